Background: an optimization exercise with open tools, aiming at small area. Do not read the settings as production practice. Where RTL was checked, it was by simulation tests only, not by an equivalence proof against the original. The runs stand in the order in which they began. Some may have run side by side, so a run need not build on the results above it, and the first need not be the original design. The series may have gaps, and a smaller design here may also do less where the tests do not look. No functional check of the RTL was part of runs 2 and 11. Power and IR drop assume default switching activity.

## flow/design.v

```verilog
`timescale 1ns/100ps
module lfsr (out, clk, rst, seed);
  output reg [7:0] out;
  input clk, rst;
  input [7:0] seed;
  wire feedback;
  assign feedback = out[7] ^ ~out[6] ^ ~out[5] ^ ~out[4];
always @(posedge clk, posedge rst)
  begin
    if (rst)
      out <= seed;
    else
      out <= {out[6:0],feedback};
  end
endmodule
`timescale 1ns/100ps
module mux(
din_0      ,  
din_1      ,  
sel        ,  
mux_out       
);
input [7:0] din_0;
input [7:0] din_1; 
input sel ;
output [7:0] mux_out;
assign mux_out = (sel) ? din_1 : din_0;
endmodule  
`timescale 1ns/100ps
module crossover_selector(clk, rst, bias, prob, seed, select);
input clk;
input rst;
input [0:0] bias;
input [7:0] prob;
input [7:0] seed;
wire [7:0] random;
lfsr random_lfsr (.out(random), .clk(clk), .rst(rst), .seed(seed));
output reg select;
always @(posedge clk)
begin
    if(rst==1'b1)
        begin
            select <= 1'b0;
        end
    else 
    begin
        if (prob > random) 
        begin
            select <= 1 ^ bias;
        end
        else begin
            select <= 0 ^ bias;
        end
    end
end
endmodule
`timescale 1ns/100ps
module perturb_selector(clk, rst, perturb_prob, seed, select);
input clk;
input rst;
input [7:0] perturb_prob;
input [7:0] seed;
wire [7:0] random;
lfsr random_lfsr (.out(random), .clk(clk), .rst(rst), .seed(seed));
output reg select;
always @(posedge clk)
begin
    if(rst==1'b1)
        begin
            select <= 1'b0;
        end
    else 
    begin
        if (perturb_prob > random) 
        begin
            select <= 1;
        end
        else begin
            select <= 0;
        end
    end
end
endmodule
`timescale 1ns/100ps
module crossover_engine(clk, rst, bias, co_prob, parent_gene0, parent_gene1, crossover_gene);
input clk;
input rst;
input [31:0] parent_gene0;
input [31:0] parent_gene1;
input bias;
input [7:0] co_prob;
wire [7:0] seed_wire1 = 8'b00001110;
wire [7:0] seed_wire2 = 8'b00001111;
wire [7:0] seed_wire3 = 8'b11000001;
wire [7:0] seed_wire4 = 8'b11000011;
wire select_out1;
wire select_out2;
wire select_out3;
wire select_out4;
output [31:0] crossover_gene;
crossover_selector c1 (.clk(clk), .rst(rst), .bias(bias), .prob(co_prob), .seed(seed_wire1), .select(select_out1));
crossover_selector c2 (.clk(clk), .rst(rst), .bias(bias), .prob(co_prob), .seed(seed_wire2), .select(select_out2));
crossover_selector c3 (.clk(clk), .rst(rst), .bias(bias), .prob(co_prob), .seed(seed_wire3), .select(select_out3));
crossover_selector c4 (.clk(clk), .rst(rst), .bias(bias), .prob(co_prob), .seed(seed_wire4), .select(select_out4));
mux m1(.din_0(parent_gene0[7:0]), .din_1(parent_gene1[7:0]), .sel(select_out1), .mux_out(crossover_gene[7:0]));
mux m2(.din_0(parent_gene0[15:8]), .din_1(parent_gene1[15:8]), .sel(select_out2), .mux_out(crossover_gene[15:8]));
mux m3(.din_0(parent_gene0[23:16]), .din_1(parent_gene1[23:16]), .sel(select_out3), .mux_out(crossover_gene[23:16]));
mux m4(.din_0(parent_gene0[31:24]), .din_1(parent_gene1[31:24]), .sel(select_out4), .mux_out(crossover_gene[31:24]));
always @(posedge clk)
begin
    if(rst==1'b1)
        begin
        end
end
endmodule
`timescale 1ns/100ps
module perturb_engine(clk, rst, perturb_prob, crossover_gene, child_gene);
input clk;
input rst;
input [31:0] crossover_gene;
input [7:0] perturb_prob;
wire [7:0] seed_wire1 = 8'b00001110;
wire [7:0] seed_wire2 = 8'b00001111;
wire [7:0] seed_wire3 = 8'b11000001;
wire [7:0] seed_wire4 = 8'b11000011;
wire [7:0] mutatedseed_wire1 = 8'b11101100;
wire [7:0] mutatedseed_wire2 = 8'b00101110;
wire [7:0] mutatedseed_wire3 = 8'b11001001;
wire [7:0] mutatedseed_wire4 = 8'b01101001;
wire [7:0] random1_wire;
wire [7:0] random2_wire;
wire [7:0] random3_wire;
wire [7:0] random4_wire;
lfsr randomp1_lfsr (.out(random1_wire), .clk(clk), .rst(rst), .seed(mutatedseed_wire1));
lfsr randomp2_lfsr (.out(random2_wire), .clk(clk), .rst(rst), .seed(mutatedseed_wire2));
lfsr randomp3_lfsr (.out(random3_wire), .clk(clk), .rst(rst), .seed(mutatedseed_wire3));
lfsr randomp4_lfsr (.out(random4_wire), .clk(clk), .rst(rst), .seed(mutatedseed_wire4));
wire select_out1;
wire select_out2;
wire select_out3;
wire select_out4;
output [31:0] child_gene;
perturb_selector p1 (.clk(clk), .rst(rst), .perturb_prob(perturb_prob), .seed(seed_wire1), .select(select_out1));
perturb_selector p2 (.clk(clk), .rst(rst), .perturb_prob(perturb_prob), .seed(seed_wire2), .select(select_out2));
perturb_selector p3 (.clk(clk), .rst(rst), .perturb_prob(perturb_prob), .seed(seed_wire3), .select(select_out3));
perturb_selector p4 (.clk(clk), .rst(rst), .perturb_prob(perturb_prob), .seed(seed_wire4), .select(select_out4));
mux m1(.din_0(crossover_gene[7:0]), .din_1(random1_wire), .sel(select_out1), .mux_out(child_gene[7:0]));
mux m2(.din_0(crossover_gene[15:8]), .din_1(random2_wire), .sel(select_out2), .mux_out(child_gene[15:8]));
mux m3(.din_0(crossover_gene[23:16]), .din_1(random3_wire), .sel(select_out3), .mux_out(child_gene[23:16]));
mux m4(.din_0(crossover_gene[31:24]), .din_1(random4_wire), .sel(select_out4), .mux_out(child_gene[31:24]));
always @(posedge clk)
begin
    if(rst==1'b1)
        begin
        end
end
endmodule
`timescale 1ns/100ps
module PE(clk, rst, bias, co_prob, perturb_prob, parent_gene0, parent_gene1, child_gene);
input clk;
input rst;
input bias;
input [7:0] co_prob;
input [7:0] perturb_prob;
input [31:0] parent_gene0;
input [31:0] parent_gene1;
reg [31:0] temp_latch;
output reg [31:0] child_gene;
wire [31:0] crossover_gene;
crossover_engine c_engine (.clk(clk), .rst(rst), .bias(bias), .co_prob(co_prob), .parent_gene0(parent_gene0), .parent_gene1(parent_gene1), .crossover_gene(crossover_gene));
perturb_engine p_engine (.clk(clk), .rst(rst), .perturb_prob(perturb_prob), .crossover_gene(temp_latch), .child_gene(child_gene));
always @(posedge clk)
begin
    if(rst == 1'b0)
        begin
            temp_latch <= crossover_gene;
        end
end
endmodule
```

## flow/run.sh

```bash
#!/bin/bash
# synth_recipe.tcl (not shown) runs the flow's synth.tcl, then flattens the netlist and writes it again
# the make line also repeats each setting of config.mk as NAME=value (left out here)
make -C /OpenROAD-flow-scripts/flow DESIGN_CONFIG=/design/flow/config.mk WORK_HOME=/design/flow/orfs CLKGATE_MAP_FILE= SYNTH_SCRIPT=/design/flow/synth_recipe.tcl finish
```

## flow/config.mk

```make
export PLATFORM = sky130hd
export DESIGN_NAME = PE
export DESIGN_NICKNAME = PE
export VERILOG_FILES = /design/flow/design.v
export SDC_FILE = /design/flow/constraint.sdc
export NUM_CORES = 4
export LEC_CHECK = 0
export CAP_MARGIN = 20
export CORE_MARGIN = 2
export CORE_UTILIZATION = 40
export SLEW_MARGIN = 20
```

## flow/constraint.sdc

```tcl
create_clock -name core_clock -period 5.0 [get_ports {clk}]
set_input_delay 1.0000 -clock core_clock [delete_from_list [all_inputs] [get_ports {clk}]]
set_output_delay 1.0000 -clock core_clock [all_outputs]
set_load 0.01 [all_outputs]
```

==> results of run 1 <==
metrics by stage:
step	hold WS, ns	cells	setup slack, ns	total power [mW]	util (%)
finish	0.3620	821	2.132	2.605	52.71
global route	0.3667	821	2.072	2.711	52.71
CTS	0.3623	821	2.106	2.645	52.71
detailed placement	0.3559	789	2.175	1.494	49.26
global placement	0.3548	789	2.184	1.486	49.26
floorplan	0.3486	465	0.6459	1.343	-
synthesized netlist by cell type (5+ instances only):
master | number | area share (%)
dfrtp_1 | 51 | 20
buf_2 | 8 | 0.63
mux2_2 | 64 | 11
o21a_1 | 8 | 0.95
nand4_1 | 16 | 1.6
dfxtp_1 | 8 | 2.5
a21oi_1 | 24 | 1.9
a21o_1 | 8 | 0.95
ha_1 | 64 | 13
xnor2_1 | 36 | 5.0
dfstp_2 | 45 | 19
nand2_1 | 5 | 0.30
nor2b_1 | 8 | 0.79
edfxtp_1 | 32 | 15
inv_1 | 59 | 3.5
kinds of logic (layout without fill, tap and decap cells):
family | after synthesis | after routing | synth area share (%)
AOI/OAI and AO/OA | 60 | 60 | 6.633
xor gates and xnor gates | 36 | 36 | 4.974
adders and majority gates | 64 | 64 | 12.63
buffers and inverters | 67 | 207 | 4.126
DFF | 136 | 136 | 56.47
muxes | 68 | 68 | 12.00
and+or+nand+nor | 34 | 34 | 3.158
worst max-delay path: stages (launching register included):
cell             delay (ns)
dfxtp_1                0.57
mux2_2                 0.38
clkdlybuf4s50_1        0.51
layer usage:
layer	vias up	track usage, %
met5	-	0
met4	0	5.756
met3	17	4.387
met2	81	25.35
met1	1862	19.74
li1	1878	-
layout make-up:
type                    instances  area share [%]
clock buffers                  19           5.227
clock inverters                13           1.314
inverters                      59           2.704
multi-input cells             262           30.16
flip-flops and latches        136           43.22
well taps                     216           3.263
repair buffers                116           14.11
power groups by stage:
stage | logic [mW] | clock network, mW | registers (mW)
2_1_floorplan | 0.150 | 0 | 1.19
3_3_place_gp | 0.276 | 0 | 1.21
3_5_place_dp | 0.283 | 0 | 1.21
4_1_cts | 0.286 | 1.17 | 1.19
5_1_grt | 0.307 | 1.21 | 1.19
6_report | 0.280 | 1.13 | 1.19
path summary, 6_finish.rpt:
path,cells after the start,start,end,slack [ns]
min in group asynchronous,2,rst,p_engine.randomp4_lfsr.out[4],1.08
max in group asynchronous,3,rst,p_engine.randomp4_lfsr.out[6],3.10
min,0,p_engine.p1.random_lfsr.out[1],p_engine.p1.random_lfsr.out[2],0.36
max,2,p_engine.p4.select,child_gene[26],2.13
min reg2reg,0,p_engine.p1.random_lfsr.out[1],p_engine.p1.random_lfsr.out[2],0.36
max reg2reg,6,c_engine.c3.random_lfsr.out[7],c_engine.c3.select,3.32
==> metrics.md, run 1 <==
| Metric | Value |
|---|---|
| CP Capture Type | `output port` |
| Cts bufs inserted | `17` |
| Hold Crit Class | `reg2reg` |
| Yosys warns | `7` |
| #FFs+latches synth | `136` |
| Crit-path max FO | `8` |
| CTS clk-pin slew, worst paths | `~0.06 ns` |
| Final Max Slew Viols | `0` |
| Num ports | `115` |
| Finished Cell Area | `8282 um2` |
| Final Hold Vio Count | `0` |
| Initial core utilization | `40.34%` |
| Minimum clock period | `2.868 ns` |
| Final setup TNS | `0 ns` |
| Post-CTS resize count | `0` |
| Placed Area | `approximately 7700 um2` |
| Final Skew | `0.006448 ns` |
| Slew HR | `57.57%` |
| TritonCTS clock tree | `yes` |
| Commonest non-fill, non-tap cell in the layout | `clkdlybuf4s50_1` |
| Synth cell types | `23` |
| Max Root-Sink Buffers | `2` |
| Most frequent cells in the layout | `clkdlybuf4s50_1, mux2_2, ha_1, inv_1, dfrtp_1` |
| Post-Syn Instances | `465` |
| I/O Buffers | `114` |
| Drt drc | `0` |
| Detailed Route WL | `about 12000 um` |
| Flip-flop and latch area | `between 3000 and 4000 um2` |
| Met3 wire len | `548 um` |
| Global placement routability congestion | `0.7785` |
| Die height | `129.9 um` |
| WL/cell | `15.11 um` |
| Core area | `15710 um2` |
| # setup viols final | `0` |
| Lkg Pwr | `3.396 nW` |
| H-tree levels | `4` |
| Pint | `2.019 mW` |
| Top reg by flops | `temp_latch` |
| RSZ-0062 raised after global routing | `no` |
| Post-CTS Setup Bufs | `0` |
| Post-synth EDFFs | `32` |
| Area grow syn2layout | `30.66%` |
| CTS Hold Buffers Added | `0` |
| Ys flop type | `dfrtp_1` |
| Number of global-route vias before repair | `4083` |
| Initial antenna violation count | `0` |
| Net count of the mapped netlist | `612` |
| Clock sink count | `136` |
| Max-Cap Viols | `0` |
| Mean Syn Cell Area | `13.63 um2` |
| Part of the Yosys area used for sequential elements | `56.47%` |
| Pwr dens | `314.6 nW/um2` |
| Startpoint Class | `register` |
| Worst slew pin tran | `0.6365 ns` |
| Detail Route Antenna Nets | `0` |
| Hpwl dp | `9109 um` |
| Clock latency (worst-skew pair) | `roughly 0.41 ns` |
| # fillers | `around 1400` |
| Root buf cell | `clkbuf_16` |
| Logic pwr share | `10.8%` |
| DR WL met2 | `6045 um` |
| Part of the power in registers | `45.7%` |
| Largest net degree at the start of global routing | `56` |
| First-pass GRT wire length | `19760 um` |
| Max reg flops | `32` |
| Top Layer Used | `met4` |
| Final period util | `roughly 57%` |
| DRT iter0 DRCs | `145` |
| Share of synthesized registers carrying an async set or reset | `a little over two thirds` |
| Critical Path RT | `4.00 ns` |
| Ant diodes | `0` |
| Die Area | `16870 um2` |
| CP Data Arrival Time | `1.87 ns` |
| Multi-input gate area | `approximately 2500 um2` |
| Layout cell share with drive strength beyond 1 | `24.79%` |
| WL met1 | `5662 um` |
| Final net count | `between 700 and 800` |
| Maximum vdd drop | `0.2413 mV` |
| FMAX | `348.6 MHz` |
| Outcome | `complete, no violations` |
| Vias/cell | `4.675` |
| Net load switching power | `0.5858 mW` |
| DR pass1 iterations | `6` |
| Net Sw Frac | `about 22%` |
| Global-route congestion overflow total | `0` |
| GRT Overall Usage | `between 15 and 20%` |
| Vias | `~3800` |
| Clock Power Share | `43.5%` |
| Rows | `46` |
| Die width | `129.9 um` |
| Setup Crit Path Kind | `reg2out` |
| Post-Syn Area | `6339 um2` |
==> inputs of run 2 (changes only) <==
==> flow/design.v (replaced) <==
`timescale 1ns/100ps
module PE(clk, rst, bias, co_prob, perturb_prob, parent_gene0, parent_gene1, child_gene);
input clk;
input rst;
input bias;
input [7:0] co_prob;
input [7:0] perturb_prob;
input [31:0] parent_gene0;
input [31:0] parent_gene1;
output [31:0] child_gene;
reg [7:0] st;
wire [7:0] st_next;
assign st_next[0] = ~(st[2] ^ st[6] ^ st[7]);
assign st_next[1] = ~(st[0] ^ st[1] ^ st[2] ^ st[5] ^ st[6]);
assign st_next[2] = st[0] ^ st[1] ^ st[3] ^ st[5] ^ st[6];
assign st_next[3] = st[0] ^ st[2] ^ st[3] ^ st[4] ^ st[6] ^ st[7];
assign st_next[4] = st[0] ^ st[2] ^ st[5] ^ st[6] ^ st[7];
assign st_next[5] = ~(~(st[6]));
assign st_next[6] = ~(~(st[0] ^ st[1] ^ st[5] ^ st[6]));
assign st_next[7] = ~(st[2] ^ st[5] ^ st[6] ^ st[7]);
always @(posedge clk, posedge rst)
begin
    if (rst)
        st <= 8'h8E;
    else
        st <= st_next;
end
wire [7:0] s0;
assign s0[0] = st[0] ^ st[1] ^ st[2] ^ st[6];
assign s0[1] = ~(st[0] ^ st[1] ^ st[7]);
assign s0[2] = ~(st[1] ^ st[7]);
assign s0[3] = st[1] ^ st[4];
assign s0[4] = ~(st[2] ^ st[3] ^ st[5] ^ st[7]);
assign s0[5] = st[2] ^ st[5] ^ st[6] ^ st[7];
assign s0[6] = ~(st[7]);
assign s0[7] = ~(st[0] ^ st[1] ^ st[5] ^ st[6]);
wire [7:0] s1;
assign s1[0] = st[1] ^ st[4] ^ st[5];
assign s1[1] = ~(st[0] ^ st[2] ^ st[3] ^ st[5]);
assign s1[2] = ~(st[0] ^ st[1] ^ st[2] ^ st[4]);
assign s1[3] = st[1] ^ st[2] ^ st[3] ^ st[4] ^ st[5] ^ st[6];
assign s1[4] = st[0] ^ st[1] ^ st[3];
assign s1[5] = st[0] ^ st[2] ^ st[5] ^ st[7];
assign s1[6] = st[4] ^ st[5];
assign s1[7] = st[2] ^ st[3] ^ st[4] ^ st[6];
wire [7:0] s2;
assign s2[0] = st[0] ^ st[1] ^ st[3] ^ st[5] ^ st[6] ^ st[7];
assign s2[1] = st[0] ^ st[1] ^ st[2] ^ st[5] ^ st[6];
assign s2[2] = ~(st[1]);
assign s2[3] = st[0] ^ st[4] ^ st[5] ^ st[6];
assign s2[4] = ~(st[2] ^ st[3] ^ st[5] ^ st[6] ^ st[7]);
assign s2[5] = st[2] ^ st[6] ^ st[7];
assign s2[6] = ~(st[0]);
assign s2[7] = st[4] ^ st[7];
wire [7:0] s3;
assign s3[0] = ~(st[1] ^ st[7]);
assign s3[1] = st[1] ^ st[4];
assign s3[2] = ~(st[2] ^ st[3] ^ st[5] ^ st[7]);
assign s3[3] = st[2] ^ st[5] ^ st[6] ^ st[7];
assign s3[4] = ~(st[7]);
assign s3[5] = ~(st[0] ^ st[1] ^ st[5] ^ st[6]);
assign s3[6] = ~(st[6]);
assign s3[7] = ~(st[5]);
wire [7:0] m0n;
assign m0n[0] = st[0] ^ st[4] ^ st[5] ^ st[6];
assign m0n[1] = ~(st[2] ^ st[3] ^ st[5] ^ st[6] ^ st[7]);
assign m0n[2] = st[2] ^ st[6] ^ st[7];
assign m0n[3] = ~(st[0]);
assign m0n[4] = st[4] ^ st[7];
assign m0n[5] = st[1] ^ st[2] ^ st[3] ^ st[4] ^ st[5] ^ st[7];
assign m0n[6] = st[3] ^ st[6];
assign m0n[7] = st[2] ^ st[5] ^ st[6];
wire [7:0] m1n;
assign m1n[0] = st[0] ^ st[2] ^ st[5] ^ st[6] ^ st[7];
assign m1n[1] = st[4];
assign m1n[2] = st[0] ^ st[2] ^ st[3] ^ st[4] ^ st[6] ^ st[7];
assign m1n[3] = st[3];
assign m1n[4] = st[2] ^ st[6];
assign m1n[5] = ~(st[1] ^ st[5] ^ st[6]);
assign m1n[6] = st[4] ^ st[6] ^ st[7];
assign m1n[7] = st[1] ^ st[2] ^ st[3] ^ st[4] ^ st[7];
wire [7:0] m2n;
assign m2n[0] = st[0] ^ st[3] ^ st[6];
assign m2n[1] = ~(st[2] ^ st[4] ^ st[5] ^ st[6] ^ st[7]);
assign m2n[2] = st[0] ^ st[2] ^ st[3] ^ st[4] ^ st[6];
assign m2n[3] = st[0] ^ st[1] ^ st[3] ^ st[5] ^ st[6];
assign m2n[4] = st[2];
assign m2n[5] = ~(st[1] ^ st[6]);
assign m2n[6] = st[0] ^ st[4] ^ st[6];
assign m2n[7] = ~(st[0] ^ st[2] ^ st[3] ^ st[5] ^ st[6]);
wire [7:0] m3n;
assign m3n[0] = st[1] ^ st[4] ^ st[5] ^ st[6];
assign m3n[1] = ~(st[0] ^ st[2] ^ st[3]);
assign m3n[2] = ~(st[1] ^ st[2] ^ st[4] ^ st[7]);
assign m3n[3] = ~(st[0] ^ st[2] ^ st[3] ^ st[7]);
assign m3n[4] = ~(st[0] ^ st[2] ^ st[4] ^ st[5] ^ st[6] ^ st[7]);
assign m3n[5] = ~(st[0] ^ st[2] ^ st[3] ^ st[6] ^ st[7]);
assign m3n[6] = ~(st[0] ^ st[2] ^ st[4] ^ st[6] ^ st[7]);
assign m3n[7] = ~(st[2] ^ st[3] ^ st[6]);
wire [31:0] s_all = {s3, s2, s1, s0};
wire [31:0] m_all = {m3n, m2n, m1n, m0n};
reg [3:0] csel;
reg [31:0] child_n;
integer i;
always @(posedge clk)
begin
    for (i = 0; i < 4; i = i + 1) begin
        if (rst)
            csel[i] <= 1'b0;
        else
            csel[i] <= (co_prob > s_all[8*i +: 8]) ^ bias;
        child_n[8*i +: 8] <= ~((perturb_prob > s_all[8*i +: 8]) ? m_all[8*i +: 8] :
                               csel[i] ? parent_gene1[8*i +: 8] : parent_gene0[8*i +: 8]);
    end
end
assign child_gene = ~child_n;
endmodule
==> flow/flow/run.sh (new file) <==
#!/bin/bash
# Own layout flow for the PE.
#
# 1. the standard synthesis (standard.sh synth), unchanged.
# 2. Its netlist is replaced by flow/netlist.v, a hand-mapped netlist of the
#    same RTL (generated by gen/gen.py) that keeps exactly the standard
#    synthesis's registers: same instance names and cell types (checked
#    here by check_regs.py; the flow stops if they differ).
# 3. the standard layout (standard.sh finish) from that netlist, with:
#    - every input and output port buffered by a sky130 buf_1
#      (buffer_ports otherwise picks clkdlybuf4s50_1, which is larger);
#    - clock tree synthesis with small clock buffers and no dummy loads.
# Each tool's output goes to a log file of its own in this folder.
set -euo pipefail
export BUFFER_PORTS_ARGS="-buffer_cell sky130_fd_sc_hd__buf_1"
export CTS_ARGS="-sink_clustering_enable -repair_clock_nets -dont_use_dummy_load -buf_list {sky130_fd_sc_hd__clkbuf_4 sky130_fd_sc_hd__clkbuf_8}"
R=orfs/results/${FLOW_PLATFORM}/PE/base
bash standard.sh synth > make_synth.log 2>&1
cp $R/1_2_yosys.v standard_synth.v
python3 flow/check_regs.py standard_synth.v flow/netlist.v > check_regs.log 2>&1 || { cat check_regs.log; exit 1; }
cp flow/netlist.v $R/1_2_yosys.v
rm -f $R/1_synth.odb
bash standard.sh finish > make_finish.log 2>&1
==> flow/flow/check_regs.py (new file) <==
#!/usr/bin/env python3
"""check_regs.py STANDARD.v MINE.v: both netlists must hold the same flip-flops
(instance name and cell type)."""
import re, sys
def regs(path):
    txt = open(path).read()
    out = {}
    for m in re.finditer(r'(sky130_fd_sc_hd__(?:df|sdf|edf|dl)\w+)\s+(\\\S+|\w+)\s*\(', txt):
        out[m.group(2)] = m.group(1)
    return out
a, b = regs(sys.argv[1]), regs(sys.argv[2])
if a != b:
    for k in sorted(set(a) | set(b)):
        if a.get(k) != b.get(k):
            print('register mismatch:', k, a.get(k), b.get(k))
    sys.exit(1)
print('registers match:', len(a))
==> flow/flow/netlist.v (new file) <==
module PE(clk, rst, bias, co_prob, perturb_prob, parent_gene0, parent_gene1, child_gene);
  input clk;
  input rst;
  input bias;
  input [7:0] co_prob;
  input [7:0] perturb_prob;
  input [31:0] parent_gene0;
  input [31:0] parent_gene1;
  output [31:0] child_gene;
  wire \child_n[0] ;
  wire \child_n[10] ;
  wire \child_n[11] ;
  wire \child_n[12] ;
  wire \child_n[13] ;
  wire \child_n[14] ;
  wire \child_n[15] ;
  wire \child_n[16] ;
  wire \child_n[17] ;
  wire \child_n[18] ;
  wire \child_n[19] ;
  wire \child_n[1] ;
  wire \child_n[20] ;
  wire \child_n[21] ;
  wire \child_n[22] ;
  wire \child_n[23] ;
  wire \child_n[24] ;
  wire \child_n[25] ;
  wire \child_n[26] ;
  wire \child_n[27] ;
  wire \child_n[28] ;
  wire \child_n[29] ;
  wire \child_n[2] ;
  wire \child_n[30] ;
  wire \child_n[31] ;
  wire \child_n[3] ;
  wire \child_n[4] ;
  wire \child_n[5] ;
  wire \child_n[6] ;
  wire \child_n[7] ;
  wire \child_n[8] ;
  wire \child_n[9] ;
  wire \csel[0] ;
  wire \csel[1] ;
  wire \csel[2] ;
  wire \csel[3] ;
  wire \st[0] ;
  wire \st[0]_n ;
  wire \st[1] ;
  wire \st[2] ;
  wire \st[3] ;
  wire \st[4] ;
  wire \st[5] ;
  wire \st[6] ;
  wire \st[7] ;
  wire cd_0;
  wire cd_1;
  wire cd_2;
  wire cd_3;
  wire cn_d0;
  wire cn_d1;
  wire cn_d10;
  wire cn_d11;
  wire cn_d12;
  wire cn_d13;
  wire cn_d14;
  wire cn_d15;
  wire cn_d16;
  wire cn_d17;
  wire cn_d18;
  wire cn_d19;
  wire cn_d2;
  wire cn_d20;
  wire cn_d21;
  wire cn_d22;
  wire cn_d23;
  wire cn_d24;
  wire cn_d25;
  wire cn_d26;
  wire cn_d27;
  wire cn_d28;
  wire cn_d29;
  wire cn_d3;
  wire cn_d30;
  wire cn_d31;
  wire cn_d4;
  wire cn_d5;
  wire cn_d6;
  wire cn_d7;
  wire cn_d8;
  wire cn_d9;
  wire co0_n;
  wire cx_0;
  wire cx_1;
  wire cx_2;
  wire cx_3;
  wire gt_c_S0_1;
  wire gt_c_S0_2;
  wire gt_c_S0_3;
  wire gt_c_S0_4;
  wire gt_c_S0_5;
  wire gt_c_S0_6;
  wire gt_c_S0_7;
  wire gt_c_S0_8;
  wire gt_c_S1_1;
  wire gt_c_S1_2;
  wire gt_c_S1_3;
  wire gt_c_S1_4;
  wire gt_c_S1_5;
  wire gt_c_S1_6;
  wire gt_c_S1_7;
  wire gt_c_S1_8;
  wire gt_c_S2_1;
  wire gt_c_S2_2;
  wire gt_c_S2_3;
  wire gt_c_S2_4;
  wire gt_c_S2_5;
  wire gt_c_S2_6;
  wire gt_c_S2_7;
  wire gt_c_S2_8;
  wire gt_c_S3_1;
  wire gt_c_S3_2;
  wire gt_c_S3_3;
  wire gt_c_S3_4;
  wire gt_c_S3_5;
  wire gt_c_S3_6;
  wire gt_c_S3_7;
  wire gt_c_S3_8;
  wire gt_p_S0_1;
  wire gt_p_S0_2;
  wire gt_p_S0_3;
  wire gt_p_S0_4;
  wire gt_p_S0_5;
  wire gt_p_S0_6;
  wire gt_p_S0_7;
  wire gt_p_S0_8;
  wire gt_p_S1_1;
  wire gt_p_S1_2;
  wire gt_p_S1_3;
  wire gt_p_S1_4;
  wire gt_p_S1_5;
  wire gt_p_S1_6;
  wire gt_p_S1_7;
  wire gt_p_S1_8;
  wire gt_p_S2_1;
  wire gt_p_S2_2;
  wire gt_p_S2_3;
  wire gt_p_S2_4;
  wire gt_p_S2_5;
  wire gt_p_S2_6;
  wire gt_p_S2_7;
  wire gt_p_S2_8;
  wire gt_p_S3_1;
  wire gt_p_S3_2;
  wire gt_p_S3_3;
  wire gt_p_S3_4;
  wire gt_p_S3_5;
  wire gt_p_S3_6;
  wire gt_p_S3_7;
  wire gt_p_S3_8;
  wire pp0_n;
  wire sel0_0;
  wire sel0_1;
  wire sel0_2;
  wire sel0_3;
  wire sel1_0;
  wire sel1_1;
  wire sel1_2;
  wire sel1_3;
  wire x_01;
  wire x_02;
  wire x_03;
  wire x_04;
  wire x_07;
  wire x_08;
  wire x_0e;
  wire x_10;
  wire x_12;
  wire x_13;
  wire x_24;
  wire x_29;
  wire x_2f;
  wire x_35;
  wire x_35_n;
  wire x_38;
  wire x_41;
  wire x_42;
  wire x_47;
  wire x_47_n;
  wire x_48;
  wire x_52;
  wire x_59;
  wire x_5e;
  wire x_62;
  wire x_6a;
  wire x_6a_n;
  wire x_6f;
  wire x_77;
  wire x_7b;
  wire x_84;
  wire x_87;
  wire x_8e;
  wire x_90;
  wire x_9d;
  wire x_9d_n;
  wire x_a4;
  wire x_a7;
  wire x_ab;
  wire x_b2;
  wire x_b3;
  wire x_ba;
  wire x_bc;
  wire x_c4;
  wire x_ce;
  wire x_d2;
  wire x_de;
  wire x_e0;
  wire x_e3;
  wire x_e3_n;
  wire x_f6;
  sky130_fd_sc_hd__inv_1 g1 (.A(rst), .Y(rst_n));
  sky130_fd_sc_hd__dfrtp_1 \st[0]$_DFF_PP0_  (.CLK(clk), .D(x_9d), .RESET_B(rst_n), .Q(\st[0] ));
  sky130_fd_sc_hd__dfstp_2 \st[1]$_DFF_PP1_  (.CLK(clk), .D(x_a7), .SET_B(rst_n), .Q(\st[1] ));
  sky130_fd_sc_hd__dfstp_2 \st[2]$_DFF_PP1_  (.CLK(clk), .D(x_d2), .SET_B(rst_n), .Q(\st[2] ));
  sky130_fd_sc_hd__dfstp_2 \st[3]$_DFF_PP1_  (.CLK(clk), .D(x_38), .SET_B(rst_n), .Q(\st[3] ));
  sky130_fd_sc_hd__dfrtp_1 \st[4]$_DFF_PP0_  (.CLK(clk), .D(x_e0), .RESET_B(rst_n), .Q(\st[4] ));
  sky130_fd_sc_hd__dfrtp_1 \st[5]$_DFF_PP0_  (.CLK(clk), .D(\st[6] ), .RESET_B(rst_n), .Q(\st[5] ));
  sky130_fd_sc_hd__dfrtp_1 \st[6]$_DFF_PP0_  (.CLK(clk), .D(x_ce), .RESET_B(rst_n), .Q(\st[6] ));
  sky130_fd_sc_hd__dfstp_2 \st[7]$_DFF_PP1_  (.CLK(clk), .D(x_29), .SET_B(rst_n), .Q(\st[7] ));
  sky130_fd_sc_hd__xor2_1 g2 (.A(\st[6] ), .B(\st[2] ), .X(x_0e));
  sky130_fd_sc_hd__xnor2_1 g3 (.A(\st[4] ), .B(\st[1] ), .Y(x_a4));
  sky130_fd_sc_hd__xnor2_1 g4 (.A(\st[6] ), .B(\st[1] ), .Y(x_b3));
  sky130_fd_sc_hd__xnor2_1 g5 (.A(\st[4] ), .B(\st[5] ), .Y(x_c4));
  sky130_fd_sc_hd__xor2_1 g6 (.A(\st[7] ), .B(\st[1] ), .X(x_47));
  sky130_fd_sc_hd__xnor2_1 g7 (.A(\st[4] ), .B(\st[7] ), .Y(x_e3));
  sky130_fd_sc_hd__xor2_1 g8 (.A(\st[3] ), .B(\st[6] ), .X(x_7b));
  sky130_fd_sc_hd__xnor2_1 g9 (.A(\st[6] ), .B(x_e3), .Y(x_84));
  sky130_fd_sc_hd__xor2_1 g10 (.A(x_b3), .B(\st[5] ), .X(x_07));
  sky130_fd_sc_hd__xor2_1 g11 (.A(x_47), .B(\st[0] ), .X(x_8e));
  sky130_fd_sc_hd__xnor2_1 g12 (.A(x_a4), .B(\st[5] ), .Y(x_10));
  sky130_fd_sc_hd__xnor2_1 g13 (.A(x_0e), .B(\st[3] ), .Y(x_12));
  sky130_fd_sc_hd__xnor2_1 g14 (.A(x_0e), .B(\st[7] ), .Y(x_9d));
  sky130_fd_sc_hd__xor2_1 g15 (.A(x_7b), .B(\st[0] ), .X(x_b2));
  sky130_fd_sc_hd__xor2_1 g16 (.A(x_0e), .B(\st[5] ), .X(x_ba));
  sky130_fd_sc_hd__xor2_1 g17 (.A(x_b3), .B(x_c4), .X(x_77));
  sky130_fd_sc_hd__xor2_1 g18 (.A(x_b2), .B(x_b3), .X(x_01));
  sky130_fd_sc_hd__xor2_1 g19 (.A(x_10), .B(x_12), .X(x_02));
  sky130_fd_sc_hd__xor2_1 g20 (.A(x_b2), .B(x_ba), .X(x_08));
  sky130_fd_sc_hd__xnor2_1 g21 (.A(x_8e), .B(x_9d), .Y(x_13));
  sky130_fd_sc_hd__xnor2_1 g22 (.A(\st[7] ), .B(x_ba), .Y(x_29));
  sky130_fd_sc_hd__xor2_1 g23 (.A(x_9d), .B(x_b2), .X(x_2f));
  sky130_fd_sc_hd__xnor2_1 g24 (.A(x_0e), .B(x_b2), .Y(x_bc));
  sky130_fd_sc_hd__xnor2_1 g25 (.A(x_07), .B(\st[0] ), .Y(x_ce));
  sky130_fd_sc_hd__xnor2_1 g26 (.A(x_9d), .B(x_c4), .Y(x_59));
  sky130_fd_sc_hd__xor2_1 g27 (.A(x_12), .B(\st[4] ), .X(x_62));
  sky130_fd_sc_hd__xor2_1 g28 (.A(x_59), .B(\st[0] ), .X(x_90));
  sky130_fd_sc_hd__xnor2_1 g29 (.A(x_13), .B(\st[5] ), .Y(x_a7));
  sky130_fd_sc_hd__xnor2_1 g30 (.A(x_2f), .B(x_84), .Y(x_ab));
  sky130_fd_sc_hd__xnor2_1 g31 (.A(\st[3] ), .B(x_29), .Y(x_35));
  sky130_fd_sc_hd__xnor2_1 g32 (.A(x_84), .B(x_bc), .Y(x_38));
  sky130_fd_sc_hd__xor2_1 g33 (.A(x_2f), .B(\st[6] ), .X(x_48));
  sky130_fd_sc_hd__xnor2_1 g34 (.A(x_29), .B(x_7b), .Y(x_52));
  sky130_fd_sc_hd__xor2_1 g35 (.A(\st[3] ), .B(x_ce), .X(x_d2));
  sky130_fd_sc_hd__xnor2_1 g36 (.A(x_07), .B(x_59), .Y(x_5e));
  sky130_fd_sc_hd__xor2_1 g37 (.A(x_10), .B(x_ce), .X(x_de));
  sky130_fd_sc_hd__xnor2_1 g38 (.A(x_29), .B(\st[0] ), .Y(x_e0));
  sky130_fd_sc_hd__xor2_1 g39 (.A(x_08), .B(x_62), .X(x_6a));
  sky130_fd_sc_hd__xnor2_1 g40 (.A(x_08), .B(\st[6] ), .Y(x_6f));
  sky130_fd_sc_hd__xnor2_1 g41 (.A(x_35), .B(x_b2), .Y(x_87));
  sky130_fd_sc_hd__xnor2_1 g42 (.A(\st[3] ), .B(x_38), .Y(x_24));
  sky130_fd_sc_hd__xor2_1 g43 (.A(x_13), .B(x_52), .X(x_41));
  sky130_fd_sc_hd__xor2_1 g44 (.A(x_10), .B(x_52), .X(x_42));
  sky130_fd_sc_hd__xor2_1 g45 (.A(x_38), .B(x_ce), .X(x_f6));
  sky130_fd_sc_hd__xor2_1 g46 (.A(x_01), .B(x_02), .X(x_03));
  sky130_fd_sc_hd__xnor2_1 g47 (.A(x_03), .B(x_07), .Y(x_04));
  sky130_fd_sc_hd__inv_1 g48 (.A(x_35), .Y(x_35_n));
  sky130_fd_sc_hd__inv_1 g49 (.A(x_47), .Y(x_47_n));
  sky130_fd_sc_hd__inv_1 g50 (.A(x_6a), .Y(x_6a_n));
  sky130_fd_sc_hd__inv_1 g51 (.A(x_9d), .Y(x_9d_n));
  sky130_fd_sc_hd__inv_1 g52 (.A(\st[0] ), .Y(\st[0]_n ));
  sky130_fd_sc_hd__inv_1 g53 (.A(x_e3), .Y(x_e3_n));
  sky130_fd_sc_hd__inv_1 g54 (.A(co_prob[0]), .Y(co0_n));
  sky130_fd_sc_hd__inv_1 g55 (.A(perturb_prob[0]), .Y(pp0_n));
  sky130_fd_sc_hd__nor2_1 g56 (.A(co0_n), .B(x_13), .Y(gt_c_S0_1));
  sky130_fd_sc_hd__maj3_1 g57 (.A(co_prob[1]), .B(x_8e), .C(gt_c_S0_1), .X(gt_c_S0_2));
  sky130_fd_sc_hd__maj3_1 g58 (.A(co_prob[2]), .B(x_47), .C(gt_c_S0_2), .X(gt_c_S0_3));
  sky130_fd_sc_hd__maj3_1 g59 (.A(co_prob[3]), .B(x_a4), .C(gt_c_S0_3), .X(gt_c_S0_4));
  sky130_fd_sc_hd__maj3_1 g60 (.A(co_prob[4]), .B(x_52), .C(gt_c_S0_4), .X(gt_c_S0_5));
  sky130_fd_sc_hd__maj3_1 g61 (.A(co_prob[5]), .B(x_29), .C(gt_c_S0_5), .X(gt_c_S0_6));
  sky130_fd_sc_hd__maj3_1 g62 (.A(co_prob[6]), .B(\st[7] ), .C(gt_c_S0_6), .X(gt_c_S0_7));
  sky130_fd_sc_hd__maj3_1 g63 (.A(co_prob[7]), .B(x_ce), .C(gt_c_S0_7), .X(gt_c_S0_8));
  sky130_fd_sc_hd__nor2_1 g64 (.A(pp0_n), .B(x_13), .Y(gt_p_S0_1));
  sky130_fd_sc_hd__maj3_1 g65 (.A(perturb_prob[1]), .B(x_8e), .C(gt_p_S0_1), .X(gt_p_S0_2));
  sky130_fd_sc_hd__maj3_1 g66 (.A(perturb_prob[2]), .B(x_47), .C(gt_p_S0_2), .X(gt_p_S0_3));
  sky130_fd_sc_hd__maj3_1 g67 (.A(perturb_prob[3]), .B(x_a4), .C(gt_p_S0_3), .X(gt_p_S0_4));
  sky130_fd_sc_hd__maj3_1 g68 (.A(perturb_prob[4]), .B(x_52), .C(gt_p_S0_4), .X(gt_p_S0_5));
  sky130_fd_sc_hd__maj3_1 g69 (.A(perturb_prob[5]), .B(x_29), .C(gt_p_S0_5), .X(gt_p_S0_6));
  sky130_fd_sc_hd__maj3_1 g70 (.A(perturb_prob[6]), .B(\st[7] ), .C(gt_p_S0_6), .X(gt_p_S0_7));
  sky130_fd_sc_hd__maj3_1 g71 (.A(perturb_prob[7]), .B(x_ce), .C(gt_p_S0_7), .X(gt_p_S0_8));
  sky130_fd_sc_hd__xnor2_1 g72 (.A(gt_c_S0_8), .B(bias), .Y(cx_0));
  sky130_fd_sc_hd__nor2_1 g73 (.A(rst), .B(cx_0), .Y(cd_0));
  sky130_fd_sc_hd__dfxtp_1 \csel[0]$_SDFF_PP0_  (.CLK(clk), .D(cd_0), .Q(\csel[0] ));
  sky130_fd_sc_hd__nor2_1 g74 (.A(gt_p_S0_8), .B(\csel[0] ), .Y(sel0_0));
  sky130_fd_sc_hd__nor2b_1 g75 (.A(gt_p_S0_8), .B_N(\csel[0] ), .Y(sel1_0));
  sky130_fd_sc_hd__a222oi_1 g76 (.A1(sel0_0), .A2(parent_gene0[0]), .B1(sel1_0), .B2(parent_gene1[0]), .C1(gt_p_S0_8), .C2(x_6a_n), .Y(cn_d0));
  sky130_fd_sc_hd__dfxtp_1 \child_n[0]$_DFF_P_  (.CLK(clk), .D(cn_d0), .Q(\child_n[0] ));
  sky130_fd_sc_hd__inv_1 g77 (.A(\child_n[0] ), .Y(child_gene[0]));
  sky130_fd_sc_hd__a222oi_1 g78 (.A1(sel0_0), .A2(parent_gene0[1]), .B1(sel1_0), .B2(parent_gene1[1]), .C1(gt_p_S0_8), .C2(x_35_n), .Y(cn_d1));
  sky130_fd_sc_hd__dfxtp_1 \child_n[1]$_DFF_P_  (.CLK(clk), .D(cn_d1), .Q(\child_n[1] ));
  sky130_fd_sc_hd__inv_1 g79 (.A(\child_n[1] ), .Y(child_gene[1]));
  sky130_fd_sc_hd__a222oi_1 g80 (.A1(sel0_0), .A2(parent_gene0[2]), .B1(sel1_0), .B2(parent_gene1[2]), .C1(gt_p_S0_8), .C2(x_9d_n), .Y(cn_d2));
  sky130_fd_sc_hd__dfxtp_1 \child_n[2]$_DFF_P_  (.CLK(clk), .D(cn_d2), .Q(\child_n[2] ));
  sky130_fd_sc_hd__inv_1 g81 (.A(\child_n[2] ), .Y(child_gene[2]));
  sky130_fd_sc_hd__a222oi_1 g82 (.A1(sel0_0), .A2(parent_gene0[3]), .B1(sel1_0), .B2(parent_gene1[3]), .C1(gt_p_S0_8), .C2(\st[0]_n ), .Y(cn_d3));
  sky130_fd_sc_hd__dfxtp_1 \child_n[3]$_DFF_P_  (.CLK(clk), .D(cn_d3), .Q(\child_n[3] ));
  sky130_fd_sc_hd__inv_1 g83 (.A(\child_n[3] ), .Y(child_gene[3]));
  sky130_fd_sc_hd__a222oi_1 g84 (.A1(sel0_0), .A2(parent_gene0[4]), .B1(sel1_0), .B2(parent_gene1[4]), .C1(gt_p_S0_8), .C2(x_e3_n), .Y(cn_d4));
  sky130_fd_sc_hd__dfxtp_1 \child_n[4]$_DFF_P_  (.CLK(clk), .D(cn_d4), .Q(\child_n[4] ));
  sky130_fd_sc_hd__inv_1 g85 (.A(\child_n[4] ), .Y(child_gene[4]));
  sky130_fd_sc_hd__a222oi_1 g86 (.A1(sel0_0), .A2(parent_gene0[5]), .B1(sel1_0), .B2(parent_gene1[5]), .C1(gt_p_S0_8), .C2(x_f6), .Y(cn_d5));
  sky130_fd_sc_hd__dfxtp_1 \child_n[5]$_DFF_P_  (.CLK(clk), .D(cn_d5), .Q(\child_n[5] ));
  sky130_fd_sc_hd__inv_1 g87 (.A(\child_n[5] ), .Y(child_gene[5]));
  sky130_fd_sc_hd__a222oi_1 g88 (.A1(sel0_0), .A2(parent_gene0[6]), .B1(sel1_0), .B2(parent_gene1[6]), .C1(gt_p_S0_8), .C2(x_7b), .Y(cn_d6));
  sky130_fd_sc_hd__dfxtp_1 \child_n[6]$_DFF_P_  (.CLK(clk), .D(cn_d6), .Q(\child_n[6] ));
  sky130_fd_sc_hd__inv_1 g89 (.A(\child_n[6] ), .Y(child_gene[6]));
  sky130_fd_sc_hd__a222oi_1 g90 (.A1(sel0_0), .A2(parent_gene0[7]), .B1(sel1_0), .B2(parent_gene1[7]), .C1(gt_p_S0_8), .C2(x_ba), .Y(cn_d7));
  sky130_fd_sc_hd__dfxtp_1 \child_n[7]$_DFF_P_  (.CLK(clk), .D(cn_d7), .Q(\child_n[7] ));
  sky130_fd_sc_hd__inv_1 g91 (.A(\child_n[7] ), .Y(child_gene[7]));
  sky130_fd_sc_hd__nor2_1 g92 (.A(co0_n), .B(x_10), .Y(gt_c_S1_1));
  sky130_fd_sc_hd__maj3_1 g93 (.A(co_prob[1]), .B(x_08), .C(gt_c_S1_1), .X(gt_c_S1_2));
  sky130_fd_sc_hd__maj3_1 g94 (.A(co_prob[2]), .B(x_04), .C(gt_c_S1_2), .X(gt_c_S1_3));
  sky130_fd_sc_hd__maj3_1 g95 (.A(co_prob[3]), .B(x_02), .C(gt_c_S1_3), .X(gt_c_S1_4));
  sky130_fd_sc_hd__maj3_1 g96 (.A(co_prob[4]), .B(x_01), .C(gt_c_S1_4), .X(gt_c_S1_5));
  sky130_fd_sc_hd__maj3_1 g97 (.A(co_prob[5]), .B(x_87), .C(gt_c_S1_5), .X(gt_c_S1_6));
  sky130_fd_sc_hd__maj3_1 g98 (.A(co_prob[6]), .B(x_c4), .C(gt_c_S1_6), .X(gt_c_S1_7));
  sky130_fd_sc_hd__maj3_1 g99 (.A(co_prob[7]), .B(x_62), .C(gt_c_S1_7), .X(gt_c_S1_8));
  sky130_fd_sc_hd__nor2_1 g100 (.A(pp0_n), .B(x_10), .Y(gt_p_S1_1));
  sky130_fd_sc_hd__maj3_1 g101 (.A(perturb_prob[1]), .B(x_08), .C(gt_p_S1_1), .X(gt_p_S1_2));
  sky130_fd_sc_hd__maj3_1 g102 (.A(perturb_prob[2]), .B(x_04), .C(gt_p_S1_2), .X(gt_p_S1_3));
  sky130_fd_sc_hd__maj3_1 g103 (.A(perturb_prob[3]), .B(x_02), .C(gt_p_S1_3), .X(gt_p_S1_4));
  sky130_fd_sc_hd__maj3_1 g104 (.A(perturb_prob[4]), .B(x_01), .C(gt_p_S1_4), .X(gt_p_S1_5));
  sky130_fd_sc_hd__maj3_1 g105 (.A(perturb_prob[5]), .B(x_87), .C(gt_p_S1_5), .X(gt_p_S1_6));
  sky130_fd_sc_hd__maj3_1 g106 (.A(perturb_prob[6]), .B(x_c4), .C(gt_p_S1_6), .X(gt_p_S1_7));
  sky130_fd_sc_hd__maj3_1 g107 (.A(perturb_prob[7]), .B(x_62), .C(gt_p_S1_7), .X(gt_p_S1_8));
  sky130_fd_sc_hd__xnor2_1 g108 (.A(gt_c_S1_8), .B(bias), .Y(cx_1));
  sky130_fd_sc_hd__nor2_1 g109 (.A(rst), .B(cx_1), .Y(cd_1));
  sky130_fd_sc_hd__dfxtp_1 \csel[1]$_SDFF_PP0_  (.CLK(clk), .D(cd_1), .Q(\csel[1] ));
  sky130_fd_sc_hd__nor2_1 g110 (.A(gt_p_S1_8), .B(\csel[1] ), .Y(sel0_1));
  sky130_fd_sc_hd__nor2b_1 g111 (.A(gt_p_S1_8), .B_N(\csel[1] ), .Y(sel1_1));
  sky130_fd_sc_hd__a222oi_1 g112 (.A1(sel0_1), .A2(parent_gene0[8]), .B1(sel1_1), .B2(parent_gene1[8]), .C1(gt_p_S1_8), .C2(x_e0), .Y(cn_d8));
  sky130_fd_sc_hd__dfxtp_1 \child_n[8]$_DFF_P_  (.CLK(clk), .D(cn_d8), .Q(\child_n[8] ));
  sky130_fd_sc_hd__inv_1 g113 (.A(\child_n[8] ), .Y(child_gene[8]));
  sky130_fd_sc_hd__a222oi_1 g114 (.A1(sel0_1), .A2(parent_gene0[9]), .B1(sel1_1), .B2(parent_gene1[9]), .C1(gt_p_S1_8), .C2(\st[4] ), .Y(cn_d9));
  sky130_fd_sc_hd__dfxtp_1 \child_n[9]$_DFF_P_  (.CLK(clk), .D(cn_d9), .Q(\child_n[9] ));
  sky130_fd_sc_hd__inv_1 g115 (.A(\child_n[9] ), .Y(child_gene[9]));
  sky130_fd_sc_hd__a222oi_1 g116 (.A1(sel0_1), .A2(parent_gene0[10]), .B1(sel1_1), .B2(parent_gene1[10]), .C1(gt_p_S1_8), .C2(x_38), .Y(cn_d10));
  sky130_fd_sc_hd__dfxtp_1 \child_n[10]$_DFF_P_  (.CLK(clk), .D(cn_d10), .Q(\child_n[10] ));
  sky130_fd_sc_hd__inv_1 g117 (.A(\child_n[10] ), .Y(child_gene[10]));
  sky130_fd_sc_hd__a222oi_1 g118 (.A1(sel0_1), .A2(parent_gene0[11]), .B1(sel1_1), .B2(parent_gene1[11]), .C1(gt_p_S1_8), .C2(\st[3] ), .Y(cn_d11));
  sky130_fd_sc_hd__dfxtp_1 \child_n[11]$_DFF_P_  (.CLK(clk), .D(cn_d11), .Q(\child_n[11] ));
  sky130_fd_sc_hd__inv_1 g119 (.A(\child_n[11] ), .Y(child_gene[11]));
  sky130_fd_sc_hd__a222oi_1 g120 (.A1(sel0_1), .A2(parent_gene0[12]), .B1(sel1_1), .B2(parent_gene1[12]), .C1(gt_p_S1_8), .C2(x_0e), .Y(cn_d12));
  sky130_fd_sc_hd__dfxtp_1 \child_n[12]$_DFF_P_  (.CLK(clk), .D(cn_d12), .Q(\child_n[12] ));
  sky130_fd_sc_hd__inv_1 g121 (.A(\child_n[12] ), .Y(child_gene[12]));
  sky130_fd_sc_hd__a222oi_1 g122 (.A1(sel0_1), .A2(parent_gene0[13]), .B1(sel1_1), .B2(parent_gene1[13]), .C1(gt_p_S1_8), .C2(x_07), .Y(cn_d13));
  sky130_fd_sc_hd__dfxtp_1 \child_n[13]$_DFF_P_  (.CLK(clk), .D(cn_d13), .Q(\child_n[13] ));
  sky130_fd_sc_hd__inv_1 g123 (.A(\child_n[13] ), .Y(child_gene[13]));
  sky130_fd_sc_hd__a222oi_1 g124 (.A1(sel0_1), .A2(parent_gene0[14]), .B1(sel1_1), .B2(parent_gene1[14]), .C1(gt_p_S1_8), .C2(x_84), .Y(cn_d14));
  sky130_fd_sc_hd__dfxtp_1 \child_n[14]$_DFF_P_  (.CLK(clk), .D(cn_d14), .Q(\child_n[14] ));
  sky130_fd_sc_hd__inv_1 g125 (.A(\child_n[14] ), .Y(child_gene[14]));
  sky130_fd_sc_hd__a222oi_1 g126 (.A1(sel0_1), .A2(parent_gene0[15]), .B1(sel1_1), .B2(parent_gene1[15]), .C1(gt_p_S1_8), .C2(x_42), .Y(cn_d15));
  sky130_fd_sc_hd__dfxtp_1 \child_n[15]$_DFF_P_  (.CLK(clk), .D(cn_d15), .Q(\child_n[15] ));
  sky130_fd_sc_hd__inv_1 g127 (.A(\child_n[15] ), .Y(child_gene[15]));
  sky130_fd_sc_hd__nor2_1 g128 (.A(co0_n), .B(x_41), .Y(gt_c_S2_1));
  sky130_fd_sc_hd__maj3_1 g129 (.A(co_prob[1]), .B(x_a7), .C(gt_c_S2_1), .X(gt_c_S2_2));
  sky130_fd_sc_hd__maj3_1 g130 (.A(co_prob[2]), .B(\st[1] ), .C(gt_c_S2_2), .X(gt_c_S2_3));
  sky130_fd_sc_hd__maj3_1 g131 (.A(co_prob[3]), .B(x_6a), .C(gt_c_S2_3), .X(gt_c_S2_4));
  sky130_fd_sc_hd__maj3_1 g132 (.A(co_prob[4]), .B(x_35), .C(gt_c_S2_4), .X(gt_c_S2_5));
  sky130_fd_sc_hd__maj3_1 g133 (.A(co_prob[5]), .B(x_9d), .C(gt_c_S2_5), .X(gt_c_S2_6));
  sky130_fd_sc_hd__maj3_1 g134 (.A(co_prob[6]), .B(\st[0] ), .C(gt_c_S2_6), .X(gt_c_S2_7));
  sky130_fd_sc_hd__maj3_1 g135 (.A(co_prob[7]), .B(x_e3), .C(gt_c_S2_7), .X(gt_c_S2_8));
  sky130_fd_sc_hd__nor2_1 g136 (.A(pp0_n), .B(x_41), .Y(gt_p_S2_1));
  sky130_fd_sc_hd__maj3_1 g137 (.A(perturb_prob[1]), .B(x_a7), .C(gt_p_S2_1), .X(gt_p_S2_2));
  sky130_fd_sc_hd__maj3_1 g138 (.A(perturb_prob[2]), .B(\st[1] ), .C(gt_p_S2_2), .X(gt_p_S2_3));
  sky130_fd_sc_hd__maj3_1 g139 (.A(perturb_prob[3]), .B(x_6a), .C(gt_p_S2_3), .X(gt_p_S2_4));
  sky130_fd_sc_hd__maj3_1 g140 (.A(perturb_prob[4]), .B(x_35), .C(gt_p_S2_4), .X(gt_p_S2_5));
  sky130_fd_sc_hd__maj3_1 g141 (.A(perturb_prob[5]), .B(x_9d), .C(gt_p_S2_5), .X(gt_p_S2_6));
  sky130_fd_sc_hd__maj3_1 g142 (.A(perturb_prob[6]), .B(\st[0] ), .C(gt_p_S2_6), .X(gt_p_S2_7));
  sky130_fd_sc_hd__maj3_1 g143 (.A(perturb_prob[7]), .B(x_e3), .C(gt_p_S2_7), .X(gt_p_S2_8));
  sky130_fd_sc_hd__xnor2_1 g144 (.A(gt_c_S2_8), .B(bias), .Y(cx_2));
  sky130_fd_sc_hd__nor2_1 g145 (.A(rst), .B(cx_2), .Y(cd_2));
  sky130_fd_sc_hd__dfxtp_1 \csel[2]$_SDFF_PP0_  (.CLK(clk), .D(cd_2), .Q(\csel[2] ));
  sky130_fd_sc_hd__nor2_1 g146 (.A(gt_p_S2_8), .B(\csel[2] ), .Y(sel0_2));
  sky130_fd_sc_hd__nor2b_1 g147 (.A(gt_p_S2_8), .B_N(\csel[2] ), .Y(sel1_2));
  sky130_fd_sc_hd__a222oi_1 g148 (.A1(sel0_2), .A2(parent_gene0[16]), .B1(sel1_2), .B2(parent_gene1[16]), .C1(gt_p_S2_8), .C2(x_b2), .Y(cn_d16));
  sky130_fd_sc_hd__dfxtp_1 \child_n[16]$_DFF_P_  (.CLK(clk), .D(cn_d16), .Q(\child_n[16] ));
  sky130_fd_sc_hd__inv_1 g149 (.A(\child_n[16] ), .Y(child_gene[16]));
  sky130_fd_sc_hd__a222oi_1 g150 (.A1(sel0_2), .A2(parent_gene0[17]), .B1(sel1_2), .B2(parent_gene1[17]), .C1(gt_p_S2_8), .C2(x_59), .Y(cn_d17));
  sky130_fd_sc_hd__dfxtp_1 \child_n[17]$_DFF_P_  (.CLK(clk), .D(cn_d17), .Q(\child_n[17] ));
  sky130_fd_sc_hd__inv_1 g151 (.A(\child_n[17] ), .Y(child_gene[17]));
  sky130_fd_sc_hd__a222oi_1 g152 (.A1(sel0_2), .A2(parent_gene0[18]), .B1(sel1_2), .B2(parent_gene1[18]), .C1(gt_p_S2_8), .C2(x_ab), .Y(cn_d18));
  sky130_fd_sc_hd__dfxtp_1 \child_n[18]$_DFF_P_  (.CLK(clk), .D(cn_d18), .Q(\child_n[18] ));
  sky130_fd_sc_hd__inv_1 g153 (.A(\child_n[18] ), .Y(child_gene[18]));
  sky130_fd_sc_hd__a222oi_1 g154 (.A1(sel0_2), .A2(parent_gene0[19]), .B1(sel1_2), .B2(parent_gene1[19]), .C1(gt_p_S2_8), .C2(x_d2), .Y(cn_d19));
  sky130_fd_sc_hd__dfxtp_1 \child_n[19]$_DFF_P_  (.CLK(clk), .D(cn_d19), .Q(\child_n[19] ));
  sky130_fd_sc_hd__inv_1 g155 (.A(\child_n[19] ), .Y(child_gene[19]));
  sky130_fd_sc_hd__a222oi_1 g156 (.A1(sel0_2), .A2(parent_gene0[20]), .B1(sel1_2), .B2(parent_gene1[20]), .C1(gt_p_S2_8), .C2(\st[2] ), .Y(cn_d20));
  sky130_fd_sc_hd__dfxtp_1 \child_n[20]$_DFF_P_  (.CLK(clk), .D(cn_d20), .Q(\child_n[20] ));
  sky130_fd_sc_hd__inv_1 g157 (.A(\child_n[20] ), .Y(child_gene[20]));
  sky130_fd_sc_hd__a222oi_1 g158 (.A1(sel0_2), .A2(parent_gene0[21]), .B1(sel1_2), .B2(parent_gene1[21]), .C1(gt_p_S2_8), .C2(x_b3), .Y(cn_d21));
  sky130_fd_sc_hd__dfxtp_1 \child_n[21]$_DFF_P_  (.CLK(clk), .D(cn_d21), .Q(\child_n[21] ));
  sky130_fd_sc_hd__inv_1 g159 (.A(\child_n[21] ), .Y(child_gene[21]));
  sky130_fd_sc_hd__a222oi_1 g160 (.A1(sel0_2), .A2(parent_gene0[22]), .B1(sel1_2), .B2(parent_gene1[22]), .C1(gt_p_S2_8), .C2(x_de), .Y(cn_d22));
  sky130_fd_sc_hd__dfxtp_1 \child_n[22]$_DFF_P_  (.CLK(clk), .D(cn_d22), .Q(\child_n[22] ));
  sky130_fd_sc_hd__inv_1 g161 (.A(\child_n[22] ), .Y(child_gene[22]));
  sky130_fd_sc_hd__a222oi_1 g162 (.A1(sel0_2), .A2(parent_gene0[23]), .B1(sel1_2), .B2(parent_gene1[23]), .C1(gt_p_S2_8), .C2(x_6f), .Y(cn_d23));
  sky130_fd_sc_hd__dfxtp_1 \child_n[23]$_DFF_P_  (.CLK(clk), .D(cn_d23), .Q(\child_n[23] ));
  sky130_fd_sc_hd__inv_1 g163 (.A(\child_n[23] ), .Y(child_gene[23]));
  sky130_fd_sc_hd__nor2_1 g164 (.A(co0_n), .B(x_47_n), .Y(gt_c_S3_1));
  sky130_fd_sc_hd__maj3_1 g165 (.A(co_prob[1]), .B(x_a4), .C(gt_c_S3_1), .X(gt_c_S3_2));
  sky130_fd_sc_hd__maj3_1 g166 (.A(co_prob[2]), .B(x_52), .C(gt_c_S3_2), .X(gt_c_S3_3));
  sky130_fd_sc_hd__maj3_1 g167 (.A(co_prob[3]), .B(x_29), .C(gt_c_S3_3), .X(gt_c_S3_4));
  sky130_fd_sc_hd__maj3_1 g168 (.A(co_prob[4]), .B(\st[7] ), .C(gt_c_S3_4), .X(gt_c_S3_5));
  sky130_fd_sc_hd__maj3_1 g169 (.A(co_prob[5]), .B(x_ce), .C(gt_c_S3_5), .X(gt_c_S3_6));
  sky130_fd_sc_hd__maj3_1 g170 (.A(co_prob[6]), .B(\st[6] ), .C(gt_c_S3_6), .X(gt_c_S3_7));
  sky130_fd_sc_hd__maj3_1 g171 (.A(co_prob[7]), .B(\st[5] ), .C(gt_c_S3_7), .X(gt_c_S3_8));
  sky130_fd_sc_hd__nor2_1 g172 (.A(pp0_n), .B(x_47_n), .Y(gt_p_S3_1));
  sky130_fd_sc_hd__maj3_1 g173 (.A(perturb_prob[1]), .B(x_a4), .C(gt_p_S3_1), .X(gt_p_S3_2));
  sky130_fd_sc_hd__maj3_1 g174 (.A(perturb_prob[2]), .B(x_52), .C(gt_p_S3_2), .X(gt_p_S3_3));
  sky130_fd_sc_hd__maj3_1 g175 (.A(perturb_prob[3]), .B(x_29), .C(gt_p_S3_3), .X(gt_p_S3_4));
  sky130_fd_sc_hd__maj3_1 g176 (.A(perturb_prob[4]), .B(\st[7] ), .C(gt_p_S3_4), .X(gt_p_S3_5));
  sky130_fd_sc_hd__maj3_1 g177 (.A(perturb_prob[5]), .B(x_ce), .C(gt_p_S3_5), .X(gt_p_S3_6));
  sky130_fd_sc_hd__maj3_1 g178 (.A(perturb_prob[6]), .B(\st[6] ), .C(gt_p_S3_6), .X(gt_p_S3_7));
  sky130_fd_sc_hd__maj3_1 g179 (.A(perturb_prob[7]), .B(\st[5] ), .C(gt_p_S3_7), .X(gt_p_S3_8));
  sky130_fd_sc_hd__xnor2_1 g180 (.A(gt_c_S3_8), .B(bias), .Y(cx_3));
  sky130_fd_sc_hd__nor2_1 g181 (.A(rst), .B(cx_3), .Y(cd_3));
  sky130_fd_sc_hd__dfxtp_1 \csel[3]$_SDFF_PP0_  (.CLK(clk), .D(cd_3), .Q(\csel[3] ));
  sky130_fd_sc_hd__nor2_1 g182 (.A(gt_p_S3_8), .B(\csel[3] ), .Y(sel0_3));
  sky130_fd_sc_hd__nor2b_1 g183 (.A(gt_p_S3_8), .B_N(\csel[3] ), .Y(sel1_3));
  sky130_fd_sc_hd__a222oi_1 g184 (.A1(sel0_3), .A2(parent_gene0[24]), .B1(sel1_3), .B2(parent_gene1[24]), .C1(gt_p_S3_8), .C2(x_77), .Y(cn_d24));
  sky130_fd_sc_hd__dfxtp_1 \child_n[24]$_DFF_P_  (.CLK(clk), .D(cn_d24), .Q(\child_n[24] ));
  sky130_fd_sc_hd__inv_1 g185 (.A(\child_n[24] ), .Y(child_gene[24]));
  sky130_fd_sc_hd__a222oi_1 g186 (.A1(sel0_3), .A2(parent_gene0[25]), .B1(sel1_3), .B2(parent_gene1[25]), .C1(gt_p_S3_8), .C2(x_bc), .Y(cn_d25));
  sky130_fd_sc_hd__dfxtp_1 \child_n[25]$_DFF_P_  (.CLK(clk), .D(cn_d25), .Q(\child_n[25] ));
  sky130_fd_sc_hd__inv_1 g187 (.A(\child_n[25] ), .Y(child_gene[25]));
  sky130_fd_sc_hd__a222oi_1 g188 (.A1(sel0_3), .A2(parent_gene0[26]), .B1(sel1_3), .B2(parent_gene1[26]), .C1(gt_p_S3_8), .C2(x_5e), .Y(cn_d26));
  sky130_fd_sc_hd__dfxtp_1 \child_n[26]$_DFF_P_  (.CLK(clk), .D(cn_d26), .Q(\child_n[26] ));
  sky130_fd_sc_hd__inv_1 g189 (.A(\child_n[26] ), .Y(child_gene[26]));
  sky130_fd_sc_hd__a222oi_1 g190 (.A1(sel0_3), .A2(parent_gene0[27]), .B1(sel1_3), .B2(parent_gene1[27]), .C1(gt_p_S3_8), .C2(x_2f), .Y(cn_d27));
  sky130_fd_sc_hd__dfxtp_1 \child_n[27]$_DFF_P_  (.CLK(clk), .D(cn_d27), .Q(\child_n[27] ));
  sky130_fd_sc_hd__inv_1 g191 (.A(\child_n[27] ), .Y(child_gene[27]));
  sky130_fd_sc_hd__a222oi_1 g192 (.A1(sel0_3), .A2(parent_gene0[28]), .B1(sel1_3), .B2(parent_gene1[28]), .C1(gt_p_S3_8), .C2(x_90), .Y(cn_d28));
  sky130_fd_sc_hd__dfxtp_1 \child_n[28]$_DFF_P_  (.CLK(clk), .D(cn_d28), .Q(\child_n[28] ));
  sky130_fd_sc_hd__inv_1 g193 (.A(\child_n[28] ), .Y(child_gene[28]));
  sky130_fd_sc_hd__a222oi_1 g194 (.A1(sel0_3), .A2(parent_gene0[29]), .B1(sel1_3), .B2(parent_gene1[29]), .C1(gt_p_S3_8), .C2(x_48), .Y(cn_d29));
  sky130_fd_sc_hd__dfxtp_1 \child_n[29]$_DFF_P_  (.CLK(clk), .D(cn_d29), .Q(\child_n[29] ));
  sky130_fd_sc_hd__inv_1 g195 (.A(\child_n[29] ), .Y(child_gene[29]));
  sky130_fd_sc_hd__a222oi_1 g196 (.A1(sel0_3), .A2(parent_gene0[30]), .B1(sel1_3), .B2(parent_gene1[30]), .C1(gt_p_S3_8), .C2(x_24), .Y(cn_d30));
  sky130_fd_sc_hd__dfxtp_1 \child_n[30]$_DFF_P_  (.CLK(clk), .D(cn_d30), .Q(\child_n[30] ));
  sky130_fd_sc_hd__inv_1 g197 (.A(\child_n[30] ), .Y(child_gene[30]));
  sky130_fd_sc_hd__a222oi_1 g198 (.A1(sel0_3), .A2(parent_gene0[31]), .B1(sel1_3), .B2(parent_gene1[31]), .C1(gt_p_S3_8), .C2(x_12), .Y(cn_d31));
  sky130_fd_sc_hd__dfxtp_1 \child_n[31]$_DFF_P_  (.CLK(clk), .D(cn_d31), .Q(\child_n[31] ));
  sky130_fd_sc_hd__inv_1 g199 (.A(\child_n[31] ), .Y(child_gene[31]));
endmodule
==> flow/standard.sh (new file) <==
#!/bin/bash
# synth_recipe.tcl (not shown) runs the flow's synth.tcl, then flattens the netlist and writes it again
# the make line also repeats each setting of config.mk as NAME=value (left out here)
make -C /OpenROAD-flow-scripts/flow DESIGN_CONFIG=/design/flow/config.mk WORK_HOME=/design/flow/orfs CLKGATE_MAP_FILE= SYNTH_SCRIPT=/design/flow/synth_recipe.tcl "${@:-finish}"
removed: flow/run.sh
==> metrics.md, run 2 <==
| Metric | Value |
|---|---|
| Mean Syn Cell Area | `10.22 um2 (-25%)` |
| Die Area | `6855 um2 (-59%)` |
| RSZ-0062 raised after global routing | `no` |
| Pint | `0.5390 mW (-73%)` |
| Pwr dens | `216.7 nW/um2 (-31%)` |
| Detail Route Antenna Nets | `0 (unchanged)` |
| Logic pwr share | `20.4% (+9.6 points)` |
| Worst Path Buf+Inv | `2 (+1)` |
| Net count of the mapped netlist | `326 (-47%)` |
| Die height | `82.80 um (-36%)` |
| Die width | `82.80 um (-36%)` |
| Setup Crit Path Kind | `reg2reg` |
| Vias/cell | `5.194 (+11%)` |
| Largest net degree at the start of global routing | `14 (-75%)` |
| WL/cell | `15.66 um (+3.6%)` |
| Max-Cap Viols | `0 (unchanged)` |
| Max Root-Sink Buffers | `2 (unchanged)` |
| Crit-path max FO | `7 (-1)` |
| Post-Syn Area | `2484 um2 (-61%)` |
| Global placement routability congestion | `0.9063 (+16%)` |
| Max reg flops | `32 (unchanged)` |
| Hpwl dp | `5824 um (-36%)` |
| Layout cell share with drive strength beyond 1 | `11.60% (-13 points)` |
| Clock latency (worst-skew pair) | `0.29 ns (-0.12 ns)` |
| Final Hold Vio Count | `0 (unchanged)` |
| Ant diodes | `0 (unchanged)` |
| Top delay family on crit path | `adder cells` |
| Slew HR | `62.66% (+5.1 points)` |
| DRT iter0 DRCs | `177 (+22%)` |
| Final Max Slew Viols | `0 (unchanged)` |
| Final net count | `473 (-36%)` |
| CP most frequent cell | `maj3_1` |
| H-tree levels | `2 (-2)` |
| Cts bufs inserted | `5 (-12)` |
| Lkg Pwr | `1.355 nW (-60%)` |
| Yosys warns | `1 (-6)` |
| Commonest non-fill, non-tap cell in the layout | `buf_1` |
| Regs by FF count | `child_n: 32 flops, st: 8 flops, csel: 4 flops` |
| Critical Path RT | `5.15 ns (+1.15 ns)` |
| Detailed Route WL | `7251 um (-42%)` |
| CP Data Arrival Time | `4.97 ns (+3.10 ns)` |
| Clock sink count | `44 (-68%)` |
| Worst slew pin tran | `0.5561 ns (-0.08041 ns)` |
| GRT Overall Usage | `21.39% (+5.9 points)` |
| Maximum vdd drop | `0.1114 mV (-54%)` |
| Vias | `2405 (-37%)` |
| Startpoint Class | `register` |
| FMAX | `207.6 MHz (-40%)` |
| CP max stage cell | `dfstp_2` |
| Core area | `5956 um2 (-62%)` |
| Global-route congestion overflow total | `0 (unchanged)` |
| Root buf cell | `clkbuf_8` |
| Final setup TNS | `0 ns (unchanged)` |
| Top reg by flops | `child_n` |
| Initial core utilization | `41.70% (+1.4 points)` |
| Initial antenna violation count | `0 (unchanged)` |
| Hold Crit Class | `reg2reg` |
| Part of the power in registers | `52.9% (+7.2 points)` |
| DR pass1 iterations | `5 (-1)` |
| Clock Power Share | `26.7% (-17 points)` |
| Most frequent cells in the layout | `buf_1, maj3_1, inv_1, dfxtp_1, a222oi_1` |
| # setup viols final | `0 (unchanged)` |
| Slowest stage delay, CP | `0.60 ns (+0.03 ns)` |
| Drt drc | `0 (unchanged)` |
| Minimum clock period | `4.816 ns (+1.948 ns)` |
| Num ports | `115 (unchanged)` |
| Number of global-route vias before repair | `2240 (-45%)` |
| Rows | `28 (-39%)` |
| Outcome | `complete, no violations` |
| Flop2flop setup slack | `0.18 ns (-3.14 ns)` |
| First-pass GRT wire length | `10850 um (-45%)` |
| Critical path, cell by cell | `xor2_4 -> buf_4 -> xnor2_1 -> xor2_1 -> xor2_1 -> xnor2_1 -> maj3_1 -> maj3_1 -> maj3_1 -> maj3_1 -> maj3_1 -> maj3_1 -> nor2b_1 -> buf_4 -> a222oi_1` |
| Post-Syn Instances | `243 (-48%)` |
| CTS clk-pin slew, worst paths | `0.08 ns (+0.02 ns)` |
| Final period util | `96.32% (+39 points)` |
| Area grow syn2layout | `35.77%` |
| TritonCTS clock tree | `yes` |
| Final Skew | `0.01155 ns (+0.005100 ns)` |
| PnR Total Power | `0.7306 mW (-72%)` |
| Net load switching power | `0.1916 mW (-67%)` |
| CP Capture Type | `register` |
| Net Sw Frac | `26.23% (+3.7 points)` |
| I/O Buffers | `114 (unchanged)` |
-- run 2: cell types whose count changed in the layout (fill, tap and decap cells not counted), moves of 18 or more --
cell	delta
xor2_1	+18
ha_1	-64
maj3_1	+55
dfrtp_1	-47
a21oi_1	-24
mux2_2	-64
buf_1	+114
dfstp_2	-41
a222oi_1	+32
edfxtp_1	-32
dfxtp_1	+28
clkdlybuf4s50_1	-114
buf_4	+25
-- run 2: area by class of cell --
cell class                      count  area (um2)
Fill cell                         578        2584
Multi-Input combinational cell    158        1506
Sequential cell                    44       925.9
Timing Repair Buffer              140       623.1
Inverter                           41       153.9
Tap cell                           75       93.84
Clock buffer                        5       68.82
-- run 2: power groups by stage --
stage	Clock, mW	Combinational [mW]	Sequential [mW]
after floorplan	0	0.0814	0.392
after global placement	0	0.146	0.394
after detailed placement	0	0.147	0.395
after CTS	0.205	0.148	0.387
after global routing	0.218	0.168	0.390
final	0.195	0.149	0.387
-- run 2: tightest hold or removal path: stages (launching register included) --
cell      delay [ns]
dfxtp_1         0.31
nor2_1          0.08
buf_4           0.15
a222oi_1        0.09
-- run 2: worst paths after layout --
check	startpoint	end	cells past startpoint
min in group asynchronous	rst	st[4]	2
hold / removal	csel[3]	child_n[26]	3
setup reg to reg	st[2]	child_n[10]	15
hold reg to reg	csel[3]	child_n[26]	3
max in group asynchronous	rst	st[1]	2
setup / recovery	st[2]	child_n[10]	15
-- run 2: timing repair --
item	CTS	global route
buffers inserted	0	1
hold buffers	0	0
endpoints found under the setup margin	0	8
gates resized for setup	0	7
-- run 2: metrics by stage --
stage / cells / cell area [um2] / setup slack, ns / utilization (%) / hold slack, ns
2_1_floorplan: 243 / 2541 / 0.02295 / - / 0.5658
3_3_place_gp: 457 / 3251 / 0.1566 / 54.58 / 0.6460
3_5_place_dp: 457 / 3251 / 0.08647 / 54.58 / 0.6447
4_1_cts: 462 / 3319 / 0.06662 / 55.74 / 0.6633
5_1_grt: 463 / 3372 / 0.03175 / 56.62 / 0.6938
6_report: 463 / 3372 / 0.1838 / 56.62 / 0.6695
-- run 2: routing by layer --
layer	part of all wire, %	up-vias	track usage [%]	routed length (um)
li1	-	1163	-	-
met1	45	1136	27.29	3236
met2	48	99	36.61	3493
met3	5.9	7	2.814	426
met4	1.3	0	8.361	94
met5	0	-	0	0
==> inputs of run 3 (changes only) <==
--- a/flow/design.v
+++ b/flow/design.v
@@ -15,8 +15,8 @@
 assign st_next[2] = st[0] ^ st[1] ^ st[3] ^ st[5] ^ st[6];
 assign st_next[3] = st[0] ^ st[2] ^ st[3] ^ st[4] ^ st[6] ^ st[7];
 assign st_next[4] = st[0] ^ st[2] ^ st[5] ^ st[6] ^ st[7];
-assign st_next[5] = ~(~(st[6]));
-assign st_next[6] = ~(~(st[0] ^ st[1] ^ st[5] ^ st[6]));
+assign st_next[5] = st[6];
+assign st_next[6] = st[0] ^ st[1] ^ st[5] ^ st[6];
 assign st_next[7] = ~(st[2] ^ st[5] ^ st[6] ^ st[7]);
 always @(posedge clk, posedge rst)
 begin
==> metrics.md, run 3 <==
| Metric | Value |
|---|---|
| TritonCTS clock tree | `yes` |
| Hpwl dp | `5824 um (unchanged)` |
| Startpoint Class | `register` |
| Final Max Slew Viols | `0 (unchanged)` |
| Largest net degree at the start of global routing | `14 (unchanged)` |
| Worst r2r path cells | `15 (unchanged)` |
| Top reg by flops | `child_n` |
| Max reg flops | `32 (unchanged)` |
| Global placement routability congestion | `0.9063 (unchanged)` |
| Crit-path max FO | `7 (unchanged)` |
| Worst slew pin tran | `0.5561 ns (unchanged)` |
| CTS Hold Buffers Added | `0 (unchanged)` |
| Post-Syn Instances | `243 (unchanged)` |
| CP Capture Type | `register` |
| Final setup TNS | `0 ns (unchanged)` |
| Yosys warns | `1 (unchanged)` |
| Core area | `5956 um2 (unchanged)` |
| CTS clk-pin slew, worst paths | `0.08 ns (about the same)` |
| Final net count | `473 (unchanged)` |
| DR pass1 iterations | `5 (unchanged)` |
| DRT iter0 DRCs | `177 (unchanged)` |
| Most frequent cells in the layout | `buf_1, maj3_1, inv_1, dfxtp_1, a222oi_1` |
| Multi-input gate area | `1506 um2 (unchanged)` |
| Setup Crit Path Kind | `reg2reg` |
| Slew HR | `62.66% (unchanged)` |
| Fin Hold WS | `0.6695 ns (unchanged)` |
| I/O Buffers | `114 (unchanged)` |
| WL/cell | `15.66 um (unchanged)` |
| Rows | `28 (unchanged)` |
| Initial core utilization | `41.70% (unchanged)` |
| Post-Syn Area | `2484 um2 (unchanged)` |
| CP Data Arrival Time | `4.97 ns (about the same)` |
| Commonest non-fill, non-tap cell in the layout | `buf_1` |
| Vias/cell | `5.194 (unchanged)` |
| Layout cell share with drive strength beyond 1 | `11.60% (unchanged)` |
| Ant diodes | `0 (unchanged)` |
| Number of global-route vias before repair | `2240 (unchanged)` |
| Max Root-Sink Buffers | `2 (unchanged)` |
| Net count of the mapped netlist | `326 (unchanged)` |
| Num ports | `115 (unchanged)` |
| # setup viols final | `0 (unchanged)` |
| FMAX | `207.6 MHz (unchanged)` |
| Flip-flop and latch area | `925.9 um2 (unchanged)` |
| Initial antenna violation count | `0 (unchanged)` |
| Die width | `82.80 um (unchanged)` |
| Hold path cells | `3 (unchanged)` |
| Clock latency (worst-skew pair) | `0.29 ns (about the same)` |
| Die Area | `6855 um2 (unchanged)` |
| Detail Route Antenna Nets | `0 (unchanged)` |
| H-tree levels | `2 (unchanged)` |
| Regs by FF count | `child_n: 32 flops, st: 8 flops, csel: 4 flops` |
| RSZ-0062 raised after global routing | `no` |
| Maximum vdd drop | `0.1114 mV (unchanged)` |
| Outcome | `complete, no violations` |
| Vias | `2405 (unchanged)` |
| Root buf cell | `clkbuf_8` |
| Detailed Route WL | `7251 um (unchanged)` |
| Drt drc | `0 (unchanged)` |
| Max-Cap Viols | `0 (unchanged)` |
| Cts bufs inserted | `5 (unchanged)` |
| Die height | `82.80 um (unchanged)` |
| Clock sink count | `44 (unchanged)` |
| Final Hold Vio Count | `0 (unchanged)` |
| Final Skew | `0.01155 ns (unchanged)` |
| GRT Overall Usage | `21.39% (unchanged)` |
| Mean Syn Cell Area | `10.22 um2 (unchanged)` |
| Final period util | `96.32% (unchanged)` |
| Area grow syn2layout | `35.77% (unchanged)` |
| Pwr dens | `216.7 nW/um2 (unchanged)` |
| First-pass GRT wire length | `10850 um (unchanged)` |
| Critical Path RT | `5.15 ns (about the same)` |
| Hold Crit Class | `reg2reg` |
| Lkg Pwr | `1.355 nW (unchanged)` |
| Minimum clock period | `4.816 ns (unchanged)` |
| # fillers | `578 (unchanged)` |
| Global-route congestion overflow total | `0 (unchanged)` |
| PnR Total Power | `0.7306 mW (unchanged)` |
==> run 3: repair_timing <==
| action | 4_1_cts | 5_1_grt |
|---|---|---|
| resized for setup | 0 | 7 |
| buffers inserted | 0 | 1 |
| endpoints found under the hold margin | 0 | 0 |
| setup endpoints to repair | 0 | 8 |
==> run 3: area by class of cell <==
cell class	count	share of cell area [%]
clock buffers	5	2.041
well taps	75	2.783
flip-flops and latches	44	27.46
inverters	41	4.564
multi-input cells	158	44.68
repair buffers	140	18.48
==> run 3: path summary, 6_finish.rpt <==
path,slack (ns),from,to
worst max-delay path,0.18,st[2],child_n[10]
worst min register to register,0.67,csel[3],child_n[26]
max in group asynchronous,3.95,rst,st[1]
min in group asynchronous,0.72,rst,st[4]
worst min-delay path,0.67,csel[3],child_n[26]
worst max register to register,0.18,st[2],child_n[10]
==> run 3: stage by stage <==
step | instance area [um2] | util, % | cells | setup slack [ns]
2_1_floorplan | 2541 | - | 243 | 0.02295
3_3_place_gp | 3251 | 54.58 | 457 | 0.1566
3_5_place_dp | 3251 | 54.58 | 457 | 0.08647
4_1_cts | 3319 | 55.74 | 462 | 0.06662
5_1_grt | 3372 | 56.62 | 463 | 0.03175
6_report | 3372 | 56.62 | 463 | 0.1838
==> run 3: worst max-delay path, stage by stage (launching register included) <==
cell	delay, ns
dfstp_2	0.60
xor2_4	0.12
buf_4	0.18
xnor2_1	0.41
xor2_1	0.35
xor2_1	0.21
xnor2_1	0.13
maj3_1	0.35
maj3_1	0.36
maj3_1	0.37
maj3_1	0.36
maj3_1	0.36
maj3_1	0.41
nor2b_1	0.21
buf_4	0.19
a222oi_1	0.08
==> run 3: metal layers <==
metal	GRT usage (%)	wire length (um)	share of wire (%)
met5	0	0	0
met4	8.361	94	1.3
met3	2.814	426	5.9
met2	36.61	3493	48
met1	27.29	3236	45
==> run 3: power by group <==
part | internal, mW | switching [mW]
combinational | 0.0699 | 0.0788
clock | 0.0901 | 0.105
sequential | 0.379 | 0.00762
total | 0.539 | 0.192
==> inputs of run 4 (changes only) <==
==> flow/design.v (replaced) <==
`timescale 1ns/100ps
module PE(clk, rst, bias, co_prob, perturb_prob, parent_gene0, parent_gene1, child_gene);
input clk;
input rst;
input bias;
input [7:0] co_prob;
input [7:0] perturb_prob;
input [31:0] parent_gene0;
input [31:0] parent_gene1;
output [31:0] child_gene;
reg [8:0] st;
wire [8:0] st_next;
assign st_next[0] = st[1];
assign st_next[1] = st[0] ^ st[1] ^ st[3] ^ st[4] ^ st[8];
assign st_next[2] = st[2] ^ st[3] ^ st[4] ^ st[5] ^ st[6] ^ st[7];
assign st_next[3] = ~(st[1] ^ st[5] ^ st[6]);
assign st_next[4] = st[0] ^ st[3] ^ st[6] ^ st[7] ^ st[8];
assign st_next[5] = st[6] ^ st[7] ^ st[8];
assign st_next[6] = st[0] ^ st[1] ^ st[3] ^ st[4] ^ st[7] ^ st[8];
assign st_next[7] = st[2] ^ st[8];
assign st_next[8] = st[0] ^ st[1] ^ st[3] ^ st[7] ^ st[8];
always @(posedge clk, posedge rst)
begin
    if (rst)
        st <= 9'h18;
    else
        st <= st_next;
end
wire [7:0] s0;
assign s0[0] = st[8];
assign s0[1] = ~(st[2] ^ st[8]);
assign s0[2] = ~(st[7]);
assign s0[3] = ~(st[1] ^ st[6]);
assign s0[4] = ~(st[4] ^ st[8]);
assign s0[5] = st[2] ^ st[6];
assign s0[6] = st[1] ^ st[5] ^ st[6] ^ st[7];
assign s0[7] = ~(st[1] ^ st[3] ^ st[6]);
wire [7:0] s1;
assign s1[0] = ~(st[1]);
assign s1[1] = ~(st[0]);
assign s1[2] = st[2] ^ st[3] ^ st[6] ^ st[7];
assign s1[3] = st[0] ^ st[1] ^ st[3] ^ st[5];
assign s1[4] = ~(st[0] ^ st[3] ^ st[5] ^ st[8]);
assign s1[5] = ~(st[2] ^ st[3] ^ st[5]);
assign s1[6] = st[5] ^ st[6];
assign s1[7] = ~(st[0] ^ st[3]);
wire [7:0] s2;
assign s2[0] = st[4];
assign s2[1] = st[6] ^ st[8];
assign s2[2] = st[1] ^ st[5] ^ st[6];
assign s2[3] = ~(st[3]);
assign s2[4] = st[2] ^ st[3] ^ st[4] ^ st[5] ^ st[6] ^ st[7];
assign s2[5] = st[2];
assign s2[6] = ~(st[2] ^ st[7] ^ st[8]);
assign s2[7] = ~(st[1] ^ st[6] ^ st[7]);
wire [7:0] s3;
assign s3[0] = ~(st[7]);
assign s3[1] = ~(st[1] ^ st[6]);
assign s3[2] = ~(st[4] ^ st[8]);
assign s3[3] = st[2] ^ st[6];
assign s3[4] = st[1] ^ st[5] ^ st[6] ^ st[7];
assign s3[5] = ~(st[1] ^ st[3] ^ st[6]);
assign s3[6] = ~(st[0] ^ st[1] ^ st[3] ^ st[4] ^ st[7] ^ st[8]);
assign s3[7] = ~(st[6]);
wire [7:0] m0n;
assign m0n[0] = ~(st[3]);
assign m0n[1] = st[2] ^ st[3] ^ st[4] ^ st[5] ^ st[6] ^ st[7];
assign m0n[2] = st[2];
assign m0n[3] = ~(st[2] ^ st[7] ^ st[8]);
assign m0n[4] = ~(st[1] ^ st[6] ^ st[7]);
assign m0n[5] = ~(st[1] ^ st[4] ^ st[6] ^ st[8]);
assign m0n[6] = st[2] ^ st[4] ^ st[6] ^ st[8];
assign m0n[7] = ~(st[1] ^ st[2] ^ st[5] ^ st[7]);
wire [7:0] m1n;
assign m1n[0] = st[6] ^ st[7] ^ st[8];
assign m1n[1] = st[5];
assign m1n[2] = ~(st[3] ^ st[4] ^ st[8]);
assign m1n[3] = ~(st[3] ^ st[4] ^ st[5] ^ st[7]);
assign m1n[4] = ~(st[1] ^ st[2] ^ st[5] ^ st[6] ^ st[7]);
assign m1n[5] = ~(st[1] ^ st[2] ^ st[3] ^ st[6] ^ st[7] ^ st[8]);
assign m1n[6] = ~(st[0] ^ st[3] ^ st[4] ^ st[6] ^ st[8]);
assign m1n[7] = ~(st[1] ^ st[4] ^ st[8]);
wire [7:0] m2n;
assign m2n[0] = st[4] ^ st[6] ^ st[7];
assign m2n[1] = ~(st[2] ^ st[5] ^ st[6]);
assign m2n[2] = ~(st[0] ^ st[2] ^ st[3] ^ st[7] ^ st[8]);
assign m2n[3] = ~(st[1] ^ st[4] ^ st[5] ^ st[6] ^ st[7]);
assign m2n[4] = ~(st[0] ^ st[2] ^ st[3] ^ st[4] ^ st[5] ^ st[6] ^ st[8]);
assign m2n[5] = st[0] ^ st[3] ^ st[4] ^ st[5] ^ st[6] ^ st[7] ^ st[8];
assign m2n[6] = ~(st[3] ^ st[6]);
assign m2n[7] = st[0] ^ st[2] ^ st[3] ^ st[5] ^ st[6] ^ st[7] ^ st[8];
wire [7:0] m3n;
assign m3n[0] = st[1] ^ st[2] ^ st[3] ^ st[5] ^ st[6] ^ st[7] ^ st[8];
assign m3n[1] = ~(st[0] ^ st[6]);
assign m3n[2] = ~(st[1] ^ st[3] ^ st[5] ^ st[7] ^ st[8]);
assign m3n[3] = ~(st[2] ^ st[4] ^ st[6] ^ st[7]);
assign m3n[4] = ~(st[5] ^ st[6] ^ st[7] ^ st[8]);
assign m3n[5] = st[3] ^ st[4] ^ st[5] ^ st[8];
assign m3n[6] = ~(st[5] ^ st[7] ^ st[8]);
assign m3n[7] = st[0] ^ st[3] ^ st[5];
wire [31:0] s_all = {s3, s2, s1, s0};
wire [31:0] m_all = {m3n, m2n, m1n, m0n};
reg [3:0] csel;
reg [31:0] child_n;
integer i;
always @(posedge clk)
begin
    for (i = 0; i < 4; i = i + 1) begin
        if (rst)
            csel[i] <= 1'b0;
        else
            csel[i] <= (co_prob > s_all[8*i +: 8]) ^ bias;
        child_n[8*i +: 8] <= ~((perturb_prob > s_all[8*i +: 8]) ? m_all[8*i +: 8] :
                               csel[i] ? parent_gene1[8*i +: 8] : parent_gene0[8*i +: 8]);
    end
end
assign child_gene = ~child_n;
endmodule
==> flow/flow/netlist.v (replaced) <==
module PE(clk, rst, bias, co_prob, perturb_prob, parent_gene0, parent_gene1, child_gene);
  input clk;
  input rst;
  input bias;
  input [7:0] co_prob;
  input [7:0] perturb_prob;
  input [31:0] parent_gene0;
  input [31:0] parent_gene1;
  output [31:0] child_gene;
  wire \child_n[0] ;
  wire \child_n[10] ;
  wire \child_n[11] ;
  wire \child_n[12] ;
  wire \child_n[13] ;
  wire \child_n[14] ;
  wire \child_n[15] ;
  wire \child_n[16] ;
  wire \child_n[17] ;
  wire \child_n[18] ;
  wire \child_n[19] ;
  wire \child_n[1] ;
  wire \child_n[20] ;
  wire \child_n[21] ;
  wire \child_n[22] ;
  wire \child_n[23] ;
  wire \child_n[24] ;
  wire \child_n[25] ;
  wire \child_n[26] ;
  wire \child_n[27] ;
  wire \child_n[28] ;
  wire \child_n[29] ;
  wire \child_n[2] ;
  wire \child_n[30] ;
  wire \child_n[31] ;
  wire \child_n[3] ;
  wire \child_n[4] ;
  wire \child_n[5] ;
  wire \child_n[6] ;
  wire \child_n[7] ;
  wire \child_n[8] ;
  wire \child_n[9] ;
  wire \csel[0] ;
  wire \csel[1] ;
  wire \csel[2] ;
  wire \csel[3] ;
  wire \st[0] ;
  wire \st[1] ;
  wire \st[1]_n ;
  wire \st[2] ;
  wire \st[2]_n ;
  wire \st[3] ;
  wire \st[3]_n ;
  wire \st[4] ;
  wire \st[5] ;
  wire \st[6] ;
  wire \st[7] ;
  wire \st[7]_n ;
  wire \st[8] ;
  wire cd_0;
  wire cd_1;
  wire cd_2;
  wire cd_3;
  wire cn_d0;
  wire cn_d1;
  wire cn_d10;
  wire cn_d11;
  wire cn_d12;
  wire cn_d13;
  wire cn_d14;
  wire cn_d15;
  wire cn_d16;
  wire cn_d17;
  wire cn_d18;
  wire cn_d19;
  wire cn_d2;
  wire cn_d20;
  wire cn_d21;
  wire cn_d22;
  wire cn_d23;
  wire cn_d24;
  wire cn_d25;
  wire cn_d26;
  wire cn_d27;
  wire cn_d28;
  wire cn_d29;
  wire cn_d3;
  wire cn_d30;
  wire cn_d31;
  wire cn_d4;
  wire cn_d5;
  wire cn_d6;
  wire cn_d7;
  wire cn_d8;
  wire cn_d9;
  wire co0_n;
  wire cx_0;
  wire cx_1;
  wire cx_2;
  wire cx_3;
  wire gt_c_S0_1;
  wire gt_c_S0_2;
  wire gt_c_S0_3;
  wire gt_c_S0_4;
  wire gt_c_S0_5;
  wire gt_c_S0_6;
  wire gt_c_S0_7;
  wire gt_c_S0_8;
  wire gt_c_S1_1;
  wire gt_c_S1_2;
  wire gt_c_S1_3;
  wire gt_c_S1_4;
  wire gt_c_S1_5;
  wire gt_c_S1_6;
  wire gt_c_S1_7;
  wire gt_c_S1_8;
  wire gt_c_S2_1;
  wire gt_c_S2_2;
  wire gt_c_S2_3;
  wire gt_c_S2_4;
  wire gt_c_S2_5;
  wire gt_c_S2_6;
  wire gt_c_S2_7;
  wire gt_c_S2_8;
  wire gt_c_S3_1;
  wire gt_c_S3_2;
  wire gt_c_S3_3;
  wire gt_c_S3_4;
  wire gt_c_S3_5;
  wire gt_c_S3_6;
  wire gt_c_S3_7;
  wire gt_c_S3_8;
  wire gt_p_S0_1;
  wire gt_p_S0_2;
  wire gt_p_S0_3;
  wire gt_p_S0_4;
  wire gt_p_S0_5;
  wire gt_p_S0_6;
  wire gt_p_S0_7;
  wire gt_p_S0_8;
  wire gt_p_S1_1;
  wire gt_p_S1_2;
  wire gt_p_S1_3;
  wire gt_p_S1_4;
  wire gt_p_S1_5;
  wire gt_p_S1_6;
  wire gt_p_S1_7;
  wire gt_p_S1_8;
  wire gt_p_S2_1;
  wire gt_p_S2_2;
  wire gt_p_S2_3;
  wire gt_p_S2_4;
  wire gt_p_S2_5;
  wire gt_p_S2_6;
  wire gt_p_S2_7;
  wire gt_p_S2_8;
  wire gt_p_S3_1;
  wire gt_p_S3_2;
  wire gt_p_S3_3;
  wire gt_p_S3_4;
  wire gt_p_S3_5;
  wire gt_p_S3_6;
  wire gt_p_S3_7;
  wire gt_p_S3_8;
  wire pp0_n;
  wire sel0_0;
  wire sel0_1;
  wire sel0_2;
  wire sel0_3;
  wire sel1_0;
  wire sel1_1;
  wire sel1_2;
  wire sel1_3;
  wire x_01;
  wire x_02;
  wire x_04;
  wire x_07;
  wire x_0e;
  wire x_12;
  wire x_1c;
  wire x_20;
  wire x_24;
  wire x_26;
  wire x_29;
  wire x_2d;
  wire x_2f;
  wire x_35;
  wire x_35_n;
  wire x_38;
  wire x_42;
  wire x_48;
  wire x_52;
  wire x_59;
  wire x_5e;
  wire x_62;
  wire x_67;
  wire x_69;
  wire x_6f;
  wire x_77;
  wire x_7b;
  wire x_82;
  wire x_84;
  wire x_87;
  wire x_8e;
  wire x_90;
  wire x_93;
  wire x_a4;
  wire x_a7;
  wire x_ab;
  wire x_b2;
  wire x_b3;
  wire x_ba;
  wire x_bc;
  wire x_c4;
  wire x_c9;
  wire x_c9_n;
  wire x_ce;
  wire x_d2;
  wire x_d4;
  wire x_de;
  wire x_e0;
  wire x_e3;
  wire x_e3_n;
  wire x_f6;
  sky130_fd_sc_hd__inv_1 g1 (.A(rst), .Y(rst_n));
  sky130_fd_sc_hd__dfrtp_1 \st[0]$_DFF_PP0_  (.CLK(clk), .D(\st[1] ), .RESET_B(rst_n), .Q(\st[0] ));
  sky130_fd_sc_hd__dfrtp_1 \st[1]$_DFF_PP0_  (.CLK(clk), .D(x_20), .RESET_B(rst_n), .Q(\st[1] ));
  sky130_fd_sc_hd__dfrtp_1 \st[2]$_DFF_PP0_  (.CLK(clk), .D(x_35_n), .RESET_B(rst_n), .Q(\st[2] ));
  sky130_fd_sc_hd__dfstp_2 \st[3]$_DFF_PP1_  (.CLK(clk), .D(x_d4), .SET_B(rst_n), .Q(\st[3] ));
  sky130_fd_sc_hd__dfstp_2 \st[4]$_DFF_PP1_  (.CLK(clk), .D(x_82), .SET_B(rst_n), .Q(\st[4] ));
  sky130_fd_sc_hd__dfrtp_1 \st[5]$_DFF_PP0_  (.CLK(clk), .D(x_e0), .RESET_B(rst_n), .Q(\st[5] ));
  sky130_fd_sc_hd__dfrtp_1 \st[6]$_DFF_PP0_  (.CLK(clk), .D(x_67), .RESET_B(rst_n), .Q(\st[6] ));
  sky130_fd_sc_hd__dfrtp_1 \st[7]$_DFF_PP0_  (.CLK(clk), .D(x_8e), .RESET_B(rst_n), .Q(\st[7] ));
  sky130_fd_sc_hd__dfrtp_1 \st[8]$_DFF_PP0_  (.CLK(clk), .D(x_26), .RESET_B(rst_n), .Q(\st[8] ));
  sky130_fd_sc_hd__xnor2_1 g2 (.A(\st[0] ), .B(\st[6] ), .Y(x_bc));
  sky130_fd_sc_hd__xnor2_1 g3 (.A(\st[8] ), .B(\st[6] ), .Y(x_a7));
  sky130_fd_sc_hd__xnor2_1 g4 (.A(\st[2] ), .B(\st[6] ), .Y(x_29));
  sky130_fd_sc_hd__xor2_1 g5 (.A(\st[8] ), .B(\st[4] ), .X(x_52));
  sky130_fd_sc_hd__xor2_1 g6 (.A(\st[1] ), .B(\st[6] ), .X(x_a4));
  sky130_fd_sc_hd__xor2_1 g7 (.A(\st[8] ), .B(\st[2] ), .X(x_8e));
  sky130_fd_sc_hd__xnor2_1 g8 (.A(\st[3] ), .B(\st[6] ), .Y(x_de));
  sky130_fd_sc_hd__xor2_1 g9 (.A(\st[0] ), .B(\st[3] ), .X(x_62));
  sky130_fd_sc_hd__xnor2_1 g10 (.A(\st[5] ), .B(\st[6] ), .Y(x_c4));
  sky130_fd_sc_hd__xor2_1 g11 (.A(x_62), .B(\st[5] ), .X(x_12));
  sky130_fd_sc_hd__xnor2_1 g12 (.A(\st[1] ), .B(x_52), .Y(x_42));
  sky130_fd_sc_hd__xnor2_1 g13 (.A(x_29), .B(x_52), .Y(x_7b));
  sky130_fd_sc_hd__xnor2_1 g14 (.A(x_52), .B(x_a4), .Y(x_f6));
  sky130_fd_sc_hd__xor2_1 g15 (.A(\st[7] ), .B(x_a4), .X(x_e3));
  sky130_fd_sc_hd__xor2_1 g16 (.A(\st[7] ), .B(x_8e), .X(x_c9));
  sky130_fd_sc_hd__xor2_1 g17 (.A(\st[1] ), .B(x_c4), .X(x_d4));
  sky130_fd_sc_hd__xnor2_1 g18 (.A(\st[1] ), .B(x_de), .Y(x_ce));
  sky130_fd_sc_hd__xor2_1 g19 (.A(x_29), .B(\st[5] ), .X(x_59));
  sky130_fd_sc_hd__xnor2_1 g20 (.A(x_52), .B(\st[3] ), .Y(x_38));
  sky130_fd_sc_hd__xnor2_1 g21 (.A(\st[7] ), .B(x_a7), .Y(x_e0));
  sky130_fd_sc_hd__xor2_1 g22 (.A(x_12), .B(\st[8] ), .X(x_01));
  sky130_fd_sc_hd__xnor2_1 g23 (.A(\st[1] ), .B(x_12), .Y(x_02));
  sky130_fd_sc_hd__xor2_1 g24 (.A(x_c4), .B(x_e0), .X(x_24));
  sky130_fd_sc_hd__xnor2_1 g25 (.A(x_38), .B(\st[5] ), .Y(x_48));
  sky130_fd_sc_hd__xor2_1 g26 (.A(x_59), .B(x_c9), .X(x_90));
  sky130_fd_sc_hd__xor2_1 g27 (.A(x_59), .B(x_e3), .X(x_ba));
  sky130_fd_sc_hd__xor2_1 g28 (.A(\st[7] ), .B(x_d4), .X(x_93));
  sky130_fd_sc_hd__xnor2_1 g29 (.A(x_12), .B(x_7b), .Y(x_69));
  sky130_fd_sc_hd__xnor2_1 g30 (.A(x_62), .B(x_c9), .Y(x_ab));
  sky130_fd_sc_hd__xor2_1 g31 (.A(x_52), .B(x_e0), .X(x_b2));
  sky130_fd_sc_hd__xnor2_1 g32 (.A(x_38), .B(x_bc), .Y(x_84));
  sky130_fd_sc_hd__xnor2_1 g33 (.A(x_c9), .B(x_ce), .Y(x_07));
  sky130_fd_sc_hd__xor2_1 g34 (.A(x_59), .B(x_de), .X(x_87));
  sky130_fd_sc_hd__xnor2_1 g35 (.A(x_42), .B(x_62), .Y(x_20));
  sky130_fd_sc_hd__xor2_1 g36 (.A(x_62), .B(x_e0), .X(x_82));
  sky130_fd_sc_hd__xnor2_1 g37 (.A(x_84), .B(x_ab), .Y(x_2f));
  sky130_fd_sc_hd__xnor2_1 g38 (.A(x_07), .B(x_59), .Y(x_5e));
  sky130_fd_sc_hd__xnor2_1 g39 (.A(x_07), .B(\st[5] ), .Y(x_77));
  sky130_fd_sc_hd__xnor2_1 g40 (.A(x_87), .B(x_b2), .Y(x_35));
  sky130_fd_sc_hd__xor2_1 g41 (.A(x_20), .B(\st[7] ), .X(x_67));
  sky130_fd_sc_hd__xor2_1 g42 (.A(x_ab), .B(x_c4), .X(x_6f));
  sky130_fd_sc_hd__xor2_1 g43 (.A(x_01), .B(x_b2), .X(x_b3));
  sky130_fd_sc_hd__xnor2_1 g44 (.A(x_24), .B(x_f6), .Y(x_d2));
  sky130_fd_sc_hd__xor2_1 g45 (.A(x_93), .B(\st[2] ), .X(x_0e));
  sky130_fd_sc_hd__xnor2_1 g46 (.A(x_24), .B(x_38), .Y(x_1c));
  sky130_fd_sc_hd__xor2_1 g47 (.A(x_02), .B(x_24), .X(x_26));
  sky130_fd_sc_hd__xor2_1 g48 (.A(\st[7] ), .B(\st[3] ), .X(x_2d));
  sky130_fd_sc_hd__xor2_1 g49 (.A(x_29), .B(x_2d), .X(x_04));
  sky130_fd_sc_hd__inv_1 g50 (.A(\st[1] ), .Y(\st[1]_n ));
  sky130_fd_sc_hd__inv_1 g51 (.A(x_35), .Y(x_35_n));
  sky130_fd_sc_hd__inv_1 g52 (.A(\st[7] ), .Y(\st[7]_n ));
  sky130_fd_sc_hd__inv_1 g53 (.A(\st[3] ), .Y(\st[3]_n ));
  sky130_fd_sc_hd__inv_1 g54 (.A(\st[2] ), .Y(\st[2]_n ));
  sky130_fd_sc_hd__inv_1 g55 (.A(x_c9), .Y(x_c9_n));
  sky130_fd_sc_hd__inv_1 g56 (.A(x_e3), .Y(x_e3_n));
  sky130_fd_sc_hd__inv_1 g57 (.A(co_prob[0]), .Y(co0_n));
  sky130_fd_sc_hd__inv_1 g58 (.A(perturb_prob[0]), .Y(pp0_n));
  sky130_fd_sc_hd__nor2_1 g59 (.A(co0_n), .B(\st[8] ), .Y(gt_c_S0_1));
  sky130_fd_sc_hd__maj3_1 g60 (.A(co_prob[1]), .B(x_8e), .C(gt_c_S0_1), .X(gt_c_S0_2));
  sky130_fd_sc_hd__maj3_1 g61 (.A(co_prob[2]), .B(\st[7] ), .C(gt_c_S0_2), .X(gt_c_S0_3));
  sky130_fd_sc_hd__maj3_1 g62 (.A(co_prob[3]), .B(x_a4), .C(gt_c_S0_3), .X(gt_c_S0_4));
  sky130_fd_sc_hd__maj3_1 g63 (.A(co_prob[4]), .B(x_52), .C(gt_c_S0_4), .X(gt_c_S0_5));
  sky130_fd_sc_hd__maj3_1 g64 (.A(co_prob[5]), .B(x_29), .C(gt_c_S0_5), .X(gt_c_S0_6));
  sky130_fd_sc_hd__maj3_1 g65 (.A(co_prob[6]), .B(x_93), .C(gt_c_S0_6), .X(gt_c_S0_7));
  sky130_fd_sc_hd__maj3_1 g66 (.A(co_prob[7]), .B(x_ce), .C(gt_c_S0_7), .X(gt_c_S0_8));
  sky130_fd_sc_hd__nor2_1 g67 (.A(pp0_n), .B(\st[8] ), .Y(gt_p_S0_1));
  sky130_fd_sc_hd__maj3_1 g68 (.A(perturb_prob[1]), .B(x_8e), .C(gt_p_S0_1), .X(gt_p_S0_2));
  sky130_fd_sc_hd__maj3_1 g69 (.A(perturb_prob[2]), .B(\st[7] ), .C(gt_p_S0_2), .X(gt_p_S0_3));
  sky130_fd_sc_hd__maj3_1 g70 (.A(perturb_prob[3]), .B(x_a4), .C(gt_p_S0_3), .X(gt_p_S0_4));
  sky130_fd_sc_hd__maj3_1 g71 (.A(perturb_prob[4]), .B(x_52), .C(gt_p_S0_4), .X(gt_p_S0_5));
  sky130_fd_sc_hd__maj3_1 g72 (.A(perturb_prob[5]), .B(x_29), .C(gt_p_S0_5), .X(gt_p_S0_6));
  sky130_fd_sc_hd__maj3_1 g73 (.A(perturb_prob[6]), .B(x_93), .C(gt_p_S0_6), .X(gt_p_S0_7));
  sky130_fd_sc_hd__maj3_1 g74 (.A(perturb_prob[7]), .B(x_ce), .C(gt_p_S0_7), .X(gt_p_S0_8));
  sky130_fd_sc_hd__xnor2_1 g75 (.A(gt_c_S0_8), .B(bias), .Y(cx_0));
  sky130_fd_sc_hd__nor2_1 g76 (.A(rst), .B(cx_0), .Y(cd_0));
  sky130_fd_sc_hd__dfxtp_1 \csel[0]$_SDFF_PP0_  (.CLK(clk), .D(cd_0), .Q(\csel[0] ));
  sky130_fd_sc_hd__nor2_1 g77 (.A(gt_p_S0_8), .B(\csel[0] ), .Y(sel0_0));
  sky130_fd_sc_hd__nor2b_1 g78 (.A(gt_p_S0_8), .B_N(\csel[0] ), .Y(sel1_0));
  sky130_fd_sc_hd__a222oi_1 g79 (.A1(sel0_0), .A2(parent_gene0[0]), .B1(sel1_0), .B2(parent_gene1[0]), .C1(gt_p_S0_8), .C2(\st[3]_n ), .Y(cn_d0));
  sky130_fd_sc_hd__dfxtp_1 \child_n[0]$_DFF_P_  (.CLK(clk), .D(cn_d0), .Q(\child_n[0] ));
  sky130_fd_sc_hd__inv_1 g80 (.A(\child_n[0] ), .Y(child_gene[0]));
  sky130_fd_sc_hd__a222oi_1 g81 (.A1(sel0_0), .A2(parent_gene0[1]), .B1(sel1_0), .B2(parent_gene1[1]), .C1(gt_p_S0_8), .C2(x_35_n), .Y(cn_d1));
  sky130_fd_sc_hd__dfxtp_1 \child_n[1]$_DFF_P_  (.CLK(clk), .D(cn_d1), .Q(\child_n[1] ));
  sky130_fd_sc_hd__inv_1 g82 (.A(\child_n[1] ), .Y(child_gene[1]));
  sky130_fd_sc_hd__a222oi_1 g83 (.A1(sel0_0), .A2(parent_gene0[2]), .B1(sel1_0), .B2(parent_gene1[2]), .C1(gt_p_S0_8), .C2(\st[2] ), .Y(cn_d2));
  sky130_fd_sc_hd__dfxtp_1 \child_n[2]$_DFF_P_  (.CLK(clk), .D(cn_d2), .Q(\child_n[2] ));
  sky130_fd_sc_hd__inv_1 g84 (.A(\child_n[2] ), .Y(child_gene[2]));
  sky130_fd_sc_hd__a222oi_1 g85 (.A1(sel0_0), .A2(parent_gene0[3]), .B1(sel1_0), .B2(parent_gene1[3]), .C1(gt_p_S0_8), .C2(x_c9_n), .Y(cn_d3));
  sky130_fd_sc_hd__dfxtp_1 \child_n[3]$_DFF_P_  (.CLK(clk), .D(cn_d3), .Q(\child_n[3] ));
  sky130_fd_sc_hd__inv_1 g86 (.A(\child_n[3] ), .Y(child_gene[3]));
  sky130_fd_sc_hd__a222oi_1 g87 (.A1(sel0_0), .A2(parent_gene0[4]), .B1(sel1_0), .B2(parent_gene1[4]), .C1(gt_p_S0_8), .C2(x_e3_n), .Y(cn_d4));
  sky130_fd_sc_hd__dfxtp_1 \child_n[4]$_DFF_P_  (.CLK(clk), .D(cn_d4), .Q(\child_n[4] ));
  sky130_fd_sc_hd__inv_1 g88 (.A(\child_n[4] ), .Y(child_gene[4]));
  sky130_fd_sc_hd__a222oi_1 g89 (.A1(sel0_0), .A2(parent_gene0[5]), .B1(sel1_0), .B2(parent_gene1[5]), .C1(gt_p_S0_8), .C2(x_f6), .Y(cn_d5));
  sky130_fd_sc_hd__dfxtp_1 \child_n[5]$_DFF_P_  (.CLK(clk), .D(cn_d5), .Q(\child_n[5] ));
  sky130_fd_sc_hd__inv_1 g90 (.A(\child_n[5] ), .Y(child_gene[5]));
  sky130_fd_sc_hd__a222oi_1 g91 (.A1(sel0_0), .A2(parent_gene0[6]), .B1(sel1_0), .B2(parent_gene1[6]), .C1(gt_p_S0_8), .C2(x_7b), .Y(cn_d6));
  sky130_fd_sc_hd__dfxtp_1 \child_n[6]$_DFF_P_  (.CLK(clk), .D(cn_d6), .Q(\child_n[6] ));
  sky130_fd_sc_hd__inv_1 g92 (.A(\child_n[6] ), .Y(child_gene[6]));
  sky130_fd_sc_hd__a222oi_1 g93 (.A1(sel0_0), .A2(parent_gene0[7]), .B1(sel1_0), .B2(parent_gene1[7]), .C1(gt_p_S0_8), .C2(x_ba), .Y(cn_d7));
  sky130_fd_sc_hd__dfxtp_1 \child_n[7]$_DFF_P_  (.CLK(clk), .D(cn_d7), .Q(\child_n[7] ));
  sky130_fd_sc_hd__inv_1 g94 (.A(\child_n[7] ), .Y(child_gene[7]));
  sky130_fd_sc_hd__nor2_1 g95 (.A(co0_n), .B(\st[1]_n ), .Y(gt_c_S1_1));
  sky130_fd_sc_hd__maj3_1 g96 (.A(co_prob[1]), .B(\st[0] ), .C(gt_c_S1_1), .X(gt_c_S1_2));
  sky130_fd_sc_hd__maj3_1 g97 (.A(co_prob[2]), .B(x_04), .C(gt_c_S1_2), .X(gt_c_S1_3));
  sky130_fd_sc_hd__maj3_1 g98 (.A(co_prob[3]), .B(x_02), .C(gt_c_S1_3), .X(gt_c_S1_4));
  sky130_fd_sc_hd__maj3_1 g99 (.A(co_prob[4]), .B(x_01), .C(gt_c_S1_4), .X(gt_c_S1_5));
  sky130_fd_sc_hd__maj3_1 g100 (.A(co_prob[5]), .B(x_87), .C(gt_c_S1_5), .X(gt_c_S1_6));
  sky130_fd_sc_hd__maj3_1 g101 (.A(co_prob[6]), .B(x_c4), .C(gt_c_S1_6), .X(gt_c_S1_7));
  sky130_fd_sc_hd__maj3_1 g102 (.A(co_prob[7]), .B(x_62), .C(gt_c_S1_7), .X(gt_c_S1_8));
  sky130_fd_sc_hd__nor2_1 g103 (.A(pp0_n), .B(\st[1]_n ), .Y(gt_p_S1_1));
  sky130_fd_sc_hd__maj3_1 g104 (.A(perturb_prob[1]), .B(\st[0] ), .C(gt_p_S1_1), .X(gt_p_S1_2));
  sky130_fd_sc_hd__maj3_1 g105 (.A(perturb_prob[2]), .B(x_04), .C(gt_p_S1_2), .X(gt_p_S1_3));
  sky130_fd_sc_hd__maj3_1 g106 (.A(perturb_prob[3]), .B(x_02), .C(gt_p_S1_3), .X(gt_p_S1_4));
  sky130_fd_sc_hd__maj3_1 g107 (.A(perturb_prob[4]), .B(x_01), .C(gt_p_S1_4), .X(gt_p_S1_5));
  sky130_fd_sc_hd__maj3_1 g108 (.A(perturb_prob[5]), .B(x_87), .C(gt_p_S1_5), .X(gt_p_S1_6));
  sky130_fd_sc_hd__maj3_1 g109 (.A(perturb_prob[6]), .B(x_c4), .C(gt_p_S1_6), .X(gt_p_S1_7));
  sky130_fd_sc_hd__maj3_1 g110 (.A(perturb_prob[7]), .B(x_62), .C(gt_p_S1_7), .X(gt_p_S1_8));
  sky130_fd_sc_hd__xnor2_1 g111 (.A(gt_c_S1_8), .B(bias), .Y(cx_1));
  sky130_fd_sc_hd__nor2_1 g112 (.A(rst), .B(cx_1), .Y(cd_1));
  sky130_fd_sc_hd__dfxtp_1 \csel[1]$_SDFF_PP0_  (.CLK(clk), .D(cd_1), .Q(\csel[1] ));
  sky130_fd_sc_hd__nor2_1 g113 (.A(gt_p_S1_8), .B(\csel[1] ), .Y(sel0_1));
  sky130_fd_sc_hd__nor2b_1 g114 (.A(gt_p_S1_8), .B_N(\csel[1] ), .Y(sel1_1));
  sky130_fd_sc_hd__a222oi_1 g115 (.A1(sel0_1), .A2(parent_gene0[8]), .B1(sel1_1), .B2(parent_gene1[8]), .C1(gt_p_S1_8), .C2(x_e0), .Y(cn_d8));
  sky130_fd_sc_hd__dfxtp_1 \child_n[8]$_DFF_P_  (.CLK(clk), .D(cn_d8), .Q(\child_n[8] ));
  sky130_fd_sc_hd__inv_1 g116 (.A(\child_n[8] ), .Y(child_gene[8]));
  sky130_fd_sc_hd__a222oi_1 g117 (.A1(sel0_1), .A2(parent_gene0[9]), .B1(sel1_1), .B2(parent_gene1[9]), .C1(gt_p_S1_8), .C2(\st[5] ), .Y(cn_d9));
  sky130_fd_sc_hd__dfxtp_1 \child_n[9]$_DFF_P_  (.CLK(clk), .D(cn_d9), .Q(\child_n[9] ));
  sky130_fd_sc_hd__inv_1 g118 (.A(\child_n[9] ), .Y(child_gene[9]));
  sky130_fd_sc_hd__a222oi_1 g119 (.A1(sel0_1), .A2(parent_gene0[10]), .B1(sel1_1), .B2(parent_gene1[10]), .C1(gt_p_S1_8), .C2(x_38), .Y(cn_d10));
  sky130_fd_sc_hd__dfxtp_1 \child_n[10]$_DFF_P_  (.CLK(clk), .D(cn_d10), .Q(\child_n[10] ));
  sky130_fd_sc_hd__inv_1 g120 (.A(\child_n[10] ), .Y(child_gene[10]));
  sky130_fd_sc_hd__a222oi_1 g121 (.A1(sel0_1), .A2(parent_gene0[11]), .B1(sel1_1), .B2(parent_gene1[11]), .C1(gt_p_S1_8), .C2(x_1c), .Y(cn_d11));
  sky130_fd_sc_hd__dfxtp_1 \child_n[11]$_DFF_P_  (.CLK(clk), .D(cn_d11), .Q(\child_n[11] ));
  sky130_fd_sc_hd__inv_1 g122 (.A(\child_n[11] ), .Y(child_gene[11]));
  sky130_fd_sc_hd__a222oi_1 g123 (.A1(sel0_1), .A2(parent_gene0[12]), .B1(sel1_1), .B2(parent_gene1[12]), .C1(gt_p_S1_8), .C2(x_0e), .Y(cn_d12));
  sky130_fd_sc_hd__dfxtp_1 \child_n[12]$_DFF_P_  (.CLK(clk), .D(cn_d12), .Q(\child_n[12] ));
  sky130_fd_sc_hd__inv_1 g124 (.A(\child_n[12] ), .Y(child_gene[12]));
  sky130_fd_sc_hd__a222oi_1 g125 (.A1(sel0_1), .A2(parent_gene0[13]), .B1(sel1_1), .B2(parent_gene1[13]), .C1(gt_p_S1_8), .C2(x_07), .Y(cn_d13));
  sky130_fd_sc_hd__dfxtp_1 \child_n[13]$_DFF_P_  (.CLK(clk), .D(cn_d13), .Q(\child_n[13] ));
  sky130_fd_sc_hd__inv_1 g126 (.A(\child_n[13] ), .Y(child_gene[13]));
  sky130_fd_sc_hd__a222oi_1 g127 (.A1(sel0_1), .A2(parent_gene0[14]), .B1(sel1_1), .B2(parent_gene1[14]), .C1(gt_p_S1_8), .C2(x_84), .Y(cn_d14));
  sky130_fd_sc_hd__dfxtp_1 \child_n[14]$_DFF_P_  (.CLK(clk), .D(cn_d14), .Q(\child_n[14] ));
  sky130_fd_sc_hd__inv_1 g128 (.A(\child_n[14] ), .Y(child_gene[14]));
  sky130_fd_sc_hd__a222oi_1 g129 (.A1(sel0_1), .A2(parent_gene0[15]), .B1(sel1_1), .B2(parent_gene1[15]), .C1(gt_p_S1_8), .C2(x_42), .Y(cn_d15));
  sky130_fd_sc_hd__dfxtp_1 \child_n[15]$_DFF_P_  (.CLK(clk), .D(cn_d15), .Q(\child_n[15] ));
  sky130_fd_sc_hd__inv_1 g130 (.A(\child_n[15] ), .Y(child_gene[15]));
  sky130_fd_sc_hd__nor2_1 g131 (.A(co0_n), .B(\st[4] ), .Y(gt_c_S2_1));
  sky130_fd_sc_hd__maj3_1 g132 (.A(co_prob[1]), .B(x_a7), .C(gt_c_S2_1), .X(gt_c_S2_2));
  sky130_fd_sc_hd__maj3_1 g133 (.A(co_prob[2]), .B(x_d4), .C(gt_c_S2_2), .X(gt_c_S2_3));
  sky130_fd_sc_hd__maj3_1 g134 (.A(co_prob[3]), .B(\st[3] ), .C(gt_c_S2_3), .X(gt_c_S2_4));
  sky130_fd_sc_hd__maj3_1 g135 (.A(co_prob[4]), .B(x_35), .C(gt_c_S2_4), .X(gt_c_S2_5));
  sky130_fd_sc_hd__maj3_1 g136 (.A(co_prob[5]), .B(\st[2]_n ), .C(gt_c_S2_5), .X(gt_c_S2_6));
  sky130_fd_sc_hd__maj3_1 g137 (.A(co_prob[6]), .B(x_c9), .C(gt_c_S2_6), .X(gt_c_S2_7));
  sky130_fd_sc_hd__maj3_1 g138 (.A(co_prob[7]), .B(x_e3), .C(gt_c_S2_7), .X(gt_c_S2_8));
  sky130_fd_sc_hd__nor2_1 g139 (.A(pp0_n), .B(\st[4] ), .Y(gt_p_S2_1));
  sky130_fd_sc_hd__maj3_1 g140 (.A(perturb_prob[1]), .B(x_a7), .C(gt_p_S2_1), .X(gt_p_S2_2));
  sky130_fd_sc_hd__maj3_1 g141 (.A(perturb_prob[2]), .B(x_d4), .C(gt_p_S2_2), .X(gt_p_S2_3));
  sky130_fd_sc_hd__maj3_1 g142 (.A(perturb_prob[3]), .B(\st[3] ), .C(gt_p_S2_3), .X(gt_p_S2_4));
  sky130_fd_sc_hd__maj3_1 g143 (.A(perturb_prob[4]), .B(x_35), .C(gt_p_S2_4), .X(gt_p_S2_5));
  sky130_fd_sc_hd__maj3_1 g144 (.A(perturb_prob[5]), .B(\st[2]_n ), .C(gt_p_S2_5), .X(gt_p_S2_6));
  sky130_fd_sc_hd__maj3_1 g145 (.A(perturb_prob[6]), .B(x_c9), .C(gt_p_S2_6), .X(gt_p_S2_7));
  sky130_fd_sc_hd__maj3_1 g146 (.A(perturb_prob[7]), .B(x_e3), .C(gt_p_S2_7), .X(gt_p_S2_8));
  sky130_fd_sc_hd__xnor2_1 g147 (.A(gt_c_S2_8), .B(bias), .Y(cx_2));
  sky130_fd_sc_hd__nor2_1 g148 (.A(rst), .B(cx_2), .Y(cd_2));
  sky130_fd_sc_hd__dfxtp_1 \csel[2]$_SDFF_PP0_  (.CLK(clk), .D(cd_2), .Q(\csel[2] ));
  sky130_fd_sc_hd__nor2_1 g149 (.A(gt_p_S2_8), .B(\csel[2] ), .Y(sel0_2));
  sky130_fd_sc_hd__nor2b_1 g150 (.A(gt_p_S2_8), .B_N(\csel[2] ), .Y(sel1_2));
  sky130_fd_sc_hd__a222oi_1 g151 (.A1(sel0_2), .A2(parent_gene0[16]), .B1(sel1_2), .B2(parent_gene1[16]), .C1(gt_p_S2_8), .C2(x_b2), .Y(cn_d16));
  sky130_fd_sc_hd__dfxtp_1 \child_n[16]$_DFF_P_  (.CLK(clk), .D(cn_d16), .Q(\child_n[16] ));
  sky130_fd_sc_hd__inv_1 g152 (.A(\child_n[16] ), .Y(child_gene[16]));
  sky130_fd_sc_hd__a222oi_1 g153 (.A1(sel0_2), .A2(parent_gene0[17]), .B1(sel1_2), .B2(parent_gene1[17]), .C1(gt_p_S2_8), .C2(x_59), .Y(cn_d17));
  sky130_fd_sc_hd__dfxtp_1 \child_n[17]$_DFF_P_  (.CLK(clk), .D(cn_d17), .Q(\child_n[17] ));
  sky130_fd_sc_hd__inv_1 g154 (.A(\child_n[17] ), .Y(child_gene[17]));
  sky130_fd_sc_hd__a222oi_1 g155 (.A1(sel0_2), .A2(parent_gene0[18]), .B1(sel1_2), .B2(parent_gene1[18]), .C1(gt_p_S2_8), .C2(x_ab), .Y(cn_d18));
  sky130_fd_sc_hd__dfxtp_1 \child_n[18]$_DFF_P_  (.CLK(clk), .D(cn_d18), .Q(\child_n[18] ));
  sky130_fd_sc_hd__inv_1 g156 (.A(\child_n[18] ), .Y(child_gene[18]));
  sky130_fd_sc_hd__a222oi_1 g157 (.A1(sel0_2), .A2(parent_gene0[19]), .B1(sel1_2), .B2(parent_gene1[19]), .C1(gt_p_S2_8), .C2(x_d2), .Y(cn_d19));
  sky130_fd_sc_hd__dfxtp_1 \child_n[19]$_DFF_P_  (.CLK(clk), .D(cn_d19), .Q(\child_n[19] ));
  sky130_fd_sc_hd__inv_1 g158 (.A(\child_n[19] ), .Y(child_gene[19]));
  sky130_fd_sc_hd__a222oi_1 g159 (.A1(sel0_2), .A2(parent_gene0[20]), .B1(sel1_2), .B2(parent_gene1[20]), .C1(gt_p_S2_8), .C2(x_69), .Y(cn_d20));
  sky130_fd_sc_hd__dfxtp_1 \child_n[20]$_DFF_P_  (.CLK(clk), .D(cn_d20), .Q(\child_n[20] ));
  sky130_fd_sc_hd__inv_1 g160 (.A(\child_n[20] ), .Y(child_gene[20]));
  sky130_fd_sc_hd__a222oi_1 g161 (.A1(sel0_2), .A2(parent_gene0[21]), .B1(sel1_2), .B2(parent_gene1[21]), .C1(gt_p_S2_8), .C2(x_b3), .Y(cn_d21));
  sky130_fd_sc_hd__dfxtp_1 \child_n[21]$_DFF_P_  (.CLK(clk), .D(cn_d21), .Q(\child_n[21] ));
  sky130_fd_sc_hd__inv_1 g162 (.A(\child_n[21] ), .Y(child_gene[21]));
  sky130_fd_sc_hd__a222oi_1 g163 (.A1(sel0_2), .A2(parent_gene0[22]), .B1(sel1_2), .B2(parent_gene1[22]), .C1(gt_p_S2_8), .C2(x_de), .Y(cn_d22));
  sky130_fd_sc_hd__dfxtp_1 \child_n[22]$_DFF_P_  (.CLK(clk), .D(cn_d22), .Q(\child_n[22] ));
  sky130_fd_sc_hd__inv_1 g164 (.A(\child_n[22] ), .Y(child_gene[22]));
  sky130_fd_sc_hd__a222oi_1 g165 (.A1(sel0_2), .A2(parent_gene0[23]), .B1(sel1_2), .B2(parent_gene1[23]), .C1(gt_p_S2_8), .C2(x_6f), .Y(cn_d23));
  sky130_fd_sc_hd__dfxtp_1 \child_n[23]$_DFF_P_  (.CLK(clk), .D(cn_d23), .Q(\child_n[23] ));
  sky130_fd_sc_hd__inv_1 g166 (.A(\child_n[23] ), .Y(child_gene[23]));
  sky130_fd_sc_hd__nor2_1 g167 (.A(co0_n), .B(\st[7]_n ), .Y(gt_c_S3_1));
  sky130_fd_sc_hd__maj3_1 g168 (.A(co_prob[1]), .B(x_a4), .C(gt_c_S3_1), .X(gt_c_S3_2));
  sky130_fd_sc_hd__maj3_1 g169 (.A(co_prob[2]), .B(x_52), .C(gt_c_S3_2), .X(gt_c_S3_3));
  sky130_fd_sc_hd__maj3_1 g170 (.A(co_prob[3]), .B(x_29), .C(gt_c_S3_3), .X(gt_c_S3_4));
  sky130_fd_sc_hd__maj3_1 g171 (.A(co_prob[4]), .B(x_93), .C(gt_c_S3_4), .X(gt_c_S3_5));
  sky130_fd_sc_hd__maj3_1 g172 (.A(co_prob[5]), .B(x_ce), .C(gt_c_S3_5), .X(gt_c_S3_6));
  sky130_fd_sc_hd__maj3_1 g173 (.A(co_prob[6]), .B(x_67), .C(gt_c_S3_6), .X(gt_c_S3_7));
  sky130_fd_sc_hd__maj3_1 g174 (.A(co_prob[7]), .B(\st[6] ), .C(gt_c_S3_7), .X(gt_c_S3_8));
  sky130_fd_sc_hd__nor2_1 g175 (.A(pp0_n), .B(\st[7]_n ), .Y(gt_p_S3_1));
  sky130_fd_sc_hd__maj3_1 g176 (.A(perturb_prob[1]), .B(x_a4), .C(gt_p_S3_1), .X(gt_p_S3_2));
  sky130_fd_sc_hd__maj3_1 g177 (.A(perturb_prob[2]), .B(x_52), .C(gt_p_S3_2), .X(gt_p_S3_3));
  sky130_fd_sc_hd__maj3_1 g178 (.A(perturb_prob[3]), .B(x_29), .C(gt_p_S3_3), .X(gt_p_S3_4));
  sky130_fd_sc_hd__maj3_1 g179 (.A(perturb_prob[4]), .B(x_93), .C(gt_p_S3_4), .X(gt_p_S3_5));
  sky130_fd_sc_hd__maj3_1 g180 (.A(perturb_prob[5]), .B(x_ce), .C(gt_p_S3_5), .X(gt_p_S3_6));
  sky130_fd_sc_hd__maj3_1 g181 (.A(perturb_prob[6]), .B(x_67), .C(gt_p_S3_6), .X(gt_p_S3_7));
  sky130_fd_sc_hd__maj3_1 g182 (.A(perturb_prob[7]), .B(\st[6] ), .C(gt_p_S3_7), .X(gt_p_S3_8));
  sky130_fd_sc_hd__xnor2_1 g183 (.A(gt_c_S3_8), .B(bias), .Y(cx_3));
  sky130_fd_sc_hd__nor2_1 g184 (.A(rst), .B(cx_3), .Y(cd_3));
  sky130_fd_sc_hd__dfxtp_1 \csel[3]$_SDFF_PP0_  (.CLK(clk), .D(cd_3), .Q(\csel[3] ));
  sky130_fd_sc_hd__nor2_1 g185 (.A(gt_p_S3_8), .B(\csel[3] ), .Y(sel0_3));
  sky130_fd_sc_hd__nor2b_1 g186 (.A(gt_p_S3_8), .B_N(\csel[3] ), .Y(sel1_3));
  sky130_fd_sc_hd__a222oi_1 g187 (.A1(sel0_3), .A2(parent_gene0[24]), .B1(sel1_3), .B2(parent_gene1[24]), .C1(gt_p_S3_8), .C2(x_77), .Y(cn_d24));
  sky130_fd_sc_hd__dfxtp_1 \child_n[24]$_DFF_P_  (.CLK(clk), .D(cn_d24), .Q(\child_n[24] ));
  sky130_fd_sc_hd__inv_1 g188 (.A(\child_n[24] ), .Y(child_gene[24]));
  sky130_fd_sc_hd__a222oi_1 g189 (.A1(sel0_3), .A2(parent_gene0[25]), .B1(sel1_3), .B2(parent_gene1[25]), .C1(gt_p_S3_8), .C2(x_bc), .Y(cn_d25));
  sky130_fd_sc_hd__dfxtp_1 \child_n[25]$_DFF_P_  (.CLK(clk), .D(cn_d25), .Q(\child_n[25] ));
  sky130_fd_sc_hd__inv_1 g190 (.A(\child_n[25] ), .Y(child_gene[25]));
  sky130_fd_sc_hd__a222oi_1 g191 (.A1(sel0_3), .A2(parent_gene0[26]), .B1(sel1_3), .B2(parent_gene1[26]), .C1(gt_p_S3_8), .C2(x_5e), .Y(cn_d26));
  sky130_fd_sc_hd__dfxtp_1 \child_n[26]$_DFF_P_  (.CLK(clk), .D(cn_d26), .Q(\child_n[26] ));
  sky130_fd_sc_hd__inv_1 g192 (.A(\child_n[26] ), .Y(child_gene[26]));
  sky130_fd_sc_hd__a222oi_1 g193 (.A1(sel0_3), .A2(parent_gene0[27]), .B1(sel1_3), .B2(parent_gene1[27]), .C1(gt_p_S3_8), .C2(x_2f), .Y(cn_d27));
  sky130_fd_sc_hd__dfxtp_1 \child_n[27]$_DFF_P_  (.CLK(clk), .D(cn_d27), .Q(\child_n[27] ));
  sky130_fd_sc_hd__inv_1 g194 (.A(\child_n[27] ), .Y(child_gene[27]));
  sky130_fd_sc_hd__a222oi_1 g195 (.A1(sel0_3), .A2(parent_gene0[28]), .B1(sel1_3), .B2(parent_gene1[28]), .C1(gt_p_S3_8), .C2(x_90), .Y(cn_d28));
  sky130_fd_sc_hd__dfxtp_1 \child_n[28]$_DFF_P_  (.CLK(clk), .D(cn_d28), .Q(\child_n[28] ));
  sky130_fd_sc_hd__inv_1 g196 (.A(\child_n[28] ), .Y(child_gene[28]));
  sky130_fd_sc_hd__a222oi_1 g197 (.A1(sel0_3), .A2(parent_gene0[29]), .B1(sel1_3), .B2(parent_gene1[29]), .C1(gt_p_S3_8), .C2(x_48), .Y(cn_d29));
  sky130_fd_sc_hd__dfxtp_1 \child_n[29]$_DFF_P_  (.CLK(clk), .D(cn_d29), .Q(\child_n[29] ));
  sky130_fd_sc_hd__inv_1 g198 (.A(\child_n[29] ), .Y(child_gene[29]));
  sky130_fd_sc_hd__a222oi_1 g199 (.A1(sel0_3), .A2(parent_gene0[30]), .B1(sel1_3), .B2(parent_gene1[30]), .C1(gt_p_S3_8), .C2(x_24), .Y(cn_d30));
  sky130_fd_sc_hd__dfxtp_1 \child_n[30]$_DFF_P_  (.CLK(clk), .D(cn_d30), .Q(\child_n[30] ));
  sky130_fd_sc_hd__inv_1 g200 (.A(\child_n[30] ), .Y(child_gene[30]));
  sky130_fd_sc_hd__a222oi_1 g201 (.A1(sel0_3), .A2(parent_gene0[31]), .B1(sel1_3), .B2(parent_gene1[31]), .C1(gt_p_S3_8), .C2(x_12), .Y(cn_d31));
  sky130_fd_sc_hd__dfxtp_1 \child_n[31]$_DFF_P_  (.CLK(clk), .D(cn_d31), .Q(\child_n[31] ));
  sky130_fd_sc_hd__inv_1 g202 (.A(\child_n[31] ), .Y(child_gene[31]));
endmodule
==> flow/config.mk (replaced) <==
export PLATFORM = sky130hd
export DESIGN_NAME = PE
export DESIGN_NICKNAME = PE
export VERILOG_FILES = /design/flow/design.v
export SDC_FILE = /design/flow/constraint.sdc
export NUM_CORES = 4
export LEC_CHECK = 0
export CAP_MARGIN = 0
export CORE_MARGIN = 2
export CORE_UTILIZATION = 65
export GPL_TIMING_DRIVEN = 0
export SLEW_MARGIN = 0
==> metrics.md, run 4 <==
| Metric | Value |
|---|---|
| Initial core utilization | `68.52% (+27 points)` |
| GRT busiest layer | `met2` |
| WL/cell | `15.99 um (+2.1%)` |
| Vias/cell | `5.831 (+12%)` |
| R2r startpoint | `st[6]` |
| Minimum clock period | `4.832 ns (+0.01590 ns)` |
| Slew HR | `37.11% (-26 points)` |
| Clock latency (worst-skew pair) | `0.30 ns (about the same)` |
| FMAX | `207.0 MHz (-0.33%)` |
| Met1 Resource Use GR | `39.25% (+12 points)` |
| Outcome | `complete, no violations` |
| Final Max Slew Viols | `0 (unchanged)` |
| Hpwl dp | `5148 um (-12%)` |
| HP Start | `st[1]` |
| Startpoint Class | `register` |
| Die height | `66.36 um (-20%)` |
| # placed instances | `409 (-11%)` |
| Post-route non-filler standard cell count | `414 (-11%)` |
| Setup WS pre-CTS | `0.2225 ns (+0.1360 ns)` |
| Cts bufs inserted | `5 (unchanged)` |
| CP Capture Type | `register` |
| CP Data Arrival Time | `4.97 ns (about the same)` |
| Rows | `22 (-21%)` |
| First-pass GRT wire length | `10530 um (-2.9%)` |
| I/O Buffers | `114 (unchanged)` |
| Setup Crit Path Kind | `reg2reg` |
| Die width | `66.36 um (-20%)` |
| # setup viols final | `0 (unchanged)` |
| TritonCTS clock tree | `yes` |
| Crit-path max FO | `10 (+3)` |
| Worst slew pin tran | `0.9401 ns (+0.3841 ns)` |
| Critical Path RT | `5.14 ns (about the same)` |
| Detail Route Antenna Nets | `0 (unchanged)` |
| Net count of the mapped netlist | `330 (+1.2%)` |
| Post-Syn Instances | `247 (+1.6%)` |
| Core area | `3689 um2 (-38%)` |
| M3 GR Usage | `5.111% (+2.3 points)` |
| Global placement routability congestion | `0.8743 (-3.5%)` |
| Lkg Pwr | `1.256 nW (-7.3%)` |
| Max-Cap Viols | `0 (unchanged)` |
| Root buf cell | `clkbuf_8` |
| RSZ-0062 raised after global routing | `no` |
| Final Hold Vio Count | `0 (unchanged)` |
| CTS Hold Buffers Added | `0 (unchanged)` |
| Final period util | `96.64% (+0.32 points)` |
| Vias | `2414 (+0.37%)` |
| Die Area | `4403 um2 (-36%)` |
| GRT met2 Usage | `57.13% (+21 points)` |
| Regs by FF count | `child_n: 32 flops, st: 9 flops, csel: 4 flops` |
| Number of global-route vias before repair | `2265 (+1.1%)` |
| Global-route congestion overflow total | `0 (unchanged)` |
| Placed Area | `3015 um2 (-7.2%)` |
| Critical Path Source | `st[6]` |
| Pwr dens | `230.6 nW/um2 (+6.4%)` |
| DR pass1 iterations | `8 (+3)` |
| DRT iter0 DRCs | `349 (+97%)` |
| Final Skew | `0.01178 ns (+0.0002272 ns)` |
| Final net count | `451 (-4.7%)` |
| Worst Setup Slack, final | `0.1679 ns (-0.01590 ns)` |
| Drt drc | `0 (unchanged)` |
| CTS clk-pin slew, worst paths | `0.08 ns (about the same)` |
| H-tree levels | `2 (unchanged)` |
| Layout cell share with drive strength beyond 1 | `2.459% (-9.1 points)` |
| Num ports | `115 (unchanged)` |
| Post-Syn Area | `2527 um2 (+1.8%)` |
| Final setup TNS | `0 ns (unchanged)` |
| Clock sink count | `45 (+2.3%)` |
| Detailed Route WL | `6618 um (-8.7%)` |
| Most frequent cells in the layout | `buf_1, maj3_1, inv_1, dfxtp_1, a222oi_1` |
| Top reg by flops | `child_n` |
| Area grow syn2layout | `22.62%` |
| Finished Cell Area | `3099 um2 (-8.1%)` |
| Yosys warns | `1 (unchanged)` |
| Maximum vdd drop | `0.1355 mV (+22%)` |
| Ant diodes | `0 (unchanged)` |
| Largest net degree at the start of global routing | `14 (unchanged)` |
| Max reg flops | `32 (unchanged)` |
| Commonest non-fill, non-tap cell in the layout | `buf_1` |
| Post-CTS Setup Bufs | `0 (unchanged)` |
| Hold Crit Class | `reg2reg` |
| GRT Overall Usage | `31.79% (+10 points)` |
| Initial antenna violation count | `0 (unchanged)` |
| Mean Syn Cell Area | `10.23 um2 (+0.12%)` |
| Max Root-Sink Buffers | `2 (unchanged)` |
## run 4: cell count changes in the layout (fill, tap and decap cells not counted), moves of 2 or more
cell,before,now
buf_4,26,0
xnor2_1,25,27
dfstp_2,4,2
xor2_4,2,0
dfrtp_1,4,7
xor2_1,18,23
## run 4: worst paths after layout
path	endpoint	slack (ns)	cells after the start
worst max register to register	child_n[20]	0.17	10
max in group asynchronous	st[3]	3.93	2
worst max-delay path	child_n[20]	0.17	10
worst min register to register	st[0]	0.59	0
min in group asynchronous	st[8]	0.74	2
worst min-delay path	st[0]	0.59	0
## run 4: worst max-delay path: stages (launching register included)
cell	delay, ns
dfrtp_1	0.55
xnor2_1	0.70
xor2_1	0.31
maj3_1	0.41
maj3_1	0.36
maj3_1	0.36
maj3_1	0.36
maj3_1	0.39
maj3_1	0.51
nor2b_1	0.52
a222oi_1	0.20
## run 4: final cells by class
class / instances / area, um2
Tap cell: 48 / 60.06
Clock buffer: 5 / 68.82
Inverter: 42 / 157.7
Sequential cell: 45 / 948.4
Timing Repair Buffer: 114 / 427.9
Multi-Input combinational cell: 160 / 1436
Fill cell: 247 / 589.3
## run 4: report_power, final
| group | total (mW) | internal [mW] | switching (mW) | leakage (nW) |
|---|---|---|---|---|
| logic | 0.119 | 0.0530 | 0.0662 | 0.820 |
| clock network | 0.203 | 0.0902 | 0.113 | 0.0359 |
| registers | 0.392 | 0.385 | 0.00725 | 0.400 |
## run 4: through the flow
step                hold slack [ns]  power, mW  utilization [%]
finish                       0.5946     0.7146            84.02
global placement             0.5768     0.5147            81.75
detailed placement           0.5818     0.5191            81.75
global route                 0.6140     0.7446            84.02
floorplan                    0.5320     0.4624                -
CTS                          0.5823     0.7148            83.62
## run 4: repair_timing
action	in CTS	in global routing
setup endpoints to repair	0	15
resized for setup	0	2
hold endpoints to repair	0	0
## run 4: layer usage
metal | vias up | share of wire [%]
li1 | 1135 | -
met1 | 1143 | 40
met2 | 123 | 50
met3 | 13 | 8.1
met4 | 0 | 1.4
met5 | - | 0
==> inputs of run 5 (changes only) <==
--- a/flow/config.mk
+++ b/flow/config.mk
@@ -7,6 +7,6 @@
 export LEC_CHECK = 0
 export CAP_MARGIN = 0
 export CORE_MARGIN = 2
-export CORE_UTILIZATION = 65
+export CORE_UTILIZATION = 55
 export GPL_TIMING_DRIVEN = 0
 export SLEW_MARGIN = 0
==> metrics.md, run 5 <==
| Metric | Value |
|---|---|
| Outcome | `complete, no violations` |
| HP Start | `st[1]` |
| Worst Setup Slack, final | `0.3126 ns (+0.1447 ns)` |
| Max reg flops | `32 (unchanged)` |
| TritonCTS clock tree | `yes` |
| GRT Overall Usage | `24.62% (-7.2 points)` |
| Pwr dens | `228.5 nW/um2 (-0.89%)` |
| Max Root-Sink Buffers | `2 (unchanged)` |
| # fillers | `384 (+55%)` |
| H-tree levels | `2 (unchanged)` |
| Largest net degree at the start of global routing | `14 (unchanged)` |
| Critical path, cell by cell | `xnor2_1 -> xor2_1 -> maj3_1 -> maj3_1 -> maj3_1 -> maj3_1 -> maj3_1 -> maj3_1 -> nor2b_1 -> a222oi_1` |
| I/O Buffers | `114 (unchanged)` |
| Clock latency (worst-skew pair) | `0.30 ns (about the same)` |
| Slew HR | `34.63% (-2.5 points)` |
| CP Capture Type | `register` |
| Minimum clock period | `4.687 ns (-0.1447 ns)` |
| Initial core utilization | `57.65% (-11 points)` |
| # setup viols final | `0 (unchanged)` |
| Final Skew | `0.008677 ns (-0.003099 ns)` |
| Critical Path RT | `5.15 ns (about the same)` |
| Die width | `71.79 um (+8.2%)` |
| Yosys warns | `1 (unchanged)` |
| Regs by FF count | `child_n: 32 flops, st: 9 flops, csel: 4 flops` |
| Hpwl dp | `4995 um (-3.0%)` |
| Post-Syn Area | `2527 um2 (unchanged)` |
| Most frequent cells in the layout | `buf_1, maj3_1, inv_1, dfxtp_1, a222oi_1` |
| CP most frequent cell | `maj3_1` |
| Root buf cell | `clkbuf_8` |
| DR pass1 iterations | `9 (+1)` |
| Ant diodes | `0 (unchanged)` |
| Worst slew pin tran | `0.9773 ns (+0.03718 ns)` |
| Mean Syn Cell Area | `10.23 um2 (unchanged)` |
| Area grow syn2layout | `22.82%` |
| Net count of the mapped netlist | `330 (unchanged)` |
| Setup Crit Path Kind | `reg2reg` |
| Final setup TNS | `0 ns (unchanged)` |
| Detail Route Antenna Nets | `0 (unchanged)` |
| CP Data Arrival Time | `4.83 ns (-0.14 ns)` |
| Hold Crit Class | `reg2reg` |
| Global placement routability congestion | `0.8516 (-2.6%)` |
| Post-Syn Instances | `247 (unchanged)` |
| Global-route congestion overflow total | `0 (unchanged)` |
| RSZ-0062 raised after global routing | `no` |
| Drt drc | `0 (unchanged)` |
| CP max stage cell | `xnor2_1` |
| Maximum vdd drop | `0.1277 mV (-5.8%)` |
| Cts bufs inserted | `5 (unchanged)` |
| Final Hold Vio Count | `0 (unchanged)` |
| Slowest stage delay, CP | `0.65 ns (-0.05 ns)` |
| Clock sink count | `45 (unchanged)` |
| Initial antenna violation count | `0 (unchanged)` |
| Top reg by flops | `child_n` |
| Core area | `4384 um2 (+19%)` |
| R2r startpoint | `st[6]` |
| Lkg Pwr | `1.256 nW (unchanged)` |
| First-pass GRT wire length | `9949 um (-5.5%)` |
| CTS clk-pin slew, worst paths | `0.08 ns (about the same)` |
| FMAX | `213.3 MHz (+3.1%)` |
| Number of global-route vias before repair | `2120 (-6.4%)` |
| Worst r2r path cells | `10 (unchanged)` |
| Startpoint Class | `register` |
| Vias | `2328 (-3.6%)` |
| Final Max Slew Viols | `0 (unchanged)` |
| Final period util | `93.75% (-2.9 points)` |
| Crit-path max FO | `10 (unchanged)` |
| Commonest non-fill, non-tap cell in the layout | `buf_1` |
| Hold path cells | `0 (unchanged)` |
| WL/cell | `15.14 um (-5.3%)` |
| CTS Hold Buffers Added | `0 (unchanged)` |
| Die height | `71.79 um (+8.2%)` |
| Num ports | `115 (unchanged)` |
| Setup WS pre-CTS | `0.1949 ns (-0.02765 ns)` |
| Detailed Route WL | `6329 um (-4.4%)` |
| Post-CTS resize count | `0 (unchanged)` |
| Flop2flop setup slack | `0.31 ns (+0.14 ns)` |
| Max-Cap Viols | `0 (unchanged)` |
| Min-Delay Endpoint | `st[0]` |
| DRT iter0 DRCs | `206 (-41%)` |
| Worst Path Buf+Inv | `0 (unchanged)` |
| Rows | `24 (+9.1%)` |
| Top delay family on crit path | `adder cells` |
| R2r endpoint | `child_n[23]` |
| Die Area | `5154 um2 (+17%)` |
| Critical Path Source | `st[6]` |
| Post-CTS Setup Bufs | `0 (unchanged)` |
| Layout cell share with drive strength beyond 1 | `2.459% (unchanged)` |
| Final net count | `451 (unchanged)` |
| Vias/cell | `5.569 (-4.5%)` |
-- run 5: power breakdown --
part / switching, mW / leakage (nW) / total (mW) / internal, mW
Clock: 0.110 / 0.0359 / 0.201 / 0.0902
Combinational: 0.0640 / 0.820 / 0.117 / 0.0530
Sequential: 0.00660 / 0.400 / 0.392 / 0.385
Total: 0.181 / 1.26 / 0.709 / 0.528
-- run 5: worst max path at each step --
stage	endpoint	slack, ns	cells after the start
finish	child_n[23]	0.31	10
global route	child_n[21]	0.05	10
CTS	child_n[14]	0.23	10
detailed placement	child_n[1]	0.19	12
global placement	child_n[2]	0.23	12
floorplan	child_n[0]	0.67	11
-- run 5: final cells by class --
cell class	instances	area [um2]	share of cell area, %
Tap cell	52	65.06	2.096
Timing Repair Buffer	114	427.9	13.78
Sequential cell	45	948.4	30.55
Inverter	42	157.7	5.079
Clock buffer	5	68.82	2.217
Multi-Input combinational cell	160	1436	46.27
-- run 5: worst register-to-register path: cells and delay by family, from the launching register on --
kind	cells	cell delay (ns)
fa+ha+maj	6	2.37
compound gates	1	0.18
simple gates	1	0.49
flops	1	0.55
xor+xnor	2	0.95
-- run 5: routing by layer --
metal / track usage [%] / vias to the layer above / wire length (um)
met2: 40.95 / 96 / 3102
met3: 4.641 / 8 / 411
met4: 6.918 / 0 / 57
met5: 0 / - / 0
li1: - / 1128 / -
met1: 32.77 / 1096 / 2758
-- run 5: metrics by stage --
step | hold slack (ns) | power (mW) | cells | cell area, um2 | utilization (%)
2_1_floorplan | 0.5320 | 0.4624 | 247 | 2527 | -
3_3_place_gp | 0.5829 | 0.5159 | 413 | 3020 | 68.89
3_5_place_dp | 0.5833 | 0.5177 | 413 | 3020 | 68.89
4_1_cts | 0.5900 | 0.7149 | 418 | 3089 | 70.46
5_1_grt | 0.6094 | 0.7390 | 418 | 3104 | 70.80
6_report | 0.5931 | 0.7093 | 418 | 3104 | 70.80
==> inputs of run 6 (changes only) <==
==> flow/design.v (replaced) <==
`timescale 1ns/100ps
module PE(clk, rst, bias, co_prob, perturb_prob, parent_gene0, parent_gene1, child_gene);
input clk;
input rst;
input bias;
input [7:0] co_prob;
input [7:0] perturb_prob;
input [31:0] parent_gene0;
input [31:0] parent_gene1;
output [31:0] child_gene;
reg [7:0] st;
wire [7:0] st_next;
assign st_next[0] = ~(st[0] ^ st[3] ^ st[4]);
assign st_next[1] = st[2] ^ st[3] ^ st[4] ^ st[5] ^ st[7];
assign st_next[2] = st[0] ^ st[2] ^ st[3] ^ st[6];
assign st_next[3] = st[1] ^ st[2] ^ st[3] ^ st[4];
assign st_next[4] = st[0] ^ st[3] ^ st[4] ^ st[5];
assign st_next[5] = ~(st[2] ^ st[4] ^ st[5]);
assign st_next[6] = st[0] ^ st[7];
assign st_next[7] = st[0] ^ st[3] ^ st[4] ^ st[7];
always @(posedge clk, posedge rst)
begin
    if (rst)
        st <= 8'h28;
    else
        st <= st_next;
end
wire [7:0] s0;
assign s0[0] = st[7];
assign s0[1] = ~(st[0] ^ st[7]);
assign s0[2] = ~(st[6]);
assign s0[3] = st[2] ^ st[4] ^ st[5];
assign s0[4] = ~(st[5]);
assign s0[5] = st[0] ^ st[4];
assign s0[6] = ~(st[1] ^ st[5] ^ st[7]);
assign s0[7] = ~(st[1] ^ st[3]);
wire [7:0] s1;
assign s1[0] = st[2] ^ st[5];
assign s1[1] = ~(st[0] ^ st[1] ^ st[6]);
assign s1[2] = ~(st[0] ^ st[1] ^ st[2] ^ st[3] ^ st[5] ^ st[6]);
assign s1[3] = st[0] ^ st[1] ^ st[2] ^ st[3] ^ st[7];
assign s1[4] = st[0] ^ st[1] ^ st[3] ^ st[5];
assign s1[5] = st[0] ^ st[3] ^ st[5] ^ st[6] ^ st[7];
assign s1[6] = st[1] ^ st[2] ^ st[6] ^ st[7];
assign s1[7] = st[0] ^ st[2] ^ st[3] ^ st[4] ^ st[5] ^ st[6];
wire [7:0] s2;
assign s2[0] = st[5] ^ st[7];
assign s2[1] = st[4] ^ st[7];
assign s2[2] = ~(st[1] ^ st[5] ^ st[6] ^ st[7]);
assign s2[3] = st[1] ^ st[2] ^ st[3] ^ st[4] ^ st[5];
assign s2[4] = ~(st[0] ^ st[3] ^ st[4]);
assign s2[5] = st[0];
assign s2[6] = ~(st[0] ^ st[6] ^ st[7]);
assign s2[7] = st[2] ^ st[4] ^ st[5] ^ st[6];
wire [7:0] s3;
assign s3[0] = ~(st[6]);
assign s3[1] = st[2] ^ st[4] ^ st[5];
assign s3[2] = ~(st[5]);
assign s3[3] = st[0] ^ st[4];
assign s3[4] = ~(st[1] ^ st[5] ^ st[7]);
assign s3[5] = ~(st[1] ^ st[3]);
assign s3[6] = ~(st[0] ^ st[3] ^ st[4] ^ st[5]);
assign s3[7] = ~(st[4]);
wire [7:0] m0n;
assign m0n[0] = st[1] ^ st[2] ^ st[3] ^ st[4] ^ st[5];
assign m0n[1] = ~(st[0] ^ st[3] ^ st[4]);
assign m0n[2] = st[0];
assign m0n[3] = ~(st[0] ^ st[6] ^ st[7]);
assign m0n[4] = st[2] ^ st[4] ^ st[5] ^ st[6];
assign m0n[5] = st[2] ^ st[4];
assign m0n[6] = st[0] ^ st[4] ^ st[5];
assign m0n[7] = st[0] ^ st[1] ^ st[4] ^ st[5] ^ st[7];
wire [7:0] m1n;
assign m1n[0] = st[4] ^ st[6] ^ st[7];
assign m1n[1] = st[1] ^ st[2] ^ st[4] ^ st[6] ^ st[7];
assign m1n[2] = st[1] ^ st[2] ^ st[3] ^ st[4];
assign m1n[3] = st[3];
assign m1n[4] = st[0] ^ st[1] ^ st[5] ^ st[7];
assign m1n[5] = ~(st[0] ^ st[1] ^ st[3] ^ st[6] ^ st[7]);
assign m1n[6] = st[0] ^ st[2] ^ st[3] ^ st[6];
assign m1n[7] = st[2];
wire [7:0] m2n;
assign m2n[0] = st[4] ^ st[5] ^ st[6] ^ st[7];
assign m2n[1] = ~(st[0] ^ st[1] ^ st[2] ^ st[6] ^ st[7]);
assign m2n[2] = st[2] ^ st[3] ^ st[4] ^ st[5] ^ st[7];
assign m2n[3] = st[1];
assign m2n[4] = st[1] ^ st[3] ^ st[4] ^ st[7];
assign m2n[5] = ~(st[0] ^ st[1] ^ st[3] ^ st[4] ^ st[6] ^ st[7]);
assign m2n[6] = st[1] ^ st[2] ^ st[3] ^ st[5];
assign m2n[7] = ~(st[1] ^ st[3] ^ st[4] ^ st[5] ^ st[6]);
wire [7:0] m3n;
assign m3n[0] = st[0] ^ st[2] ^ st[3] ^ st[4];
assign m3n[1] = ~(st[0] ^ st[1] ^ st[4] ^ st[6]);
assign m3n[2] = ~(st[2] ^ st[3]);
assign m3n[3] = ~(st[0] ^ st[4] ^ st[5] ^ st[6] ^ st[7]);
assign m3n[4] = ~(st[1] ^ st[2]);
assign m3n[5] = ~(st[3] ^ st[6] ^ st[7]);
assign m3n[6] = ~(st[1] ^ st[2] ^ st[4]);
assign m3n[7] = ~(st[0] ^ st[1] ^ st[3] ^ st[5] ^ st[7]);
wire [31:0] s_all = {s3, s2, s1, s0};
wire [31:0] m_all = {m3n, m2n, m1n, m0n};
reg [3:0] csel;
reg [31:0] child_n;
integer i;
always @(posedge clk)
begin
    for (i = 0; i < 4; i = i + 1) begin
        if (rst)
            csel[i] <= 1'b0;
        else
            csel[i] <= (co_prob > s_all[8*i +: 8]) ^ bias;
        child_n[8*i +: 8] <= ~((perturb_prob > s_all[8*i +: 8]) ? m_all[8*i +: 8] :
                               csel[i] ? parent_gene1[8*i +: 8] : parent_gene0[8*i +: 8]);
    end
end
assign child_gene = ~child_n;
endmodule
--- a/flow/flow/run.sh
+++ b/flow/flow/run.sh
@@ -13,7 +13,7 @@
 # Each tool's output goes to a log file of its own in this folder.
 set -euo pipefail
 export BUFFER_PORTS_ARGS="-buffer_cell sky130_fd_sc_hd__buf_1"
-export CTS_ARGS="-sink_clustering_enable -repair_clock_nets -dont_use_dummy_load -buf_list {sky130_fd_sc_hd__clkbuf_4 sky130_fd_sc_hd__clkbuf_8}"
+export CTS_ARGS="-sink_clustering_enable -repair_clock_nets -dont_use_dummy_load -buf_list {sky130_fd_sc_hd__clkbuf_8} -sink_clustering_size 30 -sink_clustering_max_diameter 150"
 R=orfs/results/${FLOW_PLATFORM}/PE/base
 bash standard.sh synth > make_synth.log 2>&1
 cp $R/1_2_yosys.v standard_synth.v
==> flow/flow/netlist.v (replaced) <==
module PE(clk, rst, bias, co_prob, perturb_prob, parent_gene0, parent_gene1, child_gene);
  input clk;
  input rst;
  input bias;
  input [7:0] co_prob;
  input [7:0] perturb_prob;
  input [31:0] parent_gene0;
  input [31:0] parent_gene1;
  output [31:0] child_gene;
  wire \child_n[0] ;
  wire \child_n[10] ;
  wire \child_n[11] ;
  wire \child_n[12] ;
  wire \child_n[13] ;
  wire \child_n[14] ;
  wire \child_n[15] ;
  wire \child_n[16] ;
  wire \child_n[17] ;
  wire \child_n[18] ;
  wire \child_n[19] ;
  wire \child_n[1] ;
  wire \child_n[20] ;
  wire \child_n[21] ;
  wire \child_n[22] ;
  wire \child_n[23] ;
  wire \child_n[24] ;
  wire \child_n[25] ;
  wire \child_n[26] ;
  wire \child_n[27] ;
  wire \child_n[28] ;
  wire \child_n[29] ;
  wire \child_n[2] ;
  wire \child_n[30] ;
  wire \child_n[31] ;
  wire \child_n[3] ;
  wire \child_n[4] ;
  wire \child_n[5] ;
  wire \child_n[6] ;
  wire \child_n[7] ;
  wire \child_n[8] ;
  wire \child_n[9] ;
  wire \csel[0] ;
  wire \csel[1] ;
  wire \csel[2] ;
  wire \csel[3] ;
  wire \st[0] ;
  wire \st[0]_n ;
  wire \st[1] ;
  wire \st[2] ;
  wire \st[3] ;
  wire \st[4] ;
  wire \st[5] ;
  wire \st[6] ;
  wire \st[6]_n ;
  wire \st[7] ;
  wire cd_0;
  wire cd_1;
  wire cd_2;
  wire cd_3;
  wire cn_d0;
  wire cn_d1;
  wire cn_d10;
  wire cn_d11;
  wire cn_d12;
  wire cn_d13;
  wire cn_d14;
  wire cn_d15;
  wire cn_d16;
  wire cn_d17;
  wire cn_d18;
  wire cn_d19;
  wire cn_d2;
  wire cn_d20;
  wire cn_d21;
  wire cn_d22;
  wire cn_d23;
  wire cn_d24;
  wire cn_d25;
  wire cn_d26;
  wire cn_d27;
  wire cn_d28;
  wire cn_d29;
  wire cn_d3;
  wire cn_d30;
  wire cn_d31;
  wire cn_d4;
  wire cn_d5;
  wire cn_d6;
  wire cn_d7;
  wire cn_d8;
  wire cn_d9;
  wire co0_n;
  wire cx_0;
  wire cx_1;
  wire cx_2;
  wire cx_3;
  wire gt_c_S0_1;
  wire gt_c_S0_2;
  wire gt_c_S0_3;
  wire gt_c_S0_4;
  wire gt_c_S0_5;
  wire gt_c_S0_6;
  wire gt_c_S0_7;
  wire gt_c_S0_8;
  wire gt_c_S1_1;
  wire gt_c_S1_2;
  wire gt_c_S1_3;
  wire gt_c_S1_4;
  wire gt_c_S1_5;
  wire gt_c_S1_6;
  wire gt_c_S1_7;
  wire gt_c_S1_8;
  wire gt_c_S2_1;
  wire gt_c_S2_2;
  wire gt_c_S2_3;
  wire gt_c_S2_4;
  wire gt_c_S2_5;
  wire gt_c_S2_6;
  wire gt_c_S2_7;
  wire gt_c_S2_8;
  wire gt_c_S3_1;
  wire gt_c_S3_2;
  wire gt_c_S3_3;
  wire gt_c_S3_4;
  wire gt_c_S3_5;
  wire gt_c_S3_6;
  wire gt_c_S3_7;
  wire gt_c_S3_8;
  wire gt_p_S0_1;
  wire gt_p_S0_2;
  wire gt_p_S0_3;
  wire gt_p_S0_4;
  wire gt_p_S0_5;
  wire gt_p_S0_6;
  wire gt_p_S0_7;
  wire gt_p_S0_8;
  wire gt_p_S1_1;
  wire gt_p_S1_2;
  wire gt_p_S1_3;
  wire gt_p_S1_4;
  wire gt_p_S1_5;
  wire gt_p_S1_6;
  wire gt_p_S1_7;
  wire gt_p_S1_8;
  wire gt_p_S2_1;
  wire gt_p_S2_2;
  wire gt_p_S2_3;
  wire gt_p_S2_4;
  wire gt_p_S2_5;
  wire gt_p_S2_6;
  wire gt_p_S2_7;
  wire gt_p_S2_8;
  wire gt_p_S3_1;
  wire gt_p_S3_2;
  wire gt_p_S3_3;
  wire gt_p_S3_4;
  wire gt_p_S3_5;
  wire gt_p_S3_6;
  wire gt_p_S3_7;
  wire gt_p_S3_8;
  wire pp0_n;
  wire rst_n;
  wire sel0_0;
  wire sel0_1;
  wire sel0_2;
  wire sel0_3;
  wire sel1_0;
  wire sel1_1;
  wire sel1_2;
  wire sel1_3;
  wire x_01;
  wire x_02;
  wire x_04;
  wire x_07;
  wire x_08;
  wire x_0e;
  wire x_10;
  wire x_12;
  wire x_24;
  wire x_26;
  wire x_29;
  wire x_2f;
  wire x_35;
  wire x_35_n;
  wire x_38;
  wire x_41;
  wire x_48;
  wire x_59;
  wire x_5e;
  wire x_62;
  wire x_67;
  wire x_69;
  wire x_6a;
  wire x_6a_n;
  wire x_6f;
  wire x_70;
  wire x_77;
  wire x_7b;
  wire x_84;
  wire x_87;
  wire x_8e;
  wire x_90;
  wire x_93;
  wire x_a4;
  wire x_a7;
  wire x_ab;
  wire x_b2;
  wire x_b3;
  wire x_ba;
  wire x_bc;
  wire x_c4;
  wire x_c9;
  wire x_c9_n;
  wire x_ce;
  wire x_d4;
  wire x_da;
  wire x_de;
  wire x_e0;
  wire x_e3;
  wire x_e3_n;
  wire x_f6;
  sky130_fd_sc_hd__inv_1 g1 (.A(rst), .Y(rst_n));
  sky130_fd_sc_hd__dfrtp_1 \st[0]$_DFF_PP0_  (.CLK(clk), .D(x_35_n), .RESET_B(rst_n), .Q(\st[0] ));
  sky130_fd_sc_hd__dfrtp_1 \st[1]$_DFF_PP0_  (.CLK(clk), .D(x_ab), .RESET_B(rst_n), .Q(\st[1] ));
  sky130_fd_sc_hd__dfrtp_1 \st[2]$_DFF_PP0_  (.CLK(clk), .D(x_84), .RESET_B(rst_n), .Q(\st[2] ));
  sky130_fd_sc_hd__dfstp_2 \st[3]$_DFF_PP1_  (.CLK(clk), .D(x_38), .SET_B(rst_n), .Q(\st[3] ));
  sky130_fd_sc_hd__dfrtp_1 \st[4]$_DFF_PP0_  (.CLK(clk), .D(x_67), .RESET_B(rst_n), .Q(\st[4] ));
  sky130_fd_sc_hd__dfstp_2 \st[5]$_DFF_PP1_  (.CLK(clk), .D(x_a4), .SET_B(rst_n), .Q(\st[5] ));
  sky130_fd_sc_hd__dfrtp_1 \st[6]$_DFF_PP0_  (.CLK(clk), .D(x_8e), .RESET_B(rst_n), .Q(\st[6] ));
  sky130_fd_sc_hd__dfrtp_1 \st[7]$_DFF_PP0_  (.CLK(clk), .D(x_26), .RESET_B(rst_n), .Q(\st[7] ));
  sky130_fd_sc_hd__xor2_1 g2 (.A(\st[2] ), .B(\st[5] ), .X(x_10));
  sky130_fd_sc_hd__xnor2_1 g3 (.A(\st[2] ), .B(\st[1] ), .Y(x_90));
  sky130_fd_sc_hd__xnor2_1 g4 (.A(\st[3] ), .B(\st[2] ), .Y(x_5e));
  sky130_fd_sc_hd__xor2_1 g5 (.A(\st[2] ), .B(\st[4] ), .X(x_f6));
  sky130_fd_sc_hd__xnor2_1 g6 (.A(\st[7] ), .B(\st[4] ), .Y(x_a7));
  sky130_fd_sc_hd__xor2_1 g7 (.A(\st[7] ), .B(\st[5] ), .X(x_41));
  sky130_fd_sc_hd__xor2_1 g8 (.A(\st[3] ), .B(\st[1] ), .X(x_ce));
  sky130_fd_sc_hd__xnor2_1 g9 (.A(\st[0] ), .B(\st[4] ), .Y(x_29));
  sky130_fd_sc_hd__xor2_1 g10 (.A(\st[7] ), .B(\st[0] ), .X(x_8e));
  sky130_fd_sc_hd__xor2_1 g11 (.A(x_90), .B(\st[4] ), .X(x_24));
  sky130_fd_sc_hd__xor2_1 g12 (.A(x_29), .B(x_5e), .X(x_77));
  sky130_fd_sc_hd__xnor2_1 g13 (.A(x_29), .B(\st[5] ), .Y(x_7b));
  sky130_fd_sc_hd__xor2_1 g14 (.A(\st[6] ), .B(x_8e), .X(x_c9));
  sky130_fd_sc_hd__xnor2_1 g15 (.A(\st[3] ), .B(x_29), .Y(x_35));
  sky130_fd_sc_hd__xor2_1 g16 (.A(x_41), .B(\st[1] ), .X(x_93));
  sky130_fd_sc_hd__xnor2_1 g17 (.A(x_10), .B(\st[4] ), .Y(x_a4));
  sky130_fd_sc_hd__xor2_1 g18 (.A(x_10), .B(x_ce), .X(x_de));
  sky130_fd_sc_hd__xnor2_1 g19 (.A(x_a7), .B(x_ce), .Y(x_69));
  sky130_fd_sc_hd__xor2_1 g20 (.A(x_ce), .B(x_f6), .X(x_38));
  sky130_fd_sc_hd__xnor2_1 g21 (.A(\st[6] ), .B(x_a7), .Y(x_e0));
  sky130_fd_sc_hd__xnor2_1 g22 (.A(x_69), .B(x_7b), .Y(x_12));
  sky130_fd_sc_hd__xnor2_1 g23 (.A(x_29), .B(x_93), .Y(x_ba));
  sky130_fd_sc_hd__xor2_1 g24 (.A(\st[6] ), .B(x_a4), .X(x_e3));
  sky130_fd_sc_hd__xnor2_1 g25 (.A(x_38), .B(\st[5] ), .Y(x_6a));
  sky130_fd_sc_hd__xor2_1 g26 (.A(\st[6] ), .B(x_93), .X(x_d4));
  sky130_fd_sc_hd__xor2_1 g27 (.A(x_10), .B(x_77), .X(x_67));
  sky130_fd_sc_hd__xor2_1 g28 (.A(x_38), .B(x_93), .X(x_ab));
  sky130_fd_sc_hd__xor2_1 g29 (.A(x_90), .B(x_c9), .X(x_59));
  sky130_fd_sc_hd__xor2_1 g30 (.A(\st[5] ), .B(x_e0), .X(x_b2));
  sky130_fd_sc_hd__xnor2_1 g31 (.A(x_c9), .B(x_ce), .Y(x_07));
  sky130_fd_sc_hd__xor2_1 g32 (.A(x_93), .B(\st[0] ), .X(x_0e));
  sky130_fd_sc_hd__xnor2_1 g33 (.A(x_90), .B(x_e0), .Y(x_70));
  sky130_fd_sc_hd__xor2_1 g34 (.A(x_24), .B(x_e0), .X(x_c4));
  sky130_fd_sc_hd__xor2_1 g35 (.A(\st[7] ), .B(x_35), .X(x_26));
  sky130_fd_sc_hd__xor2_1 g36 (.A(x_12), .B(\st[7] ), .X(x_01));
  sky130_fd_sc_hd__xor2_1 g37 (.A(x_10), .B(x_12), .X(x_02));
  sky130_fd_sc_hd__xnor2_1 g38 (.A(x_38), .B(x_70), .Y(x_48));
  sky130_fd_sc_hd__xnor2_1 g39 (.A(\st[0] ), .B(x_b2), .Y(x_2f));
  sky130_fd_sc_hd__xnor2_1 g40 (.A(x_0e), .B(x_b2), .Y(x_bc));
  sky130_fd_sc_hd__xor2_1 g41 (.A(x_ab), .B(x_c4), .X(x_6f));
  sky130_fd_sc_hd__xor2_1 g42 (.A(x_07), .B(\st[4] ), .X(x_b3));
  sky130_fd_sc_hd__xnor2_1 g43 (.A(x_67), .B(x_e3), .Y(x_84));
  sky130_fd_sc_hd__xor2_1 g44 (.A(x_12), .B(x_70), .X(x_62));
  sky130_fd_sc_hd__xnor2_1 g45 (.A(x_35), .B(x_b2), .Y(x_87));
  sky130_fd_sc_hd__xnor2_1 g46 (.A(\st[6] ), .B(\st[0] ), .Y(x_da));
  sky130_fd_sc_hd__xnor2_1 g47 (.A(x_da), .B(x_de), .Y(x_04));
  sky130_fd_sc_hd__xnor2_1 g48 (.A(\st[1] ), .B(x_da), .Y(x_08));
  sky130_fd_sc_hd__inv_1 g49 (.A(x_35), .Y(x_35_n));
  sky130_fd_sc_hd__inv_1 g50 (.A(\st[6] ), .Y(\st[6]_n ));
  sky130_fd_sc_hd__inv_1 g51 (.A(x_6a), .Y(x_6a_n));
  sky130_fd_sc_hd__inv_1 g52 (.A(\st[0] ), .Y(\st[0]_n ));
  sky130_fd_sc_hd__inv_1 g53 (.A(x_c9), .Y(x_c9_n));
  sky130_fd_sc_hd__inv_1 g54 (.A(x_e3), .Y(x_e3_n));
  sky130_fd_sc_hd__inv_1 g55 (.A(co_prob[0]), .Y(co0_n));
  sky130_fd_sc_hd__inv_1 g56 (.A(perturb_prob[0]), .Y(pp0_n));
  sky130_fd_sc_hd__nor2_1 g57 (.A(co0_n), .B(\st[7] ), .Y(gt_c_S0_1));
  sky130_fd_sc_hd__maj3_1 g58 (.A(co_prob[1]), .B(x_8e), .C(gt_c_S0_1), .X(gt_c_S0_2));
  sky130_fd_sc_hd__maj3_1 g59 (.A(co_prob[2]), .B(\st[6] ), .C(gt_c_S0_2), .X(gt_c_S0_3));
  sky130_fd_sc_hd__maj3_1 g60 (.A(co_prob[3]), .B(x_a4), .C(gt_c_S0_3), .X(gt_c_S0_4));
  sky130_fd_sc_hd__maj3_1 g61 (.A(co_prob[4]), .B(\st[5] ), .C(gt_c_S0_4), .X(gt_c_S0_5));
  sky130_fd_sc_hd__maj3_1 g62 (.A(co_prob[5]), .B(x_29), .C(gt_c_S0_5), .X(gt_c_S0_6));
  sky130_fd_sc_hd__maj3_1 g63 (.A(co_prob[6]), .B(x_93), .C(gt_c_S0_6), .X(gt_c_S0_7));
  sky130_fd_sc_hd__maj3_1 g64 (.A(co_prob[7]), .B(x_ce), .C(gt_c_S0_7), .X(gt_c_S0_8));
  sky130_fd_sc_hd__nor2_1 g65 (.A(pp0_n), .B(\st[7] ), .Y(gt_p_S0_1));
  sky130_fd_sc_hd__maj3_1 g66 (.A(perturb_prob[1]), .B(x_8e), .C(gt_p_S0_1), .X(gt_p_S0_2));
  sky130_fd_sc_hd__maj3_1 g67 (.A(perturb_prob[2]), .B(\st[6] ), .C(gt_p_S0_2), .X(gt_p_S0_3));
  sky130_fd_sc_hd__maj3_1 g68 (.A(perturb_prob[3]), .B(x_a4), .C(gt_p_S0_3), .X(gt_p_S0_4));
  sky130_fd_sc_hd__maj3_1 g69 (.A(perturb_prob[4]), .B(\st[5] ), .C(gt_p_S0_4), .X(gt_p_S0_5));
  sky130_fd_sc_hd__maj3_1 g70 (.A(perturb_prob[5]), .B(x_29), .C(gt_p_S0_5), .X(gt_p_S0_6));
  sky130_fd_sc_hd__maj3_1 g71 (.A(perturb_prob[6]), .B(x_93), .C(gt_p_S0_6), .X(gt_p_S0_7));
  sky130_fd_sc_hd__maj3_1 g72 (.A(perturb_prob[7]), .B(x_ce), .C(gt_p_S0_7), .X(gt_p_S0_8));
  sky130_fd_sc_hd__xnor2_1 g73 (.A(gt_c_S0_8), .B(bias), .Y(cx_0));
  sky130_fd_sc_hd__nor2_1 g74 (.A(rst), .B(cx_0), .Y(cd_0));
  sky130_fd_sc_hd__dfxtp_1 \csel[0]$_SDFF_PP0_  (.CLK(clk), .D(cd_0), .Q(\csel[0] ));
  sky130_fd_sc_hd__nor2_1 g75 (.A(gt_p_S0_8), .B(\csel[0] ), .Y(sel0_0));
  sky130_fd_sc_hd__nor2b_1 g76 (.A(gt_p_S0_8), .B_N(\csel[0] ), .Y(sel1_0));
  sky130_fd_sc_hd__a222oi_1 g77 (.A1(sel0_0), .A2(parent_gene0[0]), .B1(sel1_0), .B2(parent_gene1[0]), .C1(gt_p_S0_8), .C2(x_6a_n), .Y(cn_d0));
  sky130_fd_sc_hd__dfxtp_1 \child_n[0]$_DFF_P_  (.CLK(clk), .D(cn_d0), .Q(\child_n[0] ));
  sky130_fd_sc_hd__inv_1 g78 (.A(\child_n[0] ), .Y(child_gene[0]));
  sky130_fd_sc_hd__a222oi_1 g79 (.A1(sel0_0), .A2(parent_gene0[1]), .B1(sel1_0), .B2(parent_gene1[1]), .C1(gt_p_S0_8), .C2(x_35_n), .Y(cn_d1));
  sky130_fd_sc_hd__dfxtp_1 \child_n[1]$_DFF_P_  (.CLK(clk), .D(cn_d1), .Q(\child_n[1] ));
  sky130_fd_sc_hd__inv_1 g80 (.A(\child_n[1] ), .Y(child_gene[1]));
  sky130_fd_sc_hd__a222oi_1 g81 (.A1(sel0_0), .A2(parent_gene0[2]), .B1(sel1_0), .B2(parent_gene1[2]), .C1(gt_p_S0_8), .C2(\st[0] ), .Y(cn_d2));
  sky130_fd_sc_hd__dfxtp_1 \child_n[2]$_DFF_P_  (.CLK(clk), .D(cn_d2), .Q(\child_n[2] ));
  sky130_fd_sc_hd__inv_1 g82 (.A(\child_n[2] ), .Y(child_gene[2]));
  sky130_fd_sc_hd__a222oi_1 g83 (.A1(sel0_0), .A2(parent_gene0[3]), .B1(sel1_0), .B2(parent_gene1[3]), .C1(gt_p_S0_8), .C2(x_c9_n), .Y(cn_d3));
  sky130_fd_sc_hd__dfxtp_1 \child_n[3]$_DFF_P_  (.CLK(clk), .D(cn_d3), .Q(\child_n[3] ));
  sky130_fd_sc_hd__inv_1 g84 (.A(\child_n[3] ), .Y(child_gene[3]));
  sky130_fd_sc_hd__a222oi_1 g85 (.A1(sel0_0), .A2(parent_gene0[4]), .B1(sel1_0), .B2(parent_gene1[4]), .C1(gt_p_S0_8), .C2(x_e3_n), .Y(cn_d4));
  sky130_fd_sc_hd__dfxtp_1 \child_n[4]$_DFF_P_  (.CLK(clk), .D(cn_d4), .Q(\child_n[4] ));
  sky130_fd_sc_hd__inv_1 g86 (.A(\child_n[4] ), .Y(child_gene[4]));
  sky130_fd_sc_hd__a222oi_1 g87 (.A1(sel0_0), .A2(parent_gene0[5]), .B1(sel1_0), .B2(parent_gene1[5]), .C1(gt_p_S0_8), .C2(x_f6), .Y(cn_d5));
  sky130_fd_sc_hd__dfxtp_1 \child_n[5]$_DFF_P_  (.CLK(clk), .D(cn_d5), .Q(\child_n[5] ));
  sky130_fd_sc_hd__inv_1 g88 (.A(\child_n[5] ), .Y(child_gene[5]));
  sky130_fd_sc_hd__a222oi_1 g89 (.A1(sel0_0), .A2(parent_gene0[6]), .B1(sel1_0), .B2(parent_gene1[6]), .C1(gt_p_S0_8), .C2(x_7b), .Y(cn_d6));
  sky130_fd_sc_hd__dfxtp_1 \child_n[6]$_DFF_P_  (.CLK(clk), .D(cn_d6), .Q(\child_n[6] ));
  sky130_fd_sc_hd__inv_1 g90 (.A(\child_n[6] ), .Y(child_gene[6]));
  sky130_fd_sc_hd__a222oi_1 g91 (.A1(sel0_0), .A2(parent_gene0[7]), .B1(sel1_0), .B2(parent_gene1[7]), .C1(gt_p_S0_8), .C2(x_ba), .Y(cn_d7));
  sky130_fd_sc_hd__dfxtp_1 \child_n[7]$_DFF_P_  (.CLK(clk), .D(cn_d7), .Q(\child_n[7] ));
  sky130_fd_sc_hd__inv_1 g92 (.A(\child_n[7] ), .Y(child_gene[7]));
  sky130_fd_sc_hd__nor2_1 g93 (.A(co0_n), .B(x_10), .Y(gt_c_S1_1));
  sky130_fd_sc_hd__maj3_1 g94 (.A(co_prob[1]), .B(x_08), .C(gt_c_S1_1), .X(gt_c_S1_2));
  sky130_fd_sc_hd__maj3_1 g95 (.A(co_prob[2]), .B(x_04), .C(gt_c_S1_2), .X(gt_c_S1_3));
  sky130_fd_sc_hd__maj3_1 g96 (.A(co_prob[3]), .B(x_02), .C(gt_c_S1_3), .X(gt_c_S1_4));
  sky130_fd_sc_hd__maj3_1 g97 (.A(co_prob[4]), .B(x_01), .C(gt_c_S1_4), .X(gt_c_S1_5));
  sky130_fd_sc_hd__maj3_1 g98 (.A(co_prob[5]), .B(x_87), .C(gt_c_S1_5), .X(gt_c_S1_6));
  sky130_fd_sc_hd__maj3_1 g99 (.A(co_prob[6]), .B(x_c4), .C(gt_c_S1_6), .X(gt_c_S1_7));
  sky130_fd_sc_hd__maj3_1 g100 (.A(co_prob[7]), .B(x_62), .C(gt_c_S1_7), .X(gt_c_S1_8));
  sky130_fd_sc_hd__nor2_1 g101 (.A(pp0_n), .B(x_10), .Y(gt_p_S1_1));
  sky130_fd_sc_hd__maj3_1 g102 (.A(perturb_prob[1]), .B(x_08), .C(gt_p_S1_1), .X(gt_p_S1_2));
  sky130_fd_sc_hd__maj3_1 g103 (.A(perturb_prob[2]), .B(x_04), .C(gt_p_S1_2), .X(gt_p_S1_3));
  sky130_fd_sc_hd__maj3_1 g104 (.A(perturb_prob[3]), .B(x_02), .C(gt_p_S1_3), .X(gt_p_S1_4));
  sky130_fd_sc_hd__maj3_1 g105 (.A(perturb_prob[4]), .B(x_01), .C(gt_p_S1_4), .X(gt_p_S1_5));
  sky130_fd_sc_hd__maj3_1 g106 (.A(perturb_prob[5]), .B(x_87), .C(gt_p_S1_5), .X(gt_p_S1_6));
  sky130_fd_sc_hd__maj3_1 g107 (.A(perturb_prob[6]), .B(x_c4), .C(gt_p_S1_6), .X(gt_p_S1_7));
  sky130_fd_sc_hd__maj3_1 g108 (.A(perturb_prob[7]), .B(x_62), .C(gt_p_S1_7), .X(gt_p_S1_8));
  sky130_fd_sc_hd__xnor2_1 g109 (.A(gt_c_S1_8), .B(bias), .Y(cx_1));
  sky130_fd_sc_hd__nor2_1 g110 (.A(rst), .B(cx_1), .Y(cd_1));
  sky130_fd_sc_hd__dfxtp_1 \csel[1]$_SDFF_PP0_  (.CLK(clk), .D(cd_1), .Q(\csel[1] ));
  sky130_fd_sc_hd__nor2_1 g111 (.A(gt_p_S1_8), .B(\csel[1] ), .Y(sel0_1));
  sky130_fd_sc_hd__nor2b_1 g112 (.A(gt_p_S1_8), .B_N(\csel[1] ), .Y(sel1_1));
  sky130_fd_sc_hd__a222oi_1 g113 (.A1(sel0_1), .A2(parent_gene0[8]), .B1(sel1_1), .B2(parent_gene1[8]), .C1(gt_p_S1_8), .C2(x_e0), .Y(cn_d8));
  sky130_fd_sc_hd__dfxtp_1 \child_n[8]$_DFF_P_  (.CLK(clk), .D(cn_d8), .Q(\child_n[8] ));
  sky130_fd_sc_hd__inv_1 g114 (.A(\child_n[8] ), .Y(child_gene[8]));
  sky130_fd_sc_hd__a222oi_1 g115 (.A1(sel0_1), .A2(parent_gene0[9]), .B1(sel1_1), .B2(parent_gene1[9]), .C1(gt_p_S1_8), .C2(x_70), .Y(cn_d9));
  sky130_fd_sc_hd__dfxtp_1 \child_n[9]$_DFF_P_  (.CLK(clk), .D(cn_d9), .Q(\child_n[9] ));
  sky130_fd_sc_hd__inv_1 g116 (.A(\child_n[9] ), .Y(child_gene[9]));
  sky130_fd_sc_hd__a222oi_1 g117 (.A1(sel0_1), .A2(parent_gene0[10]), .B1(sel1_1), .B2(parent_gene1[10]), .C1(gt_p_S1_8), .C2(x_38), .Y(cn_d10));
  sky130_fd_sc_hd__dfxtp_1 \child_n[10]$_DFF_P_  (.CLK(clk), .D(cn_d10), .Q(\child_n[10] ));
  sky130_fd_sc_hd__inv_1 g118 (.A(\child_n[10] ), .Y(child_gene[10]));
  sky130_fd_sc_hd__a222oi_1 g119 (.A1(sel0_1), .A2(parent_gene0[11]), .B1(sel1_1), .B2(parent_gene1[11]), .C1(gt_p_S1_8), .C2(\st[3] ), .Y(cn_d11));
  sky130_fd_sc_hd__dfxtp_1 \child_n[11]$_DFF_P_  (.CLK(clk), .D(cn_d11), .Q(\child_n[11] ));
  sky130_fd_sc_hd__inv_1 g120 (.A(\child_n[11] ), .Y(child_gene[11]));
  sky130_fd_sc_hd__a222oi_1 g121 (.A1(sel0_1), .A2(parent_gene0[12]), .B1(sel1_1), .B2(parent_gene1[12]), .C1(gt_p_S1_8), .C2(x_0e), .Y(cn_d12));
  sky130_fd_sc_hd__dfxtp_1 \child_n[12]$_DFF_P_  (.CLK(clk), .D(cn_d12), .Q(\child_n[12] ));
  sky130_fd_sc_hd__inv_1 g122 (.A(\child_n[12] ), .Y(child_gene[12]));
  sky130_fd_sc_hd__a222oi_1 g123 (.A1(sel0_1), .A2(parent_gene0[13]), .B1(sel1_1), .B2(parent_gene1[13]), .C1(gt_p_S1_8), .C2(x_07), .Y(cn_d13));
  sky130_fd_sc_hd__dfxtp_1 \child_n[13]$_DFF_P_  (.CLK(clk), .D(cn_d13), .Q(\child_n[13] ));
  sky130_fd_sc_hd__inv_1 g124 (.A(\child_n[13] ), .Y(child_gene[13]));
  sky130_fd_sc_hd__a222oi_1 g125 (.A1(sel0_1), .A2(parent_gene0[14]), .B1(sel1_1), .B2(parent_gene1[14]), .C1(gt_p_S1_8), .C2(x_84), .Y(cn_d14));
  sky130_fd_sc_hd__dfxtp_1 \child_n[14]$_DFF_P_  (.CLK(clk), .D(cn_d14), .Q(\child_n[14] ));
  sky130_fd_sc_hd__inv_1 g126 (.A(\child_n[14] ), .Y(child_gene[14]));
  sky130_fd_sc_hd__a222oi_1 g127 (.A1(sel0_1), .A2(parent_gene0[15]), .B1(sel1_1), .B2(parent_gene1[15]), .C1(gt_p_S1_8), .C2(\st[2] ), .Y(cn_d15));
  sky130_fd_sc_hd__dfxtp_1 \child_n[15]$_DFF_P_  (.CLK(clk), .D(cn_d15), .Q(\child_n[15] ));
  sky130_fd_sc_hd__inv_1 g128 (.A(\child_n[15] ), .Y(child_gene[15]));
  sky130_fd_sc_hd__nor2_1 g129 (.A(co0_n), .B(x_41), .Y(gt_c_S2_1));
  sky130_fd_sc_hd__maj3_1 g130 (.A(co_prob[1]), .B(x_a7), .C(gt_c_S2_1), .X(gt_c_S2_2));
  sky130_fd_sc_hd__maj3_1 g131 (.A(co_prob[2]), .B(x_d4), .C(gt_c_S2_2), .X(gt_c_S2_3));
  sky130_fd_sc_hd__maj3_1 g132 (.A(co_prob[3]), .B(x_6a), .C(gt_c_S2_3), .X(gt_c_S2_4));
  sky130_fd_sc_hd__maj3_1 g133 (.A(co_prob[4]), .B(x_35), .C(gt_c_S2_4), .X(gt_c_S2_5));
  sky130_fd_sc_hd__maj3_1 g134 (.A(co_prob[5]), .B(\st[0]_n ), .C(gt_c_S2_5), .X(gt_c_S2_6));
  sky130_fd_sc_hd__maj3_1 g135 (.A(co_prob[6]), .B(x_c9), .C(gt_c_S2_6), .X(gt_c_S2_7));
  sky130_fd_sc_hd__maj3_1 g136 (.A(co_prob[7]), .B(x_e3), .C(gt_c_S2_7), .X(gt_c_S2_8));
  sky130_fd_sc_hd__nor2_1 g137 (.A(pp0_n), .B(x_41), .Y(gt_p_S2_1));
  sky130_fd_sc_hd__maj3_1 g138 (.A(perturb_prob[1]), .B(x_a7), .C(gt_p_S2_1), .X(gt_p_S2_2));
  sky130_fd_sc_hd__maj3_1 g139 (.A(perturb_prob[2]), .B(x_d4), .C(gt_p_S2_2), .X(gt_p_S2_3));
  sky130_fd_sc_hd__maj3_1 g140 (.A(perturb_prob[3]), .B(x_6a), .C(gt_p_S2_3), .X(gt_p_S2_4));
  sky130_fd_sc_hd__maj3_1 g141 (.A(perturb_prob[4]), .B(x_35), .C(gt_p_S2_4), .X(gt_p_S2_5));
  sky130_fd_sc_hd__maj3_1 g142 (.A(perturb_prob[5]), .B(\st[0]_n ), .C(gt_p_S2_5), .X(gt_p_S2_6));
  sky130_fd_sc_hd__maj3_1 g143 (.A(perturb_prob[6]), .B(x_c9), .C(gt_p_S2_6), .X(gt_p_S2_7));
  sky130_fd_sc_hd__maj3_1 g144 (.A(perturb_prob[7]), .B(x_e3), .C(gt_p_S2_7), .X(gt_p_S2_8));
  sky130_fd_sc_hd__xnor2_1 g145 (.A(gt_c_S2_8), .B(bias), .Y(cx_2));
  sky130_fd_sc_hd__nor2_1 g146 (.A(rst), .B(cx_2), .Y(cd_2));
  sky130_fd_sc_hd__dfxtp_1 \csel[2]$_SDFF_PP0_  (.CLK(clk), .D(cd_2), .Q(\csel[2] ));
  sky130_fd_sc_hd__nor2_1 g147 (.A(gt_p_S2_8), .B(\csel[2] ), .Y(sel0_2));
  sky130_fd_sc_hd__nor2b_1 g148 (.A(gt_p_S2_8), .B_N(\csel[2] ), .Y(sel1_2));
  sky130_fd_sc_hd__a222oi_1 g149 (.A1(sel0_2), .A2(parent_gene0[16]), .B1(sel1_2), .B2(parent_gene1[16]), .C1(gt_p_S2_8), .C2(x_b2), .Y(cn_d16));
  sky130_fd_sc_hd__dfxtp_1 \child_n[16]$_DFF_P_  (.CLK(clk), .D(cn_d16), .Q(\child_n[16] ));
  sky130_fd_sc_hd__inv_1 g150 (.A(\child_n[16] ), .Y(child_gene[16]));
  sky130_fd_sc_hd__a222oi_1 g151 (.A1(sel0_2), .A2(parent_gene0[17]), .B1(sel1_2), .B2(parent_gene1[17]), .C1(gt_p_S2_8), .C2(x_59), .Y(cn_d17));
  sky130_fd_sc_hd__dfxtp_1 \child_n[17]$_DFF_P_  (.CLK(clk), .D(cn_d17), .Q(\child_n[17] ));
  sky130_fd_sc_hd__inv_1 g152 (.A(\child_n[17] ), .Y(child_gene[17]));
  sky130_fd_sc_hd__a222oi_1 g153 (.A1(sel0_2), .A2(parent_gene0[18]), .B1(sel1_2), .B2(parent_gene1[18]), .C1(gt_p_S2_8), .C2(x_ab), .Y(cn_d18));
  sky130_fd_sc_hd__dfxtp_1 \child_n[18]$_DFF_P_  (.CLK(clk), .D(cn_d18), .Q(\child_n[18] ));
  sky130_fd_sc_hd__inv_1 g154 (.A(\child_n[18] ), .Y(child_gene[18]));
  sky130_fd_sc_hd__a222oi_1 g155 (.A1(sel0_2), .A2(parent_gene0[19]), .B1(sel1_2), .B2(parent_gene1[19]), .C1(gt_p_S2_8), .C2(\st[1] ), .Y(cn_d19));
  sky130_fd_sc_hd__dfxtp_1 \child_n[19]$_DFF_P_  (.CLK(clk), .D(cn_d19), .Q(\child_n[19] ));
  sky130_fd_sc_hd__inv_1 g156 (.A(\child_n[19] ), .Y(child_gene[19]));
  sky130_fd_sc_hd__a222oi_1 g157 (.A1(sel0_2), .A2(parent_gene0[20]), .B1(sel1_2), .B2(parent_gene1[20]), .C1(gt_p_S2_8), .C2(x_69), .Y(cn_d20));
  sky130_fd_sc_hd__dfxtp_1 \child_n[20]$_DFF_P_  (.CLK(clk), .D(cn_d20), .Q(\child_n[20] ));
  sky130_fd_sc_hd__inv_1 g158 (.A(\child_n[20] ), .Y(child_gene[20]));
  sky130_fd_sc_hd__a222oi_1 g159 (.A1(sel0_2), .A2(parent_gene0[21]), .B1(sel1_2), .B2(parent_gene1[21]), .C1(gt_p_S2_8), .C2(x_b3), .Y(cn_d21));
  sky130_fd_sc_hd__dfxtp_1 \child_n[21]$_DFF_P_  (.CLK(clk), .D(cn_d21), .Q(\child_n[21] ));
  sky130_fd_sc_hd__inv_1 g160 (.A(\child_n[21] ), .Y(child_gene[21]));
  sky130_fd_sc_hd__a222oi_1 g161 (.A1(sel0_2), .A2(parent_gene0[22]), .B1(sel1_2), .B2(parent_gene1[22]), .C1(gt_p_S2_8), .C2(x_de), .Y(cn_d22));
  sky130_fd_sc_hd__dfxtp_1 \child_n[22]$_DFF_P_  (.CLK(clk), .D(cn_d22), .Q(\child_n[22] ));
  sky130_fd_sc_hd__inv_1 g162 (.A(\child_n[22] ), .Y(child_gene[22]));
  sky130_fd_sc_hd__a222oi_1 g163 (.A1(sel0_2), .A2(parent_gene0[23]), .B1(sel1_2), .B2(parent_gene1[23]), .C1(gt_p_S2_8), .C2(x_6f), .Y(cn_d23));
  sky130_fd_sc_hd__dfxtp_1 \child_n[23]$_DFF_P_  (.CLK(clk), .D(cn_d23), .Q(\child_n[23] ));
  sky130_fd_sc_hd__inv_1 g164 (.A(\child_n[23] ), .Y(child_gene[23]));
  sky130_fd_sc_hd__nor2_1 g165 (.A(co0_n), .B(\st[6]_n ), .Y(gt_c_S3_1));
  sky130_fd_sc_hd__maj3_1 g166 (.A(co_prob[1]), .B(x_a4), .C(gt_c_S3_1), .X(gt_c_S3_2));
  sky130_fd_sc_hd__maj3_1 g167 (.A(co_prob[2]), .B(\st[5] ), .C(gt_c_S3_2), .X(gt_c_S3_3));
  sky130_fd_sc_hd__maj3_1 g168 (.A(co_prob[3]), .B(x_29), .C(gt_c_S3_3), .X(gt_c_S3_4));
  sky130_fd_sc_hd__maj3_1 g169 (.A(co_prob[4]), .B(x_93), .C(gt_c_S3_4), .X(gt_c_S3_5));
  sky130_fd_sc_hd__maj3_1 g170 (.A(co_prob[5]), .B(x_ce), .C(gt_c_S3_5), .X(gt_c_S3_6));
  sky130_fd_sc_hd__maj3_1 g171 (.A(co_prob[6]), .B(x_67), .C(gt_c_S3_6), .X(gt_c_S3_7));
  sky130_fd_sc_hd__maj3_1 g172 (.A(co_prob[7]), .B(\st[4] ), .C(gt_c_S3_7), .X(gt_c_S3_8));
  sky130_fd_sc_hd__nor2_1 g173 (.A(pp0_n), .B(\st[6]_n ), .Y(gt_p_S3_1));
  sky130_fd_sc_hd__maj3_1 g174 (.A(perturb_prob[1]), .B(x_a4), .C(gt_p_S3_1), .X(gt_p_S3_2));
  sky130_fd_sc_hd__maj3_1 g175 (.A(perturb_prob[2]), .B(\st[5] ), .C(gt_p_S3_2), .X(gt_p_S3_3));
  sky130_fd_sc_hd__maj3_1 g176 (.A(perturb_prob[3]), .B(x_29), .C(gt_p_S3_3), .X(gt_p_S3_4));
  sky130_fd_sc_hd__maj3_1 g177 (.A(perturb_prob[4]), .B(x_93), .C(gt_p_S3_4), .X(gt_p_S3_5));
  sky130_fd_sc_hd__maj3_1 g178 (.A(perturb_prob[5]), .B(x_ce), .C(gt_p_S3_5), .X(gt_p_S3_6));
  sky130_fd_sc_hd__maj3_1 g179 (.A(perturb_prob[6]), .B(x_67), .C(gt_p_S3_6), .X(gt_p_S3_7));
  sky130_fd_sc_hd__maj3_1 g180 (.A(perturb_prob[7]), .B(\st[4] ), .C(gt_p_S3_7), .X(gt_p_S3_8));
  sky130_fd_sc_hd__xnor2_1 g181 (.A(gt_c_S3_8), .B(bias), .Y(cx_3));
  sky130_fd_sc_hd__nor2_1 g182 (.A(rst), .B(cx_3), .Y(cd_3));
  sky130_fd_sc_hd__dfxtp_1 \csel[3]$_SDFF_PP0_  (.CLK(clk), .D(cd_3), .Q(\csel[3] ));
  sky130_fd_sc_hd__nor2_1 g183 (.A(gt_p_S3_8), .B(\csel[3] ), .Y(sel0_3));
  sky130_fd_sc_hd__nor2b_1 g184 (.A(gt_p_S3_8), .B_N(\csel[3] ), .Y(sel1_3));
  sky130_fd_sc_hd__a222oi_1 g185 (.A1(sel0_3), .A2(parent_gene0[24]), .B1(sel1_3), .B2(parent_gene1[24]), .C1(gt_p_S3_8), .C2(x_77), .Y(cn_d24));
  sky130_fd_sc_hd__dfxtp_1 \child_n[24]$_DFF_P_  (.CLK(clk), .D(cn_d24), .Q(\child_n[24] ));
  sky130_fd_sc_hd__inv_1 g186 (.A(\child_n[24] ), .Y(child_gene[24]));
  sky130_fd_sc_hd__a222oi_1 g187 (.A1(sel0_3), .A2(parent_gene0[25]), .B1(sel1_3), .B2(parent_gene1[25]), .C1(gt_p_S3_8), .C2(x_bc), .Y(cn_d25));
  sky130_fd_sc_hd__dfxtp_1 \child_n[25]$_DFF_P_  (.CLK(clk), .D(cn_d25), .Q(\child_n[25] ));
  sky130_fd_sc_hd__inv_1 g188 (.A(\child_n[25] ), .Y(child_gene[25]));
  sky130_fd_sc_hd__a222oi_1 g189 (.A1(sel0_3), .A2(parent_gene0[26]), .B1(sel1_3), .B2(parent_gene1[26]), .C1(gt_p_S3_8), .C2(x_5e), .Y(cn_d26));
  sky130_fd_sc_hd__dfxtp_1 \child_n[26]$_DFF_P_  (.CLK(clk), .D(cn_d26), .Q(\child_n[26] ));
  sky130_fd_sc_hd__inv_1 g190 (.A(\child_n[26] ), .Y(child_gene[26]));
  sky130_fd_sc_hd__a222oi_1 g191 (.A1(sel0_3), .A2(parent_gene0[27]), .B1(sel1_3), .B2(parent_gene1[27]), .C1(gt_p_S3_8), .C2(x_2f), .Y(cn_d27));
  sky130_fd_sc_hd__dfxtp_1 \child_n[27]$_DFF_P_  (.CLK(clk), .D(cn_d27), .Q(\child_n[27] ));
  sky130_fd_sc_hd__inv_1 g192 (.A(\child_n[27] ), .Y(child_gene[27]));
  sky130_fd_sc_hd__a222oi_1 g193 (.A1(sel0_3), .A2(parent_gene0[28]), .B1(sel1_3), .B2(parent_gene1[28]), .C1(gt_p_S3_8), .C2(x_90), .Y(cn_d28));
  sky130_fd_sc_hd__dfxtp_1 \child_n[28]$_DFF_P_  (.CLK(clk), .D(cn_d28), .Q(\child_n[28] ));
  sky130_fd_sc_hd__inv_1 g194 (.A(\child_n[28] ), .Y(child_gene[28]));
  sky130_fd_sc_hd__a222oi_1 g195 (.A1(sel0_3), .A2(parent_gene0[29]), .B1(sel1_3), .B2(parent_gene1[29]), .C1(gt_p_S3_8), .C2(x_48), .Y(cn_d29));
  sky130_fd_sc_hd__dfxtp_1 \child_n[29]$_DFF_P_  (.CLK(clk), .D(cn_d29), .Q(\child_n[29] ));
  sky130_fd_sc_hd__inv_1 g196 (.A(\child_n[29] ), .Y(child_gene[29]));
  sky130_fd_sc_hd__a222oi_1 g197 (.A1(sel0_3), .A2(parent_gene0[30]), .B1(sel1_3), .B2(parent_gene1[30]), .C1(gt_p_S3_8), .C2(x_24), .Y(cn_d30));
  sky130_fd_sc_hd__dfxtp_1 \child_n[30]$_DFF_P_  (.CLK(clk), .D(cn_d30), .Q(\child_n[30] ));
  sky130_fd_sc_hd__inv_1 g198 (.A(\child_n[30] ), .Y(child_gene[30]));
  sky130_fd_sc_hd__a222oi_1 g199 (.A1(sel0_3), .A2(parent_gene0[31]), .B1(sel1_3), .B2(parent_gene1[31]), .C1(gt_p_S3_8), .C2(x_12), .Y(cn_d31));
  sky130_fd_sc_hd__dfxtp_1 \child_n[31]$_DFF_P_  (.CLK(clk), .D(cn_d31), .Q(\child_n[31] ));
  sky130_fd_sc_hd__inv_1 g200 (.A(\child_n[31] ), .Y(child_gene[31]));
endmodule
--- a/flow/config.mk
+++ b/flow/config.mk
@@ -7,6 +7,6 @@
 export LEC_CHECK = 0
 export CAP_MARGIN = 0
 export CORE_MARGIN = 2
-export CORE_UTILIZATION = 55
+export CORE_UTILIZATION = 65
 export GPL_TIMING_DRIVEN = 0
 export SLEW_MARGIN = 0
==> metrics.md, run 6 <==
| Metric | Value |
|---|---|
| Outcome | `complete, no violations` |
| Root buf cell | `clkbuf_8` |
| CP max stage cell | `dfstp_2` |
| # placed instances | `406 (-1.7%)` |
| Worst Path Buf+Inv | `0 (unchanged)` |
| Critical path, cell by cell | `xor2_1 -> xor2_2 -> xor2_1 -> maj3_1 -> maj3_1 -> maj3_1 -> maj3_1 -> maj3_1 -> maj3_1 -> nor2_2 -> a222oi_1` |
| FMAX | `207.9 MHz (-2.5%)` |
| # setup viols final | `0 (unchanged)` |
| Final Skew | `0.01785 ns (+0.009177 ns)` |
| Slowest stage delay, CP | `0.67 ns (+0.02 ns)` |
| Net Sw Frac | `26.12% (+0.61 points)` |
| I/O Buffers | `114 (unchanged)` |
| Finished Cell Area | `3094 um2 (-0.32%)` |
| Layout cell share with drive strength beyond 1 | `4.408% (+1.9 points)` |
| Rows | `22 (-8.3%)` |
| Pint | `0.5326 mW (+0.81%)` |
| Global-route congestion overflow total | `0 (unchanged)` |
| Setup Crit Path Kind | `reg2reg` |
| Slew HR | `52.02% (+17 points)` |
| Hold Crit Class | `reg2reg` |
| Mean Syn Cell Area | `10.20 um2 (-0.27%)` |
| Post-Syn Instances | `244 (-1.2%)` |
| DRT iter0 DRCs | `319 (+55%)` |
| Top delay family on crit path | `adder cells` |
| Part of the power in registers | `53.6% (-1.6 points)` |
| Detail Route Antenna Nets | `0 (unchanged)` |
| Final setup TNS | `0 ns (unchanged)` |
| Net count of the mapped netlist | `327 (-0.91%)` |
| Initial core utilization | `68.01% (+10 points)` |
| Final period util | `96.18% (+2.4 points)` |
| # fillers | `235 (-39%)` |
| Post-CTS Setup Bufs | `0 (unchanged)` |
| Cts bufs inserted | `5 (unchanged)` |
| Detailed Route WL | `6442 um (+1.8%)` |
| Worst slew pin tran | `0.7172 ns (-0.2601 ns)` |
| Clock latency (worst-skew pair) | `0.29 ns (about the same)` |
| Die Area | `4341 um2 (-16%)` |
| CTS clk-pin slew, worst paths | `0.07 ns (about the same)` |
| Post-Syn Area | `2490 um2 (-1.5%)` |
| H-tree levels | `2 (unchanged)` |
| Placed Area | `2978 um2 (-1.4%)` |
| Max reg flops | `32 (unchanged)` |
| Ant diodes | `0 (unchanged)` |
| DR pass1 iterations | `8 (-1)` |
| Worst Setup Slack, final | `0.1909 ns (-0.1217 ns)` |
| CP Data Arrival Time | `4.94 ns (+0.11 ns)` |
| Final Max Slew Viols | `0 (unchanged)` |
| Num ports | `115 (unchanged)` |
| Global placement routability congestion | `0.8910 (+4.6%)` |
| Setup WS pre-CTS | `-0.05348 ns (-0.2483 ns)` |
| Final net count | `448 (-0.67%)` |
| Critical Path RT | `5.13 ns (-0.02 ns)` |
| Core area | `3661 um2 (-16%)` |
| CP Capture Type | `register` |
| Crit-path max FO | `10 (unchanged)` |
| Initial antenna violation count | `0 (unchanged)` |
| Largest net degree at the start of global routing | `16 (+2)` |
| Commonest non-fill, non-tap cell in the layout | `buf_1` |
| GRT Overall Usage | `28.70% (+4.1 points)` |
| Die width | `65.89 um (-8.2%)` |
| Logic pwr share | `19.6% (+3.1 points)` |
| TritonCTS clock tree | `yes` |
| Max-Cap Viols | `0 (unchanged)` |
| Drt drc | `0 (unchanged)` |
| Area grow syn2layout | `24.27%` |
| WL/cell | `15.67 um (+3.5%)` |
| First-pass GRT wire length | `9597 um (-3.5%)` |
| Maximum vdd drop | `0.1622 mV (+27%)` |
| Top reg by flops | `child_n` |
| Most frequent cells in the layout | `buf_1, maj3_1, inv_1, dfxtp_1, a222oi_1` |
| RSZ-0062 raised after global routing | `no` |
| Lkg Pwr | `1.202 nW (-4.3%)` |
| Vias | `2404 (+3.3%)` |
| Die height | `65.89 um (-8.2%)` |
| Startpoint Class | `register` |
| Minimum clock period | `4.809 ns (+0.1217 ns)` |
| Regs by FF count | `child_n: 32 flops, st: 8 flops, csel: 4 flops` |
| Yosys warns | `1 (unchanged)` |
| Util after Layout | `84.52% (+14 points)` |
| Hpwl dp | `4823 um (-3.5%)` |
| Final Hold Vio Count | `0 (unchanged)` |
| Post-route non-filler standard cell count | `411 (-1.7%)` |
| Clock Power Share | `26.8% (-1.5 points)` |
| CP most frequent cell | `maj3_1` |
| Clock sink count | `44 (-2.2%)` |
| Pwr dens | `233.0 nW/um2 (+2.0%)` |
| Vias/cell | `5.849 (+5.0%)` |
| Number of global-route vias before repair | `2148 (+1.3%)` |
| Max Root-Sink Buffers | `2 (unchanged)` |
| Net load switching power | `0.1883 mW (+4.1%)` |
run 6: layer usage:
layer,part of all wire (%),GRT usage (%),vias to the layer above,routed length [um]
met5,0,0,-,0
met4,1.3,5.729,0,86
met3,8.5,5.792,10,546
met2,50,49.75,126,3198
met1,41,37.02,1138,2611
li1,-,-,1130,-
run 6: through the flow:
stage	total power, mW	hold WS, ns
2_1_floorplan	0.4728	0.5644
3_5_place_dp	0.5321	0.6510
5_1_grt	0.7535	0.7324
3_3_place_gp	0.5289	0.6498
6_report	0.7209	0.7070
4_1_cts	0.7236	0.6878
run 6: final cells by class:
cell class              count  area (um2)  share of cell area (%)
well taps                  48       60.06                   1.941
multi-input cells         159        1460                   47.19
flip-flops and latches     44       923.4                   29.84
repair buffers            114       427.9                   13.83
clock buffers               5       68.82                   2.224
inverters                  41       153.9                   4.974
run 6: final timing paths:
| check | cells after the start | from | end | slack [ns] |
|---|---|---|---|---|
| min in group asynchronous | 2 | rst | st[2] | 0.74 |
| min reg2reg | 1 | st[1] | child_n[19] | 0.71 |
| max reg2reg | 11 | st[5] | child_n[16] | 0.19 |
| max in group asynchronous | 2 | rst | st[5] | 3.92 |
| min | 1 | st[1] | child_n[19] | 0.71 |
| max | 11 | st[5] | child_n[16] | 0.19 |
run 6: power groups by stage:
stage | logic (mW) | registers [mW] | clock network (mW)
2_1_floorplan | 0.0809 | 0.392 | 0
3_3_place_gp | 0.136 | 0.393 | 0
3_5_place_dp | 0.138 | 0.394 | 0
4_1_cts | 0.139 | 0.386 | 0.198
5_1_grt | 0.155 | 0.388 | 0.210
6_report | 0.141 | 0.386 | 0.193
run 6: what timing repair did:
| item | CTS | global route |
|---|---|---|
| hold buffers | 0 | 0 |
| endpoints found under the setup margin | 24 | 24 |
| cloned | 0 | 0 |
| resized for setup | 3 | 6 |
==> inputs of run 7 (changes only) <==
--- a/flow/flow/run.sh
+++ b/flow/flow/run.sh
@@ -13,7 +13,7 @@
 # Each tool's output goes to a log file of its own in this folder.
 set -euo pipefail
 export BUFFER_PORTS_ARGS="-buffer_cell sky130_fd_sc_hd__buf_1"
-export CTS_ARGS="-sink_clustering_enable -repair_clock_nets -dont_use_dummy_load -buf_list {sky130_fd_sc_hd__clkbuf_8} -sink_clustering_size 30 -sink_clustering_max_diameter 150"
+export CTS_ARGS="-sink_clustering_enable -repair_clock_nets -dont_use_dummy_load -buf_list {sky130_fd_sc_hd__clkbuf_4 sky130_fd_sc_hd__clkbuf_8}"
 R=orfs/results/${FLOW_PLATFORM}/PE/base
 bash standard.sh synth > make_synth.log 2>&1
 cp $R/1_2_yosys.v standard_synth.v
==> metrics.md, run 7 <==
| Metric | Value |
|---|---|
| Clock sink count | `44 (unchanged)` |
| Worst Path Buf+Inv | `0 (unchanged)` |
| Largest net degree at the start of global routing | `16 (unchanged)` |
| Util after Layout | `84.52% (unchanged)` |
| Critical path, cell by cell | `xor2_1 -> xor2_2 -> xor2_1 -> maj3_1 -> maj3_1 -> maj3_1 -> maj3_1 -> maj3_1 -> maj3_1 -> nor2_2 -> a222oi_1` |
| Fin Hold WS | `0.7070 ns (unchanged)` |
| Setup Crit Path Kind | `reg2reg` |
| Net Sw Frac | `26.12% (unchanged)` |
| Clock latency (worst-skew pair) | `0.29 ns (about the same)` |
| Final Hold Vio Count | `0 (unchanged)` |
| Net count of the mapped netlist | `327 (unchanged)` |
| Initial core utilization | `68.01% (unchanged)` |
| Part of the power in registers | `53.6% (about the same)` |
| Detailed Route WL | `6442 um (unchanged)` |
| Max Root-Sink Buffers | `2 (unchanged)` |
| # fillers | `235 (unchanged)` |
| Hpwl dp | `4823 um (unchanged)` |
| Commonest non-fill, non-tap cell in the layout | `buf_1` |
| Detail Route Antenna Nets | `0 (unchanged)` |
| TritonCTS clock tree | `yes` |
| Post-CTS Setup Bufs | `0 (unchanged)` |
| Layout cell share with drive strength beyond 1 | `4.408% (unchanged)` |
| Most frequent cells in the layout | `buf_1, maj3_1, inv_1, dfxtp_1, a222oi_1` |
| Crit-path max FO | `10 (unchanged)` |
| CP most frequent cell | `maj3_1` |
| Global-route congestion overflow total | `0 (unchanged)` |
| WL/cell | `15.67 um (unchanged)` |
| Die Area | `4341 um2 (unchanged)` |
| Flop2flop setup slack | `0.19 ns (about the same)` |
| Die width | `65.89 um (unchanged)` |
| Maximum vdd drop | `0.1622 mV (unchanged)` |
| Yosys warns | `1 (unchanged)` |
| Pwr dens | `233.0 nW/um2 (unchanged)` |
| Num ports | `115 (unchanged)` |
| Critical Path RT | `5.13 ns (about the same)` |
| Pint | `0.5326 mW (unchanged)` |
| Flip-flop and latch area | `923.4 um2 (unchanged)` |
| Global placement routability congestion | `0.8910 (unchanged)` |
| Max-Cap Viols | `0 (unchanged)` |
| Drt drc | `0 (unchanged)` |
| CP Capture Type | `register` |
| Hold Crit Class | `reg2reg` |
| Max reg flops | `32 (unchanged)` |
| Final period util | `96.18% (unchanged)` |
| Worst slew pin tran | `0.7172 ns (unchanged)` |
| Cts bufs inserted | `5 (unchanged)` |
| DRT iter0 DRCs | `319 (unchanged)` |
| CTS clk-pin slew, worst paths | `0.07 ns (about the same)` |
| I/O Buffers | `114 (unchanged)` |
| Top reg by flops | `child_n` |
| Minimum clock period | `4.809 ns (unchanged)` |
| Post-Syn Area | `2490 um2 (unchanged)` |
| GRT Overall Usage | `28.70% (unchanged)` |
| Net load switching power | `0.1883 mW (unchanged)` |
| Mean Syn Cell Area | `10.20 um2 (unchanged)` |
| Startpoint Class | `register` |
| Logic pwr share | `19.6% (about the same)` |
| Vias/cell | `5.849 (unchanged)` |
| Lkg Pwr | `1.202 nW (unchanged)` |
| RSZ-0062 raised after global routing | `no` |
| CP max stage cell | `dfstp_2` |
| Initial antenna violation count | `0 (unchanged)` |
| Die height | `65.89 um (unchanged)` |
| Outcome | `complete, no violations` |
| Post-Syn Instances | `244 (unchanged)` |
| Vias | `2404 (unchanged)` |
| # setup viols final | `0 (unchanged)` |
| Number of global-route vias before repair | `2148 (unchanged)` |
| Slew HR | `52.02% (unchanged)` |
| Rows | `22 (unchanged)` |
| Final Max Slew Viols | `0 (unchanged)` |
| First-pass GRT wire length | `9597 um (unchanged)` |
| Clock Power Share | `26.8% (about the same)` |
| DR pass1 iterations | `8 (unchanged)` |
| Slowest stage delay, CP | `0.67 ns (about the same)` |
| H-tree levels | `2 (unchanged)` |
| Root buf cell | `clkbuf_8` |
| Regs by FF count | `child_n: 32 flops, st: 8 flops, csel: 4 flops` |
| Ant diodes | `0 (unchanged)` |
| Final Skew | `0.01785 ns (unchanged)` |
| FMAX | `207.9 MHz (unchanged)` |
| CP Data Arrival Time | `4.94 ns (about the same)` |
| Area grow syn2layout | `24.27% (unchanged)` |
| Top delay family on crit path | `adder cells` |
| Multi-input gate area | `1460 um2 (unchanged)` |
| Core area | `3661 um2 (unchanged)` |
| Final net count | `448 (unchanged)` |
-- run 7: routing by layer --
| layer | up-vias | global-route usage [%] | routed length, um |
|---|---|---|---|
| li1 | 1130 | - | - |
| met5 | - | 0 | 0 |
| met1 | 1138 | 37.02 | 2611 |
| met2 | 126 | 49.75 | 3198 |
| met3 | 10 | 5.792 | 546 |
| met4 | 0 | 5.729 | 86 |
-- run 7: cell type report --
type | count | share of cell area, %
clock buffers | 5 | 2.224
multi-input cells | 159 | 47.19
inverters | 41 | 4.974
repair buffers | 114 | 13.83
well taps | 48 | 1.941
flip-flops and latches | 44 | 29.84
-- run 7: stage by stage --
stage | instances | setup TNS, ns | total power, mW | instance area, um2 | worst slack [ns]
after floorplan | 244 | 0 | 0.4728 | 2490 | 0.4870
after global placement | 406 | 0 | 0.5289 | 2978 | 0.02581
after detailed placement | 406 | -0.5119 | 0.5321 | 2978 | -0.05348
after CTS | 411 | 0 | 0.7236 | 3069 | 0.01079
after global routing | 411 | 0 | 0.7535 | 3094 | 0.05209
final | 411 | 0 | 0.7209 | 3094 | 0.1909
-- run 7: path summary, 6_finish.rpt --
path                                    end  startpoint  depth (start not counted)
min in group asynchronous             st[2]         rst                          2
worst max register to register  child_n[16]       st[5]                         11
max in group asynchronous             st[5]         rst                          2
worst min register to register  child_n[19]       st[1]                          1
worst max-delay path            child_n[16]       st[5]                         11
worst min-delay path            child_n[19]       st[1]                          1
-- run 7: repair_timing --
item,in CTS,in global routing
endpoints found under the setup margin,24,24
gates cloned,0,0
hold buffers,0,0
resized for setup,3,6
-- run 7: power groups by stage --
stage,Sequential (mW),Clock [mW],Combinational [mW]
2_1_floorplan,0.392,0,0.0809
3_3_place_gp,0.393,0,0.136
3_5_place_dp,0.394,0,0.138
4_1_cts,0.386,0.198,0.139
5_1_grt,0.388,0.210,0.155
6_report,0.386,0.193,0.141
==> inputs of run 8 (changes only) <==
--- a/flow/flow/run.sh
+++ b/flow/flow/run.sh
@@ -13,7 +13,7 @@
 # Each tool's output goes to a log file of its own in this folder.
 set -euo pipefail
 export BUFFER_PORTS_ARGS="-buffer_cell sky130_fd_sc_hd__buf_1"
-export CTS_ARGS="-sink_clustering_enable -repair_clock_nets -dont_use_dummy_load -buf_list {sky130_fd_sc_hd__clkbuf_4 sky130_fd_sc_hd__clkbuf_8}"
+export CTS_ARGS="-repair_clock_nets -dont_use_dummy_load -buf_list {sky130_fd_sc_hd__clkbuf_16}"
 R=orfs/results/${FLOW_PLATFORM}/PE/base
 bash standard.sh synth > make_synth.log 2>&1
 cp $R/1_2_yosys.v standard_synth.v
--- a/flow/config.mk
+++ b/flow/config.mk
@@ -7,6 +7,6 @@
 export LEC_CHECK = 0
 export CAP_MARGIN = 0
 export CORE_MARGIN = 2
-export CORE_UTILIZATION = 65
+export CORE_UTILIZATION = 55
 export GPL_TIMING_DRIVEN = 0
 export SLEW_MARGIN = 0
==> metrics.md, run 8 <==
| Metric | Value |
|---|---|
| Global-route congestion overflow total | `0 (unchanged)` |
| Top reg by flops | `child_n` |
| Rows | `24 (+9.1%)` |
| Clock sink count | `44 (unchanged)` |
| Hpwl dp | `4816 um (-0.13%)` |
| Lkg Pwr | `1.228 nW (+2.1%)` |
| CTS Hold Buffers Added | `0 (unchanged)` |
| Yosys warns | `1 (unchanged)` |
| Final net count | `448 (unchanged)` |
| Placed Area | `2983 um2 (+0.17%)` |
| Mean Syn Cell Area | `10.20 um2 (unchanged)` |
| PnR Total Power | `0.8189 mW (+14%)` |
| Cts bufs inserted | `5 (unchanged)` |
| Outcome | `complete, no violations` |
| Post-Syn Area | `2490 um2 (unchanged)` |
| TritonCTS clock tree | `yes` |
| Post-Syn Instances | `244 (unchanged)` |
| Critical Path Source | `st[5]` |
| Ant diodes | `0 (unchanged)` |
| Number of global-route vias before repair | `2148 (unchanged)` |
| RSZ-0062 raised after global routing | `yes` |
| Final Max Slew Viols | `0 (unchanged)` |
| R2r startpoint | `st[5]` |
| Net count of the mapped netlist | `327 (unchanged)` |
| WL met1 | `2794 um (+7.0%)` |
| DR WL met2 | `3003 um (-6.1%)` |
| Num ports | `115 (unchanged)` |
| Met3 wire len | `517 um (-5.3%)` |
| Commonest non-fill, non-tap cell in the layout | `buf_1` |
| Initial core utilization | `57.18% (-11 points)` |
| Root buf cell | `clkbuf_16` |
| GRT Overall Usage | `25.59% (-3.1 points)` |
| Flip-flop and latch area | `923.4 um2 (unchanged)` |
| Max Root-Sink Buffers | `2 (unchanged)` |
| Regs by FF count | `child_n: 32 flops, st: 8 flops, csel: 4 flops` |
| WL/cell | `15.32 um (-2.3%)` |
| Detailed Route WL | `6356 um (-1.3%)` |
| Post-CTS Setup Bufs | `0 (unchanged)` |
| Largest net degree at the start of global routing | `16 (unchanged)` |
| DRT iter0 DRCs | `223 (-30%)` |
| # fillers | `362 (+54%)` |
| # setup viols final | `0 (unchanged)` |
| Critical Path RT | `5.12 ns (about the same)` |
| Hold Crit Class | `reg2reg` |
| Multi-input gate area | `1460 um2 (unchanged)` |
| Vias/cell | `5.489 (-6.2%)` |
| Crit-path max FO | `10 (unchanged)` |
| CP Capture Type | `register` |
| CP Data Arrival Time | `4.88 ns (-0.06 ns)` |
| Finished Cell Area | `3156 um2 (+2.0%)` |
| Fin Hold WS | `0.7028 ns (-0.004157 ns)` |
| Final setup TNS | `0 ns (unchanged)` |
| Layout cell share with drive strength beyond 1 | `4.408% (unchanged)` |
| I/O Buffers | `114 (unchanged)` |
| FMAX | `209.8 MHz (+0.91%)` |
| Final period util | `95.31% (-0.87 points)` |
| Die Area | `5082 um2 (+17%)` |
| Die height | `71.29 um (+8.2%)` |
| Max-Cap Viols | `0 (unchanged)` |
| Detail Route Antenna Nets | `0 (unchanged)` |
| Area grow syn2layout | `26.73%` |
| Maximum vdd drop | `0.1406 mV (-13%)` |
| Pwr dens | `259.5 nW/um2 (+11%)` |
| Final Hold Vio Count | `0 (unchanged)` |
| Clock latency (worst-skew pair) | `0.28 ns (about the same)` |
| Slew HR | `47.10% (-4.9 points)` |
| Die width | `71.29 um (+8.2%)` |
| Worst slew pin tran | `0.7908 ns (+0.07356 ns)` |
| Setup Crit Path Kind | `reg2reg` |
| Core area | `4354 um2 (+19%)` |
| Vias | `2278 (-5.2%)` |
| H-tree levels | `2 (unchanged)` |
| Initial antenna violation count | `0 (unchanged)` |
| Final Skew | `0.01216 ns (-0.005697 ns)` |
| CTS clk-pin slew, worst paths | `0.05 ns (-0.02 ns)` |
| DR pass1 iterations | `7 (-1)` |
| Most frequent cells in the layout | `buf_1, maj3_1, inv_1, dfxtp_1, a222oi_1` |
| Max reg flops | `32 (unchanged)` |
| Minimum clock period | `4.766 ns (-0.04352 ns)` |
| Startpoint Class | `register` |
| Global placement routability congestion | `0.8981 (+0.80%)` |
| HP Start | `st[7]` |
| Post-CTS resize count | `4 (+1)` |
| Top Layer Used | `met4` |
| Drt drc | `0 (unchanged)` |
| First-pass GRT wire length | `10300 um (+7.3%)` |
run 8: cell count changes in the layout (fill, tap and decap cells not counted):
cell / change
clkbuf_8: -5
clkbuf_16: +5
run 8: worst max-delay path, stage by stage (launching register included):
cell      delay, ns
dfstp_2        0.67
xor2_1         0.36
xor2_2         0.49
xor2_1         0.18
maj3_1         0.37
maj3_1         0.36
maj3_1         0.36
maj3_1         0.40
maj3_1         0.38
maj3_1         0.52
nor2_2         0.34
a222oi_1       0.19
run 8: report_power, final:
part	total [mW]	switching (mW)	internal, mW
sequential	0.387	0.00718	0.379
combinational	0.138	0.0748	0.0636
clock	0.294	0.118	0.176
total	0.819	0.199	0.619
run 8: metal layers:
layer	track usage, %	vias to the layer above
met5	0	-
met4	5.660	0
met3	5.063	5
met2	42.49	107
met1	34.77	1042
li1	-	1124
run 8: final cells by class:
cell class / instances / share of cell area [%]
repair buffers: 114 / 13.56
well taps: 52 / 2.062
inverters: 41 / 4.877
clock buffers: 5 / 3.965
multi-input cells: 159 / 46.27
flip-flops and latches: 44 / 29.26
run 8: worst paths after layout:
path | to | slack, ns | cells past startpoint
min in group asynchronous | st[2] | 0.74 | 2
max in group asynchronous | st[5] | 3.93 | 2
max reg2reg | child_n[22] | 0.23 | 11
min | st[7] | 0.70 | 1
min reg2reg | st[7] | 0.70 | 1
max | child_n[22] | 0.23 | 11
run 8: stage by stage:
stage,util (%),setup WS (ns),std cells
floorplan,-,0.4870,244
CTS,72.07,0.1232,415
finish,72.47,0.2344,415
detailed placement,68.51,-0.1522,410
global placement,68.51,-0.08112,410
global route,72.47,-0.002697,415
==> inputs of run 9 (changes only) <==
--- a/flow/flow/run.sh
+++ b/flow/flow/run.sh
@@ -13,7 +13,7 @@
 # Each tool's output goes to a log file of its own in this folder.
 set -euo pipefail
 export BUFFER_PORTS_ARGS="-buffer_cell sky130_fd_sc_hd__buf_1"
-export CTS_ARGS="-repair_clock_nets -dont_use_dummy_load -buf_list {sky130_fd_sc_hd__clkbuf_16}"
+export CTS_ARGS="-sink_clustering_enable -sink_clustering_size 50 -sink_clustering_max_diameter 500 -repair_clock_nets -dont_use_dummy_load -buf_list {sky130_fd_sc_hd__clkbuf_16}"
 R=orfs/results/${FLOW_PLATFORM}/PE/base
 bash standard.sh synth > make_synth.log 2>&1
 cp $R/1_2_yosys.v standard_synth.v
==> metrics.md, run 9 <==
| Metric | Value |
|---|---|
| Initial core utilization | `57.18% (unchanged)` |
| Max Root-Sink Buffers | `2 (unchanged)` |
| Net count of the mapped netlist | `327 (unchanged)` |
| H-tree levels | `2 (unchanged)` |
| Final net count | `448 (unchanged)` |
| Number of global-route vias before repair | `2148 (unchanged)` |
| WL met1 | `2794 um (unchanged)` |
| Critical Path RT | `5.12 ns (about the same)` |
| Num ports | `115 (unchanged)` |
| Rows | `24 (unchanged)` |
| Ant diodes | `0 (unchanged)` |
| CTS Hold Buffers Added | `0 (unchanged)` |
| Post-Syn Area | `2490 um2 (unchanged)` |
| CP Data Arrival Time | `4.88 ns (about the same)` |
| Largest net degree at the start of global routing | `16 (unchanged)` |
| Clock latency (worst-skew pair) | `0.28 ns (about the same)` |
| Final Max Slew Viols | `0 (unchanged)` |
| Worst Setup Slack, final | `0.2344 ns (unchanged)` |
| RSZ-0062 raised after global routing | `yes` |
| WL/cell | `15.32 um (unchanged)` |
| Mean Syn Cell Area | `10.20 um2 (unchanged)` |
| Most frequent cells in the layout | `buf_1, maj3_1, inv_1, dfxtp_1, a222oi_1` |
| Hpwl dp | `4816 um (unchanged)` |
| Global placement routability congestion | `0.8981 (unchanged)` |
| TritonCTS clock tree | `yes` |
| Max-Cap Viols | `0 (unchanged)` |
| Final Skew | `0.01216 ns (unchanged)` |
| Post-Syn Instances | `244 (unchanged)` |
| Global-route congestion overflow total | `0 (unchanged)` |
| Detail Route Antenna Nets | `0 (unchanged)` |
| Post-CTS resize count | `4 (unchanged)` |
| I/O Buffers | `114 (unchanged)` |
| Finished Cell Area | `3156 um2 (unchanged)` |
| Area grow syn2layout | `26.73% (unchanged)` |
| Lkg Pwr | `1.228 nW (unchanged)` |
| Placed Area | `2983 um2 (unchanged)` |
| Crit-path max FO | `10 (unchanged)` |
| Initial antenna violation count | `0 (unchanged)` |
| Drt drc | `0 (unchanged)` |
| Cts bufs inserted | `5 (unchanged)` |
| Maximum vdd drop | `0.1406 mV (unchanged)` |
| Max reg flops | `32 (unchanged)` |
| Minimum clock period | `4.766 ns (unchanged)` |
| Met3 wire len | `517 um (unchanged)` |
| FMAX | `209.8 MHz (unchanged)` |
| Post-CTS Setup Bufs | `0 (unchanged)` |
| Regs by FF count | `child_n: 32 flops, st: 8 flops, csel: 4 flops` |
| GRT Overall Usage | `25.59% (unchanged)` |
| Startpoint Class | `register` |
| Yosys warns | `1 (unchanged)` |
| Clock sink count | `44 (unchanged)` |
| Top Layer Used | `met4` |
| Detailed Route WL | `6356 um (unchanged)` |
| DRT iter0 DRCs | `223 (unchanged)` |
| CP Capture Type | `register` |
| Die height | `71.29 um (unchanged)` |
| Setup WS pre-CTS | `-0.1522 ns (unchanged)` |
| Die width | `71.29 um (unchanged)` |
| Worst slew pin tran | `0.7908 ns (unchanged)` |
| DR pass1 iterations | `7 (unchanged)` |
| Vias/cell | `5.489 (unchanged)` |
| Commonest non-fill, non-tap cell in the layout | `buf_1` |
| Pwr dens | `259.5 nW/um2 (unchanged)` |
| Die Area | `5082 um2 (unchanged)` |
| Slew HR | `47.10% (unchanged)` |
| Outcome | `complete, no violations` |
| Final Hold Vio Count | `0 (unchanged)` |
| Layout cell share with drive strength beyond 1 | `4.408% (unchanged)` |
| Top reg by flops | `child_n` |
| Core area | `4354 um2 (unchanged)` |
| CTS clk-pin slew, worst paths | `0.05 ns (about the same)` |
| DR WL met2 | `3003 um (unchanged)` |
| # setup viols final | `0 (unchanged)` |
| Final period util | `95.31% (unchanged)` |
| First-pass GRT wire length | `10300 um (unchanged)` |
| Root buf cell | `clkbuf_16` |
| # fillers | `362 (unchanged)` |
| Hold Crit Class | `reg2reg` |
| Vias | `2278 (unchanged)` |
| Setup Crit Path Kind | `reg2reg` |
| PnR Total Power | `0.8189 mW (unchanged)` |
run 9: worst max-delay path: stages (launching register included):
cell and delay [ns]:
dfstp_2 0.67, xor2_1 0.36, xor2_2 0.49, xor2_1 0.18
maj3_1 0.37, maj3_1 0.36, maj3_1 0.36, maj3_1 0.40
maj3_1 0.38, maj3_1 0.52, nor2_2 0.34, a222oi_1 0.19
run 9: layout make-up:
type / count / area, um2 / share of cell area [%]
Sequential cell: 44 / 923.4 / 29.26
Timing Repair Buffer: 114 / 427.9 / 13.56
Tap cell: 52 / 65.06 / 2.062
Clock buffer: 5 / 125.1 / 3.965
Inverter: 41 / 153.9 / 4.877
Multi-Input combinational cell: 159 / 1460 / 46.27
run 9: per-layer routing:
metal	up-vias	global-route usage, %
li1	1124	-
met1	1042	34.77
met2	107	42.49
met3	5	5.063
met4	0	5.660
met5	-	0
run 9: power by group:
part / leakage, nW / internal [mW] / total (mW) / switching (mW)
clock: 0.0616 / 0.176 / 0.294 / 0.118
sequential: 0.384 / 0.379 / 0.387 / 0.00718
combinational: 0.783 / 0.0636 / 0.138 / 0.0748
total: 1.23 / 0.619 / 0.819 / 0.199
run 9: final timing paths:
path | endpoint | from | cells past startpoint | slack [ns]
max | child_n[22] | st[5] | 11 | 0.23
min | st[7] | st[7] | 1 | 0.70
max reg2reg | child_n[22] | st[5] | 11 | 0.23
min reg2reg | st[7] | st[7] | 1 | 0.70
max in group asynchronous | st[5] | rst | 2 | 3.93
min in group asynchronous | st[2] | rst | 2 | 0.74
run 9: stage by stage:
| step | hold WS [ns] | utilization, % | TNS [ns] | std cells |
|---|---|---|---|---|
| floorplan | 0.5644 | - | 0 | 244 |
| global placement | 0.6615 | 68.51 | -1.238 | 410 |
| detailed placement | 0.6660 | 68.51 | -1.462 | 410 |
| CTS | 0.6896 | 72.07 | 0 | 415 |
| global route | 0.7233 | 72.47 | -0.002697 | 415 |
| finish | 0.7028 | 72.47 | 0 | 415 |
==> inputs of run 10 (changes only) <==
--- a/flow/flow/run.sh
+++ b/flow/flow/run.sh
@@ -13,7 +13,7 @@
 # Each tool's output goes to a log file of its own in this folder.
 set -euo pipefail
 export BUFFER_PORTS_ARGS="-buffer_cell sky130_fd_sc_hd__buf_1"
-export CTS_ARGS="-sink_clustering_enable -sink_clustering_size 50 -sink_clustering_max_diameter 500 -repair_clock_nets -dont_use_dummy_load -buf_list {sky130_fd_sc_hd__clkbuf_16}"
+export CTS_ARGS="-sink_clustering_enable -repair_clock_nets -dont_use_dummy_load -buf_list {sky130_fd_sc_hd__clkbuf_4 sky130_fd_sc_hd__clkbuf_8}"
 R=orfs/results/${FLOW_PLATFORM}/PE/base
 bash standard.sh synth > make_synth.log 2>&1
 cp $R/1_2_yosys.v standard_synth.v
==> metrics.md, run 10 <==
| Metric | Value |
|---|---|
| Ant diodes | `0 (unchanged)` |
| I/O Buffers | `114 (unchanged)` |
| Num ports | `115 (unchanged)` |
| Post-Syn Instances | `244 (unchanged)` |
| Final Max Slew Viols | `0 (unchanged)` |
| Flop2flop setup slack | `0.24 ns (about the same)` |
| Outcome | `complete, no violations` |
| CP most frequent cell | `maj3_1` |
| Largest net degree at the start of global routing | `16 (unchanged)` |
| Slew HR | `49.75% (+2.6 points)` |
| H-tree levels | `2 (unchanged)` |
| Vias/cell | `5.523 (+0.61%)` |
| Cts bufs inserted | `5 (unchanged)` |
| Post-Syn Area | `2490 um2 (unchanged)` |
| CP Data Arrival Time | `4.89 ns (about the same)` |
| Final Hold Vio Count | `0 (unchanged)` |
| CP endpoint | `child_n[22]` |
| FMAX | `210.1 MHz (+0.11%)` |
| R2r startpoint | `st[5]` |
| Global placement routability congestion | `0.8981 (unchanged)` |
| Net count of the mapped netlist | `327 (unchanged)` |
| Critical path, cell by cell | `xor2_1 -> xor2_2 -> xor2_1 -> maj3_1 -> maj3_1 -> maj3_1 -> maj3_1 -> maj3_1 -> maj3_1 -> nor2b_2 -> a222oi_1` |
| Critical Path RT | `5.13 ns (about the same)` |
| Worst Setup Slack, final | `0.2397 ns (+0.005328 ns)` |
| Most frequent cells in the layout | `buf_1, maj3_1, inv_1, dfxtp_1, a222oi_1` |
| Drt drc | `0 (unchanged)` |
| WL/cell | `15.15 um (-1.1%)` |
| Initial antenna violation count | `0 (unchanged)` |
| Clock latency (worst-skew pair) | `0.30 ns (+0.02 ns)` |
| Clock sink count | `44 (unchanged)` |
| CP Capture Type | `register` |
| Global-route congestion overflow total | `0 (unchanged)` |
| Fin Hold WS | `0.6935 ns (-0.009341 ns)` |
| Final period util | `95.21% (-0.11 points)` |
| Slowest stage delay, CP | `0.67 ns (about the same)` |
| Rows | `24 (unchanged)` |
| RSZ-0062 raised after global routing | `no` |
| Commonest non-fill, non-tap cell in the layout | `buf_1` |
| Max-Cap Viols | `0 (unchanged)` |
| Minimum clock period | `4.760 ns (-0.005328 ns)` |
| DR pass1 iterations | `9 (+2)` |
| TritonCTS clock tree | `yes` |
| Final net count | `448 (unchanged)` |
| Final setup TNS | `0 ns (unchanged)` |
| # placed instances | `410 (unchanged)` |
| Die Area | `5082 um2 (unchanged)` |
| Die width | `71.29 um (unchanged)` |
| Maximum vdd drop | `0.1316 mV (-6.4%)` |
| Initial core utilization | `57.18% (unchanged)` |
| Worst slew pin tran | `0.7512 ns (-0.03959 ns)` |
| Setup WS pre-CTS | `-0.1522 ns (unchanged)` |
| Yosys warns | `1 (unchanged)` |
| # fillers | `372 (+2.8%)` |
| Max reg flops | `32 (unchanged)` |
| CTS clk-pin slew, worst paths | `0.06 ns (about the same)` |
| R2r endpoint | `child_n[22]` |
| Util after Layout | `71.18% (-1.3 points)` |
| Hold Crit Class | `reg2reg` |
| DRT iter0 DRCs | `253 (+13%)` |
| Top reg by flops | `child_n` |
| Lkg Pwr | `1.203 nW (-2.0%)` |
| Area grow syn2layout | `24.47%` |
| Final Skew | `0.02346 ns (+0.01131 ns)` |
| Startpoint Class | `register` |
| Vias | `2292 (+0.61%)` |
| Regs by FF count | `child_n: 32 flops, st: 8 flops, csel: 4 flops` |
| Setup Crit Path Kind | `reg2reg` |
| Root buf cell | `clkbuf_8` |
| Core area | `4354 um2 (unchanged)` |
| Crit-path max FO | `10 (unchanged)` |
| Max Root-Sink Buffers | `2 (unchanged)` |
| Post-route non-filler standard cell count | `415 (unchanged)` |
| Die height | `71.29 um (unchanged)` |
| First-pass GRT wire length | `10130 um (-1.7%)` |
| # setup viols final | `0 (unchanged)` |
| Number of global-route vias before repair | `2137 (-0.51%)` |
| CP max stage cell | `dfstp_2` |
| Worst r2r path cells | `11 (unchanged)` |
| GRT Overall Usage | `25.21% (-0.39 points)` |
| Detail Route Antenna Nets | `0 (unchanged)` |
| Pwr dens | `233.0 nW/um2 (-10%)` |
| Layout cell share with drive strength beyond 1 | `4.408% (unchanged)` |
| Critical Path Source | `st[5]` |
| Hpwl dp | `4816 um (unchanged)` |
| Detailed Route WL | `6287 um (-1.1%)` |
| Mean Syn Cell Area | `10.20 um2 (unchanged)` |
## run 10: worst max-delay path, delay by kind of cell, from the launching register on
family	cells	cell delay (ns)
XOR/XNOR	3	1.03
adder cells (fa/ha/maj)	6	2.38
AO/OA/AOI/OAI	1	0.17
flip-flops	1	0.67
AND/OR/NAND/NOR	1	0.35
## run 10: cell type report
type / count / area, um2 / share of cell area, %
Clock buffer: 5 / 68.82 / 2.220
Inverter: 41 / 153.9 / 4.966
Multi-Input combinational cell: 159 / 1460 / 47.11
Timing Repair Buffer: 114 / 427.9 / 13.81
Tap cell: 52 / 65.06 / 2.099
Sequential cell: 44 / 923.4 / 29.79
## run 10: power breakdown
group / switching, mW / leakage (nW) / total, mW / internal (mW)
clock network: 0.108 / 0.0359 / 0.198 / 0.0901
logic: 0.0744 / 0.784 / 0.138 / 0.0636
registers: 0.00721 / 0.384 / 0.386 / 0.379
total: 0.190 / 1.20 / 0.722 / 0.533
## run 10: layer usage
metal	GRT usage, %	wire, um	vias up
li1	-	-	1117
met1	34.05	2823	1055
met2	42.28	2870	113
met3	5.063	520	7
met4	5.031	72	0
met5	0	0	-
## run 10: worst min path at each step
| stage | endpoint | depth (start not counted) | startpoint |
|---|---|---|---|
| detailed placement | child_n[19] | 1 | st[1] |
| CTS | st[7] | 1 | st[7] |
| global placement | child_n[15] | 1 | st[2] |
| floorplan | child_n[19] | 1 | st[1] |
| global route | st[7] | 1 | st[7] |
| finish | st[7] | 1 | st[7] |
## run 10: repair_timing
action / 4_1_cts / 5_1_grt
endpoints found under the hold margin: 0 / 0
pin swaps: 0 / 1
setup buffers: 0 / 0
hold buffers: 0 / 0
setup endpoints to repair: 24 / 24
gates resized for setup: 4 / 5
## run 10: metrics by stage
stage / power, mW / instance area, um2
floorplan: 0.4728 / 2490
global placement: 0.5296 / 2983
detailed placement: 0.5307 / 2983
CTS: 0.7255 / 3082
global route: 0.7544 / 3099
finish: 0.7222 / 3099
==> inputs of run 11 (changes only) <==
==> flow/design.v (replaced) <==
`timescale 1ns/100ps
module PE(clk, rst, bias, co_prob, perturb_prob, parent_gene0, parent_gene1, child_gene);
input clk;
input rst;
input bias;
input [7:0] co_prob;
input [7:0] perturb_prob;
input [31:0] parent_gene0;
input [31:0] parent_gene1;
output [31:0] child_gene;
reg [7:0] st;
wire [7:0] st_next;
assign st_next[0] = st[0] ^ st[3] ^ st[4];
assign st_next[1] = st[2] ^ st[3] ^ st[4] ^ st[5] ^ st[7];
assign st_next[2] = ~(st[0] ^ st[2] ^ st[3] ^ st[6]);
assign st_next[3] = st[1] ^ st[2] ^ st[3] ^ st[4];
assign st_next[4] = st[0] ^ st[3] ^ st[4] ^ st[5];
assign st_next[5] = ~(st[2] ^ st[4] ^ st[5]);
assign st_next[6] = st[0] ^ st[7];
assign st_next[7] = ~(st[0] ^ st[3] ^ st[4] ^ st[7]);
always @(posedge clk, posedge rst)
begin
    if (rst)
        st <= 8'h0;
    else
        st <= st_next;
end
wire [7:0] s0;
assign s0[0] = st[7];
assign s0[1] = ~(st[0] ^ st[7]);
assign s0[2] = ~(st[6]);
assign s0[3] = ~(st[2] ^ st[4] ^ st[5]);
assign s0[4] = st[5];
assign s0[5] = st[0] ^ st[4];
assign s0[6] = st[1] ^ st[5] ^ st[7];
assign s0[7] = st[1] ^ st[3];
wire [7:0] s1;
assign s1[0] = ~(st[2] ^ st[5]);
assign s1[1] = ~(st[0] ^ st[1] ^ st[6]);
assign s1[2] = ~(st[0] ^ st[1] ^ st[2] ^ st[3] ^ st[5] ^ st[6]);
assign s1[3] = ~(st[0] ^ st[1] ^ st[2] ^ st[3] ^ st[7]);
assign s1[4] = st[0] ^ st[1] ^ st[3] ^ st[5];
assign s1[5] = st[0] ^ st[3] ^ st[5] ^ st[6] ^ st[7];
assign s1[6] = st[1] ^ st[2] ^ st[6] ^ st[7];
assign s1[7] = st[0] ^ st[2] ^ st[3] ^ st[4] ^ st[5] ^ st[6];
wire [7:0] s2;
assign s2[0] = ~(st[5] ^ st[7]);
assign s2[1] = st[4] ^ st[7];
assign s2[2] = st[1] ^ st[5] ^ st[6] ^ st[7];
assign s2[3] = st[1] ^ st[2] ^ st[3] ^ st[4] ^ st[5];
assign s2[4] = st[0] ^ st[3] ^ st[4];
assign s2[5] = st[0];
assign s2[6] = ~(st[0] ^ st[6] ^ st[7]);
assign s2[7] = ~(st[2] ^ st[4] ^ st[5] ^ st[6]);
wire [7:0] s3;
assign s3[0] = ~(st[6]);
assign s3[1] = ~(st[2] ^ st[4] ^ st[5]);
assign s3[2] = st[5];
assign s3[3] = st[0] ^ st[4];
assign s3[4] = st[1] ^ st[5] ^ st[7];
assign s3[5] = st[1] ^ st[3];
assign s3[6] = ~(st[0] ^ st[3] ^ st[4] ^ st[5]);
assign s3[7] = ~(st[4]);
wire [7:0] m0n;
assign m0n[0] = st[1] ^ st[2] ^ st[3] ^ st[4] ^ st[5];
assign m0n[1] = st[0] ^ st[3] ^ st[4];
assign m0n[2] = st[0];
assign m0n[3] = ~(st[0] ^ st[6] ^ st[7]);
assign m0n[4] = ~(st[2] ^ st[4] ^ st[5] ^ st[6]);
assign m0n[5] = st[2] ^ st[4];
assign m0n[6] = ~(st[0] ^ st[4] ^ st[5]);
assign m0n[7] = ~(st[0] ^ st[1] ^ st[4] ^ st[5] ^ st[7]);
wire [7:0] m1n;
assign m1n[0] = st[4] ^ st[6] ^ st[7];
assign m1n[1] = st[1] ^ st[2] ^ st[4] ^ st[6] ^ st[7];
assign m1n[2] = ~(st[1] ^ st[2] ^ st[3] ^ st[4]);
assign m1n[3] = ~(st[3]);
assign m1n[4] = ~(st[0] ^ st[1] ^ st[5] ^ st[7]);
assign m1n[5] = st[0] ^ st[1] ^ st[3] ^ st[6] ^ st[7];
assign m1n[6] = ~(st[0] ^ st[2] ^ st[3] ^ st[6]);
assign m1n[7] = st[2];
wire [7:0] m2n;
assign m2n[0] = ~(st[4] ^ st[5] ^ st[6] ^ st[7]);
assign m2n[1] = ~(st[0] ^ st[1] ^ st[2] ^ st[6] ^ st[7]);
assign m2n[2] = st[2] ^ st[3] ^ st[4] ^ st[5] ^ st[7];
assign m2n[3] = st[1];
assign m2n[4] = ~(st[1] ^ st[3] ^ st[4] ^ st[7]);
assign m2n[5] = st[0] ^ st[1] ^ st[3] ^ st[4] ^ st[6] ^ st[7];
assign m2n[6] = st[1] ^ st[2] ^ st[3] ^ st[5];
assign m2n[7] = ~(st[1] ^ st[3] ^ st[4] ^ st[5] ^ st[6]);
wire [7:0] m3n;
assign m3n[0] = ~(st[0] ^ st[2] ^ st[3] ^ st[4]);
assign m3n[1] = ~(st[0] ^ st[1] ^ st[4] ^ st[6]);
assign m3n[2] = st[2] ^ st[3];
assign m3n[3] = st[0] ^ st[4] ^ st[5] ^ st[6] ^ st[7];
assign m3n[4] = ~(st[1] ^ st[2]);
assign m3n[5] = st[3] ^ st[6] ^ st[7];
assign m3n[6] = ~(st[1] ^ st[2] ^ st[4]);
assign m3n[7] = ~(st[0] ^ st[1] ^ st[3] ^ st[5] ^ st[7]);
wire [31:0] s_all = {s3, s2, s1, s0};
wire [31:0] m_all = {m3n, m2n, m1n, m0n};
reg [3:0] csel;
reg [31:0] child_n;
integer i;
always @(posedge clk)
begin
    for (i = 0; i < 4; i = i + 1) begin
        if (rst)
            csel[i] <= 1'b0;
        else
            csel[i] <= (co_prob > s_all[8*i +: 8]) ^ bias;
        child_n[8*i +: 8] <= ~((perturb_prob > s_all[8*i +: 8]) ? m_all[8*i +: 8] :
                               csel[i] ? parent_gene1[8*i +: 8] : parent_gene0[8*i +: 8]);
    end
end
assign child_gene = ~child_n;
endmodule
==> flow/flow/netlist.v (replaced) <==
module PE(clk, rst, bias, co_prob, perturb_prob, parent_gene0, parent_gene1, child_gene);
  input clk;
  input rst;
  input bias;
  input [7:0] co_prob;
  input [7:0] perturb_prob;
  input [31:0] parent_gene0;
  input [31:0] parent_gene1;
  output [31:0] child_gene;
  wire \child_n[0] ;
  wire \child_n[10] ;
  wire \child_n[11] ;
  wire \child_n[12] ;
  wire \child_n[13] ;
  wire \child_n[14] ;
  wire \child_n[15] ;
  wire \child_n[16] ;
  wire \child_n[17] ;
  wire \child_n[18] ;
  wire \child_n[19] ;
  wire \child_n[1] ;
  wire \child_n[20] ;
  wire \child_n[21] ;
  wire \child_n[22] ;
  wire \child_n[23] ;
  wire \child_n[24] ;
  wire \child_n[25] ;
  wire \child_n[26] ;
  wire \child_n[27] ;
  wire \child_n[28] ;
  wire \child_n[29] ;
  wire \child_n[2] ;
  wire \child_n[30] ;
  wire \child_n[31] ;
  wire \child_n[3] ;
  wire \child_n[4] ;
  wire \child_n[5] ;
  wire \child_n[6] ;
  wire \child_n[7] ;
  wire \child_n[8] ;
  wire \child_n[9] ;
  wire \csel[0] ;
  wire \csel[1] ;
  wire \csel[2] ;
  wire \csel[3] ;
  wire \st[0] ;
  wire \st[0]_n ;
  wire \st[1] ;
  wire \st[2] ;
  wire \st[3] ;
  wire \st[3]_n ;
  wire \st[4] ;
  wire \st[5] ;
  wire \st[5]_n ;
  wire \st[6] ;
  wire \st[6]_n ;
  wire \st[7] ;
  wire cd_0;
  wire cd_1;
  wire cd_2;
  wire cd_3;
  wire cn_d0;
  wire cn_d1;
  wire cn_d10;
  wire cn_d11;
  wire cn_d12;
  wire cn_d13;
  wire cn_d14;
  wire cn_d15;
  wire cn_d16;
  wire cn_d17;
  wire cn_d18;
  wire cn_d19;
  wire cn_d2;
  wire cn_d20;
  wire cn_d21;
  wire cn_d22;
  wire cn_d23;
  wire cn_d24;
  wire cn_d25;
  wire cn_d26;
  wire cn_d27;
  wire cn_d28;
  wire cn_d29;
  wire cn_d3;
  wire cn_d30;
  wire cn_d31;
  wire cn_d4;
  wire cn_d5;
  wire cn_d6;
  wire cn_d7;
  wire cn_d8;
  wire cn_d9;
  wire co0_n;
  wire cx_0;
  wire cx_1;
  wire cx_2;
  wire cx_3;
  wire gt_c_S0_1;
  wire gt_c_S0_2;
  wire gt_c_S0_3;
  wire gt_c_S0_4;
  wire gt_c_S0_5;
  wire gt_c_S0_6;
  wire gt_c_S0_7;
  wire gt_c_S0_8;
  wire gt_c_S1_1;
  wire gt_c_S1_2;
  wire gt_c_S1_3;
  wire gt_c_S1_4;
  wire gt_c_S1_5;
  wire gt_c_S1_6;
  wire gt_c_S1_7;
  wire gt_c_S1_8;
  wire gt_c_S2_1;
  wire gt_c_S2_2;
  wire gt_c_S2_3;
  wire gt_c_S2_4;
  wire gt_c_S2_5;
  wire gt_c_S2_6;
  wire gt_c_S2_7;
  wire gt_c_S2_8;
  wire gt_c_S3_1;
  wire gt_c_S3_2;
  wire gt_c_S3_3;
  wire gt_c_S3_4;
  wire gt_c_S3_5;
  wire gt_c_S3_6;
  wire gt_c_S3_7;
  wire gt_c_S3_8;
  wire gt_p_S0_1;
  wire gt_p_S0_2;
  wire gt_p_S0_3;
  wire gt_p_S0_4;
  wire gt_p_S0_5;
  wire gt_p_S0_6;
  wire gt_p_S0_7;
  wire gt_p_S0_8;
  wire gt_p_S1_1;
  wire gt_p_S1_2;
  wire gt_p_S1_3;
  wire gt_p_S1_4;
  wire gt_p_S1_5;
  wire gt_p_S1_6;
  wire gt_p_S1_7;
  wire gt_p_S1_8;
  wire gt_p_S2_1;
  wire gt_p_S2_2;
  wire gt_p_S2_3;
  wire gt_p_S2_4;
  wire gt_p_S2_5;
  wire gt_p_S2_6;
  wire gt_p_S2_7;
  wire gt_p_S2_8;
  wire gt_p_S3_1;
  wire gt_p_S3_2;
  wire gt_p_S3_3;
  wire gt_p_S3_4;
  wire gt_p_S3_5;
  wire gt_p_S3_6;
  wire gt_p_S3_7;
  wire gt_p_S3_8;
  wire pp0_n;
  wire rst_n;
  wire sel0_0;
  wire sel0_1;
  wire sel0_2;
  wire sel0_3;
  wire sel1_0;
  wire sel1_1;
  wire sel1_2;
  wire sel1_3;
  wire x_01;
  wire x_02;
  wire x_04;
  wire x_07;
  wire x_08;
  wire x_0e;
  wire x_10;
  wire x_12;
  wire x_24;
  wire x_26;
  wire x_29;
  wire x_2f;
  wire x_35;
  wire x_35_n;
  wire x_38;
  wire x_38_n;
  wire x_41;
  wire x_48;
  wire x_59;
  wire x_5e;
  wire x_62;
  wire x_67;
  wire x_69;
  wire x_6a;
  wire x_6a_n;
  wire x_6f;
  wire x_70;
  wire x_77;
  wire x_7b;
  wire x_84;
  wire x_87;
  wire x_8e;
  wire x_90;
  wire x_93;
  wire x_a4;
  wire x_a4_n;
  wire x_a7;
  wire x_ab;
  wire x_b2;
  wire x_b3;
  wire x_ba;
  wire x_bc;
  wire x_c4;
  wire x_c9;
  wire x_c9_n;
  wire x_ce;
  wire x_d4;
  wire x_da;
  wire x_de;
  wire x_e0;
  wire x_e3;
  wire x_e3_n;
  wire x_f6;
  sky130_fd_sc_hd__inv_1 g1 (.A(rst), .Y(rst_n));
  sky130_fd_sc_hd__dfrtp_1 \st[0]$_DFF_PP0_  (.CLK(clk), .D(x_35_n), .RESET_B(rst_n), .Q(\st[0] ));
  sky130_fd_sc_hd__dfrtp_1 \st[1]$_DFF_PP0_  (.CLK(clk), .D(x_ab), .RESET_B(rst_n), .Q(\st[1] ));
  sky130_fd_sc_hd__dfrtp_1 \st[2]$_DFF_PP0_  (.CLK(clk), .D(x_84), .RESET_B(rst_n), .Q(\st[2] ));
  sky130_fd_sc_hd__dfrtp_1 \st[3]$_DFF_PP0_  (.CLK(clk), .D(x_38), .RESET_B(rst_n), .Q(\st[3] ));
  sky130_fd_sc_hd__dfrtp_1 \st[4]$_DFF_PP0_  (.CLK(clk), .D(x_67), .RESET_B(rst_n), .Q(\st[4] ));
  sky130_fd_sc_hd__dfrtp_1 \st[5]$_DFF_PP0_  (.CLK(clk), .D(x_a4_n), .RESET_B(rst_n), .Q(\st[5] ));
  sky130_fd_sc_hd__dfrtp_1 \st[6]$_DFF_PP0_  (.CLK(clk), .D(x_8e), .RESET_B(rst_n), .Q(\st[6] ));
  sky130_fd_sc_hd__dfrtp_1 \st[7]$_DFF_PP0_  (.CLK(clk), .D(x_26), .RESET_B(rst_n), .Q(\st[7] ));
  sky130_fd_sc_hd__xnor2_1 g2 (.A(\st[2] ), .B(\st[5] ), .Y(x_10));
  sky130_fd_sc_hd__xnor2_1 g3 (.A(\st[2] ), .B(\st[1] ), .Y(x_90));
  sky130_fd_sc_hd__xor2_1 g4 (.A(\st[3] ), .B(\st[2] ), .X(x_5e));
  sky130_fd_sc_hd__xor2_1 g5 (.A(\st[2] ), .B(\st[4] ), .X(x_f6));
  sky130_fd_sc_hd__xnor2_1 g6 (.A(\st[7] ), .B(\st[4] ), .Y(x_a7));
  sky130_fd_sc_hd__xnor2_1 g7 (.A(\st[7] ), .B(\st[5] ), .Y(x_41));
  sky130_fd_sc_hd__xnor2_1 g8 (.A(\st[3] ), .B(\st[1] ), .Y(x_ce));
  sky130_fd_sc_hd__xnor2_1 g9 (.A(\st[0] ), .B(\st[4] ), .Y(x_29));
  sky130_fd_sc_hd__xor2_1 g10 (.A(\st[7] ), .B(\st[0] ), .X(x_8e));
  sky130_fd_sc_hd__xor2_1 g11 (.A(x_90), .B(\st[4] ), .X(x_24));
  sky130_fd_sc_hd__xor2_1 g12 (.A(x_29), .B(x_5e), .X(x_77));
  sky130_fd_sc_hd__xor2_1 g13 (.A(x_29), .B(\st[5] ), .X(x_7b));
  sky130_fd_sc_hd__xor2_1 g14 (.A(\st[6] ), .B(x_8e), .X(x_c9));
  sky130_fd_sc_hd__xor2_1 g15 (.A(\st[3] ), .B(x_29), .X(x_35));
  sky130_fd_sc_hd__xor2_1 g16 (.A(x_41), .B(\st[1] ), .X(x_93));
  sky130_fd_sc_hd__xnor2_1 g17 (.A(x_10), .B(\st[4] ), .Y(x_a4));
  sky130_fd_sc_hd__xor2_1 g18 (.A(x_10), .B(x_ce), .X(x_de));
  sky130_fd_sc_hd__xnor2_1 g19 (.A(x_a7), .B(x_ce), .Y(x_69));
  sky130_fd_sc_hd__xnor2_1 g20 (.A(x_ce), .B(x_f6), .Y(x_38));
  sky130_fd_sc_hd__xnor2_1 g21 (.A(\st[6] ), .B(x_a7), .Y(x_e0));
  sky130_fd_sc_hd__xnor2_1 g22 (.A(x_69), .B(x_7b), .Y(x_12));
  sky130_fd_sc_hd__xnor2_1 g23 (.A(x_29), .B(x_93), .Y(x_ba));
  sky130_fd_sc_hd__xor2_1 g24 (.A(\st[6] ), .B(x_a4), .X(x_e3));
  sky130_fd_sc_hd__xnor2_1 g25 (.A(x_38), .B(\st[5] ), .Y(x_6a));
  sky130_fd_sc_hd__xor2_1 g26 (.A(\st[6] ), .B(x_93), .X(x_d4));
  sky130_fd_sc_hd__xor2_1 g27 (.A(x_10), .B(x_77), .X(x_67));
  sky130_fd_sc_hd__xnor2_1 g28 (.A(x_38), .B(x_93), .Y(x_ab));
  sky130_fd_sc_hd__xor2_1 g29 (.A(x_90), .B(x_c9), .X(x_59));
  sky130_fd_sc_hd__xnor2_1 g30 (.A(\st[5] ), .B(x_e0), .Y(x_b2));
  sky130_fd_sc_hd__xnor2_1 g31 (.A(x_c9), .B(x_ce), .Y(x_07));
  sky130_fd_sc_hd__xor2_1 g32 (.A(x_93), .B(\st[0] ), .X(x_0e));
  sky130_fd_sc_hd__xnor2_1 g33 (.A(x_90), .B(x_e0), .Y(x_70));
  sky130_fd_sc_hd__xor2_1 g34 (.A(x_24), .B(x_e0), .X(x_c4));
  sky130_fd_sc_hd__xor2_1 g35 (.A(\st[7] ), .B(x_35), .X(x_26));
  sky130_fd_sc_hd__xor2_1 g36 (.A(x_12), .B(\st[7] ), .X(x_01));
  sky130_fd_sc_hd__xor2_1 g37 (.A(x_10), .B(x_12), .X(x_02));
  sky130_fd_sc_hd__xor2_1 g38 (.A(x_38), .B(x_70), .X(x_48));
  sky130_fd_sc_hd__xnor2_1 g39 (.A(\st[0] ), .B(x_b2), .Y(x_2f));
  sky130_fd_sc_hd__xnor2_1 g40 (.A(x_0e), .B(x_b2), .Y(x_bc));
  sky130_fd_sc_hd__xor2_1 g41 (.A(x_ab), .B(x_c4), .X(x_6f));
  sky130_fd_sc_hd__xor2_1 g42 (.A(x_07), .B(\st[4] ), .X(x_b3));
  sky130_fd_sc_hd__xnor2_1 g43 (.A(x_67), .B(x_e3), .Y(x_84));
  sky130_fd_sc_hd__xor2_1 g44 (.A(x_12), .B(x_70), .X(x_62));
  sky130_fd_sc_hd__xnor2_1 g45 (.A(x_35), .B(x_b2), .Y(x_87));
  sky130_fd_sc_hd__xnor2_1 g46 (.A(\st[6] ), .B(\st[0] ), .Y(x_da));
  sky130_fd_sc_hd__xnor2_1 g47 (.A(x_da), .B(x_de), .Y(x_04));
  sky130_fd_sc_hd__xnor2_1 g48 (.A(\st[1] ), .B(x_da), .Y(x_08));
  sky130_fd_sc_hd__inv_1 g49 (.A(\st[3] ), .Y(\st[3]_n ));
  sky130_fd_sc_hd__inv_1 g50 (.A(x_35), .Y(x_35_n));
  sky130_fd_sc_hd__inv_1 g51 (.A(x_38), .Y(x_38_n));
  sky130_fd_sc_hd__inv_1 g52 (.A(\st[6] ), .Y(\st[6]_n ));
  sky130_fd_sc_hd__inv_1 g53 (.A(\st[5] ), .Y(\st[5]_n ));
  sky130_fd_sc_hd__inv_1 g54 (.A(x_6a), .Y(x_6a_n));
  sky130_fd_sc_hd__inv_1 g55 (.A(\st[0] ), .Y(\st[0]_n ));
  sky130_fd_sc_hd__inv_1 g56 (.A(x_a4), .Y(x_a4_n));
  sky130_fd_sc_hd__inv_1 g57 (.A(x_c9), .Y(x_c9_n));
  sky130_fd_sc_hd__inv_1 g58 (.A(x_e3), .Y(x_e3_n));
  sky130_fd_sc_hd__inv_1 g59 (.A(co_prob[0]), .Y(co0_n));
  sky130_fd_sc_hd__inv_1 g60 (.A(perturb_prob[0]), .Y(pp0_n));
  sky130_fd_sc_hd__nor2_1 g61 (.A(co0_n), .B(\st[7] ), .Y(gt_c_S0_1));
  sky130_fd_sc_hd__maj3_1 g62 (.A(co_prob[1]), .B(x_8e), .C(gt_c_S0_1), .X(gt_c_S0_2));
  sky130_fd_sc_hd__maj3_1 g63 (.A(co_prob[2]), .B(\st[6] ), .C(gt_c_S0_2), .X(gt_c_S0_3));
  sky130_fd_sc_hd__maj3_1 g64 (.A(co_prob[3]), .B(x_a4), .C(gt_c_S0_3), .X(gt_c_S0_4));
  sky130_fd_sc_hd__maj3_1 g65 (.A(co_prob[4]), .B(\st[5]_n ), .C(gt_c_S0_4), .X(gt_c_S0_5));
  sky130_fd_sc_hd__maj3_1 g66 (.A(co_prob[5]), .B(x_29), .C(gt_c_S0_5), .X(gt_c_S0_6));
  sky130_fd_sc_hd__maj3_1 g67 (.A(co_prob[6]), .B(x_93), .C(gt_c_S0_6), .X(gt_c_S0_7));
  sky130_fd_sc_hd__maj3_1 g68 (.A(co_prob[7]), .B(x_ce), .C(gt_c_S0_7), .X(gt_c_S0_8));
  sky130_fd_sc_hd__nor2_1 g69 (.A(pp0_n), .B(\st[7] ), .Y(gt_p_S0_1));
  sky130_fd_sc_hd__maj3_1 g70 (.A(perturb_prob[1]), .B(x_8e), .C(gt_p_S0_1), .X(gt_p_S0_2));
  sky130_fd_sc_hd__maj3_1 g71 (.A(perturb_prob[2]), .B(\st[6] ), .C(gt_p_S0_2), .X(gt_p_S0_3));
  sky130_fd_sc_hd__maj3_1 g72 (.A(perturb_prob[3]), .B(x_a4), .C(gt_p_S0_3), .X(gt_p_S0_4));
  sky130_fd_sc_hd__maj3_1 g73 (.A(perturb_prob[4]), .B(\st[5]_n ), .C(gt_p_S0_4), .X(gt_p_S0_5));
  sky130_fd_sc_hd__maj3_1 g74 (.A(perturb_prob[5]), .B(x_29), .C(gt_p_S0_5), .X(gt_p_S0_6));
  sky130_fd_sc_hd__maj3_1 g75 (.A(perturb_prob[6]), .B(x_93), .C(gt_p_S0_6), .X(gt_p_S0_7));
  sky130_fd_sc_hd__maj3_1 g76 (.A(perturb_prob[7]), .B(x_ce), .C(gt_p_S0_7), .X(gt_p_S0_8));
  sky130_fd_sc_hd__xnor2_1 g77 (.A(gt_c_S0_8), .B(bias), .Y(cx_0));
  sky130_fd_sc_hd__nor2_1 g78 (.A(rst), .B(cx_0), .Y(cd_0));
  sky130_fd_sc_hd__dfxtp_1 \csel[0]$_SDFF_PP0_  (.CLK(clk), .D(cd_0), .Q(\csel[0] ));
  sky130_fd_sc_hd__nor2_1 g79 (.A(gt_p_S0_8), .B(\csel[0] ), .Y(sel0_0));
  sky130_fd_sc_hd__nor2b_1 g80 (.A(gt_p_S0_8), .B_N(\csel[0] ), .Y(sel1_0));
  sky130_fd_sc_hd__a222oi_1 g81 (.A1(sel0_0), .A2(parent_gene0[0]), .B1(sel1_0), .B2(parent_gene1[0]), .C1(gt_p_S0_8), .C2(x_6a_n), .Y(cn_d0));
  sky130_fd_sc_hd__dfxtp_1 \child_n[0]$_DFF_P_  (.CLK(clk), .D(cn_d0), .Q(\child_n[0] ));
  sky130_fd_sc_hd__inv_1 g82 (.A(\child_n[0] ), .Y(child_gene[0]));
  sky130_fd_sc_hd__a222oi_1 g83 (.A1(sel0_0), .A2(parent_gene0[1]), .B1(sel1_0), .B2(parent_gene1[1]), .C1(gt_p_S0_8), .C2(x_35_n), .Y(cn_d1));
  sky130_fd_sc_hd__dfxtp_1 \child_n[1]$_DFF_P_  (.CLK(clk), .D(cn_d1), .Q(\child_n[1] ));
  sky130_fd_sc_hd__inv_1 g84 (.A(\child_n[1] ), .Y(child_gene[1]));
  sky130_fd_sc_hd__a222oi_1 g85 (.A1(sel0_0), .A2(parent_gene0[2]), .B1(sel1_0), .B2(parent_gene1[2]), .C1(gt_p_S0_8), .C2(\st[0] ), .Y(cn_d2));
  sky130_fd_sc_hd__dfxtp_1 \child_n[2]$_DFF_P_  (.CLK(clk), .D(cn_d2), .Q(\child_n[2] ));
  sky130_fd_sc_hd__inv_1 g86 (.A(\child_n[2] ), .Y(child_gene[2]));
  sky130_fd_sc_hd__a222oi_1 g87 (.A1(sel0_0), .A2(parent_gene0[3]), .B1(sel1_0), .B2(parent_gene1[3]), .C1(gt_p_S0_8), .C2(x_c9_n), .Y(cn_d3));
  sky130_fd_sc_hd__dfxtp_1 \child_n[3]$_DFF_P_  (.CLK(clk), .D(cn_d3), .Q(\child_n[3] ));
  sky130_fd_sc_hd__inv_1 g88 (.A(\child_n[3] ), .Y(child_gene[3]));
  sky130_fd_sc_hd__a222oi_1 g89 (.A1(sel0_0), .A2(parent_gene0[4]), .B1(sel1_0), .B2(parent_gene1[4]), .C1(gt_p_S0_8), .C2(x_e3_n), .Y(cn_d4));
  sky130_fd_sc_hd__dfxtp_1 \child_n[4]$_DFF_P_  (.CLK(clk), .D(cn_d4), .Q(\child_n[4] ));
  sky130_fd_sc_hd__inv_1 g90 (.A(\child_n[4] ), .Y(child_gene[4]));
  sky130_fd_sc_hd__a222oi_1 g91 (.A1(sel0_0), .A2(parent_gene0[5]), .B1(sel1_0), .B2(parent_gene1[5]), .C1(gt_p_S0_8), .C2(x_f6), .Y(cn_d5));
  sky130_fd_sc_hd__dfxtp_1 \child_n[5]$_DFF_P_  (.CLK(clk), .D(cn_d5), .Q(\child_n[5] ));
  sky130_fd_sc_hd__inv_1 g92 (.A(\child_n[5] ), .Y(child_gene[5]));
  sky130_fd_sc_hd__a222oi_1 g93 (.A1(sel0_0), .A2(parent_gene0[6]), .B1(sel1_0), .B2(parent_gene1[6]), .C1(gt_p_S0_8), .C2(x_7b), .Y(cn_d6));
  sky130_fd_sc_hd__dfxtp_1 \child_n[6]$_DFF_P_  (.CLK(clk), .D(cn_d6), .Q(\child_n[6] ));
  sky130_fd_sc_hd__inv_1 g94 (.A(\child_n[6] ), .Y(child_gene[6]));
  sky130_fd_sc_hd__a222oi_1 g95 (.A1(sel0_0), .A2(parent_gene0[7]), .B1(sel1_0), .B2(parent_gene1[7]), .C1(gt_p_S0_8), .C2(x_ba), .Y(cn_d7));
  sky130_fd_sc_hd__dfxtp_1 \child_n[7]$_DFF_P_  (.CLK(clk), .D(cn_d7), .Q(\child_n[7] ));
  sky130_fd_sc_hd__inv_1 g96 (.A(\child_n[7] ), .Y(child_gene[7]));
  sky130_fd_sc_hd__nor2_1 g97 (.A(co0_n), .B(x_10), .Y(gt_c_S1_1));
  sky130_fd_sc_hd__maj3_1 g98 (.A(co_prob[1]), .B(x_08), .C(gt_c_S1_1), .X(gt_c_S1_2));
  sky130_fd_sc_hd__maj3_1 g99 (.A(co_prob[2]), .B(x_04), .C(gt_c_S1_2), .X(gt_c_S1_3));
  sky130_fd_sc_hd__maj3_1 g100 (.A(co_prob[3]), .B(x_02), .C(gt_c_S1_3), .X(gt_c_S1_4));
  sky130_fd_sc_hd__maj3_1 g101 (.A(co_prob[4]), .B(x_01), .C(gt_c_S1_4), .X(gt_c_S1_5));
  sky130_fd_sc_hd__maj3_1 g102 (.A(co_prob[5]), .B(x_87), .C(gt_c_S1_5), .X(gt_c_S1_6));
  sky130_fd_sc_hd__maj3_1 g103 (.A(co_prob[6]), .B(x_c4), .C(gt_c_S1_6), .X(gt_c_S1_7));
  sky130_fd_sc_hd__maj3_1 g104 (.A(co_prob[7]), .B(x_62), .C(gt_c_S1_7), .X(gt_c_S1_8));
  sky130_fd_sc_hd__nor2_1 g105 (.A(pp0_n), .B(x_10), .Y(gt_p_S1_1));
  sky130_fd_sc_hd__maj3_1 g106 (.A(perturb_prob[1]), .B(x_08), .C(gt_p_S1_1), .X(gt_p_S1_2));
  sky130_fd_sc_hd__maj3_1 g107 (.A(perturb_prob[2]), .B(x_04), .C(gt_p_S1_2), .X(gt_p_S1_3));
  sky130_fd_sc_hd__maj3_1 g108 (.A(perturb_prob[3]), .B(x_02), .C(gt_p_S1_3), .X(gt_p_S1_4));
  sky130_fd_sc_hd__maj3_1 g109 (.A(perturb_prob[4]), .B(x_01), .C(gt_p_S1_4), .X(gt_p_S1_5));
  sky130_fd_sc_hd__maj3_1 g110 (.A(perturb_prob[5]), .B(x_87), .C(gt_p_S1_5), .X(gt_p_S1_6));
  sky130_fd_sc_hd__maj3_1 g111 (.A(perturb_prob[6]), .B(x_c4), .C(gt_p_S1_6), .X(gt_p_S1_7));
  sky130_fd_sc_hd__maj3_1 g112 (.A(perturb_prob[7]), .B(x_62), .C(gt_p_S1_7), .X(gt_p_S1_8));
  sky130_fd_sc_hd__xnor2_1 g113 (.A(gt_c_S1_8), .B(bias), .Y(cx_1));
  sky130_fd_sc_hd__nor2_1 g114 (.A(rst), .B(cx_1), .Y(cd_1));
  sky130_fd_sc_hd__dfxtp_1 \csel[1]$_SDFF_PP0_  (.CLK(clk), .D(cd_1), .Q(\csel[1] ));
  sky130_fd_sc_hd__nor2_1 g115 (.A(gt_p_S1_8), .B(\csel[1] ), .Y(sel0_1));
  sky130_fd_sc_hd__nor2b_1 g116 (.A(gt_p_S1_8), .B_N(\csel[1] ), .Y(sel1_1));
  sky130_fd_sc_hd__a222oi_1 g117 (.A1(sel0_1), .A2(parent_gene0[8]), .B1(sel1_1), .B2(parent_gene1[8]), .C1(gt_p_S1_8), .C2(x_e0), .Y(cn_d8));
  sky130_fd_sc_hd__dfxtp_1 \child_n[8]$_DFF_P_  (.CLK(clk), .D(cn_d8), .Q(\child_n[8] ));
  sky130_fd_sc_hd__inv_1 g118 (.A(\child_n[8] ), .Y(child_gene[8]));
  sky130_fd_sc_hd__a222oi_1 g119 (.A1(sel0_1), .A2(parent_gene0[9]), .B1(sel1_1), .B2(parent_gene1[9]), .C1(gt_p_S1_8), .C2(x_70), .Y(cn_d9));
  sky130_fd_sc_hd__dfxtp_1 \child_n[9]$_DFF_P_  (.CLK(clk), .D(cn_d9), .Q(\child_n[9] ));
  sky130_fd_sc_hd__inv_1 g120 (.A(\child_n[9] ), .Y(child_gene[9]));
  sky130_fd_sc_hd__a222oi_1 g121 (.A1(sel0_1), .A2(parent_gene0[10]), .B1(sel1_1), .B2(parent_gene1[10]), .C1(gt_p_S1_8), .C2(x_38_n), .Y(cn_d10));
  sky130_fd_sc_hd__dfxtp_1 \child_n[10]$_DFF_P_  (.CLK(clk), .D(cn_d10), .Q(\child_n[10] ));
  sky130_fd_sc_hd__inv_1 g122 (.A(\child_n[10] ), .Y(child_gene[10]));
  sky130_fd_sc_hd__a222oi_1 g123 (.A1(sel0_1), .A2(parent_gene0[11]), .B1(sel1_1), .B2(parent_gene1[11]), .C1(gt_p_S1_8), .C2(\st[3]_n ), .Y(cn_d11));
  sky130_fd_sc_hd__dfxtp_1 \child_n[11]$_DFF_P_  (.CLK(clk), .D(cn_d11), .Q(\child_n[11] ));
  sky130_fd_sc_hd__inv_1 g124 (.A(\child_n[11] ), .Y(child_gene[11]));
  sky130_fd_sc_hd__a222oi_1 g125 (.A1(sel0_1), .A2(parent_gene0[12]), .B1(sel1_1), .B2(parent_gene1[12]), .C1(gt_p_S1_8), .C2(x_0e), .Y(cn_d12));
  sky130_fd_sc_hd__dfxtp_1 \child_n[12]$_DFF_P_  (.CLK(clk), .D(cn_d12), .Q(\child_n[12] ));
  sky130_fd_sc_hd__inv_1 g126 (.A(\child_n[12] ), .Y(child_gene[12]));
  sky130_fd_sc_hd__a222oi_1 g127 (.A1(sel0_1), .A2(parent_gene0[13]), .B1(sel1_1), .B2(parent_gene1[13]), .C1(gt_p_S1_8), .C2(x_07), .Y(cn_d13));
  sky130_fd_sc_hd__dfxtp_1 \child_n[13]$_DFF_P_  (.CLK(clk), .D(cn_d13), .Q(\child_n[13] ));
  sky130_fd_sc_hd__inv_1 g128 (.A(\child_n[13] ), .Y(child_gene[13]));
  sky130_fd_sc_hd__a222oi_1 g129 (.A1(sel0_1), .A2(parent_gene0[14]), .B1(sel1_1), .B2(parent_gene1[14]), .C1(gt_p_S1_8), .C2(x_84), .Y(cn_d14));
  sky130_fd_sc_hd__dfxtp_1 \child_n[14]$_DFF_P_  (.CLK(clk), .D(cn_d14), .Q(\child_n[14] ));
  sky130_fd_sc_hd__inv_1 g130 (.A(\child_n[14] ), .Y(child_gene[14]));
  sky130_fd_sc_hd__a222oi_1 g131 (.A1(sel0_1), .A2(parent_gene0[15]), .B1(sel1_1), .B2(parent_gene1[15]), .C1(gt_p_S1_8), .C2(\st[2] ), .Y(cn_d15));
  sky130_fd_sc_hd__dfxtp_1 \child_n[15]$_DFF_P_  (.CLK(clk), .D(cn_d15), .Q(\child_n[15] ));
  sky130_fd_sc_hd__inv_1 g132 (.A(\child_n[15] ), .Y(child_gene[15]));
  sky130_fd_sc_hd__nor2_1 g133 (.A(co0_n), .B(x_41), .Y(gt_c_S2_1));
  sky130_fd_sc_hd__maj3_1 g134 (.A(co_prob[1]), .B(x_a7), .C(gt_c_S2_1), .X(gt_c_S2_2));
  sky130_fd_sc_hd__maj3_1 g135 (.A(co_prob[2]), .B(x_d4), .C(gt_c_S2_2), .X(gt_c_S2_3));
  sky130_fd_sc_hd__maj3_1 g136 (.A(co_prob[3]), .B(x_6a), .C(gt_c_S2_3), .X(gt_c_S2_4));
  sky130_fd_sc_hd__maj3_1 g137 (.A(co_prob[4]), .B(x_35), .C(gt_c_S2_4), .X(gt_c_S2_5));
  sky130_fd_sc_hd__maj3_1 g138 (.A(co_prob[5]), .B(\st[0]_n ), .C(gt_c_S2_5), .X(gt_c_S2_6));
  sky130_fd_sc_hd__maj3_1 g139 (.A(co_prob[6]), .B(x_c9), .C(gt_c_S2_6), .X(gt_c_S2_7));
  sky130_fd_sc_hd__maj3_1 g140 (.A(co_prob[7]), .B(x_e3), .C(gt_c_S2_7), .X(gt_c_S2_8));
  sky130_fd_sc_hd__nor2_1 g141 (.A(pp0_n), .B(x_41), .Y(gt_p_S2_1));
  sky130_fd_sc_hd__maj3_1 g142 (.A(perturb_prob[1]), .B(x_a7), .C(gt_p_S2_1), .X(gt_p_S2_2));
  sky130_fd_sc_hd__maj3_1 g143 (.A(perturb_prob[2]), .B(x_d4), .C(gt_p_S2_2), .X(gt_p_S2_3));
  sky130_fd_sc_hd__maj3_1 g144 (.A(perturb_prob[3]), .B(x_6a), .C(gt_p_S2_3), .X(gt_p_S2_4));
  sky130_fd_sc_hd__maj3_1 g145 (.A(perturb_prob[4]), .B(x_35), .C(gt_p_S2_4), .X(gt_p_S2_5));
  sky130_fd_sc_hd__maj3_1 g146 (.A(perturb_prob[5]), .B(\st[0]_n ), .C(gt_p_S2_5), .X(gt_p_S2_6));
  sky130_fd_sc_hd__maj3_1 g147 (.A(perturb_prob[6]), .B(x_c9), .C(gt_p_S2_6), .X(gt_p_S2_7));
  sky130_fd_sc_hd__maj3_1 g148 (.A(perturb_prob[7]), .B(x_e3), .C(gt_p_S2_7), .X(gt_p_S2_8));
  sky130_fd_sc_hd__xnor2_1 g149 (.A(gt_c_S2_8), .B(bias), .Y(cx_2));
  sky130_fd_sc_hd__nor2_1 g150 (.A(rst), .B(cx_2), .Y(cd_2));
  sky130_fd_sc_hd__dfxtp_1 \csel[2]$_SDFF_PP0_  (.CLK(clk), .D(cd_2), .Q(\csel[2] ));
  sky130_fd_sc_hd__nor2_1 g151 (.A(gt_p_S2_8), .B(\csel[2] ), .Y(sel0_2));
  sky130_fd_sc_hd__nor2b_1 g152 (.A(gt_p_S2_8), .B_N(\csel[2] ), .Y(sel1_2));
  sky130_fd_sc_hd__a222oi_1 g153 (.A1(sel0_2), .A2(parent_gene0[16]), .B1(sel1_2), .B2(parent_gene1[16]), .C1(gt_p_S2_8), .C2(x_b2), .Y(cn_d16));
  sky130_fd_sc_hd__dfxtp_1 \child_n[16]$_DFF_P_  (.CLK(clk), .D(cn_d16), .Q(\child_n[16] ));
  sky130_fd_sc_hd__inv_1 g154 (.A(\child_n[16] ), .Y(child_gene[16]));
  sky130_fd_sc_hd__a222oi_1 g155 (.A1(sel0_2), .A2(parent_gene0[17]), .B1(sel1_2), .B2(parent_gene1[17]), .C1(gt_p_S2_8), .C2(x_59), .Y(cn_d17));
  sky130_fd_sc_hd__dfxtp_1 \child_n[17]$_DFF_P_  (.CLK(clk), .D(cn_d17), .Q(\child_n[17] ));
  sky130_fd_sc_hd__inv_1 g156 (.A(\child_n[17] ), .Y(child_gene[17]));
  sky130_fd_sc_hd__a222oi_1 g157 (.A1(sel0_2), .A2(parent_gene0[18]), .B1(sel1_2), .B2(parent_gene1[18]), .C1(gt_p_S2_8), .C2(x_ab), .Y(cn_d18));
  sky130_fd_sc_hd__dfxtp_1 \child_n[18]$_DFF_P_  (.CLK(clk), .D(cn_d18), .Q(\child_n[18] ));
  sky130_fd_sc_hd__inv_1 g158 (.A(\child_n[18] ), .Y(child_gene[18]));
  sky130_fd_sc_hd__a222oi_1 g159 (.A1(sel0_2), .A2(parent_gene0[19]), .B1(sel1_2), .B2(parent_gene1[19]), .C1(gt_p_S2_8), .C2(\st[1] ), .Y(cn_d19));
  sky130_fd_sc_hd__dfxtp_1 \child_n[19]$_DFF_P_  (.CLK(clk), .D(cn_d19), .Q(\child_n[19] ));
  sky130_fd_sc_hd__inv_1 g160 (.A(\child_n[19] ), .Y(child_gene[19]));
  sky130_fd_sc_hd__a222oi_1 g161 (.A1(sel0_2), .A2(parent_gene0[20]), .B1(sel1_2), .B2(parent_gene1[20]), .C1(gt_p_S2_8), .C2(x_69), .Y(cn_d20));
  sky130_fd_sc_hd__dfxtp_1 \child_n[20]$_DFF_P_  (.CLK(clk), .D(cn_d20), .Q(\child_n[20] ));
  sky130_fd_sc_hd__inv_1 g162 (.A(\child_n[20] ), .Y(child_gene[20]));
  sky130_fd_sc_hd__a222oi_1 g163 (.A1(sel0_2), .A2(parent_gene0[21]), .B1(sel1_2), .B2(parent_gene1[21]), .C1(gt_p_S2_8), .C2(x_b3), .Y(cn_d21));
  sky130_fd_sc_hd__dfxtp_1 \child_n[21]$_DFF_P_  (.CLK(clk), .D(cn_d21), .Q(\child_n[21] ));
  sky130_fd_sc_hd__inv_1 g164 (.A(\child_n[21] ), .Y(child_gene[21]));
  sky130_fd_sc_hd__a222oi_1 g165 (.A1(sel0_2), .A2(parent_gene0[22]), .B1(sel1_2), .B2(parent_gene1[22]), .C1(gt_p_S2_8), .C2(x_de), .Y(cn_d22));
  sky130_fd_sc_hd__dfxtp_1 \child_n[22]$_DFF_P_  (.CLK(clk), .D(cn_d22), .Q(\child_n[22] ));
  sky130_fd_sc_hd__inv_1 g166 (.A(\child_n[22] ), .Y(child_gene[22]));
  sky130_fd_sc_hd__a222oi_1 g167 (.A1(sel0_2), .A2(parent_gene0[23]), .B1(sel1_2), .B2(parent_gene1[23]), .C1(gt_p_S2_8), .C2(x_6f), .Y(cn_d23));
  sky130_fd_sc_hd__dfxtp_1 \child_n[23]$_DFF_P_  (.CLK(clk), .D(cn_d23), .Q(\child_n[23] ));
  sky130_fd_sc_hd__inv_1 g168 (.A(\child_n[23] ), .Y(child_gene[23]));
  sky130_fd_sc_hd__nor2_1 g169 (.A(co0_n), .B(\st[6]_n ), .Y(gt_c_S3_1));
  sky130_fd_sc_hd__maj3_1 g170 (.A(co_prob[1]), .B(x_a4), .C(gt_c_S3_1), .X(gt_c_S3_2));
  sky130_fd_sc_hd__maj3_1 g171 (.A(co_prob[2]), .B(\st[5]_n ), .C(gt_c_S3_2), .X(gt_c_S3_3));
  sky130_fd_sc_hd__maj3_1 g172 (.A(co_prob[3]), .B(x_29), .C(gt_c_S3_3), .X(gt_c_S3_4));
  sky130_fd_sc_hd__maj3_1 g173 (.A(co_prob[4]), .B(x_93), .C(gt_c_S3_4), .X(gt_c_S3_5));
  sky130_fd_sc_hd__maj3_1 g174 (.A(co_prob[5]), .B(x_ce), .C(gt_c_S3_5), .X(gt_c_S3_6));
  sky130_fd_sc_hd__maj3_1 g175 (.A(co_prob[6]), .B(x_67), .C(gt_c_S3_6), .X(gt_c_S3_7));
  sky130_fd_sc_hd__maj3_1 g176 (.A(co_prob[7]), .B(\st[4] ), .C(gt_c_S3_7), .X(gt_c_S3_8));
  sky130_fd_sc_hd__nor2_1 g177 (.A(pp0_n), .B(\st[6]_n ), .Y(gt_p_S3_1));
  sky130_fd_sc_hd__maj3_1 g178 (.A(perturb_prob[1]), .B(x_a4), .C(gt_p_S3_1), .X(gt_p_S3_2));
  sky130_fd_sc_hd__maj3_1 g179 (.A(perturb_prob[2]), .B(\st[5]_n ), .C(gt_p_S3_2), .X(gt_p_S3_3));
  sky130_fd_sc_hd__maj3_1 g180 (.A(perturb_prob[3]), .B(x_29), .C(gt_p_S3_3), .X(gt_p_S3_4));
  sky130_fd_sc_hd__maj3_1 g181 (.A(perturb_prob[4]), .B(x_93), .C(gt_p_S3_4), .X(gt_p_S3_5));
  sky130_fd_sc_hd__maj3_1 g182 (.A(perturb_prob[5]), .B(x_ce), .C(gt_p_S3_5), .X(gt_p_S3_6));
  sky130_fd_sc_hd__maj3_1 g183 (.A(perturb_prob[6]), .B(x_67), .C(gt_p_S3_6), .X(gt_p_S3_7));
  sky130_fd_sc_hd__maj3_1 g184 (.A(perturb_prob[7]), .B(\st[4] ), .C(gt_p_S3_7), .X(gt_p_S3_8));
  sky130_fd_sc_hd__xnor2_1 g185 (.A(gt_c_S3_8), .B(bias), .Y(cx_3));
  sky130_fd_sc_hd__nor2_1 g186 (.A(rst), .B(cx_3), .Y(cd_3));
  sky130_fd_sc_hd__dfxtp_1 \csel[3]$_SDFF_PP0_  (.CLK(clk), .D(cd_3), .Q(\csel[3] ));
  sky130_fd_sc_hd__nor2_1 g187 (.A(gt_p_S3_8), .B(\csel[3] ), .Y(sel0_3));
  sky130_fd_sc_hd__nor2b_1 g188 (.A(gt_p_S3_8), .B_N(\csel[3] ), .Y(sel1_3));
  sky130_fd_sc_hd__a222oi_1 g189 (.A1(sel0_3), .A2(parent_gene0[24]), .B1(sel1_3), .B2(parent_gene1[24]), .C1(gt_p_S3_8), .C2(x_77), .Y(cn_d24));
  sky130_fd_sc_hd__dfxtp_1 \child_n[24]$_DFF_P_  (.CLK(clk), .D(cn_d24), .Q(\child_n[24] ));
  sky130_fd_sc_hd__inv_1 g190 (.A(\child_n[24] ), .Y(child_gene[24]));
  sky130_fd_sc_hd__a222oi_1 g191 (.A1(sel0_3), .A2(parent_gene0[25]), .B1(sel1_3), .B2(parent_gene1[25]), .C1(gt_p_S3_8), .C2(x_bc), .Y(cn_d25));
  sky130_fd_sc_hd__dfxtp_1 \child_n[25]$_DFF_P_  (.CLK(clk), .D(cn_d25), .Q(\child_n[25] ));
  sky130_fd_sc_hd__inv_1 g192 (.A(\child_n[25] ), .Y(child_gene[25]));
  sky130_fd_sc_hd__a222oi_1 g193 (.A1(sel0_3), .A2(parent_gene0[26]), .B1(sel1_3), .B2(parent_gene1[26]), .C1(gt_p_S3_8), .C2(x_5e), .Y(cn_d26));
  sky130_fd_sc_hd__dfxtp_1 \child_n[26]$_DFF_P_  (.CLK(clk), .D(cn_d26), .Q(\child_n[26] ));
  sky130_fd_sc_hd__inv_1 g194 (.A(\child_n[26] ), .Y(child_gene[26]));
  sky130_fd_sc_hd__a222oi_1 g195 (.A1(sel0_3), .A2(parent_gene0[27]), .B1(sel1_3), .B2(parent_gene1[27]), .C1(gt_p_S3_8), .C2(x_2f), .Y(cn_d27));
  sky130_fd_sc_hd__dfxtp_1 \child_n[27]$_DFF_P_  (.CLK(clk), .D(cn_d27), .Q(\child_n[27] ));
  sky130_fd_sc_hd__inv_1 g196 (.A(\child_n[27] ), .Y(child_gene[27]));
  sky130_fd_sc_hd__a222oi_1 g197 (.A1(sel0_3), .A2(parent_gene0[28]), .B1(sel1_3), .B2(parent_gene1[28]), .C1(gt_p_S3_8), .C2(x_90), .Y(cn_d28));
  sky130_fd_sc_hd__dfxtp_1 \child_n[28]$_DFF_P_  (.CLK(clk), .D(cn_d28), .Q(\child_n[28] ));
  sky130_fd_sc_hd__inv_1 g198 (.A(\child_n[28] ), .Y(child_gene[28]));
  sky130_fd_sc_hd__a222oi_1 g199 (.A1(sel0_3), .A2(parent_gene0[29]), .B1(sel1_3), .B2(parent_gene1[29]), .C1(gt_p_S3_8), .C2(x_48), .Y(cn_d29));
  sky130_fd_sc_hd__dfxtp_1 \child_n[29]$_DFF_P_  (.CLK(clk), .D(cn_d29), .Q(\child_n[29] ));
  sky130_fd_sc_hd__inv_1 g200 (.A(\child_n[29] ), .Y(child_gene[29]));
  sky130_fd_sc_hd__a222oi_1 g201 (.A1(sel0_3), .A2(parent_gene0[30]), .B1(sel1_3), .B2(parent_gene1[30]), .C1(gt_p_S3_8), .C2(x_24), .Y(cn_d30));
  sky130_fd_sc_hd__dfxtp_1 \child_n[30]$_DFF_P_  (.CLK(clk), .D(cn_d30), .Q(\child_n[30] ));
  sky130_fd_sc_hd__inv_1 g202 (.A(\child_n[30] ), .Y(child_gene[30]));
  sky130_fd_sc_hd__a222oi_1 g203 (.A1(sel0_3), .A2(parent_gene0[31]), .B1(sel1_3), .B2(parent_gene1[31]), .C1(gt_p_S3_8), .C2(x_12), .Y(cn_d31));
  sky130_fd_sc_hd__dfxtp_1 \child_n[31]$_DFF_P_  (.CLK(clk), .D(cn_d31), .Q(\child_n[31] ));
  sky130_fd_sc_hd__inv_1 g204 (.A(\child_n[31] ), .Y(child_gene[31]));
endmodule
==> metrics.md, run 11 <==
| Metric | Value |
|---|---|
| FMAX | `209.2 MHz (-0.41%)` |
| DR pass1 iterations | `11 (+2)` |
| Outcome | `complete, no violations` |
| Top reg by flops | `child_n` |
| Worst slew pin tran | `0.6877 ns (-0.06345 ns)` |
| Final period util | `95.59% (+0.39 points)` |
| Worst r2r path cells | `11 (unchanged)` |
| Worst Path Buf+Inv | `0 (unchanged)` |
| R2r startpoint | `st[2]` |
| Worst Setup Slack, final | `0.2203 ns (-0.01949 ns)` |
| Hpwl dp | `4884 um (+1.4%)` |
| Number of global-route vias before repair | `2089 (-2.2%)` |
| Hold path cells | `2 (+1)` |
| DRT iter0 DRCs | `215 (-15%)` |
| Part of the power in registers | `53.6% (about the same)` |
| Drt drc | `0 (unchanged)` |
| Initial antenna violation count | `0 (unchanged)` |
| Startpoint Class | `register` |
| Net load switching power | `0.1824 mW (-3.8%)` |
| Post-Syn Instances | `248 (+1.6%)` |
| Net Sw Frac | `25.55% (-0.69 points)` |
| Detail Route Antenna Nets | `0 (unchanged)` |
| Slowest stage delay, CP | `0.50 ns (-0.17 ns)` |
| Final Max Slew Viols | `0 (unchanged)` |
| Post-Syn Area | `2502 um2 (+0.50%)` |
| First-pass GRT wire length | `9984 um (-1.4%)` |
| Crit-path max FO | `10 (unchanged)` |
| Global-route congestion overflow total | `0 (unchanged)` |
| Die width | `71.45 um (+0.23%)` |
| Top Layer Used | `met4` |
| Critical Path RT | `5.13 ns (about the same)` |
| Min-Delay Endpoint | `child_n[11]` |
| Slew HR | `53.82% (+4.1 points)` |
| Net count of the mapped netlist | `331 (+1.2%)` |
| Final net count | `452 (+0.89%)` |
| Largest net degree at the start of global routing | `16 (unchanged)` |
| Detailed Route WL | `6253 um (-0.54%)` |
| # fillers | `353 (-5.1%)` |
| Maximum vdd drop | `0.1322 mV (+0.43%)` |
| Regs by FF count | `child_n: 32 flops, st: 8 flops, csel: 4 flops` |
| Vias | `2325 (+1.4%)` |
| H-tree levels | `2 (unchanged)` |
| Critical path, cell by cell | `xnor2_2 -> xnor2_1 -> maj3_1 -> maj3_1 -> maj3_1 -> maj3_1 -> maj3_1 -> maj3_1 -> maj3_1 -> nor2b_1 -> a222oi_1` |
| CP most frequent cell | `maj3_1` |
| Hold Crit Class | `reg2reg` |
| Global placement routability congestion | `0.8924 (-0.63%)` |
| CP Data Arrival Time | `4.91 ns (+0.02 ns)` |
| Setup WS pre-CTS | `-0.1635 ns (-0.01122 ns)` |
| Flop2flop setup slack | `0.22 ns (-0.02 ns)` |
| Vias/cell | `5.549 (+0.47%)` |
| Minimum clock period | `4.780 ns (+0.01950 ns)` |
| CP Capture Type | `register` |
| Top delay family on crit path | `adder cells` |
| Pint | `0.5313 mW (-0.25%)` |
| Clock Power Share | `27.0% (-0.4 points)` |
| Core area | `4354 um2 (unchanged)` |
| Cts bufs inserted | `5 (unchanged)` |
| Die Area | `5105 um2 (+0.46%)` |
| Post-route non-filler standard cell count | `419 (+0.96%)` |
| Max Root-Sink Buffers | `2 (unchanged)` |
| CTS clk-pin slew, worst paths | `0.09 ns (+0.03 ns)` |
| Max reg flops | `32 (unchanged)` |
| WL/cell | `14.92 um (-1.5%)` |
| Die height | `71.45 um (+0.23%)` |
| Clock sink count | `44 (unchanged)` |
| Fin Hold WS | `0.6814 ns (-0.01206 ns)` |
| Met3 wire len | `514 um (-1.2%)` |
| I/O Buffers | `114 (unchanged)` |
| Final Skew | `0.02352 ns (+0.00005790 ns)` |
| Logic pwr share | `19.4% (+0.3 points)` |
| Util after Layout | `71.24% (about the same)` |
| Lkg Pwr | `1.233 nW (+2.5%)` |
| Max-Cap Viols | `0 (unchanged)` |
| Root buf cell | `clkbuf_8` |
| Setup Crit Path Kind | `reg2reg` |
| DR WL met2 | `2971 um (+3.5%)` |
| Initial core utilization | `57.47% (+0.29 points)` |
| Ant diodes | `0 (unchanged)` |
| Yosys warns | `1 (unchanged)` |
| Area grow syn2layout | `23.95%` |
| R2r endpoint | `child_n[26]` |
| PnR Total Power | `0.7137 mW (-1.2%)` |
| Clock latency (worst-skew pair) | `0.30 ns (about the same)` |
| TritonCTS clock tree | `yes` |
| Most frequent cells in the layout | `buf_1, maj3_1, inv_1, dfxtp_1, a222oi_1` |
| Num ports | `115 (unchanged)` |
| Pwr dens | `230.1 nW/um2 (-1.3%)` |
| CP max stage cell | `dfrtp_1` |
| WL met1 | `2743 um (-2.8%)` |
| Layout cell share with drive strength beyond 1 | `2.725% (-1.7 points)` |
| # setup viols final | `0 (unchanged)` |
| Final Hold Vio Count | `0 (unchanged)` |
| Rows | `24 (unchanged)` |
| HP Start | `st[3]` |
| GRT Overall Usage | `24.76% (-0.45 points)` |
| Mean Syn Cell Area | `10.09 um2 (-1.1%)` |
| Commonest non-fill, non-tap cell in the layout | `buf_1` |
| # placed instances | `414 (+0.98%)` |
## run 11: power groups by stage
| stage | clock network (mW) | logic [mW] | registers [mW] |
|---|---|---|---|
| global placement | 0 | 0.136 | 0.390 |
| global route | 0.212 | 0.154 | 0.385 |
| CTS | 0.198 | 0.138 | 0.383 |
| detailed placement | 0 | 0.138 | 0.391 |
| floorplan | 0 | 0.0828 | 0.389 |
| finish | 0.193 | 0.138 | 0.383 |
## run 11: worst max path at each step
stage / startpoint / endpoint / depth (start not counted)
6_report: st[2] / child_n[26] / 11
5_1_grt: st[7] / child_n[19] / 11
4_1_cts: st[7] / child_n[18] / 11
3_5_place_dp: st[0] / child_n[12] / 11
3_3_place_gp: st[0] / child_n[11] / 11
2_1_floorplan: st[5] / child_n[24] / 11
## run 11: through the flow
stage / cell area [um2] / TNS (ns)
2_1_floorplan: 2502 / 0
3_3_place_gp: 2995 / -0.2480
5_1_grt: 3102 / -0.01130
4_1_cts: 3087 / 0
6_report: 3102 / 0
3_5_place_dp: 2995 / -1.350
## run 11: what timing repair did
item                                    4_1_cts  5_1_grt
endpoints found under the setup margin       16       16
setup buffers                                 0        0
hold buffers                                  0        0
resized for setup                             3        2
pin swaps                                     0        0
## run 11: layout make-up
| type | count | area (um2) | share of cell area [%] |
|---|---|---|---|
| Sequential cell | 44 | 920.9 | 29.69 |
| Inverter | 45 | 168.9 | 5.446 |
| Clock buffer | 5 | 68.82 | 2.219 |
| Tap cell | 52 | 65.06 | 2.098 |
| Multi-Input combinational cell | 159 | 1450 | 46.75 |
| Timing Repair Buffer | 114 | 427.9 | 13.80 |
## run 11: worst reg2reg max path, delay by kind of cell, from the launching register on
family                   cells  cell delay, ns
adder cells (fa/ha/maj)      7            2.69
AND/OR/NAND/NOR              1            0.47
XOR/XNOR                     2            0.76
AO/OA/AOI/OAI                1            0.17
flip-flops                   1            0.50
## run 11: layer usage
metal  global-route usage [%]  up-vias
met4                    5.031        0
met3                    4.641        4
met5                        0        -
li1                         -     1129
met2                    41.56      116
met1                    33.57     1076
==> inputs of run 12 (changes only) <==
==> flow/design.v: back to that of run 6 <==
--- a/flow/flow/run.sh
+++ b/flow/flow/run.sh
@@ -13,7 +13,7 @@
 # Each tool's output goes to a log file of its own in this folder.
 set -euo pipefail
 export BUFFER_PORTS_ARGS="-buffer_cell sky130_fd_sc_hd__buf_1"
-export CTS_ARGS="-sink_clustering_enable -repair_clock_nets -dont_use_dummy_load -buf_list {sky130_fd_sc_hd__clkbuf_4 sky130_fd_sc_hd__clkbuf_8}"
+export CTS_ARGS="-sink_clustering_enable -sink_clustering_size 30 -sink_clustering_max_diameter 150 -sink_clustering_levels 1 -repair_clock_nets -dont_use_dummy_load -buf_list {sky130_fd_sc_hd__clkbuf_8}"
 R=orfs/results/${FLOW_PLATFORM}/PE/base
 bash standard.sh synth > make_synth.log 2>&1
 cp $R/1_2_yosys.v standard_synth.v
==> flow/flow/netlist.v: back to that of run 6 <==
==> metrics.md, run 12 <==
| Metric | Value |
|---|---|
| Outcome | `complete, no violations` |
| CTS clk-pin slew, worst paths | `0.06 ns (-0.03 ns)` |
| Clock Power Share | `27.4% (+0.4 points)` |
| Worst r2r path cells | `11 (unchanged)` |
| Final net count | `448 (-0.88%)` |
| Startpoint Class | `register` |
| Final setup TNS | `0 ns (unchanged)` |
| Core area | `4354 um2 (unchanged)` |
| Max Root-Sink Buffers | `2 (unchanged)` |
| HP Start | `st[7]` |
| Clock latency (worst-skew pair) | `0.30 ns (about the same)` |
| Mean Syn Cell Area | `10.20 um2 (+1.1%)` |
| Hold Crit Class | `reg2reg` |
| CP Data Arrival Time | `4.89 ns (-0.02 ns)` |
| Top reg by flops | `child_n` |
| CP Capture Type | `register` |
| Critical Path RT | `5.13 ns (about the same)` |
| Maximum vdd drop | `0.1316 mV (-0.43%)` |
| R2r endpoint | `child_n[22]` |
| Most frequent cells in the layout | `buf_1, maj3_1, inv_1, dfxtp_1, a222oi_1` |
| Lkg Pwr | `1.203 nW (-2.4%)` |
| Post-route non-filler standard cell count | `415 (-0.95%)` |
| Post-CTS Setup Bufs | `0 (unchanged)` |
| R2r startpoint | `st[5]` |
| Die width | `71.29 um (-0.23%)` |
| DRT iter0 DRCs | `253 (+18%)` |
| Vias/cell | `5.523 (-0.47%)` |
| Number of global-route vias before repair | `2137 (+2.3%)` |
| Detail Route Antenna Nets | `0 (unchanged)` |
| RSZ-0062 raised after global routing | `no` |
| Max reg flops | `32 (unchanged)` |
| Die height | `71.29 um (-0.23%)` |
| Area grow syn2layout | `24.47%` |
| GRT Overall Usage | `25.21% (+0.45 points)` |
| Cts bufs inserted | `5 (unchanged)` |
| Commonest non-fill, non-tap cell in the layout | `buf_1` |
| Setup Crit Path Kind | `reg2reg` |
| Initial core utilization | `57.18% (-0.29 points)` |
| Final Max Slew Viols | `0 (unchanged)` |
| # placed instances | `410 (-0.97%)` |
| Vias | `2292 (-1.4%)` |
| Initial antenna violation count | `0 (unchanged)` |
| Final Skew | `0.02346 ns (-0.00005790 ns)` |
| Layout cell share with drive strength beyond 1 | `4.408% (+1.7 points)` |
| Post-Syn Area | `2490 um2 (-0.50%)` |
| Clock sink count | `44 (unchanged)` |
| Pint | `0.5327 mW (+0.25%)` |
| H-tree levels | `2 (unchanged)` |
| Post-Syn Instances | `244 (-1.6%)` |
| WL/cell | `15.15 um (+1.5%)` |
| Crit-path max FO | `10 (unchanged)` |
| Worst slew pin tran | `0.7512 ns (+0.06345 ns)` |
| Largest net degree at the start of global routing | `16 (unchanged)` |
| Part of the power in registers | `53.5% (about the same)` |
| TritonCTS clock tree | `yes` |
| # fillers | `372 (+5.4%)` |
| FMAX | `210.1 MHz (+0.41%)` |
| I/O Buffers | `114 (unchanged)` |
| Yosys warns | `1 (unchanged)` |
| Net load switching power | `0.1895 mW (+3.9%)` |
| Net Sw Frac | `26.24% (+0.69 points)` |
| Logic pwr share | `19.1% (-0.3 points)` |
| Hold path cells | `1 (-1)` |
| Regs by FF count | `child_n: 32 flops, st: 8 flops, csel: 4 flops` |
| Global-route congestion overflow total | `0 (unchanged)` |
| Min-Delay Endpoint | `st[7]` |
| Drt drc | `0 (unchanged)` |
| Flip-flop and latch area | `923.4 um2 (+0.27%)` |
| Util after Layout | `71.18% (about the same)` |
| Slew HR | `49.75% (-4.1 points)` |
| Pwr dens | `233.0 nW/um2 (+1.3%)` |
| # setup viols final | `0 (unchanged)` |
| Hpwl dp | `4816 um (-1.4%)` |
| Flop2flop setup slack | `0.24 ns (+0.02 ns)` |
| Max-Cap Viols | `0 (unchanged)` |
| Ant diodes | `0 (unchanged)` |
| Final period util | `95.21% (-0.39 points)` |
| Minimum clock period | `4.760 ns (-0.01950 ns)` |
| First-pass GRT wire length | `10130 um (+1.5%)` |
| Die Area | `5082 um2 (-0.46%)` |
| Num ports | `115 (unchanged)` |
| Multi-input gate area | `1460 um2 (+0.69%)` |
| Global placement routability congestion | `0.8981 (+0.64%)` |
| Detailed Route WL | `6287 um (+0.54%)` |
| Net count of the mapped netlist | `327 (-1.2%)` |
| Fin Hold WS | `0.6935 ns (+0.01206 ns)` |
| Rows | `24 (unchanged)` |
| CTS Hold Buffers Added | `0 (unchanged)` |
| Root buf cell | `clkbuf_8` |
| DR pass1 iterations | `9 (-2)` |
| Final Hold Vio Count | `0 (unchanged)` |
## run 12: final cells by class
cell class	count	area share (%)
clock buffers	5	2.220
inverters	41	4.966
multi-input cells	159	47.11
flip-flops and latches	44	29.79
well taps	52	2.099
repair buffers	114	13.81
## run 12: worst max path at each step
stage          startpoint           to  slack, ns  cells after the start
3_3_place_gp        st[5]  child_n[25]      -0.08                     11
5_1_grt             st[5]  child_n[22]      0.008                     11
2_1_floorplan       st[5]  child_n[24]       0.49                     11
4_1_cts             st[5]  child_n[22]       0.12                     11
6_report            st[5]  child_n[22]       0.24                     11
3_5_place_dp        st[0]  child_n[15]      -0.15                     11
## run 12: timing repair
item                       CTS  global route
setup endpoints to repair   24            24
resized for setup            4             5
pin swaps                    0             1
## run 12: worst max-delay path, stage by stage, from the launching register on
cell and delay [ns]:
dfstp_2 0.67, xor2_1 0.36, xor2_2 0.49, xor2_1 0.18
maj3_1 0.38, maj3_1 0.36, maj3_1 0.36, maj3_1 0.39
maj3_1 0.37, maj3_1 0.52, nor2b_2 0.35, a222oi_1 0.17
## run 12: power groups by stage
stage                     clock, mW  combinational, mW  sequential [mW]
after floorplan                   0             0.0809            0.392
final                         0.198              0.138            0.386
after global placement            0              0.137            0.393
after CTS                     0.202              0.138            0.386
after global routing          0.211              0.155            0.388
after detailed placement          0              0.137            0.394
## run 12: layer usage
metal,global-route usage [%],share of wire (%),vias up
met5,0,0,-
li1,-,-,1117
met3,5.063,8.3,7
met2,42.28,46,113
met4,5.031,1.1,0
met1,34.05,45,1055
## run 12: per-stage QoR
step | power (mW) | area [um2] | worst slack, ns
3_3_place_gp | 0.5296 | 2983 | -0.08112
3_5_place_dp | 0.5307 | 2983 | -0.1522
2_1_floorplan | 0.4728 | 2490 | 0.4870
5_1_grt | 0.7544 | 3099 | 0.008490
6_report | 0.7222 | 3099 | 0.2397
4_1_cts | 0.7255 | 3082 | 0.1206
==> inputs of run 13 (changes only) <==
--- a/flow/flow/run.sh
+++ b/flow/flow/run.sh
@@ -13,7 +13,7 @@
 # Each tool's output goes to a log file of its own in this folder.
 set -euo pipefail
 export BUFFER_PORTS_ARGS="-buffer_cell sky130_fd_sc_hd__buf_1"
-export CTS_ARGS="-sink_clustering_enable -sink_clustering_size 30 -sink_clustering_max_diameter 150 -sink_clustering_levels 1 -repair_clock_nets -dont_use_dummy_load -buf_list {sky130_fd_sc_hd__clkbuf_8}"
+export CTS_ARGS="-sink_clustering_enable -sink_clustering_size 24 -sink_clustering_max_diameter 200 -sink_clustering_buffer sky130_fd_sc_hd__clkbuf_8 -repair_clock_nets -dont_use_dummy_load -buf_list {sky130_fd_sc_hd__clkbuf_8}"
 R=orfs/results/${FLOW_PLATFORM}/PE/base
 bash standard.sh synth > make_synth.log 2>&1
 cp $R/1_2_yosys.v standard_synth.v
==> metrics.md, run 13 <==
| Metric | Value |
|---|---|
| CP max stage cell | `dfstp_2` |
| Number of global-route vias before repair | `2137 (unchanged)` |
| Minimum clock period | `4.760 ns (unchanged)` |
| GRT Overall Usage | `25.21% (unchanged)` |
| Hold Crit Class | `reg2reg` |
| Detailed Route WL | `6287 um (unchanged)` |
| WL/cell | `15.15 um (unchanged)` |
| Critical Path RT | `5.13 ns (about the same)` |
| CP Capture Type | `register` |
| Die width | `71.29 um (unchanged)` |
| Flip-flop and latch area | `923.4 um2 (unchanged)` |
| Drt drc | `0 (unchanged)` |
| Post-route non-filler standard cell count | `415 (unchanged)` |
| Clock latency (worst-skew pair) | `0.30 ns (about the same)` |
| Final net count | `448 (unchanged)` |
| # setup viols final | `0 (unchanged)` |
| Slew HR | `49.75% (unchanged)` |
| Final Max Slew Viols | `0 (unchanged)` |
| Setup WS pre-CTS | `-0.1522 ns (unchanged)` |
| Most frequent cells in the layout | `buf_1, maj3_1, inv_1, dfxtp_1, a222oi_1` |
| Startpoint Class | `register` |
| Initial core utilization | `57.18% (unchanged)` |
| Global placement routability congestion | `0.8981 (unchanged)` |
| CP most frequent cell | `maj3_1` |
| Vias/cell | `5.523 (unchanged)` |
| Fin Hold WS | `0.6935 ns (unchanged)` |
| Setup Crit Path Kind | `reg2reg` |
| # placed instances | `410 (unchanged)` |
| Outcome | `complete, no violations` |
| Final Hold Vio Count | `0 (unchanged)` |
| Die height | `71.29 um (unchanged)` |
| Detail Route Antenna Nets | `0 (unchanged)` |
| Post-Syn Instances | `244 (unchanged)` |
| DRT iter0 DRCs | `253 (unchanged)` |
| Final Skew | `0.02346 ns (unchanged)` |
| FMAX | `210.1 MHz (unchanged)` |
| Area grow syn2layout | `24.47% (unchanged)` |
| First-pass GRT wire length | `10130 um (unchanged)` |
| Max Root-Sink Buffers | `2 (unchanged)` |
| Ant diodes | `0 (unchanged)` |
| Final period util | `95.21% (unchanged)` |
| Mean Syn Cell Area | `10.20 um2 (unchanged)` |
| I/O Buffers | `114 (unchanged)` |
| Multi-input gate area | `1460 um2 (unchanged)` |
| H-tree levels | `2 (unchanged)` |
| Pwr dens | `233.0 nW/um2 (unchanged)` |
| Root buf cell | `clkbuf_8` |
| Vias | `2292 (unchanged)` |
| Worst Setup Slack, final | `0.2397 ns (unchanged)` |
| Regs by FF count | `child_n: 32 flops, st: 8 flops, csel: 4 flops` |
| Die Area | `5082 um2 (unchanged)` |
| Max-Cap Viols | `0 (unchanged)` |
| Num ports | `115 (unchanged)` |
| Top reg by flops | `child_n` |
| Lkg Pwr | `1.203 nW (unchanged)` |
| Critical path, cell by cell | `xor2_1 -> xor2_2 -> xor2_1 -> maj3_1 -> maj3_1 -> maj3_1 -> maj3_1 -> maj3_1 -> maj3_1 -> nor2b_2 -> a222oi_1` |
| Commonest non-fill, non-tap cell in the layout | `buf_1` |
| Initial antenna violation count | `0 (unchanged)` |
| Crit-path max FO | `10 (unchanged)` |
| Hpwl dp | `4816 um (unchanged)` |
| Worst slew pin tran | `0.7512 ns (unchanged)` |
| Maximum vdd drop | `0.1316 mV (unchanged)` |
| Layout cell share with drive strength beyond 1 | `4.408% (unchanged)` |
| CTS Hold Buffers Added | `0 (unchanged)` |
| Worst Path Buf+Inv | `0 (unchanged)` |
| Final setup TNS | `0 ns (unchanged)` |
| Largest net degree at the start of global routing | `16 (unchanged)` |
| TritonCTS clock tree | `yes` |
| CP Data Arrival Time | `4.89 ns (about the same)` |
| Post-Syn Area | `2490 um2 (unchanged)` |
| Net count of the mapped netlist | `327 (unchanged)` |
| Slowest stage delay, CP | `0.67 ns (about the same)` |
| Max reg flops | `32 (unchanged)` |
| Core area | `4354 um2 (unchanged)` |
| Top delay family on crit path | `adder cells` |
| # fillers | `372 (unchanged)` |
| Clock sink count | `44 (unchanged)` |
| Yosys warns | `1 (unchanged)` |
| Rows | `24 (unchanged)` |
| Post-CTS Setup Bufs | `0 (unchanged)` |
| Cts bufs inserted | `5 (unchanged)` |
| CTS clk-pin slew, worst paths | `0.06 ns (about the same)` |
| DR pass1 iterations | `9 (unchanged)` |
| RSZ-0062 raised after global routing | `no` |
| Global-route congestion overflow total | `0 (unchanged)` |
-- run 13: cell type report --
class | count | share of cell area (%)
Multi-Input combinational cell | 159 | 47.11
Sequential cell | 44 | 29.79
Timing Repair Buffer | 114 | 13.81
Inverter | 41 | 4.966
Tap cell | 52 | 2.099
Clock buffer | 5 | 2.220
-- run 13: final timing paths --
path / from / endpoint / slack, ns / cells after the start
min in group asynchronous: rst / st[2] / 0.72 / 2
worst min-delay path: st[7] / st[7] / 0.69 / 1
max in group asynchronous: rst / st[5] / 3.94 / 2
worst min register to register: st[7] / st[7] / 0.69 / 1
worst max register to register: st[5] / child_n[22] / 0.24 / 11
worst max-delay path: st[5] / child_n[22] / 0.24 / 11
-- run 13: report_power, final --
group	internal [mW]	switching (mW)
combinational	0.0636	0.0744
sequential	0.379	0.00721
clock	0.0901	0.108
-- run 13: worst register-to-register path, cell delays in order, from the launching register on --
cell and delay [ns]:
dfstp_2 0.67, xor2_1 0.37, xor2_2 0.49, xor2_1 0.18, maj3_1 0.38, maj3_1 0.36, maj3_1 0.36, maj3_1 0.39
maj3_1 0.37, maj3_1 0.52, nor2b_2 0.35, a222oi_1 0.17
-- run 13: routing by layer --
metal / track usage [%] / wire length, um / part of all wire (%) / up-vias
li1: - / - / - / 1117
met1: 34.05 / 2823 / 45 / 1055
met2: 42.28 / 2870 / 46 / 113
met3: 5.063 / 520 / 8.3 / 7
met4: 5.031 / 72 / 1.1 / 0
met5: 0 / 0 / 0 / -
-- run 13: timing repair --
action                                  CTS  global route
gates resized for setup                   4             5
pin swaps                                 0             1
endpoints found under the setup margin   24            24
-- run 13: stage by stage --
step	total power, mW	util (%)	area [um2]
floorplan	0.4728	-	2490
global placement	0.5296	68.51	2983
detailed placement	0.5307	68.51	2983
CTS	0.7255	70.78	3082
global route	0.7544	71.18	3099
finish	0.7222	71.18	3099

[port drivers added, routing unchanged]
The flow's constraints put no driver on any port. The routed layouts listed below were extracted and timed again, unchanged, in two steps.
Step 1 assumes that a clkbuf_16 drives the clock port and a buf_2 every other input.
Step 2 moves the port delays by t, midway between the first and last clock arrival at a register: inputs arrive t later, outputs are due t later. That takes back most of the time a late clock gives input paths.
Three values: no drivers, after step 1, after step 2; two values: the first two.
run | shift t [ns] | setup WS [ns] | cell pins on the clock port's net
run 1 | 0.446 | 2.132 / 2.092 / 2.222 | 1
run 2 | 0.311 | 0.184 / 0.184 / 0.184 | 1
run 3 | 0.311 | 0.184 / 0.184 / 0.184 | 1
run 4 | 0.315 | 0.168 / 0.168 / 0.159 | 1
run 5 | 0.317 | 0.313 / 0.313 / 0.189 | 1
run 6 | 0.309 | 0.191 / 0.191 / 0.174 | 1
run 7 | 0.309 | 0.191 / 0.191 / 0.174 | 1
run 8 | 0.306 | 0.234 / 0.234 / 0.207 | 1
run 9 | 0.306 | 0.234 / 0.234 / 0.207 | 1
run 10 | 0.316 | 0.240 / 0.240 / 0.239 | 1
run 11 | 0.309 | 0.220 / 0.220 / 0.215 | 1
run 12 | 0.316 | 0.240 / 0.240 / 0.239 | 1
run 13 | 0.316 | 0.240 / 0.240 / 0.239 | 1
After both steps setup and hold are still met in every run listed. For run 5, which loses most, drivers alone change the setup slack by 0.000 ns; drivers and shift together by -0.124 ns.
